What follows belongs to an exercise in optimizing a design on an open flow for small area and a short achievable clock period; a production flow would make more cautious choices.
Where RTL was checked, it was by simulation tests only, not by an equivalence proof against the original.
The runs stand in the order in which they began. Some may have run side by side, so a run need not build on the results above it, and the first need not be the original design.
The series may have gaps, and a smaller design here may also do less where the tests do not look.
No functional check of the RTL was part of runs 2 to 9, 16, 26, 31, 33 to 36, 41, 42, 44, 45, 50, 53, 54 and 56.
No activity file was given, so power comes from the tool's default toggle rates.

[flow/run.sh]
#!/bin/bash
# synth_recipe.tcl (not shown) runs the flow's synth.tcl, then flattens the netlist and writes it again
# the make line also repeats each setting of config.mk as NAME=value (left out here)
make -C /OpenROAD-flow-scripts/flow DESIGN_CONFIG=/design/flow/config.mk WORK_HOME=/design/flow/orfs CLKGATE_MAP_FILE= SYNTH_SCRIPT=/design/flow/synth_recipe.tcl finish
[flow/constraint.sdc]
create_clock -name core_clock -period 12.0 [get_ports {clk}]
set_input_delay 2.4000 -clock core_clock [delete_from_list [all_inputs] [get_ports {clk}]]
set_output_delay 2.4000 -clock core_clock [all_outputs]
set_load 0.01 [all_outputs]
[flow/config.mk]
export PLATFORM = sky130hd
export DESIGN_NAME = multiplier
export DESIGN_NICKNAME = multiplier
export VERILOG_FILES = /design/flow/design.v
export SDC_FILE = /design/flow/constraint.sdc
export NUM_CORES = 4
export LEC_CHECK = 0
export CAP_MARGIN = 20
export CORE_MARGIN = 2
export CORE_UTILIZATION = 40
export SLEW_MARGIN = 20
[flow/design.v]
module multiplier (a, b, prod, qnan, infinity, zero, normal, clk);
input [15:0] a,b;
input clk;
output reg [15:0] prod;
output reg qnan, infinity, zero, normal;
reg [15:0] x,y;
wire [15:0] p;
wire qn, inf, zer, norm;
mul DUU (.a(x), .b(y), .p(p), .qnan(qn), .infinity(inf), .zero(zer), .normal(norm));
always @(posedge clk) begin
	x <= a;
	y <= b;
 	qnan <= qn;
	infinity <= inf;
	zero <= zer;
	normal <= norm;
	prod <= p;
end
endmodule
module mul(a, b, p, qnan, infinity, zero, normal);
  input [15:0] a, b;
  output [15:0] p;
  output infinity, zero, normal, qnan;
  reg infinity, zero, normal, qnan;
  wire aInfinity, aZero, aNormal;
  wire bInfinity, bZero, bNormal;
  wire signed [6:0] aExp, bExp;
  reg signed [6:0] pExp, t1Exp, t2Exp;
  wire [10:0] aSig, bSig;
  reg [10:0] pSig, tSig;
  reg [15:0] pTmp;
  wire [21:0] rawSignificand;
  reg pSign;
  fp_class aClass(.f(a), .fExp(aExp), .fSig(aSig), .isInfinity(aInfinity), .isZero(aZero), .isNormal(aNormal));
  fp_class bClass(.f(b), .fExp(bExp), .fSig(bSig), .isInfinity(bInfinity), .isZero(bZero), .isNormal(bNormal));
  WTM multiplier (.result(rawSignificand), .a(aSig), .b(bSig));
  always @(*)
  begin
    pSign = a[15] ^ b[15];
    pTmp = {pSign, {5{1'b1}}, 1'b0, {9{1'b1}}};   
    {infinity, zero, qnan, normal} = 6'b0000;
    t1Exp = 7'd0; t2Exp = 7'd0; tSig = 11'd0; pExp = 7'd0; pSig = 11'd0;
    if (((aInfinity & bZero) == 1'b1) || ((bInfinity & aZero) == 1'b1))
      begin
			pTmp = {pSign, {5{1'b1}}, 1'b1, 9'h2A};  
         qnan = 1;
      end
	 else if (((aInfinity & ~bZero) == 1'b1) || ((bInfinity & ~aZero) == 1'b1))
		begin
			pTmp = {pSign, {5{1'b1}}, {10{1'b0}}};
         infinity = 1;
		end
    else if ((aZero | bZero) == 1'b1)
      begin
        pTmp = {pSign, {15{1'b0}}};
        zero = 1;
      end
    else    
      begin  
        t1Exp = aExp + bExp;
        if (rawSignificand[21] == 1'b1)  
          begin
            tSig = rawSignificand[21:11];
            t2Exp = t1Exp + 1;
          end
        else
          begin
            tSig = rawSignificand[20:10];
            t2Exp = t1Exp;
          end
		  if (t2Exp > 15)  
          begin
            pTmp = {pSign, {5{1'b1}}, {10{1'b0}}};
            infinity = 1;
          end
        else  
          begin
            pExp = t2Exp + 15;
            pSig = tSig;
            pTmp = {pSign, pExp[4:0], pSig[9:0]};
            normal = 1;
          end
      end
  end
  assign p = pTmp;
endmodule
module fa (
    input x,y,cin,
    output sum,cout
);
assign sum = x ^ y ^ cin;
assign cout = (x&y) | (y&cin) | (x&cin);
endmodule
module ha (
    input x,y,
    output sum,cout
);
assign sum = x ^ y;
assign cout = (x&y);
endmodule
module WTM (result, a, b);
input [10:0] a, b;
output [21:0] result;
reg         a0b0,a1b0,a2b0,a3b0,a4b0,a5b0,a6b0,a7b0,a8b0,a9b0,a10b0,
            a0b1,a1b1,a2b1,a3b1,a4b1,a5b1,a6b1,a7b1,a8b1,a9b1,a10b1,
            a0b2,a1b2,a2b2,a3b2,a4b2,a5b2,a6b2,a7b2,a8b2,a9b2,a10b2,
            a0b3,a1b3,a2b3,a3b3,a4b3,a5b3,a6b3,a7b3,a8b3,a9b3,a10b3,
            a0b4,a1b4,a2b4,a3b4,a4b4,a5b4,a6b4,a7b4,a8b4,a9b4,a10b4,
            a0b5,a1b5,a2b5,a3b5,a4b5,a5b5,a6b5,a7b5,a8b5,a9b5,a10b5,
            a0b6,a1b6,a2b6,a3b6,a4b6,a5b6,a6b6,a7b6,a8b6,a9b6,a10b6,
            a0b7,a1b7,a2b7,a3b7,a4b7,a5b7,a6b7,a7b7,a8b7,a9b7,a10b7,
            a0b8,a1b8,a2b8,a3b8,a4b8,a5b8,a6b8,a7b8,a8b8,a9b8,a10b8,
            a0b9,a1b9,a2b9,a3b9,a4b9,a5b9,a6b9,a7b9,a8b9,a9b9,a10b9,
            a0b10,a1b10,a2b10,a3b10,a4b10,a5b10,a6b10,a7b10, a8b10,a9b10,a10b10;
wire [34:1] s1, c1;  
wire [23:1] s2, c2;  
wire [15:1] s3, c3;   
wire [14:1] s4, c4;   
wire [11:1] s5, c5;   
wire [15:0] add;
always @(*) begin
    a0b0 = a[0] & b[0];
    a1b0 = a[1] & b[0];
    a2b0 = a[2] & b[0];
    a3b0 = a[3] & b[0];
    a4b0 = a[4] & b[0];
    a5b0 = a[5] & b[0];
    a6b0 = a[6] & b[0];
    a7b0 = a[7] & b[0];
    a8b0 = a[8] & b[0];
    a9b0 = a[9] & b[0];
    a10b0 = a[10] & b[0];
    a0b1 = a[0] & b[1];
    a1b1 = a[1] & b[1];
    a2b1 = a[2] & b[1];
    a3b1 = a[3] & b[1];
    a4b1 = a[4] & b[1];
    a5b1 = a[5] & b[1];
    a6b1 = a[6] & b[1];
    a7b1 = a[7] & b[1];
    a8b1 = a[8] & b[1];
    a9b1 = a[9] & b[1];
    a10b1 = a[10] & b[1];
    a0b2 = a[0] & b[2];
    a1b2 = a[1] & b[2];
    a2b2 = a[2] & b[2];
    a3b2 = a[3] & b[2];
    a4b2 = a[4] & b[2];
    a5b2 = a[5] & b[2];
    a6b2 = a[6] & b[2];
    a7b2 = a[7] & b[2];
    a8b2 = a[8] & b[2];
    a9b2 = a[9] & b[2];
    a10b2 = a[10] & b[2];
    a0b3 = a[0] & b[3];
    a1b3 = a[1] & b[3];
    a2b3 = a[2] & b[3];
    a3b3 = a[3] & b[3];
    a4b3 = a[4] & b[3];
    a5b3 = a[5] & b[3];
    a6b3 = a[6] & b[3];
    a7b3 = a[7] & b[3];
    a8b3 = a[8] & b[3];
    a9b3 = a[9] & b[3];
    a10b3 = a[10] & b[3];
    a0b4 = a[0] & b[4];
    a1b4 = a[1] & b[4];
    a2b4 = a[2] & b[4];
    a3b4 = a[3] & b[4];
    a4b4 = a[4] & b[4];
    a5b4 = a[5] & b[4];
    a6b4 = a[6] & b[4];
    a7b4 = a[7] & b[4];
    a8b4 = a[8] & b[4];
    a9b4 = a[9] & b[4];
    a10b4 = a[10] & b[4];
    a0b5 = a[0] & b[5];
    a1b5 = a[1] & b[5];
    a2b5 = a[2] & b[5];
    a3b5 = a[3] & b[5];
    a4b5 = a[4] & b[5];
    a5b5 = a[5] & b[5];
    a6b5 = a[6] & b[5];
    a7b5 = a[7] & b[5];
    a8b5 = a[8] & b[5];
    a9b5 = a[9] & b[5];
    a10b5 = a[10] & b[5];
    a0b6 = a[0] & b[6];
    a1b6 = a[1] & b[6];
    a2b6 = a[2] & b[6];
    a3b6 = a[3] & b[6];
    a4b6 = a[4] & b[6];
    a5b6 = a[5] & b[6];
    a6b6 = a[6] & b[6];
    a7b6 = a[7] & b[6];
    a8b6 = a[8] & b[6];
    a9b6 = a[9] & b[6];
    a10b6 = a[10] & b[6];
    a0b7 = a[0] & b[7];
    a1b7 = a[1] & b[7];
    a2b7 = a[2] & b[7];
    a3b7 = a[3] & b[7];
    a4b7 = a[4] & b[7];
    a5b7 = a[5] & b[7];
    a6b7 = a[6] & b[7];
    a7b7 = a[7] & b[7];
    a8b7 = a[8] & b[7];
    a9b7 = a[9] & b[7];
    a10b7 = a[10] & b[7];
    a0b8 = a[0] & b[8];
    a1b8 = a[1] & b[8];
    a2b8 = a[2] & b[8];
    a3b8 = a[3] & b[8];
    a4b8 = a[4] & b[8];
    a5b8 = a[5] & b[8];
    a6b8 = a[6] & b[8];
    a7b8 = a[7] & b[8];
    a8b8 = a[8] & b[8];
    a9b8 = a[9] & b[8];
    a10b8 = a[10] & b[8];
    a0b9 = a[0] & b[9];
    a1b9 = a[1] & b[9];
    a2b9 = a[2] & b[9];
    a3b9 = a[3] & b[9];
    a4b9 = a[4] & b[9];
    a5b9 = a[5] & b[9];
    a6b9 = a[6] & b[9];
    a7b9 = a[7] & b[9];
    a8b9 = a[8] & b[9];
    a9b9 = a[9] & b[9];
    a10b9 = a[10] & b[9];
    a0b10 = a[0] & b[10];
    a1b10 = a[1] & b[10];
    a2b10 = a[2] & b[10];
    a3b10 = a[3] & b[10];
    a4b10 = a[4] & b[10];
    a5b10 = a[5] & b[10];
    a6b10 = a[6] & b[10];
    a7b10 = a[7] & b[10];
    a8b10 = a[8] & b[10];
    a9b10 = a[9] & b[10];
    a10b10 = a[10] & b[10];
end
ha ha11 (.sum(s1[1]), .cout(c1[1]), .x(a1b0), .y(a0b1));
fa fa11 (.sum(s1[2]), .cout(c1[2]), .x(a2b0), .y(a1b1), .cin(a0b2));
fa fa12 (.sum(s1[3]), .cout(c1[3]), .x(a3b0), .y(a2b1), .cin(a1b2));
fa fa13 (.sum(s1[4]), .cout(c1[4]), .x(a4b0), .y(a3b1), .cin(a2b2));
fa fa14 (.sum(s1[5]), .cout(c1[5]), .x(a5b0), .y(a4b1), .cin(a3b2));
fa fa15 (.sum(s1[6]), .cout(c1[6]), .x(a2b3), .y(a1b4), .cin(a0b5));
fa fa16 (.sum(s1[7]), .cout(c1[7]), .x(a6b0), .y(a5b1), .cin(a4b2));
fa fa17 (.sum(s1[8]), .cout(c1[8]), .x(a3b3), .y(a2b4), .cin(a1b5));
fa fa18 (.sum(s1[9]), .cout(c1[9]), .x(a7b0), .y(a6b1), .cin(a5b2)); 
fa fa19 (.sum(s1[10]), .cout(c1[10]), .x(a4b3), .y(a3b4), .cin(a2b5)); 
fa fa110 (.sum(s1[11]), .cout(c1[11]), .x(a8b0), .y(a7b1), .cin(a6b2)); 
fa fa111 (.sum(s1[12]), .cout(c1[12]), .x(a5b3), .y(a4b4), .cin(a3b5)); 
fa fa112 (.sum(s1[13]), .cout(c1[13]), .x(a2b6), .y(a1b7), .cin(a0b8)); 
fa fa113 (.sum(s1[14]), .cout(c1[14]), .x(a9b0), .y(a8b1), .cin(a7b2));
fa fa114 (.sum(s1[15]), .cout(c1[15]), .x(a6b3), .y(a5b4), .cin(a4b5));
fa fa115 (.sum(s1[16]), .cout(c1[16]), .x(a3b6), .y(a2b7), .cin(a1b8));
fa fa116 (.sum(s1[17]), .cout(c1[17]), .x(a10b0), .y(a9b1), .cin(a8b2));
fa fa117 (.sum(s1[18]), .cout(c1[18]), .x(a7b3), .y(a6b4), .cin(a5b5));
fa fa118 (.sum(s1[19]), .cout(c1[19]), .x(a4b6), .y(a3b7), .cin(a2b8));
fa fa119 (.sum(s1[20]), .cout(c1[20]), .x(a10b1), .y(a9b2), .cin(a8b3));
fa fa120 (.sum(s1[21]), .cout(c1[21]), .x(a7b4), .y(a6b5), .cin(a5b6));
fa fa121 (.sum(s1[22]), .cout(c1[22]), .x(a4b7), .y(a3b8), .cin(a2b9));
fa fa122 (.sum(s1[23]), .cout(c1[23]), .x(a10b2), .y(a9b3), .cin(a8b4));
fa fa123 (.sum(s1[24]), .cout(c1[24]), .x(a7b5), .y(a6b6), .cin(a5b7));
fa fa124 (.sum(s1[25]), .cout(c1[25]), .x(a4b8), .y(a3b9), .cin(a2b10));
fa fa125 (.sum(s1[26]), .cout(c1[26]), .x(a10b3), .y(a9b4), .cin(a8b5));
fa fa126 (.sum(s1[27]), .cout(c1[27]), .x(a7b6), .y(a6b7), .cin(a5b8));
fa fa127 (.sum(s1[28]), .cout(c1[28]), .x(a10b4), .y(a9b5), .cin(a8b6));
fa fa128 (.sum(s1[29]), .cout(c1[29]), .x(a7b7), .y(a6b8), .cin(a5b9));
fa fa129 (.sum(s1[30]), .cout(c1[30]), .x(a10b5), .y(a9b6), .cin(a8b7));
fa fa130 (.sum(s1[31]), .cout(c1[31]), .x(a7b8), .y(a6b9), .cin(a5b10));
fa fa131 (.sum(s1[32]), .cout(c1[32]), .x(a10b6), .y(a9b7), .cin(a8b8));
fa fa132 (.sum(s1[33]), .cout(c1[33]), .x(a10b7), .y(a9b8), .cin(a8b9));
fa fa133 (.sum(s1[34]), .cout(c1[34]), .x(a10b8), .y(a9b9), .cin(a8b10));
ha ha21 (.sum(s2[1]), .cout(c2[1]), .x(c1[1]), .y(s1[2]));
fa fa21 (.sum(s2[2]), .cout(c2[2]), .x(c1[2]), .y(s1[3]), .cin(a0b3));
fa fa22 (.sum(s2[3]), .cout(c2[3]), .x(c1[3]), .y(s1[4]), .cin(a1b3));
fa fa23 (.sum(s2[4]), .cout(c2[4]), .x(c1[4]), .y(s1[5]), .cin(s1[6]));
fa fa24 (.sum(s2[5]), .cout(c2[5]), .x(c1[5]), .y(c1[6]), .cin(s1[7]));
fa fa25 (.sum(s2[6]), .cout(c2[6]), .x(c1[7]), .y(c1[8]), .cin(s1[9]));
fa fa26 (.sum(s2[7]), .cout(c2[7]), .x(s1[10]), .y(a1b6), .cin(a0b7));
fa fa27 (.sum(s2[8]), .cout(c2[8]), .x(c1[9]), .y(c1[10]), .cin(s1[11]));
fa fa28 (.sum(s2[9]), .cout(c2[9]), .x(c1[11]), .y(c1[12]), .cin(c1[13])); 
fa fa29 (.sum(s2[10]), .cout(c2[10]), .x(s1[14]), .y(s1[15]), .cin(s1[16]));
fa fa210 (.sum(s2[11]), .cout(c2[11]), .x(c1[14]), .y(c1[15]), .cin(c1[16]));
fa fa211 (.sum(s2[12]), .cout(c2[12]), .x(s1[17]), .y(s1[18]), .cin(s1[19]));
fa fa212 (.sum(s2[13]), .cout(c2[13]), .x(c1[17]), .y(c1[18]), .cin(c1[19]));
fa fa213 (.sum(s2[14]), .cout(c2[14]), .x(s1[20]), .y(s1[21]), .cin(s1[22]));
fa fa214 (.sum(s2[15]), .cout(c2[15]), .x(c1[20]), .y(c1[21]), .cin(c1[22]));
fa fa215 (.sum(s2[16]), .cout(c2[16]), .x(s1[23]), .y(s1[24]), .cin(s1[25]));
fa fa216 (.sum(s2[17]), .cout(c2[17]), .x(c1[23]), .y(c1[24]), .cin(c1[25]));
fa fa217 (.sum(s2[18]), .cout(c2[18]), .x(s1[26]), .y(s1[27]), .cin(a4b9));
fa fa218 (.sum(s2[19]), .cout(c2[19]), .x(c1[26]), .y(c1[27]), .cin(s1[28]));
fa fa219 (.sum(s2[20]), .cout(c2[20]), .x(c1[28]), .y(c1[29]), .cin(s1[30]));
fa fa220 (.sum(s2[21]), .cout(c2[21]), .x(c1[30]), .y(c1[31]), .cin(s1[32]));
fa fa221 (.sum(s2[22]), .cout(c2[22]), .x(c1[32]), .y(s1[33]), .cin(a7b10));
fa fa222 (.sum(s2[23]), .cout(c2[23]), .x(c1[34]), .y(a10b9), .cin(a9b10));
ha ha31 (.sum(s3[1]), .cout(c3[1]), .x(c2[1]), .y(s2[2]));
fa fa31 (.sum(s3[2]), .cout(c3[2]), .x(c2[2]), .y(s2[3]), .cin(a0b4));
fa fa32 (.sum(s3[3]), .cout(c3[3]), .x(c2[4]), .y(s2[5]), .cin(s1[8]));
fa fa33 (.sum(s3[4]), .cout(c3[4]), .x(c2[5]), .y(s2[6]), .cin(s2[7]));
fa fa34 (.sum(s3[5]), .cout(c3[5]), .x(c2[6]), .y(c2[7]), .cin(s2[8]));
fa fa35 (.sum(s3[6]), .cout(c3[6]), .x(c2[8]), .y(s2[9]), .cin(s2[10]));
fa fa36 (.sum(s3[7]), .cout(c3[7]), .x(c2[9]), .y(c2[10]), .cin(s2[11]));
fa fa37 (.sum(s3[8]), .cout(c3[8]), .x(s2[12]), .y(a1b9), .cin(a0b10));
fa fa38 (.sum(s3[9]), .cout(c3[9]), .x(c2[11]), .y(c2[12]), .cin(s2[13]));
fa fa39 (.sum(s3[10]), .cout(c3[10]), .x(c2[13]), .y(c2[14]), .cin(s2[15]));
fa fa310 (.sum(s3[11]), .cout(c3[11]), .x(c2[15]), .y(c2[16]), .cin(s2[17]));
fa fa311 (.sum(s3[12]), .cout(c3[12]), .x(c2[17]), .y(c2[18]), .cin(s2[19]));
fa fa312 (.sum(s3[13]), .cout(c3[13]), .x(c2[19]), .y(s2[20]), .cin(s1[31]));
fa fa313 (.sum(s3[14]), .cout(c3[14]), .x(c2[20]), .y(s2[21]), .cin(a7b9));
fa fa314 (.sum(s3[15]), .cout(c3[15]), .x(c2[22]), .y(c1[33]), .cin(s1[34]));
ha ha41 (.sum(s4[1]), .cout(c4[1]), .x(c3[1]), .y(s3[2]));
fa fa41 (.sum(s4[2]), .cout(c4[2]), .x(c3[2]), .y(c2[3]), .cin(s2[4]));
ha ha42 (.sum(s4[3]), .cout(c4[3]), .x(s3[3]), .y(a0b6));
ha ha43 (.sum(s4[4]), .cout(c4[4]), .x(c3[3]), .y(s3[4]));
fa fa42 (.sum(s4[5]), .cout(c4[5]), .x(c3[4]), .y(s3[5]), .cin(s1[12]));
fa fa43 (.sum(s4[6]), .cout(c4[6]), .x(c3[5]), .y(s3[6]), .cin(a0b9));
fa fa44 (.sum(s4[7]), .cout(c4[7]), .x(c3[6]), .y(s3[7]), .cin(s3[8]));
fa fa45 (.sum(s4[8]), .cout(c4[8]), .x(c3[7]), .y(c3[8]), .cin(s2[14]));
ha ha44 (.sum(s4[9]), .cout(c4[9]), .x(a1b10), .y(s3[9]));
fa fa46 (.sum(s4[10]), .cout(c4[10]), .x(c3[9]), .y(s2[16]), .cin(s3[10]));
fa fa47 (.sum(s4[11]), .cout(c4[11]), .x(c3[10]), .y(s2[18]), .cin(a3b10));
fa fa48 (.sum(s4[12]), .cout(c4[12]), .x(c3[11]), .y(s1[29]), .cin(a4b10));
fa fa49 (.sum(s4[13]), .cout(c4[13]), .x(c3[13]), .y(a6b10), .cin(s3[14]));
fa fa410 (.sum(s4[14]), .cout(c4[14]), .x(c3[14]), .y(c2[21]), .cin(s2[22]));
ha ha51 (.sum(s5[1]), .cout(c5[1]), .x(c4[1]), .y(s4[2]));
ha ha52 (.sum(s5[2]), .cout(c5[2]), .x(c4[2]), .y(s4[3]));
ha ha53 (.sum(s5[3]), .cout(c5[3]), .x(c4[3]), .y(s4[4]));
fa fa51 (.sum(s5[4]), .cout(c5[4]), .x(c4[4]), .y(s1[13]), .cin(s4[5]));
ha ha54 (.sum(s5[5]), .cout(c5[5]), .x(c4[5]), .y(s4[6]));
ha ha55 (.sum(s5[6]), .cout(c5[6]), .x(c4[6]), .y(s4[7]));
fa fa52 (.sum(s5[7]), .cout(c5[7]), .x(c4[7]), .y(s4[8]), .cin(s4[9]));
fa fa53 (.sum(s5[8]), .cout(c5[8]), .x(c4[8]), .y(c4[9]), .cin(s4[10]));
fa fa54 (.sum(s5[9]), .cout(c5[9]), .x(c4[10]), .y(s3[11]), .cin(s4[11]));
fa fa55 (.sum(s5[10]), .cout(c5[10]), .x(c4[11]), .y(s3[12]), .cin(s4[12]));
fa fa56 (.sum(s5[11]), .cout(c5[11]), .x(c4[12]), .y(c3[12]), .cin(s3[13]));
CLA adder (.result(add), .a({a10b10,c3[15],c4[14],c4[13],c5[11],c5[10],c5[9],c5[8],c5[7],c5[6],c5[5],c5[4],c5[3],c5[2],c5[1]}), .b({c2[23],s2[23],s3[15],s4[14],s4[13],s5[11],s5[10],s5[9],s5[8],s5[7],s5[6],s5[5],s5[4],s5[3],s5[2]}), .carry_in(1'b0));
assign result = {add, {s5[1],s4[1],s3[1],s2[1],s1[1],a0b0}};
endmodule
module CLA (
    input [14:0] a,         
    input [14:0] b,         
    input carry_in,         
    output [15:0] result      
);
    wire [14:0] p;          
    wire [14:0] g;          
    wire [15:0] c;          
    assign p = a ^ b;       
    assign g = a & b;       
    assign c[0] = carry_in;  
    assign c[1] = g[0] | (p[0] & c[0]);
    assign c[2] = g[1] | (p[1] & c[1]);
    assign c[3] = g[2] | (p[2] & c[2]);
    assign c[4] = g[3] | (p[3] & c[3]);
    assign c[5] = g[4] | (p[4] & c[4]);
    assign c[6] = g[5] | (p[5] & c[5]);
    assign c[7] = g[6] | (p[6] & c[6]);
    assign c[8] = g[7] | (p[7] & c[7]);
    assign c[9] = g[8] | (p[8] & c[8]);
    assign c[10] = g[9] | (p[9] & c[9]);
    assign c[11] = g[10] | (p[10] & c[10]);
    assign c[12] = g[11] | (p[11] & c[11]);
    assign c[13] = g[12] | (p[12] & c[12]);
    assign c[14] = g[13] | (p[13] & c[13]);
    assign c[15] = g[14] | (p[14] & c[14]);  
	 assign result = {c[15], p ^ c[14:0]};
endmodule
module fp_class(f, fExp, fSig, isInfinity, isZero, isNormal);
    input [15:0] f;
    output signed [6:0] fExp;
    reg signed [6:0] fExp;
    output [10:0] fSig;
    reg [10:0] fSig;
    output  isInfinity, isZero, isNormal;
    wire expOnes, expZeroes, sigZeroes;
    assign expOnes   =  &f[14:10];
    assign expZeroes = ~|f[14:10];
    assign sigZeroes = ~|f[9:0];
    assign isInfinity  =  expOnes   &  sigZeroes;
    assign isZero      =  expZeroes &  sigZeroes;
    assign isNormal    = ~expOnes   & ~expZeroes;
    always @(*)
      begin
        fExp = f[14:10];
        fSig = f[9:0];
        if (isNormal) {fExp, fSig} = {f[14:10] - 15, 1'b1, f[9:0]};
    end
endmodule
==> results of run 1 <==
## power breakdown
group	internal, mW	switching (mW)	leakage [nW]
Sequential	0.205	0.0217	0.436
Combinational	0.376	0.407	2.30
Clock	0.0778	0.0661	0.0702
## registers in the layout, summed over array words and instances (netlist names)
register  count
prod         16
x            16
y            16
infinity      1
normal        1
qnan          1
zero          1
## worst max path at each step
stage | endpoint | slack [ns]
floorplan | prod[3] | 2.33
global placement | prod[2] | 2.33
detailed placement | prod[3] | 2.10
CTS | prod[3] | 2.12
global route | prod[2] | 1.56
finish | prod[3] | 2.17
## worst max-delay path, delay by kind of cell, from the launching register on
family / cells / cell delay (ns)
AO/OA/AOI/OAI: 4 / 0.79
AND/OR/NAND/NOR: 5 / 1.23
adder cells (fa/ha/maj): 18 / 5.86
multiplexers: 1 / 0.40
flip-flops: 1 / 0.32
buffers and inverters: 12 / 1.10
## synth_stat cells (2+ instances only)
cell / number / area share (%)
inv_1: 107 / 7.3
nor4b_1: 2 / 0.32
nor4_1: 4 / 0.46
o21ai_1: 4 / 0.37
buf_6: 2 / 0.41
o21ai_0: 8 / 0.73
and2_1: 62 / 7.1
or2_2: 2 / 0.23
o211ai_1: 3 / 0.41
and3_1: 4 / 0.46
mux2i_1: 3 / 0.55
mux2_2: 3 / 0.62
dfxtp_1: 52 / 19
nand3_1: 6 / 0.55
nor2b_1: 3 / 0.34
o211ai_2: 2 / 0.46
xnor2_1: 10 / 1.6
ha_1: 25 / 5.7
fa_1: 97 / 36
o21ba_2: 2 / 0.37
clkbuf_1: 25 / 1.7
nand4_1: 2 / 0.23
nor3_1: 2 / 0.18
a211oi_2: 2 / 0.46
a22o_1: 4 / 0.64
a211oi_1: 3 / 0.41
nand2b_1: 2 / 0.23
o31a_1: 5 / 0.80
a21oi_1: 7 / 0.64
o2111ai_2: 2 / 0.55
nor2_1: 29 / 2.0
nand2_1: 64 / 4.4
xor2_1: 4 / 0.64
## cell type report
class	instances	area (um2)
clock buffers	5	125.1
well taps	176	220.2
clock inverters	3	21.27
fillers	1279	7039
inverters	107	401.6
multi-input cells	386	3904
repair buffers	55	543.0
flip-flops and latches	52	1041
## cells by family (layout without fill, tap and decap cells)
| logic type | after synthesis | count (layout) | share of synthesized area, % |
|---|---|---|---|
| xor+xnor | 16 | 16 | 3.021 |
| fa+ha+maj | 122 | 122 | 41.24 |
| simple gates | 189 | 189 | 17.87 |
| buf+inv | 135 | 170 | 9.565 |
| flops | 52 | 52 | 19.04 |
| compound gates | 53 | 53 | 8.101 |
| mux | 6 | 6 | 1.167 |
## through the flow
step                      instance area, um2  utilization [%]  total power [mW]  worst slack (ns)
after floorplan                         5468                -            0.8133             2.331
after global placement                  6110            45.95             1.016             2.327
after detailed placement                6110            45.95             1.020             2.097
after CTS                               6256            47.05             1.174             2.116
after global routing                    6256            47.05             1.301             1.564
final                                   6256            47.05             1.153             2.171
## layer usage
metal,routed length (um),up-vias
li1,-,1815
met1,4811,1928
met2,6583,65
met3,436,16
met4,232,0
met5,0,-
==> results.sh, run 1 <==
export IMPL_dieWidth_um=120.9
export IMPL_ys_types=54
export IMPL_cts_setup_buffers=0
export IMPL_wl_per_cell_um=15.39
export IMPL_ys_seq_area_share_pct=19.04
export IMPL_place_inst=776
export IMPL_grt_met2_usage_pct=35.67
export IMPL_gp_congestion=0.8353
export IMPL_hold_path_class="reg2reg"
export IMPL_cp_max_fo=26
export IMPL_slew_viol_final=0
export IMPL_grt_most_used_layer="met2"
export IMPL_die_area_um2=14620
export IMPL_worstHoldEndpoint="prod[15]"
export IMPL_vias=3824
export IMPL_mostFrequentLayoutCells="inv_1, fa_1, nand2_1"
export IMPL_setup_viol=0
export IMPL_portBuffers=52
export IMPL_slowest_delay_ns=0.54
export IMPL_drt_iter0_drc=141
export IMPL_grt_max_degree=27
export IMPL_grt_pass1_wl_mm=21.14
export IMPL_tns_ns=0
export IMPL_layout_drive_gt1_share_pct=5.428
export IMPL_hp_start="x[15]"
export IMPL_cap_violations=0
export IMPL_end_kind="register"
export IMPL_avgSynthCellArea_um2=9.542
export IMPL_worst_setup_path_start_kind="register"
export IMPL_critPathArrivalTime_ns=9.99
export IMPL_drt_pass1_iterations=4
export IMPL_die_h_um=120.9
export IMPL_synth_warnings=4
export IMPL_vias_per_cell=4.878
export IMPL_required_ns=12.16
export IMPL_critPathSlowestCell="nor4b_1"
export IMPL_grtUsageMet3_pct=1.645
export IMPL_grt_pass1_vias=4421
export IMPL_grt_usage_pct=18.38
export IMPL_p_leak_nw=2.807
export IMPL_post_route_min_period_ns=9.829
export IMPL_area_delta_synth_final_pct=14.42
export IMPL_htree_levels=2
export IMPL_core_um2=13300
export IMPL_cts_sinks=52
export IMPL_status="complete, no violations"
export IMPL_design_portCount=53
export IMPL_worst_pin_slew_ns=0.7233
export IMPL_overflow=0
export IMPL_antenna_found_initial=0
export IMPL_ys_seq_elements=52
export IMPL_rr_startpoint="x[10]"
export IMPL_hold_violations=0
export IMPL_final_nets=762
export IMPL_timing_hold_ws_ns=0.4213
export IMPL_worstRegToRegCells=40
export IMPL_diodes=0
export IMPL_p_per_area_nw_per_um2=184.3
export IMPL_vdd_drop_max_mv=0.1189
export IMPL_cp_common_cell="fa_1"
export IMPL_cts_hold_buf=0
export IMPL_netlist_area_um2=5468
export IMPL_ctsResizeCount=0
export IMPL_totalWireLength_mm=12.06
export IMPL_regToRegEndpoint="prod[3]"
export IMPL_max_freq_mhz=101.7
export IMPL_min_path_cells=1
export IMPL_syn_inst=573
export IMPL_dpl_hpwl_mm=9.533
export IMPL_tritoncts="yes"
export IMPL_r2r_slack_ns=2.17
export IMPL_rsz0062_at_grt="no"
export IMPL_clockRootBuffer="clkbuf_16"
export IMPL_synth_flop_cell="dfxtp_1"
export IMPL_final_cell_count_no_fill=784
export IMPL_path_class="reg2reg"
export IMPL_cts_buffer_depth=2
export IMPL_synthArstFlopShare_pct=0
export IMPL_insertion_delay_ns=0.29
export IMPL_placementRows=42
export IMPL_worstSetupStartpoint="x[10]"
export IMPL_drc=0
export IMPL_cts_buffers=5
export IMPL_synth_edff_count=0
export IMPL_finalCritPeriodShare_pct=81.91
export IMPL_clkSlewWorstSetupHoldPaths_ns=0.07
export IMPL_skew_ns=0.005945
export IMPL_start_util_pct=41.13
export IMPL_antenna_left=0
export IMPL_grtUsageMet1_pct=21.28
export IMPL_layout_commonest_cell="inv_1"
export IMPL_max_slew_margin_pct=51.10
==> run 2: too many edits to list; what changed since run 1 <==
flow/design.v: 393 -> 366 lines; modules unchanged: 0
  multiplier: edited, 19 -> 366 lines, shown in part
  removed: mul, fa, ha, WTM, CLA, fp_class
==> module multiplier, changes in run 2, first 55 of 381 lines <==
@@ -1,19 +1,366 @@
 module multiplier (a, b, prod, qnan, infinity, zero, normal, clk);
-input [15:0] a,b;
+input [15:0] a, b;
 input clk;
-output reg [15:0] prod;
-output reg qnan, infinity, zero, normal;
-reg [15:0] x,y;
-wire [15:0] p;
-wire qn, inf, zer, norm;
-mul DUU (.a(x), .b(y), .p(p), .qnan(qn), .infinity(inf), .zero(zer), .normal(norm));
+output [15:0] prod;
+output qnan, infinity, zero, normal;
+wire [4:0] ea = a[14:10], eb = b[14:10];
+wire a_m0 = ~|a[9:0], b_m0 = ~|b[9:0];
+wire a_e1 = &ea, b_e1 = &eb;
+wire a_e0 = ~|ea, b_e0 = ~|eb;
+wire a_n = ~a_e1 & ~a_e0, b_n = ~b_e1 & ~b_e0;
+wire a_inf = a_e1 & a_m0, b_inf = b_e1 & b_m0;
+wire a_zero = a_e0 & a_m0, b_zero = b_e0 & b_m0;
+wire c_qnan = (a_inf & b_zero) | (b_inf & a_zero);
+wire c_zero = ~a_inf & ~b_inf & (a_zero | b_zero);
+wire c_fin = ~a_e1 & ~b_e1 & ~a_zero & ~b_zero;
+wire [5:0] esum = ea + eb;
+wire [4:0] pe_nn = ea + eb + 5'd17;
+wire [4:0] c_pe0 = (a_n & b_n) ? pe_nn : a_n ? ea : b_n ? eb : 5'd15;
+wire c_f0 = c_fin & (~(a_n & b_n) | (esum <= 6'd45));
+wire c_f1 = c_fin & ((a_n & b_n) ? (esum <= 6'd44) : a_n ? (ea != 5'd30) : b_n ? (eb != 5'd30) : 1'b1);
+reg [10:0] sa, sb;
+reg sgn1, qn1, zr1, f01, f11;
+reg [4:0] pe1;
 always @(posedge clk) begin
-	x <= a;
-	y <= b;
- 	qnan <= qn;
-	infinity <= inf;
-	zero <= zer;
-	normal <= norm;
-	prod <= p;
+  sa <= {a_n, a[9:0]};
+  sb <= {b_n, b[9:0]};
+  sgn1 <= a[15] ^ b[15];
+  qn1 <= c_qnan;
+  zr1 <= c_zero;
+  f01 <= c_f0;
+  f11 <= c_f1;
+  pe1 <= c_pe0;
 end
+wire [12:0] bx = {1'b0, sb, 1'b0};
+wire [11:0] ax = {1'b0, sa};
+wire [12:0] ax2 = {1'b0, sa, 1'b0};
+wire bn0 = bx[2];
+wire b1_0 = bx[1] ^ bx[0];
+wire b2_0 = (bx[2] & ~bx[1] & ~bx[0]) | (~bx[2] & bx[1] & bx[0]);
+wire bp_0_0 = bn0 ^ ((b1_0 & ax[0]));
==> results.sh, run 2 <==
export IMPL_vias=5228
export IMPL_synth_warnings=1
export IMPL_synth_edff_count=0
export IMPL_core_um2=14420
export IMPL_path_class="reg2reg"
export IMPL_worst_setup_path_start_kind="register"
export IMPL_worstRegToRegCells=15
export IMPL_cp_cell_sequence="nor2_1, a21oi_1, nor2_1, a221oi_1, fa_1, fa_1, fa_1, fa_1, ha_1, a21oi_1, o21ai_0, o21ai_0, nand3_1, fa_1, xor2_1"
export IMPL_vias_per_cell=5.658
export IMPL_drt_pass1_iterations=5
export IMPL_cts_hold_buf=0
export IMPL_overflow=0
export IMPL_status="complete, no violations"
export IMPL_antenna_left=0
export IMPL_path_delay_family="adder cells"
export IMPL_cts_sinks=54
export IMPL_die_area_um2=15660
export IMPL_r2r_slack_ns=6.45
export IMPL_path_depth=15
export IMPL_clockRootBuffer="clkbuf_16"
export IMPL_endpoint="r2[7]"
export IMPL_synth_area_leaders="dfxtp_1, fa_1, ha_1"
export IMPL_grt_max_degree=49
export IMPL_placed_cell_area_um2=6419
export IMPL_layout_drive_gt1_share_pct=2.162
export IMPL_hp_start="qn1"
export IMPL_diodes=0
export IMPL_totalWireLength_mm=15.05
export IMPL_dieWidth_um=125.1
export IMPL_gp_congestion=0.8717
export IMPL_dpl_hpwl_mm=11.54
export IMPL_required_ns=12.19
export IMPL_design_portCount=53
export IMPL_ys_seq_elements=54
export IMPL_slew_viol_final=0
export IMPL_final_cell_count_no_fill=924
export IMPL_vdd_drop_max_mv=0.08924
export IMPL_reg_top3="r2: 12 flops, sa: 11 flops, sb: 11 flops"
export IMPL_grt_usage_pct=18.71
export IMPL_ys_seq_area_share_pct=18.41
export IMPL_worstSetupStartpoint="sb[1]"
export IMPL_grt_pass1_vias=4771
export IMPL_portBuffers=52
export IMPL_grt_pass1_wl_mm=24.16
export IMPL_cap_violations=0
export IMPL_wl_per_cell_um=16.29
export IMPL_grt_most_used_layer="met2"
export IMPL_critPathArrivalTime_ns=5.74
export IMPL_die_h_um=125.1
export IMPL_start_util_pct=40.70
export IMPL_drt_iter0_drc=496
export IMPL_yosysMostFrequentCell="nand2_1"
export IMPL_max_slew_margin_pct=31.27
export IMPL_end_kind="register"
export IMPL_slowest_delay_ns=0.79
export IMPL_largest_register="r2"
export IMPL_mostFrequentLayoutCells="nand2_1, a21oi_1, inv_1"
export IMPL_insertion_delay_ns=0.29
export IMPL_p_per_area_nw_per_um2=186.5
export IMPL_cp_max_fo=22
export IMPL_drc=0
export IMPL_ctsResizeCount=0
export IMPL_grtUsageMet3_pct=2.696
export IMPL_layout_commonest_cell="nand2_1"
export IMPL_worst_pin_slew_ns=1.027
export IMPL_largest_reg_flops=12
export IMPL_final_design_area_no_fill_um2=6570
export IMPL_cts_buffers=5
export IMPL_tns_ns=0
export IMPL_crit_buf_inv=0
export IMPL_finalPower_mw=1.225
export IMPL_final_nets=864
export IMPL_setup_viol=0
export IMPL_grt_met2_usage_pct=29.70
export IMPL_max_freq_mhz=180.2
export IMPL_tritoncts="yes"
export IMPL_rr_startpoint="sb[1]"
export IMPL_synthArstFlopShare_pct=0
export IMPL_ys_types=52
export IMPL_area_delta_synth_final_pct=11.91
export IMPL_finalCritPeriodShare_pct=46.24
export IMPL_antenna_found_initial=0
export IMPL_critPathSlowestCell="dfxtp_1"
export IMPL_cts_buffer_depth=2
export IMPL_place_inst=916
export IMPL_yosysTopAreaCellShare_pct=18.41
export IMPL_rsz0062_at_grt="no"
export IMPL_netlist_area_um2=5871
export IMPL_syn_inst=736
export IMPL_skew_ns=0.004039
export IMPL_post_route_min_period_ns=5.548
export IMPL_clkSlewWorstSetupHoldPaths_ns=0.07
export IMPL_htree_levels=2
export IMPL_regToRegEndpoint="r2[7]"
export IMPL_cp_common_cell="fa_1"
export IMPL_yosys_area_top_type="dfxtp_1"
export IMPL_cts_setup_buffers=0
export IMPL_hold_violations=0
export IMPL_synth_flop_cell="dfxtp_1"
export IMPL_avgSynthCellArea_um2=7.976
export IMPL_placementRows=44
export IMPL_synth_common_cells="nand2_1, a21oi_1, inv_1"
export IMPL_p_leak_nw=2.820
export IMPL_grtUsageMet1_pct=27.02
export IMPL_hold_path_class="reg2reg"
## run 2: changes by cell type in the layout (fill, tap and decap cells not counted), moves of 15 or more
cell and delta:
a21oi_1 +53, inv_1 -52, and2_1 -50, fa_1 -50
a22oi_1 +32, o21ai_0 +32, nor2_1 +24, ha_1 +20
nand2_1 +17, mux2i_1 +15
## run 2: kinds of logic after synthesis
logic type	count (synthesis)	share of synthesized area (%)
buf+inv	115	7.417
simple gates	204	15.75
mux	19	3.261
flops	54	18.41
fa+ha+maj	102	27.32
xor+xnor	29	4.327
compound gates	213	23.51
## run 2: cell type report
cell class,count,area [um2]
Clock buffer,5,125.1
Clock inverter,3,26.28
Fill cell,1454,7854
Inverter,56,210.2
Multi-Input combinational cell,567,4354
Sequential cell,54,1081
Tap cell,184,230.2
Timing Repair Buffer,55,543.0
## run 2: how the worst min path moves through the flow
stage / end / slack (ns) / depth (start not counted)
floorplan: f02 / 0.31 / 0
global placement: sgn2 / 0.31 / 0
detailed placement: pe2[2] / 0.31 / 0
CTS: qn2 / 0.33 / 0
global route: qn2 / 0.33 / 0
finish: qn2 / 0.33 / 0
## run 2: per-layer routing
layer	part of all wire [%]	routed length, um
met1	48	7235
met3	5.8	870
met5	0	0
met2	45	6745
met4	1.3	198
## run 2: per-stage QoR
stage                     util (%)  hold WS, ns  setup WS [ns]
after floorplan                  -       0.3096          7.262
after global placement       44.50       0.3114          6.730
after detailed placement     44.50       0.3121          6.555
after CTS                    45.55       0.3278          6.537
after global routing         45.55       0.3326          6.094
final                        45.55       0.3274          6.452
## run 2: report_power, final
group	total (mW)	internal [mW]	switching, mW
Combinational	0.808	0.379	0.429
Sequential	0.271	0.227	0.0438
Clock	0.147	0.0792	0.0674
Total	1.23	0.685	0.540
==> run 3: too many edits to list; what changed since run 2 <==
flow/design.v: 366 -> 458 lines; modules unchanged: 0
  multiplier: edited, 366 -> 458 lines, shown in part
==> module multiplier as of run 3, first 56 of 458 lines <==
module multiplier (a, b, prod, qnan, infinity, zero, normal, clk);
input [15:0] a, b;
input clk;
output [15:0] prod;
output qnan, infinity, zero, normal;
wire [4:0] ea = a[14:10], eb = b[14:10];
wire a_m0 = ~|a[9:0], b_m0 = ~|b[9:0];
wire a_e1 = &ea, b_e1 = &eb;
wire a_e0 = ~|ea, b_e0 = ~|eb;
wire a_n = ~a_e1 & ~a_e0, b_n = ~b_e1 & ~b_e0;
wire a_inf = a_e1 & a_m0, b_inf = b_e1 & b_m0;
wire a_zero = a_e0 & a_m0, b_zero = b_e0 & b_m0;
wire c_qnan = (a_inf & b_zero) | (b_inf & a_zero);
wire c_zero = ~a_inf & ~b_inf & (a_zero | b_zero);
wire c_fin = ~a_e1 & ~b_e1 & ~a_zero & ~b_zero;
wire [5:0] esum = ea + eb;
wire [4:0] pe_nn = ea + eb + 5'd17;
wire [4:0] c_pe0 = (a_n & b_n) ? pe_nn : a_n ? ea : b_n ? eb : 5'd15;
wire c_f0 = c_fin & (~(a_n & b_n) | (esum <= 6'd45));
wire c_f1 = c_fin & ((a_n & b_n) ? (esum <= 6'd44) : a_n ? (ea != 5'd30) : b_n ? (eb != 5'd30) : 1'b1);
reg [10:0] sa, sb;
reg sgn1, qn1, zr1, f01, f11;
reg [4:0] pe1;
always @(posedge clk) begin
  sa <= {a_n, a[9:0]};
  sb <= {b_n, b[9:0]};
  sgn1 <= a[15] ^ b[15];
  qn1 <= c_qnan;
  zr1 <= c_zero;
  f01 <= c_f0;
  f11 <= c_f1;
  pe1 <= c_pe0;
end
wire pp_0_0 = sa[0] & sb[0];
wire pp_0_1 = sa[0] & sb[1];
wire pp_0_2 = sa[0] & sb[2];
wire pp_0_3 = sa[0] & sb[3];
wire pp_0_4 = sa[0] & sb[4];
wire pp_0_5 = sa[0] & sb[5];
wire pp_0_6 = sa[0] & sb[6];
wire pp_0_7 = sa[0] & sb[7];
wire pp_0_8 = sa[0] & sb[8];
wire pp_0_9 = sa[0] & sb[9];
wire pp_0_10 = sa[0] & sb[10];
wire pp_1_0 = sa[1] & sb[0];
wire pp_1_1 = sa[1] & sb[1];
wire pp_1_2 = sa[1] & sb[2];
wire pp_1_3 = sa[1] & sb[3];
wire pp_1_4 = sa[1] & sb[4];
wire pp_1_5 = sa[1] & sb[5];
wire pp_1_6 = sa[1] & sb[6];
wire pp_1_7 = sa[1] & sb[7];
wire pp_1_8 = sa[1] & sb[8];
wire pp_1_9 = sa[1] & sb[9];
wire pp_1_10 = sa[1] & sb[10];
wire pp_2_0 = sa[2] & sb[0];
==> results.sh, run 3 <==
export IMPL_grt_pass1_wl_mm=21.40
export IMPL_synth_warnings=1
export IMPL_nClkBuffers=5
export IMPL_vdd_drop_max_mv=0.1183
export IMPL_vias_per_cell=4.952
export IMPL_cp_max_fo=16
export IMPL_dpl_hpwl_mm=10.12
export IMPL_ctsResizeCount=0
export IMPL_worst_setup_path_start_kind="register"
export IMPL_status="complete, no violations"
export IMPL_multi_input_area_share_pct=63.04
export IMPL_hold_path_class="reg2reg"
export IMPL_die_area_um2=14830
export IMPL_reg_top3="r2: 12 flops, sa: 11 flops, sb: 11 flops"
export IMPL_cts_buffers=5
export IMPL_finalPower_mw=1.208
export IMPL_area_delta_synth_final_pct=14.49
export IMPL_wl_per_cell_um=14.64
export IMPL_num_nonclk_buffers=52
export IMPL_sh_seq_area_pct=17.01
export IMPL_seq_cell_count=54
export IMPL_portBuffers=52
export IMPL_synth_compound_area_share_pct=7.822
export IMPL_ys_seq_area_share_pct=19.48
export IMPL_worst_pin_slew_ns=0.6867
export IMPL_design_portCount=53
export IMPL_max_slew_margin_pct=52.91
export IMPL_antenna_left=0
export IMPL_grt_max_degree=20
export IMPL_cts_buffer_depth=2
export IMPL_antenna_found_initial=0
export IMPL_rsz0062_at_grt="no"
export IMPL_gp_congestion=0.9991
export IMPL_clk_share_pct=2.422
export IMPL_multi_input_area_um2=4006
export IMPL_dominant_cells="multi-input combinational cells"
export IMPL_register_area_um2=1081
export IMPL_cts_hold_buf=0
export IMPL_htree_levels=2
export IMPL_synthArstFlopShare_pct=0
export IMPL_finalCritPeriodShare_pct=42.20
export IMPL_cts_setup_buffers=0
export IMPL_fillers=1335
export IMPL_layout_commonest_cell="inv_1"
export IMPL_yosysTopAreaCellShare_pct=31.02
export IMPL_largest_reg_flops=12
export IMPL_clockRootBuffer="clkbuf_16"
export IMPL_tritoncts="yes"
export IMPL_synthXorXnorAreaFrac_pct=2.525
export IMPL_clkSlewWorstSetupHoldPaths_ns=0.07
export IMPL_insertion_delay_ns=0.30
export IMPL_start_util_pct=40.46
export IMPL_placementRows=43
export IMPL_synth_area_leaders="fa_1, dfxtp_1, and2_1"
export IMPL_die_h_um=121.8
export IMPL_slew_viol_final=0
export IMPL_yosys_area_top_type="fa_1"
export IMPL_synth_top_family_by_area="adder cells"
export IMPL_tns_ns=0
export IMPL_max_freq_mhz=197.5
export IMPL_avgSynthCellArea_um2=9.266
export IMPL_cap_violations=0
export IMPL_final_nets=793
export IMPL_path_class="reg2out"
export IMPL_synth_common_cells="inv_1, fa_1, and2_1"
export IMPL_synth_flop_cell="dfxtp_1"
export IMPL_critPathArrivalTime_ns=2.66
export IMPL_core_um2=13720
export IMPL_overflow=0
export IMPL_grt_usage_pct=18.17
export IMPL_synth_edff_count=0
export IMPL_buf_share_pct=8.191
export IMPL_skew_ns=0.006001
export IMPL_diodes=0
export IMPL_drc=0
export IMPL_totalWireLength_mm=11.93
export IMPL_synth_simple_area_share_pct=20.54
export IMPL_layout_drive_gt1_share_pct=3.307
export IMPL_ys_types=48
export IMPL_synth_fa_ha_area_share_pct=40.04
export IMPL_ys_seq_elements=54
export IMPL_mostFrequentLayoutCells="inv_1, fa_1, and2_1"
export IMPL_required_ns=9.60
export IMPL_largest_register="r2"
export IMPL_n_tap_cell=180
export IMPL_dieWidth_um=121.8
export IMPL_synth_area_mux_share_pct=1.262
export IMPL_drt_pass1_iterations=4
export IMPL_drt_iter0_drc=139
export IMPL_post_route_min_period_ns=5.064
export IMPL_setup_viol=0
export IMPL_cts_sinks=54
export IMPL_syn_inst=599
export IMPL_netlist_area_um2=5550
export IMPL_yosysMostFrequentCell="inv_1"
export IMPL_nMultiInputCombCells=423
export IMPL_p_per_area_nw_per_um2=190.1
export IMPL_hold_violations=0
export IMPL_end_kind="primary output"
export IMPL_inverters=98
export IMPL_vias=4036
export IMPL_p_leak_nw=2.952
export IMPL_grt_pass1_vias=4572
==> run 3: kinds of logic (layout without fill, tap and decap cells) <==
kind of cell | count (synthesis) | in the layout
compound gates | 59 | 59
fa+ha+maj | 126 | 126
buf+inv | 122 | 158
mux | 7 | 7
xor+xnor | 16 | 16
flops | 54 | 54
simple gates | 215 | 215
==> run 3: per-stage QoR <==
stage / std cells / hold WS [ns] / worst slack [ns] / cell area (um2) / utilization [%]
5_1_grt: 815 / 0.3368 / 6.580 / 6355 / 46.32
6_report: 815 / 0.3276 / 6.936 / 6355 / 46.32
3_5_place_dp: 807 / 0.3143 / 6.981 / 6201 / 45.20
3_3_place_gp: 807 / 0.3110 / 7.080 / 6201 / 45.20
2_1_floorplan: 599 / 0.3096 / 7.275 / 5550 / -
4_1_cts: 815 / 0.3307 / 6.853 / 6355 / 46.32
==> run 3: worst max-delay path: stages, from the launching register on <==
cell             delay [ns]
dfxtp_1                0.74
mux2i_1                0.68
inv_1                  0.21
nor3_1                 0.17
clkdlybuf4s50_1        0.56
==> run 3: power breakdown <==
| group | internal (mW) | switching (mW) | total [mW] |
|---|---|---|---|
| Sequential | 0.225 | 0.0321 | 0.258 |
| Combinational | 0.379 | 0.424 | 0.803 |
| Clock | 0.0795 | 0.0677 | 0.147 |
| Total | 0.684 | 0.524 | 1.21 |
==> run 3: metal layers <==
| layer | wire length (um) | track usage, % |
|---|---|---|
| met3 | 340 | 1.873 |
| met2 | 6218 | 33.34 |
| met1 | 4926 | 21.32 |
| met5 | 0 | 0 |
| met4 | 447 | 8.190 |
==> run 3: worst paths after layout <==
kind	start	endpoint	slack (ns)	cells past startpoint
worst max register to register	sb[1]	r2[7]	6.97	15
worst min-delay path	sgn1	sgn2	0.33	0
worst max-delay path	r2[11]	infinity	6.94	4
worst min register to register	sgn1	sgn2	0.33	0
==> run 4: too many edits to list; what changed since run 3 <==
flow/design.v: 458 -> 460 lines; modules unchanged: 0
  multiplier: edited, 458 -> 444 lines, not shown
  nhs: new, 5 lines
  nhc: new, 5 lines
  fa: new, 6 lines
==> module nhs as of run 4 <==
module nhs (a, b, y);
input a, b;
output y;
assign y = ~(a ^ b);
endmodule
==> module nhc as of run 4 <==
module nhc (a, b, y);
input a, b;
output y;
assign y = a | b;
endmodule
==> module fa as of run 4 <==
module fa (x, y, cin, sum, cout);
input x, y, cin;
output sum, cout;
assign sum = x ^ y ^ cin;
assign cout = (x & y) | (x & cin) | (y & cin);
endmodule
--- a/flow/config.mk
+++ b/flow/config.mk
@@ -10,2 +10,3 @@
 export CORE_UTILIZATION = 40
 export SLEW_MARGIN = 20
+export SYNTH_HIERARCHICAL = 1
==> results.sh, run 4 <==
export IMPL_status="complete, no violations"
export IMPL_setup_viol=0
export IMPL_crit_buf_inv=3
export IMPL_critPathArrivalTime_ns=2.85
export IMPL_fillers=1288
export IMPL_mostFrequentLayoutCells="nand2_1, fa_1, dfxtp_1"
export IMPL_vias=4148
export IMPL_slew_viol_final=0
export IMPL_p_leak_nw=2.423
export IMPL_die_area_um2=14270
export IMPL_skew_ns=0.007302
export IMPL_met3WireLength_um=451
export IMPL_drt_pass1_iterations=4
export IMPL_routed_wl_met2_mm=6.316
export IMPL_grtUsageMet1_pct=22.38
export IMPL_r2r_slack_ns=6.84
export IMPL_cts_buffer_depth=2
export IMPL_grt_pass1_vias=4292
export IMPL_multi_input_area_um2=4026
export IMPL_yosysTopAreaCellShare_pct=31.17
export IMPL_die_h_um=119.5
export IMPL_rsz0062_at_grt="no"
export IMPL_cap_violations=0
export IMPL_min_path_cells=0
export IMPL_final_cell_count_no_fill=781
export IMPL_cts_hold_buf=0
export IMPL_cts_buffers=5
export IMPL_gp_congestion=0.8402
export IMPL_dieWidth_um=119.5
export IMPL_path_depth=6
export IMPL_max_freq_mhz=190.5
export IMPL_utilization_pct=46.55
export IMPL_yosys_area_top_type="fa_1"
export IMPL_drt_iter0_drc=222
export IMPL_finalCritPeriodShare_pct=43.74
export IMPL_drc=0
export IMPL_ctsResizeCount=0
export IMPL_tritoncts="yes"
export IMPL_placed_cell_area_um2=5948
export IMPL_final_nets=752
export IMPL_clockRootBuffer="clkbuf_16"
export IMPL_path_delay_family="buffers and inverters"
export IMPL_worstRegToRegCells=12
export IMPL_cp_max_fo=13
export IMPL_hold_path_class="reg2reg"
export IMPL_path_class="reg2out"
export IMPL_avgSynthCellArea_um2=9.240
export IMPL_netlist_area_um2=5331
export IMPL_htree_levels=2
export IMPL_worst_setup_path_start_kind="register"
export IMPL_vdd_drop_max_mv=0.1422
export IMPL_synth_edff_count=0
export IMPL_grt_met2_usage_pct=31.18
export IMPL_synth_warnings=7
export IMPL_end_kind="primary output"
export IMPL_diodes=0
export IMPL_vias_per_cell=5.311
export IMPL_grt_pass1_wl_mm=20.29
export IMPL_synth_area_leaders="fa_1, dfxtp_1, nand2_1"
export IMPL_worst_pin_slew_ns=0.9459
export IMPL_post_route_min_period_ns=5.249
export IMPL_totalWireLength_mm=12.14
export IMPL_endpoint="prod[9]"
export IMPL_slowest_delay_ns=0.74
export IMPL_ys_types=48
export IMPL_grt_most_used_layer="met2"
export IMPL_overflow=0
export IMPL_design_portCount=53
export IMPL_wl_per_cell_um=15.54
export IMPL_met1Wirelength_mm=5.138
export IMPL_core_um2=13140
export IMPL_synth_common_cells="nand2_1, fa_1, dfxtp_1"
export IMPL_clkSlewWorstSetupHoldPaths_ns=0.07
export IMPL_layout_commonest_cell="nand2_1"
export IMPL_regToRegEndpoint="r2[7]"
export IMPL_ys_seq_elements=56
export IMPL_register_area_um2=1121
export IMPL_dpl_hpwl_mm=9.619
export IMPL_p_per_area_nw_per_um2=243.3
export IMPL_worstHoldEndpoint="sgn2"
export IMPL_cts_sinks=56
export IMPL_antenna_left=0
export IMPL_worstSetupStartpoint="r2[11]"
export IMPL_placementRows=42
export IMPL_start_util_pct=40.58
export IMPL_grtUsageMet3_pct=2.059
export IMPL_layout_drive_gt1_share_pct=1.983
export IMPL_place_inst=773
export IMPL_tns_ns=0
export IMPL_cts_setup_buffers=0
export IMPL_highest_layer="met4"
export IMPL_grt_usage_pct=17.59
export IMPL_max_slew_margin_pct=36.85
export IMPL_synth_flop_cell="dfxtp_1"
export IMPL_antenna_found_initial=0
export IMPL_hp_start="sgn1"
export IMPL_grt_max_degree=28
export IMPL_largest_register="r2"
export IMPL_final_design_area_no_fill_um2=6116
export IMPL_syn_inst=577
export IMPL_hold_violations=0
export IMPL_cp_cell_sequence="inv_1, a21oi_1, inv_1, nor2_1, a21oi_1, clkdlybuf4s50_1"
==> run 4: changes by cell type in the layout (fill, tap and decap cells not counted), moves of 6 or more <==
cell and change:
nand2_1 +83, ha_1 -8, o21ai_0 +11, xnor2_1 +12
or2_1 +10, nand3_1 -6, a21oi_1 +14, mux2i_1 +8
inv_1 -82, and2_1 -79
==> run 4: Yosys stat by module (local to each module, per instance) <==
module / cells inside / times used / flops+latches / cell area [um2]
multiplier: 477 / 1 / 56 / 3580
fa: 1 / 80 / 0 / 20.02
nhc: 1 / 10 / 0 / 6.256
nhs: 1 / 10 / 0 / 8.758
==> run 4: area by class of cell <==
type / count / share of cell area [%]
flip-flops and latches: 56 / 18.33
well taps: 176 / 3.601
repair buffers: 52 / 8.511
clock inverters: 2 / 0.6342
multi-input cells: 473 / 65.83
inverters: 16 / 0.9820
clock buffers: 6 / 2.107
==> run 4: metrics by stage <==
step           power, mW  hold slack [ns]  worst slack (ns)
2_1_floorplan      1.046           0.3096             6.995
3_3_place_gp       1.319           0.3175             6.938
3_5_place_dp       1.327           0.3230             6.885
4_1_cts            1.501           0.3424             6.680
5_1_grt            1.626           0.3471             6.436
6_report           1.488           0.3387             6.751
==> run 4: logic make-up (layout without fill, tap and decap cells) <==
group | after synthesis | in the layout | synth area share, %
AND/OR/NAND/NOR | 223 | 223 | 18.24
adder cells (fa/ha/maj) | 115 | 115 | 38.68
AO/OA/AOI/OAI | 89 | 89 | 10.70
flip-flops | 56 | 56 | 21.03
buffers and inverters | 48 | 76 | 3.450
XOR/XNOR | 31 | 31 | 5.093
multiplexers | 15 | 15 | 2.816
==> run 4: power breakdown <==
| group | internal (mW) | total [mW] | switching (mW) |
|---|---|---|---|
| Combinational | 0.473 | 1.05 | 0.573 |
| Sequential | 0.233 | 0.273 | 0.0402 |
| Clock | 0.0995 | 0.168 | 0.0688 |
| Total | 0.806 | 1.49 | 0.682 |
==> run 5, diff against run 4 <==
--- a/flow/config.mk
+++ b/flow/config.mk
@@ -10,3 +10,2 @@
 export CORE_UTILIZATION = 40
 export SLEW_MARGIN = 20
-export SYNTH_HIERARCHICAL = 1
==> results.sh, run 5 <==
export IMPL_avgSynthCellArea_um2=9.014
export IMPL_netlist_area_um2=5742
export IMPL_p_leak_nw=3.045
export IMPL_crit_buf_inv=3
export IMPL_vias=4295
export IMPL_synth_warnings=1
export IMPL_layout_drive_gt1_share_pct=2.388
export IMPL_worst_pin_slew_ns=0.7882
export IMPL_diodes=0
export IMPL_yosysMostFrequentCell="inv_1"
export IMPL_antenna_found_initial=0
export IMPL_wl_per_cell_um=15.13
export IMPL_final_nets=829
export IMPL_antenna_left=0
export IMPL_max_freq_mhz=189.6
export IMPL_min_path_cells=0
export IMPL_rr_startpoint="sa[10]"
export IMPL_finalCritPeriodShare_pct=43.96
export IMPL_gp_congestion=0.8454
export IMPL_path_delay_family="buffers and inverters"
export IMPL_placementRows=43
export IMPL_reg_top3="r2: 12 flops, sa: 11 flops, sb: 11 flops"
export IMPL_cp_cell_sequence="inv_1, a21oi_1, inv_1, nor2_1, a21oi_1, clkdlybuf4s50_1"
export IMPL_cap_violations=0
export IMPL_layout_commonest_cell="inv_1"
export IMPL_setup_viol=0
export IMPL_final_design_area_no_fill_um2=6535
export IMPL_required_ns=9.60
export IMPL_core_um2=13930
export IMPL_drc=0
export IMPL_cp_max_fo=13
export IMPL_mostFrequentLayoutCells="inv_1, and2_1, fa_1"
export IMPL_worst_setup_path_start_kind="register"
export IMPL_hold_path_class="reg2reg"
export IMPL_grt_pass1_wl_mm=22.64
export IMPL_ys_types=48
export IMPL_synth_common_cells="inv_1, and2_1, fa_1"
export IMPL_area_delta_synth_final_pct=13.82
export IMPL_dpl_hpwl_mm=10.35
export IMPL_tritoncts="yes"
export IMPL_die_area_um2=15330
export IMPL_cts_buffers=5
export IMPL_worstHoldEndpoint="sgn2"
export IMPL_portBuffers=52
export IMPL_yosys_area_top_type="fa_1"
export IMPL_drt_iter0_drc=163
export IMPL_post_route_min_period_ns=5.276
export IMPL_synth_area_leaders="fa_1, dfxtp_1, and2_1"
export IMPL_drt_pass1_iterations=4
export IMPL_path_class="reg2out"
export IMPL_cts_buffer_depth=2
export IMPL_cts_sinks=56
export IMPL_max_slew_margin_pct=47.38
export IMPL_grt_usage_pct=18.89
export IMPL_clockRootBuffer="clkbuf_16"
export IMPL_cts_hold_buf=0
export IMPL_end_kind="primary output"
export IMPL_start_util_pct=41.20
export IMPL_regToRegEndpoint="r2[9]"
export IMPL_largest_register="r2"
export IMPL_tns_ns=0
export IMPL_die_h_um=123.8
export IMPL_design_portCount=53
export IMPL_slew_viol_final=0
export IMPL_placed_cell_area_um2=6382
export IMPL_critPathArrivalTime_ns=2.88
export IMPL_yosysTopAreaCellShare_pct=29.64
export IMPL_ys_seq_area_share_pct=19.52
export IMPL_syn_inst=637
export IMPL_status="complete, no violations"
export IMPL_grt_pass1_vias=4714
export IMPL_synth_flop_cell="dfxtp_1"
export IMPL_cts_setup_buffers=0
export IMPL_hp_start="sgn1"
export IMPL_dieWidth_um=123.8
export IMPL_critPathSlowestCell="dfxtp_1"
export IMPL_rsz0062_at_grt="no"
export IMPL_hold_violations=0
export IMPL_p_per_area_nw_per_um2=215.4
export IMPL_insertion_delay_ns=0.30
export IMPL_vdd_drop_max_mv=0.1425
export IMPL_slowest_delay_ns=0.73
export IMPL_ctsResizeCount=0
export IMPL_grt_max_degree=23
export IMPL_skew_ns=0.004875
export IMPL_r2r_slack_ns=7.05
export IMPL_totalWireLength_mm=12.86
export IMPL_clkSlewWorstSetupHoldPaths_ns=0.07
export IMPL_htree_levels=2
export IMPL_synth_edff_count=0
export IMPL_overflow=0
export IMPL_synthArstFlopShare_pct=0
export IMPL_worstRegToRegCells=12
export IMPL_largest_reg_flops=12
export IMPL_ys_seq_elements=56
export IMPL_fillers=1334
export IMPL_vias_per_cell=5.053
[run 5: worst max-delay path by stage]
stage | startpoint | end | slack (ns) | cells past startpoint
global placement | r2[11] | prod[1] | 7.09 | 6
detailed placement | r2[11] | prod[3] | 7.01 | 6
finish | r2[11] | prod[3] | 6.72 | 6
global route | r2[11] | prod[3] | 6.35 | 6
CTS | r2[11] | prod[1] | 6.68 | 6
floorplan | sa[10] | r2[4] | 7.25 | 18
[run 5: cell families after synthesis]
logic type	count (synthesis)	share of synthesized area, %
compound gates	81	8.935
xor+xnor	17	2.593
fa+ha+maj	127	38.79
buf+inv	136	8.956
flops	56	19.53
mux	13	2.266
simple gates	207	18.94
[run 5: per-stage QoR]
stage | std cells | power, mW | hold WS (ns) | utilization [%] | setup slack [ns]
floorplan | 637 | 1.006 | 0.3096 | - | 7.246
detailed placement | 842 | 1.268 | 0.3153 | 45.80 | 7.013
finish | 850 | 1.408 | 0.3294 | 46.90 | 6.724
global route | 850 | 1.569 | 0.3514 | 46.90 | 6.353
global placement | 842 | 1.249 | 0.3114 | 45.80 | 7.086
CTS | 850 | 1.424 | 0.3330 | 46.90 | 6.678
[run 5: cell type report]
| cell class | instances | area, um2 | share of cell area (%) |
|---|---|---|---|
| Clock buffer | 5 | 125.1 | 1.915 |
| Sequential cell | 56 | 1121 | 17.15 |
| Inverter | 109 | 409.1 | 6.261 |
| Clock inverter | 3 | 27.53 | 0.4212 |
| Multi-Input combinational cell | 445 | 4106 | 62.84 |
| Tap cell | 180 | 225.2 | 3.446 |
| Timing Repair Buffer | 52 | 520.5 | 7.965 |
[run 5: metal layers]
layer,GRT usage [%],vias to the layer above,part of all wire (%)
met4,5.114,0,1.8
met1,24.04,2141,43
met2,33.79,86,51
met3,2.335,14,4.4
met5,0,-,0
li1,-,2054,-
[run 5: power by group]
group          switching [mW]  internal [mW]
combinational           0.521          0.463
sequential             0.0395          0.233
clock                  0.0719         0.0793
total                   0.632          0.776
==> run 6, diff against run 5 <==
--- a/flow/design.v
+++ b/flow/design.v
@@ -16,5 +16,5 @@
 wire a_m0 = ~|sa[9:0], b_m0 = ~|sb[9:0];
 wire a_e1 = &ea, b_e1 = &eb;
-wire a_n = sa[10], b_n = sb[10];
+wire a_n = ~a_e1 & |ea, b_n = ~b_e1 & |eb;
 wire a_inf = a_e1 & a_m0, b_inf = b_e1 & b_m0;
 wire a_zero = ~a_n & ~a_e1 & a_m0, b_zero = ~b_n & ~b_e1 & b_m0;
@@ -416,30 +416,30 @@
 assign ncy[22] = G4_21;
 wire [21:0] raw = ~(pg_p ^ ncy[21:0]);
+wire [4:0] c_pe1 = c_pe0 + 5'd1;
 reg [11:0] r2;
-reg sgn2;
-reg [4:0] pe2;
-reg q2, z2, f12, f012, idef2;
+reg sgn2, q2, z2, f02, f12;
+reg [4:0] e02, e12;
+reg hin2;
 always @(posedge clk) begin
   r2 <= raw[21:10];
+  hin2 <= ~raw[21];
   sgn2 <= sgn1;
-  pe2 <= c_pe0;
   q2 <= c_qnan;
   z2 <= c_zero;
+  f02 <= c_f0;
   f12 <= c_f1;
-  f012 <= c_f0 & ~c_f1;
-  idef2 <= ~c_qnan & ~c_zero & ~c_f0;
+  e02 <= c_f0 ? c_pe0 : {5{~c_zero}};
+  e12 <= c_f1 ? c_pe1 : {5{~c_zero}};
 end
 wire hi = r2[11];
-wire fin = f12 | (f012 & ~hi);
-wire [9:0] sig = hi ? r2[10:1] : r2[9:0];
-wire [4:0] pe = pe2 + hi;
+wire lo = hin2;
+wire fin = (hi & f12) | (lo & f02);
 assign qnan = q2;
 assign zero = z2;
 assign normal = fin;
-assign infinity = idef2 | (f012 & hi);
+assign infinity = ~(q2 | z2 | fin);
 assign prod[15] = sgn2;
-assign prod[14:10] = fin ? pe : {5{~z2}};
-assign prod[9] = fin ? sig[9] : q2;
-assign prod[8:0] = fin ? sig[8:0] : {3'b000, q2, 1'b0, q2, 1'b0, q2, 1'b0};
+assign prod[14:10] = ({5{hi}} & e12) | ({5{lo}} & e02);
+assign prod[9:0] = ({10{hi & f12}} & r2[10:1]) | ({10{lo & f02}} & r2[9:0]) | {q2, 3'b000, q2, 1'b0, q2, 1'b0, q2, 1'b0};
 endmodule
 module nhs (a, b, y);
--- a/flow/config.mk
+++ b/flow/config.mk
@@ -10,2 +10,3 @@
 export CORE_UTILIZATION = 40
 export SLEW_MARGIN = 20
+export SYNTH_HIERARCHICAL = 1
==> results.sh, run 6 <==
export IMPL_ys_types=60
export IMPL_antenna_left=0
export IMPL_rsz0062_at_grt="no"
export IMPL_synth_flop_cell="dfxtp_1"
export IMPL_wl_per_cell_um=16.07
export IMPL_netlist_area_um2=5487
export IMPL_finalCritPeriodShare_pct=42.55
export IMPL_grt_max_degree=13
export IMPL_cts_buffers=9
export IMPL_drt_pass1_iterations=4
export IMPL_ctsResizeCount=0
export IMPL_finalPower_mw=1.584
export IMPL_start_util_pct=41.27
export IMPL_synth_compound_area_share_pct=13.64
export IMPL_reg_top3="r2: 12 flops, sa: 11 flops, sb: 11 flops"
export IMPL_portBuffers=52
export IMPL_area_delta_synth_final_pct=16.53
export IMPL_synth_edff_count=0
export IMPL_place_inst=762
export IMPL_hold_path_class="reg2reg"
export IMPL_post_route_min_period_ns=5.105
export IMPL_hold_violations=0
export IMPL_layout_setup_ws_ns=6.895
export IMPL_layout_commonest_cell="nand2_1"
export IMPL_r2r_slack_ns=6.89
export IMPL_synth_common_cells="nand2_1, fa_1, dfxtp_1"
export IMPL_clkSlewWorstSetupHoldPaths_ns=0.06
export IMPL_grt_pass1_vias=4366
export IMPL_timing_hold_ws_ns=0.3267
export IMPL_multi_input_area_um2=4095
export IMPL_end_kind="register"
export IMPL_max_freq_mhz=195.9
export IMPL_syn_inst=562
export IMPL_mostFrequentLayoutCells="nand2_1, fa_1, dfxtp_1"
export IMPL_htree_levels=3
export IMPL_p_seq_mw=0.294
export IMPL_design_portCount=53
export IMPL_yosys_area_top_type="fa_1"
export IMPL_ys_seq_elements=61
export IMPL_insertion_delay_ns=0.34
export IMPL_yosysMostFrequentCell="nand2_1"
export IMPL_synthArstFlopShare_pct=0
export IMPL_diodes=0
export IMPL_cts_hold_buf=0
export IMPL_max_slew_margin_pct=45.81
export IMPL_placed_cell_area_um2=6117
export IMPL_avgSynthCellArea_um2=9.762
export IMPL_core_um2=13300
export IMPL_utilization_pct=48.09
export IMPL_cts_setup_buffers=0
export IMPL_totalWireLength_mm=12.50
export IMPL_p_comb_mw=1.05
export IMPL_layout_drive_gt1_share_pct=5.814
export IMPL_yosysTopAreaCellShare_pct=30.65
export IMPL_path_class="reg2reg"
export IMPL_placementRows=42
export IMPL_vdd_drop_max_mv=0.1689
export IMPL_setup_viol=0
export IMPL_worst_setup_path_start_kind="register"
export IMPL_synthXorXnorAreaFrac_pct=4.789
export IMPL_cap_violations=0
export IMPL_skew_ns=0.006815
export IMPL_worstRegToRegCells=15
export IMPL_die_area_um2=14670
export IMPL_synth_area_leaders="fa_1, dfxtp_1, nand2_1"
export IMPL_min_path_cells=0
export IMPL_gp_congestion=0.8877
export IMPL_critPathArrivalTime_ns=5.33
export IMPL_synth_simple_area_share_pct=16.76
export IMPL_final_nets=745
export IMPL_rr_startpoint="sb[5]"
export IMPL_maxPowerGroup="combinational logic"
export IMPL_final_design_area_no_fill_um2=6394
export IMPL_overflow=0
export IMPL_synth_fa_ha_area_share_pct=37.72
export IMPL_ys_seq_area_share_pct=22.26
export IMPL_regToRegEndpoint="r2[10]"
export IMPL_vias_per_cell=5.350
export IMPL_dieWidth_um=121.1
export IMPL_grt_pass1_wl_mm=21.26
export IMPL_p_per_area_nw_per_um2=247.8
export IMPL_status="complete, no violations"
export IMPL_dpl_worst_slack_ns=6.922
export IMPL_synth_area_mux_share_pct=1.733
export IMPL_switchingPower_mw=0.6786
export IMPL_tritoncts="yes"
export IMPL_power_internal_mw=0.9057
export IMPL_fillers=1262
export IMPL_synth_warnings=7
export IMPL_worstHoldEndpoint="sgn2"
export IMPL_tns_ns=0
export IMPL_cts_sinks=61
export IMPL_largest_reg_flops=12
export IMPL_cp_max_fo=12
export IMPL_synth_top_family_by_area="adder cells"
export IMPL_cts_buffer_depth=2
export IMPL_clockRootBuffer="clkbuf_16"
export IMPL_p_leak_nw=2.506
export IMPL_antenna_found_initial=0
export IMPL_largest_register="r2"
export IMPL_required_ns=12.22
export IMPL_worst_pin_slew_ns=0.8128
run 6: cell count changes in the layout (fill, tap and decap cells not counted), sizes merged, moves of 11 or more:
cell and change:
inv -93, and2 -82, nand2 +76, xnor2 +15, a21oi -13, a22o +12
nor2 -12, or2 +12, ha -11
run 6: how the worst max path moves through the flow:
stage | cells after the start | from | endpoint
global placement | 15 | sb[8] | r2[10]
finish | 15 | sb[5] | r2[10]
CTS | 15 | sb[5] | r2[10]
floorplan | 16 | sb[8] | r2[10]
detailed placement | 15 | sb[5] | r2[10]
global route | 15 | sb[5] | r2[10]
run 6: routing by layer:
| metal | up-vias | part of all wire [%] | wire length (um) | global-route usage, % |
|---|---|---|---|---|
| met5 | - | 0 | 0 | 0 |
| met4 | 0 | 3.0 | 381 | 8.721 |
| met3 | 24 | 4.6 | 570 | 2.961 |
| met2 | 114 | 49 | 6162 | 31.04 |
| met1 | 2045 | 43 | 5385 | 24.02 |
| li1 | 1979 | - | - | - |
run 6: modules after synthesis (local to each module, per instance):
| module | cells inside | flops+latches |
|---|---|---|
| nhc | 1 | 0 |
| nhs | 1 | 0 |
| multiplier | 462 | 61 |
| fa | 1 | 0 |
run 6: cell type report:
type / instances / area share, %
Multi-Input combinational cell: 457 / 64.05
Sequential cell: 61 / 19.10
Timing Repair Buffer: 52 / 8.141
Clock buffer: 9 / 3.523
Tap cell: 176 / 3.444
Inverter: 16 / 0.9393
Clock inverter: 7 / 0.8023
run 6: critical path, stage by stage (launching register included):
cell and delay (ns):
dfxtp_1 0.65, nand2_1 0.17, fa_1 0.45, fa_1 0.38, fa_1 0.41, fa_1 0.46, fa_1 0.39, fa_1 0.37
ha_1 0.38, a21o_1 0.18, a21o_1 0.17, a21o_1 0.19, a21oi_1 0.18, o21ai_0 0.11, a221o_1 0.37, xnor2_1 0.13
==> run 7, diff against run 6 <==
--- a/flow/design.v
+++ b/flow/design.v
@@ -14,5 +14,6 @@
   sgn1 <= a[15] ^ b[15];
 end
-wire a_m0 = ~|sa[9:0], b_m0 = ~|sb[9:0];
+wire b_m0 = ~|sb[9:0];
+wire a_m0 = ~|sa[9:0];
 wire a_e1 = &ea, b_e1 = &eb;
 wire a_n = ~a_e1 & |ea, b_n = ~b_e1 & |eb;
@@ -25,4 +26,5 @@
 wire [4:0] pe_nn = ea + eb + 5'd17;
 wire [4:0] c_pe0 = (a_n & b_n) ? pe_nn : a_n ? ea : b_n ? eb : 5'd15;
+wire [4:0] c_pe1 = c_pe0 + 5'd1;
 wire c_f0 = c_fin & (~(a_n & b_n) | (esum <= 6'd45));
 wire c_f1 = c_fin & ((a_n & b_n) ? (esum <= 6'd44) : a_n ? (ea != 5'd30) : b_n ? (eb != 5'd30) : 1'b1);
@@ -249,51 +251,50 @@
 fa us177 (.y(c170), .x(s175), .cin(c172), .sum(s177), .cout(c178));
 fa us179 (.y(pp_10_9), .x(pp_9_10), .cin(c176), .sum(s179), .cout(c180));
-wire [21:0] rowa = ~{1'b1, pp_10_10, s179, s177, s173, s167, c150, c138, s137, c108, s105, c72, s69, s53, s39, s29, s17, s11, s5, pp_2_0, pp_0_1, pp_0_0};
-wire [21:0] rowb = ~{1'b1, c180, c178, c174, c168, c160, s159, s149, c124, s123, s107, s89, s71, s55, s41, s27, s19, s9, s3, s1, pp_1_0, 1'b1};
-wire [21:0] an = ~rowa, bn = ~rowb;
-wire [21:0] pg_g = an & bn;
-wire [21:0] pg_p = an ^ bn;
-wire G0_1 = pg_g[1] | (pg_p[1] & (an[0] | bn[0]));
-wire G0_2 = pg_g[2] | (pg_p[2] & pg_g[1]);
-wire P0_2 = pg_p[2] & pg_p[1];
-wire G0_3 = pg_g[3] | (pg_p[3] & pg_g[2]);
-wire P0_3 = pg_p[3] & pg_p[2];
-wire G0_4 = pg_g[4] | (pg_p[4] & pg_g[3]);
-wire P0_4 = pg_p[4] & pg_p[3];
-wire G0_5 = pg_g[5] | (pg_p[5] & pg_g[4]);
-wire P0_5 = pg_p[5] & pg_p[4];
-wire G0_6 = pg_g[6] | (pg_p[6] & pg_g[5]);
-wire P0_6 = pg_p[6] & pg_p[5];
-wire G0_7 = pg_g[7] | (pg_p[7] & pg_g[6]);
-wire P0_7 = pg_p[7] & pg_p[6];
-wire G0_8 = pg_g[8] | (pg_p[8] & pg_g[7]);
-wire P0_8 = pg_p[8] & pg_p[7];
-wire G0_9 = pg_g[9] | (pg_p[9] & pg_g[8]);
-wire P0_9 = pg_p[9] & pg_p[8];
-wire G0_10 = pg_g[10] | (pg_p[10] & pg_g[9]);
-wire P0_10 = pg_p[10] & pg_p[9];
-wire G0_11 = pg_g[11] | (pg_p[11] & pg_g[10]);
-wire P0_11 = pg_p[11] & pg_p[10];
-wire G0_12 = pg_g[12] | (pg_p[12] & pg_g[11]);
-wire P0_12 = pg_p[12] & pg_p[11];
-wire G0_13 = pg_g[13] | (pg_p[13] & pg_g[12]);
-wire P0_13 = pg_p[13] & pg_p[12];
-wire G0_14 = pg_g[14] | (pg_p[14] & pg_g[13]);
-wire P0_14 = pg_p[14] & pg_p[13];
-wire G0_15 = pg_g[15] | (pg_p[15] & pg_g[14]);
-wire P0_15 = pg_p[15] & pg_p[14];
-wire G0_16 = pg_g[16] | (pg_p[16] & pg_g[15]);
-wire P0_16 = pg_p[16] & pg_p[15];
-wire G0_17 = pg_g[17] | (pg_p[17] & pg_g[16]);
-wire P0_17 = pg_p[17] & pg_p[16];
-wire G0_18 = pg_g[18] | (pg_p[18] & pg_g[17]);
-wire P0_18 = pg_p[18] & pg_p[17];
-wire G0_19 = pg_g[19] | (pg_p[19] & pg_g[18]);
-wire P0_19 = pg_p[19] & pg_p[18];
-wire G0_20 = pg_g[20] | (pg_p[20] & pg_g[19]);
-wire P0_20 = pg_p[20] & pg_p[19];
-wire G0_21 = pg_g[21] | (pg_p[21] & pg_g[20]);
-wire P0_21 = pg_p[21] & pg_p[20];
-wire G1_2 = G0_2 | (P0_2 & (an[0] | bn[0]));
+wire [21:0] ra_n = {1'b1, pp_10_10, s179, s177, s173, s167, c150, c138, s137, c108, s105, c72, s69, s53, s39, s29, s17, s11, s5, pp_2_0, pp_0_1, pp_0_0};
+wire [21:0] rb_n = {1'b1, c180, c178, c174, c168, c160, s159, s149, c124, s123, s107, s89, s71, s55, s41, s27, s19, s9, s3, s1, pp_1_0, 1'b1};
+wire [21:0] ck = ra_n & rb_n;
+wire [21:0] cp = ra_n ^ rb_n;
+wire G0_1 = ck[1] | (cp[1] & (ra_n[0] | rb_n[0]));
+wire G0_2 = ck[2] | (cp[2] & ck[1]);
+wire P0_2 = cp[2] & cp[1];
+wire G0_3 = ck[3] | (cp[3] & ck[2]);
+wire P0_3 = cp[3] & cp[2];
+wire G0_4 = ck[4] | (cp[4] & ck[3]);
+wire P0_4 = cp[4] & cp[3];
+wire G0_5 = ck[5] | (cp[5] & ck[4]);
+wire P0_5 = cp[5] & cp[4];
+wire G0_6 = ck[6] | (cp[6] & ck[5]);
+wire P0_6 = cp[6] & cp[5];
+wire G0_7 = ck[7] | (cp[7] & ck[6]);
+wire P0_7 = cp[7] & cp[6];
+wire G0_8 = ck[8] | (cp[8] & ck[7]);
+wire P0_8 = cp[8] & cp[7];
+wire G0_9 = ck[9] | (cp[9] & ck[8]);
+wire P0_9 = cp[9] & cp[8];
+wire G0_10 = ck[10] | (cp[10] & ck[9]);
+wire P0_10 = cp[10] & cp[9];
+wire G0_11 = ck[11] | (cp[11] & ck[10]);
+wire P0_11 = cp[11] & cp[10];
+wire G0_12 = ck[12] | (cp[12] & ck[11]);
+wire P0_12 = cp[12] & cp[11];
+wire G0_13 = ck[13] | (cp[13] & ck[12]);
+wire P0_13 = cp[13] & cp[12];
+wire G0_14 = ck[14] | (cp[14] & ck[13]);
+wire P0_14 = cp[14] & cp[13];
+wire G0_15 = ck[15] | (cp[15] & ck[14]);
+wire P0_15 = cp[15] & cp[14];
+wire G0_16 = ck[16] | (cp[16] & ck[15]);
+wire P0_16 = cp[16] & cp[15];
+wire G0_17 = ck[17] | (cp[17] & ck[16]);
+wire P0_17 = cp[17] & cp[16];
+wire G0_18 = ck[18] | (cp[18] & ck[17]);
+wire P0_18 = cp[18] & cp[17];
+wire G0_19 = ck[19] | (cp[19] & ck[18]);
+wire P0_19 = cp[19] & cp[18];
+wire G0_20 = ck[20] | (cp[20] & ck[19]);
+wire P0_20 = cp[20] & cp[19];
+wire G0_21 = ck[21] | (cp[21] & ck[20]);
+wire P0_21 = cp[21] & cp[20];
+wire G1_2 = G0_2 | (P0_2 & (ra_n[0] | rb_n[0]));
 wire G1_3 = G0_3 | (P0_3 & G0_1);
 wire G1_4 = G0_4 | (P0_4 & G0_2);
@@ -333,5 +334,5 @@
 wire G1_21 = G0_21 | (P0_21 & G0_19);
 wire P1_21 = P0_21 & P0_19;
-wire G2_4 = G1_4 | (P1_4 & (an[0] | bn[0]));
+wire G2_4 = G1_4 | (P1_4 & (ra_n[0] | rb_n[0]));
 wire G2_5 = G1_5 | (P1_5 & G0_1);
 wire G2_6 = G1_6 | (P1_6 & G1_2);
@@ -365,5 +366,5 @@
 wire G2_21 = G1_21 | (P1_21 & G1_17);
 wire P2_21 = P1_21 & P1_17;
-wire G3_8 = G2_8 | (P2_8 & (an[0] | bn[0]));
+wire G3_8 = G2_8 | (P2_8 & (ra_n[0] | rb_n[0]));
 wire G3_9 = G2_9 | (P2_9 & G0_1);
 wire G3_10 = G2_10 | (P2_10 & G1_2);
@@ -385,5 +386,5 @@
 wire G3_21 = G2_21 | (P2_21 & G2_13);
 wire P3_21 = P2_21 & P2_13;
-wire G4_16 = G3_16 | (P3_16 & (an[0] | bn[0]));
+wire G4_16 = G3_16 | (P3_16 & (ra_n[0] | rb_n[0]));
 wire G4_17 = G3_17 | (P3_17 & G0_1);
 wire G4_18 = G3_18 | (P3_18 & G1_2);
@@ -393,5 +394,5 @@
 wire [22:0] ncy;
 assign ncy[0] = 1'b1;
-assign ncy[1] = (an[0] | bn[0]);
+assign ncy[1] = (ra_n[0] | rb_n[0]);
 assign ncy[2] = G0_1;
 assign ncy[3] = G1_2;
@@ -415,10 +416,8 @@
 assign ncy[21] = G4_20;
 assign ncy[22] = G4_21;
-wire [21:0] raw = ~(pg_p ^ ncy[21:0]);
-wire [4:0] c_pe1 = c_pe0 + 5'd1;
+wire [21:0] raw = ~(cp ^ ncy[21:0]);
 reg [11:0] r2;
-reg sgn2, q2, z2, f02, f12;
+reg hin2, sgn2, q2, z2, f02, f12;
 reg [4:0] e02, e12;
-reg hin2;
 always @(posedge clk) begin
   r2 <= raw[21:10];
==> results.sh, run 7 <==
export IMPL_largest_register="r2"
export IMPL_drt_pass1_iterations=5
export IMPL_hold_path_class="reg2reg"
export IMPL_finalPower_mw=1.724
export IMPL_insertion_delay_ns=0.33
export IMPL_ys_seq_area_share_pct=21.59
export IMPL_grt_usage_pct=20.10
export IMPL_totalWireLength_mm=13.92
export IMPL_die_h_um=122.9
export IMPL_worst_pin_slew_ns=0.6220
export IMPL_cp_cell_sequence="nand2_1, fa_1, fa_1, fa_1, fa_1, fa_1, fa_1, ha_1, a21oi_1, o21bai_1, a21oi_1, mux2_2, a311oi_1, o221ai_1"
export IMPL_overflow=0
export IMPL_vias=4547
export IMPL_drt_iter0_drc=250
export IMPL_placementRows=43
export IMPL_required_ns=12.19
export IMPL_wl_per_cell_um=17.01
export IMPL_grt_max_degree=13
export IMPL_dieWidth_um=122.9
export IMPL_ctsResizeCount=0
export IMPL_critPathArrivalTime_ns=5.08
export IMPL_cap_violations=0
export IMPL_max_freq_mhz=204.6
export IMPL_vias_per_cell=5.559
export IMPL_max_slew_margin_pct=58.25
export IMPL_mostFrequentLayoutCells="nand2_1, fa_1, dfxtp_1"
export IMPL_multi_input_area_um2=4223
export IMPL_skew_ns=0.005568
export IMPL_yosys_area_top_type="fa_1"
export IMPL_cts_hold_buf=0
export IMPL_cp_max_fo=12
export IMPL_worst_setup_path_start_kind="register"
export IMPL_gp_congestion=0.9114
export IMPL_status="complete, no violations"
export IMPL_end_kind="register"
export IMPL_synth_area_leaders="fa_1, dfxtp_1, nand2_1"
export IMPL_synth_edff_count=0
export IMPL_ys_types=56
export IMPL_tritoncts="yes"
export IMPL_synthArstFlopShare_pct=0
export IMPL_path_delay_family="adder cells"
export IMPL_synth_common_cells="nand2_1, fa_1, dfxtp_1"
export IMPL_final_nets=782
export IMPL_cts_buffer_depth=2
export IMPL_cts_buffers=9
export IMPL_diodes=0
export IMPL_start_util_pct=40.91
export IMPL_p_per_area_nw_per_um2=262.6
export IMPL_layout_commonest_cell="nand2_1"
export IMPL_hold_violations=0
export IMPL_clockRootBuffer="clkbuf_16"
export IMPL_grt_pass1_wl_mm=23.43
export IMPL_htree_levels=3
export IMPL_clkSlewWorstSetupHoldPaths_ns=0.05
export IMPL_p_leak_nw=2.535
export IMPL_yosysMostFrequentCell="nand2_1"
export IMPL_setup_viol=0
export IMPL_tns_ns=0
export IMPL_netlist_area_um2=5657
export IMPL_post_route_min_period_ns=4.887
export IMPL_reg_top3="r2: 12 flops, sa: 11 flops, sb: 11 flops"
export IMPL_vdd_drop_max_mv=0.1543
export IMPL_crit_buf_inv=0
export IMPL_core_um2=13830
export IMPL_path_class="reg2reg"
export IMPL_syn_inst=604
export IMPL_drc=0
export IMPL_slowest_delay_ns=0.61
export IMPL_critPathSlowestCell="dfxtp_1"
export IMPL_register_area_um2=1221
export IMPL_grt_pass1_vias=4689
export IMPL_dpl_hpwl_mm=11.04
export IMPL_die_area_um2=15110
export IMPL_area_delta_synth_final_pct=16.06
export IMPL_cts_setup_buffers=0
export IMPL_antenna_found_initial=0
export IMPL_synth_flop_cell="dfxtp_1"
export IMPL_timing_hold_ws_ns=0.3255
export IMPL_synth_warnings=7
export IMPL_design_portCount=53
export IMPL_slew_viol_final=0
export IMPL_finalCritPeriodShare_pct=40.72
export IMPL_avgSynthCellArea_um2=9.365
export IMPL_fillers=1327
export IMPL_cp_common_cell="fa_1"
export IMPL_cts_sinks=61
export IMPL_final_design_area_no_fill_um2=6565
export IMPL_placed_cell_area_um2=6269
export IMPL_largest_reg_flops=12
export IMPL_ys_seq_elements=61
export IMPL_yosysTopAreaCellShare_pct=29.73
export IMPL_antenna_left=0
export IMPL_portBuffers=52
export IMPL_layout_drive_gt1_share_pct=4.389
export IMPL_rsz0062_at_grt="no"
## run 7: cell count changes in the layout (fill, tap and decap cells not counted), moves of 4 or more
cell / before / now
a211o_1: 1 / 6
a21oi_1: 21 / 25
a31oi_1: 4 / 10
clkbuf_8: 0 / 4
inv_1: 16 / 21
nand2_1: 133 / 137
nor2_1: 13 / 28
nor3_1: 6 / 11
o21a_1: 10 / 2
xor2_1: 7 / 3
## run 7: final timing paths
kind	startpoint	to	slack (ns)	cells past startpoint
hold / removal	sgn1	sgn2	0.33	0
setup reg to reg	sb[5]	r2[7]	7.11	14
setup / recovery	sb[5]	r2[7]	7.11	14
hold reg to reg	sgn1	sgn2	0.33	0
## run 7: power breakdown
| part | total [mW] | switching [mW] | internal [mW] | leakage [nW] |
|---|---|---|---|---|
| sequential | 0.295 | 0.0375 | 0.258 | 0.513 |
| combinational | 1.18 | 0.649 | 0.529 | 1.88 |
| clock | 0.251 | 0.0894 | 0.161 | 0.144 |
## run 7: cell type report
class                   count  area share [%]
clock buffers              13           4.269
inverters                  21           1.201
multi-input cells         489           64.32
repair buffers             52           7.928
clock inverters             2          0.2478
well taps                 180           3.431
flip-flops and latches     61           18.60
## run 7: routing by layer
layer,part of all wire (%),GRT usage (%)
met1,45,26.69
met2,47,33.11
met3,4.9,3.137
met4,2.5,7.615
met5,0,0
## run 7: through the flow
| stage | util, % | cells | worst slack [ns] |
|---|---|---|---|
| 2_1_floorplan | - | 604 | 7.376 |
| 3_3_place_gp | 45.34 | 803 | 7.189 |
| 3_5_place_dp | 45.34 | 803 | 7.134 |
| 4_1_cts | 47.48 | 818 | 7.133 |
| 5_1_grt | 47.48 | 818 | 6.811 |
| 6_report | 47.48 | 818 | 7.113 |
## run 7: kinds of logic (layout without fill, tap and decap cells)
kind of cell	after synthesis	count (layout)	share of synthesized area, %
compound gates	113	113	14.67
xor+xnor	24	24	3.716
fa+ha+maj	115	115	36.58
buf+inv	54	88	3.760
flops	61	61	21.59
mux	6	6	1.349
simple gates	231	231	18.34
## Run 8: large edit since run 7, in outline
flow/design.v: 459 -> 390 lines; modules unchanged: 3
  multiplier: edited, 443 -> 374 lines, shown in part
==> module multiplier, changes in run 8, first 56 of 404 lines <==
@@ -4,15 +4,26 @@
 output [15:0] prod;
 output qnan, infinity, zero, normal;
-reg [10:0] sa, sb;
+wire [12:0] bx = {1'b0, ~&b[14:10] & |b[14:10], b[9:0], 1'b0};
+wire [5:0] c_bo, c_bt;
+genvar gi;
+generate for (gi = 0; gi < 6; gi = gi + 1) begin : rec
+  assign c_bo[gi] = bx[2*gi+1] ^ bx[2*gi];
+  assign c_bt[gi] = (bx[2*gi+2] & ~bx[2*gi+1] & ~bx[2*gi]) | (~bx[2*gi+2] & bx[2*gi+1] & bx[2*gi]);
+end endgenerate
+reg [10:0] sa;
+reg [5:0] bo, bt;
+reg [4:0] bn;
 reg [4:0] ea, eb;
-reg sgn1;
+reg sgn1, b_m0;
 always @(posedge clk) begin
   sa <= {~&a[14:10] & |a[14:10], a[9:0]};
-  sb <= {~&b[14:10] & |b[14:10], b[9:0]};
+  bo <= c_bo;
+  bt <= c_bt;
+  bn <= {b[9], b[7], b[5], b[3], b[1]};
+  b_m0 <= ~|b[9:0];
   ea <= a[14:10];
   eb <= b[14:10];
   sgn1 <= a[15] ^ b[15];
 end
-wire b_m0 = ~|sb[9:0];
 wire a_m0 = ~|sa[9:0];
 wire a_e1 = &ea, b_e1 = &eb;
@@ -29,228 +40,148 @@
 wire c_f0 = c_fin & (~(a_n & b_n) | (esum <= 6'd45));
 wire c_f1 = c_fin & ((a_n & b_n) ? (esum <= 6'd44) : a_n ? (ea != 5'd30) : b_n ? (eb != 5'd30) : 1'b1);
-wire pp_0_0 = ~(sa[0] & sb[0]);
-wire pp_0_1 = ~(sa[0] & sb[1]);
-wire pp_0_2 = ~(sa[0] & sb[2]);
-wire pp_0_3 = ~(sa[0] & sb[3]);
-wire pp_0_4 = ~(sa[0] & sb[4]);
-wire pp_0_5 = ~(sa[0] & sb[5]);
-wire pp_0_6 = ~(sa[0] & sb[6]);
-wire pp_0_7 = ~(sa[0] & sb[7]);
-wire pp_0_8 = ~(sa[0] & sb[8]);
-wire pp_0_9 = ~(sa[0] & sb[9]);
-wire pp_0_10 = ~(sa[0] & sb[10]);
-wire pp_1_0 = ~(sa[1] & sb[0]);
-wire pp_1_1 = ~(sa[1] & sb[1]);
-wire pp_1_2 = ~(sa[1] & sb[2]);
-wire pp_1_3 = ~(sa[1] & sb[3]);
-wire pp_1_4 = ~(sa[1] & sb[4]);
-wire pp_1_5 = ~(sa[1] & sb[5]);
-wire pp_1_6 = ~(sa[1] & sb[6]);
-wire pp_1_7 = ~(sa[1] & sb[7]);
-wire pp_1_8 = ~(sa[1] & sb[8]);
-wire pp_1_9 = ~(sa[1] & sb[9]);
-wire pp_1_10 = ~(sa[1] & sb[10]);
==> results.sh, run 8 <==
export IMPL_placementRows=43
export IMPL_vias=4289
export IMPL_synth_area_leaders="dfxtp_1, fa_1, xnor2_1"
export IMPL_reg_top3="r2: 12 flops, sa: 11 flops"
export IMPL_slew_viol_final=0
export IMPL_skew_ns=0.007440
export IMPL_clockRootBuffer="clkbuf_16"
export IMPL_cap_violations=0
export IMPL_drt_pass1_iterations=5
export IMPL_finalCritPeriodShare_pct=39.82
export IMPL_rsz0062_at_grt="no"
export IMPL_layout_drive_gt1_share_pct=5.863
export IMPL_worst_setup_path_start_kind="register"
export IMPL_netlist_area_um2=5542
export IMPL_antenna_found_initial=0
export IMPL_final_nets=701
export IMPL_layout_commonest_cell="xnor2_1"
export IMPL_die_h_um=121.7
export IMPL_grt_usage_pct=17.51
export IMPL_hold_violations=0
export IMPL_slowest_delay_ns=0.48
export IMPL_cts_buffers=9
export IMPL_max_freq_mhz=209.3
export IMPL_critPathArrivalTime_ns=4.98
export IMPL_ctsResizeCount=0
export IMPL_p_leak_nw=2.446
export IMPL_start_util_pct=40.39
export IMPL_wl_per_cell_um=15.93
export IMPL_dieWidth_um=121.7
export IMPL_placed_cell_area_um2=6132
export IMPL_design_portCount=53
export IMPL_yosys_area_top_type="dfxtp_1"
export IMPL_critPathSlowestCell="clkinv_1"
export IMPL_grt_max_degree=15
export IMPL_ys_types=63
export IMPL_synth_common_cells="xnor2_1, dfxtp_1, a22oi_1"
export IMPL_dpl_hpwl_mm=9.609
export IMPL_synth_warnings=7
export IMPL_worst_pin_slew_ns=0.7239
export IMPL_path_depth=13
export IMPL_overflow=0
export IMPL_htree_levels=3
export IMPL_die_area_um2=14810
export IMPL_syn_inst=569
export IMPL_synth_edff_count=0
export IMPL_cts_buffer_depth=2
export IMPL_path_class="reg2reg"
export IMPL_vias_per_cell=5.520
export IMPL_p_per_area_nw_per_um2=279.9
export IMPL_cts_sinks=68
export IMPL_worstRegToRegCells=13
export IMPL_worstSetupStartpoint="bn[1]"
export IMPL_largest_reg_flops=12
export IMPL_ys_seq_area_share_pct=24.57
export IMPL_end_kind="register"
export IMPL_totalWireLength_mm=12.37
export IMPL_setup_viol=0
export IMPL_cp_common_cell="fa_1"
export IMPL_path_delay_family="adder cells"
export IMPL_cp_max_fo=14
export IMPL_gp_congestion=0.8753
export IMPL_synth_flop_cell="dfxtp_1"
export IMPL_post_route_min_period_ns=4.778
export IMPL_yosysMostFrequentCell="xnor2_1"
export IMPL_cp_cell_sequence="clkinv_1, xnor2_1, fa_1, fa_1, fa_1, fa_1, ha_1, a21o_1, a31oi_1, o2111ai_1, a31oi_2, o21ai_1, xor2_1"
export IMPL_drc=0
export IMPL_area_delta_synth_final_pct=16.71
export IMPL_portBuffers=52
export IMPL_avgSynthCellArea_um2=9.739
export IMPL_insertion_delay_ns=0.33
export IMPL_clkSlewWorstSetupHoldPaths_ns=0.06
export IMPL_tns_ns=0
export IMPL_largest_register="r2"
export IMPL_ys_seq_elements=68
export IMPL_status="complete, no violations"
export IMPL_yosysTopAreaCellShare_pct=24.57
export IMPL_core_um2=13720
export IMPL_mostFrequentLayoutCells="xnor2_1, dfxtp_1, a22oi_1"
export IMPL_fillers=1282
export IMPL_max_slew_margin_pct=51.41
export IMPL_rr_startpoint="bn[1]"
export IMPL_diodes=0
export IMPL_synthArstFlopShare_pct=0
export IMPL_final_design_area_no_fill_um2=6467
export IMPL_tritoncts="yes"
export IMPL_antenna_left=0
export IMPL_grt_pass1_wl_mm=20.88
export IMPL_drt_iter0_drc=395
export IMPL_crit_buf_inv=1
export IMPL_timing_hold_ws_ns=0.3278
export IMPL_min_path_cells=0
export IMPL_hold_path_class="reg2reg"
export IMPL_grt_pass1_vias=4227
export IMPL_cts_setup_buffers=0
export IMPL_vdd_drop_max_mv=0.1434
export IMPL_required_ns=12.20
export IMPL_hp_start="sgn1"
export IMPL_cts_hold_buf=0
==> run 8: cell count changes after synthesis, moves of 5 or more <==
cell      before  now
nand2_1      137   26
xnor2_1       21   83
a22oi_1        0   59
fa_1          84   48
nor2_1        28   19
dfxtp_1       61   68
nor3_1        11    4
xor2_1         3   10
a211o_1        6    0
a21oi_1       25   19
buf_1          0    6
nand2b_1       0    5
==> run 8: report_power, final <==
group          switching [mW]  leakage (nW)  internal, mW
logic                   0.630          1.71         0.563
registers              0.0419         0.571         0.286
clock network          0.0912         0.165         0.198
total                   0.763          2.45          1.05
==> run 8: cells by family after synthesis <==
group	after synthesis	share of synthesized area, %
compound gates	153	20.82
xor+xnor	93	14.70
fa+ha+maj	75	23.44
buf+inv	61	4.290
flops	68	24.57
mux	6	1.084
simple gates	113	11.11
==> run 8: routing by layer <==
metal / vias up / track usage (%) / share of wire, %
met1: 2019 / 24.92 / 48
met3: 16 / 4.916 / 7.1
li1: 2074 / - / -
met2: 180 / 26.02 / 43
met4: 0 / 4.957 / 1.3
met5: - / 0 / 0
==> run 8: path summary, 6_finish.rpt <==
check	endpoint	slack (ns)
setup reg to reg	hin2	7.22
setup / recovery	hin2	7.22
hold reg to reg	sgn2	0.33
hold / removal	sgn2	0.33
==> run 8: per-stage QoR <==
step | setup slack [ns] | instances | total power [mW] | utilization [%]
6_report | 7.222 | 777 | 1.810 | 47.14
5_1_grt | 7.009 | 777 | 1.974 | 47.14
4_1_cts | 7.274 | 777 | 1.811 | 47.14
3_5_place_dp | 7.309 | 762 | 1.512 | 44.70
3_3_place_gp | 7.485 | 762 | 1.501 | 44.70
2_1_floorplan | 7.620 | 569 | 1.231 | -
==> run 8: final cells by class <==
type                    instances  area [um2]  area share, %
flip-flops and latches         68        1361          21.05
clock buffers                  12       266.5          4.121
clock inverters                 3       68.82          1.064
inverters                      22       82.58          1.277
multi-input cells             440        3943          60.96
repair buffers                 52       520.5          8.048
well taps                     180       225.2          3.482
==> run 9, diff against run 8 <==
--- a/flow/design.v
+++ b/flow/design.v
@@ -113,5 +113,5 @@
 wire pp_5_11 = ~((bt[5] & sa[10]));
 wire [4:0] bnn = ~bn;
-wire s1, c2, s3, c4, s5, c6, s7, c8, s9, c10, s11, c12, s13, c14, s15, c16, s17, c18, s19, c20, s21, c22, s23, c24, s25, c26, s27, c28, s29, c30, s31, c32, s33, c34, s35, c36, s37, c38, s39, c40, s41, c42, s43, c44, s45, c46, s47, c48, s49, c50, s51, c52, s53, c54, s55, c56, s57, c58, s59, c60, s61, c62, s63, c64, s65, c66, s67, c68, s69, c70, s71, c72, s73, c74, s75, c76, s77, c78, s79, c80, s81, c82, s83, c84, s85, c86, s87, c88, s89, c90, s91, c92, s93, c94, s95, c96, s97, c98, s99, c100, s101, c102, s103, c104, s105, c106, s107, c108, s109, c110, s111, c112;
+wire s1, c2, s3, c4, s5, c6, s7, c8, s9, c10, s11, c12, s13, c14, s15, c16, s17, c18, s19, c20, s21, c22, s23, c24, s25, c26, s27, c28, s29, c30, s31, c32, s33, c34, s35, c36, s37, c38, s39, c40, s41, c42, s43, c44, s45, c46, s47, c48, s49, c50, s51, c52, s53, c54, s55, c56, s57, c58, s59, c60, s61, c62, s63, c64, s65, c66, s67, c68, s69, c70, s71, c72, s73, c74, s75, c76, s77, c78, s79, c80, s81, c82, s83, c84, s85, c86, s87, c88, s89, c90, s91, c92, s93, c94, s95, c96, s97, c98, s99, c100, s101, c102, s103, c104, s105, c106, s107, c108, s109, c110, s111;
 nhs us1 (.a(bnn[1]), .b(pp_0_2), .y(s1));
 nhc uc2 (.a(bnn[1]), .b(pp_0_2), .y(c2));
@@ -162,26 +162,25 @@
 fa us77 (.y(c66), .x(c68), .cin(s73), .sum(s77), .cout(c78));
 fa us79 (.y(s75), .x(c70), .cin(s77), .sum(s79), .cout(c80));
-fa us81 (.y(pp_2_11), .x(pp_3_9), .cin(pp_4_7), .sum(s81), .cout(c82));
-fa us83 (.y(pp_5_5), .x(c74), .cin(c76), .sum(s83), .cout(c84));
-fa us85 (.y(s81), .x(c78), .cin(s83), .sum(s85), .cout(c86));
-nhs us87 (.a(c80), .b(s85), .y(s87));
-nhc uc88 (.a(c80), .b(s85), .y(c88));
+ha us81 (.a(pp_2_11), .b(pp_3_9), .sum(s81), .cout(c82));
+fa us83 (.y(pp_4_7), .x(pp_5_5), .cin(s81), .sum(s83), .cout(c84));
+fa us85 (.y(c74), .x(c76), .cin(s83), .sum(s85), .cout(c86));
+nhs us87 (.a(c78), .b(s85), .y(s87));
+nhc uc88 (.a(c78), .b(s85), .y(c88));
 fa us89 (.y(bn[2]), .x(pp_3_10), .cin(pp_4_8), .sum(s89), .cout(c90));
 fa us91 (.y(pp_5_6), .x(c82), .cin(s89), .sum(s91), .cout(c92));
 fa us93 (.y(c84), .x(s91), .cin(c86), .sum(s93), .cout(c94));
-fa us95 (.y(pp_3_11), .x(pp_4_9), .cin(pp_5_7), .sum(s95), .cout(c96));
-fa us97 (.y(c90), .x(s95), .cin(c92), .sum(s97), .cout(c98));
-nhs us99 (.a(s97), .b(c94), .y(s99));
-nhc uc100 (.a(s97), .b(c94), .y(c100));
+ha us95 (.a(pp_3_11), .b(pp_4_9), .sum(s95), .cout(c96));
+fa us97 (.y(pp_5_7), .x(s95), .cin(c90), .sum(s97), .cout(c98));
+nhs us99 (.a(s97), .b(c92), .y(s99));
+nhc uc100 (.a(s97), .b(c92), .y(c100));
 fa us101 (.y(bn[3]), .x(pp_4_10), .cin(pp_5_8), .sum(s101), .cout(c102));
 fa us103 (.y(c96), .x(s101), .cin(c98), .sum(s103), .cout(c104));
-fa us105 (.y(pp_4_11), .x(pp_5_9), .cin(c102), .sum(s105), .cout(c106));
-nhs us107 (.a(s105), .b(c104), .y(s107));
-nhc uc108 (.a(s105), .b(c104), .y(c108));
+ha us105 (.a(pp_4_11), .b(pp_5_9), .sum(s105), .cout(c106));
+nhs us107 (.a(s105), .b(c102), .y(s107));
+nhc uc108 (.a(s105), .b(c102), .y(c108));
 fa us109 (.y(bn[4]), .x(pp_5_10), .cin(c106), .sum(s109), .cout(c110));
-nhs us111 (.a(pp_5_11), .b(c110), .y(s111));
-nhc uc112 (.a(pp_5_11), .b(c110), .y(c112));
-wire [21:0] ra_n = {s111, s109, s107, s103, s99, c88, s87, c72, c64, c56, s55, c40, s37, c24, s21, s17, s9, s7, c2, pp_1_0, pp_0_1, bnn[0]};
-wire [21:0] rb_n = {1'b0, c108, 1'b0, c100, 1'b0, s93, 1'b0, s79, s71, s63, c48, s47, s39, s31, s23, s15, s11, s5, s3, s1, 1'b1, pp_0_0};
+assign s111 = ~pp_5_11;
+wire [21:0] ra_n = {s111, c108, s107, c100, s99, c88, c80, c72, c64, c56, s55, c40, s37, c24, s21, s17, s9, s7, c2, pp_1_0, pp_0_1, bnn[0]};
+wire [21:0] rb_n = {c110, s109, c104, s103, c94, s93, s87, s79, s71, s63, c48, s47, s39, s31, s23, s15, s11, s5, s3, s1, 1'b1, pp_0_0};
 wire [21:0] ck = ra_n & rb_n;
 wire [21:0] cp = ra_n ^ rb_n;
@@ -383,4 +382,10 @@
 assign y = a | b;
 endmodule
+module ha (a, b, sum, cout);
+input a, b;
+output sum, cout;
+assign sum = a ^ b;
+assign cout = a & b;
+endmodule
 module fa (x, y, cin, sum, cout);
 input x, y, cin;
==> results.sh, run 9 <==
export IMPL_status="complete, no violations"
export IMPL_placed_cell_area_um2=6027
export IMPL_synth_simple_area_share_pct=10.29
export IMPL_drt_iter0_drc=326
export IMPL_grt_pass1_vias=4058
export IMPL_synth_common_cells="xnor2_1, dfxtp_1, a22oi_1"
export IMPL_core_um2=13240
export IMPL_seqPwrFrac_pct=19.7
export IMPL_slew_viol_final=0
export IMPL_min_path_cells=0
export IMPL_drc=0
export IMPL_portBuffers=52
export IMPL_power_frac_clock_pct=18.2
export IMPL_syn_inst=544
export IMPL_place_inst=740
export IMPL_htree_levels=3
export IMPL_p_leak_nw=2.390
export IMPL_critPathArrivalTime_ns=4.99
export IMPL_yosys_area_top_type="dfxtp_1"
export IMPL_cts_buffer_depth=2
export IMPL_worst_setup_path_start_kind="register"
export IMPL_drt_pass1_iterations=6
export IMPL_layout_setup_ws_ns=7.275
export IMPL_p_comb_mw=1.03
export IMPL_ys_seq_area_share_pct=25.15
export IMPL_synth_warnings=7
export IMPL_vdd_drop_max_mv=0.1213
export IMPL_max_freq_mhz=211.6
export IMPL_post_route_min_period_ns=4.725
export IMPL_synthXorXnorAreaFrac_pct=15.70
export IMPL_layout_drive_gt1_share_pct=3.966
export IMPL_overflow=0
export IMPL_cts_hold_buf=0
export IMPL_hold_violations=0
export IMPL_avgSynthCellArea_um2=9.950
export IMPL_cts_sinks=68
export IMPL_worstRegToRegCells=14
export IMPL_required_ns=12.26
export IMPL_layout_commonest_cell="xnor2_1"
export IMPL_wl_per_cell_um=15.90
export IMPL_cp_max_fo=14
export IMPL_area_delta_synth_final_pct=17.64
export IMPL_largest_reg_flops=12
export IMPL_reg_top3="r2: 12 flops, sa: 11 flops"
export IMPL_tns_ns=0
export IMPL_synth_compound_area_share_pct=19.58
export IMPL_synth_area_mux_share_pct=1.572
export IMPL_worstSetupStartpoint="bn[1]"
export IMPL_rsz0062_at_grt="no"
export IMPL_grt_pass1_wl_mm=19.82
export IMPL_die_h_um=120.3
export IMPL_hp_start="sgn1"
export IMPL_largest_register="r2"
export IMPL_grt_usage_pct=17.01
export IMPL_p_seq_mw=0.328
export IMPL_dpl_worst_slack_ns=7.297
export IMPL_clkSlewWorstSetupHoldPaths_ns=0.06
export IMPL_end_kind="register"
export IMPL_gp_congestion=0.9000
export IMPL_dieWidth_um=120.3
export IMPL_tritoncts="yes"
export IMPL_switchingPower_mw=0.6652
export IMPL_grt_max_degree=15
export IMPL_utilization_pct=48.08
export IMPL_synth_top_family_by_area="adder cells"
export IMPL_ys_seq_elements=68
export IMPL_power_internal_mw=0.9961
export IMPL_timing_hold_ws_ns=0.3281
export IMPL_setup_viol=0
export IMPL_vias=4145
export IMPL_antenna_found_initial=0
export IMPL_p_per_area_nw_per_um2=260.9
export IMPL_finalCritPeriodShare_pct=39.38
export IMPL_swShare_pct=40.04
export IMPL_ctsResizeCount=0
export IMPL_start_util_pct=40.87
export IMPL_insertion_delay_ns=0.33
export IMPL_synth_fa_ha_area_share_pct=24.27
export IMPL_synth_flop_cell="dfxtp_1"
export IMPL_placementRows=42
export IMPL_powerClk_mw=0.302
export IMPL_synth_area_leaders="dfxtp_1, fa_1, xnor2_1"
export IMPL_finalPower_mw=1.661
export IMPL_fillers=1258
export IMPL_mostFrequentLayoutCells="xnor2_1, dfxtp_1, a22oi_1"
export IMPL_final_nets=686
export IMPL_max_slew_margin_pct=48.06
export IMPL_cts_buffers=9
export IMPL_antenna_left=0
export IMPL_synthArstFlopShare_pct=0
export IMPL_hold_path_class="reg2reg"
export IMPL_yosysMostFrequentCell="xnor2_1"
export IMPL_die_area_um2=14480
export IMPL_dpl_hpwl_mm=9.442
export IMPL_final_cell_count_no_fill=756
export IMPL_power_frac_comb_pct=62.1
export IMPL_final_design_area_no_fill_um2=6367
export IMPL_cts_setup_buffers=0
export IMPL_skew_ns=0.008565
export IMPL_design_portCount=53
export IMPL_worst_pin_slew_ns=0.7791
export IMPL_ys_types=54
## run 9: changes by cell type in the layout (fill, tap and decap cells not counted), sizes merged, moves of 4 or more
cell / delta
nand3: -5
inv: -5
ha: +6
nor2: -8
o21ai: +7
nor2b: +4
## run 9: path summary, 6_finish.rpt
| kind | to | slack, ns |
|---|---|---|
| hold / removal | sgn2 | 0.33 |
| setup reg to reg | hin2 | 7.27 |
| setup / recovery | hin2 | 7.27 |
| hold reg to reg | sgn2 | 0.33 |
## run 9: routing by layer
metal | up-vias | GRT usage, % | share of wire [%]
li1 | 2007 | - | -
met5 | - | 0 | 0
met1 | 1985 | 24.87 | 50
met3 | 15 | 3.255 | 5.3
met2 | 138 | 25.14 | 43
met4 | 0 | 5.814 | 1.5
## run 9: logic make-up after synthesis
logic type               Yosys count
AND/OR/NAND/NOR                   97
multiplexers                       8
buffers and inverters             48
AO/OA/AOI/OAI                    148
adder cells (fa/ha/maj)           78
XOR/XNOR                          97
flip-flops                        68
## run 9: modules after synthesis, one instance, submodules excluded
| module | cells | flip-flops and latches | area (um2) |
|---|---|---|---|
| multiplier | 478 | 68 | 4389 |
| nhc | 1 | 0 | 6.256 |
| ha | 1 | 0 | 12.51 |
| nhs | 1 | 0 | 8.758 |
| fa | 1 | 0 | 20.02 |
## run 9: critical path, cell delays in order, from the launching register on
cell	delay [ns]
dfxtp_1	0.37
clkinv_1	0.48
xnor2_1	0.33
fa_1	0.42
fa_1	0.47
fa_1	0.39
fa_1	0.44
ha_1	0.33
nand2_1	0.12
nor3_1	0.07
o311ai_1	0.09
o211ai_1	0.28
a221o_1	0.42
a21oi_1	0.25
xor2_1	0.16
## run 9: cell type report
class | count | area (um2) | area share (%)
Multi-Input combinational cell | 428 | 3865 | 60.70
Sequential cell | 68 | 1361 | 21.38
Timing Repair Buffer | 52 | 520.5 | 8.174
Clock buffer | 10 | 229.0 | 3.596
Tap cell | 176 | 220.2 | 3.458
Clock inverter | 6 | 111.4 | 1.749
Inverter | 16 | 60.06 | 0.9432
==> run 10, diff against run 9 <==
--- a/flow/design.v
+++ b/flow/design.v
@@ -113,74 +113,72 @@
 wire pp_5_11 = ~((bt[5] & sa[10]));
 wire [4:0] bnn = ~bn;
-wire s1, c2, s3, c4, s5, c6, s7, c8, s9, c10, s11, c12, s13, c14, s15, c16, s17, c18, s19, c20, s21, c22, s23, c24, s25, c26, s27, c28, s29, c30, s31, c32, s33, c34, s35, c36, s37, c38, s39, c40, s41, c42, s43, c44, s45, c46, s47, c48, s49, c50, s51, c52, s53, c54, s55, c56, s57, c58, s59, c60, s61, c62, s63, c64, s65, c66, s67, c68, s69, c70, s71, c72, s73, c74, s75, c76, s77, c78, s79, c80, s81, c82, s83, c84, s85, c86, s87, c88, s89, c90, s91, c92, s93, c94, s95, c96, s97, c98, s99, c100, s101, c102, s103, c104, s105, c106, s107, c108, s109, c110, s111;
-nhs us1 (.a(bnn[1]), .b(pp_0_2), .y(s1));
-nhc uc2 (.a(bnn[1]), .b(pp_0_2), .y(c2));
-nhs us3 (.a(pp_0_3), .b(pp_1_1), .y(s3));
-nhc uc4 (.a(pp_0_3), .b(pp_1_1), .y(c4));
-fa us5 (.y(bnn[2]), .x(pp_0_4), .cin(pp_1_2), .sum(s5), .cout(c6));
-nhs us7 (.a(pp_2_0), .b(c4), .y(s7));
-nhc uc8 (.a(pp_2_0), .b(c4), .y(c8));
-fa us9 (.y(pp_0_5), .x(pp_1_3), .cin(pp_2_1), .sum(s9), .cout(c10));
-nhs us11 (.a(c6), .b(c8), .y(s11));
-nhc uc12 (.a(c6), .b(c8), .y(c12));
-fa us13 (.y(bnn[3]), .x(pp_0_6), .cin(pp_1_4), .sum(s13), .cout(c14));
-fa us15 (.y(pp_2_2), .x(pp_3_0), .cin(c10), .sum(s15), .cout(c16));
-nhs us17 (.a(s13), .b(c12), .y(s17));
-nhc uc18 (.a(s13), .b(c12), .y(c18));
-fa us19 (.y(pp_0_7), .x(pp_1_5), .cin(pp_2_3), .sum(s19), .cout(c20));
-fa us21 (.y(pp_3_1), .x(c14), .cin(s19), .sum(s21), .cout(c22));
-nhs us23 (.a(c16), .b(c18), .y(s23));
-nhc uc24 (.a(c16), .b(c18), .y(c24));
-fa us25 (.y(bnn[4]), .x(pp_0_8), .cin(pp_1_6), .sum(s25), .cout(c26));
-fa us27 (.y(pp_2_4), .x(pp_3_2), .cin(pp_4_0), .sum(s27), .cout(c28));
-fa us29 (.y(c20), .x(s25), .cin(s27), .sum(s29), .cout(c30));
-nhs us31 (.a(c22), .b(s29), .y(s31));
-nhc uc32 (.a(c22), .b(s29), .y(c32));
-fa us33 (.y(pp_0_9), .x(pp_1_7), .cin(pp_2_5), .sum(s33), .cout(c34));
-fa us35 (.y(pp_3_3), .x(pp_4_1), .cin(c26), .sum(s35), .cout(c36));
-fa us37 (.y(c28), .x(s33), .cin(s35), .sum(s37), .cout(c38));
-nhs us39 (.a(c30), .b(c32), .y(s39));
-nhc uc40 (.a(c30), .b(c32), .y(c40));
-fa us41 (.y(pp_0_10), .x(pp_1_8), .cin(pp_2_6), .sum(s41), .cout(c42));
-fa us43 (.y(pp_3_4), .x(pp_4_2), .cin(pp_5_0), .sum(s43), .cout(c44));
-fa us45 (.y(c34), .x(s41), .cin(s43), .sum(s45), .cout(c46));
-fa us47 (.y(c36), .x(s45), .cin(c38), .sum(s47), .cout(c48));
-fa us49 (.y(pp_0_11), .x(pp_1_9), .cin(pp_2_7), .sum(s49), .cout(c50));
-fa us51 (.y(pp_3_5), .x(pp_4_3), .cin(pp_5_1), .sum(s51), .cout(c52));
-fa us53 (.y(c42), .x(c44), .cin(s49), .sum(s53), .cout(c54));
-fa us55 (.y(s51), .x(c46), .cin(s53), .sum(s55), .cout(c56));
-fa us57 (.y(bnn[0]), .x(pp_1_10), .cin(pp_2_8), .sum(s57), .cout(c58));
-fa us59 (.y(pp_3_6), .x(pp_4_4), .cin(pp_5_2), .sum(s59), .cout(c60));
-fa us61 (.y(c50), .x(c52), .cin(s57), .sum(s61), .cout(c62));
-fa us63 (.y(s59), .x(c54), .cin(s61), .sum(s63), .cout(c64));
-fa us65 (.y(bnn[0]), .x(pp_1_11), .cin(pp_2_9), .sum(s65), .cout(c66));
-fa us67 (.y(pp_3_7), .x(pp_4_5), .cin(pp_5_3), .sum(s67), .cout(c68));
-fa us69 (.y(c58), .x(c60), .cin(s65), .sum(s69), .cout(c70));
-fa us71 (.y(s67), .x(c62), .cin(s69), .sum(s71), .cout(c72));
-fa us73 (.y(bn[0]), .x(bn[1]), .cin(pp_2_10), .sum(s73), .cout(c74));
-fa us75 (.y(pp_3_8), .x(pp_4_6), .cin(pp_5_4), .sum(s75), .cout(c76));
-fa us77 (.y(c66), .x(c68), .cin(s73), .sum(s77), .cout(c78));
-fa us79 (.y(s75), .x(c70), .cin(s77), .sum(s79), .cout(c80));
-ha us81 (.a(pp_2_11), .b(pp_3_9), .sum(s81), .cout(c82));
-fa us83 (.y(pp_4_7), .x(pp_5_5), .cin(s81), .sum(s83), .cout(c84));
-fa us85 (.y(c74), .x(c76), .cin(s83), .sum(s85), .cout(c86));
-nhs us87 (.a(c78), .b(s85), .y(s87));
-nhc uc88 (.a(c78), .b(s85), .y(c88));
-fa us89 (.y(bn[2]), .x(pp_3_10), .cin(pp_4_8), .sum(s89), .cout(c90));
-fa us91 (.y(pp_5_6), .x(c82), .cin(s89), .sum(s91), .cout(c92));
-fa us93 (.y(c84), .x(s91), .cin(c86), .sum(s93), .cout(c94));
-ha us95 (.a(pp_3_11), .b(pp_4_9), .sum(s95), .cout(c96));
-fa us97 (.y(pp_5_7), .x(s95), .cin(c90), .sum(s97), .cout(c98));
-nhs us99 (.a(s97), .b(c92), .y(s99));
-nhc uc100 (.a(s97), .b(c92), .y(c100));
-fa us101 (.y(bn[3]), .x(pp_4_10), .cin(pp_5_8), .sum(s101), .cout(c102));
-fa us103 (.y(c96), .x(s101), .cin(c98), .sum(s103), .cout(c104));
-ha us105 (.a(pp_4_11), .b(pp_5_9), .sum(s105), .cout(c106));
-nhs us107 (.a(s105), .b(c102), .y(s107));
-nhc uc108 (.a(s105), .b(c102), .y(c108));
-fa us109 (.y(bn[4]), .x(pp_5_10), .cin(c106), .sum(s109), .cout(c110));
-assign s111 = ~pp_5_11;
-wire [21:0] ra_n = {s111, c108, s107, c100, s99, c88, c80, c72, c64, c56, s55, c40, s37, c24, s21, s17, s9, s7, c2, pp_1_0, pp_0_1, bnn[0]};
-wire [21:0] rb_n = {c110, s109, c104, s103, c94, s93, s87, s79, s71, s63, c48, s47, s39, s31, s23, s15, s11, s5, s3, s1, 1'b1, pp_0_0};
+wire s1, c2, s3, c4, s5, c6, s7, c8, s9, c10, s11, c12, s13, c14, s15, c16, s17, c18, s19, c20, s21, c22, s23, c24, s25, c26, s27, c28, s29, c30, s31, c32, s33, c34, s35, c36, s37, c38, s39, s40, c41, s42, c43, s44, c45, s46, c47, s48, c49, s50, c51, s52, c53, s54, c55, s56, c57, s58, c59, s60, c61, s62, c63, s64, c65, s66, c67, s68, c69, s70, s71, c72, s73, c74, s75, c76, s77, c78, s79, c80, s81, c82, s83, c84, s85, c86, s87, c88, s89, c90, s91, c92, s93, c94, s95, c96, s97, c98, s99, c100, s101, c102, s103, c104, s105, c106, s107, c108, s109;
+nhs us1 (.a(bnn[3]), .b(pp_0_6), .y(s1));
+nhc uc2 (.a(bnn[3]), .b(pp_0_6), .y(c2));
+nhs us3 (.a(pp_0_7), .b(pp_1_5), .y(s3));
+nhc uc4 (.a(pp_0_7), .b(pp_1_5), .y(c4));
+fa us5 (.y(bnn[4]), .x(pp_0_8), .cin(pp_1_6), .sum(s5), .cout(c6));
+nhs us7 (.a(pp_2_4), .b(pp_3_2), .y(s7));
+nhc uc8 (.a(pp_2_4), .b(pp_3_2), .y(c8));
+fa us9 (.y(pp_0_9), .x(pp_1_7), .cin(pp_2_5), .sum(s9), .cout(c10));
+nhs us11 (.a(pp_3_3), .b(pp_4_1), .y(s11));
+nhc uc12 (.a(pp_3_3), .b(pp_4_1), .y(c12));
+fa us13 (.y(pp_0_10), .x(pp_1_8), .cin(pp_2_6), .sum(s13), .cout(c14));
+fa us15 (.y(pp_3_4), .x(pp_4_2), .cin(pp_5_0), .sum(s15), .cout(c16));
+fa us17 (.y(pp_0_11), .x(pp_1_9), .cin(pp_2_7), .sum(s17), .cout(c18));
+fa us19 (.y(pp_3_5), .x(pp_4_3), .cin(pp_5_1), .sum(s19), .cout(c20));
+fa us21 (.y(bnn[0]), .x(pp_1_10), .cin(pp_2_8), .sum(s21), .cout(c22));
+fa us23 (.y(pp_3_6), .x(pp_4_4), .cin(pp_5_2), .sum(s23), .cout(c24));
+fa us25 (.y(bnn[0]), .x(pp_1_11), .cin(pp_2_9), .sum(s25), .cout(c26));
+fa us27 (.y(pp_3_7), .x(pp_4_5), .cin(pp_5_3), .sum(s27), .cout(c28));
+fa us29 (.y(bn[0]), .x(bn[1]), .cin(pp_2_10), .sum(s29), .cout(c30));
+fa us31 (.y(pp_3_8), .x(pp_4_6), .cin(pp_5_4), .sum(s31), .cout(c32));
+ha us33 (.a(pp_2_11), .b(pp_3_9), .sum(s33), .cout(c34));
+nhs us35 (.a(pp_4_7), .b(pp_5_5), .y(s35));
+nhc uc36 (.a(pp_4_7), .b(pp_5_5), .y(c36));
+fa us37 (.y(bn[2]), .x(pp_3_10), .cin(pp_4_8), .sum(s37), .cout(c38));
+assign s39 = ~pp_3_11;
+nhs us40 (.a(bnn[2]), .b(pp_0_4), .y(s40));
+nhc uc41 (.a(bnn[2]), .b(pp_0_4), .y(c41));
+nhs us42 (.a(pp_0_5), .b(pp_1_3), .y(s42));
+nhc uc43 (.a(pp_0_5), .b(pp_1_3), .y(c43));
+fa us44 (.y(pp_1_4), .x(pp_2_2), .cin(pp_3_0), .sum(s44), .cout(c45));
+fa us46 (.y(pp_2_3), .x(pp_3_1), .cin(c2), .sum(s46), .cout(c47));
+fa us48 (.y(pp_4_0), .x(c4), .cin(s7), .sum(s48), .cout(c49));
+fa us50 (.y(c8), .x(s11), .cin(c6), .sum(s50), .cout(c51));
+fa us52 (.y(c12), .x(c10), .cin(s13), .sum(s52), .cout(c53));
+fa us54 (.y(c14), .x(c16), .cin(s17), .sum(s54), .cout(c55));
+fa us56 (.y(c18), .x(c20), .cin(s21), .sum(s56), .cout(c57));
+fa us58 (.y(c22), .x(c24), .cin(s25), .sum(s58), .cout(c59));
+fa us60 (.y(c26), .x(c28), .cin(s29), .sum(s60), .cout(c61));
+fa us62 (.y(s35), .x(s33), .cin(c30), .sum(s62), .cout(c63));
+fa us64 (.y(pp_5_6), .x(c34), .cin(c36), .sum(s64), .cout(c65));
+fa us66 (.y(pp_4_9), .x(pp_5_7), .cin(s39), .sum(s66), .cout(c67));
+fa us68 (.y(bn[3]), .x(pp_3_11), .cin(pp_4_10), .sum(s68), .cout(c69));
+assign s70 = ~pp_4_11;
+nhs us71 (.a(bnn[1]), .b(pp_0_2), .y(s71));
+nhc uc72 (.a(bnn[1]), .b(pp_0_2), .y(c72));
+nhs us73 (.a(pp_0_3), .b(pp_1_1), .y(s73));
+nhc uc74 (.a(pp_0_3), .b(pp_1_1), .y(c74));
+fa us75 (.y(pp_1_2), .x(pp_2_0), .cin(s40), .sum(s75), .cout(c76));
+fa us77 (.y(pp_2_1), .x(c41), .cin(s42), .sum(s77), .cout(c78));
+fa us79 (.y(c43), .x(s1), .cin(s44), .sum(s79), .cout(c80));
+fa us81 (.y(s3), .x(c45), .cin(s46), .sum(s81), .cout(c82));
+fa us83 (.y(s5), .x(c47), .cin(s48), .sum(s83), .cout(c84));
+fa us85 (.y(s9), .x(c49), .cin(s50), .sum(s85), .cout(c86));
+fa us87 (.y(s15), .x(c51), .cin(s52), .sum(s87), .cout(c88));
+fa us89 (.y(s19), .x(c53), .cin(s54), .sum(s89), .cout(c90));
+fa us91 (.y(s23), .x(c55), .cin(s56), .sum(s91), .cout(c92));
+fa us93 (.y(s27), .x(c57), .cin(s58), .sum(s93), .cout(c94));
+fa us95 (.y(s31), .x(c59), .cin(s60), .sum(s95), .cout(c96));
+fa us97 (.y(c32), .x(c61), .cin(s62), .sum(s97), .cout(c98));
+fa us99 (.y(s37), .x(s64), .cin(c63), .sum(s99), .cout(c100));
+fa us101 (.y(c38), .x(s66), .cin(c65), .sum(s101), .cout(c102));
+fa us103 (.y(pp_5_8), .x(c67), .cin(s68), .sum(s103), .cout(c104));
+fa us105 (.y(pp_5_9), .x(s70), .cin(c69), .sum(s105), .cout(c106));
+fa us107 (.y(bn[4]), .x(pp_4_11), .cin(pp_5_10), .sum(s107), .cout(c108));
+assign s109 = ~pp_5_11;
+wire [21:0] ra_n = {s109, s107, s105, s103, s101, s99, c96, c94, c92, c90, c88, c86, c84, c82, c80, c78, c76, c74, c72, pp_1_0, pp_0_1, bnn[0]};
+wire [21:0] rb_n = {c108, c106, c104, c102, c100, c98, s97, s95, s93, s91, s89, s87, s85, s83, s81, s79, s77, s75, s73, s71, 1'b1, pp_0_0};
 wire [21:0] ck = ra_n & rb_n;
 wire [21:0] cp = ra_n ^ rb_n;
==> results.sh, run 10 <==
export IMPL_drt_pass1_iterations=5
export IMPL_layout_drive_gt1_share_pct=4.152
export IMPL_grt_pass1_wl_mm=20.79
export IMPL_cts_sinks=68
export IMPL_antenna_left=0
export IMPL_grt_usage_pct=18.20
export IMPL_synth_warnings=7
export IMPL_dpl_worst_slack_ns=7.535
export IMPL_finalCritPeriodShare_pct=37.74
export IMPL_cts_buffers=9
export IMPL_hold_path_class="reg2reg"
export IMPL_portBuffers=52
export IMPL_routed_wl_met2_mm=5.579
export IMPL_status="complete, no violations"
export IMPL_clkSlewWorstSetupHoldPaths_ns=0.06
export IMPL_hold_violations=0
export IMPL_critPathArrivalTime_ns=4.80
export IMPL_p_per_area_nw_per_um2=246.0
export IMPL_antenna_found_initial=0
export IMPL_yosys_area_top_type="dfxtp_1"
export IMPL_synth_flop_cell="dfxtp_1"
export IMPL_grt_pass1_vias=4022
export IMPL_layout_setup_ws_ns=7.472
export IMPL_totalWireLength_mm=12.66
export IMPL_synth_area_leaders="dfxtp_1, fa_1, xnor2_1"
export IMPL_gp_congestion=0.8714
export IMPL_insertion_delay_ns=0.34
export IMPL_max_slew_margin_pct=46.13
export IMPL_placed_cell_area_um2=6020
export IMPL_grt_max_degree=15
export IMPL_setup_viol=0
export IMPL_skew_ns=0.01116
export IMPL_syn_inst=542
export IMPL_post_route_min_period_ns=4.528
export IMPL_p_leak_nw=2.371
export IMPL_dpl_hpwl_mm=9.730
export IMPL_final_nets=684
export IMPL_synthArstFlopShare_pct=0
export IMPL_vias_per_cell=5.569
export IMPL_dieWidth_um=120.2
export IMPL_wl_per_cell_um=16.79
export IMPL_vias=4199
export IMPL_finalPower_mw=1.549
export IMPL_placementRows=42
export IMPL_worst_pin_slew_ns=0.8081
export IMPL_final_cell_count_no_fill=754
export IMPL_ys_seq_elements=68
export IMPL_largest_register="r2"
export IMPL_slew_viol_final=0
export IMPL_mostFrequentLayoutCells="xnor2_1, dfxtp_1, a22oi_1"
export IMPL_netlist_area_um2=5405
export IMPL_die_area_um2=14460
export IMPL_max_freq_mhz=220.8
export IMPL_layout_commonest_cell="xnor2_1"
export IMPL_synth_edff_count=0
export IMPL_drt_iter0_drc=325
export IMPL_vdd_drop_max_mv=0.1252
export IMPL_clockRootBuffer="clkbuf_16"
export IMPL_cap_violations=0
export IMPL_path_class="reg2reg"
export IMPL_cts_hold_buf=0
export IMPL_largest_reg_flops=12
export IMPL_utilization_pct=47.56
export IMPL_core_um2=13240
export IMPL_rsz0062_at_grt="no"
export IMPL_cp_max_fo=14
export IMPL_end_kind="register"
export IMPL_drc=0
export IMPL_worst_setup_path_start_kind="register"
export IMPL_tns_ns=0
export IMPL_met3WireLength_um=659
export IMPL_ys_types=54
export IMPL_htree_levels=3
export IMPL_area_delta_synth_final_pct=16.53
export IMPL_yosysMostFrequentCell="xnor2_1"
export IMPL_diodes=0
export IMPL_avgSynthCellArea_um2=9.973
export IMPL_required_ns=12.27
export IMPL_timing_hold_ws_ns=0.3299
export IMPL_overflow=0
export IMPL_die_h_um=120.2
export IMPL_start_util_pct=40.82
export IMPL_synth_common_cells="xnor2_1, dfxtp_1, a22oi_1"
export IMPL_cts_buffer_depth=2
export IMPL_reg_top3="r2: 12 flops, sa: 11 flops"
export IMPL_yosysTopAreaCellShare_pct=25.19
export IMPL_place_inst=738
export IMPL_ctsResizeCount=0
export IMPL_cts_setup_buffers=0
export IMPL_design_portCount=53
export IMPL_highest_layer="met4"
export IMPL_ys_seq_area_share_pct=25.19
export IMPL_met1Wirelength_mm=6.304
export IMPL_final_design_area_no_fill_um2=6299
export IMPL_tritoncts="yes"
-- run 10: where the power goes --
group | total, mW | switching (mW) | internal (mW)
Sequential | 0.328 | 0.0432 | 0.285
Clock | 0.244 | 0.0991 | 0.145
Combinational | 0.978 | 0.501 | 0.476
-- run 10: cell type report --
class	instances	area, um2
clock buffer	10	239.0
multi-input combinational	424	3850
tap	176	220.2
inverter	18	67.56
clock inverter	6	40.04
fill	1269	6944
timing repair buffer	52	520.5
sequential	68	1361
-- run 10: modules after synthesis, one instance, submodules excluded --
module,copies in the design,cells inside,flip-flops and latches
fa,43,1,0
ha,1,1,0
multiplier,1,480,68
nhc,9,1,0
nhs,9,1,0
-- run 10: final timing paths --
path / cells after the start / start / to / slack, ns
worst min-delay path: 0 / sgn1 / sgn2 / 0.33
worst max-delay path: 13 / bn[2] / hin2 / 7.47
worst min register to register: 0 / sgn1 / sgn2 / 0.33
worst max register to register: 13 / bn[2] / hin2 / 7.47
-- run 10: logic make-up (layout without fill, tap and decap cells) --
kind of cell / after synthesis / count (layout) / share of synthesized area, %
xor+xnor: 95 / 95 / 15.39
flops: 68 / 68 / 25.19
compound gates: 148 / 148 / 19.61
buf+inv: 50 / 86 / 3.588
fa+ha+maj: 78 / 78 / 24.58
simple gates: 95 / 95 / 10.07
mux: 8 / 8 / 1.574
-- run 10: critical path, cell delays in order, from the launching register on --
cell      delay [ns]
dfxtp_1         0.36
clkinv_1        0.51
xnor2_1         0.41
fa_1            0.47
fa_1            0.41
fa_1            0.47
ha_1            0.38
a21oi_1         0.26
o21a_1          0.16
o21ai_0         0.07
a21o_1          0.18
a221o_1         0.36
a21oi_1         0.25
xor2_1          0.16
-- run 10: routing by layer --
metal | vias to the layer above | global-route usage (%)
met4 | 0 | 5.741
met5 | - | 0
met3 | 9 | 2.925
li1 | 2003 | -
met2 | 137 | 27.63
met1 | 2050 | 26.60
==> run 11, diff against run 10 <==
--- a/flow/config.mk
+++ b/flow/config.mk
@@ -8,5 +8,9 @@
 export CAP_MARGIN = 20
 export CORE_MARGIN = 2
-export CORE_UTILIZATION = 40
+export CORE_UTILIZATION = 65
+export CTS_BUF_LIST = sky130_fd_sc_hd__clkbuf_8
+export CTS_CLUSTER_DIAMETER = 100
+export CTS_CLUSTER_SIZE = 30
+export PLACE_DENSITY = 0.8
 export SLEW_MARGIN = 20
 export SYNTH_HIERARCHICAL = 1
==> results.sh, run 11 <==
export IMPL_status="complete, no violations"
export IMPL_drt_pass1_iterations=6
export IMPL_die_h_um=95.19
export IMPL_worst_pin_slew_ns=0.7755
export IMPL_finalPower_mw=1.530
export IMPL_fillers=587
export IMPL_layout_drive_gt1_share_pct=4.152
export IMPL_totalWireLength_mm=12.39
export IMPL_drt_iter0_drc=294
export IMPL_grt_usage_pct=28.74
export IMPL_tritoncts="yes"
export IMPL_avgSynthCellArea_um2=9.973
export IMPL_slew_viol_final=0
export IMPL_max_freq_mhz=224.0
export IMPL_cap_violations=0
export IMPL_gp_congestion=0.9258
export IMPL_ys_seq_elements=68
export IMPL_die_area_um2=9061
export IMPL_tns_ns=0
export IMPL_clkSlewWorstSetupHoldPaths_ns=0.08
export IMPL_post_route_min_period_ns=4.464
export IMPL_regToRegEndpoint="hin2"
export IMPL_grt_max_degree=15
export IMPL_cts_buffer_depth=2
export IMPL_diodes=0
export IMPL_largest_reg_flops=12
export IMPL_critPathArrivalTime_ns=4.74
export IMPL_drc=0
export IMPL_critPathSlowestCell="xnor2_1"
export IMPL_start_util_pct=66.45
export IMPL_largest_register="r2"
export IMPL_rr_startpoint="bn[2]"
export IMPL_worst_setup_path_start_kind="register"
export IMPL_yosysTopAreaCellShare_pct=25.19
export IMPL_cp_cell_sequence="clkinv_1, xnor2_1, xnor2_1, fa_1, fa_1, ha_1, a211oi_1, o21ai_0, a21oi_1, o211ai_1, a221o_1, a21oi_1, xor2_1"
export IMPL_cts_setup_buffers=0
export IMPL_end_kind="register"
export IMPL_vdd_drop_max_mv=0.1649
export IMPL_slowest_delay_ns=0.53
export IMPL_max_slew_margin_pct=48.30
export IMPL_cts_buffers=9
export IMPL_antenna_found_initial=0
export IMPL_worstHoldEndpoint="sgn2"
export IMPL_dieWidth_um=95.19
export IMPL_cp_max_fo=14
export IMPL_overflow=0
export IMPL_final_nets=684
export IMPL_hold_violations=0
export IMPL_synthArstFlopShare_pct=0
export IMPL_path_class="reg2reg"
export IMPL_synth_warnings=7
export IMPL_vias_per_cell=6.223
export IMPL_yosys_area_top_type="dfxtp_1"
export IMPL_p_per_area_nw_per_um2=248.7
export IMPL_rsz0062_at_grt="no"
export IMPL_r2r_slack_ns=7.54
export IMPL_design_portCount=53
export IMPL_synth_flop_cell="dfxtp_1"
export IMPL_synth_common_cells="xnor2_1, dfxtp_1, a22oi_1"
export IMPL_netlist_area_um2=5405
export IMPL_setup_viol=0
export IMPL_yosysMostFrequentCell="xnor2_1"
export IMPL_insertion_delay_ns=0.34
export IMPL_mostFrequentLayoutCells="xnor2_1, dfxtp_1, a22oi_1"
export IMPL_antenna_left=0
export IMPL_ctsResizeCount=0
export IMPL_syn_inst=542
export IMPL_clockRootBuffer="clkbuf_8"
export IMPL_worstSetupStartpoint="bn[2]"
export IMPL_wl_per_cell_um=18.14
export IMPL_worstRegToRegCells=13
export IMPL_synth_area_leaders="dfxtp_1, fa_1, xnor2_1"
export IMPL_reg_top3="r2: 12 flops, sa: 11 flops"
export IMPL_timing_hold_ws_ns=0.3454
export IMPL_dpl_hpwl_mm=9.706
export IMPL_core_um2=8134
export IMPL_area_delta_synth_final_pct=13.84
export IMPL_grt_pass1_wl_mm=19.92
export IMPL_htree_levels=3
export IMPL_placementRows=33
export IMPL_utilization_pct=75.65
export IMPL_hold_path_class="reg2reg"
export IMPL_vias=4250
export IMPL_p_leak_nw=2.343
export IMPL_ys_types=54
export IMPL_cts_sinks=68
export IMPL_required_ns=12.28
export IMPL_finalCritPeriodShare_pct=37.20
export IMPL_grt_pass1_vias=3974
export IMPL_endpoint="hin2"
export IMPL_cts_hold_buf=0
export IMPL_min_path_cells=0
export IMPL_skew_ns=0.01442
export IMPL_layout_commonest_cell="xnor2_1"
export IMPL_ys_seq_area_share_pct=25.19
export IMPL_synth_edff_count=0
export IMPL_portBuffers=52
export IMPL_hp_start="sgn1"
==> run 11: per-module statistics from Yosys, one instance, submodules excluded <==
module	area, um2	cells inside	times used	flops+latches
fa	20.02	1	43	0
ha	12.51	1	1	0
multiplier	4397	480	1	68
nhc	6.256	1	9	0
nhs	8.758	1	9	0
==> run 11: final cells by class <==
cell class / count / area (um2) / share of cell area (%)
timing repair buffer: 52 / 520.5 / 8.459
clock buffer: 9 / 123.9 / 2.013
multi-input combinational: 424 / 3850 / 62.57
clock inverter: 7 / 98.84 / 1.606
sequential: 68 / 1361 / 22.12
tap: 105 / 131.4 / 2.135
inverter: 18 / 67.56 / 1.098
==> run 11: metrics by stage <==
step / setup WS (ns) / cell area, um2 / instances
finish: 7.536 / 6153 / 683
global route: 7.308 / 6153 / 683
CTS: 7.534 / 6153 / 683
detailed placement: 7.558 / 5931 / 667
global placement: 7.666 / 5931 / 667
floorplan: 7.878 / 5405 / 542
==> run 11: critical path, delay by kind of cell, from the launching register on <==
family	cells	cell delay, ns
compound gates	6	1.58
xor+xnor	3	0.88
fa+ha+maj	3	1.10
buf+inv	1	0.48
flops	1	0.36
==> run 11: cell families (layout without fill, tap and decap cells) <==
family,Yosys count,in the layout,synth area share [%]
AOI/OAI and AO/OA,148,148,19.61
and+or+nand+nor,95,95,10.07
adders and majority gates,78,78,24.58
muxes,8,8,1.574
buffers and inverters,50,86,3.588
xor gates and xnor gates,95,95,15.39
DFF,68,68,25.19
==> run 11: per-layer routing <==
metal  GRT usage (%)  wire, um
met2           43.54      5566
met5               0         0
met1           41.22      5546
met3           7.273      1063
met4           7.246       211
==> run 11: power by group <==
group	internal [mW]	switching (mW)	leakage, nW	total (mW)
Combinational	0.475	0.516	1.66	0.991
Clock	0.118	0.0954	0.110	0.213
Sequential	0.284	0.0422	0.571	0.326
==> run 12, diff against run 11 <==
--- a/flow/config.mk
+++ b/flow/config.mk
@@ -9,7 +9,7 @@
 export CORE_MARGIN = 2
 export CORE_UTILIZATION = 65
-export CTS_BUF_LIST = sky130_fd_sc_hd__clkbuf_8
-export CTS_CLUSTER_DIAMETER = 100
-export CTS_CLUSTER_SIZE = 30
+export CTS_BUF_LIST = sky130_fd_sc_hd__clkbuf_16
+export CTS_CLUSTER_DIAMETER = 300
+export CTS_CLUSTER_SIZE = 50
 export PLACE_DENSITY = 0.8
 export SLEW_MARGIN = 20
==> results.sh, run 12 <==
export IMPL_placementRows=33
export IMPL_vias_per_cell=6.186
export IMPL_synth_compound_area_share_pct=19.61
export IMPL_cp_cell_sequence="clkinv_1, xnor2_1, fa_1, fa_1, fa_1, ha_1, nand2_1, nor3_1, o311ai_1, o211ai_1, a221o_1, a21oi_1, xor2_1"
export IMPL_synth_edff_count=0
export IMPL_setup_viol=0
export IMPL_diodes=0
export IMPL_worst_setup_path_start_kind="register"
export IMPL_grt_max_degree=15
export IMPL_end_kind="register"
export IMPL_vias=4225
export IMPL_area_delta_synth_final_pct=15.72
export IMPL_tns_ns=0
export IMPL_design_portCount=53
export IMPL_critPathArrivalTime_ns=4.74
export IMPL_synth_common_cells="xnor2_1, dfxtp_1, a22oi_1"
export IMPL_rr_startpoint="bn[1]"
export IMPL_clkSlewWorstSetupHoldPaths_ns=0.06
export IMPL_finalCritPeriodShare_pct=37.28
export IMPL_cts_setup_buffers=0
export IMPL_skew_ns=0.01002
export IMPL_cts_sinks=68
export IMPL_p_leak_nw=2.389
export IMPL_drt_iter0_drc=312
export IMPL_ys_seq_area_share_pct=25.19
export IMPL_dpl_hpwl_mm=9.706
export IMPL_start_util_pct=66.45
export IMPL_tritoncts="yes"
export IMPL_finalPower_mw=1.611
export IMPL_dieWidth_um=95.19
export IMPL_ctsResizeCount=0
export IMPL_core_um2=8134
export IMPL_synthXorXnorAreaFrac_pct=15.39
export IMPL_grt_pass1_vias=4069
export IMPL_path_class="reg2reg"
export IMPL_min_path_cells=0
export IMPL_cap_violations=0
export IMPL_wl_per_cell_um=18.49
export IMPL_max_slew_margin_pct=46.61
export IMPL_r2r_slack_ns=7.53
export IMPL_regToRegEndpoint="hin2"
export IMPL_avgSynthCellArea_um2=9.973
export IMPL_portBuffers=52
export IMPL_post_route_min_period_ns=4.474
export IMPL_cp_max_fo=14
export IMPL_critPathSlowestCell="fa_1"
export IMPL_slowest_delay_ns=0.51
export IMPL_largest_reg_flops=12
export IMPL_path_delay_family="adder cells"
export IMPL_required_ns=12.26
export IMPL_layout_drive_gt1_share_pct=4.152
export IMPL_vdd_drop_max_mv=0.1670
export IMPL_netlist_area_um2=5405
export IMPL_hp_start="sgn1"
export IMPL_cts_hold_buf=0
export IMPL_insertion_delay_ns=0.33
export IMPL_synth_flop_cell="dfxtp_1"
export IMPL_final_cell_count_no_fill=683
export IMPL_final_nets=684
export IMPL_antenna_found_initial=0
export IMPL_clockRootBuffer="clkbuf_16"
export IMPL_grt_usage_pct=29.47
export IMPL_status="complete, no violations"
export IMPL_syn_inst=542
export IMPL_htree_levels=3
export IMPL_slew_viol_final=0
export IMPL_synth_warnings=7
export IMPL_cp_common_cell="fa_1"
export IMPL_largest_register="r2"
export IMPL_yosys_area_top_type="dfxtp_1"
export IMPL_crit_buf_inv=1
export IMPL_synth_top_family_by_area="adder cells"
export IMPL_synth_simple_area_share_pct=10.07
export IMPL_rsz0062_at_grt="no"
export IMPL_worstRegToRegCells=13
export IMPL_drc=0
export IMPL_totalWireLength_mm=12.63
export IMPL_mostFrequentLayoutCells="xnor2_1, dfxtp_1, a22oi_1"
export IMPL_grt_pass1_wl_mm=20.38
export IMPL_max_freq_mhz=223.5
export IMPL_overflow=0
export IMPL_cts_buffer_depth=2
export IMPL_die_h_um=95.19
export IMPL_reg_top3="r2: 12 flops, sa: 11 flops"
export IMPL_worst_pin_slew_ns=0.8008
export IMPL_drt_pass1_iterations=5
export IMPL_ys_types=54
export IMPL_synth_area_leaders="dfxtp_1, fa_1, xnor2_1"
export IMPL_worstHoldEndpoint="sgn2"
export IMPL_hold_violations=0
export IMPL_place_inst=667
export IMPL_synthArstFlopShare_pct=0
export IMPL_synth_area_mux_share_pct=1.574
export IMPL_yosysMostFrequentCell="xnor2_1"
export IMPL_layout_commonest_cell="xnor2_1"
export IMPL_ys_seq_elements=68
export IMPL_die_area_um2=9061
export IMPL_utilization_pct=76.90
export IMPL_synth_fa_ha_area_share_pct=24.58
export IMPL_cts_buffers=9
export IMPL_gp_congestion=0.9258
export IMPL_yosysTopAreaCellShare_pct=25.19
export IMPL_p_per_area_nw_per_um2=257.5
export IMPL_antenna_left=0
export IMPL_hold_path_class="reg2reg"
[run 12: cell type report]
class,count,area [um2]
multi-input combinational,424,3850
clock inverter,7,98.84
sequential,68,1361
inverter,18,67.56
clock buffer,9,225.2
fill,563,1879
timing repair buffer,52,520.5
tap,105,131.4
[run 12: how the worst max path moves through the flow]
stage | start | end | slack (ns) | depth (start not counted)
floorplan | bn[0] | hin2 | 7.88 | 14
global placement | bn[1] | hin2 | 7.67 | 13
detailed placement | bn[1] | hin2 | 7.56 | 13
CTS | bn[1] | hin2 | 7.52 | 13
global route | bn[1] | hin2 | 7.24 | 13
finish | bn[1] | hin2 | 7.53 | 13
[run 12: per-module statistics from Yosys (local to each module, per instance)]
module	area, um2	times used
nhs	8.758	9
ha	12.51	1
nhc	6.256	9
fa	20.02	43
multiplier	4397	1
[run 12: cell families after synthesis]
kind of cell / after synthesis
AOI/OAI and AO/OA: 148
xor gates and xnor gates: 95
and+or+nand+nor: 95
adders and majority gates: 78
DFF: 68
buffers and inverters: 50
muxes: 8
[run 12: per-stage QoR]
stage | cell area, um2 | worst slack, ns | hold slack (ns)
finish | 6255 | 7.526 | 0.3402
global placement | 5931 | 7.666 | 0.3193
floorplan | 5405 | 7.878 | 0.3096
global route | 6255 | 7.244 | 0.3479
detailed placement | 5931 | 7.558 | 0.3234
CTS | 6255 | 7.521 | 0.3431
[run 12: layer usage]
metal,track usage [%],routed length (um)
met1,40.84,5538
met2,45.83,5819
met3,8.854,1149
met4,6.159,124
met5,0,0
[run 12: where the power goes]
group | internal, mW | total [mW] | switching, mW
clock network | 0.183 | 0.290 | 0.107
registers | 0.284 | 0.327 | 0.0428
logic | 0.475 | 0.993 | 0.518
total | 0.943 | 1.61 | 0.668
==> run 13, diff against run 12 <==
--- a/flow/config.mk
+++ b/flow/config.mk
@@ -6,10 +6,9 @@
 export NUM_CORES = 4
 export LEC_CHECK = 0
+export ABC_AREA = 1
 export CAP_MARGIN = 20
 export CORE_MARGIN = 2
 export CORE_UTILIZATION = 65
-export CTS_BUF_LIST = sky130_fd_sc_hd__clkbuf_16
-export CTS_CLUSTER_DIAMETER = 300
-export CTS_CLUSTER_SIZE = 50
+export CTS_BUF_LIST = sky130_fd_sc_hd__clkbuf_8
 export PLACE_DENSITY = 0.8
 export SLEW_MARGIN = 20
==> results.sh, run 13 <==
export IMPL_status="complete, no violations"
export IMPL_cts_setup_buffers=0
export IMPL_htree_levels=3
export IMPL_hp_start="sgn1"
export IMPL_overflow=0
export IMPL_p_leak_nw=3.375
export IMPL_ys_seq_area_share_pct=22.18
export IMPL_finalCritPeriodShare_pct=35.54
export IMPL_power_frac_clock_pct=12.5
export IMPL_mostFrequentLayoutCells="nand2_1, inv_1, dfxtp_1"
export IMPL_synth_flop_cell="dfxtp_1"
export IMPL_portBuffers=52
export IMPL_rsz0062_at_grt="no"
export IMPL_end_kind="primary output"
export IMPL_r2r_slack_ns=7.98
export IMPL_tns_ns=0
export IMPL_clockRootBuffer="clkbuf_8"
export IMPL_synth_area_leaders="dfxtp_1, fa_1, nand2_1"
export IMPL_cts_sinks=68
export IMPL_die_area_um2=10240
export IMPL_yosys_area_top_type="dfxtp_1"
export IMPL_dpl_worst_slack_ns=8.071
export IMPL_placed_cell_area_um2=6730
export IMPL_diodes=0
export IMPL_final_nets=951
export IMPL_grt_pass1_vias=5185
export IMPL_layout_setup_ws_ns=7.735
export IMPL_synth_simple_area_share_pct=24.06
export IMPL_rr_startpoint="bt[3]"
export IMPL_setup_viol=0
export IMPL_worstRegToRegCells=15
export IMPL_max_slew_margin_pct=60.87
export IMPL_totalWireLength_mm=14.63
export IMPL_core_um2=9196
export IMPL_min_path_cells=0
export IMPL_regToRegEndpoint="r2[6]"
export IMPL_gp_congestion=1.003
export IMPL_drt_iter0_drc=492
export IMPL_grt_max_degree=15
export IMPL_antenna_found_initial=0
export IMPL_worst_pin_slew_ns=0.5863
export IMPL_multi_input_area_um2=4208
export IMPL_synth_common_cells="nand2_1, inv_1, dfxtp_1"
export IMPL_cp_max_fo=8
export IMPL_hold_violations=0
export IMPL_clkSlewWorstSetupHoldPaths_ns=0.08
export IMPL_design_portCount=53
export IMPL_worst_setup_path_start_kind="register"
export IMPL_dpl_hpwl_mm=11.63
export IMPL_seqPwrFrac_pct=18.8
export IMPL_synthArstFlopShare_pct=0
export IMPL_worstHoldEndpoint="sgn2"
export IMPL_insertion_delay_ns=0.36
export IMPL_layout_drive_gt1_share_pct=8.284
export IMPL_endpoint="prod[3]"
export IMPL_synth_compound_area_share_pct=12.64
export IMPL_final_design_area_no_fill_um2=6937
export IMPL_wl_per_cell_um=15.30
export IMPL_die_h_um=101.2
export IMPL_avgSynthCellArea_um2=7.749
export IMPL_cts_buffer_depth=2
export IMPL_path_class="reg2out"
export IMPL_antenna_left=0
export IMPL_worstSetupStartpoint="r2[11]"
export IMPL_cts_buffers=9
export IMPL_tritoncts="yes"
export IMPL_max_freq_mhz=234.5
export IMPL_utilization_pct=75.43
export IMPL_largest_reg_flops=12
export IMPL_required_ns=9.60
export IMPL_register_area_um2=1361
export IMPL_power_frac_comb_pct=68.7
export IMPL_synth_top_family_by_area="simple AND/OR/NAND/NOR gates"
export IMPL_p_per_area_nw_per_um2=236.4
export IMPL_ys_seq_elements=68
export IMPL_placementRows=35
export IMPL_vias=5454
export IMPL_synth_warnings=7
export IMPL_drc=0
export IMPL_netlist_area_um2=6137
export IMPL_reg_top3="r2: 12 flops, sa: 11 flops"
export IMPL_synthXorXnorAreaFrac_pct=9.847
export IMPL_cap_violations=0
export IMPL_grt_pass1_wl_mm=24.26
export IMPL_fillers=729
export IMPL_drt_pass1_iterations=5
export IMPL_yosysTopAreaCellShare_pct=22.18
export IMPL_switchingPower_mw=0.7953
export IMPL_ctsResizeCount=0
export IMPL_layout_commonest_cell="nand2_1"
export IMPL_synth_area_mux_share_pct=0.3670
export IMPL_cts_hold_buf=0
export IMPL_finalPower_mw=1.640
export IMPL_start_util_pct=66.73
export IMPL_synth_edff_count=0
export IMPL_skew_ns=0.01928
export IMPL_yosysMostFrequentCell="nand2_1"
export IMPL_critPathArrivalTime_ns=1.86
export IMPL_post_route_min_period_ns=4.265
export IMPL_area_delta_synth_final_pct=13.03
export IMPL_largest_register="r2"
export IMPL_slew_viol_final=0
==> run 13: cell types whose count changed in the layout (fill, tap and decap cells not counted), sizes merged, moves of 38 or more <==
cell / delta
a22oi: -59
xor2: +50
nor2: +38
nand2: +162
o22ai: +58
xnor2: -76
nand3: +38
inv: +108
==> run 13: logic make-up after synthesis <==
family	after synthesis
DFF	68
adders and majority gates	78
AOI/OAI and AO/OA	124
and+or+nand+nor	303
xor gates and xnor gates	69
muxes	2
buffers and inverters	148
==> run 13: layout make-up <==
class,instances,area share (%)
well taps,111,2.002
clock inverters,7,1.190
clock buffers,9,1.786
multi-input cells,576,60.66
inverters,133,7.233
repair buffers,52,7.504
flip-flops and latches,68,19.62
==> run 13: routing by layer <==
layer | share of wire (%) | global-route usage [%] | vias to the layer above | wire (um)
li1 | - | - | 2672 | -
met1 | 44 | 41.74 | 2497 | 6459
met5 | 0 | 0 | - | 0
met3 | 8.6 | 5.590 | 24 | 1264
met4 | 1.7 | 7.069 | 0 | 252
met2 | 45 | 48.29 | 261 | 6651
==> run 13: power groups by stage <==
stage	registers (mW)	logic, mW	clock network, mW
6_report	0.308	1.13	0.205
5_1_grt	0.315	1.27	0.218
4_1_cts	0.309	1.11	0.208
3_5_place_dp	0.314	1.11	0
3_3_place_gp	0.311	1.08	0
2_1_floorplan	0.305	0.815	0
==> run 13: worst max-delay path, stage by stage (launching register included) <==
cell and delay, ns:
dfxtp_1 0.43, nand2_1 0.14, inv_1 0.22, a221o_1 0.19, clkdlybuf4s50_1 0.53
==> run 13: Yosys stat by module (local to each module, per instance) <==
| module | copies in the design | flip-flops and latches |
|---|---|---|
| multiplier | 1 | 68 |
| nhs | 9 | 0 |
| fa | 43 | 0 |
| ha | 1 | 0 |
| nhc | 9 | 0 |
==> run 13: through the flow <==
stage          instances  hold WS, ns
5_1_grt              956       0.3448
3_5_place_dp         940       0.3213
3_3_place_gp         940       0.3188
4_1_cts              956       0.3418
6_report             956       0.3355
2_1_floorplan        792       0.3096
==> run 14, diff against run 13 <==
--- a/flow/design.v
+++ b/flow/design.v
@@ -347,5 +347,5 @@
 reg [11:0] r2;
 reg hin2, sgn2, q2, z2, f02, f12;
-reg [4:0] e02, e12;
+reg [4:0] pe2;
 always @(posedge clk) begin
   r2 <= raw[21:10];
@@ -356,7 +356,9 @@
   f02 <= c_f0;
   f12 <= c_f1;
-  e02 <= c_f0 ? c_pe0 : {5{~c_zero}};
-  e12 <= c_f1 ? c_pe1 : {5{~c_zero}};
+  pe2 <= c_pe0;
 end
+wire [4:0] pe2i = pe2 + 5'd1;
+wire [4:0] e0 = f02 ? pe2 : {5{~z2}};
+wire [4:0] e1 = f12 ? pe2i : {5{~z2}};
 wire hi = r2[11];
 wire lo = hin2;
@@ -367,5 +369,5 @@
 assign infinity = ~(q2 | z2 | fin);
 assign prod[15] = sgn2;
-assign prod[14:10] = ({5{hi}} & e12) | ({5{lo}} & e02);
+assign prod[14:10] = ({5{hi}} & e1) | ({5{lo}} & e0);
 assign prod[9:0] = ({10{hi & f12}} & r2[10:1]) | ({10{lo & f02}} & r2[9:0]) | {q2, 3'b000, q2, 1'b0, q2, 1'b0, q2, 1'b0};
 endmodule
@@ -380,4 +382,44 @@
 assign y = a | b;
 endmodule
+module g_xor2 (a, b, y);
+input a, b;
+output y;
+assign y = a ^ b;
+endmodule
+module g_xnor2 (a, b, y);
+input a, b;
+output y;
+assign y = ~(a ^ b);
+endmodule
+module g_nor2 (a, b, y);
+input a, b;
+output y;
+assign y = ~(a | b);
+endmodule
+module g_nand2 (a, b, y);
+input a, b;
+output y;
+assign y = ~(a & b);
+endmodule
+module g_inv (a, y);
+input a;
+output y;
+assign y = ~a;
+endmodule
+module g_a21oi (a, b, c, y);
+input a, b, c;
+output y;
+assign y = ~((a & b) | c);
+endmodule
+module g_o21ai (a, b, c, y);
+input a, b, c;
+output y;
+assign y = ~((a | b) & c);
+endmodule
+module xr2 (a, b, y);
+input a, b;
+output y;
+assign y = a ^ b;
+endmodule
 module ha (a, b, sum, cout);
 input a, b;
--- a/flow/config.mk
+++ b/flow/config.mk
@@ -6,10 +6,9 @@
 export NUM_CORES = 4
 export LEC_CHECK = 0
-export ABC_AREA = 1
 export CAP_MARGIN = 20
 export CORE_MARGIN = 2
-export CORE_UTILIZATION = 65
+export CORE_UTILIZATION = 75
 export CTS_BUF_LIST = sky130_fd_sc_hd__clkbuf_8
-export PLACE_DENSITY = 0.8
+export PLACE_DENSITY = 0.9
 export SLEW_MARGIN = 20
 export SYNTH_HIERARCHICAL = 1
==> results.sh, run 14 <==
export IMPL_status="complete, no violations"
export IMPL_seqPwrFrac_pct=19.5
export IMPL_mostFrequentLayoutCells="xnor2_1, dfxtp_1, a22oi_1"
export IMPL_worst_setup_path_start_kind="register"
export IMPL_switchingPower_mw=0.7120
export IMPL_htree_levels=3
export IMPL_finalPower_mw=1.555
export IMPL_slowest_delay_ns=0.47
export IMPL_place_inst=674
export IMPL_largest_register="r2"
export IMPL_antenna_found_initial=0
export IMPL_setup_viol=0
export IMPL_met3WireLength_mm=1.351
export IMPL_crit_buf_inv=2
export IMPL_gp_congestion=0.9968
export IMPL_dpl_hpwl_mm=10.12
export IMPL_cap_violations=0
export IMPL_avgSynthCellArea_um2=9.602
export IMPL_area_delta_synth_final_pct=12.80
export IMPL_totalWireLength_mm=14.15
export IMPL_final_cell_count_no_fill=690
export IMPL_grtUsageMet3_pct=9.795
export IMPL_path_depth=5
export IMPL_cts_setup_buffers=0
export IMPL_cts_hold_buf=0
export IMPL_worstRegToRegCells=11
export IMPL_power_frac_comb_pct=69.2
export IMPL_multi_input_area_um2=3896
export IMPL_die_area_um2=7850
export IMPL_power_frac_clock_pct=11.3
export IMPL_design_portCount=53
export IMPL_timing_hold_ws_ns=0.3480
export IMPL_grt_pass1_wl_mm=22.89
export IMPL_largest_reg_flops=12
export IMPL_placementRows=30
export IMPL_post_route_min_period_ns=4.611
export IMPL_drt_pass1_iterations=8
export IMPL_slew_viol_final=0
export IMPL_hold_violations=0
export IMPL_end_kind="primary output"
export IMPL_path_class="reg2out"
export IMPL_yosysTopAreaCellShare_pct=23.50
export IMPL_insertion_delay_ns=0.36
export IMPL_yosys_area_top_type="dfxtp_1"
export IMPL_utilization_pct=88.14
export IMPL_tns_ns=0
export IMPL_grt_met2_usage_pct=64.66
export IMPL_cts_sinks=63
export IMPL_required_ns=9.60
export IMPL_ys_seq_elements=63
export IMPL_core_um2=6869
export IMPL_synthArstFlopShare_pct=0
export IMPL_ys_seq_area_share_pct=23.50
export IMPL_overflow=0
export IMPL_drc=0
export IMPL_ctsResizeCount=0
export IMPL_wl_per_cell_um=20.51
export IMPL_cp_common_cell="o21ai_0"
export IMPL_rsz0062_at_grt="no"
export IMPL_synth_common_cells="xnor2_1, dfxtp_1, a22oi_1"
export IMPL_grtUsageMet1_pct=48.23
export IMPL_drt_iter0_drc=624
export IMPL_layout_drive_gt1_share_pct=4.714
export IMPL_cts_buffer_depth=2
export IMPL_r2r_slack_ns=7.42
export IMPL_vias=4714
export IMPL_layout_commonest_cell="xnor2_1"
export IMPL_clockRootBuffer="clkbuf_8"
export IMPL_max_slew_margin_pct=41.77
export IMPL_grt_most_used_layer="met2"
export IMPL_portBuffers=52
==> run 14: changes by cell type in the layout (fill, tap and decap cells not counted), sizes merged, moves of 6 or more <==
cell	previous run	this run
nor2	49	23
or4	0	7
nand3	42	8
a22oi	0	61
nand2	189	29
o22ai	61	2
clkinv	12	5
inv	125	20
xnor2	6	76
or2	1	12
nand2b	0	8
xor2	63	14
and2	0	6
==> run 14: logic make-up after synthesis <==
family	Yosys count	share of synthesized area (%)
muxes	2	0.3730
DFF	63	23.50
adders and majority gates	77	24.38
buffers and inverters	53	3.916
xor gates and xnor gates	90	14.69
AOI/OAI and AO/OA	151	21.00
and+or+nand+nor	123	12.14
==> run 14: power by group through the flow <==
stage                     sequential (mW)  clock, mW  combinational (mW)
after CTS                           0.301      0.175                1.06
after floorplan                     0.282          0               0.801
final                               0.303      0.176                1.08
after global routing                0.307      0.185                1.19
after detailed placement            0.306          0                1.05
after global placement              0.302          0               0.977
==> run 14: per-stage QoR <==
| step | setup WS (ns) | instance area (um2) |
|---|---|---|
| 2_1_floorplan | 7.899 | 5368 |
| 3_3_place_gp | 7.764 | 5873 |
| 3_5_place_dp | 7.506 | 5873 |
| 4_1_cts | 7.382 | 6055 |
| 5_1_grt | 7.226 | 6055 |
| 6_report | 7.389 | 6055 |
==> run 14: worst min path at each step <==
stage                     endpoint  slack [ns]  depth (start not counted)
after floorplan               sgn2        0.31                          0
after global placement        sgn2        0.32                          0
after detailed placement      sgn2        0.33                          0
after CTS                     sgn2        0.35                          0
after global routing          sgn2        0.35                          0
final                         sgn2        0.35                          0
==> run 14: layout make-up <==
class | count | share of cell area (%)
clock buffers | 10 | 2.273
clock inverters | 6 | 0.7233
inverters | 20 | 1.240
multi-input cells | 443 | 64.35
flip-flops and latches | 63 | 20.83
well taps | 96 | 1.984
repair buffers | 52 | 8.597
==> run 14: Yosys stat by module (local to each module, per instance) <==
module      flops+latches  cells inside
nhc                     0             1
multiplier             63           497
ha                      0             1
fa                      0             1
nhs                     0             1
==> run 15, diff against run 14 <==
--- a/flow/config.mk
+++ b/flow/config.mk
@@ -8,7 +8,7 @@
 export CAP_MARGIN = 20
 export CORE_MARGIN = 2
-export CORE_UTILIZATION = 75
+export CORE_UTILIZATION = 65
 export CTS_BUF_LIST = sky130_fd_sc_hd__clkbuf_8
-export PLACE_DENSITY = 0.9
+export PLACE_DENSITY = 0.8
 export SLEW_MARGIN = 20
 export SYNTH_HIERARCHICAL = 1
==> results.sh, run 15 <==
export IMPL_critPathSlowestCell="clkdlybuf4s50_1"
export IMPL_slowest_delay_ns=0.48
export IMPL_layout_commonest_cell="xnor2_1"
export IMPL_synth_flop_cell="dfxtp_1"
export IMPL_mostFrequentLayoutCells="xnor2_1, dfxtp_1, a22oi_1"
export IMPL_cts_buffers=9
export IMPL_required_ns=9.60
export IMPL_gp_congestion=0.9067
export IMPL_htree_levels=3
export IMPL_max_freq_mhz=215.6
export IMPL_totalWireLength_mm=12.10
export IMPL_dpl_hpwl_mm=9.310
export IMPL_min_path_cells=0
export IMPL_path_depth=5
export IMPL_grt_max_degree=15
export IMPL_path_class="reg2out"
export IMPL_clkSlewWorstSetupHoldPaths_ns=0.07
export IMPL_insertion_delay_ns=0.35
export IMPL_cts_buffer_depth=2
export IMPL_drc=0
export IMPL_antenna_left=0
export IMPL_tritoncts="yes"
export IMPL_p_leak_nw=2.301
export IMPL_cap_violations=0
export IMPL_slew_viol_final=0
export IMPL_cts_hold_buf=0
export IMPL_drt_pass1_iterations=5
export IMPL_reg_top3="r2: 12 flops, sa: 11 flops"
export IMPL_r2r_slack_ns=7.56
export IMPL_worst_pin_slew_ns=0.7939
export IMPL_worstHoldEndpoint="sgn2"
export IMPL_ys_seq_area_share_pct=23.50
export IMPL_path_delay_family="compound AO/OA/AOI/OAI gates"
export IMPL_worstRegToRegCells=11
export IMPL_yosysMostFrequentCell="xnor2_1"
export IMPL_portBuffers=52
export IMPL_ys_types=56
export IMPL_cp_max_fo=6
export IMPL_start_util_pct=66.33
export IMPL_grt_pass1_wl_mm=20.47
export IMPL_cp_common_cell="o21ai_0"
export IMPL_status="complete, no violations"
export IMPL_final_cell_count_no_fill=699
export IMPL_hold_violations=0
export IMPL_rr_startpoint="bn[2]"
export IMPL_synthArstFlopShare_pct=0
export IMPL_grt_pass1_vias=4353
export IMPL_die_h_um=94.88
export IMPL_crit_buf_inv=2
export IMPL_syn_inst=559
export IMPL_avgSynthCellArea_um2=9.602
export IMPL_setup_viol=0
export IMPL_seqPwrFrac_pct=19.7
export IMPL_largest_reg_flops=12
export IMPL_hold_path_class="reg2reg"
export IMPL_yosys_area_top_type="dfxtp_1"
export IMPL_design_portCount=53
export IMPL_overflow=0
export IMPL_tns_ns=0
export IMPL_power_internal_mw=0.8590
export IMPL_post_route_min_period_ns=4.638
export IMPL_rsz0062_at_grt="no"
export IMPL_hp_start="sgn1"
export IMPL_finalCritPeriodShare_pct=38.65
export IMPL_final_design_area_no_fill_um2=6090
export IMPL_largest_register="r2"
export IMPL_critPathArrivalTime_ns=2.24
export IMPL_area_delta_synth_final_pct=13.45
export IMPL_vias=4380
export IMPL_worstSetupStartpoint="z2"
export IMPL_ys_seq_elements=63
export IMPL_worst_setup_path_start_kind="register"
export IMPL_synth_edff_count=0
export IMPL_synth_common_cells="xnor2_1, dfxtp_1, a22oi_1"
export IMPL_power_frac_clock_pct=12.4
export IMPL_netlist_area_um2=5368
export IMPL_end_kind="primary output"
export IMPL_layout_drive_gt1_share_pct=4.714
export IMPL_diodes=0
export IMPL_synth_area_leaders="dfxtp_1, fa_1, xnor2_1"
export IMPL_yosysTopAreaCellShare_pct=23.50
export IMPL_vias_per_cell=6.266
export IMPL_antenna_found_initial=0
export IMPL_place_inst=683
export IMPL_ctsResizeCount=0
export IMPL_grt_usage_pct=29.28
export IMPL_power_frac_comb_pct=67.8
export IMPL_final_nets=699
export IMPL_placementRows=33
export IMPL_placed_cell_area_um2=5884
export IMPL_max_slew_margin_pct=46.59
export IMPL_cp_cell_sequence="inv_1, o21ai_0, o21ai_0, a211o_1, clkdlybuf4s50_1"
export IMPL_endpoint="prod[12]"
export IMPL_cts_setup_buffers=0
export IMPL_die_area_um2=9001
export IMPL_skew_ns=0.01229
export IMPL_wl_per_cell_um=17.31
export IMPL_switchingPower_mw=0.6703
export IMPL_cts_sinks=63
export IMPL_drt_iter0_drc=387
export IMPL_clockRootBuffer="clkbuf_8"
export IMPL_core_um2=8093
## run 15: cell counts after synthesis
Identical to the previous run, type by type.
## run 15: kinds of logic (layout without fill, tap and decap cells)
logic type,Yosys count,in the layout,synth area share (%)
compound gates,151,151,21.00
xor+xnor,90,90,14.69
fa+ha+maj,77,77,24.38
buf+inv,53,88,3.916
flops,63,63,23.50
mux,2,2,0.3730
simple gates,123,123,12.14
## run 15: power by group through the flow
stage | logic (mW) | clock network (mW) | registers (mW)
final | 1.04 | 0.190 | 0.302
after global routing | 1.16 | 0.203 | 0.307
after CTS | 1.03 | 0.191 | 0.301
after detailed placement | 1.02 | 0 | 0.305
after global placement | 0.985 | 0 | 0.303
after floorplan | 0.801 | 0 | 0.282
## run 15: layer usage
layer / track usage (%) / share of wire, %
met5: 0 / 0
met4: 6.763 / 1.5
met3: 5.986 / 8.8
met2: 46.45 / 46
met1: 41.41 / 43
## run 15: final cells by class
cell class                 instances  area, um2  share of cell area (%)
clock buffer                      10      137.6                   2.260
clock inverter                     6      67.56                   1.110
inverter                          20      75.07                   1.233
multi-input combinational        443       3896                   63.98
sequential                        63       1261                   20.71
tap                              105      131.4                   2.157
timing repair buffer              52      520.5                   8.547
## run 15: per-module statistics from Yosys, one instance, submodules excluded
| module | copies in the design | area [um2] | cells | flops+latches |
|---|---|---|---|---|
| fa | 43 | 20.02 | 1 | 0 |
| nhc | 9 | 6.256 | 1 | 0 |
| nhs | 9 | 8.758 | 1 | 0 |
| ha | 1 | 12.51 | 1 | 0 |
| multiplier | 1 | 4359 | 497 | 63 |
## run 15: stage by stage
step	hold WS [ns]	utilization, %	power [mW]	worst slack [ns]
floorplan	0.3096	-	1.083	7.899
global placement	0.3139	72.71	1.288	7.738
detailed placement	0.3203	72.71	1.330	7.625
CTS	0.3312	75.25	1.523	7.358
global route	0.3405	75.25	1.674	7.201
finish	0.3279	75.25	1.529	7.362
## Run 16: large edit since run 15, in outline
flow/design.v: 435 -> 471 lines; modules unchanged: 12
  multiplier: edited, 373 -> 409 lines, shown in part
==> module multiplier as of run 16, first 46 of 409 lines <==
module multiplier (a, b, prod, qnan, infinity, zero, normal, clk);
input [15:0] a, b;
input clk;
output [15:0] prod;
output qnan, infinity, zero, normal;
wire [12:0] bx = {1'b0, ~&b[14:10] & |b[14:10], b[9:0], 1'b0};
wire [5:0] c_bo, c_bt;
genvar gi;
generate for (gi = 0; gi < 6; gi = gi + 1) begin : rec
  assign c_bo[gi] = bx[2*gi+1] ^ bx[2*gi];
  assign c_bt[gi] = (bx[2*gi+2] & ~bx[2*gi+1] & ~bx[2*gi]) | (~bx[2*gi+2] & bx[2*gi+1] & bx[2*gi]);
end endgenerate
reg [10:0] sa;
reg [5:0] bo, bt;
reg [4:0] bn;
reg [4:0] ea, eb;
reg sgn1, b_m0;
always @(posedge clk) begin
  sa <= {~&a[14:10] & |a[14:10], a[9:0]};
  bo <= c_bo;
  bt <= c_bt;
  bn <= {b[9], b[7], b[5], b[3], b[1]};
  b_m0 <= ~|b[9:0];
  ea <= a[14:10];
  eb <= b[14:10];
  sgn1 <= a[15] ^ b[15];
end
wire a_m0 = ~|sa[9:0];
wire a_e1 = &ea, b_e1 = &eb;
wire a_n = ~a_e1 & |ea, b_n = ~b_e1 & |eb;
wire a_inf = a_e1 & a_m0, b_inf = b_e1 & b_m0;
wire a_zero = ~a_n & ~a_e1 & a_m0, b_zero = ~b_n & ~b_e1 & b_m0;
wire c_qnan = (a_inf & b_zero) | (b_inf & a_zero);
wire c_zero = ~a_inf & ~b_inf & (a_zero | b_zero);
wire c_fin = ~a_e1 & ~b_e1 & ~a_zero & ~b_zero;
wire [5:0] esum = ea + eb;
wire [4:0] pe_nn = ea + eb + 5'd17;
wire [4:0] c_pe0 = (a_n & b_n) ? pe_nn : a_n ? ea : b_n ? eb : 5'd15;
wire [4:0] c_pe1 = c_pe0 + 5'd1;
wire c_f0 = c_fin & (~(a_n & b_n) | (esum <= 6'd45));
wire c_f1 = c_fin & ((a_n & b_n) ? (esum <= 6'd44) : a_n ? (ea != 5'd30) : b_n ? (eb != 5'd30) : 1'b1);
wire pp_0_0 = ~(bn[0] ^ ((bo[0] & sa[0])));
wire pp_0_1 = ~(bn[0] ^ ((bo[0] & sa[1]) | (bt[0] & sa[0])));
wire pp_0_2 = ~(bn[0] ^ ((bo[0] & sa[2]) | (bt[0] & sa[1])));
wire pp_0_3 = ~(bn[0] ^ ((bo[0] & sa[3]) | (bt[0] & sa[2])));
wire pp_0_4 = ~(bn[0] ^ ((bo[0] & sa[4]) | (bt[0] & sa[3])));
--- a/flow/config.mk
+++ b/flow/config.mk
@@ -8,7 +8,7 @@
 export CAP_MARGIN = 20
 export CORE_MARGIN = 2
-export CORE_UTILIZATION = 65
+export CORE_UTILIZATION = 75
 export CTS_BUF_LIST = sky130_fd_sc_hd__clkbuf_8
-export PLACE_DENSITY = 0.8
+export PLACE_DENSITY = 0.9
 export SLEW_MARGIN = 20
 export SYNTH_HIERARCHICAL = 1
==> results.sh, run 16 <==
export IMPL_grt_usage_pct=40.19
export IMPL_vias=5336
export IMPL_layout_commonest_cell="xnor2_1"
export IMPL_slew_viol_final=0
export IMPL_worstHoldEndpoint="sgn2"
export IMPL_syn_inst=638
export IMPL_netlist_area_um2=5746
export IMPL_yosys_area_top_type="dfxtp_1"
export IMPL_avgSynthCellArea_um2=9.006
export IMPL_critPathArrivalTime_ns=2.20
export IMPL_cts_buffer_depth=2
export IMPL_dpl_hpwl_mm=11.55
export IMPL_core_um2=7331
export IMPL_antenna_left=0
export IMPL_final_nets=760
export IMPL_worst_pin_slew_ns=0.7701
export IMPL_overflow=0
export IMPL_start_util_pct=78.38
export IMPL_insertion_delay_ns=0.37
export IMPL_area_delta_synth_final_pct=12.83
export IMPL_drc=0
export IMPL_ctsResizeCount=0
export IMPL_met3WireLength_mm=1.753
export IMPL_ys_seq_area_share_pct=21.95
export IMPL_routed_wl_met2_mm=7.788
export IMPL_rr_startpoint="bn[0]"
export IMPL_vias_per_cell=6.903
export IMPL_dieWidth_um=91.53
export IMPL_layout_drive_gt1_share_pct=10.39
export IMPL_cap_violations=0
export IMPL_worstRegToRegCells=13
export IMPL_largest_reg_flops=12
export IMPL_grt_max_degree=16
export IMPL_reg_top3="r2: 12 flops, sa: 11 flops"
export IMPL_yosysMostFrequentCell="xnor2_1"
export IMPL_wl_per_cell_um=20.88
export IMPL_grtUsageMet1_pct=48.87
export IMPL_totalWireLength_mm=16.14
export IMPL_synth_flop_cell="dfxtp_1"
export IMPL_max_slew_margin_pct=48.18
export IMPL_largest_register="r2"
export IMPL_p_leak_nw=2.382
export IMPL_skew_ns=0.01544
export IMPL_grt_met2_usage_pct=70.04
export IMPL_drt_pass1_iterations=5
export IMPL_status="complete, no violations"
export IMPL_required_ns=9.60
export IMPL_worst_setup_path_start_kind="register"
export IMPL_vdd_drop_max_mv=0.1371
export IMPL_tritoncts="yes"
export IMPL_min_path_cells=0
export IMPL_finalCritPeriodShare_pct=38.31
export IMPL_cts_setup_buffers=0
export IMPL_clockRootBuffer="clkbuf_8"
export IMPL_cts_sinks=63
export IMPL_setup_viol=0
export IMPL_synth_warnings=7
export IMPL_tns_ns=0
export IMPL_clkSlewWorstSetupHoldPaths_ns=0.08
export IMPL_gp_congestion=1.114
export IMPL_die_h_um=91.53
export IMPL_placementRows=31
export IMPL_cp_max_fo=6
export IMPL_yosysTopAreaCellShare_pct=21.95
export IMPL_cts_buffers=9
export IMPL_design_portCount=53
export IMPL_grt_most_used_layer="met2"
export IMPL_synth_area_leaders="dfxtp_1, fa_1, xnor2_1"
export IMPL_max_freq_mhz=217.5
export IMPL_highest_layer="met4"
export IMPL_regToRegEndpoint="hin2"
export IMPL_met1Wirelength_mm=5.813
export IMPL_synthArstFlopShare_pct=0
export IMPL_htree_levels=3
export IMPL_end_kind="primary output"
export IMPL_antenna_found_initial=0
export IMPL_synth_edff_count=0
export IMPL_utilization_pct=88.43
export IMPL_synth_common_cells="xnor2_1, dfxtp_1, a22oi_1"
export IMPL_grt_pass1_vias=5256
export IMPL_grt_pass1_wl_mm=26.52
export IMPL_mostFrequentLayoutCells="xnor2_1, dfxtp_1, a22oi_1"
export IMPL_endpoint="prod[13]"
export IMPL_grtUsageMet3_pct=7.635
export IMPL_diodes=0
export IMPL_cts_hold_buf=0
export IMPL_die_area_um2=8377
export IMPL_portBuffers=52
export IMPL_hp_start="sgn1"
export IMPL_r2r_slack_ns=7.54
export IMPL_p_per_area_nw_per_um2=281.4
export IMPL_hold_path_class="reg2reg"
export IMPL_path_class="reg2out"
export IMPL_rsz0062_at_grt="no"
export IMPL_drt_iter0_drc=566
export IMPL_ys_types=56
export IMPL_ys_seq_elements=63
export IMPL_hold_violations=0
export IMPL_post_route_min_period_ns=4.598
export IMPL_worstSetupStartpoint="z2"
run 16: worst max-delay path, stage by stage (launching register included):
cell             delay (ns)
dfxtp_1                0.36
inv_1                  0.06
o21ai_0                0.44
o21ai_0                0.19
a211o_1                0.32
clkdlybuf4s50_1        0.47
run 16: where the power goes:
| part | internal [mW] | leakage (nW) | switching [mW] |
|---|---|---|---|
| Clock | 0.119 | 0.114 | 0.0974 |
| Combinational | 0.520 | 1.74 | 0.782 |
| Sequential | 0.262 | 0.530 | 0.0438 |
run 16: per-stage QoR:
| stage | cells | hold slack (ns) | total power [mW] | setup WS (ns) | instance area [um2] |
|---|---|---|---|---|---|
| final | 773 | 0.3349 | 1.824 | 7.402 | 6482 |
| after global routing | 773 | 0.3436 | 1.946 | 7.154 | 6482 |
| after CTS | 773 | 0.3378 | 1.787 | 7.414 | 6482 |
| after detailed placement | 757 | 0.3191 | 1.562 | 7.633 | 6255 |
| after global placement | 757 | 0.3106 | 1.529 | 7.867 | 6255 |
| after floorplan | 639 | 0.3096 | 1.260 | 8.247 | 5749 |
run 16: kinds of logic after synthesis:
family	after synthesis	share of synthesized area, %
fa+ha+maj	58	18.64
compound gates	187	23.80
other cells	1	0.06527
buf+inv	52	3.659
xor+xnor	114	17.38
mux	3	0.5227
simple gates	160	13.98
flops	63	21.95
run 16: Yosys stat by module, one instance, submodules excluded, excerpt:
module	cell area (um2)	flip-flops and latches	cells inside	copies in the design
g_nand2	3.754	0	1	32
g_o21ai	5.005	0	1	31
ha	12.51	0	1	1
nhs	8.758	0	1	9
g_a21oi	8.758	0	1	42
g_xnor2	8.758	0	1	5
run 16: layout make-up:
cell class / count / area (um2)
Clock buffer: 9 / 123.9
Multi-Input combinational cell: 524 / 4278
Inverter: 19 / 71.32
Sequential cell: 63 / 1261
Timing Repair Buffer: 52 / 520.5
Clock inverter: 7 / 103.9
Fill cell: 330 / 848.3
Tap cell: 99 / 123.9
==> run 17, diff against run 16 <==
==> flow/design.v: back to that of run 14 <==
==> flow/flow/run.sh (new file) <==
#!/bin/bash
set -euo pipefail
cp standard.sh standard_copy.sh
sed 's|^make -C|make SETUP_SLACK_MARGIN=7 -C|' standard.sh > tight.sh
grep -q "SETUP_SLACK_MARGIN=7" tight.sh
bash tight.sh > make_flow.log 2>&1
==> flow/standard.sh (new file) <==
#!/bin/bash
# synth_recipe.tcl (not shown) runs the flow's synth.tcl, then flattens the netlist and writes it again
# the make line also repeats each setting of config.mk as NAME=value (left out here)
make -C /OpenROAD-flow-scripts/flow DESIGN_CONFIG=/design/flow/config.mk WORK_HOME=/design/flow/orfs CLKGATE_MAP_FILE= SYNTH_SCRIPT=/design/flow/synth_recipe.tcl "${@:-finish}"
removed: flow/run.sh
==> results.sh, run 17 <==
export IMPL_max_freq_mhz=216.9
export IMPL_grtUsageMet3_pct=9.795
export IMPL_clockRootBuffer="clkbuf_8"
export IMPL_status="complete, no violations"
export IMPL_timing_hold_ws_ns=0.3480
export IMPL_synthArstFlopShare_pct=0
export IMPL_dieWidth_um=88.60
export IMPL_tns_ns=0
export IMPL_grt_pass1_vias=4768
export IMPL_skew_ns=0.009705
export IMPL_ys_seq_area_share_pct=23.50
export IMPL_cts_sinks=63
export IMPL_avgSynthCellArea_um2=9.602
export IMPL_synthXorXnorAreaFrac_pct=14.69
export IMPL_worst_pin_slew_ns=0.8654
export IMPL_antenna_left=0
export IMPL_start_util_pct=78.14
export IMPL_max_slew_margin_pct=41.77
export IMPL_path_class="reg2out"
export IMPL_reg_top3="r2: 12 flops, sa: 11 flops"
export IMPL_hold_path_class="reg2reg"
export IMPL_place_inst=674
export IMPL_required_ns=9.60
export IMPL_largest_reg_flops=12
export IMPL_finalPower_mw=1.555
export IMPL_placed_cell_area_um2=5873
export IMPL_cts_buffers=9
export IMPL_ctsResizeCount=0
export IMPL_portBuffers=52
export IMPL_cts_setup_buffers=0
export IMPL_area_delta_synth_final_pct=12.80
export IMPL_rsz0062_at_grt="no"
export IMPL_vias=4714
export IMPL_mostFrequentLayoutCells="xnor2_1, dfxtp_1, a22oi_1"
export IMPL_vdd_drop_max_mv=0.1418
export IMPL_layout_setup_ws_ns=7.389
export IMPL_largest_register="r2"
export IMPL_die_h_um=88.60
export IMPL_dpl_worst_slack_ns=7.506
export IMPL_synth_warnings=7
export IMPL_htree_levels=3
export IMPL_ys_types=56
export IMPL_final_cell_count_no_fill=690
export IMPL_drt_iter0_drc=624
export IMPL_end_kind="primary output"
export IMPL_synth_compound_area_share_pct=21.00
export IMPL_worst_setup_path_start_kind="register"
export IMPL_tritoncts="yes"
export IMPL_cap_violations=0
export IMPL_met3WireLength_mm=1.351
export IMPL_synth_fa_ha_area_share_pct=24.38
export IMPL_antenna_found_initial=0
export IMPL_design_portCount=53
export IMPL_gp_congestion=0.9968
export IMPL_overflow=0
export IMPL_layout_drive_gt1_share_pct=4.714
export IMPL_hold_violations=0
export IMPL_synth_top_family_by_area="adder cells"
export IMPL_critPathArrivalTime_ns=2.21
export IMPL_cp_max_fo=6
export IMPL_synth_simple_area_share_pct=12.14
export IMPL_vias_per_cell=6.832
export IMPL_met1Wirelength_mm=5.249
export IMPL_synth_area_leaders="dfxtp_1, fa_1, xnor2_1"
export IMPL_post_route_min_period_ns=4.611
export IMPL_yosysMostFrequentCell="xnor2_1"
export IMPL_totalWireLength_mm=14.15
export IMPL_utilization_pct=88.14
export IMPL_highest_layer="met4"
export IMPL_final_design_area_no_fill_um2=6055
export IMPL_syn_inst=559
export IMPL_ys_seq_elements=63
export IMPL_netlist_area_um2=5368
export IMPL_cts_buffer_depth=2
export IMPL_p_per_area_nw_per_um2=256.8
export IMPL_final_nets=699
export IMPL_routed_wl_met2_mm=6.902
export IMPL_grt_usage_pct=39.02
export IMPL_insertion_delay_ns=0.36
export IMPL_yosysTopAreaCellShare_pct=23.50
export IMPL_die_area_um2=7850
export IMPL_drc=0
export IMPL_synth_edff_count=0
export IMPL_grt_met2_usage_pct=64.66
export IMPL_diodes=0
export IMPL_synth_area_mux_share_pct=0.3730
export IMPL_clkSlewWorstSetupHoldPaths_ns=0.08
export IMPL_grt_most_used_layer="met2"
export IMPL_synth_flop_cell="dfxtp_1"
export IMPL_layout_commonest_cell="xnor2_1"
export IMPL_wl_per_cell_um=20.51
export IMPL_slew_viol_final=0
export IMPL_grt_pass1_wl_mm=22.89
export IMPL_dpl_hpwl_mm=10.12
export IMPL_setup_viol=0
export IMPL_finalCritPeriodShare_pct=38.42
export IMPL_synth_common_cells="xnor2_1, dfxtp_1, a22oi_1"
export IMPL_drt_pass1_iterations=8
export IMPL_grtUsageMet1_pct=48.23
export IMPL_yosys_area_top_type="dfxtp_1"
export IMPL_core_um2=6869
export IMPL_cts_hold_buf=0
[run 17: changes by cell type after synthesis, moves of 4 or more]
cell	change
a21oi_2	-40
nor2_1	-28
nand2_1	-20
o21ai_1	-29
ha_1	+19
o211ai_1	+4
xor2_1	-23
buf_1	+4
o21ai_0	+7
a21oi_1	+15
nand3_1	+6
[run 17: cell families after synthesis]
kind of cell | after synthesis
AO/OA/AOI/OAI | 151
AND/OR/NAND/NOR | 123
XOR/XNOR | 90
adder cells (fa/ha/maj) | 77
flip-flops | 63
buffers and inverters | 53
multiplexers | 2
[run 17: per-module statistics from Yosys (local to each module, per instance)]
| module | flip-flops and latches | cells inside | cell area (um2) | copies in the design |
|---|---|---|---|---|
| nhc | 0 | 1 | 6.256 | 9 |
| nhs | 0 | 1 | 8.758 | 9 |
| ha | 0 | 1 | 12.51 | 1 |
| fa | 0 | 1 | 20.02 | 43 |
| multiplier | 63 | 497 | 4359 | 1 |
[run 17: critical path, cell delays in order (launching register included)]
cell and delay (ns):
dfxtp_1 0.36, inv_1 0.06, o21ai_0 0.44, o21ai_0 0.19
a211o_1 0.32, clkdlybuf4s50_1 0.47
[run 17: power by group]
| group | leakage [nW] | switching (mW) | internal (mW) |
|---|---|---|---|
| sequential | 0.530 | 0.0417 | 0.261 |
| combinational | 1.67 | 0.576 | 0.500 |
| clock | 0.0930 | 0.0941 | 0.0816 |
[run 17: final timing paths]
kind | start | cells after the start | slack, ns | end
max | z2 | 5 | 7.39 | prod[14]
min | sgn1 | 0 | 0.35 | sgn2
max reg2reg | bn[2] | 11 | 7.42 | r2[11]
min reg2reg | sgn1 | 0 | 0.35 | sgn2
[run 17: cell type report]
class                           instances  area (um2)
Timing Repair Buffer                   52       520.5
Inverter                               20       75.07
Tap cell                               96       120.1
Clock inverter                          6       43.79
Sequential cell                        63        1261
Multi-Input combinational cell        443        3896
Fill cell                             342       814.5
Clock buffer                           10       137.6
==> run 18, diff against run 17 <==
==> flow/flow/run.sh (replaced) <==
#!/bin/bash
set -euo pipefail
cp standard.sh standard_copy.sh
sed 's|^make -C|make SETUP_SLACK_MARGIN=8 -C|' standard.sh > tight.sh
grep -q "SETUP_SLACK_MARGIN=8" tight.sh
bash tight.sh > make_flow.log 2>&1
==> results.sh, run 18 <==
export IMPL_status="stopped before the end"
export IMPL_stop_stage="global routing (5_1_grt)"
export IMPL_error="[ERROR GRT-0232] Routing congestion too high. Check the congestion heatmap in the GUI."
export IMPL_syn_inst=559
export IMPL_yosysTopAreaCellShare_pct=23.50
export IMPL_ys_types=56
export IMPL_grt_worst_setup_endpoint="r2[8]$_DFF_P_/D"
export IMPL_ys_seq_elements=63
export IMPL_die_h_um=88.60
export IMPL_placementRows=30
export IMPL_overflow=631
export IMPL_avgSynthCellArea_um2=9.602
export IMPL_synth_edff_count=0
export IMPL_synth_warnings=7
export IMPL_start_util_pct=78.14
export IMPL_htree_levels=3
export IMPL_placed_cell_area_um2=5873
export IMPL_endpoint_type="sequential cell input"
export IMPL_cts_buffer_depth=2
export IMPL_design_portCount=53
export IMPL_synth_common_cells="xnor2_1, dfxtp_1, a22oi_1"
export IMPL_cts_sinks=63
export IMPL_gp_congestion=0.9778
export IMPL_netlist_area_um2=5368
export IMPL_dpl_hpwl_mm=10.00
export IMPL_yosys_area_top_type="dfxtp_1"
export IMPL_synthArstFlopShare_pct=0
export IMPL_synth_area_leaders="dfxtp_1, fa_1, xnor2_1"
export IMPL_clockRootBuffer="clkbuf_8"
export IMPL_yosysMostFrequentCell="xnor2_1"
export IMPL_ys_seq_area_share_pct=23.50
export IMPL_cts_buffers=9
export IMPL_portBuffers=52
export IMPL_dieWidth_um=88.60
export IMPL_grt_usage_pct=96.90
export IMPL_synth_flop_cell="dfxtp_1"
export IMPL_grt_max_degree=15
[run 18: cells by family after synthesis]
logic type               share of synthesized area, %
AO/OA/AOI/OAI                                   21.00
AND/OR/NAND/NOR                                 12.14
XOR/XNOR                                        14.69
adder cells (fa/ha/maj)                         24.38
flip-flops                                      23.50
buffers and inverters                           3.916
multiplexers                                   0.3730
[run 18: per-layer routing]
layer	GRT overflow	GRT usage, %
met2	428	125.6
met5	1	33.12
met3	9	73.13
met4	190	116.4
met1	3	84.36
[run 18: worst max path at each step]
| stage | endpoint |
|---|---|
| after global placement | hin2 |
| after detailed placement | r2[11] |
| after floorplan | r2[11] |
| after CTS | prod[12] |
[run 18: repair_timing]
| item | CTS |
|---|---|
| hold buffers | 0 |
| resized for setup | 80 |
| gates cloned | 2 |
| buffers inserted | 23 |
| pin swaps | 5 |
| setup endpoints to repair | 28 |
[run 18: metrics by stage]
step                      worst slack [ns]  cells  total power, mW  hold slack, ns  util [%]
after floorplan                      8.007    559            1.083          0.3096         -
after global placement               7.760    674            1.278          0.3141     85.50
after detailed placement             7.517    674            1.354          0.3243     85.50
after CTS                            7.927    714            1.641          0.3396     93.26
[run 18: per-module statistics from Yosys, one instance, submodules excluded]
| module | copies in the design | area [um2] | cells inside | flops+latches |
|---|---|---|---|---|
| fa | 43 | 20.02 | 1 | 0 |
| nhc | 9 | 6.256 | 1 | 0 |
| ha | 1 | 12.51 | 1 | 0 |
| multiplier | 1 | 4359 | 497 | 63 |
| nhs | 9 | 8.758 | 1 | 0 |
[run 18: power groups by stage]
stage / registers [mW] / clock network (mW) / logic, mW
4_1_cts: 0.308 / 0.216 / 1.12
3_5_place_dp: 0.305 / 0 / 1.05
3_3_place_gp: 0.302 / 0 / 0.976
2_1_floorplan: 0.282 / 0 / 0.801
==> run 19, diff against run 18 <==
==> flow/flow/run.sh (replaced) <==
#!/bin/bash
set -euo pipefail
cp standard.sh standard_copy.sh
sed 's|^make -C|make SETUP_SLACK_MARGIN=9 -C|' standard.sh > tight.sh
grep -q "SETUP_SLACK_MARGIN=9" tight.sh
bash tight.sh > make_flow.log 2>&1
--- a/flow/config.mk
+++ b/flow/config.mk
@@ -8,7 +8,7 @@
 export CAP_MARGIN = 20
 export CORE_MARGIN = 2
-export CORE_UTILIZATION = 75
+export CORE_UTILIZATION = 55
 export CTS_BUF_LIST = sky130_fd_sc_hd__clkbuf_8
-export PLACE_DENSITY = 0.9
+export PLACE_DENSITY = 0.7
 export SLEW_MARGIN = 20
 export SYNTH_HIERARCHICAL = 1
==> results.sh, run 19 <==
export IMPL_synth_fa_ha_area_share_pct=24.38
export IMPL_design_portCount=53
export IMPL_overflow=0
export IMPL_worst_setup_path_start_kind="register"
export IMPL_grt_pass1_wl_mm=22.84
export IMPL_start_util_pct=55.69
export IMPL_core_um2=9639
export IMPL_post_route_min_period_ns=3.912
export IMPL_rr_startpoint="bn[0]"
export IMPL_insertion_delay_ns=0.34
export IMPL_dpl_worst_slack_ns=7.967
export IMPL_synth_compound_area_share_pct=21.00
export IMPL_power_frac_comb_pct=76.8
export IMPL_end_kind="primary output"
export IMPL_portBuffers=52
export IMPL_antenna_left=0
export IMPL_ys_seq_elements=63
export IMPL_avgSynthCellArea_um2=9.602
export IMPL_layout_commonest_cell="xnor2_1"
export IMPL_yosysMostFrequentCell="xnor2_1"
export IMPL_cts_hold_buf=0
export IMPL_reg_top3="r2: 12 flops, sa: 11 flops"
export IMPL_endpoint="prod[14]"
export IMPL_slew_viol_final=0
export IMPL_finalCritPeriodShare_pct=32.60
export IMPL_hold_path_class="reg2reg"
export IMPL_seqPwrFrac_pct=14.3
export IMPL_cp_max_fo=3
export IMPL_cap_violations=0
export IMPL_largest_register="r2"
export IMPL_final_cell_count_no_fill=800
export IMPL_grt_pass1_vias=4618
export IMPL_synth_area_leaders="dfxtp_1, fa_1, xnor2_1"
export IMPL_antenna_found_initial=0
export IMPL_die_h_um=102.8
export IMPL_hold_violations=0
export IMPL_cts_buffer_depth=2
export IMPL_utilization_pct=77.43
export IMPL_final_nets=772
export IMPL_status="complete, no violations"
export IMPL_synth_edff_count=0
export IMPL_wl_per_cell_um=18.48
export IMPL_setup_viol=0
export IMPL_hp_start="sgn1"
export IMPL_placementRows=36
export IMPL_swShare_pct=42.44
export IMPL_finalPower_mw=2.162
export IMPL_skew_ns=0.01076
export IMPL_clkSlewWorstSetupHoldPaths_ns=0.08
export IMPL_synth_area_mux_share_pct=0.3730
export IMPL_synthXorXnorAreaFrac_pct=14.69
export IMPL_placed_cell_area_um2=6143
export IMPL_critPathArrivalTime_ns=1.51
export IMPL_yosysTopAreaCellShare_pct=23.50
export IMPL_synth_common_cells="xnor2_1, dfxtp_1, a22oi_1"
export IMPL_regToRegEndpoint="r2[3]"
export IMPL_dieWidth_um=102.8
export IMPL_mostFrequentLayoutCells="xnor2_1, buf_4, a22oi_1"
export IMPL_dpl_hpwl_mm=9.481
export IMPL_totalWireLength_mm=14.78
export IMPL_grt_usage_pct=27.76
export IMPL_worstHoldEndpoint="sgn2"
export IMPL_layout_setup_ws_ns=8.088
export IMPL_vias_per_cell=6.006
export IMPL_rsz0062_at_grt="yes"
export IMPL_synth_warnings=7
export IMPL_drc=0
export IMPL_timing_hold_ws_ns=0.3447
export IMPL_ys_types=56
export IMPL_grt_max_degree=14
export IMPL_die_area_um2=10570
export IMPL_gp_congestion=0.8836
export IMPL_required_ns=9.60
export IMPL_place_inst=711
export IMPL_tritoncts="yes"
export IMPL_worst_pin_slew_ns=0.7161
export IMPL_synth_simple_area_share_pct=12.14
export IMPL_drt_pass1_iterations=6
export IMPL_ys_seq_area_share_pct=23.50
export IMPL_synth_flop_cell="dfxtp_1"
export IMPL_power_internal_mw=1.244
export IMPL_r2r_slack_ns=8.18
export IMPL_clockRootBuffer="clkbuf_8"
export IMPL_max_freq_mhz=255.6
export IMPL_netlist_area_um2=5368
export IMPL_diodes=0
export IMPL_synth_top_family_by_area="adder cells"
export IMPL_switchingPower_mw=0.9177
export IMPL_tns_ns=0
export IMPL_layout_drive_gt1_share_pct=39.73
export IMPL_syn_inst=559
export IMPL_worstRegToRegCells=14
export IMPL_htree_levels=3
export IMPL_final_design_area_no_fill_um2=7463
export IMPL_largest_reg_flops=12
export IMPL_area_delta_synth_final_pct=39.04
export IMPL_cts_sinks=63
export IMPL_yosys_area_top_type="dfxtp_1"
export IMPL_p_leak_nw=2.893
export IMPL_synthArstFlopShare_pct=0
export IMPL_cts_buffers=9
export IMPL_power_frac_clock_pct=8.8
[run 19: cell counts after synthesis]
No cell type changed its count.
[run 19: cell type report]
type | count | area (um2) | share of cell area (%)
Sequential cell | 63 | 1380 | 18.49
Timing Repair inverter | 1 | 5.005 | 0.06706
Clock buffer | 10 | 137.6 | 1.844
Inverter | 20 | 98.84 | 1.324
Tap cell | 133 | 166.4 | 2.230
Multi-Input combinational cell | 445 | 4578 | 61.34
Clock inverter | 6 | 68.82 | 0.9220
Timing Repair Buffer | 122 | 1028 | 13.78
[run 19: power by group through the flow]
stage / clock (mW) / combinational, mW / sequential (mW)
after CTS: 0.194 / 1.44 / 0.306
final: 0.191 / 1.66 / 0.310
after global routing: 0.205 / 1.79 / 0.314
after global placement: 0 / 1.12 / 0.311
after floorplan: 0 / 0.948 / 0.287
after detailed placement: 0 / 1.15 / 0.311
[run 19: worst max-delay path: stages, from the launching register on]
cell	delay, ns
dfxtp_4	0.36
ha_4	0.16
and3_4	0.14
nand2b_1	0.07
a21oi_1	0.08
a211o_1	0.22
buf_2	0.14
[run 19: logic make-up after synthesis]
logic type / count (synthesis)
flip-flops: 63
AO/OA/AOI/OAI: 151
adder cells (fa/ha/maj): 77
buffers and inverters: 53
AND/OR/NAND/NOR: 123
XOR/XNOR: 90
multiplexers: 2
[run 19: routing by layer]
metal	up-vias	track usage, %	routed length [um]
li1	2215	-	-
met1	2318	38.17	6336
met2	237	45.10	7063
met5	-	0	0
met4	0	8.097	282
met3	35	5.085	1100
[run 19: what timing repair did]
| item | CTS | global route |
|---|---|---|
| gates cloned | 3 | 0 |
| pin swaps | 39 | 38 |
| resized for setup | 246 | 64 |
| setup endpoints to repair | 37 | 38 |
| setup buffers | 62 | 8 |
==> run 20, diff against run 19 <==
==> flow/flow/run.sh (replaced) <==
#!/bin/bash
set -euo pipefail
cp standard.sh standard_copy.sh
sed 's|^make -C|make SETUP_SLACK_MARGIN=8 -C|' standard.sh > tight.sh
grep -q "SETUP_SLACK_MARGIN=8" tight.sh
bash tight.sh > make_flow.log 2>&1
==> results.sh, run 20 <==
export IMPL_status="complete, no violations"
export IMPL_core_um2=9639
export IMPL_critPathSlowestCell="dfxtp_4"
export IMPL_layout_setup_ws_ns=8.009
export IMPL_vias_per_cell=5.995
export IMPL_slew_viol_final=0
export IMPL_gp_congestion=0.8764
export IMPL_slowest_delay_ns=0.36
export IMPL_switchingPower_mw=0.7140
export IMPL_dpl_worst_slack_ns=7.538
export IMPL_area_delta_synth_final_pct=22.94
export IMPL_grt_max_degree=15
export IMPL_power_frac_comb_pct=69.9
export IMPL_rr_startpoint="bn[0]"
export IMPL_netlist_area_um2=5368
export IMPL_final_cell_count_no_fill=753
export IMPL_dieWidth_um=102.8
export IMPL_totalWireLength_mm=13.05
export IMPL_cp_cell_sequence="ha_2, and3_1, o21ai_0, a211o_1, buf_2"
export IMPL_largest_reg_flops=12
export IMPL_power_internal_mw=0.9427
export IMPL_max_freq_mhz=250.6
export IMPL_die_h_um=102.8
export IMPL_required_ns=9.60
export IMPL_ys_types=56
export IMPL_synth_edff_count=0
export IMPL_yosysTopAreaCellShare_pct=23.50
export IMPL_post_route_min_period_ns=3.991
export IMPL_power_frac_clock_pct=11.5
export IMPL_final_nets=725
export IMPL_setup_viol=0
export IMPL_worst_pin_slew_ns=0.5688
export IMPL_antenna_left=0
export IMPL_ys_seq_elements=63
export IMPL_largest_register="r2"
export IMPL_worstRegToRegCells=11
export IMPL_end_kind="primary output"
export IMPL_max_slew_margin_pct=62.08
export IMPL_overflow=0
export IMPL_grt_pass1_vias=4325
export IMPL_swShare_pct=43.10
export IMPL_place_inst=711
export IMPL_clkSlewWorstSetupHoldPaths_ns=0.07
export IMPL_placed_cell_area_um2=5919
export IMPL_p_per_area_nw_per_um2=251.1
export IMPL_dpl_hpwl_mm=9.359
export IMPL_drc=0
export IMPL_synthArstFlopShare_pct=0
export IMPL_hold_violations=0
export IMPL_design_portCount=53
export IMPL_layout_drive_gt1_share_pct=19.19
export IMPL_path_depth=5
export IMPL_antenna_found_initial=0
export IMPL_cap_violations=0
export IMPL_htree_levels=3
export IMPL_avgSynthCellArea_um2=9.602
export IMPL_diodes=0
export IMPL_timing_hold_ws_ns=0.3426
export IMPL_worst_setup_path_start_kind="register"
export IMPL_rsz0062_at_grt="yes"
export IMPL_yosys_area_top_type="dfxtp_1"
export IMPL_cp_max_fo=4
export IMPL_final_design_area_no_fill_um2=6599
export IMPL_skew_ns=0.007379
export IMPL_insertion_delay_ns=0.34
export IMPL_crit_buf_inv=1
export IMPL_cts_buffer_depth=2
export IMPL_tritoncts="yes"
export IMPL_grt_pass1_wl_mm=20.63
export IMPL_hold_path_class="reg2reg"
export IMPL_cts_hold_buf=0
export IMPL_syn_inst=559
export IMPL_synth_common_cells="xnor2_1, dfxtp_1, a22oi_1"
export IMPL_ys_seq_area_share_pct=23.50
export IMPL_cts_buffers=9
export IMPL_seqPwrFrac_pct=18.7
export IMPL_finalCritPeriodShare_pct=33.26
export IMPL_wl_per_cell_um=17.33
export IMPL_mostFrequentLayoutCells="xnor2_1, a22oi_1, fa_1"
export IMPL_start_util_pct=55.69
export IMPL_tns_ns=0
export IMPL_yosysMostFrequentCell="xnor2_1"
export IMPL_portBuffers=52
export IMPL_utilization_pct=68.46
export IMPL_synth_warnings=7
export IMPL_grt_usage_pct=25.03
export IMPL_finalPower_mw=1.657
export IMPL_clockRootBuffer="clkbuf_8"
export IMPL_placementRows=36
export IMPL_p_leak_nw=2.579
export IMPL_cts_sinks=63
export IMPL_synth_area_leaders="dfxtp_1, fa_1, xnor2_1"
export IMPL_drt_pass1_iterations=7
export IMPL_vdd_drop_max_mv=0.1983
export IMPL_hp_start="sgn1"
export IMPL_critPathArrivalTime_ns=1.59
export IMPL_synth_flop_cell="dfxtp_1"
export IMPL_reg_top3="r2: 12 flops, sa: 11 flops"
export IMPL_path_class="reg2out"
export IMPL_layout_commonest_cell="xnor2_1"
export IMPL_die_area_um2=10570
export IMPL_path_delay_family="compound AO/OA/AOI/OAI gates"
==> run 20: cell counts after synthesis <==
Identical to the previous run, type by type.
==> run 20: power groups by stage <==
stage	clock network (mW)	registers (mW)	logic, mW
2_1_floorplan	0	0.282	0.801
3_3_place_gp	0	0.303	0.994
3_5_place_dp	0	0.304	1.02
4_1_cts	0.194	0.308	1.05
5_1_grt	0.205	0.314	1.29
6_report	0.190	0.309	1.16
==> run 20: logic make-up (layout without fill, tap and decap cells) <==
family | after synthesis | after routing | share of synthesized area [%]
compound gates | 151 | 151 | 21.00
xor+xnor | 90 | 90 | 14.69
buf+inv | 53 | 112 | 3.916
fa+ha+maj | 77 | 77 | 24.38
flops | 63 | 63 | 23.50
mux | 2 | 2 | 0.3730
simple gates | 123 | 125 | 12.14
==> run 20: repair_timing <==
action,CTS,global route
pin swaps,2,11
endpoints found under the setup margin,28,21
gates resized for setup,67,51
gates cloned,2,0
setup buffers,14,10
==> run 20: Yosys stat by module, one instance, submodules excluded <==
module / flip-flops and latches / cells / cell area [um2] / copies in the design
nhs: 0 / 1 / 8.758 / 9
ha: 0 / 1 / 12.51 / 1
nhc: 0 / 1 / 6.256 / 9
fa: 0 / 1 / 20.02 / 43
multiplier: 63 / 497 / 4359 / 1
==> run 20: path summary, 6_finish.rpt <==
kind / endpoint / slack [ns]
max: prod[14] / 8.01
max reg2reg: r2[8] / 8.13
min: sgn2 / 0.34
min reg2reg: sgn2 / 0.34
==> run 20: final cells by class <==
type,count,area [um2]
fillers,761,3040
inverters,20,96.34
well taps,133,166.4
multi-input cells,445,4085
flip-flops and latches,63,1338
clock inverters,5,56.30
clock buffers,11,151.4
repair buffers,76,705.7
==> run 20: metal layers <==
metal	part of all wire [%]	vias to the layer above	GRT usage [%]
li1	-	2116	-
met1	45	2153	35.15
met2	47	217	40.02
met3	6.5	28	4.271
met4	1.9	0	7.287
met5	0	-	0
==> run 21, diff against run 20 <==
==> flow/flow/run.sh (replaced) <==
#!/bin/bash
set -euo pipefail
cp standard.sh standard_copy.sh
sed 's|^make -C|make SETUP_SLACK_MARGIN=7.8 -C|' standard.sh > tight.sh
grep -q "SETUP_SLACK_MARGIN=7.8" tight.sh
bash tight.sh > make_flow.log 2>&1
==> results.sh, run 21 <==
export IMPL_mostFrequentLayoutCells="xnor2_1, a22oi_1, fa_1, clkdlybuf4s50_1, dfxtp_1"
export IMPL_ys_seq_area_share_pct=23.50
export IMPL_portBuffers=52
export IMPL_tritoncts="yes"
export IMPL_setup_viol=0
export IMPL_clockRootBuffer="clkbuf_8"
export IMPL_grt_usage_pct=24.62
export IMPL_final_design_area_no_fill_um2=6320
export IMPL_hold_violations=0
export IMPL_skew_ns=0.01078
export IMPL_p_leak_nw=2.407
export IMPL_grt_pass1_vias=4189
export IMPL_cts_hold_buf=0
export IMPL_vdd_drop_max_mv=0.1525
export IMPL_finalPower_mw=1.564
export IMPL_cts_buffers=9
export IMPL_antenna_left=0
export IMPL_slew_viol_final=0
export IMPL_synth_flop_cell="dfxtp_1"
export IMPL_cp_cell_sequence="and2_4, a221o_1, clkdlybuf4s50_1"
export IMPL_die_area_um2=10570
export IMPL_critPathArrivalTime_ns=1.72
export IMPL_path_class="reg2out"
export IMPL_regToRegEndpoint="hin2"
export IMPL_synth_compound_area_share_pct=21.00
export IMPL_vias=4284
export IMPL_layout_commonest_cell="xnor2_1"
export IMPL_timing_hold_ws_ns=0.3453
export IMPL_overflow=0
export IMPL_endpoint="prod[1]"
export IMPL_cts_buffer_depth=2
export IMPL_yosys_area_top_type="dfxtp_1"
export IMPL_area_delta_synth_final_pct=17.74
export IMPL_design_portCount=53
export IMPL_largest_register="r2"
export IMPL_synth_edff_count=0
export IMPL_worstRegToRegCells=11
export IMPL_rsz0062_at_grt="yes"
export IMPL_critPathSlowestCell="clkdlybuf4s50_1"
export IMPL_yosysTopAreaCellShare_pct=23.50
export IMPL_r2r_slack_ns=7.98
export IMPL_end_kind="primary output"
export IMPL_placed_cell_area_um2=5919
export IMPL_totalWireLength_mm=12.28
export IMPL_rr_startpoint="bo[4]"
export IMPL_synthXorXnorAreaFrac_pct=14.69
export IMPL_insertion_delay_ns=0.35
export IMPL_gp_congestion=0.8767
export IMPL_post_route_min_period_ns=4.125
export IMPL_finalCritPeriodShare_pct=34.37
export IMPL_core_um2=9639
export IMPL_fillers=843
export IMPL_antenna_found_initial=0
export IMPL_synth_common_cells="xnor2_1, dfxtp_1, a22oi_1"
export IMPL_cp_max_fo=11
export IMPL_cap_violations=0
export IMPL_synth_area_leaders="dfxtp_1, fa_1, xnor2_1"
export IMPL_synth_warnings=7
export IMPL_ys_seq_elements=63
export IMPL_status="complete, no violations"
export IMPL_synth_simple_area_share_pct=12.14
export IMPL_diodes=0
export IMPL_cts_sinks=63
export IMPL_p_per_area_nw_per_um2=247.4
export IMPL_tns_ns=0
export IMPL_worstSetupStartpoint="f02"
export IMPL_drc=0
export IMPL_max_freq_mhz=242.4
export IMPL_wl_per_cell_um=16.64
export IMPL_htree_levels=3
export IMPL_ctsResizeCount=24
export IMPL_start_util_pct=55.69
export IMPL_clkSlewWorstSetupHoldPaths_ns=0.07
export IMPL_grt_max_degree=15
export IMPL_grt_pass1_wl_mm=20.23
export IMPL_largest_reg_flops=12
export IMPL_hold_path_class="reg2reg"
export IMPL_final_nets=712
export IMPL_required_ns=9.60
export IMPL_dpl_hpwl_mm=9.378
export IMPL_ys_types=56
export IMPL_vias_per_cell=5.805
export IMPL_yosysMostFrequentCell="xnor2_1"
export IMPL_synth_area_mux_share_pct=0.3730
export IMPL_drt_pass1_iterations=5
export IMPL_synth_top_family_by_area="adder cells"
export IMPL_die_h_um=102.8
export IMPL_slowest_delay_ns=0.48
export IMPL_netlist_area_um2=5368
export IMPL_cts_setup_buffers=12
export IMPL_avgSynthCellArea_um2=9.602
export IMPL_dieWidth_um=102.8
export IMPL_syn_inst=559
export IMPL_reg_top3="r2: 12 flops, sa: 11 flops"
export IMPL_placementRows=36
export IMPL_max_slew_margin_pct=64.16
export IMPL_synthArstFlopShare_pct=0
export IMPL_utilization_pct=65.56
export IMPL_synth_fa_ha_area_share_pct=24.38
export IMPL_worst_pin_slew_ns=0.5375
export IMPL_layout_drive_gt1_share_pct=12.23
export IMPL_worst_setup_path_start_kind="register"
==> run 21: cell counts after synthesis <==
No cell type changed its count.
==> run 21: worst min-delay path by stage <==
stage                     from    to  slack (ns)  depth (start not counted)
after detailed placement  sgn1  sgn2        0.33                          0
final                     sgn1  sgn2        0.35                          0
after CTS                 sgn1  sgn2        0.35                          0
after floorplan           sgn1  sgn2        0.31                          0
after global placement    sgn1  sgn2        0.31                          0
after global routing      sgn1  sgn2        0.35                          0
==> run 21: per-stage QoR <==
stage	cells	setup WS [ns]
after CTS	737	7.675
after global routing	738	7.776
after floorplan	559	7.899
final	738	7.875
after global placement	711	7.705
after detailed placement	711	7.553
==> run 21: cells by family after synthesis <==
| logic type | after synthesis |
|---|---|
| AND/OR/NAND/NOR | 123 |
| AO/OA/AOI/OAI | 151 |
| adder cells (fa/ha/maj) | 77 |
| buffers and inverters | 53 |
| flip-flops | 63 |
| XOR/XNOR | 90 |
| multiplexers | 2 |
==> run 21: critical path, delay by kind of cell, from the launching register on <==
family | cells | cell delay, ns
AOI/OAI and AO/OA | 1 | 0.35
buffers and inverters | 1 | 0.48
DFF | 1 | 0.36
and+or+nand+nor | 1 | 0.18
==> run 21: area by class of cell <==
cell class                 count  area, um2  share of cell area, %
clock buffer                   9      123.9                  1.960
clock inverter                 5      76.32                  1.208
inverter                      20      91.34                  1.445
multi-input combinational    443       3958                  62.62
sequential                    63       1290                  20.41
tap                          133      166.4                  2.633
timing repair buffer          65      614.3                  9.721
==> run 21: power by group <==
part	internal [mW]	switching (mW)
Sequential	0.263	0.0428
Clock	0.113	0.0793
Combinational	0.512	0.554
Total	0.888	0.676
==> run 21: routing by layer <==
layer / vias to the layer above / GRT usage [%] / part of all wire [%]
met5: - / 0 / 0
met1: 2042 / 34.40 / 46
met3: 13 / 5.831 / 6.0
met4: 0 / 5.972 / 0.90
met2: 139 / 38.96 / 47
li1: 2090 / - / -
==> run 22, diff against run 21 <==
==> flow/flow/run.sh (replaced) <==
#!/bin/bash
set -euo pipefail
cp standard.sh standard_copy.sh
sed 's|^make -C|make SETUP_SLACK_MARGIN=7.8 MATCH_CELL_FOOTPRINT=0 -C|' standard.sh > tight.sh
grep -q "SETUP_SLACK_MARGIN=7.8 MATCH_CELL_FOOTPRINT=0" tight.sh
bash tight.sh > make_flow.log 2>&1
==> results.sh, run 22 <==
export IMPL_clkSlewWorstSetupHoldPaths_ns=0.07
export IMPL_met1Wirelength_mm=5.636
export IMPL_largest_reg_flops=12
export IMPL_vdd_drop_max_mv=0.1530
export IMPL_die_h_um=102.8
export IMPL_syn_inst=559
export IMPL_swShare_pct=43.19
export IMPL_start_util_pct=55.69
export IMPL_power_internal_mw=0.8914
export IMPL_rsz0062_at_grt="yes"
export IMPL_switchingPower_mw=0.6776
export IMPL_antenna_left=0
export IMPL_required_ns=9.60
export IMPL_cts_sinks=63
export IMPL_die_area_um2=10570
export IMPL_worst_pin_slew_ns=0.5329
export IMPL_yosys_area_top_type="dfxtp_1"
export IMPL_vias=4376
export IMPL_ys_seq_area_share_pct=23.50
export IMPL_place_inst=711
export IMPL_critPathArrivalTime_ns=1.72
export IMPL_highest_layer="met4"
export IMPL_synth_edff_count=0
export IMPL_slew_viol_final=0
export IMPL_layout_setup_ws_ns=7.876
export IMPL_power_frac_clock_pct=12.3
export IMPL_synth_common_cells="xnor2_1, dfxtp_1, a22oi_1"
export IMPL_antenna_found_initial=0
export IMPL_path_class="reg2out"
export IMPL_synth_area_mux_share_pct=0.3730
export IMPL_finalPower_mw=1.569
export IMPL_final_nets=718
export IMPL_utilization_pct=66.17
export IMPL_grt_most_used_layer="met2"
export IMPL_cts_buffer_depth=2
export IMPL_synth_fa_ha_area_share_pct=24.38
export IMPL_final_cell_count_no_fill=744
export IMPL_placed_cell_area_um2=5919
export IMPL_grt_met2_usage_pct=38.61
export IMPL_totalWireLength_mm=12.49
export IMPL_max_freq_mhz=242.5
export IMPL_overflow=0
export IMPL_netlist_area_um2=5368
export IMPL_skew_ns=0.01092
export IMPL_grt_max_degree=14
export IMPL_cap_violations=0
export IMPL_synth_top_family_by_area="adder cells"
export IMPL_dpl_hpwl_mm=9.378
export IMPL_grtUsageMet1_pct=34.71
export IMPL_layout_commonest_cell="xnor2_1"
export IMPL_core_um2=9639
export IMPL_diodes=0
export IMPL_p_leak_nw=2.453
export IMPL_timing_hold_ws_ns=0.3459
export IMPL_grt_usage_pct=24.81
export IMPL_portBuffers=52
export IMPL_grt_pass1_vias=4217
export IMPL_finalCritPeriodShare_pct=34.37
export IMPL_multi_input_area_um2=3950
export IMPL_area_delta_synth_final_pct=18.83
export IMPL_hold_violations=0
export IMPL_vias_per_cell=5.882
export IMPL_post_route_min_period_ns=4.124
export IMPL_tritoncts="yes"
export IMPL_htree_levels=3
export IMPL_reg_top3="r2: 12 flops, sa: 11 flops"
export IMPL_gp_congestion=0.8767
export IMPL_tns_ns=0
export IMPL_power_frac_comb_pct=68.2
export IMPL_seqPwrFrac_pct=19.5
export IMPL_synthXorXnorAreaFrac_pct=14.69
export IMPL_hold_path_class="reg2reg"
export IMPL_worst_setup_path_start_kind="register"
export IMPL_final_design_area_no_fill_um2=6379
export IMPL_fillers=829
export IMPL_routed_wl_met2_mm=5.762
export IMPL_grtUsageMet3_pct=5.966
export IMPL_placementRows=36
export IMPL_mostFrequentLayoutCells="xnor2_1, a22oi_1, fa_1, clkdlybuf4s50_1, dfxtp_1"
export IMPL_clockRootBuffer="clkbuf_8"
export IMPL_dpl_worst_slack_ns=7.553
export IMPL_cts_buffers=9
export IMPL_ys_seq_elements=63
export IMPL_drt_pass1_iterations=5
export IMPL_synth_area_leaders="dfxtp_1, fa_1, xnor2_1"
export IMPL_synth_flop_cell="dfxtp_1"
export IMPL_synth_simple_area_share_pct=12.14
export IMPL_layout_drive_gt1_share_pct=12.93
export IMPL_status="complete, no violations"
export IMPL_synth_compound_area_share_pct=21.00
export IMPL_design_portCount=53
export IMPL_register_area_um2=1290
export IMPL_yosysMostFrequentCell="xnor2_1"
export IMPL_grt_pass1_wl_mm=20.34
export IMPL_drc=0
export IMPL_ys_types=56
export IMPL_largest_register="r2"
export IMPL_wl_per_cell_um=16.79
export IMPL_p_per_area_nw_per_um2=246.0
export IMPL_synthArstFlopShare_pct=0
export IMPL_max_slew_margin_pct=64.47
export IMPL_insertion_delay_ns=0.35
## run 22: cell types whose count changed in the layout (fill, tap and decap cells not counted), moves of 2 or more
cell / delta
clkinvlp_4: +2
dlygate4sd2_1: -3
dlymetal6s2s_1: +4
buf_4: +6
inv_4: -2
## run 22: cells by family (layout without fill, tap and decap cells)
family	after synthesis	after routing
muxes	2	2
DFF	63	63
and+or+nand+nor	123	123
adders and majority gates	77	77
AOI/OAI and AO/OA	151	151
xor gates and xnor gates	90	90
buffers and inverters	53	105
## run 22: critical path, cell delays in order, from the launching register on
cell and delay [ns]:
dfxtp_1 0.34, and2_4 0.20, a221o_1 0.35, clkdlybuf4s50_1 0.48
## run 22: modules after synthesis, one instance, submodules excluded
module      copies in the design  flops+latches
multiplier                     1             63
nhc                            9              0
fa                            43              0
ha                             1              0
nhs                            9              0
## run 22: final cells by class
cell class | count | area share (%)
Multi-Input combinational cell | 443 | 61.93
Clock buffer | 9 | 1.942
Timing Repair Buffer | 71 | 10.63
Inverter | 20 | 1.471
Sequential cell | 63 | 20.22
Tap cell | 133 | 2.609
Clock inverter | 5 | 1.197
## run 22: power by group through the flow
stage | logic [mW] | clock network, mW | registers, mW
after detailed placement | 1.03 | 0 | 0.304
final | 1.07 | 0.193 | 0.306
after floorplan | 0.801 | 0 | 0.282
after CTS | 1.04 | 0.196 | 0.302
after global placement | 0.994 | 0 | 0.303
after global routing | 1.20 | 0.207 | 0.311
## run 22: path summary, 6_finish.rpt
check | startpoint | end | slack, ns | cells past startpoint
setup / recovery | hin2 | prod[1] | 7.88 | 3
hold / removal | sgn1 | sgn2 | 0.35 | 0
setup reg to reg | bn[2] | r2[8] | 7.94 | 12
hold reg to reg | sgn1 | sgn2 | 0.35 | 0
## run 22: timing repair
item / in CTS / in global routing
endpoints found under the setup margin: 26 / 15
pin swaps: 2 / 2
buffers inserted: 15 / 4
gates resized for setup: 21 / 26
==> run 23, diff against run 22 <==
--- a/flow/design.v
+++ b/flow/design.v
@@ -15,5 +15,5 @@
 reg [4:0] bn;
 reg [4:0] ea, eb;
-reg sgn1, b_m0;
+reg sgn1;
 always @(posedge clk) begin
   sa <= {~&a[14:10] & |a[14:10], a[9:0]};
@@ -21,9 +21,9 @@
   bt <= c_bt;
   bn <= {b[9], b[7], b[5], b[3], b[1]};
-  b_m0 <= ~|b[9:0];
   ea <= a[14:10];
   eb <= b[14:10];
   sgn1 <= a[15] ^ b[15];
 end
+wire b_m0 = ~|{bo[4:0], bt[4:0]};
 wire a_m0 = ~|sa[9:0];
 wire a_e1 = &ea, b_e1 = &eb;
@@ -114,11 +114,11 @@
 wire [4:0] bnn = ~bn;
 wire s1, c2, s3, c4, s5, c6, s7, c8, s9, c10, s11, c12, s13, c14, s15, c16, s17, c18, s19, c20, s21, c22, s23, c24, s25, c26, s27, c28, s29, c30, s31, c32, s33, c34, s35, c36, s37, c38, s39, s40, c41, s42, c43, s44, c45, s46, c47, s48, c49, s50, c51, s52, c53, s54, c55, s56, c57, s58, c59, s60, c61, s62, c63, s64, c65, s66, c67, s68, c69, s70, s71, c72, s73, c74, s75, c76, s77, c78, s79, c80, s81, c82, s83, c84, s85, c86, s87, c88, s89, c90, s91, c92, s93, c94, s95, c96, s97, c98, s99, c100, s101, c102, s103, c104, s105, c106, s107, c108, s109;
-nhs us1 (.a(bnn[3]), .b(pp_0_6), .y(s1));
-nhc uc2 (.a(bnn[3]), .b(pp_0_6), .y(c2));
+nhs us1 (.a(pp_0_6), .b(pp_1_4), .y(s1));
+nhc uc2 (.a(pp_0_6), .b(pp_1_4), .y(c2));
 nhs us3 (.a(pp_0_7), .b(pp_1_5), .y(s3));
 nhc uc4 (.a(pp_0_7), .b(pp_1_5), .y(c4));
-fa us5 (.y(bnn[4]), .x(pp_0_8), .cin(pp_1_6), .sum(s5), .cout(c6));
-nhs us7 (.a(pp_2_4), .b(pp_3_2), .y(s7));
-nhc uc8 (.a(pp_2_4), .b(pp_3_2), .y(c8));
+fa us5 (.y(pp_0_8), .x(pp_1_6), .cin(pp_2_4), .sum(s5), .cout(c6));
+nhs us7 (.a(pp_3_2), .b(pp_4_0), .y(s7));
+nhc uc8 (.a(pp_3_2), .b(pp_4_0), .y(c8));
 fa us9 (.y(pp_0_9), .x(pp_1_7), .cin(pp_2_5), .sum(s9), .cout(c10));
 nhs us11 (.a(pp_3_3), .b(pp_4_1), .y(s11));
@@ -128,38 +128,38 @@
 fa us17 (.y(pp_0_11), .x(pp_1_9), .cin(pp_2_7), .sum(s17), .cout(c18));
 fa us19 (.y(pp_3_5), .x(pp_4_3), .cin(pp_5_1), .sum(s19), .cout(c20));
-fa us21 (.y(bnn[0]), .x(pp_1_10), .cin(pp_2_8), .sum(s21), .cout(c22));
-fa us23 (.y(pp_3_6), .x(pp_4_4), .cin(pp_5_2), .sum(s23), .cout(c24));
-fa us25 (.y(bnn[0]), .x(pp_1_11), .cin(pp_2_9), .sum(s25), .cout(c26));
-fa us27 (.y(pp_3_7), .x(pp_4_5), .cin(pp_5_3), .sum(s27), .cout(c28));
-fa us29 (.y(bn[0]), .x(bn[1]), .cin(pp_2_10), .sum(s29), .cout(c30));
-fa us31 (.y(pp_3_8), .x(pp_4_6), .cin(pp_5_4), .sum(s31), .cout(c32));
+fa us21 (.y(pp_1_10), .x(pp_2_8), .cin(pp_3_6), .sum(s21), .cout(c22));
+fa us23 (.y(pp_4_4), .x(pp_5_2), .cin(bnn[0]), .sum(s23), .cout(c24));
+fa us25 (.y(pp_1_11), .x(pp_2_9), .cin(pp_3_7), .sum(s25), .cout(c26));
+fa us27 (.y(pp_4_5), .x(pp_5_3), .cin(bnn[0]), .sum(s27), .cout(c28));
+fa us29 (.y(pp_2_10), .x(pp_3_8), .cin(pp_4_6), .sum(s29), .cout(c30));
+fa us31 (.y(pp_5_4), .x(bn[0]), .cin(bn[1]), .sum(s31), .cout(c32));
 ha us33 (.a(pp_2_11), .b(pp_3_9), .sum(s33), .cout(c34));
 nhs us35 (.a(pp_4_7), .b(pp_5_5), .y(s35));
 nhc uc36 (.a(pp_4_7), .b(pp_5_5), .y(c36));
-fa us37 (.y(bn[2]), .x(pp_3_10), .cin(pp_4_8), .sum(s37), .cout(c38));
+fa us37 (.y(pp_3_10), .x(pp_4_8), .cin(pp_5_6), .sum(s37), .cout(c38));
 assign s39 = ~pp_3_11;
-nhs us40 (.a(bnn[2]), .b(pp_0_4), .y(s40));
-nhc uc41 (.a(bnn[2]), .b(pp_0_4), .y(c41));
+nhs us40 (.a(pp_0_4), .b(pp_1_2), .y(s40));
+nhc uc41 (.a(pp_0_4), .b(pp_1_2), .y(c41));
 nhs us42 (.a(pp_0_5), .b(pp_1_3), .y(s42));
 nhc uc43 (.a(pp_0_5), .b(pp_1_3), .y(c43));
-fa us44 (.y(pp_1_4), .x(pp_2_2), .cin(pp_3_0), .sum(s44), .cout(c45));
+fa us44 (.y(pp_2_2), .x(pp_3_0), .cin(bnn[3]), .sum(s44), .cout(c45));
 fa us46 (.y(pp_2_3), .x(pp_3_1), .cin(c2), .sum(s46), .cout(c47));
-fa us48 (.y(pp_4_0), .x(c4), .cin(s7), .sum(s48), .cout(c49));
+fa us48 (.y(bnn[4]), .x(c4), .cin(s7), .sum(s48), .cout(c49));
 fa us50 (.y(c8), .x(s11), .cin(c6), .sum(s50), .cout(c51));
 fa us52 (.y(c12), .x(c10), .cin(s13), .sum(s52), .cout(c53));
 fa us54 (.y(c14), .x(c16), .cin(s17), .sum(s54), .cout(c55));
 fa us56 (.y(c18), .x(c20), .cin(s21), .sum(s56), .cout(c57));
-fa us58 (.y(c22), .x(c24), .cin(s25), .sum(s58), .cout(c59));
-fa us60 (.y(c26), .x(c28), .cin(s29), .sum(s60), .cout(c61));
+fa us58 (.y(c22), .x(s25), .cin(c24), .sum(s58), .cout(c59));
+fa us60 (.y(c26), .x(s29), .cin(c28), .sum(s60), .cout(c61));
 fa us62 (.y(s35), .x(s33), .cin(c30), .sum(s62), .cout(c63));
-fa us64 (.y(pp_5_6), .x(c34), .cin(c36), .sum(s64), .cout(c65));
+fa us64 (.y(bn[2]), .x(c34), .cin(c36), .sum(s64), .cout(c65));
 fa us66 (.y(pp_4_9), .x(pp_5_7), .cin(s39), .sum(s66), .cout(c67));
-fa us68 (.y(bn[3]), .x(pp_3_11), .cin(pp_4_10), .sum(s68), .cout(c69));
+fa us68 (.y(pp_3_11), .x(pp_4_10), .cin(pp_5_8), .sum(s68), .cout(c69));
 assign s70 = ~pp_4_11;
-nhs us71 (.a(bnn[1]), .b(pp_0_2), .y(s71));
-nhc uc72 (.a(bnn[1]), .b(pp_0_2), .y(c72));
+nhs us71 (.a(pp_0_2), .b(pp_1_0), .y(s71));
+nhc uc72 (.a(pp_0_2), .b(pp_1_0), .y(c72));
 nhs us73 (.a(pp_0_3), .b(pp_1_1), .y(s73));
 nhc uc74 (.a(pp_0_3), .b(pp_1_1), .y(c74));
-fa us75 (.y(pp_1_2), .x(pp_2_0), .cin(s40), .sum(s75), .cout(c76));
+fa us75 (.y(pp_2_0), .x(bnn[2]), .cin(s40), .sum(s75), .cout(c76));
 fa us77 (.y(pp_2_1), .x(c41), .cin(s42), .sum(s77), .cout(c78));
 fa us79 (.y(c43), .x(s1), .cin(s44), .sum(s79), .cout(c80));
@@ -172,13 +172,13 @@
 fa us93 (.y(s27), .x(c57), .cin(s58), .sum(s93), .cout(c94));
 fa us95 (.y(s31), .x(c59), .cin(s60), .sum(s95), .cout(c96));
-fa us97 (.y(c32), .x(c61), .cin(s62), .sum(s97), .cout(c98));
+fa us97 (.y(c32), .x(s62), .cin(c61), .sum(s97), .cout(c98));
 fa us99 (.y(s37), .x(s64), .cin(c63), .sum(s99), .cout(c100));
 fa us101 (.y(c38), .x(s66), .cin(c65), .sum(s101), .cout(c102));
-fa us103 (.y(pp_5_8), .x(c67), .cin(s68), .sum(s103), .cout(c104));
+fa us103 (.y(bn[3]), .x(c67), .cin(s68), .sum(s103), .cout(c104));
 fa us105 (.y(pp_5_9), .x(s70), .cin(c69), .sum(s105), .cout(c106));
-fa us107 (.y(bn[4]), .x(pp_4_11), .cin(pp_5_10), .sum(s107), .cout(c108));
+fa us107 (.y(pp_4_11), .x(pp_5_10), .cin(bn[4]), .sum(s107), .cout(c108));
 assign s109 = ~pp_5_11;
-wire [21:0] ra_n = {s109, s107, s105, s103, s101, s99, c96, c94, c92, c90, c88, c86, c84, c82, c80, c78, c76, c74, c72, pp_1_0, pp_0_1, bnn[0]};
-wire [21:0] rb_n = {c108, c106, c104, c102, c100, c98, s97, s95, s93, s91, s89, s87, s85, s83, s81, s79, s77, s75, s73, s71, 1'b1, pp_0_0};
+wire [21:0] ra_n = {s109, s107, c104, s103, s101, s99, c96, c94, c92, c90, c88, c86, c84, c82, c80, c78, c76, c74, c72, bnn[1], pp_0_1, pp_0_0};
+wire [21:0] rb_n = {c108, c106, s105, c102, c100, c98, s97, s95, s93, s91, s89, s87, s85, s83, s81, s79, s77, s75, s73, s71, 1'b1, bnn[0]};
 wire [21:0] ck = ra_n & rb_n;
 wire [21:0] cp = ra_n ^ rb_n;
==> flow/flow/run.sh (replaced) <==
#!/bin/bash
set -euo pipefail
cp standard.sh standard_copy.sh
sed 's|^make -C|make SETUP_SLACK_MARGIN=7.8 -C|' standard.sh > tight.sh
grep -q "SETUP_SLACK_MARGIN=7.8" tight.sh
bash tight.sh > make_flow.log 2>&1
==> results.sh, run 23 <==
export IMPL_status="complete, no violations"
export IMPL_layout_commonest_cell="xnor2_1"
export IMPL_diodes=0
export IMPL_p_seq_mw=0.306
export IMPL_swShare_pct=44.75
export IMPL_required_ns=9.60
export IMPL_worstRegToRegCells=12
export IMPL_ys_seq_area_share_pct=23.28
export IMPL_netlist_area_um2=5331
export IMPL_worstHoldEndpoint="sgn2"
export IMPL_regToRegEndpoint="hin2"
export IMPL_drt_iter0_drc=322
export IMPL_mostFrequentLayoutCells="xnor2_1, a22oi_1, fa_1, clkdlybuf4s50_1, dfxtp_1"
export IMPL_die_h_um=102.5
export IMPL_switchingPower_mw=0.7405
export IMPL_design_portCount=53
export IMPL_vdd_drop_max_mv=0.1606
export IMPL_tns_ns=0
export IMPL_max_freq_mhz=242.6
export IMPL_p_per_area_nw_per_um2=261.4
export IMPL_timing_hold_ws_ns=0.3393
export IMPL_cts_sinks=62
export IMPL_drc=0
export IMPL_r2r_slack_ns=8.02
export IMPL_synth_common_cells="xnor2_1, dfxtp_1, a22oi_1"
export IMPL_rsz0062_at_grt="no"
export IMPL_p_comb_mw=1.14
export IMPL_start_util_pct=57.16
export IMPL_final_nets=712
export IMPL_ys_types=56
export IMPL_slowest_delay_ns=0.48
export IMPL_drt_pass1_iterations=6
export IMPL_insertion_delay_ns=0.34
export IMPL_grt_usage_pct=25.80
export IMPL_hold_violations=0
export IMPL_layout_setup_ws_ns=7.878
export IMPL_hold_path_class="reg2reg"
export IMPL_cap_violations=0
export IMPL_utilization_pct=67.86
export IMPL_syn_inst=558
export IMPL_synth_flop_cell="dfxtp_1"
export IMPL_cts_buffers=9
export IMPL_power_frac_comb_pct=68.7
export IMPL_critPathArrivalTime_ns=1.72
export IMPL_layout_drive_gt1_share_pct=12.36
export IMPL_dpl_hpwl_mm=9.718
export IMPL_gp_congestion=0.9385
export IMPL_p_leak_nw=2.479
export IMPL_place_inst=706
export IMPL_slew_viol_final=0
export IMPL_totalWireLength_mm=12.80
export IMPL_skew_ns=0.007141
export IMPL_dpl_worst_slack_ns=7.669
export IMPL_worst_pin_slew_ns=0.5284
export IMPL_min_path_cells=0
export IMPL_yosys_area_top_type="dfxtp_1"
export IMPL_core_um2=9328
export IMPL_cp_cell_sequence="and2_4, a221o_1, clkdlybuf4s50_1"
export IMPL_max_slew_margin_pct=64.73
export IMPL_synth_area_leaders="dfxtp_1, fa_1, xnor2_1"
export IMPL_synthArstFlopShare_pct=0
export IMPL_rr_startpoint="sa[10]"
export IMPL_crit_buf_inv=1
export IMPL_tritoncts="yes"
export IMPL_largest_reg_flops=12
export IMPL_power_frac_clock_pct=12.8
export IMPL_finalPower_mw=1.655
export IMPL_area_delta_synth_final_pct=18.73
export IMPL_grt_max_degree=14
export IMPL_final_design_area_no_fill_um2=6330
export IMPL_ys_seq_elements=62
export IMPL_largest_register="r2"
export IMPL_powerClk_mw=0.212
export IMPL_overflow=0
export IMPL_vias=4389
export IMPL_yosysMostFrequentCell="xnor2_1"
export IMPL_critPathSlowestCell="clkdlybuf4s50_1"
export IMPL_placed_cell_area_um2=5886
export IMPL_maxPowerGroup="combinational logic"
export IMPL_hp_start="sgn1"
export IMPL_die_area_um2=10500
export IMPL_antenna_found_initial=0
export IMPL_vias_per_cell=5.963
export IMPL_synth_edff_count=0
export IMPL_placementRows=35
export IMPL_post_route_min_period_ns=4.122
export IMPL_finalCritPeriodShare_pct=34.35
export IMPL_antenna_left=0
export IMPL_power_internal_mw=0.9142
export IMPL_final_cell_count_no_fill=736
export IMPL_worst_setup_path_start_kind="register"
export IMPL_grt_pass1_vias=4312
export IMPL_seqPwrFrac_pct=18.5
export IMPL_htree_levels=3
export IMPL_clockRootBuffer="clkbuf_8"
export IMPL_grt_pass1_wl_mm=20.98
export IMPL_path_delay_family="buffers and inverters"
export IMPL_cts_buffer_depth=2
export IMPL_clkSlewWorstSetupHoldPaths_ns=0.06
export IMPL_reg_top3="r2: 12 flops, sa: 11 flops"
export IMPL_path_class="reg2out"
export IMPL_portBuffers=52
## run 23: cell count changes after synthesis, sizes merged, moves of 3 or more
cell | previous run | this run
inv | 18 | 13
a21o | 2 | 7
and3 | 4 | 9
nand3 | 8 | 5
or4 | 7 | 4
a311oi | 3 | 0
## run 23: layout make-up
type | instances | area [um2]
clock buffer | 9 | 123.9
clock inverter | 7 | 106.4
fill | 770 | 2998
inverter | 15 | 72.57
multi-input combinational | 448 | 3940
sequential | 62 | 1266
tap | 129 | 161.4
timing repair buffer | 66 | 659.4
## run 23: layer usage
layer	vias to the layer above	part of all wire, %	track usage (%)
met5	-	0	0
met4	0	2.0	8.718
met3	23	6.2	3.830
met2	167	50	44.95
met1	2108	41	32.72
li1	2091	-	-
## run 23: cells by family after synthesis
| family | Yosys count | share of synthesized area (%) |
|---|---|---|
| AO/OA/AOI/OAI | 155 | 21.10 |
| XOR/XNOR | 90 | 14.79 |
| adder cells (fa/ha/maj) | 77 | 24.55 |
| buffers and inverters | 48 | 3.450 |
| flip-flops | 62 | 23.28 |
| multiplexers | 4 | 0.7510 |
| AND/OR/NAND/NOR | 122 | 12.09 |
## run 23: modules after synthesis (local to each module, per instance)
module      times used  cells inside  area, um2  flip-flops and latches
nhs                  9             1      8.758                       0
ha                   1             1      12.51                       0
nhc                  9             1      6.256                       0
fa                  43             1      20.02                       0
multiplier           1           496       4323                      62
## run 23: what timing repair did
action / in CTS / in global routing
pin swaps: 1 / 2
setup buffers: 3 / 11
endpoints found under the hold margin: 0 / 0
gates resized for setup: 13 / 33
setup endpoints to repair: 25 / 26
## run 23: worst max-delay path by stage
stage,from,to,slack [ns],cells after the start
final,f02,prod[5],7.88,3
after global routing,f02,prod[5],7.80,3
after CTS,z2,prod[12],7.65,5
after detailed placement,bn[2],r2[4],7.67,12
after global placement,bn[2],r2[4],7.74,12
after floorplan,bn[3],r2[8],8.09,14
==> run 24, diff against run 23 <==
==> flow/flow/run.sh (replaced) <==
#!/bin/bash
set -euo pipefail
cp standard.sh standard_copy.sh
sed 's|^make -C|make SETUP_SLACK_MARGIN=7.6 -C|' standard.sh > tight.sh
grep -q "SETUP_SLACK_MARGIN=7.6" tight.sh
bash tight.sh > make_flow.log 2>&1
==> results.sh, run 24 <==
export IMPL_worst_pin_slew_ns=0.6559
export IMPL_required_ns=9.60
export IMPL_ys_types=56
export IMPL_placementRows=35
export IMPL_die_h_um=102.5
export IMPL_layout_commonest_cell="xnor2_1"
export IMPL_end_kind="primary output"
export IMPL_hold_path_class="reg2reg"
export IMPL_grt_usage_pct=25.71
export IMPL_dpl_hpwl_mm=9.718
export IMPL_skew_ns=0.009452
export IMPL_status="complete, no violations"
export IMPL_reg_top3="r2: 12 flops, sa: 11 flops"
export IMPL_final_nets=703
export IMPL_totalWireLength_mm=12.70
export IMPL_area_delta_synth_final_pct=16.31
export IMPL_synth_area_leaders="dfxtp_1, fa_1, xnor2_1"
export IMPL_cts_setup_buffers=0
export IMPL_place_inst=706
export IMPL_p_per_area_nw_per_um2=264.1
export IMPL_mostFrequentLayoutCells="xnor2_1, dfxtp_1, a22oi_1"
export IMPL_ys_seq_area_share_pct=23.28
export IMPL_largest_register="r2"
export IMPL_ys_seq_elements=62
export IMPL_worst_setup_path_start_kind="register"
export IMPL_vias=4389
export IMPL_yosysTopAreaCellShare_pct=23.28
export IMPL_cp_max_fo=8
export IMPL_path_class="reg2out"
export IMPL_yosysMostFrequentCell="xnor2_1"
export IMPL_switchingPower_mw=0.7382
export IMPL_tritoncts="yes"
export IMPL_clockRootBuffer="clkbuf_8"
export IMPL_syn_inst=558
export IMPL_vias_per_cell=6.037
export IMPL_grt_pass1_wl_mm=20.87
export IMPL_synth_common_cells="xnor2_1, dfxtp_1, a22oi_1"
export IMPL_grt_pass1_vias=4293
export IMPL_power_frac_comb_pct=68.5
export IMPL_portBuffers=52
export IMPL_ctsResizeCount=6
export IMPL_hold_violations=0
export IMPL_dieWidth_um=102.5
export IMPL_p_leak_nw=2.426
export IMPL_synth_warnings=7
export IMPL_max_slew_margin_pct=56.23
export IMPL_vdd_drop_max_mv=0.1606
export IMPL_dpl_worst_slack_ns=7.669
export IMPL_grt_max_degree=14
export IMPL_core_um2=9328
export IMPL_clkSlewWorstSetupHoldPaths_ns=0.06
export IMPL_cts_sinks=62
export IMPL_htree_levels=3
export IMPL_finalCritPeriodShare_pct=35.61
export IMPL_design_portCount=53
export IMPL_utilization_pct=66.48
export IMPL_drt_iter0_drc=312
export IMPL_drc=0
export IMPL_power_internal_mw=0.8996
export IMPL_critPathArrivalTime_ns=1.87
export IMPL_antenna_found_initial=0
export IMPL_insertion_delay_ns=0.35
export IMPL_netlist_area_um2=5331
export IMPL_cts_hold_buf=0
export IMPL_overflow=0
export IMPL_post_route_min_period_ns=4.273
export IMPL_setup_viol=0
export IMPL_final_cell_count_no_fill=727
export IMPL_yosys_area_top_type="dfxtp_1"
export IMPL_layout_setup_ws_ns=7.727
export IMPL_start_util_pct=57.16
export IMPL_power_frac_clock_pct=13.0
export IMPL_drt_pass1_iterations=5
export IMPL_wl_per_cell_um=17.46
export IMPL_avgSynthCellArea_um2=9.554
export IMPL_cts_buffer_depth=2
export IMPL_synthArstFlopShare_pct=0
export IMPL_multi_input_area_um2=3933
export IMPL_gp_congestion=0.9385
export IMPL_tns_ns=0
export IMPL_swShare_pct=45.07
export IMPL_register_area_um2=1241
export IMPL_synth_edff_count=0
export IMPL_cts_buffers=9
export IMPL_fillers=790
export IMPL_rsz0062_at_grt="yes"
export IMPL_die_area_um2=10500
export IMPL_cap_violations=0
export IMPL_diodes=0
export IMPL_max_freq_mhz=234.0
export IMPL_largest_reg_flops=12
export IMPL_slew_viol_final=0
export IMPL_synth_flop_cell="dfxtp_1"
export IMPL_antenna_left=0
export IMPL_seqPwrFrac_pct=18.6
export IMPL_layout_drive_gt1_share_pct=6.856
## run 24: final cells by class
class	count	share of cell area, %
inverters	15	1.090
flip-flops and latches	62	20.02
multi-input cells	448	63.42
clock inverters	7	1.715
repair buffers	57	9.161
clock buffers	9	1.998
well taps	129	2.603
## run 24: final timing paths
kind	cells past startpoint	to	from	slack [ns]
worst max-delay path	4	prod[10]	f12	7.73
worst min-delay path	0	sgn2	sgn1	0.34
worst max register to register	12	r2[4]	sa[7]	7.78
worst min register to register	0	sgn2	sgn1	0.34
## run 24: kinds of logic (layout without fill, tap and decap cells)
logic type,after synthesis,in the layout,synth area share (%)
AO/OA/AOI/OAI,155,155,21.10
AND/OR/NAND/NOR,122,122,12.09
XOR/XNOR,90,90,14.79
adder cells (fa/ha/maj),77,77,24.55
flip-flops,62,62,23.28
buffers and inverters,48,88,3.450
multiplexers,4,4,0.7510
## run 24: metal layers
| metal | routed length (um) | track usage [%] |
|---|---|---|
| met1 | 5358 | 32.63 |
| met3 | 697 | 3.830 |
| met5 | 0 | 0 |
| met4 | 235 | 8.615 |
| met2 | 6402 | 44.80 |
## run 24: worst max-delay path, cell delays in order, from the launching register on
cell and delay [ns]:
dfxtp_1 0.51, o21ai_4 0.15, a21o_1 0.17, a32oi_1 0.15
clkdlybuf4s50_1 0.56
## run 24: stage by stage
| stage | instance area [um2] | power [mW] | hold WS [ns] |
|---|---|---|---|
| finish | 6201 | 1.638 | 0.3393 |
| global route | 6201 | 1.789 | 0.3530 |
| CTS | 6127 | 1.625 | 0.3374 |
| detailed placement | 5886 | 1.405 | 0.3168 |
| global placement | 5886 | 1.375 | 0.3195 |
| floorplan | 5331 | 1.100 | 0.3096 |
## run 24: power by group through the flow
stage	registers (mW)	logic (mW)	clock network, mW
6_report	0.304	1.12	0.213
5_1_grt	0.310	1.25	0.226
4_1_cts	0.301	1.11	0.215
3_5_place_dp	0.304	1.10	0
3_3_place_gp	0.303	1.07	0
2_1_floorplan	0.280	0.820	0
==> run 25, diff against run 24 <==
==> flow/flow/run.sh (replaced) <==
#!/bin/bash
set -euo pipefail
cp standard.sh standard_copy.sh
sed 's|^make -C|make SETUP_SLACK_MARGIN=7.8 -C|' standard.sh > tight.sh
grep -q "SETUP_SLACK_MARGIN=7.8" tight.sh
bash tight.sh > make_flow.log 2>&1
--- a/flow/config.mk
+++ b/flow/config.mk
@@ -9,5 +9,7 @@
 export CORE_MARGIN = 2
 export CORE_UTILIZATION = 55
-export CTS_BUF_LIST = sky130_fd_sc_hd__clkbuf_8
+export CTS_BUF_LIST = sky130_fd_sc_hd__clkbuf_16
+export CTS_CLUSTER_DIAMETER = 300
+export CTS_CLUSTER_SIZE = 60
 export PLACE_DENSITY = 0.7
 export SLEW_MARGIN = 20
==> results.sh, run 25 <==
export IMPL_status="complete, no violations"
export IMPL_cts_sinks=62
export IMPL_final_design_area_no_fill_um2=6404
export IMPL_overflow=0
export IMPL_p_per_area_nw_per_um2=268.6
export IMPL_timing_hold_ws_ns=0.3351
export IMPL_clockRootBuffer="clkbuf_16"
export IMPL_max_freq_mhz=240.8
export IMPL_register_area_um2=1267
export IMPL_gp_congestion=0.9385
export IMPL_cts_hold_buf=0
export IMPL_path_class="reg2out"
export IMPL_core_um2=9328
export IMPL_syn_inst=558
export IMPL_die_h_um=102.5
export IMPL_finalPower_mw=1.720
export IMPL_vias=4438
export IMPL_layout_setup_ws_ns=7.848
export IMPL_insertion_delay_ns=0.33
export IMPL_synth_warnings=7
export IMPL_design_portCount=53
export IMPL_die_area_um2=10500
export IMPL_drt_iter0_drc=341
export IMPL_synth_area_mux_share_pct=0.7510
export IMPL_synth_simple_area_share_pct=12.09
export IMPL_antenna_found_initial=0
export IMPL_layout_commonest_cell="xnor2_1"
export IMPL_p_leak_nw=2.507
export IMPL_ys_seq_elements=62
export IMPL_slowest_delay_ns=0.38
export IMPL_synthXorXnorAreaFrac_pct=14.79
export IMPL_setup_viol=0
export IMPL_wl_per_cell_um=17.79
export IMPL_placed_cell_area_um2=5886
export IMPL_yosysTopAreaCellShare_pct=23.28
export IMPL_fillers=765
export IMPL_tritoncts="yes"
export IMPL_crit_buf_inv=1
export IMPL_place_inst=706
export IMPL_cap_violations=0
export IMPL_layout_drive_gt1_share_pct=12.23
export IMPL_ys_seq_area_share_pct=23.28
export IMPL_worst_pin_slew_ns=0.5269
export IMPL_multi_input_area_um2=3940
export IMPL_portBuffers=52
export IMPL_reg_top3="r2: 12 flops, sa: 11 flops"
export IMPL_synth_top_family_by_area="adder cells"
export IMPL_area_delta_synth_final_pct=20.11
export IMPL_end_kind="primary output"
export IMPL_dieWidth_um=102.5
export IMPL_dpl_hpwl_mm=9.718
export IMPL_utilization_pct=68.65
export IMPL_synth_flop_cell="dfxtp_1"
export IMPL_vias_per_cell=6.046
export IMPL_grt_pass1_wl_mm=21.19
export IMPL_synthArstFlopShare_pct=0
export IMPL_cts_buffers=9
export IMPL_placementRows=35
export IMPL_critPathSlowestCell="dfxtp_1"
export IMPL_largest_register="r2"
export IMPL_htree_levels=3
export IMPL_grt_usage_pct=25.98
export IMPL_required_ns=9.60
export IMPL_drc=0
export IMPL_rsz0062_at_grt="yes"
export IMPL_hold_violations=0
export IMPL_diodes=0
export IMPL_start_util_pct=57.16
export IMPL_post_route_min_period_ns=4.152
export IMPL_netlist_area_um2=5331
export IMPL_synth_fa_ha_area_share_pct=24.55
export IMPL_largest_reg_flops=12
export IMPL_synth_compound_area_share_pct=21.10
export IMPL_synth_common_cells="xnor2_1, dfxtp_1, a22oi_1"
export IMPL_synth_edff_count=0
export IMPL_final_cell_count_no_fill=734
export IMPL_mostFrequentLayoutCells="xnor2_1, a22oi_1, fa_1, clkdlybuf4s50_1, dfxtp_1"
export IMPL_antenna_left=0
export IMPL_dpl_worst_slack_ns=7.669
export IMPL_hold_path_class="reg2reg"
export IMPL_cp_cell_sequence="ha_2, and3_1, o21ai_0, a211o_1, dlygate4sd2_1"
export IMPL_slew_viol_final=0
export IMPL_final_nets=710
export IMPL_path_delay_family="compound AO/OA/AOI/OAI gates"
export IMPL_yosysMostFrequentCell="xnor2_1"
export IMPL_totalWireLength_mm=13.06
export IMPL_skew_ns=0.005035
export IMPL_vdd_drop_max_mv=0.1758
export IMPL_grt_pass1_vias=4360
export IMPL_tns_ns=0
export IMPL_critPathArrivalTime_ns=1.75
export IMPL_grt_max_degree=14
export IMPL_clkSlewWorstSetupHoldPaths_ns=0.05
export IMPL_cp_max_fo=4
export IMPL_cts_buffer_depth=2
export IMPL_synth_area_leaders="dfxtp_1, fa_1, xnor2_1"
export IMPL_avgSynthCellArea_um2=9.554
export IMPL_ys_types=56
export IMPL_yosys_area_top_type="dfxtp_1"
export IMPL_drt_pass1_iterations=6
export IMPL_finalCritPeriodShare_pct=34.60
export IMPL_max_slew_margin_pct=64.83
export IMPL_worst_setup_path_start_kind="register"
## run 25: cell types whose count changed in the layout (fill, tap and decap cells not counted), moves of 2 or more
cell             previous run  this run
clkdlybuf4s50_1            48        46
buf_4                       5        10
dlygate4sd2_1               0         2
dfxtp_2                     0        21
inv_1                      15        12
clkbuf_16                   0         9
dfxtp_1                    62        41
clkbuf_8                    9         0
inv_4                       0         2
## run 25: metal layers
layer  part of all wire (%)  vias to the layer above  global-route usage (%)
met3                    7.1                       21                   4.378
li1                       -                     2087                       -
met2                     50                      200                   46.10
met1                     41                     2130                   32.43
met5                      0                        -                       0
met4                    1.6                        0                   7.487
## run 25: repair_timing
action / CTS / global route
setup buffers: 3 / 8
cloned: 0 / 1
resized for setup: 13 / 34
pin swaps: 1 / 1
setup endpoints to repair: 25 / 22
## run 25: worst paths after layout
path                              from       end  slack (ns)  depth (start not counted)
worst min-delay path              sgn1      sgn2        0.34                          0
worst max-delay path            pe2[0]  prod[14]        7.85                          5
worst max register to register   bt[4]      hin2        8.02                         12
worst min register to register    sgn1      sgn2        0.34                          0
## run 25: power breakdown
| part | leakage (nW) | switching [mW] | internal [mW] |
|---|---|---|---|
| clock | 0.173 | 0.0860 | 0.200 |
| combinational | 1.81 | 0.617 | 0.510 |
| sequential | 0.522 | 0.0467 | 0.260 |
## run 25: area by class of cell
type	count	area share [%]
flip-flops and latches	62	19.79
repair inverters	1	0.1172
repair buffers	63	9.730
well taps	129	2.521
inverters	15	1.133
clock inverters	7	1.661
multi-input cells	448	61.53
clock buffers	9	3.517
## run 25: kinds of logic after synthesis
| kind of cell | after synthesis |
|---|---|
| AO/OA/AOI/OAI | 155 |
| AND/OR/NAND/NOR | 122 |
| XOR/XNOR | 90 |
| adder cells (fa/ha/maj) | 77 |
| flip-flops | 62 |
| buffers and inverters | 48 |
| multiplexers | 4 |
==> run 26, diff against run 25 <==
--- a/flow/design.v
+++ b/flow/design.v
@@ -345,23 +345,18 @@
 assign ncy[22] = G4_21;
 wire [21:0] raw = ~(cp ^ ncy[21:0]);
-reg [11:0] r2;
-reg hin2, sgn2, q2, z2, f02, f12;
+reg [10:0] r2;
+reg s02, s12, sgn2, q2, z2;
 reg [4:0] pe2;
 always @(posedge clk) begin
-  r2 <= raw[21:10];
-  hin2 <= ~raw[21];
+  r2 <= raw[20:10];
+  s12 <= raw[21] & c_f1;
+  s02 <= ~raw[21] & c_f0;
   sgn2 <= sgn1;
   q2 <= c_qnan;
   z2 <= c_zero;
-  f02 <= c_f0;
-  f12 <= c_f1;
   pe2 <= c_pe0;
 end
 wire [4:0] pe2i = pe2 + 5'd1;
-wire [4:0] e0 = f02 ? pe2 : {5{~z2}};
-wire [4:0] e1 = f12 ? pe2i : {5{~z2}};
-wire hi = r2[11];
-wire lo = hin2;
-wire fin = (hi & f12) | (lo & f02);
+wire fin = s12 | s02;
 assign qnan = q2;
 assign zero = z2;
@@ -369,6 +364,6 @@
 assign infinity = ~(q2 | z2 | fin);
 assign prod[15] = sgn2;
-assign prod[14:10] = ({5{hi}} & e1) | ({5{lo}} & e0);
-assign prod[9:0] = ({10{hi & f12}} & r2[10:1]) | ({10{lo & f02}} & r2[9:0]) | {q2, 3'b000, q2, 1'b0, q2, 1'b0, q2, 1'b0};
+assign prod[14:10] = ({5{s12}} & pe2i) | ({5{s02}} & pe2) | {5{~fin & ~z2}};
+assign prod[9:0] = ({10{s12}} & r2[10:1]) | ({10{s02}} & r2[9:0]) | {q2, 3'b000, q2, 1'b0, q2, 1'b0, q2, 1'b0};
 endmodule
 module nhs (a, b, y);
--- a/flow/config.mk
+++ b/flow/config.mk
@@ -9,7 +9,5 @@
 export CORE_MARGIN = 2
 export CORE_UTILIZATION = 55
-export CTS_BUF_LIST = sky130_fd_sc_hd__clkbuf_16
-export CTS_CLUSTER_DIAMETER = 300
-export CTS_CLUSTER_SIZE = 60
+export CTS_BUF_LIST = sky130_fd_sc_hd__clkbuf_8
 export PLACE_DENSITY = 0.7
 export SLEW_MARGIN = 20
==> results.sh, run 26 <==
export IMPL_status="complete, no violations"
export IMPL_avgSynthCellArea_um2=9.216
export IMPL_switchingPower_mw=0.8570
export IMPL_cts_sinks=60
export IMPL_cp_max_fo=3
export IMPL_vdd_drop_max_mv=0.1847
export IMPL_end_kind="primary output"
export IMPL_synth_flop_cell="dfxtp_1"
export IMPL_antenna_found_initial=0
export IMPL_hold_violations=0
export IMPL_tns_ns=0
export IMPL_cts_setup_buffers=8
export IMPL_totalWireLength_mm=13.77
export IMPL_min_path_cells=0
export IMPL_post_route_min_period_ns=4.166
export IMPL_power_frac_comb_pct=73.4
export IMPL_htree_levels=3
export IMPL_design_portCount=53
export IMPL_syn_inst=601
export IMPL_synth_area_leaders="dfxtp_1, fa_1, xnor2_1"
export IMPL_synth_warnings=7
export IMPL_max_freq_mhz=240.0
export IMPL_insertion_delay_ns=0.35
export IMPL_synth_common_cells="xnor2_1, a22oi_1, dfxtp_1"
export IMPL_drt_pass1_iterations=5
export IMPL_drt_iter0_drc=314
export IMPL_max_slew_margin_pct=54.37
export IMPL_reg_top3="r2: 11 flops, sa: 11 flops"
export IMPL_crit_buf_inv=1
export IMPL_clkSlewWorstSetupHoldPaths_ns=0.08
export IMPL_gp_congestion=0.8577
export IMPL_mostFrequentLayoutCells="xnor2_1, a22oi_1, clkdlybuf4s50_1"
export IMPL_tritoncts="yes"
export IMPL_die_h_um=104.4
export IMPL_met3WireLength_um=830
export IMPL_vias_per_cell=6.183
export IMPL_overflow=0
export IMPL_seqPwrFrac_pct=16.4
export IMPL_power_internal_mw=0.9526
export IMPL_grt_pass1_vias=4804
export IMPL_grt_pass1_wl_mm=22.85
export IMPL_area_delta_synth_final_pct=17.69
export IMPL_grt_max_degree=17
export IMPL_critPathArrivalTime_ns=1.77
export IMPL_worst_pin_slew_ns=0.6787
export IMPL_cp_cell_sequence="ha_2, a221o_1, clkdlybuf4s50_1"
export IMPL_met1Wirelength_mm=5.323
export IMPL_slew_viol_final=0
export IMPL_fillers=845
export IMPL_highest_layer="met4"
export IMPL_final_nets=755
export IMPL_yosysTopAreaCellShare_pct=21.69
export IMPL_clockRootBuffer="clkbuf_8"
export IMPL_setup_viol=0
export IMPL_layout_commonest_cell="xnor2_1"
export IMPL_placementRows=36
export IMPL_die_area_um2=10890
export IMPL_wl_per_cell_um=17.58
export IMPL_skew_ns=0.01023
export IMPL_core_um2=9774
export IMPL_timing_hold_ws_ns=0.3344
export IMPL_worst_setup_path_start_kind="register"
export IMPL_cts_hold_buf=0
export IMPL_ctsResizeCount=27
export IMPL_vias=4841
export IMPL_finalCritPeriodShare_pct=34.72
export IMPL_path_delay_family="buffers and inverters"
export IMPL_hold_path_class="reg2reg"
export IMPL_rsz0062_at_grt="yes"
export IMPL_synth_edff_count=0
export IMPL_slowest_delay_ns=0.48
export IMPL_path_class="reg2out"
export IMPL_swShare_pct=47.36
export IMPL_drc=0
export IMPL_path_depth=3
export IMPL_grt_usage_pct=26.05
export IMPL_antenna_left=0
export IMPL_layout_drive_gt1_share_pct=11.23
export IMPL_critPathSlowestCell="clkdlybuf4s50_1"
export IMPL_dieWidth_um=104.4
export IMPL_yosys_area_top_type="dfxtp_1"
export IMPL_worstRegToRegCells=12
export IMPL_routed_wl_met2_mm=7.227
export IMPL_netlist_area_um2=5539
export IMPL_p_per_area_nw_per_um2=277.6
export IMPL_required_ns=9.60
export IMPL_synthArstFlopShare_pct=0
export IMPL_p_leak_nw=2.512
export IMPL_yosysMostFrequentCell="xnor2_1"
export IMPL_portBuffers=52
export IMPL_cap_violations=0
export IMPL_cts_buffers=9
export IMPL_start_util_pct=56.67
export IMPL_utilization_pct=66.69
export IMPL_power_frac_clock_pct=10.2
export IMPL_cts_buffer_depth=2
export IMPL_ys_types=57
export IMPL_ys_seq_elements=60
export IMPL_ys_seq_area_share_pct=21.69
export IMPL_dpl_hpwl_mm=10.62
export IMPL_diodes=0
## run 26: area by class of cell
class	instances	area (um2)	area share [%]
well taps	133	166.4	2.553
clock buffers	9	123.9	1.900
repair buffers	68	659.4	10.12
clock inverters	7	77.57	1.190
flip-flops and latches	60	1237	18.98
inverters	15	72.57	1.113
multi-input cells	491	4182	64.15
## run 26: metrics by stage
stage | instances | setup WS (ns) | area, um2 | power, mW
floorplan | 601 | 7.974 | 5539 | 1.234
CTS | 775 | 7.702 | 6412 | 1.765
finish | 783 | 7.834 | 6519 | 1.810
global placement | 751 | 7.683 | 6088 | 1.542
detailed placement | 751 | 7.522 | 6088 | 1.569
global route | 783 | 7.778 | 6519 | 1.981
## run 26: power groups by stage
stage | sequential, mW | combinational (mW) | clock [mW]
2_1_floorplan | 0.274 | 0.960 | 0
3_3_place_gp | 0.304 | 1.24 | 0
3_5_place_dp | 0.306 | 1.26 | 0
4_1_cts | 0.304 | 1.27 | 0.189
5_1_grt | 0.302 | 1.48 | 0.198
6_report | 0.297 | 1.33 | 0.185
## run 26: cells by family after synthesis
| kind of cell | after synthesis | synth area share, % |
|---|---|---|
| fa+ha+maj | 77 | 23.63 |
| buf+inv | 50 | 3.501 |
| xor+xnor | 90 | 14.23 |
| mux | 6 | 1.084 |
| compound gates | 170 | 22.02 |
| simple gates | 148 | 13.85 |
| flops | 60 | 21.69 |
## run 26: worst paths after layout
| check | slack [ns] | end | start |
|---|---|---|---|
| worst min register to register | 0.33 | sgn2 | sgn1 |
| worst max register to register | 7.97 | s12 | bn[0] |
| worst min-delay path | 0.33 | sgn2 | sgn1 |
| worst max-delay path | 7.83 | prod[11] | pe2[1] |
## run 26: metal layers
| metal | vias to the layer above | GRT usage (%) |
|---|---|---|
| met5 | - | 0 |
| met4 | 0 | 10.81 |
| met3 | 39 | 4.762 |
| met2 | 200 | 47.71 |
| met1 | 2333 | 29.54 |
| li1 | 2269 | - |
==> run 27, diff against run 26 <==
--- a/flow/design.v
+++ b/flow/design.v
@@ -345,18 +345,23 @@
 assign ncy[22] = G4_21;
 wire [21:0] raw = ~(cp ^ ncy[21:0]);
-reg [10:0] r2;
-reg s02, s12, sgn2, q2, z2;
+reg [11:0] r2;
+reg hin2, sgn2, q2, z2, f02, f12;
 reg [4:0] pe2;
 always @(posedge clk) begin
-  r2 <= raw[20:10];
-  s12 <= raw[21] & c_f1;
-  s02 <= ~raw[21] & c_f0;
+  r2 <= raw[21:10];
+  hin2 <= ~raw[21];
   sgn2 <= sgn1;
   q2 <= c_qnan;
   z2 <= c_zero;
+  f02 <= c_f0;
+  f12 <= c_f1;
   pe2 <= c_pe0;
 end
 wire [4:0] pe2i = pe2 + 5'd1;
-wire fin = s12 | s02;
+wire [4:0] e0 = f02 ? pe2 : {5{~z2}};
+wire [4:0] e1 = f12 ? pe2i : {5{~z2}};
+wire hi = r2[11];
+wire lo = hin2;
+wire fin = (hi & f12) | (lo & f02);
 assign qnan = q2;
 assign zero = z2;
@@ -364,6 +369,6 @@
 assign infinity = ~(q2 | z2 | fin);
 assign prod[15] = sgn2;
-assign prod[14:10] = ({5{s12}} & pe2i) | ({5{s02}} & pe2) | {5{~fin & ~z2}};
-assign prod[9:0] = ({10{s12}} & r2[10:1]) | ({10{s02}} & r2[9:0]) | {q2, 3'b000, q2, 1'b0, q2, 1'b0, q2, 1'b0};
+assign prod[14:10] = ({5{hi}} & e1) | ({5{lo}} & e0);
+assign prod[9:0] = ({10{hi & f12}} & r2[10:1]) | ({10{lo & f02}} & r2[9:0]) | {q2, 3'b000, q2, 1'b0, q2, 1'b0, q2, 1'b0};
 endmodule
 module nhs (a, b, y);
==> flow/flow/run.sh (replaced) <==
#!/bin/bash
set -euo pipefail
cp standard.sh standard_copy.sh
sed 's|^make -C|make SETUP_SLACK_MARGIN=7.8 RECOVER_POWER=100 -C|' standard.sh > tight.sh
grep -q "SETUP_SLACK_MARGIN=7.8 RECOVER_POWER=100" tight.sh
bash tight.sh > make_flow.log 2>&1
==> results.sh, run 27 <==
export IMPL_vias_per_cell=5.995
export IMPL_place_inst=706
export IMPL_hold_violations=0
export IMPL_synth_edff_count=0
export IMPL_layout_commonest_cell="xnor2_1"
export IMPL_synth_area_leaders="dfxtp_1, fa_1, xnor2_1"
export IMPL_netlist_area_um2=5331
export IMPL_mostFrequentLayoutCells="xnor2_1, a22oi_1, fa_1"
export IMPL_largest_reg_flops=12
export IMPL_p_leak_nw=2.466
export IMPL_clockRootBuffer="clkbuf_8"
export IMPL_min_path_cells=0
export IMPL_slew_viol_final=0
export IMPL_drt_pass1_iterations=5
export IMPL_end_kind="primary output"
export IMPL_synth_fa_ha_area_share_pct=24.55
export IMPL_hold_path_class="reg2reg"
export IMPL_design_portCount=53
export IMPL_synth_area_mux_share_pct=0.7510
export IMPL_synthXorXnorAreaFrac_pct=14.79
export IMPL_required_ns=9.60
export IMPL_grtUsageMet3_pct=3.830
export IMPL_vdd_drop_max_mv=0.1567
export IMPL_htree_levels=3
export IMPL_worstRegToRegCells=12
export IMPL_die_h_um=102.5
export IMPL_core_um2=9328
export IMPL_largest_register="r2"
export IMPL_drt_iter0_drc=285
export IMPL_cp_max_fo=4
export IMPL_rsz0062_at_grt="no"
export IMPL_grt_pass1_vias=4312
export IMPL_post_route_min_period_ns=4.471
export IMPL_synth_flop_cell="dfxtp_1"
export IMPL_final_cell_count_no_fill=736
export IMPL_layout_drive_gt1_share_pct=10.71
export IMPL_setup_viol=0
export IMPL_drc=0
export IMPL_ys_seq_area_share_pct=23.28
export IMPL_dieWidth_um=102.5
export IMPL_vias=4412
export IMPL_cts_sinks=62
export IMPL_synth_compound_area_share_pct=21.10
export IMPL_yosysMostFrequentCell="xnor2_1"
export IMPL_ys_seq_elements=62
export IMPL_finalCritPeriodShare_pct=37.26
export IMPL_dpl_hpwl_mm=9.718
export IMPL_overflow=0
export IMPL_antenna_left=0
export IMPL_reg_top3="r2: 12 flops, sa: 11 flops"
export IMPL_grt_most_used_layer="met2"
export IMPL_portBuffers=52
export IMPL_synth_top_family_by_area="adder cells"
export IMPL_status="complete, no violations"
export IMPL_tns_ns=0
export IMPL_area_delta_synth_final_pct=17.55
export IMPL_placementRows=35
export IMPL_max_freq_mhz=223.7
export IMPL_die_area_um2=10500
export IMPL_grt_usage_pct=25.80
export IMPL_ys_types=56
export IMPL_totalWireLength_mm=12.81
export IMPL_insertion_delay_ns=0.34
export IMPL_cts_buffer_depth=2
export IMPL_synth_warnings=7
export IMPL_synth_common_cells="xnor2_1, dfxtp_1, a22oi_1"
export IMPL_antenna_found_initial=0
export IMPL_finalPower_mw=1.602
export IMPL_worst_setup_path_start_kind="register"
export IMPL_yosysTopAreaCellShare_pct=23.28
export IMPL_critPathArrivalTime_ns=2.07
export IMPL_grt_pass1_wl_mm=20.98
export IMPL_final_nets=712
export IMPL_wl_per_cell_um=17.40
export IMPL_synthArstFlopShare_pct=0
export IMPL_grt_met2_usage_pct=44.95
export IMPL_cts_buffers=9
export IMPL_synth_simple_area_share_pct=12.09
export IMPL_diodes=0
export IMPL_clkSlewWorstSetupHoldPaths_ns=0.07
export IMPL_tritoncts="yes"
export IMPL_syn_inst=558
export IMPL_max_slew_margin_pct=63.77
export IMPL_path_class="reg2out"
export IMPL_cts_hold_buf=0
export IMPL_p_per_area_nw_per_um2=255.6
export IMPL_skew_ns=0.007229
export IMPL_grt_max_degree=14
export IMPL_grtUsageMet1_pct=32.72
export IMPL_cap_violations=0
export IMPL_gp_congestion=0.9385
export IMPL_avgSynthCellArea_um2=9.554
export IMPL_yosys_area_top_type="dfxtp_1"
export IMPL_start_util_pct=57.16
export IMPL_worst_pin_slew_ns=0.5427
## run 27: routing by layer
layer	wire [um]	vias up
li1	-	2096
met1	5296	2120
met2	6398	180
met3	897	16
met4	212	0
met5	0	-
## run 27: per-stage QoR
step           setup slack [ns]  hold WS, ns  utilization [%]  cell area (um2)
6_report                  7.529       0.3392            67.19             6267
5_1_grt                   7.343       0.3530            67.19             6267
4_1_cts                   7.651       0.3374            66.06             6162
3_5_place_dp              7.669       0.3168            63.10             5886
3_3_place_gp              7.742       0.3195            63.10             5886
2_1_floorplan             8.090       0.3096                -             5331
## run 27: where the power goes
| part | internal (mW) | switching [mW] |
|---|---|---|
| Combinational | 0.486 | 0.598 |
| Clock | 0.135 | 0.0779 |
| Sequential | 0.260 | 0.0442 |
## run 27: area by class of cell
cell class              instances  area (um2)
well taps                     129       161.4
repair buffers                 66       641.9
flip-flops and latches         62        1264
clock buffers                   9       123.9
inverters                      15       72.57
multi-input cells             448        3897
fillers                       783        3060
clock inverters                 7       106.4
## run 27: Yosys stat by module, one instance, submodules excluded
| module | copies in the design | area, um2 | flip-flops and latches |
|---|---|---|---|
| ha | 1 | 12.51 | 0 |
| nhs | 9 | 8.758 | 0 |
| multiplier | 1 | 4323 | 62 |
| nhc | 9 | 6.256 | 0 |
| fa | 43 | 20.02 | 0 |
## run 27: repair_timing
action	4_1_cts	5_1_grt
resized for setup	13	33
pin swaps	1	2
endpoints found under the setup margin	25	26
setup buffers	3	11
## run 27: worst paths after layout
check / end / slack [ns] / from
max: prod[14] / 7.53 / z2
min: sgn2 / 0.34 / sgn1
max reg2reg: r2[4] / 7.60 / sa[7]
min reg2reg: sgn2 / 0.34 / sgn1
## run 27: worst max-delay path, cell delays in order (launching register included)
cell and delay [ns]:
dfxtp_1 0.38, inv_2 0.07, o21ai_0 0.40, buf_4 0.20, o21ai_0 0.07, a211o_1 0.30
clkdlybuf4s25_1 0.29
==> run 28, diff against run 27 <==
==> flow/flow/run.sh (replaced) <==
#!/bin/bash
set -euo pipefail
cp standard.sh standard_copy.sh
sed "s|^make -C|make SETUP_SLACK_MARGIN=7.8 'CTS_ARGS=-sink_clustering_enable -repair_clock_nets -buf_list sky130_fd_sc_hd__clkbuf_8 -dont_use_dummy_load' -C|" standard.sh > tight.sh
grep -q "SETUP_SLACK_MARGIN=7.8 'CTS_ARGS=" tight.sh
bash tight.sh > make_flow.log 2>&1
==> results.sh, run 28 <==
export IMPL_status="complete, no violations"
export IMPL_dpl_hpwl_mm=9.718
export IMPL_finalCritPeriodShare_pct=34.24
export IMPL_yosys_area_top_type="dfxtp_1"
export IMPL_r2r_slack_ns=7.94
export IMPL_layout_drive_gt1_share_pct=12.11
export IMPL_largest_register="r2"
export IMPL_cts_buffer_depth=2
export IMPL_power_internal_mw=0.8457
export IMPL_synthArstFlopShare_pct=0
export IMPL_insertion_delay_ns=0.34
export IMPL_grt_pass1_wl_mm=20.82
export IMPL_cp_max_fo=11
export IMPL_mostFrequentLayoutCells="xnor2_1, a22oi_1, fa_1, clkdlybuf4s50_1, dfxtp_1"
export IMPL_switchingPower_mw=0.7331
export IMPL_yosysMostFrequentCell="xnor2_1"
export IMPL_start_util_pct=57.16
export IMPL_ys_seq_elements=62
export IMPL_die_h_um=102.5
export IMPL_swShare_pct=46.43
export IMPL_worst_pin_slew_ns=0.5169
export IMPL_cap_violations=0
export IMPL_layout_commonest_cell="xnor2_1"
export IMPL_cts_buffers=9
export IMPL_overflow=0
export IMPL_placementRows=35
export IMPL_powerClk_mw=0.133
export IMPL_synth_edff_count=0
export IMPL_die_area_um2=10500
export IMPL_required_ns=9.60
export IMPL_vias=4415
export IMPL_clkSlewWorstSetupHoldPaths_ns=0.06
export IMPL_drc=0
export IMPL_gp_congestion=0.9385
export IMPL_p_leak_nw=2.427
export IMPL_synth_flop_cell="dfxtp_1"
export IMPL_synth_warnings=7
export IMPL_power_frac_comb_pct=72.2
export IMPL_grt_pass1_vias=4293
export IMPL_regToRegEndpoint="hin2"
export IMPL_placed_cell_area_um2=5886
export IMPL_syn_inst=558
export IMPL_worstSetupStartpoint="f02"
export IMPL_path_class="reg2out"
export IMPL_post_route_min_period_ns=4.109
export IMPL_seqPwrFrac_pct=19.4
export IMPL_portBuffers=52
export IMPL_max_freq_mhz=243.4
export IMPL_netlist_area_um2=5331
export IMPL_p_per_area_nw_per_um2=253.3
export IMPL_critPathArrivalTime_ns=1.71
export IMPL_diodes=0
export IMPL_maxPowerGroup="combinational logic"
export IMPL_worst_setup_path_start_kind="register"
export IMPL_cts_sinks=62
export IMPL_final_nets=715
export IMPL_core_um2=9328
export IMPL_design_portCount=53
export IMPL_totalWireLength_mm=12.84
export IMPL_hold_path_class="reg2reg"
export IMPL_setup_viol=0
export IMPL_rsz0062_at_grt="no"
export IMPL_ys_seq_area_share_pct=23.28
export IMPL_vdd_drop_max_mv=0.1597
export IMPL_skew_ns=0.01788
export IMPL_max_slew_margin_pct=65.50
export IMPL_final_design_area_no_fill_um2=6232
export IMPL_avgSynthCellArea_um2=9.554
export IMPL_grt_usage_pct=25.55
export IMPL_yosysTopAreaCellShare_pct=23.28
export IMPL_tns_ns=0
export IMPL_tritoncts="yes"
export IMPL_antenna_left=0
export IMPL_dieWidth_um=102.5
export IMPL_vias_per_cell=6.031
export IMPL_end_kind="primary output"
export IMPL_reg_top3="r2: 12 flops, sa: 11 flops"
export IMPL_p_comb_mw=1.14
export IMPL_htree_levels=3
export IMPL_timing_hold_ws_ns=0.3375
export IMPL_rr_startpoint="sa[9]"
export IMPL_synth_common_cells="xnor2_1, dfxtp_1, a22oi_1"
export IMPL_ys_types=56
export IMPL_area_delta_synth_final_pct=16.90
export IMPL_antenna_found_initial=0
export IMPL_largest_reg_flops=12
export IMPL_worstRegToRegCells=12
export IMPL_slew_viol_final=0
export IMPL_hp_start="sgn1"
export IMPL_endpoint="prod[5]"
export IMPL_hold_violations=0
export IMPL_p_seq_mw=0.306
export IMPL_drt_iter0_drc=287
export IMPL_grt_max_degree=14
export IMPL_wl_per_cell_um=17.55
export IMPL_power_frac_clock_pct=8.4
export IMPL_drt_pass1_iterations=6
export IMPL_synth_area_leaders="dfxtp_1, fa_1, xnor2_1"
export IMPL_clockRootBuffer="clkbuf_8"
run 28: repair_timing:
item / in CTS / in global routing
hold buffers: 0 / 0
gates cloned: 0 / 0
setup buffers: 3 / 14
setup endpoints to repair: 25 / 22
pin swaps: 1 / 2
resized for setup: 13 / 32
run 28: kinds of logic (layout without fill, tap and decap cells):
logic type | after synthesis | in the layout | share of synthesized area, %
buffers and inverters | 48 | 93 | 3.450
DFF | 62 | 62 | 23.28
adders and majority gates | 77 | 77 | 24.55
muxes | 4 | 4 | 0.7510
and+or+nand+nor | 122 | 122 | 12.09
AOI/OAI and AO/OA | 155 | 155 | 21.10
xor gates and xnor gates | 90 | 90 | 14.79
run 28: area by class of cell:
class	instances	area, um2
fillers	781	3095
well taps	129	161.4
clock buffers	9	123.9
multi-input cells	448	3940
flip-flops and latches	62	1265
repair buffers	69	669.4
inverters	15	72.57
run 28: routing by layer:
| metal | wire, um | share of wire (%) | GRT usage (%) | vias up |
|---|---|---|---|---|
| met3 | 756 | 5.9 | 4.172 | 20 |
| met5 | 0 | 0 | 0 | - |
| li1 | - | - | - | 2089 |
| met1 | 5391 | 42 | 32.41 | 2149 |
| met2 | 6433 | 50 | 44.49 | 157 |
| met4 | 263 | 2.0 | 8.103 | 0 |
run 28: worst max-delay path: stages (launching register included):
cell and delay, ns:
dfxtp_1 0.36, and2_4 0.20, a221o_1 0.34, clkdlybuf4s50_1 0.48
run 28: through the flow:
stage | std cells | utilization, % | worst slack (ns) | total power, mW
global route | 732 | 66.81 | 7.770 | 1.730
detailed placement | 706 | 63.10 | 7.669 | 1.405
global placement | 706 | 63.10 | 7.742 | 1.375
floorplan | 558 | - | 8.090 | 1.100
CTS | 718 | 64.92 | 7.662 | 1.547
finish | 732 | 66.81 | 7.891 | 1.579
run 28: how the worst min path moves through the flow:
stage                     endpoint  cells past startpoint
after global routing          sgn2                      0
after detailed placement      sgn2                      0
after global placement        sgn2                      0
after floorplan               sgn2                      0
final                         sgn2                      0
after CTS                     sgn2                      0
==> run 29, diff against run 28 <==
==> flow/flow/run.sh (replaced) <==
#!/bin/bash
set -euo pipefail
cp standard.sh standard_copy.sh
sed "s|^make -C|make SETUP_SLACK_MARGIN=7.8 'CTS_ARGS=-sink_clustering_enable -repair_clock_nets -buf_list {sky130_fd_sc_hd__clkbuf_4 sky130_fd_sc_hd__clkbuf_8} -dont_use_dummy_load' -C|" standard.sh > tight.sh
grep -q "SETUP_SLACK_MARGIN=7.8 'CTS_ARGS=" tight.sh
bash tight.sh > make_flow.log 2>&1
==> results.sh, run 29 <==
export IMPL_seqPwrFrac_pct=19.4
export IMPL_vias_per_cell=6.031
export IMPL_totalWireLength_mm=12.84
export IMPL_path_class="reg2out"
export IMPL_skew_ns=0.01788
export IMPL_max_slew_margin_pct=65.50
export IMPL_p_leak_nw=2.427
export IMPL_synthArstFlopShare_pct=0
export IMPL_synthXorXnorAreaFrac_pct=14.79
export IMPL_power_internal_mw=0.8457
export IMPL_max_freq_mhz=243.4
export IMPL_ys_seq_area_share_pct=23.28
export IMPL_finalCritPeriodShare_pct=34.24
export IMPL_start_util_pct=57.16
export IMPL_largest_reg_flops=12
export IMPL_antenna_left=0
export IMPL_gp_congestion=0.9385
export IMPL_timing_hold_ws_ns=0.3375
export IMPL_grt_pass1_wl_mm=20.82
export IMPL_ys_types=56
export IMPL_r2r_slack_ns=7.94
export IMPL_fillers=781
export IMPL_final_nets=715
export IMPL_multi_input_area_um2=3940
export IMPL_layout_commonest_cell="xnor2_1"
export IMPL_synth_area_leaders="dfxtp_1, fa_1, xnor2_1"
export IMPL_die_area_um2=10500
export IMPL_power_frac_comb_pct=72.2
export IMPL_yosysTopAreaCellShare_pct=23.28
export IMPL_tritoncts="yes"
export IMPL_power_frac_clock_pct=8.4
export IMPL_cp_max_fo=11
export IMPL_grt_pass1_vias=4293
export IMPL_yosys_area_top_type="dfxtp_1"
export IMPL_ys_seq_elements=62
export IMPL_critPathArrivalTime_ns=1.71
export IMPL_design_portCount=53
export IMPL_swShare_pct=46.43
export IMPL_cts_sinks=62
export IMPL_core_um2=9328
export IMPL_synth_compound_area_share_pct=21.10
export IMPL_mostFrequentLayoutCells="xnor2_1, a22oi_1, fa_1, clkdlybuf4s50_1, dfxtp_1"
export IMPL_cts_buffer_depth=2
export IMPL_area_delta_synth_final_pct=16.90
export IMPL_cts_buffers=9
export IMPL_worst_pin_slew_ns=0.5169
export IMPL_synth_simple_area_share_pct=12.09
export IMPL_cap_violations=0
export IMPL_overflow=0
export IMPL_dpl_hpwl_mm=9.718
export IMPL_drt_iter0_drc=287
export IMPL_slew_viol_final=0
export IMPL_grt_max_degree=14
export IMPL_antenna_found_initial=0
export IMPL_end_kind="primary output"
export IMPL_grt_usage_pct=25.55
export IMPL_wl_per_cell_um=17.55
export IMPL_drc=0
export IMPL_largest_register="r2"
export IMPL_tns_ns=0
export IMPL_synth_fa_ha_area_share_pct=24.55
export IMPL_drt_pass1_iterations=6
export IMPL_min_path_cells=0
export IMPL_worstRegToRegCells=12
export IMPL_post_route_min_period_ns=4.109
export IMPL_dieWidth_um=102.5
export IMPL_die_h_um=102.5
export IMPL_final_design_area_no_fill_um2=6232
export IMPL_required_ns=9.60
export IMPL_reg_top3="r2: 12 flops, sa: 11 flops"
export IMPL_hold_path_class="reg2reg"
export IMPL_layout_drive_gt1_share_pct=12.11
export IMPL_status="complete, no violations"
export IMPL_worst_setup_path_start_kind="register"
export IMPL_switchingPower_mw=0.7331
export IMPL_synth_edff_count=0
export IMPL_vdd_drop_max_mv=0.1597
export IMPL_clockRootBuffer="clkbuf_8"
export IMPL_setup_viol=0
export IMPL_avgSynthCellArea_um2=9.554
export IMPL_clkSlewWorstSetupHoldPaths_ns=0.06
export IMPL_diodes=0
export IMPL_synth_warnings=7
export IMPL_synth_common_cells="xnor2_1, dfxtp_1, a22oi_1"
export IMPL_p_per_area_nw_per_um2=253.3
export IMPL_cts_hold_buf=0
export IMPL_netlist_area_um2=5331
export IMPL_syn_inst=558
export IMPL_synth_top_family_by_area="adder cells"
export IMPL_register_area_um2=1265
export IMPL_placed_cell_area_um2=5886
export IMPL_rsz0062_at_grt="no"
export IMPL_portBuffers=52
export IMPL_hold_violations=0
export IMPL_synth_flop_cell="dfxtp_1"
export IMPL_yosysMostFrequentCell="xnor2_1"
export IMPL_synth_area_mux_share_pct=0.7510
export IMPL_vias=4415
export IMPL_htree_levels=3
export IMPL_insertion_delay_ns=0.34
export IMPL_placementRows=35
[run 29: cell counts after synthesis]
No cell type changed its count.
[run 29: repair_timing]
action / CTS / global route
setup endpoints to repair: 25 / 22
pin swaps: 1 / 2
resized for setup: 13 / 32
setup buffers: 3 / 14
[run 29: metal layers]
layer / global-route usage [%] / up-vias / part of all wire [%]
met5: 0 / - / 0
met4: 8.103 / 0 / 2.0
met3: 4.172 / 20 / 5.9
met2: 44.49 / 157 / 50
met1: 32.41 / 2149 / 42
li1: - / 2089 / -
[run 29: final cells by class]
cell class	count	share of cell area (%)
tap	129	2.590
multi-input combinational	448	63.22
clock buffer	9	1.988
sequential	62	20.30
timing repair buffer	69	10.74
inverter	15	1.164
[run 29: logic make-up after synthesis]
group	count (synthesis)
compound gates	155
flops	62
mux	4
xor+xnor	90
buf+inv	48
simple gates	122
fa+ha+maj	77
[run 29: metrics by stage]
stage          setup WS (ns)  cells  util [%]  total power, mW
2_1_floorplan          8.090    558         -            1.100
3_3_place_gp           7.742    706     63.10            1.375
3_5_place_dp           7.669    706     63.10            1.405
4_1_cts                7.662    718     64.92            1.547
5_1_grt                7.770    732     66.81            1.730
6_report               7.891    732     66.81            1.579
[run 29: path summary, 6_finish.rpt]
check,from,to
worst max register to register,sa[9],hin2
worst max-delay path,f02,prod[5]
worst min register to register,sgn1,sgn2
worst min-delay path,sgn1,sgn2
[run 29: critical path: stages, from the launching register on]
cell and delay [ns]:
dfxtp_1 0.36, and2_4 0.20, a221o_1 0.34, clkdlybuf4s50_1 0.48
[run 29: power by group through the flow]
| stage | registers [mW] | clock network [mW] | logic, mW |
|---|---|---|---|
| floorplan | 0.280 | 0 | 0.820 |
| global placement | 0.303 | 0 | 1.07 |
| detailed placement | 0.304 | 0 | 1.10 |
| CTS | 0.302 | 0.136 | 1.11 |
| global route | 0.311 | 0.144 | 1.27 |
| finish | 0.306 | 0.133 | 1.14 |
==> run 30, diff against run 29 <==
==> flow/flow/run.sh (replaced) <==
#!/bin/bash
set -euo pipefail
cp standard.sh standard_copy.sh
sed "s|^make -C|make SETUP_SLACK_MARGIN=7.8 'CTS_ARGS=-sink_clustering_enable -repair_clock_nets -buf_list sky130_fd_sc_hd__clkbuf_8 -dont_use_dummy_load' -C|" standard.sh > tight.sh
grep -q "SETUP_SLACK_MARGIN=7.8 'CTS_ARGS=" tight.sh
bash tight.sh > make_flow.log 2>&1
--- a/flow/config.mk
+++ b/flow/config.mk
@@ -8,7 +8,7 @@
 export CAP_MARGIN = 20
 export CORE_MARGIN = 2
-export CORE_UTILIZATION = 55
+export CORE_UTILIZATION = 62
 export CTS_BUF_LIST = sky130_fd_sc_hd__clkbuf_8
-export PLACE_DENSITY = 0.7
+export PLACE_DENSITY = 0.75
 export SLEW_MARGIN = 20
 export SYNTH_HIERARCHICAL = 1
==> results.sh, run 30 <==
export IMPL_cp_max_fo=11
export IMPL_setup_viol=0
export IMPL_ys_types=56
export IMPL_dieWidth_um=96.73
export IMPL_finalCritPeriodShare_pct=34.37
export IMPL_max_freq_mhz=242.5
export IMPL_p_per_area_nw_per_um2=253.2
export IMPL_synth_edff_count=0
export IMPL_antenna_found_initial=0
export IMPL_hold_violations=0
export IMPL_syn_inst=558
export IMPL_swShare_pct=46.09
export IMPL_portBuffers=52
export IMPL_synth_fa_ha_area_share_pct=24.55
export IMPL_max_slew_margin_pct=65.87
export IMPL_hold_path_class="reg2reg"
export IMPL_cts_buffer_depth=2
export IMPL_final_nets=712
export IMPL_placementRows=33
export IMPL_cts_sinks=62
export IMPL_avgSynthCellArea_um2=9.554
export IMPL_yosysTopAreaCellShare_pct=23.28
export IMPL_seqPwrFrac_pct=19.6
export IMPL_finalPower_mw=1.564
export IMPL_post_route_min_period_ns=4.125
export IMPL_die_area_um2=9357
export IMPL_area_delta_synth_final_pct=15.82
export IMPL_layout_drive_gt1_share_pct=11.17
export IMPL_netlist_area_um2=5331
export IMPL_crit_buf_inv=1
export IMPL_utilization_pct=74.77
export IMPL_diodes=0
export IMPL_drc=0
export IMPL_dpl_hpwl_mm=9.620
export IMPL_rr_startpoint="bn[3]"
export IMPL_vdd_drop_max_mv=0.1691
export IMPL_path_delay_family="buffers and inverters"
export IMPL_power_frac_comb_pct=71.8
export IMPL_core_um2=8258
export IMPL_ys_seq_elements=62
export IMPL_overflow=0
export IMPL_yosysMostFrequentCell="xnor2_1"
export IMPL_hp_start="sgn1"
export IMPL_wl_per_cell_um=17.95
export IMPL_tritoncts="yes"
export IMPL_vias_per_cell=6.270
export IMPL_rsz0062_at_grt="no"
export IMPL_mostFrequentLayoutCells="xnor2_1, a22oi_1, dfxtp_1, clkdlybuf4s50_1, fa_1"
export IMPL_slew_viol_final=0
export IMPL_start_util_pct=64.56
export IMPL_antenna_left=0
export IMPL_cts_buffers=9
export IMPL_switchingPower_mw=0.7207
export IMPL_layout_setup_ws_ns=7.875
export IMPL_largest_reg_flops=12
export IMPL_vias=4420
export IMPL_worst_pin_slew_ns=0.5112
export IMPL_synth_top_family_by_area="adder cells"
export IMPL_power_frac_clock_pct=8.6
export IMPL_synth_simple_area_share_pct=12.09
export IMPL_end_kind="primary output"
export IMPL_synth_flop_cell="dfxtp_1"
export IMPL_synth_area_leaders="dfxtp_1, fa_1, xnor2_1"
export IMPL_synth_compound_area_share_pct=21.10
export IMPL_path_class="reg2out"
export IMPL_status="complete, no violations"
export IMPL_clkSlewWorstSetupHoldPaths_ns=0.06
export IMPL_cap_violations=0
export IMPL_met1Wirelength_mm=5.453
export IMPL_place_inst=682
export IMPL_synth_common_cells="xnor2_1, dfxtp_1, a22oi_1"
## run 30: path summary, 6_finish.rpt
check,endpoint,cells after the start,slack (ns)
worst min-delay path,sgn2,0,0.32
worst min register to register,sgn2,0,0.32
worst max-delay path,prod[9],3,7.88
worst max register to register,r2[4],11,7.93
## run 30: area by class of cell
type | count | area, um2
sequential | 62 | 1260
tap | 105 | 131.4
timing repair buffer | 66 | 639.4
clock buffer | 9 | 123.9
fill | 601 | 2083
multi-input combinational | 448 | 3948
inverter | 15 | 72.57
## run 30: per-stage QoR
step / hold slack [ns] / instance area [um2]
3_5_place_dp: 0.3144 / 5856
4_1_cts: 0.3243 / 6045
5_1_grt: 0.3275 / 6175
2_1_floorplan: 0.3096 / 5331
6_report: 0.3200 / 6175
3_3_place_gp: 0.3132 / 5856
## run 30: cells by family (layout without fill, tap and decap cells)
logic type / after synthesis / after routing
muxes: 4 / 4
DFF: 62 / 62
xor gates and xnor gates: 90 / 90
buffers and inverters: 48 / 90
AOI/OAI and AO/OA: 155 / 155
and+or+nand+nor: 122 / 122
adders and majority gates: 77 / 77
## run 30: power by group through the flow
stage               logic (mW)  registers, mW  clock network [mW]
finish                    1.12          0.307               0.135
global placement          1.06          0.304                   0
global route              1.24          0.312               0.147
CTS                       1.09          0.303               0.138
detailed placement        1.08          0.305                   0
floorplan                0.820          0.280                   0
## run 30: modules after synthesis (local to each module, per instance)
module / cells inside / area [um2] / flip-flops and latches / copies in the design
fa: 1 / 20.02 / 0 / 43
ha: 1 / 12.51 / 0 / 1
multiplier: 496 / 4323 / 62 / 1
nhc: 1 / 6.256 / 0 / 9
nhs: 1 / 8.758 / 0 / 9
## run 30: per-layer routing
layer  GRT usage, %  vias up
met5              0        -
met4          8.776        0
met3          5.130       24
met2          43.80      182
met1          38.08     2133
li1               -     2081
## run 30: timing repair
action                                  CTS  global route
setup buffers                             5             9
cloned                                    0             0
gates resized for setup                  13            27
hold buffers                              0             0
pin swaps                                 0             1
endpoints found under the setup margin   25            26
==> run 31, diff against run 30 <==
--- a/flow/design.v
+++ b/flow/design.v
@@ -13,5 +13,5 @@
 reg [10:0] sa;
 reg [5:0] bo, bt;
-reg [4:0] bn;
+reg [4:0] bn, bnn;
 reg [4:0] ea, eb;
 reg sgn1;
@@ -21,4 +21,5 @@
   bt <= c_bt;
   bn <= {b[9], b[7], b[5], b[3], b[1]};
+  bnn <= ~{b[9], b[7], b[5], b[3], b[1]};
   ea <= a[14:10];
   eb <= b[14:10];
@@ -112,5 +113,4 @@
 wire pp_5_10 = ~((bo[5] & sa[10]) | (bt[5] & sa[9]));
 wire pp_5_11 = ~((bt[5] & sa[10]));
-wire [4:0] bnn = ~bn;
 wire s1, c2, s3, c4, s5, c6, s7, c8, s9, c10, s11, c12, s13, c14, s15, c16, s17, c18, s19, c20, s21, c22, s23, c24, s25, c26, s27, c28, s29, c30, s31, c32, s33, c34, s35, c36, s37, c38, s39, s40, c41, s42, c43, s44, c45, s46, c47, s48, c49, s50, c51, s52, c53, s54, c55, s56, c57, s58, c59, s60, c61, s62, c63, s64, c65, s66, c67, s68, c69, s70, s71, c72, s73, c74, s75, c76, s77, c78, s79, c80, s81, c82, s83, c84, s85, c86, s87, c88, s89, c90, s91, c92, s93, c94, s95, c96, s97, c98, s99, c100, s101, c102, s103, c104, s105, c106, s107, c108, s109;
 nhs us1 (.a(pp_0_6), .b(pp_1_4), .y(s1));
==> results.sh, run 31 <==
export IMPL_ys_seq_elements=67
export IMPL_hold_violations=0
export IMPL_area_delta_synth_final_pct=13.69
export IMPL_yosysTopAreaCellShare_pct=24.01
export IMPL_path_class="reg2out"
export IMPL_slew_viol_final=0
export IMPL_clockRootBuffer="clkbuf_8"
export IMPL_p_per_area_nw_per_um2=277.3
export IMPL_routed_wl_met2_mm=6.660
export IMPL_design_portCount=53
export IMPL_cts_buffer_depth=2
export IMPL_dpl_hpwl_mm=10.68
export IMPL_antenna_left=0
export IMPL_fillers=695
export IMPL_layout_drive_gt1_share_pct=11.84
export IMPL_reg_top3="r2: 12 flops, sa: 11 flops"
export IMPL_placementRows=34
export IMPL_wl_per_cell_um=19.58
export IMPL_synthArstFlopShare_pct=0
export IMPL_grtUsageMet3_pct=6.738
export IMPL_grt_max_degree=14
export IMPL_max_freq_mhz=241.1
export IMPL_vdd_drop_max_mv=0.1371
export IMPL_setup_viol=0
export IMPL_totalWireLength_mm=14.02
export IMPL_mostFrequentLayoutCells="xor2_1, a22oi_1, clkdlybuf4s50_1"
export IMPL_dieWidth_um=98.92
export IMPL_worstSetupStartpoint="hin2"
export IMPL_portBuffers=52
export IMPL_gp_congestion=0.9751
export IMPL_layout_commonest_cell="xor2_1"
export IMPL_synth_edff_count=0
export IMPL_die_h_um=98.92
export IMPL_synth_warnings=7
export IMPL_worst_pin_slew_ns=0.6543
export IMPL_rsz0062_at_grt="yes"
export IMPL_rr_startpoint="sa[8]"
export IMPL_vias_per_cell=6.412
export IMPL_cp_max_fo=11
export IMPL_final_nets=720
export IMPL_ys_seq_area_share_pct=24.01
export IMPL_cts_hold_buf=0
export IMPL_die_area_um2=9784
export IMPL_largest_reg_flops=12
export IMPL_end_kind="primary output"
export IMPL_antenna_found_initial=0
export IMPL_synthXorXnorAreaFrac_pct=14.11
export IMPL_grt_usage_pct=29.94
export IMPL_status="complete, no violations"
export IMPL_insertion_delay_ns=0.34
export IMPL_overflow=0
export IMPL_max_slew_margin_pct=55.25
export IMPL_post_route_min_period_ns=4.147
export IMPL_core_um2=8721
export IMPL_ys_types=64
export IMPL_htree_levels=3
export IMPL_synth_top_family_by_area="adder cells"
export IMPL_diodes=0
export IMPL_cts_buffers=9
export IMPL_vias=4591
export IMPL_highest_layer="met4"
export IMPL_synth_area_mux_share_pct=0.7392
export IMPL_yosysMostFrequentCell="xor2_1"
export IMPL_synth_simple_area_share_pct=12.75
export IMPL_p_leak_nw=2.497
export IMPL_yosys_area_top_type="dfxtp_1"
export IMPL_grt_pass1_wl_mm=23.52
export IMPL_critPathArrivalTime_ns=1.75
export IMPL_layout_setup_ws_ns=7.853
export IMPL_skew_ns=0.02284
export IMPL_cts_sinks=67
export IMPL_synth_compound_area_share_pct=21.53
export IMPL_drt_iter0_drc=306
export IMPL_worst_setup_path_start_kind="register"
export IMPL_largest_register="r2"
export IMPL_drt_pass1_iterations=5
export IMPL_grtUsageMet1_pct=41.76
export IMPL_clkSlewWorstSetupHoldPaths_ns=0.07
export IMPL_dpl_worst_slack_ns=7.545
export IMPL_hold_path_class="reg2reg"
export IMPL_required_ns=9.60
export IMPL_synth_flop_cell="dfxtp_1"
export IMPL_grt_pass1_vias=4752
export IMPL_start_util_pct=64.05
export IMPL_met3WireLength_mm=1.053
export IMPL_synth_area_leaders="dfxtp_1, fa_1, xor2_1"
export IMPL_tns_ns=0
export IMPL_tritoncts="yes"
export IMPL_avgSynthCellArea_um2=9.680
export IMPL_synth_fa_ha_area_share_pct=23.43
export IMPL_met1Wirelength_mm=6.140
export IMPL_grt_met2_usage_pct=47.92
export IMPL_finalCritPeriodShare_pct=34.56
export IMPL_netlist_area_um2=5585
export IMPL_synth_common_cells="xor2_1, dfxtp_1, a22oi_1"
export IMPL_hp_start="sgn1"
export IMPL_drc=0
export IMPL_cap_violations=0
export IMPL_syn_inst=577
export IMPL_grt_most_used_layer="met2"
## run 31: changes by cell type after synthesis, moves of 3 or more
cell      change
buf_1         +8
nand2_1       +9
nor3_1        -3
nor2_2        -3
xor2_1       +54
nand3b_1      -3
o21ai_0       +5
or3_1         +3
xnor2_1      -54
clkbuf_1     -10
a21oi_1       -5
dfxtp_1       +5
## run 31: critical path, cell delays in order, from the launching register on
cell             delay [ns]
dfxtp_1                0.35
and2_4                 0.21
a221o_1                0.35
clkdlybuf4s50_1        0.49
## run 31: timing repair
action,in CTS,in global routing
pin swaps,2,4
endpoints found under the hold margin,0,0
buffers inserted,1,1
gates resized for setup,38,19
setup endpoints to repair,23,22
gates cloned,1,0
## run 31: power breakdown
| group | internal [mW] | switching (mW) | total (mW) | leakage (nW) |
|---|---|---|---|---|
| sequential | 0.278 | 0.0515 | 0.330 | 0.565 |
| combinational | 0.590 | 0.703 | 1.29 | 1.87 |
| clock | 0.0667 | 0.0713 | 0.138 | 0.0647 |
## run 31: path summary, 6_finish.rpt
check,end,slack [ns],depth (start not counted)
setup / recovery,prod[9],7.85,3
hold / removal,sgn2,0.34,0
setup reg to reg,hin2,7.86,12
hold reg to reg,sgn2,0.34,0
## run 31: through the flow
step,util [%],total power [mW],cell area (um2),instances,hold slack (ns)
floorplan,-,1.228,5585,577,0.3096
global placement,69.93,1.518,6098,704,0.3182
detailed placement,69.93,1.543,6098,704,0.3161
CTS,72.20,1.697,6296,715,0.3342
global route,72.81,1.915,6350,716,0.3483
finish,72.81,1.761,6350,716,0.3374
## run 31: cell type report
class                      count  area (um2)  share of cell area [%]
multi-input combinational    465        4121                   64.91
sequential                    67        1383                   21.77
timing repair buffer          54       538.0                   8.473
tap                          108       135.1                   2.128
clock buffer                   9       123.9                   1.951
inverter                      13       48.80                  0.7685
## run 31: per-module statistics from Yosys, one instance, submodules excluded
module	copies in the design	cell area, um2
ha	1	12.51
nhs	9	8.758
nhc	9	6.256
fa	43	20.02
multiplier	1	4577
==> run 32, diff against run 31 <==
--- a/flow/design.v
+++ b/flow/design.v
@@ -13,5 +13,5 @@
 reg [10:0] sa;
 reg [5:0] bo, bt;
-reg [4:0] bn, bnn;
+reg [4:0] bn;
 reg [4:0] ea, eb;
 reg sgn1;
@@ -21,5 +21,4 @@
   bt <= c_bt;
   bn <= {b[9], b[7], b[5], b[3], b[1]};
-  bnn <= ~{b[9], b[7], b[5], b[3], b[1]};
   ea <= a[14:10];
   eb <= b[14:10];
@@ -113,4 +112,5 @@
 wire pp_5_10 = ~((bo[5] & sa[10]) | (bt[5] & sa[9]));
 wire pp_5_11 = ~((bt[5] & sa[10]));
+wire [4:0] bnn = ~bn;
 wire s1, c2, s3, c4, s5, c6, s7, c8, s9, c10, s11, c12, s13, c14, s15, c16, s17, c18, s19, c20, s21, c22, s23, c24, s25, c26, s27, c28, s29, c30, s31, c32, s33, c34, s35, c36, s37, c38, s39, s40, c41, s42, c43, s44, c45, s46, c47, s48, c49, s50, c51, s52, c53, s54, c55, s56, c57, s58, c59, s60, c61, s62, c63, s64, c65, s66, c67, s68, c69, s70, s71, c72, s73, c74, s75, c76, s77, c78, s79, c80, s81, c82, s83, c84, s85, c86, s87, c88, s89, c90, s91, c92, s93, c94, s95, c96, s97, c98, s99, c100, s101, c102, s103, c104, s105, c106, s107, c108, s109;
 nhs us1 (.a(pp_0_6), .b(pp_1_4), .y(s1));
==> flow/flow/run.sh (replaced) <==
#!/bin/bash
set -euo pipefail
cp standard.sh standard_copy.sh
sed "s|^make -C|make SETUP_SLACK_MARGIN=7.8 MATCH_CELL_FOOTPRINT=0 'CTS_ARGS=-sink_clustering_enable -repair_clock_nets -buf_list sky130_fd_sc_hd__clkbuf_8 -dont_use_dummy_load' -C|" standard.sh > tight.sh
grep -q "SETUP_SLACK_MARGIN=7.8 MATCH_CELL_FOOTPRINT=0 'CTS_ARGS=" tight.sh
bash tight.sh > make_flow.log 2>&1
==> results.sh, run 32 <==
export IMPL_place_inst=682
export IMPL_grt_pass1_vias=4341
export IMPL_slew_viol_final=0
export IMPL_cap_violations=0
export IMPL_totalWireLength_mm=12.94
export IMPL_grt_max_degree=14
export IMPL_setup_viol=0
export IMPL_dpl_worst_slack_ns=7.707
export IMPL_worst_setup_path_start_kind="register"
export IMPL_fillers=596
export IMPL_synth_edff_count=0
export IMPL_end_kind="primary output"
export IMPL_dpl_hpwl_mm=9.620
export IMPL_drt_iter0_drc=280
export IMPL_required_ns=9.60
export IMPL_cp_max_fo=11
export IMPL_largest_register="r2"
export IMPL_mostFrequentLayoutCells="xnor2_1, a22oi_1, dfxtp_1, clkdlybuf4s50_1, fa_1"
export IMPL_diodes=0
export IMPL_drt_pass1_iterations=5
export IMPL_synthArstFlopShare_pct=0
export IMPL_power_frac_comb_pct=71.8
export IMPL_antenna_found_initial=0
export IMPL_rsz0062_at_grt="no"
export IMPL_path_class="reg2out"
export IMPL_power_internal_mw=0.8462
export IMPL_hold_path_class="reg2reg"
export IMPL_htree_levels=3
export IMPL_crit_buf_inv=1
export IMPL_tns_ns=0
export IMPL_gp_congestion=0.8568
export IMPL_layout_drive_gt1_share_pct=12.62
export IMPL_yosys_area_top_type="dfxtp_1"
export IMPL_maxPowerGroup="combinational logic"
export IMPL_yosysTopAreaCellShare_pct=23.28
export IMPL_start_util_pct=64.56
export IMPL_clkSlewWorstSetupHoldPaths_ns=0.06
export IMPL_p_leak_nw=2.467
export IMPL_ys_seq_elements=62
export IMPL_largest_reg_flops=12
export IMPL_ys_seq_area_share_pct=23.28
export IMPL_max_freq_mhz=242.4
export IMPL_hold_violations=0
export IMPL_synth_common_cells="xnor2_1, dfxtp_1, a22oi_1"
export IMPL_placed_cell_area_um2=5856
export IMPL_dieWidth_um=96.73
export IMPL_die_area_um2=9357
export IMPL_p_seq_mw=0.307
export IMPL_die_h_um=96.73
export IMPL_clockRootBuffer="clkbuf_8"
export IMPL_powerClk_mw=0.135
export IMPL_final_design_area_no_fill_um2=6276
export IMPL_cts_buffer_depth=2
export IMPL_cp_cell_sequence="and2_4, a221o_1, clkdlybuf4s50_1"
export IMPL_worst_pin_slew_ns=0.5334
export IMPL_final_cell_count_no_fill=715
export IMPL_core_um2=8258
export IMPL_avgSynthCellArea_um2=9.554
export IMPL_antenna_left=0
export IMPL_layout_commonest_cell="xnor2_1"
export IMPL_synth_flop_cell="dfxtp_1"
export IMPL_vias=4477
export IMPL_overflow=0
export IMPL_syn_inst=558
export IMPL_area_delta_synth_final_pct=17.72
export IMPL_netlist_area_um2=5331
export IMPL_status="complete, no violations"
export IMPL_switchingPower_mw=0.7204
export IMPL_portBuffers=52
export IMPL_slowest_delay_ns=0.48
export IMPL_insertion_delay_ns=0.34
export IMPL_placementRows=33
export IMPL_finalCritPeriodShare_pct=34.38
export IMPL_finalPower_mw=1.567
export IMPL_synth_warnings=7
export IMPL_yosysMostFrequentCell="xnor2_1"
export IMPL_swShare_pct=45.98
export IMPL_reg_top3="r2: 12 flops, sa: 11 flops"
export IMPL_ys_types=56
export IMPL_vdd_drop_max_mv=0.1695
export IMPL_timing_hold_ws_ns=0.3200
export IMPL_final_nets=722
export IMPL_grt_usage_pct=27.47
export IMPL_skew_ns=0.01433
export IMPL_cts_sinks=62
export IMPL_p_comb_mw=1.12
export IMPL_p_per_area_nw_per_um2=249.6
export IMPL_design_portCount=53
export IMPL_post_route_min_period_ns=4.126
export IMPL_cts_buffers=9
export IMPL_power_frac_clock_pct=8.6
export IMPL_critPathSlowestCell="clkdlybuf4s50_1"
export IMPL_grt_pass1_wl_mm=21.10
export IMPL_wl_per_cell_um=18.10
export IMPL_synth_area_leaders="dfxtp_1, fa_1, xnor2_1"
export IMPL_vias_per_cell=6.262
export IMPL_max_slew_margin_pct=64.39
export IMPL_path_delay_family="buffers and inverters"
export IMPL_layout_setup_ws_ns=7.874
export IMPL_critPathArrivalTime_ns=1.73
export IMPL_seqPwrFrac_pct=19.6
export IMPL_utilization_pct=76.00
-- run 32: cell types whose count changed after synthesis, moves of 5 or more --
cell | previous run | this run
xor2_1 | 69 | 15
clkbuf_1 | 15 | 25
xnor2_1 | 21 | 75
dfxtp_1 | 67 | 62
nand2_1 | 36 | 27
o21ai_0 | 22 | 17
a21oi_1 | 19 | 24
buf_1 | 15 | 7
-- run 32: layout make-up --
| class | instances | area [um2] | share of cell area [%] |
|---|---|---|---|
| Inverter | 15 | 75.07 | 1.196 |
| Multi-Input combinational cell | 448 | 3948 | 62.90 |
| Clock buffer | 9 | 123.9 | 1.974 |
| Tap cell | 105 | 131.4 | 2.093 |
| Timing Repair Buffer | 76 | 738.2 | 11.76 |
| Sequential cell | 62 | 1260 | 20.08 |
-- run 32: worst paths after layout --
path / start / endpoint / slack (ns) / cells past startpoint
setup / recovery: hin2 / prod[9] / 7.87 / 3
hold / removal: sgn1 / sgn2 / 0.32 / 0
setup reg to reg: bn[3] / r2[4] / 7.92 / 11
hold reg to reg: sgn1 / sgn2 / 0.32 / 0
-- run 32: cells by family after synthesis --
| group | after synthesis | share of synthesized area [%] |
|---|---|---|
| DFF | 62 | 23.28 |
| AOI/OAI and AO/OA | 155 | 21.10 |
| muxes | 4 | 0.7510 |
| buffers and inverters | 48 | 3.450 |
| and+or+nand+nor | 122 | 12.09 |
| xor gates and xnor gates | 90 | 14.79 |
| adders and majority gates | 77 | 24.55 |
-- run 32: layer usage --
| metal | routed length, um | global-route usage [%] |
|---|---|---|
| met5 | 0 | 0 |
| met4 | 313 | 8.776 |
| met3 | 969 | 5.130 |
| met2 | 6141 | 43.86 |
| met1 | 5515 | 37.99 |
-- run 32: timing repair --
item	4_1_cts	5_1_grt
hold buffers	0	0
endpoints found under the hold margin	0	0
endpoints found under the setup margin	25	24
buffers inserted	5	19
pin swaps	0	1
cloned	0	0
gates resized for setup	13	25
--- run 33: outline of the changes from run 32 ---
flow/design.v: 435 -> 429 lines; modules unchanged: 12
  multiplier: edited, 373 -> 367 lines, shown in part
==> module multiplier as of run 33, first 46 of 367 lines <==
module multiplier (a, b, prod, qnan, infinity, zero, normal, clk);
input [15:0] a, b;
input clk;
output [15:0] prod;
output qnan, infinity, zero, normal;
wire [12:0] bx = {1'b0, ~&b[14:10] & |b[14:10], b[9:0], 1'b0};
wire [5:0] c_bo, c_bt;
genvar gi;
generate for (gi = 0; gi < 6; gi = gi + 1) begin : rec
  assign c_bo[gi] = bx[2*gi+1] ^ bx[2*gi];
  assign c_bt[gi] = (bx[2*gi+2] & ~bx[2*gi+1] & ~bx[2*gi]) | (~bx[2*gi+2] & bx[2*gi+1] & bx[2*gi]);
end endgenerate
reg [10:0] sa;
reg [5:0] bo, bt;
reg [4:0] bn;
reg [4:0] ea, eb;
reg sgn1;
always @(posedge clk) begin
  sa <= {~&a[14:10] & |a[14:10], a[9:0]};
  bo <= c_bo;
  bt <= c_bt;
  bn <= {b[9], b[7], b[5], b[3], b[1]};
  ea <= a[14:10];
  eb <= b[14:10];
  sgn1 <= a[15] ^ b[15];
end
wire b_m0 = ~|{bo[4:0], bt[4:0]};
wire a_m0 = ~|sa[9:0];
wire a_e1 = &ea, b_e1 = &eb;
wire a_n = ~a_e1 & |ea, b_n = ~b_e1 & |eb;
wire a_inf = a_e1 & a_m0, b_inf = b_e1 & b_m0;
wire a_zero = ~a_n & ~a_e1 & a_m0, b_zero = ~b_n & ~b_e1 & b_m0;
wire c_qnan = (a_inf & b_zero) | (b_inf & a_zero);
wire c_zero = ~a_inf & ~b_inf & (a_zero | b_zero);
wire c_fin = ~a_e1 & ~b_e1 & ~a_zero & ~b_zero;
wire [5:0] esum = ea + eb;
wire [4:0] pe_nn = esum[4:0] + 5'd17;
wire [4:0] c_pe0 = (a_n & b_n) ? pe_nn : a_n ? ea : b_n ? eb : 5'd15;
wire [4:0] c_pe1 = c_pe0 + 5'd1;
wire c_f0 = c_fin & (~(a_n & b_n) | (esum <= 6'd45));
wire c_f1 = c_fin & ((a_n & b_n) ? (esum <= 6'd44) : a_n ? (ea != 5'd30) : b_n ? (eb != 5'd30) : 1'b1);
wire pp_0_0 = ~(bn[0] ^ ((bo[0] & sa[0])));
wire pp_0_1 = ~(bn[0] ^ ((bo[0] & sa[1]) | (bt[0] & sa[0])));
wire pp_0_2 = ~(bn[0] ^ ((bo[0] & sa[2]) | (bt[0] & sa[1])));
wire pp_0_3 = ~(bn[0] ^ ((bo[0] & sa[3]) | (bt[0] & sa[2])));
wire pp_0_4 = ~(bn[0] ^ ((bo[0] & sa[4]) | (bt[0] & sa[3])));
==> flow/flow/run.sh (replaced) <==
#!/bin/bash
set -euo pipefail
cp standard.sh standard_copy.sh
sed "s|^make -C|make SETUP_SLACK_MARGIN=7.8 'CTS_ARGS=-sink_clustering_enable -repair_clock_nets -buf_list sky130_fd_sc_hd__clkbuf_8 -dont_use_dummy_load' -C|" standard.sh > tight.sh
grep -q "SETUP_SLACK_MARGIN=7.8 'CTS_ARGS=" tight.sh
bash tight.sh > make_flow.log 2>&1
==> results.sh, run 33 <==
export IMPL_start_util_pct=62.80
export IMPL_crit_buf_inv=1
export IMPL_worstRegToRegCells=14
export IMPL_vdd_drop_max_mv=0.1724
export IMPL_tns_ns=0
export IMPL_highest_layer="met4"
export IMPL_cts_buffer_depth=2
export IMPL_max_freq_mhz=240.2
export IMPL_synthArstFlopShare_pct=0
export IMPL_routed_wl_met2_mm=6.418
export IMPL_largest_reg_flops=12
export IMPL_largest_register="r2"
export IMPL_drt_iter0_drc=340
export IMPL_slowest_delay_ns=0.55
export IMPL_antenna_found_initial=0
export IMPL_p_per_area_nw_per_um2=267.0
export IMPL_vias_per_cell=6.072
export IMPL_grt_pass1_vias=4316
export IMPL_die_area_um2=9466
export IMPL_worstSetupStartpoint="f02"
export IMPL_drt_pass1_iterations=6
export IMPL_tritoncts="yes"
export IMPL_setup_viol=0
export IMPL_overflow=0
export IMPL_wl_per_cell_um=16.89
export IMPL_yosysTopAreaCellShare_pct=23.00
export IMPL_core_um2=8593
export IMPL_status="complete, no violations"
export IMPL_path_delay_family="buffers and inverters"
export IMPL_max_slew_margin_pct=58.96
export IMPL_cap_violations=0
export IMPL_place_inst=733
export IMPL_layout_commonest_cell="xnor2_1"
export IMPL_hold_path_class="reg2reg"
export IMPL_synth_common_cells="xnor2_1, dfxtp_1, a22oi_1"
export IMPL_antenna_left=0
export IMPL_required_ns=9.60
export IMPL_design_portCount=53
export IMPL_syn_inst=603
export IMPL_worst_pin_slew_ns=0.6136
export IMPL_worst_setup_path_start_kind="register"
export IMPL_yosysMostFrequentCell="xnor2_1"
export IMPL_cp_max_fo=11
export IMPL_clockRootBuffer="clkbuf_8"
export IMPL_insertion_delay_ns=0.34
export IMPL_layout_drive_gt1_share_pct=13.18
export IMPL_ys_types=46
export IMPL_drc=0
export IMPL_path_depth=3
export IMPL_rr_startpoint="bn[4]"
export IMPL_synth_edff_count=0
export IMPL_final_nets=736
export IMPL_synth_flop_cell="dfxtp_1"
export IMPL_critPathArrivalTime_ns=1.76
export IMPL_slew_viol_final=0
export IMPL_finalCritPeriodShare_pct=34.69
export IMPL_vias=4572
export IMPL_diodes=0
export IMPL_mostFrequentLayoutCells="xnor2_1, a22oi_1, nor2_1, dfxtp_1, clkdlybuf4s50_1"
export IMPL_utilization_pct=72.66
export IMPL_synth_warnings=7
export IMPL_area_delta_synth_final_pct=15.70
export IMPL_clkSlewWorstSetupHoldPaths_ns=0.07
export IMPL_grt_pass1_wl_mm=20.87
export IMPL_cts_sinks=62
export IMPL_portBuffers=52
export IMPL_regToRegEndpoint="hin2"
export IMPL_htree_levels=3
export IMPL_endpoint="prod[9]"
export IMPL_path_class="reg2out"
export IMPL_netlist_area_um2=5396
export IMPL_placementRows=34
export IMPL_cts_buffers=9
export IMPL_totalWireLength_mm=12.72
export IMPL_critPathSlowestCell="clkdlybuf4s50_1"
export IMPL_dieWidth_um=97.30
export IMPL_skew_ns=0.02329
export IMPL_yosys_area_top_type="dfxtp_1"
export IMPL_grt_max_degree=16
export IMPL_grt_usage_pct=26.81
export IMPL_hold_violations=0
export IMPL_cts_hold_buf=0
export IMPL_met1Wirelength_mm=5.348
export IMPL_die_h_um=97.30
export IMPL_gp_congestion=0.9093
export IMPL_ys_seq_area_share_pct=23.00
export IMPL_end_kind="primary output"
export IMPL_final_cell_count_no_fill=753
export IMPL_p_leak_nw=2.322
export IMPL_met3WireLength_um=834
export IMPL_post_route_min_period_ns=4.163
export IMPL_synth_area_leaders="dfxtp_1, fa_1, xnor2_1"
export IMPL_dpl_hpwl_mm=9.657
export IMPL_ys_seq_elements=62
export IMPL_rsz0062_at_grt="yes"
export IMPL_avgSynthCellArea_um2=8.949
export IMPL_cp_cell_sequence="and2_4, a221o_1, clkdlybuf4s50_1"
export IMPL_r2r_slack_ns=7.90
export IMPL_reg_top3="r2: 12 flops, sa: 11 flops"
==> run 33: worst min-delay path by stage <==
stage               from  endpoint  cells past startpoint
CTS                 sgn1      sgn2                      0
floorplan           sgn1      sgn2                      0
detailed placement  sgn1      sgn2                      0
global route        sgn1      sgn2                      0
finish              sgn1      sgn2                      0
global placement    sgn1      sgn2                      0
==> run 33: area by class of cell <==
type	count	area, um2
clock buffer	9	123.9
fill	672	2350
inverter	26	110.1
multi-input combinational	485	4013
sequential	62	1257
tap	108	135.1
timing repair buffer	63	604.3
==> run 33: kinds of logic (layout without fill, tap and decap cells) <==
family	after synthesis	after routing	share of synthesized area [%]
AOI/OAI and AO/OA	164	164	22.12
and+or+nand+nor	151	151	13.49
xor gates and xnor gates	112	112	18.18
DFF	62	62	23.00
buffers and inverters	57	98	4.034
adders and majority gates	56	56	19.10
other	1	2	0.06949
==> run 33: routing by layer <==
layer  GRT usage (%)  vias to the layer above
met1           36.69                     2209
met4           7.265                        0
met3           3.885                       12
li1                -                     2167
met5               0                        -
met2           44.82                      184
==> run 33: power by group <==
part / total [mW] / leakage, nW / internal, mW / switching [mW]
logic: 1.23 / 1.74 / 0.521 / 0.709
clock network: 0.134 / 0.0647 / 0.0665 / 0.0677
registers: 0.303 / 0.522 / 0.260 / 0.0432
total: 1.67 / 2.32 / 0.848 / 0.820
==> run 33: metrics by stage <==
step,setup WS [ns],hold WS [ns],instance area [um2],power (mW)
final,7.837,0.3301,6243,1.667
after global routing,7.774,0.3352,6243,1.811
after CTS,7.675,0.3337,6093,1.614
after detailed placement,7.611,0.3178,5936,1.468
after global placement,7.735,0.3138,5936,1.453
after floorplan,8.105,0.3096,5400,1.190
==> run 33: repair_timing <==
| action | 4_1_cts | 5_1_grt |
|---|---|---|
| setup endpoints to repair | 26 | 7 |
| gates cloned | 0 | 0 |
| buffers inserted | 1 | 10 |
| pin swaps | 0 | 2 |
| resized for setup | 17 | 24 |
==> run 34, diff against run 33 <==
--- a/flow/design.v
+++ b/flow/design.v
@@ -13,5 +13,5 @@
 reg [10:0] sa;
 reg [5:0] bo, bt;
-reg [4:0] bn;
+reg [4:0] bn, bnn;
 reg [4:0] ea, eb;
 reg sgn1;
@@ -21,4 +21,5 @@
   bt <= c_bt;
   bn <= {b[9], b[7], b[5], b[3], b[1]};
+  bnn <= ~{b[9], b[7], b[5], b[3], b[1]};
   ea <= a[14:10];
   eb <= b[14:10];
@@ -112,5 +113,4 @@
 wire pp_5_10 = ~((bo[5] & sa[10]) | (bt[5] & sa[9]));
 wire pp_5_11 = ~((bt[5] & sa[10]));
-wire [4:0] bnn = ~bn;
 wire s1, c2, s3, c4, s5, c6, s7, c8, s9, c10, s11, c12, s13, c14, s15, c16, s17, c18, s19, c20, s21, c22, s23, c24, s25, c26, s27, c28, s29, c30, s31, c32, s33, c34, s35, c36, s37, c38, s39, s40, c41, s42, c43, s44, c45, s46, c47, s48, c49, s50, c51, s52, c53, s54, c55, s56, c57, s58, c59, s60, c61, s62, c63, s64, c65, s66, c67, s68, c69, s70, s71, c72, s73, c74, s75, c76, s77, c78, s79, c80, s81, c82, s83, c84, s85, c86, s87, c88, s89, c90, s91, c92, s93, c94, s95, c96, s97, c98, s99, c100, s101, c102, s103, c104, s105, c106, s107, c108, s109;
 nhs us1 (.a(pp_0_6), .b(pp_1_4), .y(s1));
==> results.sh, run 34 <==
export IMPL_seq_cell_count=67
export IMPL_highest_layer="met4"
export IMPL_sh_seq_area_pct=21.72
export IMPL_tns_ns=0
export IMPL_diodes=0
export IMPL_min_path_cells=0
export IMPL_overflow=0
export IMPL_dominant_cells="multi-input combinational cells"
export IMPL_drt_iter0_drc=425
export IMPL_hold_violations=0
export IMPL_skew_ns=0.04234
export IMPL_utilization_pct=72.88
export IMPL_largest_reg_flops=12
export IMPL_post_route_min_period_ns=4.169
export IMPL_drc=0
export IMPL_clockRootBuffer="clkbuf_8"
export IMPL_cts_buffer_depth=2
export IMPL_cp_max_fo=4
export IMPL_met1Wirelength_mm=5.671
export IMPL_met3WireLength_um=933
export IMPL_required_ns=9.60
export IMPL_ys_seq_elements=67
export IMPL_largest_register="r2"
export IMPL_grt_usage_pct=26.78
export IMPL_antenna_left=0
export IMPL_grtUsageMet1_pct=37.22
export IMPL_yosys_area_top_type="dfxtp_1"
export IMPL_num_nonclk_buffers=55
export IMPL_worst_setup_path_start_kind="register"
export IMPL_critPathArrivalTime_ns=1.77
export IMPL_synth_flop_cell="dfxtp_1"
export IMPL_setup_viol=0
export IMPL_final_nets=730
export IMPL_htree_levels=3
export IMPL_start_util_pct=63.71
export IMPL_routed_wl_met2_mm=5.936
export IMPL_portBuffers=52
export IMPL_synth_warnings=7
export IMPL_grtUsageMet3_pct=6.809
export IMPL_ys_types=56
export IMPL_hold_path_class="reg2reg"
export IMPL_design_portCount=53
export IMPL_finalCritPeriodShare_pct=34.74
export IMPL_yosysMostFrequentCell="xor2_1"
export IMPL_path_class="reg2out"
export IMPL_status="complete, no violations"
export IMPL_die_h_um=98.44
export IMPL_synth_edff_count=0
export IMPL_cap_violations=0
export IMPL_inverters=26
export IMPL_p_leak_nw=2.454
export IMPL_max_slew_margin_pct=59.85
export IMPL_area_delta_synth_final_pct=14.39
export IMPL_clkSlewWorstSetupHoldPaths_ns=0.09
export IMPL_netlist_area_um2=5529
export IMPL_wl_per_cell_um=17.16
export IMPL_multi_input_area_um2=4046
export IMPL_layout_drive_gt1_share_pct=14.55
export IMPL_n_tap_cell=108
export IMPL_syn_inst=604
export IMPL_insertion_delay_ns=0.36
export IMPL_synth_area_leaders="dfxtp_1, fa_1, xor2_1"
export IMPL_end_kind="primary output"
export IMPL_p_per_area_nw_per_um2=265.1
export IMPL_vdd_drop_max_mv=0.1594
export IMPL_die_area_um2=9689
export IMPL_tritoncts="yes"
export IMPL_vias=4604
export IMPL_grt_most_used_layer="met2"
export IMPL_nClkBuffers=9
export IMPL_synth_common_cells="xor2_1, dfxtp_1, a22oi_1"
export IMPL_cts_buffers=9
export IMPL_synthArstFlopShare_pct=0
export IMPL_cts_hold_buf=0
export IMPL_grt_pass1_vias=4430
export IMPL_rsz0062_at_grt="yes"
export IMPL_fillers=662
export IMPL_mostFrequentLayoutCells="xor2_1, a22oi_1, clkdlybuf4s50_1"
export IMPL_register_area_um2=1374
export IMPL_grt_pass1_wl_mm=21.05
export IMPL_nMultiInputCombCells=482
export IMPL_drt_pass1_iterations=6
export IMPL_dieWidth_um=98.44
export IMPL_avgSynthCellArea_um2=9.154
export IMPL_worstRegToRegCells=13
export IMPL_yosysTopAreaCellShare_pct=24.26
export IMPL_worst_pin_slew_ns=0.6003
export IMPL_ys_seq_area_share_pct=24.26
export IMPL_grt_max_degree=15
export IMPL_buf_share_pct=8.665
export IMPL_cts_sinks=67
export IMPL_dpl_worst_slack_ns=7.711
export IMPL_multi_input_area_share_pct=63.98
export IMPL_max_freq_mhz=239.9
export IMPL_place_inst=734
export IMPL_gp_congestion=0.9953
export IMPL_core_um2=8678
export IMPL_slew_viol_final=0
export IMPL_dpl_hpwl_mm=9.894
export IMPL_totalWireLength_mm=12.82
export IMPL_vias_per_cell=6.163
export IMPL_antenna_found_initial=0
==> run 34: changes by cell type in the layout (fill, tap and decap cells not counted), moves of 4 or more <==
cell,delta
inv_1,+5
o21ai_0,-4
xor2_1,+57
xnor2_1,-56
buf_4,-8
nand3b_1,-4
dfxtp_1,-6
dfxtp_2,+10
==> run 34: worst paths after layout <==
kind	from	endpoint	slack, ns
worst max-delay path	pe2[0]	prod[14]	7.83
worst min-delay path	sgn1	sgn2	0.35
worst max register to register	bo[1]	hin2	7.95
worst min register to register	sgn1	sgn2	0.35
==> run 34: repair_timing <==
item / 4_1_cts / 5_1_grt
setup buffers: 1 / 2
endpoints found under the setup margin: 24 / 20
pin swaps: 1 / 1
gates cloned: 1 / 0
gates resized for setup: 15 / 31
==> run 34: through the flow <==
| step | hold WS, ns | cell area, um2 |
|---|---|---|
| finish | 0.3542 | 6325 |
| global route | 0.3683 | 6325 |
| CTS | 0.3580 | 6235 |
| detailed placement | 0.3150 | 6068 |
| global placement | 0.3117 | 6068 |
| floorplan | 0.3096 | 5533 |
==> run 34: critical path, cell delays in order (launching register included) <==
cell and delay, ns:
dfxtp_2 0.33, ha_2 0.19, and3_1 0.19, nand2b_1 0.07
a21oi_1 0.07, a211o_1 0.28, dlygate4sd2_1 0.30
==> run 34: logic make-up after synthesis <==
family / count (synthesis) / share of synthesized area, %
buffers and inverters: 57 / 3.938
and+or+nand+nor: 146 / 12.88
adders and majority gates: 56 / 18.65
xor gates and xnor gates: 112 / 17.74
AOI/OAI and AO/OA: 163 / 22.11
other: 1 / 0.06782
DFF: 67 / 24.26
muxes: 2 / 0.3621
==> run 34: power breakdown <==
group          leakage [nW]  total, mW  internal [mW]  switching [mW]
Clock                0.0647      0.143         0.0667          0.0765
Combinational          1.82       1.21          0.506           0.699
Sequential            0.565      0.328          0.278          0.0504
Total                  2.45       1.68          0.851           0.826
==> run 35: too many edits to list; what changed since run 34 <==
flow/design.v: 429 -> 433 lines; modules unchanged: 12
  multiplier: edited, 367 -> 371 lines, shown in part
==> module multiplier as of run 35, first 46 of 371 lines <==
module multiplier (a, b, prod, qnan, infinity, zero, normal, clk);
input [15:0] a, b;
input clk;
output [15:0] prod;
output qnan, infinity, zero, normal;
wire [12:0] bx = {1'b0, ~&b[14:10] & |b[14:10], b[9:0], 1'b0};
wire [5:0] c_bo, c_bt;
genvar gi;
generate for (gi = 0; gi < 6; gi = gi + 1) begin : rec
  assign c_bo[gi] = bx[2*gi+1] ^ bx[2*gi];
  assign c_bt[gi] = (bx[2*gi+2] & ~bx[2*gi+1] & ~bx[2*gi]) | (~bx[2*gi+2] & bx[2*gi+1] & bx[2*gi]);
end endgenerate
reg [10:0] sa;
reg [5:0] bo, bt;
reg [4:0] bn;
reg [4:0] ea, eb;
reg sgn1;
always @(posedge clk) begin
  sa <= {~&a[14:10] & |a[14:10], a[9:0]};
  bo <= c_bo;
  bt <= c_bt;
  bn <= {b[9], b[7], b[5], b[3], b[1]};
  ea <= a[14:10];
  eb <= b[14:10];
  sgn1 <= a[15] ^ b[15];
end
wire b_m0 = ~|{bo[4:0], bt[4:0]};
wire a_m0 = ~|sa[9:0];
wire a_e1 = &ea, b_e1 = &eb;
wire a_n = ~a_e1 & |ea, b_n = ~b_e1 & |eb;
wire a_inf = a_e1 & a_m0, b_inf = b_e1 & b_m0;
wire a_zero = ~a_n & ~a_e1 & a_m0, b_zero = ~b_n & ~b_e1 & b_m0;
wire c_qnan = (a_inf & b_zero) | (b_inf & a_zero);
wire c_zero = ~a_inf & ~b_inf & (a_zero | b_zero);
wire c_fin = ~a_e1 & ~b_e1 & ~a_zero & ~b_zero;
wire [5:0] esum = ea + eb;
wire [4:0] pe_nn = esum[4:0] + 5'd17;
wire [4:0] c_pe0 = (a_n & b_n) ? pe_nn : a_n ? ea : b_n ? eb : 5'd15;
wire [4:0] c_pe1 = c_pe0 + 5'd1;
wire c_f0 = c_fin & (~(a_n & b_n) | (esum <= 6'd45));
wire c_f1 = c_fin & ((a_n & b_n) ? (esum <= 6'd44) : a_n ? (ea != 5'd30) : b_n ? (eb != 5'd30) : 1'b1);
wire pp_0_0 = ~(bn[0] ^ ((bo[0] & sa[0])));
wire pp_0_1 = ~(bn[0] ^ ((bo[0] & sa[1]) | (bt[0] & sa[0])));
wire pp_0_2 = ~(bn[0] ^ ((bo[0] & sa[2]) | (bt[0] & sa[1])));
wire pp_0_3 = ~(bn[0] ^ ((bo[0] & sa[3]) | (bt[0] & sa[2])));
wire pp_0_4 = ~(bn[0] ^ ((bo[0] & sa[4]) | (bt[0] & sa[3])));
==> results.sh, run 35 <==
export IMPL_area_delta_synth_final_pct=15.37
export IMPL_ys_seq_elements=67
export IMPL_yosysMostFrequentCell="xnor2_1"
export IMPL_cts_hold_buf=0
export IMPL_status="complete, no violations"
export IMPL_grt_max_degree=14
export IMPL_critPathArrivalTime_ns=1.71
export IMPL_p_seq_mw=0.330
export IMPL_switchingPower_mw=0.7042
export IMPL_synthArstFlopShare_pct=0
export IMPL_slew_viol_final=0
export IMPL_largest_register="r2"
export IMPL_ctsResizeCount=13
export IMPL_cts_buffer_depth=2
export IMPL_post_route_min_period_ns=4.108
export IMPL_grt_pass1_vias=4535
export IMPL_gp_congestion=0.8977
export IMPL_seqPwrFrac_pct=20.6
export IMPL_vias=4479
export IMPL_powerClk_mw=0.138
export IMPL_syn_inst=562
export IMPL_power_internal_mw=0.8958
export IMPL_power_frac_comb_pct=70.7
export IMPL_drc=0
export IMPL_required_ns=9.60
export IMPL_p_comb_mw=1.13
export IMPL_insertion_delay_ns=0.35
export IMPL_ys_seq_area_share_pct=24.85
export IMPL_rr_startpoint="bn[3]"
export IMPL_core_um2=8593
export IMPL_path_depth=3
export IMPL_layout_drive_gt1_share_pct=10.33
export IMPL_antenna_found_initial=0
export IMPL_worst_pin_slew_ns=0.7074
export IMPL_endpoint="prod[9]"
export IMPL_worst_setup_path_start_kind="register"
export IMPL_yosysTopAreaCellShare_pct=24.85
export IMPL_cts_sinks=67
export IMPL_die_h_um=97.31
export IMPL_setup_viol=0
export IMPL_fillers=672
export IMPL_regToRegEndpoint="r2[9]"
export IMPL_cp_cell_sequence="and2_4, a221o_1, clkdlybuf4s50_1"
export IMPL_critPathSlowestCell="clkdlybuf4s50_1"
export IMPL_synth_edff_count=0
export IMPL_utilization_pct=72.47
export IMPL_clkSlewWorstSetupHoldPaths_ns=0.09
export IMPL_diodes=0
export IMPL_cp_max_fo=11
export IMPL_clockRootBuffer="clkbuf_8"
export IMPL_dieWidth_um=97.31
export IMPL_synth_area_leaders="dfxtp_1, fa_1, xnor2_1"
export IMPL_dpl_hpwl_mm=9.425
export IMPL_power_frac_clock_pct=8.6
export IMPL_rsz0062_at_grt="yes"
export IMPL_wl_per_cell_um=17.66
export IMPL_drt_iter0_drc=301
export IMPL_max_slew_margin_pct=52.56
export IMPL_htree_levels=3
export IMPL_mostFrequentLayoutCells="xnor2_1, a22oi_1, clkdlybuf4s50_1"
export IMPL_largest_reg_flops=12
export IMPL_start_util_pct=62.81
export IMPL_crit_buf_inv=1
export IMPL_hold_violations=0
export IMPL_place_inst=687
export IMPL_path_class="reg2out"
export IMPL_swShare_pct=44.01
export IMPL_r2r_slack_ns=7.99
export IMPL_overflow=0
export IMPL_dpl_worst_slack_ns=7.589
export IMPL_grt_usage_pct=27.49
export IMPL_maxPowerGroup="combinational logic"
export IMPL_worstSetupStartpoint="hin2"
export IMPL_worstRegToRegCells=12
export IMPL_cts_buffers=9
export IMPL_drt_pass1_iterations=6
export IMPL_antenna_left=0
export IMPL_finalCritPeriodShare_pct=34.23
export IMPL_grt_pass1_wl_mm=21.23
export IMPL_die_area_um2=9468
export IMPL_cts_setup_buffers=7
export IMPL_slowest_delay_ns=0.49
export IMPL_vias_per_cell=6.326
export IMPL_ys_types=57
export IMPL_skew_ns=0.04117
export IMPL_vdd_drop_max_mv=0.1747
export IMPL_design_portCount=53
export IMPL_tns_ns=0
export IMPL_synth_common_cells="xnor2_1, dfxtp_1, a22oi_1"
export IMPL_layout_setup_ws_ns=7.892
export IMPL_p_leak_nw=2.408
export IMPL_portBuffers=52
export IMPL_avgSynthCellArea_um2=9.604
export IMPL_yosys_area_top_type="dfxtp_1"
export IMPL_hold_path_class="reg2reg"
export IMPL_path_delay_family="buffers and inverters"
export IMPL_netlist_area_um2=5398
export IMPL_synth_warnings=7
export IMPL_max_freq_mhz=243.4
export IMPL_p_per_area_nw_per_um2=256.9
export IMPL_cap_violations=0
export IMPL_synth_flop_cell="dfxtp_1"
run 35: changes by cell type after synthesis, sizes merged, moves of 11 or more:
| cell | previous run | this run |
|---|---|---|
| o21ai | 31 | 11 |
| nor2 | 48 | 19 |
| xor2 | 91 | 14 |
| xnor2 | 21 | 78 |
| a21oi | 40 | 27 |
| clkbuf | 19 | 30 |
| ha | 12 | 30 |
| nand2 | 40 | 25 |
run 35: how the worst min path moves through the flow:
stage / slack (ns) / startpoint / endpoint / depth (start not counted)
floorplan: 0.31 / sgn1 / sgn2 / 0
global placement: 0.32 / sgn1 / sgn2 / 0
detailed placement: 0.33 / sgn1 / sgn2 / 0
CTS: 0.35 / sgn1 / sgn2 / 0
global route: 0.36 / sgn1 / sgn2 / 0
finish: 0.35 / sgn1 / sgn2 / 0
run 35: area by class of cell:
cell class,instances,area (um2),area share [%]
clock buffer,9,123.9,1.989
sequential,67,1383,22.20
multi-input combinational,440,3872,62.19
inverter,20,91.34,1.467
timing repair buffer,64,621.8,9.986
tap,108,135.1,2.170
run 35: modules after synthesis (local to each module, per instance):
module	copies in the design	cells inside
ha	1	1
multiplier	1	500
fa	43	1
nhc	9	1
nhs	9	1
run 35: stage by stage:
| step | hold slack (ns) | cell area [um2] |
|---|---|---|
| after floorplan | 0.3096 | 5398 |
| after global routing | 0.3614 | 6227 |
| after CTS | 0.3480 | 6112 |
| after global placement | 0.3161 | 5917 |
| after detailed placement | 0.3277 | 5917 |
| final | 0.3457 | 6227 |
run 35: cells by family after synthesis:
kind of cell             synth area share, %
AO/OA/AOI/OAI                          20.49
XOR/XNOR                               15.35
adder cells (fa/ha/maj)                23.27
buffers and inverters                  3.917
flip-flops                             24.85
multiplexers                          0.6490
AND/OR/NAND/NOR                        11.47
run 35: layer usage:
layer  wire length, um  vias up  global-route usage (%)
met2              5978      206                   45.57
met3               814       33                   4.604
met1              5324     2154                   35.96
li1                  -     2086                       -
met4               384        0                   11.11
met5                 0        -                       0
==> run 36, diff against run 35 <==
==> flow/flow/run.sh (replaced) <==
#!/bin/bash
set -euo pipefail
cp standard.sh standard_copy.sh
sed "s|^make -C|make SETUP_SLACK_MARGIN=7.95 'CTS_ARGS=-sink_clustering_enable -repair_clock_nets -buf_list sky130_fd_sc_hd__clkbuf_8 -dont_use_dummy_load' -C|" standard.sh > tight.sh
grep -q "SETUP_SLACK_MARGIN=7.95 'CTS_ARGS=" tight.sh
bash tight.sh > make_flow.log 2>&1
==> results.sh, run 36 <==
export IMPL_grt_most_used_layer="met2"
export IMPL_cts_sinks=67
export IMPL_antenna_found_initial=0
export IMPL_cts_hold_buf=0
export IMPL_post_route_min_period_ns=4.033
export IMPL_max_slew_margin_pct=52.53
export IMPL_tns_ns=0
export IMPL_critPathSlowestCell="fa_1"
export IMPL_grt_pass1_wl_mm=21.02
export IMPL_dieWidth_um=97.31
export IMPL_syn_inst=562
export IMPL_grt_usage_pct=27.31
export IMPL_status="complete, no violations"
export IMPL_start_util_pct=62.81
export IMPL_cp_cell_sequence="clkinvlp_4, xnor2_1, fa_1, fa_1, fa_1, ha_1, a21o_1, o21bai_1, a21o_1, a21oi_1, o31ai_1, a21oi_1, xor2_1"
export IMPL_die_h_um=97.31
export IMPL_mostFrequentLayoutCells="xnor2_1, a22oi_1, fa_1"
export IMPL_drt_pass1_iterations=5
export IMPL_setup_viol=0
export IMPL_synth_area_leaders="dfxtp_1, fa_1, xnor2_1"
export IMPL_slew_viol_final=0
export IMPL_largest_reg_flops=12
export IMPL_largest_register="r2"
export IMPL_skew_ns=0.02936
export IMPL_drc=0
export IMPL_dpl_hpwl_mm=9.381
export IMPL_netlist_area_um2=5398
export IMPL_clockRootBuffer="clkbuf_8"
export IMPL_synth_edff_count=0
export IMPL_tritoncts="yes"
export IMPL_rsz0062_at_grt="yes"
export IMPL_vias=4447
export IMPL_avgSynthCellArea_um2=9.604
export IMPL_p_leak_nw=2.496
export IMPL_portBuffers=52
export IMPL_vdd_drop_max_mv=0.1726
export IMPL_ys_seq_area_share_pct=24.85
export IMPL_overflow=0
export IMPL_critPathArrivalTime_ns=4.31
export IMPL_placementRows=34
export IMPL_final_nets=716
export IMPL_synthArstFlopShare_pct=0
export IMPL_crit_buf_inv=1
export IMPL_die_area_um2=9468
export IMPL_grtUsageMet1_pct=36.44
export IMPL_layout_commonest_cell="xnor2_1"
export IMPL_path_delay_family="adder cells"
export IMPL_synth_warnings=7
export IMPL_area_delta_synth_final_pct=17.20
export IMPL_register_area_um2=1404
export IMPL_cp_max_fo=9
export IMPL_diodes=0
export IMPL_highest_layer="met4"
export IMPL_antenna_left=0
export IMPL_grt_met2_usage_pct=44.82
export IMPL_end_kind="register"
export IMPL_grtUsageMet3_pct=4.604
export IMPL_cap_violations=0
export IMPL_routed_wl_met2_mm=6.109
export IMPL_path_class="reg2reg"
export IMPL_worst_setup_path_start_kind="register"
export IMPL_vias_per_cell=6.220
export IMPL_core_um2=8593
export IMPL_yosysTopAreaCellShare_pct=24.85
export IMPL_multi_input_area_um2=3900
export IMPL_finalCritPeriodShare_pct=33.61
export IMPL_cts_buffer_depth=2
export IMPL_yosysMostFrequentCell="xnor2_1"
export IMPL_reg_top3="r2: 12 flops, sa: 11 flops"
export IMPL_design_portCount=53
export IMPL_timing_hold_ws_ns=0.3166
export IMPL_required_ns=12.28
export IMPL_met3WireLength_um=707
export IMPL_insertion_delay_ns=0.36
export IMPL_ys_seq_elements=67
export IMPL_worst_pin_slew_ns=0.7078
export IMPL_grt_max_degree=14
export IMPL_cp_common_cell="fa_1"
export IMPL_cts_buffers=9
export IMPL_p_per_area_nw_per_um2=254.2
export IMPL_fillers=651
export IMPL_max_freq_mhz=247.9
export IMPL_hold_path_class="reg2reg"
export IMPL_yosys_area_top_type="dfxtp_1"
export IMPL_hold_violations=0
export IMPL_totalWireLength_mm=12.60
export IMPL_slowest_delay_ns=0.54
export IMPL_synth_common_cells="xnor2_1, dfxtp_1, a22oi_1"
export IMPL_ys_types=57
export IMPL_met1Wirelength_mm=5.482
export IMPL_drt_iter0_drc=286
export IMPL_wl_per_cell_um=17.62
export IMPL_grt_pass1_vias=4406
export IMPL_gp_congestion=0.8987
export IMPL_htree_levels=3
export IMPL_clkSlewWorstSetupHoldPaths_ns=0.08
export IMPL_layout_drive_gt1_share_pct=12.36
export IMPL_synth_flop_cell="dfxtp_1"
[run 36: final cells by class]
| type | count | area share [%] |
|---|---|---|
| Multi-Input combinational cell | 442 | 61.65 |
| Clock buffer | 9 | 1.958 |
| Sequential cell | 67 | 22.19 |
| Tap cell | 108 | 2.136 |
| Timing Repair Buffer | 69 | 10.58 |
| Inverter | 20 | 1.483 |
[run 36: timing repair]
item,4_1_cts,5_1_grt
setup endpoints to repair,22,18
buffers inserted,10,7
pin swaps,0,3
cloned,0,2
gates resized for setup,35,33
[run 36: cells by family after synthesis]
logic type | Yosys count | share of synthesized area (%)
xor gates and xnor gates | 93 | 15.35
AOI/OAI and AO/OA | 154 | 20.49
DFF | 67 | 24.85
and+or+nand+nor | 116 | 11.47
muxes | 3 | 0.6490
adders and majority gates | 74 | 23.27
buffers and inverters | 55 | 3.917
[run 36: final timing paths]
path                             from  endpoint  slack, ns  depth (start not counted)
worst max-delay path            bn[3]     r2[8]       7.97                         13
worst min-delay path             sgn1      sgn2       0.32                          0
worst min register to register   sgn1      sgn2       0.32                          0
worst max register to register  bn[3]     r2[8]       7.97                         13
[run 36: per-stage QoR]
stage	setup slack (ns)	cells	power [mW]	utilization, %	area (um2)
6_report	7.967	715	1.608	73.62	6326
5_1_grt	7.782	715	1.757	73.62	6326
4_1_cts	7.915	706	1.586	71.67	6158
3_5_place_dp	7.596	687	1.442	68.86	5917
3_3_place_gp	7.730	687	1.408	68.86	5917
2_1_floorplan	7.979	562	1.142	-	5400
[run 36: where the power goes]
part / switching, mW / internal (mW)
combinational: 0.593 / 0.543
clock: 0.0732 / 0.0666
sequential: 0.0463 / 0.285
total: 0.713 / 0.895
[run 36: worst register-to-register path, delay by kind of cell, from the launching register on]
family,cells,cell delay [ns]
buffers and inverters,1,0.16
AOI/OAI and AO/OA,6,1.12
DFF,1,0.39
adders and majority gates,4,1.85
xor gates and xnor gates,2,0.45
==> run 37, diff against run 36 <==
--- a/flow/design.v
+++ b/flow/design.v
@@ -35,5 +35,5 @@
 wire c_fin = ~a_e1 & ~b_e1 & ~a_zero & ~b_zero;
 wire [5:0] esum = ea + eb;
-wire [4:0] pe_nn = esum[4:0] + 5'd17;
+wire [4:0] pe_nn = ea + eb + 5'd17;
 wire [4:0] c_pe0 = (a_n & b_n) ? pe_nn : a_n ? ea : b_n ? eb : 5'd15;
 wire [4:0] c_pe1 = c_pe0 + 5'd1;
@@ -347,5 +347,5 @@
 reg [11:0] r2;
 reg hin2, sgn2, q2, z2, f02, f12;
-reg [4:0] e02, e12;
+reg [4:0] pe2;
 always @(posedge clk) begin
   r2 <= raw[21:10];
@@ -356,7 +356,9 @@
   f02 <= c_f0;
   f12 <= c_f1;
-  e02 <= c_f0 ? c_pe0 : {5{~c_zero}};
-  e12 <= c_f1 ? c_pe1 : {5{~c_zero}};
+  pe2 <= c_pe0;
 end
+wire [4:0] pe2i = pe2 + 5'd1;
+wire [4:0] e0 = f02 ? pe2 : {5{~z2}};
+wire [4:0] e1 = f12 ? pe2i : {5{~z2}};
 wire hi = r2[11];
 wire lo = hin2;
@@ -367,5 +369,5 @@
 assign infinity = ~(q2 | z2 | fin);
 assign prod[15] = sgn2;
-assign prod[14:10] = ({5{hi}} & e12) | ({5{lo}} & e02);
+assign prod[14:10] = ({5{hi}} & e1) | ({5{lo}} & e0);
 assign prod[9:0] = ({10{hi & f12}} & r2[10:1]) | ({10{lo & f02}} & r2[9:0]) | {q2, 3'b000, q2, 1'b0, q2, 1'b0, q2, 1'b0};
 endmodule
==> flow/flow/run.sh (replaced) <==
#!/bin/bash
set -euo pipefail
cp standard.sh standard_copy.sh
sed "s|^make -C|make SETUP_SLACK_MARGIN=7.8 'CTS_ARGS=-sink_clustering_enable -repair_clock_nets -buf_list sky130_fd_sc_hd__clkbuf_8 -dont_use_dummy_load' -C|" standard.sh > tight.sh
grep -q "SETUP_SLACK_MARGIN=7.8 'CTS_ARGS=" tight.sh
bash tight.sh > make_flow.log 2>&1
--- a/flow/config.mk
+++ b/flow/config.mk
@@ -8,7 +8,6 @@
 export CAP_MARGIN = 20
 export CORE_MARGIN = 2
-export CORE_UTILIZATION = 62
-export CTS_BUF_LIST = sky130_fd_sc_hd__clkbuf_8
-export PLACE_DENSITY = 0.75
+export CORE_UTILIZATION = 70
+export PLACE_DENSITY = 0.85
 export SLEW_MARGIN = 20
 export SYNTH_HIERARCHICAL = 1
==> results.sh, run 37 <==
export IMPL_cap_violations=0
export IMPL_hold_violations=0
export IMPL_start_util_pct=72.73
export IMPL_hp_start="sgn1"
export IMPL_dieWidth_um=91.27
export IMPL_design_portCount=53
export IMPL_layout_commonest_cell="xnor2_1"
export IMPL_vias_per_cell=6.570
export IMPL_yosys_area_top_type="dfxtp_1"
export IMPL_regToRegEndpoint="r2[8]"
export IMPL_antenna_found_initial=0
export IMPL_worst_pin_slew_ns=0.5375
export IMPL_grt_most_used_layer="met2"
export IMPL_drt_pass1_iterations=8
export IMPL_rr_startpoint="bn[3]"
export IMPL_drt_iter0_drc=486
export IMPL_grt_max_degree=14
export IMPL_p_comb_mw=1.15
export IMPL_power_frac_clock_pct=8.5
export IMPL_cp_cell_sequence="and2_4, a221o_1, clkdlybuf4s50_1"
export IMPL_die_h_um=91.27
export IMPL_tritoncts="yes"
export IMPL_netlist_area_um2=5331
export IMPL_status="complete, no violations"
export IMPL_synth_fa_ha_area_share_pct=24.55
export IMPL_crit_buf_inv=1
export IMPL_gp_congestion=0.9199
export IMPL_totalWireLength_mm=13.51
export IMPL_power_frac_comb_pct=72.2
export IMPL_power_internal_mw=0.8395
export IMPL_slew_viol_final=0
export IMPL_worstHoldEndpoint="sgn2"
export IMPL_switchingPower_mw=0.7581
export IMPL_ys_seq_area_share_pct=23.28
export IMPL_synthArstFlopShare_pct=0
export IMPL_p_leak_nw=2.430
export IMPL_grtUsageMet1_pct=43.10
export IMPL_htree_levels=3
export IMPL_path_delay_family="buffers and inverters"
export IMPL_critPathArrivalTime_ns=1.72
export IMPL_final_nets=717
export IMPL_synth_flop_cell="dfxtp_1"
export IMPL_yosysTopAreaCellShare_pct=23.28
export IMPL_portBuffers=52
export IMPL_ys_seq_elements=62
export IMPL_grtUsageMet3_pct=6.058
export IMPL_mostFrequentLayoutCells="xnor2_1, a22oi_1, fa_1"
export IMPL_placementRows=31
export IMPL_synth_compound_area_share_pct=21.10
export IMPL_timing_hold_ws_ns=0.3325
export IMPL_powerClk_mw=0.135
export IMPL_fillers=427
export IMPL_hold_path_class="reg2reg"
export IMPL_synth_common_cells="xnor2_1, dfxtp_1, a22oi_1"
export IMPL_tns_ns=0
export IMPL_skew_ns=0.02341
export IMPL_cts_buffer_depth=2
export IMPL_synthXorXnorAreaFrac_pct=14.79
export IMPL_synth_edff_count=0
export IMPL_grt_pass1_vias=4540
export IMPL_slowest_delay_ns=0.48
export IMPL_diodes=0
export IMPL_die_area_um2=8330
export IMPL_p_per_area_nw_per_um2=257.8
export IMPL_clkSlewWorstSetupHoldPaths_ns=0.06
export IMPL_path_class="reg2out"
export IMPL_end_kind="primary output"
export IMPL_cts_sinks=62
export IMPL_vias=4625
export IMPL_dpl_hpwl_mm=9.716
export IMPL_required_ns=9.60
export IMPL_critPathSlowestCell="clkdlybuf4s50_1"
export IMPL_min_path_cells=0
export IMPL_clockRootBuffer="clkbuf_8"
export IMPL_drc=0
export IMPL_p_seq_mw=0.309
export IMPL_finalCritPeriodShare_pct=34.35
export IMPL_wl_per_cell_um=19.20
export IMPL_avgSynthCellArea_um2=9.554
export IMPL_synth_area_leaders="dfxtp_1, fa_1, xnor2_1"
export IMPL_antenna_left=0
export IMPL_maxPowerGroup="combinational logic"
export IMPL_core_um2=7331
export IMPL_largest_register="r2"
export IMPL_max_freq_mhz=242.6
export IMPL_ys_types=56
export IMPL_met3WireLength_mm=1.131
export IMPL_worst_setup_path_start_kind="register"
export IMPL_overflow=0
export IMPL_area_delta_synth_final_pct=16.24
export IMPL_routed_wl_met2_mm=6.432
export IMPL_setup_viol=0
export IMPL_met1Wirelength_mm=5.424
export IMPL_grt_met2_usage_pct=52.78
export IMPL_utilization_pct=84.54
export IMPL_multi_input_area_um2=3944
export IMPL_max_slew_margin_pct=64.12
export IMPL_r2r_slack_ns=7.95
export IMPL_worstRegToRegCells=13
export IMPL_rsz0062_at_grt="yes"
export IMPL_swShare_pct=47.45
export IMPL_cts_buffers=9
-- run 37: cell types whose count changed after synthesis, sizes merged, moves of 5 or more --
cell | previous run | this run
dfxtp | 67 | 62
nor2 | 19 | 24
inv | 18 | 13
o21ai | 11 | 19
nand3 | 13 | 5
clkbuf | 30 | 25
-- run 37: what timing repair did --
item / CTS / global route
gates cloned: 0 / 1
gates resized for setup: 18 / 38
setup buffers: 8 / 10
setup endpoints to repair: 22 / 22
pin swaps: 2 / 1
-- run 37: cell families (layout without fill, tap and decap cells) --
family,Yosys count,in the layout
buffers and inverters,48,95
muxes,4,4
AOI/OAI and AO/OA,155,155
and+or+nand+nor,122,122
DFF,62,62
adders and majority gates,77,77
xor gates and xnor gates,90,90
-- run 37: Yosys stat by module (local to each module, per instance) --
module,cell area [um2],cells
nhc,6.256,1
ha,12.51,1
multiplier,4323,496
nhs,8.758,1
fa,20.02,1
-- run 37: final cells by class --
cell class / count / share of cell area, %
flip-flops and latches: 62 / 20.51
well taps: 99 / 1.999
repair inverters: 1 / 0.1211
inverters: 15 / 1.171
clock buffers: 9 / 1.999
multi-input cells: 448 / 63.64
repair buffers: 70 / 10.56
-- run 37: metrics by stage --
| step | instance area (um2) | instances | worst slack (ns) |
|---|---|---|---|
| 3_3_place_gp | 5848 | 676 | 7.804 |
| 4_1_cts | 6062 | 693 | 7.774 |
| 3_5_place_dp | 5848 | 676 | 7.676 |
| 6_report | 6197 | 704 | 7.878 |
| 5_1_grt | 6197 | 704 | 7.744 |
| 2_1_floorplan | 5331 | 558 | 8.090 |
-- run 37: how the worst max path moves through the flow --
stage / start / to / slack [ns] / depth (start not counted)
2_1_floorplan: bn[3] / r2[8] / 8.09 / 14
3_3_place_gp: z2 / prod[14] / 7.80 / 5
3_5_place_dp: z2 / prod[14] / 7.68 / 5
4_1_cts: pe2[0] / prod[14] / 7.77 / 6
5_1_grt: sa[0] / r2[4] / 7.74 / 12
6_report: hin2 / prod[5] / 7.88 / 3
==> run 38, diff against run 37 <==
--- a/flow/config.mk
+++ b/flow/config.mk
@@ -6,8 +6,8 @@
 export NUM_CORES = 4
 export LEC_CHECK = 0
-export CAP_MARGIN = 20
+export CAP_MARGIN = 0
 export CORE_MARGIN = 2
-export CORE_UTILIZATION = 70
-export PLACE_DENSITY = 0.85
-export SLEW_MARGIN = 20
+export CORE_UTILIZATION = 62
+export PLACE_DENSITY = 0.75
+export SLEW_MARGIN = 0
 export SYNTH_HIERARCHICAL = 1
==> results.sh, run 38 <==
export IMPL_start_util_pct=64.56
export IMPL_post_route_min_period_ns=4.125
export IMPL_p_leak_nw=2.400
export IMPL_synth_edff_count=0
export IMPL_drc=0
export IMPL_placementRows=33
export IMPL_nClkBuffers=9
export IMPL_synth_flop_cell="dfxtp_1"
export IMPL_cap_violations=0
export IMPL_path_class="reg2out"
export IMPL_p_seq_mw=0.307
export IMPL_nMultiInputCombCells=448
export IMPL_slew_viol_final=0
export IMPL_die_h_um=96.73
export IMPL_p_comb_mw=1.12
export IMPL_htree_levels=3
export IMPL_power_frac_clock_pct=8.6
export IMPL_overflow=0
export IMPL_largest_register="r2"
export IMPL_antenna_left=0
export IMPL_num_nonclk_buffers=66
export IMPL_fillers=601
export IMPL_synth_common_cells="xnor2_1, dfxtp_1, a22oi_1"
export IMPL_area_delta_synth_final_pct=15.82
export IMPL_seqPwrFrac_pct=19.6
export IMPL_syn_inst=558
export IMPL_status="complete, no violations"
export IMPL_cts_buffer_depth=2
export IMPL_required_ns=9.60
export IMPL_max_slew_margin_pct=65.87
export IMPL_antenna_found_initial=0
export IMPL_seq_cell_count=62
export IMPL_tns_ns=0
export IMPL_tritoncts="yes"
export IMPL_vdd_drop_max_mv=0.1691
export IMPL_final_cell_count_no_fill=705
export IMPL_cts_buffers=9
export IMPL_sh_seq_area_pct=20.41
export IMPL_diodes=0
export IMPL_switchingPower_mw=0.7207
export IMPL_drt_iter0_drc=324
export IMPL_wl_per_cell_um=17.95
export IMPL_clockRootBuffer="clkbuf_8"
export IMPL_power_internal_mw=0.8429
export IMPL_dpl_hpwl_mm=9.620
export IMPL_register_area_um2=1260
export IMPL_p_per_area_nw_per_um2=253.2
export IMPL_yosysTopAreaCellShare_pct=23.28
export IMPL_dominant_cells="multi-input combinational cells"
export IMPL_design_portCount=53
export IMPL_netlist_area_um2=5331
export IMPL_powerClk_mw=0.135
export IMPL_setup_viol=0
export IMPL_gp_congestion=0.8568
export IMPL_grt_usage_pct=27.49
export IMPL_dieWidth_um=96.73
export IMPL_drt_pass1_iterations=5
export IMPL_layout_drive_gt1_share_pct=11.17
export IMPL_worst_pin_slew_ns=0.5112
export IMPL_grt_pass1_wl_mm=21.13
export IMPL_synth_area_leaders="dfxtp_1, fa_1, xnor2_1"
export IMPL_mostFrequentLayoutCells="xnor2_1, a22oi_1, dfxtp_1, clkdlybuf4s50_1, fa_1"
export IMPL_n_tap_cell=105
export IMPL_place_inst=682
export IMPL_cp_max_fo=11
export IMPL_cts_sinks=62
export IMPL_hold_path_class="reg2reg"
export IMPL_ys_seq_area_share_pct=23.28
export IMPL_clk_share_pct=2.006
export IMPL_yosys_area_top_type="dfxtp_1"
export IMPL_power_frac_comb_pct=71.8
export IMPL_multi_input_area_um2=3948
export IMPL_hold_violations=0
export IMPL_max_freq_mhz=242.5
export IMPL_vias=4420
export IMPL_buf_share_pct=10.35
export IMPL_vias_per_cell=6.270
export IMPL_synthArstFlopShare_pct=0
export IMPL_swShare_pct=46.09
export IMPL_final_nets=712
export IMPL_clkSlewWorstSetupHoldPaths_ns=0.06
export IMPL_worst_setup_path_start_kind="register"
export IMPL_layout_commonest_cell="xnor2_1"
export IMPL_avgSynthCellArea_um2=9.554
export IMPL_largest_reg_flops=12
export IMPL_finalCritPeriodShare_pct=34.37
export IMPL_skew_ns=0.01425
export IMPL_die_area_um2=9357
export IMPL_core_um2=8258
export IMPL_inverters=15
export IMPL_totalWireLength_mm=12.66
export IMPL_grt_max_degree=14
export IMPL_ys_types=56
export IMPL_ys_seq_elements=62
export IMPL_rsz0062_at_grt="no"
export IMPL_insertion_delay_ns=0.34
export IMPL_critPathArrivalTime_ns=1.72
export IMPL_maxPowerGroup="combinational logic"
export IMPL_portBuffers=52
export IMPL_multi_input_area_share_pct=63.93
export IMPL_end_kind="primary output"
export IMPL_grt_pass1_vias=4340
[run 38: cell counts after synthesis]
Identical to the previous run, type by type.
[run 38: Yosys stat by module, one instance, submodules excluded]
module / cells inside / flops+latches / cell area, um2 / copies in the design
fa: 1 / 0 / 20.02 / 43
ha: 1 / 0 / 12.51 / 1
multiplier: 496 / 62 / 4323 / 1
nhc: 1 / 0 / 6.256 / 9
nhs: 1 / 0 / 8.758 / 9
[run 38: metal layers]
metal,wire length [um],track usage (%)
met5,0,0
met4,243,8.776
met3,895,5.130
met2,6063,43.80
met1,5453,38.08
[run 38: worst max-delay path, cell delays in order, from the launching register on]
cell,delay [ns]
dfxtp_1,0.34
and2_4,0.21
a221o_1,0.35
clkdlybuf4s50_1,0.48
[run 38: final timing paths]
path / from / end / slack (ns) / depth (start not counted)
worst max-delay path: hin2 / prod[9] / 7.88 / 3
worst min-delay path: sgn1 / sgn2 / 0.32 / 0
worst min register to register: sgn1 / sgn2 / 0.32 / 0
worst max register to register: bn[3] / r2[4] / 7.93 / 11
[run 38: repair_timing]
item                                    CTS  global route
endpoints found under the setup margin   25            26
buffers inserted                          5             9
pin swaps                                 0             1
cloned                                    0             0
hold buffers                              0             0
gates resized for setup                  13            27
[run 38: cell families after synthesis]
logic type	Yosys count	synth area share (%)
muxes	4	0.7510
DFF	62	23.28
adders and majority gates	77	24.55
buffers and inverters	48	3.450
and+or+nand+nor	122	12.09
AOI/OAI and AO/OA	155	21.10
xor gates and xnor gates	90	14.79
[run 38: stage by stage]
step / total power, mW / instance area (um2) / hold slack [ns] / setup WS [ns] / utilization, %
final: 1.564 / 6175 / 0.3200 / 7.875 / 74.77
after detailed placement: 1.388 / 5856 / 0.3144 / 7.707 / 70.91
after global placement: 1.360 / 5856 / 0.3132 / 7.815 / 70.91
after CTS: 1.531 / 6045 / 0.3243 / 7.592 / 73.20
after global routing: 1.702 / 6175 / 0.3275 / 7.779 / 74.77
after floorplan: 1.100 / 5331 / 0.3096 / 8.090 / -
==> run 39, diff against run 38 <==
--- a/flow/config.mk
+++ b/flow/config.mk
@@ -6,8 +6,9 @@
 export NUM_CORES = 4
 export LEC_CHECK = 0
-export CAP_MARGIN = 0
+export CAP_MARGIN = 20
 export CORE_MARGIN = 2
 export CORE_UTILIZATION = 62
 export PLACE_DENSITY = 0.75
-export SLEW_MARGIN = 0
+export SLEW_MARGIN = 20
 export SYNTH_HIERARCHICAL = 1
+export TNS_END_PERCENT = 0
==> results.sh, run 39 <==
export IMPL_ys_types=56
export IMPL_cp_cell_sequence="inv_1, o21ai_4, o21ai_0, a211o_1, clkdlybuf4s50_1"
export IMPL_worst_setup_path_start_kind="register"
export IMPL_path_delay_family="compound AO/OA/AOI/OAI gates"
export IMPL_vdd_drop_max_mv=0.1571
export IMPL_cts_hold_buf=0
export IMPL_swShare_pct=46.08
export IMPL_insertion_delay_ns=0.34
export IMPL_rsz0062_at_grt="yes"
export IMPL_synth_top_family_by_area="adder cells"
export IMPL_synth_area_mux_share_pct=0.7510
export IMPL_antenna_found_initial=0
export IMPL_switchingPower_mw=0.7045
export IMPL_post_route_min_period_ns=4.353
export IMPL_synthXorXnorAreaFrac_pct=14.79
export IMPL_grt_max_degree=14
export IMPL_synth_area_leaders="dfxtp_1, fa_1, xnor2_1"
export IMPL_start_util_pct=64.56
export IMPL_critPathArrivalTime_ns=1.95
export IMPL_synth_common_cells="xnor2_1, dfxtp_1, a22oi_1"
export IMPL_overflow=0
export IMPL_skew_ns=0.01566
export IMPL_area_delta_synth_final_pct=12.67
export IMPL_critPathSlowestCell="clkdlybuf4s50_1"
export IMPL_p_per_area_nw_per_um2=254.5
export IMPL_grt_pass1_vias=4294
export IMPL_status="complete, no violations"
export IMPL_mostFrequentLayoutCells="xnor2_1, a22oi_1, dfxtp_1"
export IMPL_core_um2=8258
export IMPL_cts_sinks=62
export IMPL_grt_most_used_layer="met2"
export IMPL_setup_viol=0
export IMPL_maxPowerGroup="combinational logic"
export IMPL_layout_drive_gt1_share_pct=5.461
export IMPL_max_freq_mhz=229.7
export IMPL_finalPower_mw=1.529
export IMPL_synth_compound_area_share_pct=21.10
export IMPL_cts_buffer_depth=2
export IMPL_worstHoldEndpoint="sgn2"
export IMPL_vias=4325
export IMPL_slew_viol_final=0
export IMPL_grtUsageMet3_pct=5.130
export IMPL_p_seq_mw=0.304
export IMPL_gp_congestion=0.8568
export IMPL_vias_per_cell=6.259
export IMPL_largest_reg_flops=12
export IMPL_clkSlewWorstSetupHoldPaths_ns=0.06
export IMPL_slowest_delay_ns=0.48
export IMPL_syn_inst=558
export IMPL_dpl_hpwl_mm=9.620
export IMPL_power_frac_comb_pct=71.3
export IMPL_layout_commonest_cell="xnor2_1"
export IMPL_utilization_pct=72.74
export IMPL_hold_violations=0
export IMPL_drt_pass1_iterations=5
export IMPL_grt_pass1_wl_mm=20.95
export IMPL_yosys_area_top_type="dfxtp_1"
export IMPL_yosysTopAreaCellShare_pct=23.28
export IMPL_wl_per_cell_um=17.81
export IMPL_synth_flop_cell="dfxtp_1"
export IMPL_die_h_um=96.73
export IMPL_largest_register="r2"
export IMPL_diodes=0
export IMPL_netlist_area_um2=5331
export IMPL_regToRegEndpoint="r2[4]"
export IMPL_synth_simple_area_share_pct=12.09
export IMPL_synth_edff_count=0
export IMPL_clockRootBuffer="clkbuf_8"
export IMPL_ys_seq_area_share_pct=23.28
export IMPL_totalWireLength_mm=12.31
export IMPL_avgSynthCellArea_um2=9.554
run 39: cell counts after synthesis:
No cell type changed its count.
run 39: what timing repair did:
action | in CTS | in global routing
endpoints found under the setup margin | 25 | 27
resized for setup | 7 | 4
buffers inserted | 0 | 0
run 39: cells by family after synthesis:
| group | after synthesis |
|---|---|
| DFF | 62 |
| and+or+nand+nor | 122 |
| xor gates and xnor gates | 90 |
| AOI/OAI and AO/OA | 155 |
| adders and majority gates | 77 |
| muxes | 4 |
| buffers and inverters | 48 |
run 39: final cells by class:
| type | count | area (um2) | share of cell area, % |
|---|---|---|---|
| multi-input combinational | 448 | 3924 | 65.32 |
| sequential | 62 | 1242 | 20.68 |
| timing repair buffer | 52 | 521.8 | 8.686 |
| tap | 105 | 131.4 | 2.187 |
| clock buffer | 9 | 123.9 | 2.062 |
| inverter | 15 | 63.81 | 1.062 |
run 39: how the worst max path moves through the flow:
stage | to | slack (ns) | cells past startpoint | start
after floorplan | r2[8] | 8.09 | 14 | bn[3]
after global placement | r2[4] | 7.82 | 12 | bn[1]
after detailed placement | r2[4] | 7.71 | 12 | bn[2]
after CTS | prod[14] | 7.59 | 6 | pe2[0]
after global routing | prod[13] | 7.53 | 5 | z2
final | prod[13] | 7.65 | 5 | z2
run 39: modules after synthesis, one instance, submodules excluded:
module,cells,flops+latches,cell area (um2)
nhs,1,0,8.758
multiplier,496,62,4323
ha,1,0,12.51
nhc,1,0,6.256
fa,1,0,20.02
run 39: layer usage:
layer,vias up,share of wire (%)
met3,17,6.8
met2,182,47
li1,2053,-
met5,-,0
met4,0,1.7
met1,2073,44
run 39: metrics by stage:
step                cell area, um2  std cells  setup WS (ns)  hold slack [ns]
global placement              5856        682          7.815           0.3132
detailed placement            5856        682          7.707           0.3144
floorplan                     5331        558          8.090           0.3096
global route                  6007        691          7.535           0.3274
CTS                           5996        691          7.592           0.3243
finish                        6007        691          7.647           0.3200
==> run 40, diff against run 39 <==
--- a/flow/config.mk
+++ b/flow/config.mk
@@ -12,3 +12,3 @@
 export SLEW_MARGIN = 20
 export SYNTH_HIERARCHICAL = 1
-export TNS_END_PERCENT = 0
+export TNS_END_PERCENT = 30
==> results.sh, run 40 <==
export IMPL_diodes=0
export IMPL_register_area_um2=1260
export IMPL_wl_per_cell_um=17.93
export IMPL_overflow=0
export IMPL_dieWidth_um=96.73
export IMPL_clk_share_pct=2.009
export IMPL_cap_violations=0
export IMPL_layout_drive_gt1_share_pct=10.85
export IMPL_final_design_area_no_fill_um2=6167
export IMPL_die_area_um2=9357
export IMPL_status="complete, no violations"
export IMPL_grt_pass1_vias=4340
export IMPL_antenna_found_initial=0
export IMPL_largest_reg_flops=12
export IMPL_synth_common_cells="xnor2_1, dfxtp_1, a22oi_1"
export IMPL_final_nets=711
export IMPL_synth_edff_count=0
export IMPL_ys_seq_area_share_pct=23.28
export IMPL_slowest_delay_ns=0.56
export IMPL_yosys_area_top_type="dfxtp_1"
export IMPL_sh_seq_area_pct=20.43
export IMPL_worst_pin_slew_ns=0.5195
export IMPL_synth_area_leaders="dfxtp_1, fa_1, xnor2_1"
export IMPL_clockRootBuffer="clkbuf_8"
export IMPL_drt_pass1_iterations=5
export IMPL_path_delay_family="buffers and inverters"
export IMPL_portBuffers=52
export IMPL_place_inst=682
export IMPL_syn_inst=558
export IMPL_inverters=15
export IMPL_die_h_um=96.73
export IMPL_ctsResizeCount=13
export IMPL_worst_setup_path_start_kind="register"
export IMPL_critPathSlowestCell="clkdlybuf4s50_1"
export IMPL_crit_buf_inv=3
export IMPL_buf_share_pct=10.25
export IMPL_skew_ns=0.01456
export IMPL_cp_max_fo=8
export IMPL_cp_cell_sequence="inv_1, o21ai_4, buf_4, o22ai_1, clkdlybuf4s50_1"
export IMPL_hold_violations=0
export IMPL_synth_flop_cell="dfxtp_1"
export IMPL_ys_types=56
export IMPL_vias_per_cell=6.266
export IMPL_post_route_min_period_ns=4.173
export IMPL_cts_sinks=62
export IMPL_placementRows=33
export IMPL_drt_iter0_drc=306
export IMPL_seq_cell_count=62
export IMPL_largest_register="r2"
export IMPL_multi_input_area_share_pct=64.01
export IMPL_finalPower_mw=1.559
export IMPL_path_class="reg2out"
export IMPL_critPathArrivalTime_ns=1.77
export IMPL_yosysTopAreaCellShare_pct=23.28
export IMPL_layout_commonest_cell="xnor2_1"
export IMPL_area_delta_synth_final_pct=15.68
export IMPL_yosysMostFrequentCell="xnor2_1"
export IMPL_vias=4411
export IMPL_grt_pass1_wl_mm=21.13
export IMPL_start_util_pct=64.56
export IMPL_totalWireLength_mm=12.62
export IMPL_cts_setup_buffers=5
export IMPL_hold_path_class="reg2reg"
export IMPL_clkSlewWorstSetupHoldPaths_ns=0.06
export IMPL_setup_viol=0
export IMPL_antenna_left=0
export IMPL_gp_congestion=0.8568
export IMPL_ys_seq_elements=62
export IMPL_slew_viol_final=0
export IMPL_dpl_hpwl_mm=9.620
export IMPL_reg_top3="r2: 12 flops, sa: 11 flops"
export IMPL_drc=0
export IMPL_synthArstFlopShare_pct=0
export IMPL_final_cell_count_no_fill=704
export IMPL_nClkBuffers=9
export IMPL_htree_levels=3
export IMPL_cts_buffer_depth=2
export IMPL_vdd_drop_max_mv=0.1693
export IMPL_mostFrequentLayoutCells="xnor2_1, a22oi_1, dfxtp_1, clkdlybuf4s50_1, fa_1"
export IMPL_core_um2=8258
export IMPL_dominant_cells="multi-input combinational cells"
export IMPL_tns_ns=0
export IMPL_fillers=603
export IMPL_finalCritPeriodShare_pct=34.77
export IMPL_netlist_area_um2=5331
export IMPL_required_ns=9.60
export IMPL_multi_input_area_um2=3948
export IMPL_design_portCount=53
export IMPL_placed_cell_area_um2=5856
export IMPL_n_tap_cell=105
export IMPL_synth_warnings=7
export IMPL_tritoncts="yes"
export IMPL_num_nonclk_buffers=65
export IMPL_p_per_area_nw_per_um2=252.9
export IMPL_cts_hold_buf=0
export IMPL_cts_buffers=9
export IMPL_rsz0062_at_grt="yes"
export IMPL_insertion_delay_ns=0.34
export IMPL_avgSynthCellArea_um2=9.554
export IMPL_nMultiInputCombCells=448
export IMPL_max_freq_mhz=239.6
export IMPL_grt_max_degree=14
run 40: cell families (layout without fill, tap and decap cells):
group           after synthesis  count (layout)  synth area share (%)
compound gates              155             155                 21.10
xor+xnor                     90              90                 14.79
fa+ha+maj                    77              77                 24.55
buf+inv                      48              89                 3.450
flops                        62              62                 23.28
mux                           4               4                0.7510
simple gates                122             122                 12.09
run 40: routing by layer:
| metal | global-route usage, % | share of wire [%] | wire [um] |
|---|---|---|---|
| met1 | 38.08 | 44 | 5527 |
| met2 | 43.80 | 48 | 6026 |
| met3 | 5.130 | 6.5 | 815 |
| met4 | 8.776 | 2.0 | 254 |
| met5 | 0 | 0 | 0 |
run 40: worst paths after layout:
check,from,endpoint,slack [ns],cells after the start
min,sgn1,sgn2,0.32,0
max reg2reg,bn[3],r2[4],7.93,11
min reg2reg,sgn1,sgn2,0.32,0
max,z2,prod[11],7.83,5
run 40: worst register-to-register path, stage by stage, from the launching register on:
cell and delay [ns]:
dfxtp_1 0.46, clkinvlp_4 0.30, buf_12 0.21, xnor2_1 0.14
fa_1 0.46, fa_1 0.56, fa_1 0.42, ha_1 0.45
nand4_1 0.22, o211ai_2 0.31, a2111oi_2 0.12, nor3_1 0.32
run 40: stage by stage:
step / setup WS [ns] / utilization (%) / hold slack [ns]
2_1_floorplan: 8.090 / - / 0.3096
3_3_place_gp: 7.815 / 70.91 / 0.3132
3_5_place_dp: 7.707 / 70.91 / 0.3144
4_1_cts: 7.592 / 73.20 / 0.3243
5_1_grt: 7.764 / 74.68 / 0.3275
6_report: 7.827 / 74.68 / 0.3197
run 40: modules after synthesis (local to each module, per instance):
module      flops+latches  cells  cell area [um2]
ha                      0      1            12.51
multiplier             62    496             4323
fa                      0      1            20.02
nhc                     0      1            6.256
nhs                     0      1            8.758
run 40: power breakdown:
part	leakage [nW]	internal [mW]	switching (mW)
combinational	1.81	0.514	0.604
sequential	0.522	0.260	0.0468
clock	0.0647	0.0665	0.0683
==> run 41, diff against run 40 <==
--- a/flow/design.v
+++ b/flow/design.v
@@ -13,5 +13,5 @@
 reg [10:0] sa;
 reg [5:0] bo, bt;
-reg [4:0] bn;
+reg [4:0] bn, bnn;
 reg [4:0] ea, eb;
 reg sgn1;
@@ -21,4 +21,5 @@
   bt <= c_bt;
   bn <= {b[9], b[7], b[5], b[3], b[1]};
+  bnn <= ~{b[9], b[7], b[5], b[3], b[1]};
   ea <= a[14:10];
   eb <= b[14:10];
@@ -35,5 +36,5 @@
 wire c_fin = ~a_e1 & ~b_e1 & ~a_zero & ~b_zero;
 wire [5:0] esum = ea + eb;
-wire [4:0] pe_nn = ea + eb + 5'd17;
+wire [4:0] pe_nn = esum[4:0] + 5'd17;
 wire [4:0] c_pe0 = (a_n & b_n) ? pe_nn : a_n ? ea : b_n ? eb : 5'd15;
 wire [4:0] c_pe1 = c_pe0 + 5'd1;
@@ -112,5 +113,4 @@
 wire pp_5_10 = ~((bo[5] & sa[10]) | (bt[5] & sa[9]));
 wire pp_5_11 = ~((bt[5] & sa[10]));
-wire [4:0] bnn = ~bn;
 wire s1, c2, s3, c4, s5, c6, s7, c8, s9, c10, s11, c12, s13, c14, s15, c16, s17, c18, s19, c20, s21, c22, s23, c24, s25, c26, s27, c28, s29, c30, s31, c32, s33, c34, s35, c36, s37, c38, s39, s40, c41, s42, c43, s44, c45, s46, c47, s48, c49, s50, c51, s52, c53, s54, c55, s56, c57, s58, c59, s60, c61, s62, c63, s64, c65, s66, c67, s68, c69, s70, s71, c72, s73, c74, s75, c76, s77, c78, s79, c80, s81, c82, s83, c84, s85, c86, s87, c88, s89, c90, s91, c92, s93, c94, s95, c96, s97, c98, s99, c100, s101, c102, s103, c104, s105, c106, s107, c108, s109;
 nhs us1 (.a(pp_0_6), .b(pp_1_4), .y(s1));
@@ -345,30 +345,26 @@
 assign ncy[22] = G4_21;
 wire [21:0] raw = ~(cp ^ ncy[21:0]);
-reg [11:0] r2;
-reg hin2, sgn2, q2, z2, f02, f12;
-reg [4:0] pe2;
+wire c_f01 = c_f0 & ~c_f1;
+reg [10:0] r2;
+reg s02, s12, nf2, sgn2, q2, z2;
+reg [4:0] pe02, pe12;
 always @(posedge clk) begin
-  r2 <= raw[21:10];
-  hin2 <= ~raw[21];
+  r2 <= raw[20:10];
+  s12 <= raw[21] & c_f1;
+  s02 <= ~raw[21] & c_f0;
+  nf2 <= ~c_zero & (~c_f0 | (raw[21] & c_f01));
   sgn2 <= sgn1;
   q2 <= c_qnan;
   z2 <= c_zero;
-  f02 <= c_f0;
-  f12 <= c_f1;
-  pe2 <= c_pe0;
+  pe02 <= c_pe0;
+  pe12 <= c_pe1;
 end
-wire [4:0] pe2i = pe2 + 5'd1;
-wire [4:0] e0 = f02 ? pe2 : {5{~z2}};
-wire [4:0] e1 = f12 ? pe2i : {5{~z2}};
-wire hi = r2[11];
-wire lo = hin2;
-wire fin = (hi & f12) | (lo & f02);
 assign qnan = q2;
 assign zero = z2;
-assign normal = fin;
-assign infinity = ~(q2 | z2 | fin);
+assign normal = s12 | s02;
+assign infinity = nf2 & ~q2;
 assign prod[15] = sgn2;
-assign prod[14:10] = ({5{hi}} & e1) | ({5{lo}} & e0);
-assign prod[9:0] = ({10{hi & f12}} & r2[10:1]) | ({10{lo & f02}} & r2[9:0]) | {q2, 3'b000, q2, 1'b0, q2, 1'b0, q2, 1'b0};
+assign prod[14:10] = ({5{s12}} & pe12) | ({5{s02}} & pe02) | {5{nf2}};
+assign prod[9:0] = ({10{s12}} & r2[10:1]) | ({10{s02}} & r2[9:0]) | {q2, 3'b000, q2, 1'b0, q2, 1'b0, q2, 1'b0};
 endmodule
 module nhs (a, b, y);
--- a/flow/config.mk
+++ b/flow/config.mk
@@ -9,6 +9,6 @@
 export CORE_MARGIN = 2
 export CORE_UTILIZATION = 62
+export CTS_BUF_LIST = sky130_fd_sc_hd__clkbuf_8
 export PLACE_DENSITY = 0.75
 export SLEW_MARGIN = 20
 export SYNTH_HIERARCHICAL = 1
-export TNS_END_PERCENT = 30
==> results.sh, run 41 <==
export IMPL_worst_setup_path_start_kind="register"
export IMPL_post_route_min_period_ns=4.050
export IMPL_vdd_drop_max_mv=0.1725
export IMPL_maxPowerGroup="combinational logic"
export IMPL_die_h_um=98.96
export IMPL_grt_max_degree=17
export IMPL_vias=4535
export IMPL_path_class="reg2reg"
export IMPL_vias_per_cell=6.247
export IMPL_mostFrequentLayoutCells="xor2_1, a22oi_1, clkdlybuf4s50_1"
export IMPL_drc=0
export IMPL_cts_sinks=71
export IMPL_final_nets=728
export IMPL_drt_pass1_iterations=6
export IMPL_tritoncts="yes"
export IMPL_totalWireLength_mm=13.56
export IMPL_swShare_pct=46.42
export IMPL_required_ns=12.26
export IMPL_cts_hold_buf=0
export IMPL_finalCritPeriodShare_pct=33.75
export IMPL_synth_area_leaders="dfxtp_1, fa_1, xor2_1"
export IMPL_clockRootBuffer="clkbuf_8"
export IMPL_netlist_area_um2=5590
export IMPL_power_frac_clock_pct=8.4
export IMPL_synthArstFlopShare_pct=0
export IMPL_synth_warnings=7
export IMPL_slew_viol_final=0
export IMPL_p_per_area_nw_per_um2=275.0
export IMPL_p_seq_mw=0.355
export IMPL_clkSlewWorstSetupHoldPaths_ns=0.08
export IMPL_layout_drive_gt1_share_pct=8.738
export IMPL_cp_max_fo=12
export IMPL_setup_viol=0
export IMPL_grt_pass1_wl_mm=23.01
export IMPL_p_comb_mw=1.23
export IMPL_max_freq_mhz=246.9
export IMPL_syn_inst=594
export IMPL_final_cell_count_no_fill=726
export IMPL_status="complete, no violations"
export IMPL_critPathArrivalTime_ns=4.31
export IMPL_timing_hold_ws_ns=0.3349
export IMPL_synth_flop_cell="dfxtp_1"
export IMPL_wl_per_cell_um=18.68
export IMPL_antenna_found_initial=0
export IMPL_layout_commonest_cell="xor2_1"
export IMPL_avgSynthCellArea_um2=9.411
export IMPL_overflow=0
export IMPL_yosys_area_top_type="dfxtp_1"
export IMPL_power_internal_mw=0.9277
export IMPL_worst_pin_slew_ns=0.5115
export IMPL_power_frac_comb_pct=71.0
export IMPL_design_portCount=53
export IMPL_ys_types=56
export IMPL_drt_iter0_drc=352
export IMPL_yosysMostFrequentCell="dfxtp_1"
export IMPL_hold_violations=0
export IMPL_grt_pass1_vias=4642
export IMPL_utilization_pct=72.21
export IMPL_ys_seq_area_share_pct=25.43
export IMPL_htree_levels=3
export IMPL_reg_top3="r2: 11 flops, sa: 11 flops"
export IMPL_core_um2=8721
export IMPL_skew_ns=0.01948
export IMPL_antenna_left=0
export IMPL_gp_congestion=0.9694
export IMPL_cap_violations=0
export IMPL_critPathSlowestCell="fa_1"
export IMPL_crit_buf_inv=0
export IMPL_fillers=680
export IMPL_ys_seq_elements=71
export IMPL_cts_buffers=9
[run 41: changes by cell type in the layout (fill, tap and decap cells not counted), moves of 9 or more]
cell	before	now
buf_4	12	0
dfxtp_2	15	24
inv_1	10	21
nand2_1	27	37
xnor2_1	75	22
xor2_1	15	68
[run 41: modules after synthesis (local to each module, per instance)]
module      cells inside  cell area, um2  flip-flops and latches
ha                     1           12.51                       0
nhc                    1           6.256                       0
fa                     1           20.02                       0
multiplier           532            4582                      71
nhs                    1           8.758                       0
[run 41: cell families (layout without fill, tap and decap cells)]
group | Yosys count | after routing | share of synthesized area, %
AND/OR/NAND/NOR | 139 | 139 | 12.24
buffers and inverters | 58 | 82 | 3.962
adder cells (fa/ha/maj) | 75 | 75 | 22.69
flip-flops | 71 | 71 | 25.43
AO/OA/AOI/OAI | 156 | 156 | 20.66
XOR/XNOR | 90 | 90 | 14.10
multiplexers | 5 | 5 | 0.9177
[run 41: routing by layer]
metal / wire (um) / track usage [%] / vias to the layer above
met4: 287 / 10.12 / 0
met5: 0 / 0 / -
met1: 6165 / 42.91 / 2172
li1: - / - / 2155
met2: 6150 / 44.59 / 181
met3: 959 / 5.177 / 27
[run 41: final timing paths]
kind	slack, ns	startpoint	to	cells past startpoint
max	7.95	bo[2]	s12	13
min	0.33	sgn1	sgn2	0
max reg2reg	7.95	bo[2]	s12	13
min reg2reg	0.33	sgn1	sgn2	0
[run 41: timing repair]
action | in CTS | in global routing
setup buffers | 0 | 0
setup endpoints to repair | 4 | 24
gates resized for setup | 9 | 29
[run 41: layout make-up]
type | instances | area (um2) | area share, %
inverters | 21 | 78.83 | 1.252
well taps | 108 | 135.1 | 2.146
flip-flops and latches | 71 | 1463 | 23.23
multi-input cells | 465 | 3976 | 63.14
repair buffers | 52 | 520.5 | 8.265
clock buffers | 9 | 123.9 | 1.967
[run 41: metrics by stage]
stage	cell area [um2]	setup slack, ns
floorplan	5590	7.927
global placement	6103	7.772
detailed placement	6103	7.697
CTS	6238	7.803
global route	6297	7.727
finish	6297	7.950
==> run 42, diff against run 41 <==
--- a/flow/design.v
+++ b/flow/design.v
@@ -13,5 +13,5 @@
 reg [10:0] sa;
 reg [5:0] bo, bt;
-reg [4:0] bn, bnn;
+reg [4:0] bn;
 reg [4:0] ea, eb;
 reg sgn1;
@@ -21,5 +21,4 @@
   bt <= c_bt;
   bn <= {b[9], b[7], b[5], b[3], b[1]};
-  bnn <= ~{b[9], b[7], b[5], b[3], b[1]};
   ea <= a[14:10];
   eb <= b[14:10];
@@ -113,4 +112,5 @@
 wire pp_5_10 = ~((bo[5] & sa[10]) | (bt[5] & sa[9]));
 wire pp_5_11 = ~((bt[5] & sa[10]));
+wire [4:0] bnn = ~bn;
 wire s1, c2, s3, c4, s5, c6, s7, c8, s9, c10, s11, c12, s13, c14, s15, c16, s17, c18, s19, c20, s21, c22, s23, c24, s25, c26, s27, c28, s29, c30, s31, c32, s33, c34, s35, c36, s37, c38, s39, s40, c41, s42, c43, s44, c45, s46, c47, s48, c49, s50, c51, s52, c53, s54, c55, s56, c57, s58, c59, s60, c61, s62, c63, s64, c65, s66, c67, s68, c69, s70, s71, c72, s73, c74, s75, c76, s77, c78, s79, c80, s81, c82, s83, c84, s85, c86, s87, c88, s89, c90, s91, c92, s93, c94, s95, c96, s97, c98, s99, c100, s101, c102, s103, c104, s105, c106, s107, c108, s109;
 nhs us1 (.a(pp_0_6), .b(pp_1_4), .y(s1));
==> results.sh, run 42 <==
export IMPL_vias_per_cell=6.275
export IMPL_synth_area_leaders="dfxtp_1, fa_1, xnor2_1"
export IMPL_synthArstFlopShare_pct=0
export IMPL_required_ns=12.21
export IMPL_grt_pass1_vias=4510
export IMPL_antenna_left=0
export IMPL_p_per_area_nw_per_um2=252.6
export IMPL_power_internal_mw=0.8964
export IMPL_power_frac_clock_pct=8.6
export IMPL_power_frac_comb_pct=70.5
export IMPL_cp_max_fo=6
export IMPL_grt_pass1_wl_mm=22.11
export IMPL_worst_pin_slew_ns=0.4763
export IMPL_die_area_um2=9636
export IMPL_clockRootBuffer="clkbuf_8"
export IMPL_crit_buf_inv=2
export IMPL_swShare_pct=44.18
export IMPL_timing_hold_ws_ns=0.3252
export IMPL_synth_warnings=7
export IMPL_syn_inst=569
export IMPL_tritoncts="yes"
export IMPL_ys_types=63
export IMPL_final_design_area_no_fill_um2=6357
export IMPL_drt_pass1_iterations=6
export IMPL_fillers=673
export IMPL_critPathSlowestCell="fa_1"
export IMPL_setup_viol=0
export IMPL_cts_buffers=9
export IMPL_gp_congestion=0.8866
export IMPL_design_portCount=53
export IMPL_vdd_drop_max_mv=0.1433
export IMPL_die_h_um=98.17
export IMPL_final_cell_count_no_fill=717
export IMPL_mostFrequentLayoutCells="xnor2_1, a22oi_1, clkdlybuf4s50_1"
export IMPL_path_class="reg2reg"
export IMPL_register_area_um2=1363
export IMPL_hp_start="sgn1"
export IMPL_slew_viol_final=0
export IMPL_critPathArrivalTime_ns=4.30
export IMPL_clkSlewWorstSetupHoldPaths_ns=0.07
export IMPL_finalCritPeriodShare_pct=34.06
export IMPL_worst_setup_path_start_kind="register"
export IMPL_multi_input_area_um2=4014
export IMPL_drc=0
export IMPL_wl_per_cell_um=18.47
export IMPL_rr_startpoint="bn[0]"
export IMPL_synth_flop_cell="dfxtp_1"
export IMPL_antenna_found_initial=0
export IMPL_reg_top3="r2: 11 flops, sa: 11 flops"
export IMPL_netlist_area_um2=5498
export IMPL_final_nets=719
export IMPL_totalWireLength_mm=13.24
export IMPL_core_um2=8678
export IMPL_skew_ns=0.03571
export IMPL_ys_seq_area_share_pct=24.03
export IMPL_drt_iter0_drc=351
export IMPL_post_route_min_period_ns=4.087
export IMPL_ys_seq_elements=66
export IMPL_hold_violations=0
export IMPL_cts_hold_buf=0
export IMPL_worstSetupStartpoint="bn[0]"
export IMPL_cap_violations=0
export IMPL_layout_drive_gt1_share_pct=12.48
export IMPL_layout_commonest_cell="xnor2_1"
export IMPL_status="complete, no violations"
export IMPL_vias=4499
export IMPL_placed_cell_area_um2=6003
export IMPL_grt_max_degree=17
export IMPL_yosysMostFrequentCell="xnor2_1"
export IMPL_overflow=0
export IMPL_avgSynthCellArea_um2=9.662
==> run 42: cell types whose count changed after synthesis, sizes merged, moves of 6 or more <==
cell / previous run / this run
nand2: 38 / 29
xnor2: 22 / 80
o21ai: 19 / 11
nor2: 29 / 21
a21o: 8 / 2
a211oi: 6 / 12
xor2: 68 / 12
==> run 42: power groups by stage <==
stage	Combinational [mW]	Sequential (mW)	Clock, mW
floorplan	0.827	0.299	0
global placement	1.07	0.334	0
detailed placement	1.07	0.335	0
CTS	1.08	0.332	0.141
global route	1.26	0.342	0.152
finish	1.13	0.335	0.138
==> run 42: logic make-up (layout without fill, tap and decap cells) <==
family                     after synthesis  count (layout)  synth area share [%]
muxes                                    6               6                 1.388
DFF                                     66              66                 24.03
and+or+nand+nor                        130             130                 12.93
xor gates and xnor gates                92              92                 14.66
adders and majority gates               75              75                 23.08
buffers and inverters                   53              93                 3.960
AOI/OAI and AO/OA                      147             147                 19.96
==> run 42: final cells by class <==
class,count,area share [%]
flip-flops and latches,66,21.43
multi-input cells,450,63.14
well taps,108,2.126
repair buffers,66,10.04
inverters,18,1.319
clock buffers,9,1.948
==> run 42: final timing paths <==
kind | depth (start not counted) | slack (ns) | end
max | 13 | 7.91 | r2[10]
min | 0 | 0.33 | sgn2
max reg2reg | 13 | 7.91 | r2[10]
min reg2reg | 0 | 0.33 | sgn2
==> run 42: repair_timing <==
item,in CTS,in global routing
cloned,0,0
gates resized for setup,11,35
pin swaps,0,4
endpoints found under the setup margin,11,25
buffers inserted,10,4
==> run 42: layer usage <==
layer | track usage, % | vias to the layer above | part of all wire [%]
met4 | 8.746 | 0 | 1.9
met5 | 0 | - | 0
met1 | 38.88 | 2156 | 43
met3 | 5.727 | 19 | 6.6
met2 | 44.78 | 186 | 48
li1 | - | 2138 | -
==> run 42: stage by stage <==
step / util [%] / worst slack [ns]
floorplan: - / 7.955
CTS: 71.86 / 7.802
finish: 73.26 / 7.913
global placement: 69.18 / 7.679
global route: 73.26 / 7.767
detailed placement: 69.18 / 7.581
==> run 43, diff against run 42 <==
==> flow/design.v: back to that of run 10 <==
==> flow/run.sh (new file) <==
#!/bin/bash
# synth_recipe.tcl (not shown) runs the flow's synth.tcl, then flattens the netlist and writes it again
# the make line also repeats each setting of config.mk as NAME=value (left out here)
make -C /OpenROAD-flow-scripts/flow DESIGN_CONFIG=/design/flow/config.mk WORK_HOME=/design/flow/orfs CLKGATE_MAP_FILE= SYNTH_SCRIPT=/design/flow/synth_recipe.tcl finish
--- a/flow/config.mk
+++ b/flow/config.mk
@@ -8,7 +8,7 @@
 export CAP_MARGIN = 20
 export CORE_MARGIN = 2
-export CORE_UTILIZATION = 62
+export CORE_UTILIZATION = 65
 export CTS_BUF_LIST = sky130_fd_sc_hd__clkbuf_8
-export PLACE_DENSITY = 0.75
+export PLACE_DENSITY = 0.8
 export SLEW_MARGIN = 20
 export SYNTH_HIERARCHICAL = 1
removed: flow/flow/run.sh
removed: flow/standard.sh
==> results.sh, run 43 <==
export IMPL_portBuffers=52
export IMPL_tns_ns=0
export IMPL_ys_types=54
export IMPL_design_portCount=53
export IMPL_cts_buffers=9
export IMPL_register_area_um2=1361
export IMPL_slowest_delay_ns=0.53
export IMPL_max_freq_mhz=224.0
export IMPL_fillers=587
export IMPL_netlist_area_um2=5405
export IMPL_layout_commonest_cell="xnor2_1"
export IMPL_cp_cell_sequence="clkinv_1, xnor2_1, xnor2_1, fa_1, fa_1, ha_1, a211oi_1, o21ai_0, a21oi_1, o211ai_1, a221o_1, a21oi_1, xor2_1"
export IMPL_totalWireLength_mm=12.39
export IMPL_crit_buf_inv=1
export IMPL_clkSlewWorstSetupHoldPaths_ns=0.08
export IMPL_insertion_delay_ns=0.34
export IMPL_grt_pass1_wl_mm=19.92
export IMPL_required_ns=12.28
export IMPL_rsz0062_at_grt="no"
export IMPL_cts_sinks=68
export IMPL_power_internal_mw=0.8770
export IMPL_synthArstFlopShare_pct=0
export IMPL_hold_path_class="reg2reg"
export IMPL_path_class="reg2reg"
export IMPL_layout_drive_gt1_share_pct=4.152
export IMPL_swShare_pct=42.70
export IMPL_worstRegToRegCells=13
export IMPL_regToRegEndpoint="hin2"
export IMPL_rr_startpoint="bn[2]"
export IMPL_p_comb_mw=0.991
export IMPL_synth_flop_cell="dfxtp_1"
export IMPL_vias=4250
export IMPL_powerClk_mw=0.213
export IMPL_multi_input_area_um2=3850
export IMPL_setup_viol=0
export IMPL_hp_start="sgn1"
export IMPL_avgSynthCellArea_um2=9.973
export IMPL_start_util_pct=66.45
export IMPL_p_seq_mw=0.326
export IMPL_p_per_area_nw_per_um2=248.7
export IMPL_overflow=0
export IMPL_yosys_area_top_type="dfxtp_1"
export IMPL_die_area_um2=9061
export IMPL_worst_setup_path_start_kind="register"
export IMPL_ys_seq_elements=68
export IMPL_syn_inst=542
export IMPL_power_frac_comb_pct=64.7
export IMPL_grt_pass1_vias=3974
export IMPL_critPathArrivalTime_ns=4.74
export IMPL_critPathSlowestCell="xnor2_1"
export IMPL_cp_max_fo=14
export IMPL_yosysTopAreaCellShare_pct=25.19
export IMPL_final_nets=684
export IMPL_hold_violations=0
export IMPL_vdd_drop_max_mv=0.1649
export IMPL_wl_per_cell_um=18.14
export IMPL_synth_warnings=7
export IMPL_maxPowerGroup="combinational logic"
export IMPL_gp_congestion=0.9258
export IMPL_grt_usage_pct=28.74
export IMPL_ctsResizeCount=0
export IMPL_placementRows=33
export IMPL_ys_seq_area_share_pct=25.19
export IMPL_antenna_found_initial=0
export IMPL_drc=0
export IMPL_synth_area_leaders="dfxtp_1, fa_1, xnor2_1"
export IMPL_clockRootBuffer="clkbuf_8"
export IMPL_slew_viol_final=0
export IMPL_worst_pin_slew_ns=0.7755
export IMPL_die_h_um=95.19
export IMPL_largest_register="r2"
export IMPL_worstHoldEndpoint="sgn2"
export IMPL_utilization_pct=75.65
export IMPL_end_kind="register"
export IMPL_r2r_slack_ns=7.54
export IMPL_cts_hold_buf=0
export IMPL_seqPwrFrac_pct=21.3
export IMPL_tritoncts="yes"
export IMPL_power_frac_clock_pct=13.9
export IMPL_timing_hold_ws_ns=0.3454
export IMPL_drt_iter0_drc=294
export IMPL_vias_per_cell=6.223
export IMPL_yosysMostFrequentCell="xnor2_1"
export IMPL_grt_max_degree=15
export IMPL_antenna_left=0
export IMPL_dpl_hpwl_mm=9.706
export IMPL_dieWidth_um=95.19
export IMPL_cap_violations=0
export IMPL_core_um2=8134
export IMPL_skew_ns=0.01442
export IMPL_post_route_min_period_ns=4.464
export IMPL_min_path_cells=0
export IMPL_synth_edff_count=0
export IMPL_cts_setup_buffers=0
export IMPL_reg_top3="r2: 12 flops, sa: 11 flops"
export IMPL_drt_pass1_iterations=6
export IMPL_final_design_area_no_fill_um2=6153
export IMPL_status="complete, no violations"
export IMPL_placed_cell_area_um2=5931
export IMPL_mostFrequentLayoutCells="xnor2_1, dfxtp_1, a22oi_1"
export IMPL_finalCritPeriodShare_pct=37.20
export IMPL_path_delay_family="compound AO/OA/AOI/OAI gates"
==> run 43: cell types whose count changed in the layout (fill, tap and decap cells not counted), moves of 11 or more <==
cell,delta
buf_4,-13
dfxtp_2,-21
nor2_1,-11
dfxtp_1,+27
==> run 43: metal layers <==
| metal | routed length (um) | up-vias | track usage [%] | share of wire, % |
|---|---|---|---|---|
| met2 | 5566 | 193 | 43.54 | 45 |
| li1 | - | 2002 | - | - |
| met4 | 211 | 0 | 7.246 | 1.7 |
| met1 | 5546 | 2038 | 41.22 | 45 |
| met5 | 0 | - | 0 | 0 |
| met3 | 1063 | 17 | 7.273 | 8.6 |
==> run 43: cells by family (layout without fill, tap and decap cells) <==
group                    Yosys count  after routing  share of synthesized area (%)
AO/OA/AOI/OAI                    148            148                          19.61
XOR/XNOR                          95             95                          15.39
AND/OR/NAND/NOR                   95             95                          10.07
adder cells (fa/ha/maj)           78             78                          24.58
flip-flops                        68             68                          25.19
buffers and inverters             50             86                          3.588
multiplexers                       8              8                          1.574
==> run 43: worst max path at each step <==
stage	slack, ns	cells after the start	endpoint	start
2_1_floorplan	7.88	14	hin2	bn[0]
3_3_place_gp	7.67	13	hin2	bn[1]
3_5_place_dp	7.56	13	hin2	bn[1]
4_1_cts	7.53	13	hin2	bn[1]
5_1_grt	7.31	13	hin2	bn[1]
6_report	7.54	13	hin2	bn[2]
==> run 43: per-stage QoR <==
stage	cells	setup slack (ns)	total power, mW
3_3_place_gp	667	7.666	1.299
2_1_floorplan	542	7.878	1.040
4_1_cts	683	7.534	1.532
5_1_grt	683	7.308	1.661
6_report	683	7.536	1.530
3_5_place_dp	667	7.558	1.317
==> run 43: layout make-up <==
type,count,area share (%)
Multi-Input combinational cell,424,62.57
Inverter,18,1.098
Tap cell,105,2.135
Sequential cell,68,22.12
Timing Repair Buffer,52,8.459
Clock inverter,7,1.606
Clock buffer,9,2.013
==> run 44, diff against run 43 <==
==> flow/design.v: back to that of run 41 <==
==> flow/flow/run.sh (new file) <==
#!/bin/bash
set -euo pipefail
cp standard.sh standard_copy.sh
sed "s|^make -C|make SETUP_SLACK_MARGIN=7.95 'CTS_ARGS=-sink_clustering_enable -repair_clock_nets -buf_list sky130_fd_sc_hd__clkbuf_8 -dont_use_dummy_load' -C|" standard.sh > tight.sh
grep -q "SETUP_SLACK_MARGIN=7.95 'CTS_ARGS=" tight.sh
bash tight.sh > make_flow.log 2>&1
==> flow/standard.sh (new file) <==
#!/bin/bash
# synth_recipe.tcl (not shown) runs the flow's synth.tcl, then flattens the netlist and writes it again
# the make line also repeats each setting of config.mk as NAME=value (left out here)
make -C /OpenROAD-flow-scripts/flow DESIGN_CONFIG=/design/flow/config.mk WORK_HOME=/design/flow/orfs CLKGATE_MAP_FILE= SYNTH_SCRIPT=/design/flow/synth_recipe.tcl "${@:-finish}"
--- a/flow/config.mk
+++ b/flow/config.mk
@@ -8,7 +8,7 @@
 export CAP_MARGIN = 20
 export CORE_MARGIN = 2
-export CORE_UTILIZATION = 65
+export CORE_UTILIZATION = 62
 export CTS_BUF_LIST = sky130_fd_sc_hd__clkbuf_8
-export PLACE_DENSITY = 0.8
+export PLACE_DENSITY = 0.75
 export SLEW_MARGIN = 20
 export SYNTH_HIERARCHICAL = 1
removed: flow/run.sh
==> results.sh, run 44 <==
export IMPL_p_per_area_nw_per_um2=279.5
export IMPL_synth_flop_cell="dfxtp_1"
export IMPL_tns_ns=0
export IMPL_synthArstFlopShare_pct=0
export IMPL_p_leak_nw=2.524
export IMPL_drc=0
export IMPL_grt_pass1_wl_mm=22.65
export IMPL_yosysTopAreaCellShare_pct=25.43
export IMPL_antenna_found_initial=0
export IMPL_area_delta_synth_final_pct=14.88
export IMPL_die_h_um=98.96
export IMPL_skew_ns=0.02378
export IMPL_required_ns=9.60
export IMPL_worst_setup_path_start_kind="register"
export IMPL_clockRootBuffer="clkbuf_8"
export IMPL_diodes=0
export IMPL_drt_pass1_iterations=5
export IMPL_cap_violations=0
export IMPL_yosys_area_top_type="dfxtp_1"
export IMPL_syn_inst=594
export IMPL_cts_buffer_depth=2
export IMPL_utilization_pct=73.64
export IMPL_hold_violations=0
export IMPL_vias_per_cell=6.433
export IMPL_tritoncts="yes"
export IMPL_status="complete, no violations"
export IMPL_layout_setup_ws_ns=8.017
export IMPL_vdd_drop_max_mv=0.1699
export IMPL_netlist_area_um2=5590
export IMPL_finalPower_mw=1.795
export IMPL_grt_usage_pct=29.14
export IMPL_cts_hold_buf=0
export IMPL_ys_seq_elements=71
export IMPL_max_slew_margin_pct=63.93
export IMPL_dpl_worst_slack_ns=7.703
export IMPL_mostFrequentLayoutCells="xor2_1, a22oi_1, clkdlybuf4s50_1"
export IMPL_clkSlewWorstSetupHoldPaths_ns=0.08
export IMPL_vias=4670
export IMPL_htree_levels=3
export IMPL_layout_commonest_cell="xor2_1"
export IMPL_cts_setup_buffers=0
export IMPL_insertion_delay_ns=0.35
export IMPL_grt_pass1_vias=4543
export IMPL_path_class="reg2out"
export IMPL_dpl_hpwl_mm=10.48
export IMPL_dieWidth_um=98.96
export IMPL_critPathArrivalTime_ns=1.58
export IMPL_overflow=0
export IMPL_placed_cell_area_um2=6103
export IMPL_ys_seq_area_share_pct=25.43
export IMPL_yosysMostFrequentCell="dfxtp_1"
export IMPL_wl_per_cell_um=19.22
export IMPL_cts_sinks=71
export IMPL_start_util_pct=64.10
export IMPL_final_design_area_no_fill_um2=6422
export IMPL_drt_iter0_drc=371
export IMPL_antenna_left=0
export IMPL_portBuffers=52
export IMPL_cp_max_fo=16
export IMPL_placementRows=34
export IMPL_synth_common_cells="dfxtp_1, xor2_1, a22oi_1"
export IMPL_place_inst=717
export IMPL_grt_max_degree=17
export IMPL_setup_viol=0
export IMPL_final_nets=728
export IMPL_finalCritPeriodShare_pct=33.19
export IMPL_rsz0062_at_grt="yes"
export IMPL_final_cell_count_no_fill=726
export IMPL_totalWireLength_mm=13.95
export IMPL_post_route_min_period_ns=3.983
export IMPL_gp_congestion=0.9351
export IMPL_design_portCount=53
export IMPL_layout_drive_gt1_share_pct=11.00
export IMPL_max_freq_mhz=251.1
export IMPL_reg_top3="r2: 11 flops, sa: 11 flops"
export IMPL_synth_edff_count=0
export IMPL_slew_viol_final=0
export IMPL_synth_area_leaders="dfxtp_1, fa_1, xor2_1"
export IMPL_synth_warnings=7
export IMPL_core_um2=8721
export IMPL_hold_path_class="reg2reg"
export IMPL_timing_hold_ws_ns=0.3387
export IMPL_avgSynthCellArea_um2=9.411
export IMPL_worst_pin_slew_ns=0.5399
export IMPL_die_area_um2=9792
export IMPL_end_kind="primary output"
export IMPL_ys_types=56
export IMPL_cts_buffers=9
run 44: cell count changes in the layout (fill, tap and decap cells not counted), sizes merged, moves of 6 or more:
cell and change:
xnor2 -60, xor2 +55, nor2 +18, nand2 +11
nand3 +9, nor3 +8, a22o -6
run 44: repair_timing:
| item | 4_1_cts | 5_1_grt |
|---|---|---|
| setup endpoints to repair | 23 | 9 |
| pin swaps | 0 | 2 |
| gates cloned | 0 | 0 |
| resized for setup | 24 | 38 |
run 44: per-layer routing:
metal	up-vias	global-route usage [%]	wire length [um]
met5	-	0	0
met4	0	8.746	299
met3	28	4.752	1068
met2	233	44.07	6369
met1	2248	43.17	6213
li1	2161	-	-
run 44: path summary, 6_finish.rpt:
| kind | to | from | cells after the start | slack [ns] |
|---|---|---|---|---|
| max reg2reg | r2[8] | sa[7] | 13 | 8.10 |
| min reg2reg | sgn2 | sgn1 | 0 | 0.34 |
| min | sgn2 | sgn1 | 0 | 0.34 |
| max | prod[14] | s02 | 2 | 8.02 |
run 44: worst max-delay path, cell delays in order, from the launching register on:
cell,delay [ns]
dfxtp_2,0.40
a221o_1,0.36
clkdlybuf4s50_1,0.49
run 44: cell type report:
type                       count  area [um2]
clock buffer                   9       123.9
fill                         643        2298
inverter                      21       78.83
multi-input combinational    465        4083
sequential                    71        1481
tap                          108       135.1
timing repair buffer          52       520.5
run 44: cells by family after synthesis:
family / count (synthesis) / share of synthesized area, %
fa+ha+maj: 75 / 22.69
simple gates: 139 / 12.24
xor+xnor: 90 / 14.10
buf+inv: 58 / 3.962
mux: 5 / 0.9177
flops: 71 / 25.43
compound gates: 156 / 20.66
run 44: Yosys stat by module, one instance, submodules excluded:
module	copies in the design	cells inside	flops+latches
ha	1	1	0
nhs	9	1	0
nhc	9	1	0
multiplier	1	532	71
fa	43	1	0
run 44: report_power, final:
part           internal [mW]  leakage [nW]  total (mW)  switching, mW
registers              0.298         0.602       0.358         0.0610
logic                  0.611          1.86        1.29          0.680
clock network         0.0669        0.0647       0.145         0.0782
==> run 45, diff against run 44 <==
==> flow/flow/run.sh (replaced) <==
#!/bin/bash
set -euo pipefail
cp standard.sh standard_copy.sh
sed "s|^make -C|make SETUP_SLACK_MARGIN=7.8 'CTS_ARGS=-sink_clustering_enable -repair_clock_nets -buf_list sky130_fd_sc_hd__clkbuf_8 -dont_use_dummy_load' 'BUFFER_PORTS_ARGS=-buffer_cell sky130_fd_sc_hd__buf_2' -C|" standard.sh > tight.sh
grep -q "BUFFER_PORTS_ARGS=-buffer_cell" tight.sh
bash tight.sh > make_flow.log 2>&1
==> results.sh, run 45 <==
export IMPL_crit_buf_inv=0
export IMPL_post_route_min_period_ns=4.015
export IMPL_placementRows=34
export IMPL_die_area_um2=9792
export IMPL_vias=4522
export IMPL_synth_flop_cell="dfxtp_1"
export IMPL_netlist_area_um2=5590
export IMPL_antenna_left=0
export IMPL_portBuffers=52
export IMPL_final_design_area_no_fill_um2=6021
export IMPL_dieWidth_um=98.96
export IMPL_ys_seq_elements=71
export IMPL_drt_iter0_drc=351
export IMPL_regToRegEndpoint="r2[7]"
export IMPL_reg_top3="r2: 11 flops, sa: 11 flops"
export IMPL_max_slew_margin_pct=64.42
export IMPL_hp_start="sgn1"
export IMPL_path_delay_family="adder cells"
export IMPL_layout_commonest_cell="xor2_1"
export IMPL_finalCritPeriodShare_pct=33.46
export IMPL_die_h_um=98.96
export IMPL_slew_viol_final=0
export IMPL_mostFrequentLayoutCells="xor2_1, a22oi_1, buf_2"
export IMPL_syn_inst=594
export IMPL_cts_buffers=9
export IMPL_synth_common_cells="dfxtp_1, xor2_1, a22oi_1"
export IMPL_dpl_hpwl_mm=10.08
export IMPL_htree_levels=3
export IMPL_cp_cell_sequence="a22oi_1, xor2_1, fa_1, fa_1, fa_1, ha_1, a21oi_1, o21bai_1, a21o_1, a21o_1, a21oi_2, a21oi_1, xnor2_1"
export IMPL_avgSynthCellArea_um2=9.411
export IMPL_vias_per_cell=6.229
export IMPL_synth_area_leaders="dfxtp_1, fa_1, xor2_1"
export IMPL_final_nets=728
export IMPL_cts_setup_buffers=0
export IMPL_register_area_um2=1456
export IMPL_path_class="reg2reg"
export IMPL_grt_max_degree=17
export IMPL_layout_setup_ws_ns=7.985
export IMPL_wl_per_cell_um=17.84
export IMPL_area_delta_synth_final_pct=7.699
export IMPL_required_ns=12.23
export IMPL_critPathArrivalTime_ns=4.25
export IMPL_grt_pass1_wl_mm=21.71
export IMPL_ys_seq_area_share_pct=25.43
export IMPL_hold_violations=0
export IMPL_worstRegToRegCells=13
export IMPL_fillers=706
export IMPL_grt_pass1_vias=4448
export IMPL_totalWireLength_mm=12.95
export IMPL_drt_pass1_iterations=5
export IMPL_synth_edff_count=0
export IMPL_synthArstFlopShare_pct=0
export IMPL_antenna_found_initial=0
export IMPL_yosysMostFrequentCell="dfxtp_1"
export IMPL_cp_max_fo=13
export IMPL_grt_usage_pct=27.87
export IMPL_worst_pin_slew_ns=0.5329
export IMPL_synth_warnings=7
export IMPL_tns_ns=0
export IMPL_worst_setup_path_start_kind="register"
export IMPL_dpl_worst_slack_ns=7.810
export IMPL_rsz0062_at_grt="no"
export IMPL_p_leak_nw=2.520
export IMPL_status="complete, no violations"
export IMPL_drc=0
export IMPL_yosys_area_top_type="dfxtp_1"
export IMPL_slowest_delay_ns=0.52
export IMPL_vdd_drop_max_mv=0.1386
export IMPL_cts_sinks=71
export IMPL_multi_input_area_um2=3966
export IMPL_hold_path_class="reg2reg"
export IMPL_clockRootBuffer="clkbuf_8"
export IMPL_min_path_cells=0
export IMPL_core_um2=8721
export IMPL_cap_violations=0
export IMPL_timing_hold_ws_ns=0.3353
export IMPL_cts_buffer_depth=2
export IMPL_r2r_slack_ns=7.98
export IMPL_critPathSlowestCell="fa_1"
export IMPL_tritoncts="yes"
export IMPL_cts_hold_buf=0
export IMPL_diodes=0
export IMPL_setup_viol=0
export IMPL_yosysTopAreaCellShare_pct=25.43
export IMPL_start_util_pct=64.10
export IMPL_max_freq_mhz=249.1
export IMPL_clkSlewWorstSetupHoldPaths_ns=0.08
export IMPL_p_per_area_nw_per_um2=274.2
export IMPL_worstHoldEndpoint="sgn2"
export IMPL_layout_drive_gt1_share_pct=16.18
export IMPL_end_kind="register"
export IMPL_placed_cell_area_um2=5843
export IMPL_skew_ns=0.02581
export IMPL_insertion_delay_ns=0.35
export IMPL_cp_common_cell="fa_1"
export IMPL_overflow=0
export IMPL_ys_types=56
export IMPL_gp_congestion=0.9619
export IMPL_design_portCount=53
export IMPL_rr_startpoint="sa[7]"
run 45: cell counts after synthesis:
No cell type changed its count.
run 45: cells by family after synthesis:
logic type | share of synthesized area, %
buffers and inverters | 3.962
DFF | 25.43
and+or+nand+nor | 12.24
muxes | 0.9177
adders and majority gates | 22.69
AOI/OAI and AO/OA | 20.66
xor gates and xnor gates | 14.10
run 45: metrics by stage:
stage / utilization, % / std cells / total power [mW]
4_1_cts: 68.45 / 726 / 1.632
6_report: 69.04 / 726 / 1.651
3_5_place_dp: 67.00 / 717 / 1.486
5_1_grt: 69.04 / 726 / 1.809
2_1_floorplan: - / 594 / 1.225
3_3_place_gp: 67.00 / 717 / 1.453
run 45: routing by layer:
metal  track usage [%]  share of wire [%]  wire length [um]  vias up
met1             39.32                 45              5816     2148
li1                  -                  -                 -     2153
met5                 0                  0                 0        -
met4             9.378                2.5               319        0
met3             7.730                8.6              1109       23
met2             41.53                 44              5707      198
run 45: report_power, final:
| group | switching [mW] | total [mW] | internal (mW) | leakage (nW) |
|---|---|---|---|---|
| registers | 0.0572 | 0.354 | 0.297 | 0.599 |
| clock network | 0.0778 | 0.145 | 0.0668 | 0.0647 |
| logic | 0.643 | 1.15 | 0.510 | 1.86 |
| total | 0.778 | 1.65 | 0.873 | 2.52 |
run 45: repair_timing:
action | in CTS | in global routing
pin swaps | 0 | 0
setup endpoints to repair | 2 | 8
resized for setup | 2 | 28
run 45: worst max-delay path by stage:
| stage | from | to | cells past startpoint |
|---|---|---|---|
| finish | sa[7] | r2[7] | 13 |
| detailed placement | sa[9] | s02 | 13 |
| floorplan | bn[3] | s02 | 14 |
| global placement | sa[9] | s02 | 13 |
| global route | sa[5] | s02 | 12 |
| CTS | bn[1] | s02 | 12 |
run 45: cell type report:
type | instances | share of cell area, %
clock buffer | 9 | 2.057
inverter | 21 | 1.309
multi-input combinational | 465 | 65.88
sequential | 71 | 24.19
tap | 108 | 2.244
timing repair buffer | 52 | 4.323
==> run 46, diff against run 45 <==
==> flow/design.v: back to that of run 23 <==
==> results.sh, run 46 <==
export IMPL_worstSetupStartpoint="f12"
export IMPL_place_inst=682
export IMPL_overflow=0
export IMPL_placementRows=33
export IMPL_dpl_worst_slack_ns=7.648
export IMPL_tritoncts="yes"
export IMPL_power_frac_clock_pct=8.8
export IMPL_dieWidth_um=96.73
export IMPL_switchingPower_mw=0.7277
export IMPL_rsz0062_at_grt="no"
export IMPL_yosysTopAreaCellShare_pct=23.28
export IMPL_htree_levels=3
export IMPL_synth_area_leaders="dfxtp_1, fa_1, xnor2_1"
export IMPL_cts_hold_buf=0
export IMPL_ys_seq_elements=62
export IMPL_fillers=648
export IMPL_portBuffers=52
export IMPL_drt_pass1_iterations=5
export IMPL_max_slew_margin_pct=67.52
export IMPL_reg_top3="r2: 12 flops, sa: 11 flops"
export IMPL_drt_iter0_drc=273
export IMPL_finalCritPeriodShare_pct=33.63
export IMPL_clkSlewWorstSetupHoldPaths_ns=0.07
export IMPL_start_util_pct=64.56
export IMPL_grt_pass1_vias=4222
export IMPL_wl_per_cell_um=17.08
export IMPL_max_freq_mhz=247.8
export IMPL_die_area_um2=9357
export IMPL_dpl_hpwl_mm=9.157
export IMPL_worstRegToRegCells=12
export IMPL_regToRegEndpoint="r2[8]"
export IMPL_synthArstFlopShare_pct=0
export IMPL_seqPwrFrac_pct=19.8
export IMPL_core_um2=8258
export IMPL_synth_edff_count=0
export IMPL_diodes=0
export IMPL_status="complete, no violations"
export IMPL_power_frac_comb_pct=71.3
export IMPL_drc=0
export IMPL_yosys_area_top_type="dfxtp_1"
export IMPL_vias=4418
export IMPL_post_route_min_period_ns=4.036
export IMPL_netlist_area_um2=5331
export IMPL_insertion_delay_ns=0.34
export IMPL_totalWireLength_mm=12.09
export IMPL_grt_usage_pct=26.59
export IMPL_setup_viol=0
export IMPL_end_kind="primary output"
export IMPL_required_ns=9.60
export IMPL_cp_cell_sequence="and2_1, or2_2, nor3_1, buf_2"
export IMPL_path_delay_family="simple AND/OR/NAND/NOR gates"
export IMPL_antenna_found_initial=0
export IMPL_timing_hold_ws_ns=0.3298
export IMPL_antenna_left=0
export IMPL_die_h_um=96.73
export IMPL_worst_setup_path_start_kind="register"
export IMPL_layout_drive_gt1_share_pct=19.57
export IMPL_cp_max_fo=11
export IMPL_syn_inst=558
export IMPL_area_delta_synth_final_pct=10.80
export IMPL_cts_setup_buffers=0
export IMPL_synthXorXnorAreaFrac_pct=14.79
export IMPL_hold_path_class="reg2reg"
export IMPL_synth_common_cells="xnor2_1, dfxtp_1, a22oi_1"
export IMPL_cap_violations=0
export IMPL_path_class="reg2out"
export IMPL_slew_viol_final=0
export IMPL_cts_buffers=9
export IMPL_clockRootBuffer="clkbuf_8"
export IMPL_swShare_pct=47.64
export IMPL_vias_per_cell=6.240
run 46: layout make-up:
class                   count  area [um2]  area share (%)
clock buffers               9       123.9           2.097
inverters                  15       71.32           1.207
multi-input cells         448        3934           66.60
flip-flops and latches     62        1259           21.31
well taps                 105       131.4           2.224
repair buffers             69       387.9           6.566
run 46: stage by stage:
stage	area (um2)	util [%]
2_1_floorplan	5331	-
3_3_place_gp	5595	67.76
3_5_place_dp	5595	67.76
4_1_cts	5725	69.33
5_1_grt	5907	71.53
6_report	5907	71.53
run 46: worst min path at each step:
stage                     start    to  slack (ns)  cells after the start
after global placement     sgn1  sgn2        0.31                      0
after global routing       sgn1  sgn2        0.35                      0
final                      sgn1  sgn2        0.33                      0
after CTS                  sgn1  sgn2        0.33                      0
after floorplan            sgn1  sgn2        0.31                      0
after detailed placement   sgn1  sgn2        0.32                      0
run 46: worst register-to-register path: cells and delay by family, from the launching register on:
| family | cells | cell delay, ns |
|---|---|---|
| buffers and inverters | 1 | 0.28 |
| and+or+nand+nor | 3 | 0.53 |
| adders and majority gates | 4 | 1.89 |
| AOI/OAI and AO/OA | 2 | 0.36 |
| DFF | 1 | 0.46 |
| xor gates and xnor gates | 2 | 0.42 |
run 46: power by group through the flow:
| stage | logic (mW) | clock network (mW) | registers, mW |
|---|---|---|---|
| floorplan | 0.820 | 0 | 0.280 |
| global placement | 1.01 | 0 | 0.301 |
| detailed placement | 1.04 | 0 | 0.303 |
| CTS | 1.05 | 0.140 | 0.299 |
| global route | 1.20 | 0.149 | 0.308 |
| finish | 1.09 | 0.135 | 0.303 |
run 46: modules after synthesis (local to each module, per instance):
module      copies in the design  cell area (um2)
nhc                            9            6.256
fa                            43            20.02
multiplier                     1             4323
ha                             1            12.51
nhs                            9            8.758
run 46: routing by layer:
layer / wire, um / vias up / track usage (%)
li1: - / 2084 / -
met1: 5384 / 2112 / 37.23
met2: 5598 / 193 / 40.76
met3: 799 / 29 / 4.769
met4: 312 / 0 / 11.16
met5: 0 / - / 0
==> run 47, diff against run 46 <==
==> flow/flow/run.sh (replaced) <==
#!/bin/bash
set -euo pipefail
cp standard.sh standard_copy.sh
sed "s|^make -C|make SETUP_SLACK_MARGIN=8.4 'CTS_ARGS=-sink_clustering_enable -repair_clock_nets -buf_list sky130_fd_sc_hd__clkbuf_8 -dont_use_dummy_load' 'BUFFER_PORTS_ARGS=-buffer_cell sky130_fd_sc_hd__buf_2' -C|" standard.sh > tight.sh
grep -q "BUFFER_PORTS_ARGS=-buffer_cell" tight.sh
bash tight.sh > make_flow.log 2>&1
==> results.sh, run 47 <==
export IMPL_end_kind="primary output"
export IMPL_overflow=0
export IMPL_cp_max_fo=2
export IMPL_final_nets=762
export IMPL_layout_drive_gt1_share_pct=42.77
export IMPL_htree_levels=3
export IMPL_ys_seq_elements=62
export IMPL_met3WireLength_mm=1.465
export IMPL_p_seq_mw=0.313
export IMPL_cp_cell_sequence="ha_4, and3_4, o21ai_2, a211o_1, buf_2"
export IMPL_netlist_area_um2=5331
export IMPL_p_comb_mw=1.75
export IMPL_layout_commonest_cell="xnor2_1"
export IMPL_p_per_area_nw_per_um2=310.5
export IMPL_highest_layer="met4"
export IMPL_synthArstFlopShare_pct=0
export IMPL_drt_iter0_drc=746
export IMPL_placementRows=33
export IMPL_grt_pass1_vias=4711
export IMPL_status="complete, no violations"
export IMPL_rr_startpoint="sa[6]"
export IMPL_required_ns=9.60
export IMPL_wl_per_cell_um=23.10
export IMPL_seqPwrFrac_pct=14.2
export IMPL_largest_register="r2"
export IMPL_drc=0
export IMPL_dieWidth_um=96.73
export IMPL_regToRegEndpoint="hin2"
export IMPL_maxPowerGroup="combinational logic"
export IMPL_cts_buffers=9
export IMPL_antenna_left=0
export IMPL_grt_met2_usage_pct=50.32
export IMPL_vdd_drop_max_mv=0.2182
export IMPL_cts_hold_buf=0
export IMPL_yosysTopAreaCellShare_pct=23.28
export IMPL_yosysMostFrequentCell="xnor2_1"
export IMPL_antenna_found_initial=0
export IMPL_routed_wl_met2_mm=8.365
export IMPL_yosys_area_top_type="dfxtp_1"
export IMPL_slowest_delay_ns=0.38
export IMPL_area_delta_synth_final_pct=33.09
export IMPL_grt_most_used_layer="met2"
export IMPL_hp_start="sgn1"
export IMPL_dpl_hpwl_mm=9.398
export IMPL_reg_top3="r2: 12 flops, sa: 11 flops"
export IMPL_finalCritPeriodShare_pct=32.67
export IMPL_worst_pin_slew_ns=0.5508
export IMPL_power_internal_mw=1.159
export IMPL_path_class="reg2out"
export IMPL_grtUsageMet3_pct=5.997
export IMPL_timing_hold_ws_ns=0.3340
export IMPL_tns_ns=0
export IMPL_synth_warnings=7
export IMPL_swShare_pct=47.37
export IMPL_start_util_pct=64.56
export IMPL_vias=5134
export IMPL_switchingPower_mw=1.044
export IMPL_grtUsageMet1_pct=41.45
export IMPL_r2r_slack_ns=8.14
export IMPL_cap_violations=0
export IMPL_grt_usage_pct=30.91
export IMPL_power_frac_comb_pct=79.5
export IMPL_power_frac_clock_pct=6.3
export IMPL_tritoncts="yes"
export IMPL_skew_ns=0.01578
export IMPL_portBuffers=52
export IMPL_totalWireLength_mm=17.44
export IMPL_max_slew_margin_pct=63.14
export IMPL_largest_reg_flops=12
export IMPL_worstRegToRegCells=10
export IMPL_vias_per_cell=6.800
export IMPL_clkSlewWorstSetupHoldPaths_ns=0.07
export IMPL_crit_buf_inv=1
export IMPL_cts_sinks=62
export IMPL_slew_viol_final=0
export IMPL_post_route_min_period_ns=3.920
export IMPL_syn_inst=558
export IMPL_rsz0062_at_grt="yes"
export IMPL_path_delay_family="flip-flops"
export IMPL_max_freq_mhz=255.1
export IMPL_worstHoldEndpoint="sgn2"
export IMPL_powerClk_mw=0.139
export IMPL_hold_violations=0
export IMPL_worst_setup_path_start_kind="register"
export IMPL_min_path_cells=0
export IMPL_hold_path_class="reg2reg"
export IMPL_insertion_delay_ns=0.34
export IMPL_setup_viol=0
export IMPL_synth_edff_count=0
export IMPL_synth_common_cells="xnor2_1, dfxtp_1, a22oi_1"
export IMPL_fillers=408
export IMPL_die_area_um2=9357
export IMPL_utilization_pct=85.92
export IMPL_met1Wirelength_mm=6.542
export IMPL_critPathArrivalTime_ns=1.52
export IMPL_synth_area_leaders="dfxtp_1, fa_1, xnor2_1"
export IMPL_drt_pass1_iterations=5
export IMPL_diodes=0
export IMPL_die_h_um=96.73
export IMPL_clockRootBuffer="clkbuf_8"
export IMPL_core_um2=8258
export IMPL_p_leak_nw=2.841
-- run 47: per-module statistics from Yosys, one instance, submodules excluded --
module / cells / area, um2 / times used
nhs: 1 / 8.758 / 9
fa: 1 / 20.02 / 43
ha: 1 / 12.51 / 1
nhc: 1 / 6.256 / 9
multiplier: 496 / 4323 / 1
-- run 47: cell families (layout without fill, tap and decap cells) --
kind of cell / after synthesis / in the layout / synth area share [%]
AOI/OAI and AO/OA: 155 / 155 / 21.10
adders and majority gates: 77 / 77 / 24.55
buffers and inverters: 48 / 138 / 3.450
DFF: 62 / 62 / 23.28
and+or+nand+nor: 122 / 124 / 12.09
muxes: 4 / 4 / 0.7510
xor gates and xnor gates: 90 / 90 / 14.79
-- run 47: per-stage QoR --
stage          instances  cell area [um2]  total power [mW]  worst slack [ns]
6_report             755             7096             2.203             8.080
2_1_floorplan        558             5401             1.121             8.373
3_5_place_dp         682             5624             1.369             7.676
4_1_cts              727             6524             1.767             8.078
5_1_grt              755             7096             2.325             8.036
3_3_place_gp         682             5624             1.326             7.812
-- run 47: what timing repair did --
item | CTS | global route
resized for setup | 129 | 72
cloned | 1 | 1
setup buffers | 35 | 27
pin swaps | 49 | 56
endpoints found under the setup margin | 30 | 29
-- run 47: worst max-delay path by stage --
stage / start / to / cells after the start
after floorplan: bn[2] / r2[8] / 13
after CTS: pe2[1] / prod[14] / 5
after detailed placement: bn[2] / r2[8] / 12
after global placement: bn[2] / r2[8] / 12
final: pe2[0] / prod[14] / 5
after global routing: z2 / prod[13] / 5
-- run 47: area by class of cell --
| type | count | area (um2) | area share (%) |
|---|---|---|---|
| clock buffers | 9 | 123.9 | 1.746 |
| well taps | 105 | 131.4 | 1.852 |
| repair buffers | 114 | 847.1 | 11.94 |
| multi-input cells | 450 | 4567 | 64.36 |
| flip-flops and latches | 62 | 1336 | 18.83 |
| inverters | 15 | 90.09 | 1.270 |
==> run 48, diff against run 47 <==
==> flow/flow/run.sh (replaced) <==
#!/bin/bash
set -euo pipefail
cp standard.sh standard_copy.sh
sed "s|^make -C|make SETUP_SLACK_MARGIN=8.2 'CTS_ARGS=-sink_clustering_enable -repair_clock_nets -buf_list sky130_fd_sc_hd__clkbuf_8 -dont_use_dummy_load' 'BUFFER_PORTS_ARGS=-buffer_cell sky130_fd_sc_hd__buf_2' -C|" standard.sh > tight.sh
grep -q "BUFFER_PORTS_ARGS=-buffer_cell" tight.sh
bash tight.sh > make_flow.log 2>&1
==> results.sh, run 48 <==
export IMPL_wl_per_cell_um=18.96
export IMPL_synth_area_leaders="dfxtp_1, fa_1, xnor2_1"
export IMPL_post_route_min_period_ns=3.949
export IMPL_grt_usage_pct=28.20
export IMPL_area_delta_synth_final_pct=22.72
export IMPL_overflow=0
export IMPL_dieWidth_um=96.73
export IMPL_mostFrequentLayoutCells="xnor2_1, a22oi_1, buf_2"
export IMPL_fillers=522
export IMPL_crit_buf_inv=1
export IMPL_clkSlewWorstSetupHoldPaths_ns=0.07
export IMPL_worst_setup_path_start_kind="register"
export IMPL_synth_flop_cell="dfxtp_1"
export IMPL_p_leak_nw=2.612
export IMPL_cap_violations=0
export IMPL_rsz0062_at_grt="yes"
export IMPL_yosysTopAreaCellShare_pct=23.28
export IMPL_diodes=0
export IMPL_met3WireLength_mm=1.084
export IMPL_vdd_drop_max_mv=0.2162
export IMPL_cts_buffer_depth=2
export IMPL_largest_register="r2"
export IMPL_largest_reg_flops=12
export IMPL_ys_seq_area_share_pct=23.28
export IMPL_utilization_pct=79.23
export IMPL_critPathArrivalTime_ns=1.55
export IMPL_reg_top3="r2: 12 flops, sa: 11 flops"
export IMPL_slowest_delay_ns=0.34
export IMPL_layout_drive_gt1_share_pct=32.97
export IMPL_insertion_delay_ns=0.35
export IMPL_grt_max_degree=14
export IMPL_synth_edff_count=0
export IMPL_path_class="reg2out"
export IMPL_avgSynthCellArea_um2=9.554
export IMPL_antenna_found_initial=0
export IMPL_layout_commonest_cell="xnor2_1"
export IMPL_vias=4687
export IMPL_antenna_left=0
export IMPL_hold_violations=0
export IMPL_path_delay_family="flip-flops"
export IMPL_slew_viol_final=0
export IMPL_synthArstFlopShare_pct=0
export IMPL_finalCritPeriodShare_pct=32.91
export IMPL_grt_pass1_wl_mm=21.55
export IMPL_die_area_um2=9357
export IMPL_skew_ns=0.02133
export IMPL_die_h_um=96.73
export IMPL_max_slew_margin_pct=66.07
export IMPL_end_kind="primary output"
export IMPL_grt_pass1_vias=4502
export IMPL_syn_inst=558
export IMPL_setup_viol=0
export IMPL_routed_wl_met2_mm=6.581
export IMPL_core_um2=8258
export IMPL_portBuffers=52
export IMPL_synth_warnings=7
export IMPL_final_nets=746
export IMPL_cp_max_fo=2
export IMPL_gp_congestion=0.9119
export IMPL_yosys_area_top_type="dfxtp_1"
export IMPL_worst_pin_slew_ns=0.5071
export IMPL_timing_hold_ws_ns=0.3284
export IMPL_ys_types=56
export IMPL_tns_ns=0
export IMPL_start_util_pct=64.56
export IMPL_yosysMostFrequentCell="xnor2_1"
export IMPL_met1Wirelength_mm=5.826
export IMPL_ys_seq_elements=62
export IMPL_clockRootBuffer="clkbuf_8"
export IMPL_drt_pass1_iterations=6
export IMPL_totalWireLength_mm=14.01
export IMPL_hold_path_class="reg2reg"
export IMPL_highest_layer="met4"
export IMPL_netlist_area_um2=5331
export IMPL_tritoncts="yes"
export IMPL_drc=0
export IMPL_p_per_area_nw_per_um2=279.7
export IMPL_design_portCount=53
export IMPL_cp_cell_sequence="ha_4, and3_4, nand2b_1, a21oi_1, a211o_1, buf_2"
export IMPL_critPathSlowestCell="dfxtp_2"
export IMPL_synth_common_cells="xnor2_1, dfxtp_1, a22oi_1"
export IMPL_placementRows=33
export IMPL_htree_levels=3
export IMPL_drt_iter0_drc=454
export IMPL_cts_sinks=62
export IMPL_vias_per_cell=6.342
export IMPL_dpl_hpwl_mm=9.186
export IMPL_status="complete, no violations"
export IMPL_max_freq_mhz=253.2
export IMPL_cts_buffers=9
export IMPL_required_ns=9.60
run 48: cell counts after synthesis:
Identical to the previous run, type by type.
run 48: cell type report:
cell class / count / area [um2] / share of cell area, %
well taps: 105 / 131.4 / 2.008
clock buffers: 9 / 123.9 / 1.893
inverters: 15 / 82.58 / 1.262
flip-flops and latches: 62 / 1328 / 20.29
repair buffers: 99 / 633.1 / 9.677
multi-input cells: 449 / 4244 / 64.87
run 48: layer usage:
| layer | vias up | GRT usage [%] |
|---|---|---|
| li1 | 2152 | - |
| met4 | 0 | 13.65 |
| met5 | - | 0 |
| met1 | 2230 | 38.87 |
| met3 | 58 | 4.480 |
| met2 | 247 | 43.43 |
run 48: repair_timing:
item                                    CTS  global route
gates resized for setup                  74            56
endpoints found under the setup margin   29            23
cloned                                    1             0
pin swaps                                 7            25
buffers inserted                         19            28
hold buffers                              0             0
run 48: path summary, 6_finish.rpt:
| path | cells past startpoint | end | slack (ns) | from |
|---|---|---|---|---|
| max | 6 | prod[14] | 8.05 | pe2[1] |
| min | 0 | sgn2 | 0.33 | sgn1 |
| max reg2reg | 14 | hin2 | 8.15 | bn[3] |
| min reg2reg | 0 | sgn2 | 0.33 | sgn1 |
run 48: kinds of logic after synthesis:
group	count (synthesis)	share of synthesized area [%]
simple gates	122	12.09
compound gates	155	21.10
buf+inv	48	3.450
mux	4	0.7510
fa+ha+maj	77	24.55
flops	62	23.28
xor+xnor	90	14.79
run 48: power by group:
group	switching (mW)	leakage (nW)	internal [mW]
Sequential	0.0485	0.529	0.260
Combinational	0.729	2.02	0.659
Clock	0.0674	0.0647	0.0663
run 48: stage by stage:
step	instance area, um2	power (mW)	setup WS (ns)	cells
floorplan	5336	1.100	8.190	558
detailed placement	5595	1.335	7.718	682
global placement	5595	1.309	7.761	682
global route	6543	1.970	8.006	739
finish	6543	1.830	8.051	739
CTS	6078	1.564	8.084	711
==> run 49, diff against run 48 <==
==> flow/flow/run.sh (replaced) <==
#!/bin/bash
set -euo pipefail
cp standard.sh standard_copy.sh
sed "s|^make -C|make SETUP_SLACK_MARGIN=7.9 'CTS_ARGS=-sink_clustering_enable -repair_clock_nets -buf_list sky130_fd_sc_hd__clkbuf_8 -dont_use_dummy_load' 'BUFFER_PORTS_ARGS=-buffer_cell sky130_fd_sc_hd__buf_2' -C|" standard.sh > tight.sh
grep -q "BUFFER_PORTS_ARGS=-buffer_cell" tight.sh
bash tight.sh > make_flow.log 2>&1
==> results.sh, run 49 <==
export IMPL_status="complete, no violations"
export IMPL_hold_violations=0
export IMPL_avgSynthCellArea_um2=9.554
export IMPL_max_slew_margin_pct=66.88
export IMPL_slew_viol_final=0
export IMPL_tritoncts="yes"
export IMPL_min_path_cells=0
export IMPL_placementRows=33
export IMPL_grt_pass1_vias=4237
export IMPL_drc=0
export IMPL_register_area_um2=1266
export IMPL_ys_seq_elements=62
export IMPL_layout_commonest_cell="xnor2_1"
export IMPL_mostFrequentLayoutCells="xnor2_1, a22oi_1, buf_2"
export IMPL_gp_congestion=0.9304
export IMPL_synth_edff_count=0
export IMPL_p_leak_nw=2.400
export IMPL_yosysMostFrequentCell="xnor2_1"
export IMPL_largest_reg_flops=12
export IMPL_dieWidth_um=96.73
export IMPL_tns_ns=0
export IMPL_timing_hold_ws_ns=0.3297
export IMPL_antenna_found_initial=0
export IMPL_design_portCount=53
export IMPL_diodes=0
export IMPL_reg_top3="r2: 12 flops, sa: 11 flops"
export IMPL_yosys_area_top_type="dfxtp_1"
export IMPL_worstRegToRegCells=12
export IMPL_grt_max_degree=14
export IMPL_ctsResizeCount=6
export IMPL_setup_viol=0
export IMPL_netlist_area_um2=5331
export IMPL_syn_inst=558
export IMPL_drt_pass1_iterations=7
export IMPL_end_kind="primary output"
export IMPL_synth_warnings=7
export IMPL_worst_setup_path_start_kind="register"
export IMPL_skew_ns=0.01896
export IMPL_cts_buffers=9
export IMPL_area_delta_synth_final_pct=11.31
export IMPL_layout_drive_gt1_share_pct=21.32
export IMPL_die_area_um2=9357
export IMPL_yosysTopAreaCellShare_pct=23.28
export IMPL_ys_types=56
export IMPL_rsz0062_at_grt="yes"
export IMPL_worstSetupStartpoint="pe2[0]"
export IMPL_critPathSlowestCell="dfxtp_2"
export IMPL_r2r_slack_ns=8.05
export IMPL_post_route_min_period_ns=4.023
export IMPL_die_h_um=96.73
export IMPL_rr_startpoint="bn[1]"
export IMPL_hp_start="sgn1"
export IMPL_synth_area_leaders="dfxtp_1, fa_1, xnor2_1"
export IMPL_regToRegEndpoint="r2[9]"
export IMPL_clockRootBuffer="clkbuf_8"
export IMPL_place_inst=682
export IMPL_totalWireLength_mm=12.21
export IMPL_start_util_pct=64.56
export IMPL_vias_per_cell=6.308
export IMPL_cts_buffer_depth=2
export IMPL_synth_common_cells="xnor2_1, dfxtp_1, a22oi_1"
export IMPL_antenna_left=0
export IMPL_cts_setup_buffers=3
export IMPL_largest_register="r2"
export IMPL_ys_seq_area_share_pct=23.28
export IMPL_wl_per_cell_um=17.20
export IMPL_portBuffers=52
export IMPL_finalPower_mw=1.537
export IMPL_utilization_pct=71.86
export IMPL_drt_iter0_drc=309
export IMPL_insertion_delay_ns=0.34
export IMPL_synthArstFlopShare_pct=0
export IMPL_finalCritPeriodShare_pct=33.53
export IMPL_cts_hold_buf=0
export IMPL_worst_pin_slew_ns=0.4962
export IMPL_worstHoldEndpoint="sgn2"
export IMPL_htree_levels=3
export IMPL_required_ns=9.60
export IMPL_hold_path_class="reg2reg"
export IMPL_overflow=0
export IMPL_vdd_drop_max_mv=0.1689
export IMPL_slowest_delay_ns=0.34
export IMPL_cap_violations=0
export IMPL_dpl_hpwl_mm=9.157
export IMPL_grt_usage_pct=26.67
export IMPL_path_class="reg2out"
export IMPL_cp_cell_sequence="ha_1, and3_1, nand2b_1, a21oi_1, a211o_1, buf_2"
export IMPL_synth_flop_cell="dfxtp_1"
export IMPL_core_um2=8258
export IMPL_endpoint="prod[14]"
export IMPL_p_per_area_nw_per_um2=259.0
export IMPL_multi_input_area_um2=3939
export IMPL_cts_sinks=62
export IMPL_vias=4479
export IMPL_clkSlewWorstSetupHoldPaths_ns=0.07
export IMPL_grt_pass1_wl_mm=20.39
export IMPL_cp_max_fo=4
export IMPL_final_cell_count_no_fill=710
export IMPL_fillers=642
export IMPL_critPathArrivalTime_ns=1.62
export IMPL_max_freq_mhz=248.6
export IMPL_final_nets=717
-- run 49: cell types whose count changed in the layout (fill, tap and decap cells not counted), sizes merged --
cell,previous run,this run
and2,6,5
clkinvlp,3,4
inv,10,11
clkinv,2,1
buf,99,70
-- run 49: Yosys stat by module (local to each module, per instance) --
module / flip-flops and latches / times used / cells
fa: 0 / 43 / 1
ha: 0 / 1 / 1
multiplier: 62 / 1 / 496
nhc: 0 / 9 / 1
nhs: 0 / 9 / 1
-- run 49: layer usage --
layer	GRT usage [%]	vias to the layer above	share of wire (%)
met3	4.408	30	6.1
met5	0	-	0
met1	37.42	2166	45
met4	10.94	0	2.7
li1	-	2090	-
met2	41.19	193	47
-- run 49: worst max-delay path, delay by kind of cell, from the launching register on --
kind,cells,cell delay [ns]
AO/OA/AOI/OAI,2,0.33
adder cells (fa/ha/maj),1,0.22
buffers and inverters,1,0.14
flip-flops,1,0.34
AND/OR/NAND/NOR,2,0.26
-- run 49: final cells by class --
cell class              count  area share [%]
multi-input cells         448           66.37
inverters                  15           1.202
repair inverters            1          0.1265
flip-flops and latches     62           21.34
clock buffers               9           2.087
well taps                 105           2.214
repair buffers             70           6.662
-- run 49: power breakdown --
group	internal (mW)	switching (mW)	total, mW
sequential	0.260	0.0442	0.304
combinational	0.482	0.616	1.10
clock	0.0665	0.0686	0.135
total	0.808	0.729	1.54
-- run 49: cell families (layout without fill, tap and decap cells) --
logic type / after synthesis / in the layout / synth area share, %
buffers and inverters: 48 / 95 / 3.450
XOR/XNOR: 90 / 90 / 14.79
AND/OR/NAND/NOR: 122 / 122 / 12.09
AO/OA/AOI/OAI: 155 / 155 / 21.10
adder cells (fa/ha/maj): 77 / 77 / 24.55
multiplexers: 4 / 4 / 0.7510
flip-flops: 62 / 62 / 23.28
-- run 49: through the flow --
step | area, um2 | worst slack, ns
finish | 5934 | 7.977
global route | 5934 | 7.875
CTS | 5753 | 7.889
detailed placement | 5595 | 7.648
global placement | 5595 | 7.791
floorplan | 5331 | 8.090
==> run 50, diff against run 49 <==
--- a/flow/design.v
+++ b/flow/design.v
@@ -35,5 +35,5 @@
 wire c_fin = ~a_e1 & ~b_e1 & ~a_zero & ~b_zero;
 wire [5:0] esum = ea + eb;
-wire [4:0] pe_nn = ea + eb + 5'd17;
+wire [4:0] pe_nn = esum[4:0] + 5'd17;
 wire [4:0] c_pe0 = (a_n & b_n) ? pe_nn : a_n ? ea : b_n ? eb : 5'd15;
 wire [4:0] c_pe1 = c_pe0 + 5'd1;
@@ -165,20 +165,32 @@
 fa us79 (.y(c43), .x(s1), .cin(s44), .sum(s79), .cout(c80));
 fa us81 (.y(s3), .x(c45), .cin(s46), .sum(s81), .cout(c82));
-fa us83 (.y(s5), .x(c47), .cin(s48), .sum(s83), .cout(c84));
-fa us85 (.y(s9), .x(c49), .cin(s50), .sum(s85), .cout(c86));
-fa us87 (.y(s15), .x(c51), .cin(s52), .sum(s87), .cout(c88));
-fa us89 (.y(s19), .x(c53), .cin(s54), .sum(s89), .cout(c90));
-fa us91 (.y(s23), .x(c55), .cin(s56), .sum(s91), .cout(c92));
-fa us93 (.y(s27), .x(c57), .cin(s58), .sum(s93), .cout(c94));
-fa us95 (.y(s31), .x(c59), .cin(s60), .sum(s95), .cout(c96));
-fa us97 (.y(c32), .x(s62), .cin(c61), .sum(s97), .cout(c98));
-fa us99 (.y(s37), .x(s64), .cin(c63), .sum(s99), .cout(c100));
-fa us101 (.y(c38), .x(s66), .cin(c65), .sum(s101), .cout(c102));
-fa us103 (.y(bn[3]), .x(c67), .cin(s68), .sum(s103), .cout(c104));
-fa us105 (.y(pp_5_9), .x(s70), .cin(c69), .sum(s105), .cout(c106));
+x3 us83 (.a(s5), .b(c47), .c(s48), .y(s83));
+m3 uc84 (.a(s5), .b(c47), .c(s48), .y(c84));
+x3 us85 (.a(s9), .b(c49), .c(s50), .y(s85));
+m3 uc86 (.a(s9), .b(c49), .c(s50), .y(c86));
+x3 us87 (.a(s15), .b(c51), .c(s52), .y(s87));
+m3 uc88 (.a(s15), .b(c51), .c(s52), .y(c88));
+x3 us89 (.a(s19), .b(c53), .c(s54), .y(s89));
+m3 uc90 (.a(s19), .b(c53), .c(s54), .y(c90));
+x3 us91 (.a(s23), .b(c55), .c(s56), .y(s91));
+m3 uc92 (.a(s23), .b(c55), .c(s56), .y(c92));
+x3 us93 (.a(s27), .b(c57), .c(s58), .y(s93));
+m3 uc94 (.a(s27), .b(c57), .c(s58), .y(c94));
+x3 us95 (.a(s31), .b(c59), .c(s60), .y(s95));
+m3 uc96 (.a(s31), .b(c59), .c(s60), .y(c96));
+x3 us97 (.a(c32), .b(s62), .c(c61), .y(s97));
+m3 uc98 (.a(c32), .b(s62), .c(c61), .y(c98));
+x3 us99 (.a(s37), .b(s64), .c(c63), .y(s99));
+m3 uc100 (.a(s37), .b(s64), .c(c63), .y(c100));
+x3 us101 (.a(c38), .b(s66), .c(c65), .y(s101));
+m3 uc102 (.a(c38), .b(s66), .c(c65), .y(c102));
+x3 us103 (.a(bn[3]), .b(c67), .c(s68), .y(s103));
+m3 uc104 (.a(bn[3]), .b(c67), .c(s68), .y(c104));
+x3 us105 (.a(pp_5_9), .b(s70), .c(c69), .y(s105));
+m3 uc106 (.a(pp_5_9), .b(s70), .c(c69), .y(c106));
 fa us107 (.y(pp_4_11), .x(pp_5_10), .cin(bn[4]), .sum(s107), .cout(c108));
 assign s109 = ~pp_5_11;
-wire [21:0] ra_n = {s109, s107, c104, s103, s101, s99, c96, c94, c92, c90, c88, c86, c84, c82, c80, c78, c76, c74, c72, bnn[1], pp_0_1, pp_0_0};
-wire [21:0] rb_n = {c108, c106, s105, c102, c100, c98, s97, s95, s93, s91, s89, s87, s85, s83, s81, s79, s77, s75, s73, s71, 1'b1, bnn[0]};
+wire [21:0] ra_n = {s109, s107, s105, s103, s101, s99, s97, s95, s93, s91, s89, s87, c84, s83, c80, c78, c76, c74, c72, bnn[1], pp_0_1, pp_0_0};
+wire [21:0] rb_n = {c108, c106, c104, c102, c100, c98, c96, c94, c92, c90, c88, c86, s85, c82, s81, s79, s77, s75, s73, s71, 1'b1, bnn[0]};
 wire [21:0] ck = ra_n & rb_n;
 wire [21:0] cp = ra_n ^ rb_n;
@@ -428,4 +440,14 @@
 assign cout = a & b;
 endmodule
+module x3 (a, b, c, y);
+input a, b, c;
+output y;
+assign y = a ^ b ^ c;
+endmodule
+module m3 (a, b, c, y);
+input a, b, c;
+output y;
+assign y = (a & b) | (a & c) | (b & c);
+endmodule
 module fa (x, y, cin, sum, cout);
 input x, y, cin;
==> flow/flow/run.sh (replaced) <==
#!/bin/bash
set -euo pipefail
cp standard.sh standard_copy.sh
sed "s|^make -C|make SETUP_SLACK_MARGIN=8.0 'CTS_ARGS=-sink_clustering_enable -repair_clock_nets -buf_list sky130_fd_sc_hd__clkbuf_8 -dont_use_dummy_load' 'BUFFER_PORTS_ARGS=-buffer_cell sky130_fd_sc_hd__buf_2' -C|" standard.sh > tight.sh
grep -q "BUFFER_PORTS_ARGS=-buffer_cell" tight.sh
bash tight.sh > make_flow.log 2>&1
==> results.sh, run 50 <==
export IMPL_status="complete, no violations"
export IMPL_utilization_pct=70.75
export IMPL_layout_commonest_cell="xnor2_1"
export IMPL_vias=4471
export IMPL_ys_seq_area_share_pct=22.64
export IMPL_ys_types=62
export IMPL_insertion_delay_ns=0.34
export IMPL_placementRows=34
export IMPL_p_leak_nw=2.530
export IMPL_ys_seq_elements=62
export IMPL_antenna_found_initial=0
export IMPL_synthXorXnorAreaFrac_pct=19.74
export IMPL_path_class="reg2out"
export IMPL_synth_compound_area_share_pct=19.93
export IMPL_synth_fa_ha_area_share_pct=21.23
export IMPL_grtUsageMet1_pct=36.51
export IMPL_synth_common_cells="xnor2_1, dfxtp_1, a22oi_1"
export IMPL_htree_levels=3
export IMPL_area_delta_synth_final_pct=11.46
export IMPL_die_h_um=98.03
export IMPL_cts_hold_buf=0
export IMPL_hold_violations=0
export IMPL_vias_per_cell=6.244
export IMPL_cts_buffer_depth=2
export IMPL_path_delay_family="buffers and inverters"
export IMPL_slew_viol_final=0
export IMPL_register_area_um2=1286
export IMPL_max_freq_mhz=252.3
export IMPL_syn_inst=563
export IMPL_largest_reg_flops=12
export IMPL_critPathSlowestCell="dfxtp_2"
export IMPL_grt_usage_pct=26.99
export IMPL_dpl_worst_slack_ns=7.795
export IMPL_overflow=0
export IMPL_largest_register="r2"
export IMPL_portBuffers=52
export IMPL_die_area_um2=9609
export IMPL_grt_max_degree=14
export IMPL_crit_buf_inv=4
export IMPL_grt_pass1_vias=4365
export IMPL_vdd_drop_max_mv=0.1622
export IMPL_yosysTopAreaCellShare_pct=22.64
export IMPL_skew_ns=0.01593
export IMPL_cts_setup_buffers=2
export IMPL_synth_top_family_by_area="adder cells"
export IMPL_ctsResizeCount=9
export IMPL_synth_warnings=7
export IMPL_critPathArrivalTime_ns=1.56
export IMPL_grtUsageMet3_pct=5.583
export IMPL_netlist_area_um2=5482
export IMPL_cts_buffers=9
export IMPL_mostFrequentLayoutCells="xnor2_1, a22oi_1, buf_2"
export IMPL_cap_violations=0
export IMPL_synthArstFlopShare_pct=0
export IMPL_clkSlewWorstSetupHoldPaths_ns=0.05
export IMPL_max_slew_margin_pct=46.74
export IMPL_tritoncts="yes"
export IMPL_antenna_left=0
export IMPL_rsz0062_at_grt="yes"
export IMPL_clockRootBuffer="clkbuf_8"
export IMPL_avgSynthCellArea_um2=9.736
export IMPL_layout_setup_ws_ns=8.037
export IMPL_dpl_hpwl_mm=9.355
export IMPL_cts_sinks=62
export IMPL_drt_pass1_iterations=6
export IMPL_layout_drive_gt1_share_pct=24.34
export IMPL_fillers=682
export IMPL_totalWireLength_mm=12.93
export IMPL_tns_ns=0
export IMPL_slowest_delay_ns=0.34
export IMPL_synth_flop_cell="dfxtp_1"
-- run 50: cell count changes after synthesis, sizes merged, moves of 3 or more --
cell / before / now
o211ai: 3 / 0
fa: 46 / 32
maj3: 0 / 12
nand2: 27 / 30
inv: 13 / 17
o21ai: 19 / 24
nor3: 6 / 3
nand2b: 7 / 10
xor3: 0 / 12
-- run 50: cells by family after synthesis --
logic type	after synthesis
xor+xnor	103
fa+ha+maj	75
compound gates	149
buf+inv	50
mux	2
flops	62
simple gates	122
-- run 50: worst paths after layout --
check,slack [ns],to,cells after the start,startpoint
setup / recovery,8.04,prod[10],7,z2
hold / removal,0.32,sgn2,0,sgn1
setup reg to reg,8.14,r2[8],12,bn[4]
hold reg to reg,0.32,sgn2,0,sgn1
-- run 50: layer usage --
layer	up-vias	routed length (um)
li1	2116	-
met1	2152	5505
met2	175	6178
met3	28	1001
met4	0	242
met5	-	0
-- run 50: per-stage QoR --
stage	hold slack (ns)	cells	power, mW	instance area [um2]
after floorplan	0.3096	563	1.159	5482
after global placement	0.3174	692	1.378	5749
after detailed placement	0.3171	692	1.392	5749
after CTS	0.3291	703	1.538	5913
after global routing	0.3301	716	1.709	6110
final	0.3244	716	1.561	6110
-- run 50: per-module statistics from Yosys, one instance, submodules excluded --
| module | times used | area [um2] |
|---|---|---|
| multiplier | 1 | 4293 |
| nhs | 9 | 8.758 |
| fa | 31 | 20.02 |
| x3 | 12 | 23.77 |
| nhc | 9 | 6.256 |
| m3 | 12 | 11.26 |
| ha | 1 | 12.51 |
-- run 50: layout make-up --
class	instances	share of cell area, %
multi-input combinational	451	67.17
timing repair inverter	2	0.2458
timing repair buffer	65	5.816
tap	108	2.212
sequential	62	21.05
inverter	19	1.475
clock buffer	9	2.027
-- run 50: power breakdown --
| group | leakage, nW | switching, mW | internal [mW] |
|---|---|---|---|
| registers | 0.524 | 0.0465 | 0.262 |
| clock network | 0.0647 | 0.0684 | 0.0665 |
| logic | 1.94 | 0.581 | 0.537 |
| total | 2.53 | 0.696 | 0.865 |
==> run 51, diff against run 50 <==
==> flow/design.v: back to that of run 23 <==
==> results.sh, run 51 <==
export IMPL_utilization_pct=73.05
export IMPL_r2r_slack_ns=8.13
export IMPL_start_util_pct=64.56
export IMPL_synth_edff_count=0
export IMPL_cap_violations=0
export IMPL_worst_pin_slew_ns=0.4759
export IMPL_largest_register="r2"
export IMPL_path_class="reg2out"
export IMPL_grt_pass1_wl_mm=20.67
export IMPL_vias=4451
export IMPL_core_um2=8258
export IMPL_layout_commonest_cell="xnor2_1"
export IMPL_max_slew_margin_pct=68.16
export IMPL_worstSetupStartpoint="pe2[0]"
export IMPL_overflow=0
export IMPL_place_inst=682
export IMPL_diodes=0
export IMPL_netlist_area_um2=5331
export IMPL_synth_top_family_by_area="adder cells"
export IMPL_synth_common_cells="xnor2_1, dfxtp_1, a22oi_1"
export IMPL_cts_sinks=62
export IMPL_clkSlewWorstSetupHoldPaths_ns=0.07
export IMPL_synth_fa_ha_area_share_pct=24.55
export IMPL_placementRows=33
export IMPL_yosys_area_top_type="dfxtp_1"
export IMPL_hp_start="sgn1"
export IMPL_avgSynthCellArea_um2=9.554
export IMPL_yosysMostFrequentCell="xnor2_1"
export IMPL_antenna_left=0
export IMPL_design_portCount=53
export IMPL_max_freq_mhz=254.6
export IMPL_antenna_found_initial=0
export IMPL_synthArstFlopShare_pct=0
export IMPL_area_delta_synth_final_pct=13.14
export IMPL_portBuffers=52
export IMPL_finalCritPeriodShare_pct=32.73
export IMPL_dieWidth_um=96.73
export IMPL_drt_pass1_iterations=5
export IMPL_synth_flop_cell="dfxtp_1"
export IMPL_layout_drive_gt1_share_pct=23.71
export IMPL_fillers=616
export IMPL_totalWireLength_mm=12.42
export IMPL_worstRegToRegCells=12
export IMPL_rsz0062_at_grt="yes"
export IMPL_vdd_drop_max_mv=0.1722
export IMPL_cts_hold_buf=0
export IMPL_reg_top3="r2: 12 flops, sa: 11 flops"
export IMPL_syn_inst=558
export IMPL_p_per_area_nw_per_um2=266.8
export IMPL_grt_usage_pct=27.10
export IMPL_synth_area_mux_share_pct=0.7510
export IMPL_synth_simple_area_share_pct=12.09
export IMPL_grt_pass1_vias=4244
export IMPL_largest_reg_flops=12
export IMPL_cts_buffers=9
export IMPL_die_h_um=96.73
export IMPL_required_ns=9.60
export IMPL_synth_warnings=7
export IMPL_end_kind="primary output"
export IMPL_cts_buffer_depth=2
export IMPL_mostFrequentLayoutCells="xnor2_1, a22oi_1, buf_2"
export IMPL_gp_congestion=0.9304
export IMPL_cts_setup_buffers=12
export IMPL_status="complete, no violations"
export IMPL_worst_setup_path_start_kind="register"
export IMPL_htree_levels=3
export IMPL_ys_seq_elements=62
export IMPL_drc=0
export IMPL_tritoncts="yes"
export IMPL_die_area_um2=9357
export IMPL_vias_per_cell=6.287
export IMPL_ys_types=56
export IMPL_drt_iter0_drc=341
export IMPL_clockRootBuffer="clkbuf_8"
export IMPL_p_leak_nw=2.418
export IMPL_regToRegEndpoint="r2[6]"
export IMPL_hold_violations=0
export IMPL_ys_seq_area_share_pct=23.28
export IMPL_final_cell_count_no_fill=708
export IMPL_setup_viol=0
export IMPL_critPathArrivalTime_ns=1.53
export IMPL_endpoint="prod[14]"
export IMPL_wl_per_cell_um=17.54
export IMPL_dpl_hpwl_mm=9.157
export IMPL_synth_compound_area_share_pct=21.10
export IMPL_cp_max_fo=4
export IMPL_ctsResizeCount=26
export IMPL_hold_path_class="reg2reg"
export IMPL_synth_area_leaders="dfxtp_1, fa_1, xnor2_1"
export IMPL_yosysTopAreaCellShare_pct=23.28
export IMPL_min_path_cells=0
export IMPL_skew_ns=0.01897
export IMPL_worstHoldEndpoint="sgn2"
export IMPL_insertion_delay_ns=0.34
export IMPL_final_nets=715
export IMPL_grt_max_degree=14
export IMPL_rr_startpoint="bn[3]"
export IMPL_slew_viol_final=0
export IMPL_post_route_min_period_ns=3.927
export IMPL_synthXorXnorAreaFrac_pct=14.79
export IMPL_tns_ns=0
[run 51: changes by cell type after synthesis, sizes merged, moves of 4 or more]
cell,change
inv,-4
maj3,-12
fa,+14
o21ai,-5
xor3,-12
[run 51: routing by layer]
layer	global-route usage, %	up-vias	share of wire [%]
li1	-	2089	-
met1	38.31	2153	45
met2	42.47	182	47
met3	3.829	27	5.7
met4	10.18	0	2.6
met5	0	-	0
[run 51: area by class of cell]
| type | instances | area [um2] | area share, % |
|---|---|---|---|
| clock buffer | 9 | 123.9 | 2.054 |
| timing repair buffer | 69 | 404.1 | 6.700 |
| sequential | 62 | 1279 | 21.20 |
| multi-input combinational | 448 | 4019 | 66.63 |
| tap | 105 | 131.4 | 2.178 |
| inverter | 15 | 75.07 | 1.245 |
[run 51: through the flow]
step,total power [mW],hold slack (ns),area [um2],setup WS (ns)
2_1_floorplan,1.100,0.3096,5331,8.090
3_3_place_gp,1.308,0.3114,5595,7.791
3_5_place_dp,1.346,0.3164,5595,7.648
4_1_cts,1.501,0.3332,5868,7.992
5_1_grt,1.745,0.3502,6032,7.961
6_report,1.609,0.3298,6032,8.073
[run 51: modules after synthesis, one instance, submodules excluded]
| module | copies in the design | flip-flops and latches | area [um2] | cells |
|---|---|---|---|---|
| nhs | 9 | 0 | 8.758 | 1 |
| ha | 1 | 0 | 12.51 | 1 |
| multiplier | 1 | 62 | 4323 | 496 |
| nhc | 9 | 0 | 6.256 | 1 |
| fa | 43 | 0 | 20.02 | 1 |
[run 51: where the power goes]
group | leakage [nW] | internal (mW) | switching, mW
logic | 1.83 | 0.522 | 0.646
registers | 0.523 | 0.260 | 0.0459
clock network | 0.0647 | 0.0665 | 0.0691
total | 2.42 | 0.849 | 0.761
[run 51: worst max-delay path: stages (launching register included)]
cell and delay (ns):
dfxtp_4 0.37, ha_4 0.14, and3_4 0.18, o21ai_1 0.06, a211o_1 0.30, buf_2 0.14
==> run 52, diff against run 51 <==
==> flow/flow/run.sh (replaced) <==
#!/bin/bash
set -euo pipefail
cp standard.sh standard_copy.sh
sed "s|^make -C|make SETUP_SLACK_MARGIN=8.1 'CTS_ARGS=-sink_clustering_enable -repair_clock_nets -buf_list sky130_fd_sc_hd__clkbuf_8 -dont_use_dummy_load' 'BUFFER_PORTS_ARGS=-buffer_cell sky130_fd_sc_hd__buf_2' -C|" standard.sh > tight.sh
grep -q "BUFFER_PORTS_ARGS=-buffer_cell" tight.sh
bash tight.sh > make_flow.log 2>&1
==> results.sh, run 52 <==
export IMPL_layout_commonest_cell="xnor2_1"
export IMPL_slowest_delay_ns=0.36
export IMPL_vias_per_cell=6.327
export IMPL_tritoncts="yes"
export IMPL_drt_iter0_drc=368
export IMPL_path_delay_family="flip-flops"
export IMPL_crit_buf_inv=1
export IMPL_p_seq_mw=0.308
export IMPL_layout_drive_gt1_share_pct=27.24
export IMPL_skew_ns=0.01375
export IMPL_power_frac_clock_pct=8.2
export IMPL_reg_top3="r2: 12 flops, sa: 11 flops"
export IMPL_grt_pass1_wl_mm=21.56
export IMPL_cp_cell_sequence="ha_4, and3_4, nand2b_1, a21oi_1, a211o_1, buf_2"
export IMPL_synth_area_leaders="dfxtp_1, fa_1, xnor2_1"
export IMPL_start_util_pct=64.56
export IMPL_hold_path_class="reg2reg"
export IMPL_rr_startpoint="bn[2]"
export IMPL_dpl_hpwl_mm=9.367
export IMPL_yosysMostFrequentCell="xnor2_1"
export IMPL_grt_usage_pct=28.15
export IMPL_vdd_drop_max_mv=0.1817
export IMPL_final_design_area_no_fill_um2=6185
export IMPL_synth_edff_count=0
export IMPL_worstSetupStartpoint="pe2[0]"
export IMPL_tns_ns=0
export IMPL_swShare_pct=46.42
export IMPL_placed_cell_area_um2=5595
export IMPL_gp_congestion=0.9289
export IMPL_yosysTopAreaCellShare_pct=23.28
export IMPL_max_slew_margin_pct=66.47
export IMPL_htree_levels=3
export IMPL_cts_buffer_depth=2
export IMPL_synth_warnings=7
export IMPL_placementRows=33
export IMPL_die_area_um2=9357
export IMPL_netlist_area_um2=5331
export IMPL_grt_pass1_vias=4381
export IMPL_ctsResizeCount=49
export IMPL_antenna_left=0
export IMPL_timing_hold_ws_ns=0.3276
export IMPL_wl_per_cell_um=18.18
export IMPL_overflow=0
export IMPL_ys_seq_area_share_pct=23.28
export IMPL_final_nets=725
export IMPL_dieWidth_um=96.73
export IMPL_portBuffers=52
export IMPL_clockRootBuffer="clkbuf_8"
export IMPL_finalCritPeriodShare_pct=32.67
export IMPL_p_comb_mw=1.21
export IMPL_p_leak_nw=2.468
export IMPL_final_cell_count_no_fill=718
export IMPL_critPathSlowestCell="dfxtp_4"
export IMPL_setup_viol=0
export IMPL_seqPwrFrac_pct=18.6
export IMPL_post_route_min_period_ns=3.921
export IMPL_power_internal_mw=0.8848
export IMPL_powerClk_mw=0.135
export IMPL_design_portCount=53
export IMPL_synth_flop_cell="dfxtp_1"
export IMPL_finalPower_mw=1.651
export IMPL_required_ns=9.60
export IMPL_cts_buffers=9
export IMPL_switchingPower_mw=0.7667
export IMPL_cts_sinks=62
export IMPL_syn_inst=558
export IMPL_grt_max_degree=14
export IMPL_synth_common_cells="xnor2_1, dfxtp_1, a22oi_1"
export IMPL_ys_seq_elements=62
export IMPL_max_freq_mhz=255.1
export IMPL_insertion_delay_ns=0.35
export IMPL_slew_viol_final=0
export IMPL_core_um2=8258
export IMPL_drt_pass1_iterations=6
export IMPL_p_per_area_nw_per_um2=267.0
export IMPL_totalWireLength_mm=13.05
export IMPL_hp_start="sgn1"
export IMPL_die_h_um=96.73
export IMPL_synthArstFlopShare_pct=0
export IMPL_worst_pin_slew_ns=0.5011
export IMPL_place_inst=682
export IMPL_antenna_found_initial=0
export IMPL_worst_setup_path_start_kind="register"
export IMPL_hold_violations=0
export IMPL_diodes=0
export IMPL_cts_hold_buf=0
export IMPL_area_delta_synth_final_pct=16.01
export IMPL_mostFrequentLayoutCells="xnor2_1, a22oi_1, buf_2"
export IMPL_largest_register="r2"
export IMPL_cp_max_fo=2
export IMPL_path_class="reg2out"
export IMPL_power_frac_comb_pct=73.2
export IMPL_cap_violations=0
export IMPL_maxPowerGroup="combinational logic"
export IMPL_largest_reg_flops=12
export IMPL_ys_types=56
export IMPL_end_kind="primary output"
export IMPL_avgSynthCellArea_um2=9.554
export IMPL_status="complete, no violations"
export IMPL_vias=4543
export IMPL_rsz0062_at_grt="yes"
export IMPL_cts_setup_buffers=15
==> run 52: worst reg2reg max path, cell delays in order (launching register included) <==
cell      delay, ns
dfxtp_1        0.42
clkinv_4       0.17
buf_4          0.18
xnor2_1        0.24
ha_1           0.30
fa_2           0.58
fa_2           0.44
ha_1           0.23
a21o_1         0.19
a21oi_1        0.14
o21ai_1        0.11
or3_1          0.36
a21o_1         0.17
and3_1         0.16
==> run 52: cell families (layout without fill, tap and decap cells) <==
group	Yosys count	in the layout	synth area share [%]
AO/OA/AOI/OAI	155	156	21.10
AND/OR/NAND/NOR	122	122	12.09
XOR/XNOR	90	90	14.79
adder cells (fa/ha/maj)	77	77	24.55
flip-flops	62	62	23.28
buffers and inverters	48	102	3.450
multiplexers	4	4	0.7510
==> run 52: stage by stage <==
stage	util, %	setup WS, ns
6_report	74.89	8.079
5_1_grt	74.89	8.026
3_3_place_gp	67.76	7.797
4_1_cts	72.15	8.081
2_1_floorplan	-	8.106
3_5_place_dp	67.76	7.695
==> run 52: worst paths after layout <==
| path | slack, ns | endpoint | depth (start not counted) |
|---|---|---|---|
| setup reg to reg | 8.18 | hin2 | 13 |
| setup / recovery | 8.08 | prod[14] | 6 |
| hold reg to reg | 0.33 | sgn2 | 0 |
| hold / removal | 0.33 | sgn2 | 0 |
==> run 52: per-layer routing <==
layer / share of wire (%) / wire length [um] / global-route usage [%]
met2: 47 / 6132 / 43.38
met5: 0 / 0 / 0
met3: 8.0 / 1044 / 5.347
met4: 3.1 / 399 / 10.62
met1: 42 / 5478 / 39.54
==> run 52: final cells by class <==
cell class	instances	area, um2
timing repair buffer	78	459.2
tap	105	131.4
fill	606	2073
inverter	15	77.57
clock buffer	9	123.9
sequential	62	1311
multi-input combinational	449	4081
==> run 52: modules after synthesis (local to each module, per instance) <==
module | cells | flip-flops and latches
fa | 1 | 0
ha | 1 | 0
multiplier | 496 | 62
nhc | 1 | 0
nhs | 1 | 0
==> run 53, diff against run 52 <==
==> flow/design.v: back to that of run 41 <==
==> flow/flow/run.sh (replaced) <==
#!/bin/bash
set -euo pipefail
cp standard.sh standard_copy.sh
sed "s|^make -C|make SETUP_SLACK_MARGIN=8.0 'CTS_ARGS=-sink_clustering_enable -repair_clock_nets -buf_list sky130_fd_sc_hd__clkbuf_8 -dont_use_dummy_load' 'BUFFER_PORTS_ARGS=-buffer_cell sky130_fd_sc_hd__buf_1' -C|" standard.sh > tight.sh
grep -q "BUFFER_PORTS_ARGS=-buffer_cell" tight.sh
bash tight.sh > make_flow.log 2>&1
==> results.sh, run 53 <==
export IMPL_cts_sinks=71
export IMPL_rr_startpoint="sa[7]"
export IMPL_synth_simple_area_share_pct=12.24
export IMPL_layout_commonest_cell="xor2_1"
export IMPL_path_class="reg2reg"
export IMPL_ys_seq_area_share_pct=25.43
export IMPL_slowest_delay_ns=0.54
export IMPL_min_path_cells=0
export IMPL_vias_per_cell=6.302
export IMPL_syn_inst=594
export IMPL_ys_types=56
export IMPL_fillers=684
export IMPL_maxPowerGroup="combinational logic"
export IMPL_yosysMostFrequentCell="dfxtp_1"
export IMPL_hold_path_class="reg2reg"
export IMPL_swShare_pct=47.15
export IMPL_ctsResizeCount=30
export IMPL_synth_area_mux_share_pct=0.9176
export IMPL_grt_usage_pct=27.63
export IMPL_worst_setup_path_start_kind="register"
export IMPL_cap_violations=0
export IMPL_avgSynthCellArea_um2=9.411
export IMPL_grt_max_degree=17
export IMPL_hold_violations=0
export IMPL_grt_pass1_vias=4469
export IMPL_crit_buf_inv=0
export IMPL_cts_buffers=9
export IMPL_totalWireLength_mm=13.31
export IMPL_synth_area_leaders="dfxtp_1, fa_1, xor2_1"
export IMPL_netlist_area_um2=5590
export IMPL_p_leak_nw=2.403
export IMPL_tritoncts="yes"
export IMPL_start_util_pct=64.10
export IMPL_post_route_min_period_ns=3.940
export IMPL_skew_ns=0.01785
export IMPL_die_area_um2=9792
export IMPL_clockRootBuffer="clkbuf_8"
export IMPL_power_frac_comb_pct=72.1
export IMPL_p_per_area_nw_per_um2=289.9
export IMPL_end_kind="register"
export IMPL_setup_viol=0
export IMPL_antenna_found_initial=0
export IMPL_worst_pin_slew_ns=0.5235
export IMPL_utilization_pct=70.77
export IMPL_grt_pass1_wl_mm=21.66
export IMPL_ys_seq_elements=71
export IMPL_area_delta_synth_final_pct=10.41
export IMPL_placementRows=34
export IMPL_cts_setup_buffers=0
export IMPL_required_ns=12.22
export IMPL_synth_top_family_by_area="adder cells"
export IMPL_drt_pass1_iterations=6
export IMPL_finalCritPeriodShare_pct=32.83
export IMPL_max_freq_mhz=253.8
export IMPL_tns_ns=0
export IMPL_regToRegEndpoint="r2[10]"
export IMPL_status="complete, no violations"
export IMPL_gp_congestion=0.9089
export IMPL_power_internal_mw=0.9456
export IMPL_vias=4594
export IMPL_synthArstFlopShare_pct=0
export IMPL_diodes=0
export IMPL_seqPwrFrac_pct=19.8
export IMPL_drt_iter0_drc=395
export IMPL_final_nets=731
export IMPL_synth_common_cells="dfxtp_1, xor2_1, a22oi_1"
export IMPL_worstHoldEndpoint="sgn2"
export IMPL_synthXorXnorAreaFrac_pct=14.10
export IMPL_antenna_left=0
export IMPL_overflow=0
export IMPL_synth_compound_area_share_pct=20.66
-- run 53: changes by cell type after synthesis, sizes merged, moves of 7 or more --
cell / before / now
xnor2: 75 / 22
nand2: 27 / 38
nand3: 5 / 13
xor2: 15 / 68
dfxtp: 62 / 71
inv: 13 / 21
a221o: 4 / 11
-- run 53: layout make-up --
class	instances	share of cell area (%)
clock buffers	9	2.007
inverters	21	1.277
multi-input cells	465	66.98
flip-flops and latches	71	24.10
well taps	108	2.189
repair buffers	55	3.446
-- run 53: logic make-up (layout without fill, tap and decap cells) --
logic type,Yosys count,after routing
AOI/OAI and AO/OA,156,156
xor gates and xnor gates,90,90
adders and majority gates,75,75
buffers and inverters,58,85
DFF,71,71
muxes,5,5
and+or+nand+nor,139,139
-- run 53: how the worst max path moves through the flow --
| stage | startpoint | end | slack (ns) |
|---|---|---|---|
| floorplan | sa[9] | s02 | 8.03 |
| global placement | sa[9] | r2[10] | 7.81 |
| detailed placement | sa[9] | r2[10] | 7.60 |
| CTS | bt[1] | s12 | 8.01 |
| global route | bo[2] | s12 | 7.95 |
| finish | sa[7] | r2[10] | 8.06 |
-- run 53: Yosys stat by module (local to each module, per instance) --
module | cells inside | flip-flops and latches | times used
fa | 1 | 0 | 43
ha | 1 | 0 | 1
multiplier | 532 | 71 | 1
nhc | 1 | 0 | 9
nhs | 1 | 0 | 9
-- run 53: routing by layer --
layer | GRT usage (%) | wire length [um] | up-vias
li1 | - | - | 2160
met1 | 39.98 | 5949 | 2197
met2 | 42.62 | 6009 | 215
met3 | 5.745 | 1119 | 22
met4 | 6.849 | 229 | 0
met5 | 0 | 0 | -
-- run 53: metrics by stage --
step                      setup slack (ns)  power, mW  std cells  hold WS [ns]  instance area, um2
final                                8.060      1.789        729        0.3326                6172
after global routing                 7.954      1.950        729        0.3505                6172
after CTS                            8.014      1.646        726        0.3358                5958
after detailed placement             7.598      1.473        717        0.3164                5778
after global placement               7.815      1.437        717        0.3100                5778
after floorplan                      8.026      1.226        594        0.3096                5594
==> run 54, diff against run 53 <==
--- a/flow/design.v
+++ b/flow/design.v
@@ -36,5 +36,5 @@
 wire c_fin = ~a_e1 & ~b_e1 & ~a_zero & ~b_zero;
 wire [5:0] esum = ea + eb;
-wire [4:0] pe_nn = esum[4:0] + 5'd17;
+wire [4:0] pe_nn = ea + eb + 5'd17;
 wire [4:0] c_pe0 = (a_n & b_n) ? pe_nn : a_n ? ea : b_n ? eb : 5'd15;
 wire [4:0] c_pe1 = c_pe0 + 5'd1;
@@ -345,26 +345,30 @@
 assign ncy[22] = G4_21;
 wire [21:0] raw = ~(cp ^ ncy[21:0]);
-wire c_f01 = c_f0 & ~c_f1;
-reg [10:0] r2;
-reg s02, s12, nf2, sgn2, q2, z2;
-reg [4:0] pe02, pe12;
+reg [11:0] r2;
+reg hin2, sgn2, q2, z2, f02, f12;
+reg [4:0] pe2;
 always @(posedge clk) begin
-  r2 <= raw[20:10];
-  s12 <= raw[21] & c_f1;
-  s02 <= ~raw[21] & c_f0;
-  nf2 <= ~c_zero & (~c_f0 | (raw[21] & c_f01));
+  r2 <= raw[21:10];
+  hin2 <= ~raw[21];
   sgn2 <= sgn1;
   q2 <= c_qnan;
   z2 <= c_zero;
-  pe02 <= c_pe0;
-  pe12 <= c_pe1;
+  f02 <= c_f0;
+  f12 <= c_f1;
+  pe2 <= c_pe0;
 end
+wire [4:0] pe2i = pe2 + 5'd1;
+wire [4:0] e0 = f02 ? pe2 : {5{~z2}};
+wire [4:0] e1 = f12 ? pe2i : {5{~z2}};
+wire hi = r2[11];
+wire lo = hin2;
+wire fin = (hi & f12) | (lo & f02);
 assign qnan = q2;
 assign zero = z2;
-assign normal = s12 | s02;
-assign infinity = nf2 & ~q2;
+assign normal = fin;
+assign infinity = ~(q2 | z2 | fin);
 assign prod[15] = sgn2;
-assign prod[14:10] = ({5{s12}} & pe12) | ({5{s02}} & pe02) | {5{nf2}};
-assign prod[9:0] = ({10{s12}} & r2[10:1]) | ({10{s02}} & r2[9:0]) | {q2, 3'b000, q2, 1'b0, q2, 1'b0, q2, 1'b0};
+assign prod[14:10] = ({5{hi}} & e1) | ({5{lo}} & e0);
+assign prod[9:0] = ({10{hi & f12}} & r2[10:1]) | ({10{lo & f02}} & r2[9:0]) | {q2, 3'b000, q2, 1'b0, q2, 1'b0, q2, 1'b0};
 endmodule
 module nhs (a, b, y);
==> results.sh, run 54 <==
export IMPL_status="complete, no violations"
export IMPL_dpl_hpwl_mm=10.39
export IMPL_clockRootBuffer="clkbuf_8"
export IMPL_hold_path_class="reg2reg"
export IMPL_max_slew_margin_pct=44.91
export IMPL_p_per_area_nw_per_um2=310.2
export IMPL_tritoncts="yes"
export IMPL_routed_wl_met2_mm=6.941
export IMPL_met1Wirelength_mm=6.186
export IMPL_synth_area_leaders="dfxtp_1, fa_1, xor2_1"
export IMPL_finalCritPeriodShare_pct=33.28
export IMPL_highest_layer="met4"
export IMPL_insertion_delay_ns=0.34
export IMPL_largest_register="r2"
export IMPL_die_area_um2=9784
export IMPL_ys_types=64
export IMPL_slew_viol_final=0
export IMPL_setup_viol=0
export IMPL_clkSlewWorstSetupHoldPaths_ns=0.07
export IMPL_reg_top3="r2: 12 flops, sa: 11 flops"
export IMPL_synth_flop_cell="dfxtp_1"
export IMPL_yosys_area_top_type="dfxtp_1"
export IMPL_final_design_area_no_fill_um2=6435
export IMPL_cp_common_cell="fa_1"
export IMPL_worst_setup_path_start_kind="register"
export IMPL_end_kind="register"
export IMPL_grt_pass1_wl_mm=22.87
export IMPL_hold_violations=0
export IMPL_fillers=623
export IMPL_post_route_min_period_ns=3.994
export IMPL_placementRows=34
export IMPL_layout_commonest_cell="xor2_1"
export IMPL_synthArstFlopShare_pct=0
export IMPL_rsz0062_at_grt="yes"
export IMPL_drc=0
export IMPL_placed_cell_area_um2=5773
export IMPL_critPathSlowestCell="fa_1"
export IMPL_worst_pin_slew_ns=0.8177
export IMPL_vdd_drop_max_mv=0.1975
export IMPL_critPathArrivalTime_ns=4.23
export IMPL_met3WireLength_mm=1.140
export IMPL_crit_buf_inv=0
export IMPL_portBuffers=52
export IMPL_diodes=0
export IMPL_ys_seq_area_share_pct=24.01
export IMPL_yosysMostFrequentCell="xor2_1"
export IMPL_skew_ns=0.01688
export IMPL_area_delta_synth_final_pct=15.21
export IMPL_p_leak_nw=2.443
export IMPL_dieWidth_um=98.92
export IMPL_synth_warnings=7
export IMPL_drt_iter0_drc=468
export IMPL_grt_max_degree=14
export IMPL_wl_per_cell_um=19.95
export IMPL_grt_pass1_vias=4636
export IMPL_timing_hold_ws_ns=0.3341
export IMPL_antenna_found_initial=0
export IMPL_drt_pass1_iterations=7
export IMPL_htree_levels=3
export IMPL_synth_common_cells="xor2_1, dfxtp_1, a22oi_1"
export IMPL_vias=4731
export IMPL_syn_inst=577
export IMPL_cts_sinks=67
export IMPL_avgSynthCellArea_um2=9.680
export IMPL_netlist_area_um2=5585
export IMPL_max_freq_mhz=250.4
export IMPL_overflow=0
export IMPL_die_h_um=98.92
export IMPL_cp_cell_sequence="a22oi_1, xor2_1, fa_1, fa_1, fa_1, ha_4, and4_4, and3_4, nand3_1, nand3_2, mux2_4, and2_1"
export IMPL_multi_input_area_um2=4360
export IMPL_cts_hold_buf=0
export IMPL_vias_per_cell=6.481
export IMPL_design_portCount=53
export IMPL_path_class="reg2reg"
export IMPL_largest_reg_flops=12
export IMPL_cts_buffer_depth=2
export IMPL_yosysTopAreaCellShare_pct=24.01
export IMPL_gp_congestion=0.9703
export IMPL_slowest_delay_ns=0.53
export IMPL_cp_max_fo=13
export IMPL_antenna_left=0
export IMPL_tns_ns=0
export IMPL_layout_drive_gt1_share_pct=19.94
export IMPL_cap_violations=0
export IMPL_required_ns=12.24
export IMPL_ys_seq_elements=67
export IMPL_core_um2=8721
export IMPL_grt_usage_pct=29.22
export IMPL_path_delay_family="adder cells"
export IMPL_totalWireLength_mm=14.57
export IMPL_start_util_pct=64.05
export IMPL_mostFrequentLayoutCells="xor2_1, buf_1, a22oi_1"
export IMPL_synth_edff_count=0
export IMPL_final_nets=734
export IMPL_finalPower_mw=1.996
export IMPL_cts_buffers=9
export IMPL_register_area_um2=1433
run 54: cell families (layout without fill, tap and decap cells):
logic type | count (synthesis) | in the layout | share of synthesized area [%]
AO/OA/AOI/OAI | 159 | 160 | 21.53
AND/OR/NAND/NOR | 134 | 134 | 12.75
XOR/XNOR | 90 | 90 | 14.11
flip-flops | 67 | 67 | 24.01
multiplexers | 4 | 4 | 0.7393
buffers and inverters | 46 | 90 | 3.427
adder cells (fa/ha/maj) | 77 | 77 | 23.43
run 54: power by group:
part	switching [mW]	internal, mW	total, mW
Clock	0.0736	0.0666	0.140
Combinational	0.806	0.719	1.52
Sequential	0.0545	0.276	0.331
run 54: final cells by class:
cell class	count	area share, %
timing repair buffer	68	5.192
clock buffer	9	1.925
inverter	13	0.7583
multi-input combinational	465	67.76
tap	108	2.100
sequential	67	22.26
run 54: final timing paths:
check	start	to	slack [ns]	cells after the start
max	sa[3]	hin2	8.01	12
min reg2reg	sgn1	sgn2	0.33	0
min	sgn1	sgn2	0.33	0
max reg2reg	sa[3]	hin2	8.01	12
run 54: per-module statistics from Yosys, one instance, submodules excluded:
| module | area (um2) | copies in the design |
|---|---|---|
| multiplier | 4577 | 1 |
| fa | 20.02 | 43 |
| ha | 12.51 | 1 |
| nhs | 8.758 | 9 |
| nhc | 6.256 | 9 |
run 54: routing by layer:
metal  up-vias  global-route usage (%)
met5         -                       0
met4         0                   7.587
met3        37                   7.305
met2       233                   46.15
met1      2286                   40.36
li1       2175                       -
run 54: through the flow:
| stage | instances | worst slack, ns | util [%] |
|---|---|---|---|
| final | 730 | 8.006 | 73.79 |
| after global routing | 730 | 7.925 | 73.79 |
| after CTS | 715 | 7.955 | 68.88 |
| after detailed placement | 704 | 7.504 | 66.20 |
| after global placement | 704 | 7.585 | 66.20 |
| after floorplan | 577 | 8.001 | - |
run 54: timing repair:
action	4_1_cts	5_1_grt
buffers inserted	2	14
cloned	0	1
pin swaps	3	26
setup endpoints to repair	15	13
resized for setup	48	74
==> run 55, diff against run 54 <==
--- a/flow/design.v
+++ b/flow/design.v
@@ -13,5 +13,5 @@
 reg [10:0] sa;
 reg [5:0] bo, bt;
-reg [4:0] bn, bnn;
+reg [4:0] bn;
 reg [4:0] ea, eb;
 reg sgn1;
@@ -21,5 +21,4 @@
   bt <= c_bt;
   bn <= {b[9], b[7], b[5], b[3], b[1]};
-  bnn <= ~{b[9], b[7], b[5], b[3], b[1]};
   ea <= a[14:10];
   eb <= b[14:10];
@@ -113,4 +112,5 @@
 wire pp_5_10 = ~((bo[5] & sa[10]) | (bt[5] & sa[9]));
 wire pp_5_11 = ~((bt[5] & sa[10]));
+wire [4:0] bnn = ~bn;
 wire s1, c2, s3, c4, s5, c6, s7, c8, s9, c10, s11, c12, s13, c14, s15, c16, s17, c18, s19, c20, s21, c22, s23, c24, s25, c26, s27, c28, s29, c30, s31, c32, s33, c34, s35, c36, s37, c38, s39, s40, c41, s42, c43, s44, c45, s46, c47, s48, c49, s50, c51, s52, c53, s54, c55, s56, c57, s58, c59, s60, c61, s62, c63, s64, c65, s66, c67, s68, c69, s70, s71, c72, s73, c74, s75, c76, s77, c78, s79, c80, s81, c82, s83, c84, s85, c86, s87, c88, s89, c90, s91, c92, s93, c94, s95, c96, s97, c98, s99, c100, s101, c102, s103, c104, s105, c106, s107, c108, s109;
 nhs us1 (.a(pp_0_6), .b(pp_1_4), .y(s1));
==> flow/flow/run.sh (replaced) <==
#!/bin/bash
set -euo pipefail
cp standard.sh standard_copy.sh
sed "s|^make -C|make SETUP_SLACK_MARGIN=8.1 'CTS_ARGS=-sink_clustering_enable -repair_clock_nets -buf_list sky130_fd_sc_hd__clkbuf_8 -dont_use_dummy_load' 'BUFFER_PORTS_ARGS=-buffer_cell sky130_fd_sc_hd__buf_1' -C|" standard.sh > tight.sh
grep -q "BUFFER_PORTS_ARGS=-buffer_cell" tight.sh
bash tight.sh > make_flow.log 2>&1
==> results.sh, run 55 <==
export IMPL_met1Wirelength_mm=5.600
export IMPL_avgSynthCellArea_um2=9.554
export IMPL_synth_flop_cell="dfxtp_1"
export IMPL_vias=4445
export IMPL_overflow=0
export IMPL_wl_per_cell_um=17.39
export IMPL_cap_violations=0
export IMPL_drt_iter0_drc=372
export IMPL_ys_types=56
export IMPL_ys_seq_area_share_pct=23.28
export IMPL_design_portCount=53
export IMPL_synth_area_leaders="dfxtp_1, fa_1, xnor2_1"
export IMPL_p_per_area_nw_per_um2=268.5
export IMPL_final_design_area_no_fill_um2=6106
export IMPL_dieWidth_um=96.73
export IMPL_largest_reg_flops=12
export IMPL_htree_levels=3
export IMPL_worstRegToRegCells=12
export IMPL_yosys_area_top_type="dfxtp_1"
export IMPL_end_kind="primary output"
export IMPL_layout_commonest_cell="xnor2_1"
export IMPL_path_class="reg2out"
export IMPL_syn_inst=558
export IMPL_status="complete, no violations"
export IMPL_synth_edff_count=0
export IMPL_largest_register="r2"
export IMPL_netlist_area_um2=5331
export IMPL_antenna_found_initial=0
export IMPL_setup_viol=0
export IMPL_tns_ns=0
export IMPL_utilization_pct=73.94
export IMPL_r2r_slack_ns=8.20
export IMPL_final_nets=724
export IMPL_max_freq_mhz=252.8
export IMPL_synthArstFlopShare_pct=0
export IMPL_grt_pass1_vias=4265
export IMPL_finalCritPeriodShare_pct=32.96
export IMPL_grt_max_degree=14
export IMPL_cts_buffers=9
export IMPL_core_um2=8258
export IMPL_path_depth=6
export IMPL_slowest_delay_ns=0.36
export IMPL_min_path_cells=0
export IMPL_synth_common_cells="xnor2_1, dfxtp_1, a22oi_1"
export IMPL_die_h_um=96.73
export IMPL_met3WireLength_um=766
export IMPL_reg_top3="r2: 12 flops, sa: 11 flops"
export IMPL_clockRootBuffer="clkbuf_8"
export IMPL_drc=0
export IMPL_routed_wl_met2_mm=5.843
export IMPL_critPathArrivalTime_ns=1.56
export IMPL_path_delay_family="flip-flops"
export IMPL_placed_cell_area_um2=5530
export IMPL_required_ns=9.60
export IMPL_vdd_drop_max_mv=0.1872
export IMPL_antenna_left=0
export IMPL_ys_seq_elements=62
export IMPL_portBuffers=52
export IMPL_drt_pass1_iterations=5
export IMPL_mostFrequentLayoutCells="xnor2_1, a22oi_1, buf_1"
export IMPL_highest_layer="met4"
export IMPL_p_leak_nw=2.336
export IMPL_start_util_pct=64.56
export IMPL_synth_warnings=7
export IMPL_cp_max_fo=3
export IMPL_placementRows=33
export IMPL_grt_usage_pct=26.73
export IMPL_clkSlewWorstSetupHoldPaths_ns=0.06
export IMPL_diodes=0
export IMPL_worst_setup_path_start_kind="register"
export IMPL_timing_hold_ws_ns=0.3299
export IMPL_gp_congestion=0.9238
export IMPL_layout_drive_gt1_share_pct=18.63
export IMPL_crit_buf_inv=1
export IMPL_hold_path_class="reg2reg"
export IMPL_tritoncts="yes"
export IMPL_slew_viol_final=0
export IMPL_rsz0062_at_grt="yes"
export IMPL_post_route_min_period_ns=3.955
export IMPL_critPathSlowestCell="dfxtp_4"
export IMPL_vias_per_cell=6.199
export IMPL_dpl_hpwl_mm=9.091
export IMPL_skew_ns=0.02382
export IMPL_max_slew_margin_pct=67.88
export IMPL_worst_pin_slew_ns=0.4800
export IMPL_cts_sinks=62
export IMPL_cts_hold_buf=0
export IMPL_hold_violations=0
export IMPL_cp_cell_sequence="ha_4, and3_4, nand2b_1, a21oi_1, a211o_1, buf_2"
export IMPL_insertion_delay_ns=0.35
export IMPL_area_delta_synth_final_pct=14.53
export IMPL_cts_buffer_depth=2
export IMPL_yosysMostFrequentCell="xnor2_1"
export IMPL_die_area_um2=9357
export IMPL_grt_pass1_wl_mm=20.44
export IMPL_yosysTopAreaCellShare_pct=23.28
export IMPL_totalWireLength_mm=12.47
==> run 55: logic make-up after synthesis <==
family / count (synthesis) / synth area share, %
simple gates: 122 / 12.09
xor+xnor: 90 / 14.79
flops: 62 / 23.28
fa+ha+maj: 77 / 24.55
compound gates: 155 / 21.10
buf+inv: 48 / 3.450
mux: 4 / 0.7510
==> run 55: per-module statistics from Yosys, one instance, submodules excluded <==
module / cells / cell area [um2]
multiplier: 496 / 4323
fa: 1 / 20.02
ha: 1 / 12.51
nhs: 1 / 8.758
nhc: 1 / 6.256
==> run 55: worst paths after layout <==
path,to,startpoint
worst min-delay path,sgn2,sgn1
worst max-delay path,prod[14],pe2[0]
worst min register to register,sgn2,sgn1
worst max register to register,r2[6],bn[2]
==> run 55: what timing repair did <==
item / CTS / global route
buffers inserted: 13 / 12
hold endpoints to repair: 0 / 0
setup endpoints to repair: 24 / 16
resized for setup: 47 / 45
pin swaps: 6 / 10
gates cloned: 0 / 1
==> run 55: final cells by class <==
class,count,area (um2)
Clock buffer,9,123.9
Multi-Input combinational cell,449,4061
Sequential cell,62,1311
Fill cell,601,2152
Timing Repair Buffer,77,400.4
Tap cell,105,131.4
Inverter,15,77.57
==> run 55: metrics by stage <==
stage	std cells	power, mW	worst slack, ns
after floorplan	558	1.100	8.106
after global placement	682	1.297	7.795
after detailed placement	682	1.333	7.638
after CTS	704	1.513	8.040
after global routing	717	1.775	7.988
final	717	1.639	8.045
==> run 55: per-layer routing <==
metal  global-route usage (%)  vias up
li1                         -     2105
met3                    4.697       23
met1                    37.43     2146
met4                    9.859        0
met2                    41.72      171
met5                        0        -
==> run 55: report_power, final <==
group | total, mW | internal, mW | switching, mW
registers | 0.308 | 0.261 | 0.0470
clock network | 0.134 | 0.0663 | 0.0677
logic | 1.20 | 0.546 | 0.651
==> run 56, diff against run 55 <==
--- a/flow/design.v
+++ b/flow/design.v
@@ -35,5 +35,5 @@
 wire c_fin = ~a_e1 & ~b_e1 & ~a_zero & ~b_zero;
 wire [5:0] esum = ea + eb;
-wire [4:0] pe_nn = ea + eb + 5'd17;
+wire [4:0] pe_nn = esum[4:0] + 5'd17;
 wire [4:0] c_pe0 = (a_n & b_n) ? pe_nn : a_n ? ea : b_n ? eb : 5'd15;
 wire [4:0] c_pe1 = c_pe0 + 5'd1;
==> flow/flow/run.sh (replaced) <==
#!/bin/bash
set -euo pipefail
cp standard.sh standard_copy.sh
sed "s|^make -C|make SETUP_SLACK_MARGIN=8.0 'CTS_ARGS=-sink_clustering_enable -repair_clock_nets -buf_list sky130_fd_sc_hd__clkbuf_8 -dont_use_dummy_load' 'BUFFER_PORTS_ARGS=-buffer_cell sky130_fd_sc_hd__buf_1' -C|" standard.sh > tight.sh
grep -q "BUFFER_PORTS_ARGS=-buffer_cell" tight.sh
bash tight.sh > make_flow.log 2>&1
==> results.sh, run 56 <==
export IMPL_ctsResizeCount=24
export IMPL_core_um2=8258
export IMPL_vdd_drop_max_mv=0.1471
export IMPL_power_frac_comb_pct=70.8
export IMPL_insertion_delay_ns=0.34
export IMPL_design_portCount=53
export IMPL_cts_hold_buf=0
export IMPL_yosysMostFrequentCell="xnor2_1"
export IMPL_worst_pin_slew_ns=0.6660
export IMPL_die_area_um2=9306
export IMPL_tritoncts="yes"
export IMPL_hold_violations=0
export IMPL_cts_sinks=62
export IMPL_power_internal_mw=0.7972
export IMPL_power_frac_clock_pct=8.8
export IMPL_seqPwrFrac_pct=20.3
export IMPL_setup_viol=0
export IMPL_vias_per_cell=6.223
export IMPL_clkSlewWorstSetupHoldPaths_ns=0.06
export IMPL_htree_levels=3
export IMPL_met3WireLength_um=984
export IMPL_mostFrequentLayoutCells="xnor2_1, a22oi_1, buf_1"
export IMPL_max_freq_mhz=252.9
export IMPL_rsz0062_at_grt="yes"
export IMPL_syn_inst=551
export IMPL_utilization_pct=71.86
export IMPL_overflow=0
export IMPL_antenna_found_initial=0
export IMPL_ys_types=60
export IMPL_switchingPower_mw=0.7088
export IMPL_wl_per_cell_um=17.61
export IMPL_highest_layer="met4"
export IMPL_reg_top3="r2: 12 flops, sa: 11 flops"
export IMPL_hold_path_class="reg2reg"
export IMPL_gp_congestion=0.9159
export IMPL_start_util_pct=64.20
export IMPL_post_route_min_period_ns=3.954
export IMPL_final_nets=703
export IMPL_drt_pass1_iterations=6
export IMPL_synthArstFlopShare_pct=0
export IMPL_yosysTopAreaCellShare_pct=23.41
export IMPL_max_slew_margin_pct=55.13
export IMPL_finalPower_mw=1.506
export IMPL_largest_register="r2"
export IMPL_path_class="reg2out"
export IMPL_crit_buf_inv=1
export IMPL_portBuffers=52
export IMPL_drc=0
export IMPL_avgSynthCellArea_um2=9.621
export IMPL_skew_ns=0.01356
export IMPL_area_delta_synth_final_pct=11.94
export IMPL_layout_commonest_cell="xnor2_1"
export IMPL_placementRows=33
export IMPL_final_cell_count_no_fill=698
export IMPL_clockRootBuffer="clkbuf_8"
export IMPL_required_ns=9.60
export IMPL_slowest_delay_ns=0.35
export IMPL_routed_wl_met2_mm=5.652
export IMPL_grt_pass1_vias=4041
export IMPL_totalWireLength_mm=12.29
export IMPL_met1Wirelength_mm=5.361
export IMPL_grt_pass1_wl_mm=19.57
export IMPL_cp_max_fo=4
export IMPL_grt_usage_pct=27.30
export IMPL_dieWidth_um=96.47
export IMPL_diodes=0
export IMPL_antenna_left=0
export IMPL_yosys_area_top_type="dfxtp_1"
export IMPL_synth_edff_count=0
export IMPL_cp_cell_sequence="ha_4, and3_4, nand2b_1, a21oi_1, a211o_1, buf_2"
export IMPL_cts_setup_buffers=8
export IMPL_cts_buffer_depth=2
export IMPL_p_per_area_nw_per_um2=253.8
export IMPL_critPathSlowestCell="dfxtp_2"
export IMPL_slew_viol_final=0
export IMPL_drt_iter0_drc=428
export IMPL_worst_setup_path_start_kind="register"
export IMPL_synth_common_cells="xnor2_1, dfxtp_1, a22oi_1"
export IMPL_status="complete, no violations"
export IMPL_synth_flop_cell="dfxtp_1"
export IMPL_synth_warnings=7
export IMPL_netlist_area_um2=5301
export IMPL_p_leak_nw=2.290
export IMPL_vias=4344
export IMPL_end_kind="primary output"
export IMPL_tns_ns=0
export IMPL_dpl_hpwl_mm=9.076
export IMPL_die_h_um=96.47
export IMPL_place_inst=677
export IMPL_finalCritPeriodShare_pct=32.95
export IMPL_synth_area_leaders="dfxtp_1, fa_1, xnor2_1"
export IMPL_grt_max_degree=14
export IMPL_swShare_pct=47.06
export IMPL_cap_violations=0
export IMPL_path_delay_family="flip-flops"
export IMPL_ys_seq_elements=62
export IMPL_cts_buffers=9
export IMPL_ys_seq_area_share_pct=23.41
export IMPL_layout_drive_gt1_share_pct=15.85
export IMPL_largest_reg_flops=12
export IMPL_critPathArrivalTime_ns=1.55
## run 56: power groups by stage
stage | sequential (mW) | combinational [mW] | clock (mW)
3_3_place_gp | 0.302 | 0.968 | 0
5_1_grt | 0.311 | 1.19 | 0.147
6_report | 0.306 | 1.07 | 0.133
3_5_place_dp | 0.303 | 0.999 | 0
2_1_floorplan | 0.281 | 0.798 | 0
4_1_cts | 0.302 | 1.02 | 0.138
## run 56: layer usage
| layer | GRT usage [%] | vias up |
|---|---|---|
| met5 | 0 | - |
| met4 | 7.746 | 0 |
| met3 | 5.198 | 35 |
| met2 | 42.36 | 210 |
| met1 | 39.08 | 2059 |
| li1 | - | 2040 |
## run 56: cell type report
cell class / instances / area [um2]
repair buffers: 64 / 300.3
clock buffers: 9 / 123.9
inverters: 19 / 87.58
flip-flops and latches: 62 / 1296
well taps: 105 / 131.4
multi-input cells: 439 / 3995
fillers: 641 / 2323
## run 56: logic make-up after synthesis
logic type | after synthesis | share of synthesized area, %
compound gates | 149 | 20.60
xor+xnor | 91 | 15.03
fa+ha+maj | 75 | 23.93
buf+inv | 50 | 3.753
flops | 62 | 23.41
mux | 2 | 0.3776
simple gates | 122 | 12.89
## run 56: worst paths after layout
kind | from | to | slack, ns | cells past startpoint
max | pe2[0] | prod[14] | 8.05 | 6
min | sgn1 | sgn2 | 0.32 | 0
min reg2reg | sgn1 | sgn2 | 0.32 | 0
max reg2reg | bn[4] | r2[8] | 8.07 | 12
## run 56: through the flow
step                area (um2)  hold WS [ns]  worst slack, ns
floorplan                 5301        0.3096            8.036
global placement          5500        0.3106            7.812
detailed placement        5500        0.3196            7.692
CTS                       5739        0.3249            7.991
global route              5934        0.3401            7.966
finish                    5934        0.3196            8.046
## run 56: Yosys stat by module (local to each module, per instance)
module	flops+latches	cell area, um2	copies in the design	cells inside
multiplier	62	4293	1	489
fa	0	20.02	43	1
ha	0	12.51	1	1
nhs	0	8.758	9	1
nhc	0	6.256	9	1
==> run 57, diff against run 56 <==
--- a/flow/design.v
+++ b/flow/design.v
@@ -35,5 +35,5 @@
 wire c_fin = ~a_e1 & ~b_e1 & ~a_zero & ~b_zero;
 wire [5:0] esum = ea + eb;
-wire [4:0] pe_nn = esum[4:0] + 5'd17;
+wire [4:0] pe_nn = ea + eb + 5'd17;
 wire [4:0] c_pe0 = (a_n & b_n) ? pe_nn : a_n ? ea : b_n ? eb : 5'd15;
 wire [4:0] c_pe1 = c_pe0 + 5'd1;
==> results.sh, run 57 <==
export IMPL_status="complete, no violations"
export IMPL_r2r_slack_ns=8.14
export IMPL_crit_buf_inv=2
export IMPL_fillers=629
export IMPL_avgSynthCellArea_um2=9.554
export IMPL_vdd_drop_max_mv=0.1781
export IMPL_totalWireLength_mm=12.02
export IMPL_synth_flop_cell="dfxtp_1"
export IMPL_tns_ns=0
export IMPL_grt_pass1_wl_mm=20.24
export IMPL_antenna_left=0
export IMPL_grtUsageMet1_pct=37.47
export IMPL_design_portCount=53
export IMPL_final_nets=714
export IMPL_cts_buffer_depth=2
export IMPL_largest_register="r2"
export IMPL_power_internal_mw=0.8037
export IMPL_max_freq_mhz=252.8
export IMPL_tritoncts="yes"
export IMPL_p_leak_nw=2.264
export IMPL_seqPwrFrac_pct=20.0
export IMPL_final_cell_count_no_fill=707
export IMPL_grt_pass1_vias=4227
export IMPL_vias=4392
export IMPL_synth_warnings=7
export IMPL_mostFrequentLayoutCells="xnor2_1, a22oi_1, buf_1"
export IMPL_vias_per_cell=6.212
export IMPL_yosysMostFrequentCell="xnor2_1"
export IMPL_synth_common_cells="xnor2_1, dfxtp_1, a22oi_1"
export IMPL_cp_max_fo=3
export IMPL_yosys_area_top_type="dfxtp_1"
export IMPL_placementRows=33
export IMPL_cp_cell_sequence="buf_4, and3_1, o21ai_0, a211o_1, buf_1"
export IMPL_hold_path_class="reg2reg"
export IMPL_p_per_area_nw_per_um2=255.9
export IMPL_hold_violations=0
export IMPL_switchingPower_mw=0.7170
export IMPL_routed_wl_met2_mm=5.653
export IMPL_required_ns=9.60
export IMPL_die_h_um=96.73
export IMPL_layout_drive_gt1_share_pct=14.78
export IMPL_wl_per_cell_um=17.00
export IMPL_post_route_min_period_ns=3.956
export IMPL_synth_area_leaders="dfxtp_1, fa_1, xnor2_1"
export IMPL_ys_types=56
export IMPL_netlist_area_um2=5331
export IMPL_portBuffers=52
export IMPL_reg_top3="r2: 12 flops, sa: 11 flops"
export IMPL_grt_met2_usage_pct=40.33
export IMPL_critPathArrivalTime_ns=1.56
export IMPL_die_area_um2=9357
export IMPL_setup_viol=0
export IMPL_ys_seq_elements=62
export IMPL_worstRegToRegCells=13
export IMPL_core_um2=8258
export IMPL_swShare_pct=47.15
export IMPL_worstSetupStartpoint="pe2[0]"
export IMPL_skew_ns=0.02426
export IMPL_overflow=0
export IMPL_slew_viol_final=0
export IMPL_rsz0062_at_grt="yes"
export IMPL_grtUsageMet3_pct=4.986
export IMPL_worst_setup_path_start_kind="register"
export IMPL_rr_startpoint="bn[3]"
export IMPL_slowest_delay_ns=0.35
export IMPL_met1Wirelength_mm=5.361
export IMPL_met3WireLength_um=745
export IMPL_path_depth=5
export IMPL_grt_max_degree=14
export IMPL_cts_buffers=9
export IMPL_path_delay_family="compound AO/OA/AOI/OAI gates"
export IMPL_power_frac_comb_pct=71.2
export IMPL_ys_seq_area_share_pct=23.28
export IMPL_drt_pass1_iterations=6
export IMPL_synthArstFlopShare_pct=0
export IMPL_highest_layer="met4"
export IMPL_regToRegEndpoint="r2[8]"
export IMPL_clkSlewWorstSetupHoldPaths_ns=0.07
export IMPL_layout_commonest_cell="xnor2_1"
export IMPL_cap_violations=0
export IMPL_dpl_hpwl_mm=9.011
export IMPL_finalCritPeriodShare_pct=32.97
export IMPL_synth_edff_count=0
export IMPL_yosysTopAreaCellShare_pct=23.28
export IMPL_area_delta_synth_final_pct=11.45
export IMPL_start_util_pct=64.56
export IMPL_end_kind="primary output"
export IMPL_endpoint="prod[13]"
export IMPL_diodes=0
export IMPL_place_inst=682
export IMPL_drt_iter0_drc=347
export IMPL_max_slew_margin_pct=66.89
export IMPL_drc=0
export IMPL_grt_most_used_layer="met2"
export IMPL_syn_inst=558
export IMPL_grt_usage_pct=26.40
export IMPL_path_class="reg2out"
export IMPL_htree_levels=3
export IMPL_power_frac_clock_pct=8.8
export IMPL_dieWidth_um=96.73
export IMPL_clockRootBuffer="clkbuf_8"
export IMPL_cts_sinks=62
## run 57: kinds of logic after synthesis
logic type,count (synthesis),share of synthesized area [%]
xor+xnor,90,14.79
buf+inv,48,3.450
mux,4,0.7510
simple gates,122,12.09
flops,62,23.28
fa+ha+maj,77,24.55
compound gates,155,21.10
## run 57: cell type report
type | count | area [um2] | area share [%]
Clock buffer | 9 | 123.9 | 2.085
Inverter | 15 | 72.57 | 1.221
Multi-Input combinational cell | 448 | 3981 | 67.00
Sequential cell | 62 | 1303 | 21.92
Tap cell | 105 | 131.4 | 2.211
Timing Repair Buffer | 68 | 330.3 | 5.559
## run 57: per-module statistics from Yosys, one instance, submodules excluded
module,cells,flops+latches
fa,1,0
nhs,1,0
multiplier,496,62
ha,1,0
nhc,1,0
## run 57: what timing repair did
item,in CTS,in global routing
endpoints found under the setup margin,13,15
setup buffers,13,3
hold buffers,0,0
resized for setup,28,41
pin swaps,1,3
## run 57: per-stage QoR
step	util (%)	power [mW]	setup slack (ns)	hold slack, ns	cell area, um2
after floorplan	-	1.100	8.090	0.3096	5331
after global placement	66.97	1.295	7.806	0.3100	5530
after detailed placement	66.97	1.325	7.665	0.3150	5530
after CTS	70.58	1.484	7.953	0.3286	5828
after global routing	71.95	1.664	7.965	0.3475	5942
final	71.95	1.521	8.044	0.3257	5942
## run 57: worst min path at each step
stage | from | cells after the start | slack, ns | end
4_1_cts | sgn1 | 0 | 0.33 | sgn2
6_report | sgn1 | 0 | 0.33 | sgn2
2_1_floorplan | sgn1 | 0 | 0.31 | sgn2
5_1_grt | sgn1 | 0 | 0.35 | sgn2
3_3_place_gp | sgn1 | 0 | 0.31 | sgn2
3_5_place_dp | sgn1 | 0 | 0.31 | sgn2
## run 57: power groups by stage
stage	clock (mW)	combinational (mW)	sequential, mW
final	0.134	1.08	0.304
after global routing	0.147	1.21	0.310
after CTS	0.139	1.04	0.302
after detailed placement	0	1.02	0.302
after global placement	0	0.994	0.301
after floorplan	0	0.820	0.280
==> run 58, diff against run 57 <==
==> flow/flow/run.sh (replaced) <==
#!/bin/bash
set -euo pipefail
cp standard.sh standard_copy.sh
sed "s|^make -C|make SETUP_SLACK_MARGIN=8.0 'CTS_ARGS=-sink_clustering_enable -repair_clock_nets -buf_list sky130_fd_sc_hd__clkbuf_4 -dont_use_dummy_load' 'BUFFER_PORTS_ARGS=-buffer_cell sky130_fd_sc_hd__buf_1' -C|" standard.sh > tight.sh
grep -q "BUFFER_PORTS_ARGS=-buffer_cell" tight.sh
bash tight.sh > make_flow.log 2>&1
==> results.sh, run 58 <==
export IMPL_status="complete, no violations"
export IMPL_cap_violations=0
export IMPL_wl_per_cell_um=17.04
export IMPL_grt_usage_pct=26.38
export IMPL_drt_iter0_drc=365
export IMPL_synth_area_mux_share_pct=0.7510
export IMPL_post_route_min_period_ns=4.018
export IMPL_synthArstFlopShare_pct=0
export IMPL_skew_ns=0.04233
export IMPL_synth_common_cells="xnor2_1, dfxtp_1, a22oi_1"
export IMPL_drt_pass1_iterations=5
export IMPL_clkSlewWorstSetupHoldPaths_ns=0.11
export IMPL_antenna_found_initial=0
export IMPL_reg_top3="r2: 12 flops, sa: 11 flops"
export IMPL_slowest_delay_ns=0.38
export IMPL_hold_violations=0
export IMPL_path_class="reg2out"
export IMPL_cp_cell_sequence="ha_4, and3_4, nand2b_1, a21oi_1, a211o_1, buf_2"
export IMPL_insertion_delay_ns=0.41
export IMPL_synth_warnings=7
export IMPL_hold_path_class="reg2reg"
export IMPL_syn_inst=558
export IMPL_cts_buffer_depth=2
export IMPL_synth_area_leaders="dfxtp_1, fa_1, xnor2_1"
export IMPL_p_leak_nw=2.270
export IMPL_die_area_um2=9357
export IMPL_ys_types=56
export IMPL_synth_compound_area_share_pct=21.10
export IMPL_netlist_area_um2=5331
export IMPL_layout_setup_ws_ns=7.982
export IMPL_setup_viol=0
export IMPL_fillers=629
export IMPL_grt_pass1_vias=4200
export IMPL_die_h_um=96.73
export IMPL_vias=4489
export IMPL_cts_sinks=62
export IMPL_dpl_worst_slack_ns=7.665
export IMPL_synth_edff_count=0
export IMPL_htree_levels=3
export IMPL_layout_drive_gt1_share_pct=16.14
export IMPL_antenna_left=0
export IMPL_worst_pin_slew_ns=0.4859
export IMPL_placementRows=33
export IMPL_dpl_hpwl_mm=9.011
export IMPL_tritoncts="yes"
export IMPL_synth_fa_ha_area_share_pct=24.55
export IMPL_cp_max_fo=3
export IMPL_diodes=0
export IMPL_synth_flop_cell="dfxtp_1"
export IMPL_design_portCount=53
export IMPL_final_nets=719
export IMPL_max_freq_mhz=248.9
export IMPL_ys_seq_elements=62
export IMPL_synth_top_family_by_area="adder cells"
export IMPL_required_ns=9.60
export IMPL_cts_buffers=9
export IMPL_timing_hold_ws_ns=0.3323
export IMPL_critPathArrivalTime_ns=1.62
export IMPL_multi_input_area_um2=3996
export IMPL_layout_commonest_cell="xnor2_1"
export IMPL_largest_register="r2"
export IMPL_drc=0
export IMPL_end_kind="primary output"
export IMPL_synthXorXnorAreaFrac_pct=14.79
export IMPL_tns_ns=0
export IMPL_yosysMostFrequentCell="xnor2_1"
export IMPL_slew_viol_final=0
export IMPL_clockRootBuffer="clkbuf_4"
export IMPL_core_um2=8258
export IMPL_p_per_area_nw_per_um2=252.2
export IMPL_area_delta_synth_final_pct=11.62
export IMPL_synth_simple_area_share_pct=12.09
export IMPL_rsz0062_at_grt="yes"
export IMPL_dieWidth_um=96.73
export IMPL_worst_setup_path_start_kind="register"
export IMPL_grt_max_degree=14
export IMPL_gp_congestion=0.9220
export IMPL_finalCritPeriodShare_pct=33.49
export IMPL_max_slew_margin_pct=67.56
export IMPL_grt_pass1_wl_mm=20.22
export IMPL_final_design_area_no_fill_um2=5951
export IMPL_register_area_um2=1304
export IMPL_yosys_area_top_type="dfxtp_1"
export IMPL_avgSynthCellArea_um2=9.554
export IMPL_overflow=0
export IMPL_portBuffers=52
export IMPL_critPathSlowestCell="dfxtp_4"
export IMPL_vdd_drop_max_mv=0.1774
export IMPL_totalWireLength_mm=12.13
export IMPL_largest_reg_flops=12
export IMPL_placed_cell_area_um2=5530
export IMPL_start_util_pct=64.56
export IMPL_ys_seq_area_share_pct=23.28
export IMPL_yosysTopAreaCellShare_pct=23.28
export IMPL_vias_per_cell=6.305
export IMPL_mostFrequentLayoutCells="xnor2_1, a22oi_1, buf_1"
run 58: per-stage QoR:
step / instances / utilization [%] / total power, mW
2_1_floorplan: 558 / - / 1.100
3_3_place_gp: 682 / 66.97 / 1.295
3_5_place_dp: 682 / 66.97 / 1.325
4_1_cts: 705 / 70.50 / 1.454
5_1_grt: 712 / 72.06 / 1.644
6_report: 712 / 72.06 / 1.500
run 58: Yosys stat by module, one instance, submodules excluded:
module	copies in the design	cell area, um2
fa	43	20.02
ha	1	12.51
nhs	9	8.758
multiplier	1	4323
nhc	9	6.256
run 58: layer usage:
metal | routed length, um | GRT usage, %
met1 | 5327 | 37.83
met2 | 5753 | 41.35
met3 | 817 | 5.058
met4 | 233 | 6.609
met5 | 0 | 0
run 58: cells by family after synthesis:
kind of cell / count (synthesis)
buf+inv: 48
compound gates: 155
flops: 62
xor+xnor: 90
fa+ha+maj: 77
mux: 4
simple gates: 122
run 58: worst paths after layout:
kind,startpoint,end,slack [ns],cells past startpoint
worst max-delay path,pe2[1],prod[14],7.98,6
worst min-delay path,sgn1,sgn2,0.33,0
worst max register to register,bt[3],r2[6],8.08,12
worst min register to register,sgn1,sgn2,0.33,0
run 58: repair_timing:
action | in CTS | in global routing
endpoints found under the setup margin | 26 | 15
hold buffers | 0 | 0
resized for setup | 46 | 33
buffers inserted | 14 | 7
pin swaps | 4 | 5
run 58: critical path: cells and delay by family (launching register included):
family	cells	cell delay, ns
flip-flops	1	0.38
AO/OA/AOI/OAI	2	0.29
AND/OR/NAND/NOR	2	0.24
adder cells (fa/ha/maj)	1	0.16
buffers and inverters	1	0.14
run 58: where the power goes:
group          internal, mW  switching [mW]  leakage [nW]
combinational         0.488           0.609          1.70
clock                0.0347          0.0633        0.0414
sequential            0.260          0.0457         0.526
total                 0.783           0.718          2.27
run 58: layout make-up:
type | count | share of cell area (%)
clock buffer | 9 | 1.135
inverter | 15 | 1.304
multi-input combinational | 448 | 67.16
sequential | 62 | 21.91
tap | 105 | 2.208
timing repair buffer | 73 | 6.287
==> run 59, diff against run 58 <==
==> flow/flow/run.sh (replaced) <==
#!/bin/bash
set -euo pipefail
cp standard.sh standard_copy.sh
sed "s|^make -C|make SETUP_SLACK_MARGIN=7.95 'CTS_ARGS=-sink_clustering_enable -repair_clock_nets -buf_list sky130_fd_sc_hd__clkbuf_8 -dont_use_dummy_load' 'BUFFER_PORTS_ARGS=-buffer_cell sky130_fd_sc_hd__buf_1' -C|" standard.sh > tight.sh
grep -q "BUFFER_PORTS_ARGS=-buffer_cell" tight.sh
bash tight.sh > make_flow.log 2>&1
==> results.sh, run 59 <==
export IMPL_cts_buffer_depth=2
export IMPL_htree_levels=3
export IMPL_post_route_min_period_ns=3.959
export IMPL_p_per_area_nw_per_um2=256.6
export IMPL_max_freq_mhz=252.6
export IMPL_wl_per_cell_um=16.70
export IMPL_ys_seq_elements=62
export IMPL_dpl_hpwl_mm=9.011
export IMPL_avgSynthCellArea_um2=9.554
export IMPL_tns_ns=0
export IMPL_slew_viol_final=0
export IMPL_netlist_area_um2=5331
export IMPL_gp_congestion=0.9220
export IMPL_start_util_pct=64.56
export IMPL_layout_commonest_cell="xnor2_1"
export IMPL_synth_flop_cell="dfxtp_1"
export IMPL_grt_max_degree=14
export IMPL_end_kind="primary output"
export IMPL_vias=4366
export IMPL_timing_hold_ws_ns=0.3256
export IMPL_core_um2=8258
export IMPL_placementRows=33
export IMPL_reg_top3="r2: 12 flops, sa: 11 flops"
export IMPL_cts_buffers=9
export IMPL_synthXorXnorAreaFrac_pct=14.79
export IMPL_layout_drive_gt1_share_pct=13.76
export IMPL_finalPower_mw=1.517
export IMPL_grt_usage_pct=25.92
export IMPL_critPathArrivalTime_ns=1.56
export IMPL_synth_warnings=7
export IMPL_syn_inst=558
export IMPL_synth_area_leaders="dfxtp_1, fa_1, xnor2_1"
export IMPL_synth_common_cells="xnor2_1, dfxtp_1, a22oi_1"
export IMPL_synth_fa_ha_area_share_pct=24.55
export IMPL_synth_simple_area_share_pct=12.09
export IMPL_diodes=0
export IMPL_dieWidth_um=96.73
export IMPL_insertion_delay_ns=0.34
export IMPL_die_h_um=96.73
export IMPL_final_nets=715
export IMPL_ys_seq_area_share_pct=23.28
export IMPL_grt_pass1_wl_mm=19.90
export IMPL_multi_input_area_um2=3971
export IMPL_antenna_found_initial=0
export IMPL_antenna_left=0
export IMPL_path_class="reg2out"
export IMPL_finalCritPeriodShare_pct=33.00
export IMPL_largest_register="r2"
export IMPL_portBuffers=52
export IMPL_slowest_delay_ns=0.34
export IMPL_tritoncts="yes"
export IMPL_drt_pass1_iterations=6
export IMPL_cp_max_fo=7
export IMPL_hold_path_class="reg2reg"
export IMPL_design_portCount=53
export IMPL_cp_cell_sequence="inv_1, o21ai_4, buf_4, a21oi_1, a211o_1, buf_1"
export IMPL_max_slew_margin_pct=67.90
export IMPL_critPathSlowestCell="dfxtp_2"
export IMPL_synth_area_mux_share_pct=0.7510
export IMPL_vdd_drop_max_mv=0.1743
export IMPL_status="complete, no violations"
export IMPL_die_area_um2=9357
export IMPL_synth_top_family_by_area="adder cells"
export IMPL_yosys_area_top_type="dfxtp_1"
export IMPL_cap_violations=0
export IMPL_hold_violations=0
export IMPL_mostFrequentLayoutCells="xnor2_1, a22oi_1, buf_1"
export IMPL_drt_iter0_drc=339
export IMPL_clkSlewWorstSetupHoldPaths_ns=0.07
export IMPL_cts_sinks=62
export IMPL_clockRootBuffer="clkbuf_8"
export IMPL_synth_compound_area_share_pct=21.10
export IMPL_yosysMostFrequentCell="xnor2_1"
export IMPL_area_delta_synth_final_pct=10.87
export IMPL_totalWireLength_mm=11.83
export IMPL_setup_viol=0
export IMPL_cts_hold_buf=0
export IMPL_required_ns=9.60
export IMPL_yosysTopAreaCellShare_pct=23.28
export IMPL_p_leak_nw=2.259
export IMPL_largest_reg_flops=12
export IMPL_worst_setup_path_start_kind="register"
export IMPL_skew_ns=0.02301
export IMPL_grt_pass1_vias=4157
export IMPL_ys_types=56
export IMPL_drc=0
export IMPL_rsz0062_at_grt="yes"
export IMPL_overflow=0
export IMPL_register_area_um2=1275
export IMPL_worst_pin_slew_ns=0.4797
export IMPL_fillers=621
export IMPL_synth_edff_count=0
export IMPL_vias_per_cell=6.167
export IMPL_synthArstFlopShare_pct=0
[run 59: metrics by stage]
step           area [um2]  setup WS (ns)  util, %  instances
2_1_floorplan        5331          8.090        -        558
3_3_place_gp         5530          7.806    66.97        682
3_5_place_dp         5530          7.665    66.97        682
4_1_cts              5723          7.913    69.30        696
5_1_grt              5911          7.935    71.58        708
6_report             5911          8.041    71.58        708
[run 59: area by class of cell]
type | count | area share (%)
inverter | 15 | 1.228
sequential | 62 | 21.57
tap | 105 | 2.223
multi-input combinational | 448 | 67.19
clock buffer | 9 | 2.096
timing repair buffer | 69 | 5.694
[run 59: worst max-delay path: cells and delay by family (launching register included)]
kind | cells | cell delay (ns)
buf+inv | 3 | 0.36
compound gates | 3 | 0.51
flops | 1 | 0.34
[run 59: final timing paths]
kind | from | endpoint | slack, ns | depth (start not counted)
worst max-delay path | z2 | prod[14] | 8.04 | 6
worst min-delay path | sgn1 | sgn2 | 0.33 | 0
worst max register to register | bn[4] | r2[6] | 8.08 | 13
worst min register to register | sgn1 | sgn2 | 0.33 | 0
[run 59: modules after synthesis (local to each module, per instance)]
module      times used  cells inside  cell area (um2)
multiplier           1           496             4323
fa                  43             1            20.02
ha                   1             1            12.51
nhs                  9             1            8.758
nhc                  9             1            6.256
[run 59: power by group]
group,switching (mW),internal (mW)
registers,0.0446,0.260
clock network,0.0665,0.0664
logic,0.601,0.477
[run 59: metal layers]
| layer | share of wire [%] | vias to the layer above | GRT usage, % |
|---|---|---|---|
| li1 | - | 2088 | - |
| met1 | 45 | 2091 | 37.31 |
| met2 | 47 | 171 | 39.53 |
| met3 | 6.6 | 16 | 4.841 |
| met4 | 1.9 | 0 | 8.559 |
| met5 | 0 | - | 0 |
[run 59: repair_timing]
item,CTS,global route
endpoints found under the setup margin,12,15
gates resized for setup,14,36
setup buffers,5,12
pin swaps,0,2
gates cloned,0,0
==> run 60, diff against run 59 <==
==> flow/flow/run.sh (replaced) <==
#!/bin/bash
set -euo pipefail
cp standard.sh standard_copy.sh
sed "s|^make -C|make SETUP_SLACK_MARGIN=8.0 'CTS_ARGS=-sink_clustering_enable -repair_clock_nets -buf_list sky130_fd_sc_hd__clkbuf_8 -dont_use_dummy_load' 'BUFFER_PORTS_ARGS=-buffer_cell sky130_fd_sc_hd__buf_1' -C|" standard.sh > tight.sh
grep -q "BUFFER_PORTS_ARGS=-buffer_cell" tight.sh
bash tight.sh > make_flow.log 2>&1
--- a/flow/config.mk
+++ b/flow/config.mk
@@ -8,7 +8,6 @@
 export CAP_MARGIN = 20
 export CORE_MARGIN = 2
-export CORE_UTILIZATION = 62
-export CTS_BUF_LIST = sky130_fd_sc_hd__clkbuf_8
-export PLACE_DENSITY = 0.75
+export CORE_UTILIZATION = 58
+export PLACE_DENSITY = 0.72
 export SLEW_MARGIN = 20
 export SYNTH_HIERARCHICAL = 1
==> results.sh, run 60 <==
export IMPL_portBuffers=52
export IMPL_setup_viol=0
export IMPL_path_class="reg2out"
export IMPL_ys_seq_area_share_pct=23.28
export IMPL_sh_seq_area_pct=21.79
export IMPL_antenna_found_initial=0
export IMPL_required_ns=9.60
export IMPL_yosys_area_top_type="dfxtp_1"
export IMPL_cts_setup_buffers=8
export IMPL_fillers=726
export IMPL_vias=4418
export IMPL_dieWidth_um=99.88
export IMPL_buf_share_pct=4.748
export IMPL_dominant_cells="multi-input combinational cells"
export IMPL_seq_cell_count=62
export IMPL_antenna_left=0
export IMPL_reg_top3="r2: 12 flops, sa: 11 flops"
export IMPL_p_leak_nw=2.239
export IMPL_r2r_slack_ns=8.07
export IMPL_path_depth=4
export IMPL_cp_cell_sequence="and2_4, or2_2, nor3_1, clkbuf_2"
export IMPL_place_inst=685
export IMPL_avgSynthCellArea_um2=9.554
export IMPL_ys_types=56
export IMPL_syn_inst=558
export IMPL_tns_ns=0
export IMPL_end_kind="primary output"
export IMPL_cts_buffers=9
export IMPL_ys_seq_elements=62
export IMPL_final_cell_count_no_fill=705
export IMPL_endpoint="infinity"
export IMPL_largest_reg_flops=12
export IMPL_status="complete, no violations"
export IMPL_drt_iter0_drc=442
export IMPL_overflow=0
export IMPL_gp_congestion=0.9369
export IMPL_critPathSlowestCell="dfxtp_1"
export IMPL_slowest_delay_ns=0.38
export IMPL_layout_commonest_cell="xnor2_1"
export IMPL_yosysMostFrequentCell="xnor2_1"
export IMPL_tritoncts="yes"
export IMPL_n_tap_cell=108
export IMPL_synth_area_leaders="dfxtp_1, fa_1, xnor2_1"
export IMPL_layout_drive_gt1_share_pct=14.57
export IMPL_die_area_um2=9975
export IMPL_utilization_pct=67.04
export IMPL_totalWireLength_mm=12.32
export IMPL_grt_pass1_wl_mm=20.73
export IMPL_regToRegEndpoint="r2[8]"
export IMPL_drc=0
export IMPL_worst_pin_slew_ns=0.4964
export IMPL_dpl_hpwl_mm=9.216
export IMPL_max_slew_margin_pct=66.79
export IMPL_register_area_um2=1286
export IMPL_htree_levels=3
export IMPL_design_portCount=53
export IMPL_slew_viol_final=0
export IMPL_worst_setup_path_start_kind="register"
export IMPL_finalCritPeriodShare_pct=32.89
export IMPL_critPathArrivalTime_ns=1.55
export IMPL_die_h_um=99.88
export IMPL_clkSlewWorstSetupHoldPaths_ns=0.07
export IMPL_hold_path_class="reg2reg"
export IMPL_rr_startpoint="bn[3]"
export IMPL_vias_per_cell=6.267
export IMPL_diodes=0
export IMPL_rsz0062_at_grt="yes"
export IMPL_mostFrequentLayoutCells="xnor2_1, a22oi_1, buf_1"
export IMPL_grt_usage_pct=25.77
export IMPL_area_delta_synth_final_pct=10.73
export IMPL_cap_violations=0
export IMPL_synthArstFlopShare_pct=0
export IMPL_clk_share_pct=2.098
export IMPL_clockRootBuffer="clkbuf_8"
export IMPL_worstRegToRegCells=12
export IMPL_num_nonclk_buffers=63
export IMPL_cts_buffer_depth=2
export IMPL_multi_input_area_share_pct=67.80
export IMPL_core_um2=8806
export IMPL_netlist_area_um2=5331
export IMPL_yosysTopAreaCellShare_pct=23.28
export IMPL_placementRows=34
export IMPL_drt_pass1_iterations=5
export IMPL_multi_input_area_um2=4003
export IMPL_ctsResizeCount=29
export IMPL_path_delay_family="simple AND/OR/NAND/NOR gates"
export IMPL_cp_max_fo=11
export IMPL_synth_common_cells="xnor2_1, dfxtp_1, a22oi_1"
export IMPL_worstSetupStartpoint="f02"
export IMPL_nMultiInputCombCells=448
export IMPL_p_per_area_nw_per_um2=260.6
export IMPL_crit_buf_inv=1
export IMPL_synth_flop_cell="dfxtp_1"
export IMPL_largest_register="r2"
export IMPL_nClkBuffers=9
export IMPL_wl_per_cell_um=17.47
export IMPL_grt_pass1_vias=4270
export IMPL_inverters=15
export IMPL_final_nets=709
export IMPL_cts_hold_buf=0
export IMPL_max_freq_mhz=253.4
export IMPL_cts_sinks=62
==> run 60: cell families after synthesis <==
logic type               share of synthesized area [%]
AO/OA/AOI/OAI                                    21.10
XOR/XNOR                                         14.79
adder cells (fa/ha/maj)                          24.55
buffers and inverters                            3.450
flip-flops                                       23.28
multiplexers                                    0.7510
AND/OR/NAND/NOR                                  12.09
==> run 60: worst min-delay path by stage <==
stage / startpoint / to / slack [ns] / depth (start not counted)
after floorplan: sgn1 / sgn2 / 0.31 / 0
after global placement: sgn1 / sgn2 / 0.31 / 0
after detailed placement: sgn1 / sgn2 / 0.32 / 0
after CTS: sgn1 / sgn2 / 0.34 / 0
after global routing: sgn1 / sgn2 / 0.37 / 0
final: sgn1 / sgn2 / 0.34 / 0
==> run 60: routing by layer <==
| layer | wire length (um) | global-route usage, % | vias up |
|---|---|---|---|
| li1 | - | - | 2075 |
| met1 | 5514 | 36.79 | 2133 |
| met2 | 5708 | 40.80 | 191 |
| met3 | 900 | 4.457 | 19 |
| met4 | 195 | 6.955 | 0 |
| met5 | 0 | 0 | - |
==> run 60: through the flow <==
step                hold slack [ns]  cell area (um2)  setup WS, ns  power (mW)
floorplan                    0.3096             5331         8.090       1.100
global placement             0.3098             5534         7.754       1.302
detailed placement           0.3164             5534         7.680       1.338
CTS                          0.3435             5781         7.986       1.493
global route                 0.3670             5903         7.955       1.675
finish                       0.3384             5903         8.053       1.538
==> run 60: Yosys stat by module (local to each module, per instance) <==
module | cells inside | copies in the design | cell area, um2 | flops+latches
nhc | 1 | 9 | 6.256 | 0
multiplier | 496 | 1 | 4323 | 62
fa | 1 | 43 | 20.02 | 0
ha | 1 | 1 | 12.51 | 0
nhs | 1 | 9 | 8.758 | 0
==> run 60: power by group <==
group          total, mW  switching (mW)  leakage (nW)  internal (mW)
Sequential         0.306          0.0461         0.524          0.260
Clock              0.135          0.0690        0.0647         0.0665
Combinational       1.10           0.617          1.65          0.480
Total               1.54           0.732          2.24          0.807

-- separate check: timing with driven ports --
How much do the figures lean on ideal ports? The routed layouts below were timed once more, with nothing changed but the port constraints.
Step 1, drivers: a clkbuf_16 drives clk and a buf_2 each remaining input, both assumed.
Step 2 times the ports against the registers' clock, not the clock port: input delays grow and output delays shrink by t, the midpoint of the rising clock arrivals with the driver on.
a / b / c = no drivers / after step 1 / after step 2; a / b = the first two.
run	t (ns)	setup slack, ns	worst hold slack (ns)	latest minus earliest clock arrival (ns)	worst data-port slew with drivers (ns)
run 1	0.331	2.171 / 2.171 / 2.171	0.421 / 0.421 / 0.421	0.007 / 0.007	0.04
run 2	0.335	6.452 / 6.452 / 6.452	0.327 / 0.327 / 0.327	0.008 / 0.008	0.03
run 3	0.331	6.936 / 6.900 / 6.974	0.328 / 0.328 / 0.328	0.007 / 0.007	0.05
run 4	0.334	6.751 / 6.712 / 6.844	0.339 / 0.339 / 0.339	0.008 / 0.008	0.03
run 5	0.336	6.724 / 6.687 / 7.022	0.329 / 0.329 / 0.329	0.005 / 0.005	0.04
run 6	0.373	6.895 / 6.895 / 6.895	0.327 / 0.327 / 0.327	0.007 / 0.007	0.03
run 7	0.366	7.113 / 7.113 / 7.113	0.326 / 0.326 / 0.326	0.006 / 0.007	0.03
run 8	0.364	7.222 / 7.222 / 7.222	0.328 / 0.328 / 0.328	0.009 / 0.009	0.03
run 9	0.368	7.275 / 7.275 / 7.275	0.328 / 0.328 / 0.328	0.008 / 0.008	0.03
run 10	0.374	7.472 / 7.472 / 7.472	0.330 / 0.330 / 0.330	0.012 / 0.011	0.04
run 11	0.369	7.536 / 7.526 / 7.536	0.345 / 0.345 / 0.345	0.014 / 0.014	0.04
run 12	0.365	7.526 / 7.526 / 7.526	0.340 / 0.340 / 0.340	0.010 / 0.010	0.04
run 13	0.385	7.735 / 7.704 / 7.982	0.335 / 0.335 / 0.335	0.019 / 0.020	0.03
run 14	0.384	7.389 / 7.359 / 7.417	0.348 / 0.348 / 0.348	0.010 / 0.010	0.04
run 15	0.373	7.362 / 7.337 / 7.556	0.328 / 0.328 / 0.328	0.012 / 0.013	0.04
run 16	0.395	7.402 / 7.370 / 7.539	0.335 / 0.335 / 0.335	0.017 / 0.016	0.05
run 17	0.384	7.389 / 7.359 / 7.417	0.348 / 0.348 / 0.348	0.010 / 0.010	0.04
run 19	0.362	8.088 / 8.057 / 8.184	0.345 / 0.345 / 0.345	0.011 / 0.010	0.05
run 20	0.359	8.009 / 7.983 / 8.075	0.343 / 0.343 / 0.343	0.007 / 0.007	0.04
run 21	0.372	7.875 / 7.844 / 7.976	0.345 / 0.345 / 0.345	0.013 / 0.013	0.05
run 22	0.373	7.876 / 7.845 / 7.945	0.346 / 0.346 / 0.346	0.012 / 0.013	0.05
run 23	0.368	7.878 / 7.846 / 8.020	0.339 / 0.339 / 0.339	0.009 / 0.009	0.03
run 24	0.373	7.727 / 7.693 / 7.778	0.339 / 0.339 / 0.339	0.011 / 0.011	0.03
run 25	0.362	7.848 / 7.810 / 8.022	0.335 / 0.335 / 0.335	0.006 / 0.006	0.03
run 26	0.379	7.834 / 7.800 / 7.967	0.334 / 0.334 / 0.334	0.012 / 0.012	0.04
run 27	0.373	7.529 / 7.497 / 7.597	0.339 / 0.339 / 0.339	0.011 / 0.011	0.03
run 28	0.366	7.891 / 7.858 / 7.942	0.338 / 0.338 / 0.338	0.018 / 0.018	0.03
run 29	0.366	7.891 / 7.858 / 7.942	0.338 / 0.338 / 0.338	0.018 / 0.018	0.03
run 30	0.364	7.875 / 7.844 / 7.932	0.320 / 0.320 / 0.320	0.014 / 0.014	0.04
run 31	0.358	7.853 / 7.823 / 7.865	0.337 / 0.337 / 0.337	0.026 / 0.026	0.04
run 32	0.365	7.874 / 7.843 / 7.923	0.320 / 0.320 / 0.320	0.014 / 0.014	0.04
run 33	0.364	7.837 / 7.805 / 7.898	0.330 / 0.330 / 0.330	0.023 / 0.023	0.04
run 34	0.366	7.831 / 7.800 / 7.949	0.354 / 0.354 / 0.354	0.042 / 0.042	0.04
run 35	0.363	7.892 / 7.859 / 7.992	0.346 / 0.346 / 0.346	0.042 / 0.042	0.03
run 36	0.373	7.967 / 7.965 / 7.967	0.317 / 0.317 / 0.317	0.030 / 0.029	0.03
run 37	0.369	7.878 / 7.847 / 7.948	0.332 / 0.332 / 0.332	0.023 / 0.024	0.03
run 38	0.364	7.875 / 7.844 / 7.932	0.320 / 0.320 / 0.320	0.014 / 0.014	0.04
run 39	0.361	7.647 / 7.616 / 7.755	0.320 / 0.320 / 0.320	0.016 / 0.015	0.04
run 40	0.363	7.827 / 7.796 / 7.928	0.320 / 0.320 / 0.320	0.014 / 0.014	0.04
run 41	0.380	7.950 / 7.950 / 7.950	0.335 / 0.335 / 0.335	0.019 / 0.020	0.05
run 42	0.357	7.913 / 7.913 / 7.913	0.325 / 0.325 / 0.325	0.036 / 0.036	0.04
run 43	0.369	7.536 / 7.526 / 7.536	0.345 / 0.345 / 0.345	0.014 / 0.014	0.04
run 44	0.377	8.017 / 7.983 / 8.061	0.339 / 0.339 / 0.339	0.024 / 0.024	0.05
run 45	0.367	7.985 / 7.985 / 7.985	0.335 / 0.335 / 0.335	0.025 / 0.026	0.03
run 46	0.362	7.964 / 7.930 / 7.965	0.330 / 0.330 / 0.330	0.021 / 0.021	0.03
run 47	0.364	8.080 / 8.046 / 8.143	0.334 / 0.334 / 0.334	0.017 / 0.017	0.04
run 48	0.372	8.051 / 8.018 / 8.152	0.328 / 0.328 / 0.328	0.022 / 0.022	0.03
run 49	0.364	7.977 / 7.943 / 8.048	0.330 / 0.330 / 0.330	0.021 / 0.021	0.03
run 50	0.366	8.037 / 8.006 / 8.143	0.324 / 0.324 / 0.324	0.016 / 0.016	0.04
run 51	0.364	8.073 / 8.039 / 8.133	0.330 / 0.330 / 0.330	0.022 / 0.022	0.03
run 52	0.372	8.079 / 8.046 / 8.183	0.328 / 0.328 / 0.328	0.014 / 0.014	0.03
run 53	0.366	8.060 / 8.060 / 8.060	0.333 / 0.333 / 0.333	0.022 / 0.021	0.04
run 54	0.364	8.006 / 8.006 / 8.006	0.334 / 0.334 / 0.334	0.020 / 0.020	0.05
run 55	0.371	8.045 / 8.014 / 8.197	0.330 / 0.330 / 0.330	0.024 / 0.024	0.04
run 56	0.362	8.046 / 8.013 / 8.068	0.320 / 0.320 / 0.320	0.013 / 0.014	0.03
run 57	0.364	8.044 / 8.010 / 8.142	0.326 / 0.326 / 0.326	0.024 / 0.024	0.03
run 58	0.418	7.982 / 7.952 / 8.085	0.332 / 0.332 / 0.332	0.042 / 0.043	0.03
run 59	0.362	8.041 / 8.007 / 8.082	0.326 / 0.326 / 0.326	0.023 / 0.023	0.03
run 60	0.358	8.053 / 8.020 / 8.068	0.338 / 0.338 / 0.338	0.021 / 0.020	0.03
After both steps setup and hold are still met in every run listed.
